From an optimization exercise on the open Yosys and OpenROAD flow, aimed at small area, a short achievable clock period and few clock cycles per item; shortcuts taken in it are not production practice. Where RTL was checked, it was by simulation tests only, not by an equivalence proof against the original. The runs stand in the order in which they began. Some may have run side by side, so a run need not build on the results above it, and the first need not be the original design. The series may have gaps, and a smaller design here may also do less where the tests do not look. No functional check of the RTL was part of runs 23 to 27, 29, 30, 36, 49, 55 and 59. In runs 51 and 52 the design's own scripts or RTL, not TritonCTS, make the clock network. The flow treats the clock pin as an ideal source. Dropping or thinning the clock tree relies on that and would not hold on a real chip. No activity file was given, so power comes from the tool's default toggle rates.

==> design.v <==
module mdc (clk, rst_n, start, A, B, out, done);
input clk, rst_n, start;
input [7:0] A, B;
output reg [7:0] out;
output reg done;
reg [1:0] state;
reg [7:0] A_aux, B_aux;
localparam IDLE = 2'b00;
localparam SUBTRACT = 2'b01;
localparam FINISHED = 2'b10;
always @(posedge clk or negedge rst_n) begin
    if (!rst_n) begin
        state <= IDLE;
        out <= 0;
        done <= 0;
    end else begin
        done <= 0;
        case (state)
            IDLE: begin
                state <= IDLE;
                if (start) begin
                    state <= SUBTRACT;
                    A_aux <= A;
                    B_aux <= B;
                end
            end
            SUBTRACT: begin
                state <= SUBTRACT;
                if (A_aux > B_aux)
                    A_aux <= A_aux - B_aux;
                else if (B_aux > A_aux)
                    B_aux <= B_aux - A_aux;
                else
                    state <= FINISHED;
            end
            FINISHED: begin
                state <= IDLE;
                done <= 1;
                out <= A_aux;
            end
            default: state <= IDLE;
        endcase
    end
end
endmodule
==> run.sh <==
#!/bin/bash
# synth_recipe.tcl (not shown) runs the flow's synth.tcl, then flattens the netlist and writes it again
# the make line also repeats each setting of config.mk as NAME=value (left out here)
make -C /OpenROAD-flow-scripts/flow DESIGN_CONFIG=/design/flow/config.mk WORK_HOME=/design/flow/orfs CLKGATE_MAP_FILE= SYNTH_SCRIPT=/design/flow/synth_recipe.tcl finish
==> config.mk <==
export PLATFORM = sky130hd
export DESIGN_NAME = mdc
export DESIGN_NICKNAME = mdc
export VERILOG_FILES = /design/flow/design.v
export SDC_FILE = /design/flow/constraint.sdc
export NUM_CORES = 4
export LEC_CHECK = 0
export CAP_MARGIN = 20
export CORE_MARGIN = 2
export CORE_UTILIZATION = 40
export CTS_BUF_LIST = sky130_fd_sc_hd__clkbuf_16
export SLEW_MARGIN = 20
==> constraint.sdc <==
create_clock -name core_clock -period 4.0 [get_ports {clk}]
set_input_delay 0.8000 -clock core_clock [delete_from_list [all_inputs] [get_ports {clk}]]
set_output_delay 0.8000 -clock core_clock [all_outputs]
set_load 0.01 [all_outputs]
==> results of run 1 <==
==> through the flow <==
step                      worst slack, ns  power [µW]  std cells  hold WS, ns  util (%)
after floorplan                      1.50        1380        204        0.454         -
after global placement               1.53        1640        279        0.460      47.4
after detailed placement             1.52        1660        279        0.470      47.4
after CTS                            1.52        1890        283        0.485      49.1
after global routing                 1.42        2060        283        0.510      49.1
final                                1.54        1880        283        0.478      49.1
==> how the worst max path moves through the flow <==
stage	slack [ns]	startpoint	cells after the start	endpoint
5_1_grt	1.42	A_aux[0]	7	B_aux[6]
6_report	1.54	A_aux[0]	7	B_aux[5]
3_5_place_dp	1.52	rst_n	6	B_aux[0]
4_1_cts	1.52	A_aux[0]	7	B_aux[1]
3_3_place_gp	1.53	rst_n	6	B_aux[1]
2_1_floorplan	1.50	A_aux[0]	6	B_aux[0]
==> critical path, delay by kind of cell, from the launching register on <==
| family | cells | cell delay (ns) |
|---|---|---|
| adders and majority gates | 2 | 0.65 |
| DFF | 1 | 0.39 |
| AOI/OAI and AO/OA | 3 | 0.71 |
| buffers and inverters | 1 | 0.23 |
| and+or+nand+nor | 1 | 0.18 |
==> cells in the final DEF (no fill, tap or decap), types with 3 or more instances in the layout <==
cell type and count:
sky130_fd_sc_hd__nand2b_1 4, sky130_fd_sc_hd__ha_1 16, sky130_fd_sc_hd__dfrtp_1 11, sky130_fd_sc_hd__nor3_1 4
sky130_fd_sc_hd__nor2b_1 3, sky130_fd_sc_hd__edfxtp_1 16, sky130_fd_sc_hd__nor3b_1 5, sky130_fd_sc_hd__buf_4 5
sky130_fd_sc_hd__o21ai_0 22, sky130_fd_sc_hd__o31ai_1 4, sky130_fd_sc_hd__xnor2_1 4, sky130_fd_sc_hd__inv_1 19
sky130_fd_sc_hd__o21ai_1 4, sky130_fd_sc_hd__a21oi_1 9, sky130_fd_sc_hd__clkbuf_16 3, sky130_fd_sc_hd__nor2_1 8
sky130_fd_sc_hd__clkdlybuf4s50_1 27, sky130_fd_sc_hd__nand2_1 31
==> layout make-up <==
type,count,share of cell area [%]
inverter,20,3.28
multi-input combinational,146,43.8
clock buffer,3,3.28
timing repair buffer,32,13.4
tap,54,2.95
clock inverter,1,0.219
sequential,27,33.0
==> routing by layer <==
metal  vias to the layer above  global-route usage [%]
li1                        764                       -
met1                       660                    22.5
met2                        28                    26.0
met3                         5                    1.80
met4                         0                    4.73
met5                         -                       0
==> report_power, final <==
group	switching (µW)	internal [µW]	leakage, µW
Combinational	652	479	0.000649
Clock	96.8	135	0.0000409
Sequential	60.5	458	0.000288
Total	810	1070	0.000978
==> registers in the layout, indices dropped and copies added, names as in the netlist <==
name / cells
out: 8
A_aux: 8
state: 2
done: 1
B_aux: 8
==> kinds of logic after synthesis <==
logic type                 after synthesis  share of synthesized area (%)
muxes                                    2                           1.05
xor gates and xnor gates                 6                           2.77
and+or+nand+nor                         62                           16.0
buffers and inverters                   31                           7.32
AOI/OAI and AO/OA                       58                           20.4
DFF                                     27                           39.8
adders and majority gates               18                           12.7
==> impl_metrics.py, run 1 <==
metrics = {
    "status": {
        "outcome": "complete, no violations",
    },
    "logic_synthesis": {
        "synth_edf_count": 16,
        "synthTopCellsByArea": "sky130_fd_sc_hd__edfxtp_1 25%, sky130_fd_sc_hd__dfrtp_1 15%, sky130_fd_sc_hd__ha_1 11%",
        "netlist.top_cell.by_area": "sky130_fd_sc_hd__edfxtp_1",
        "netlist_instances": 204,
        "synth-seq-cells": 27,
        "synth.cell_area_mm2": 0.00190,
        "post_synth_most_frequent_cells": "31 x sky130_fd_sc_hd__nand2_1, 22 x sky130_fd_sc_hd__o21ai_0, 19 x sky130_fd_sc_hd__inv_1, 16 x sky130_fd_sc_hd__edfxtp_1, 16 x sky130_fd_sc_hd__ha_1",
        "synth_most_common_cell": "sky130_fd_sc_hd__nand2_1",
        "yosys.cell_types.count": 43,
        "ys_async_sr_fraction_pct": 40.7,
        "predominant_post_synthesis_flop_cell": "sky130_fd_sc_hd__edfxtp_1",
        "synth_largest_type_area_fraction_pct": 25.3,
        "postSynthNetCount": 241,
        "per_instance_average_area_after_synthesis_um2": 9.30,
        "yosysWarningCount": 1,
        "synth-seq-area-share_pct": 39.8,
    },
    "routing": {
        "initialDrtViolationCount": 73,
        "wirelength_met1_um": 1970,
        "routed_via_density": 5.15,
        "drt.antenna.violating_nets": 0,
        "top_signal_layer_used": "met4",
        "route.met3.wl_um": 128,
        "dr_total_vias": 1457,
        "detailedRoute.firstPassIterationCount": 4,
        "detail_route.drc_violations": 0,
        "met2_wirelength_um": 1800,
        "wire_per_inst_um": 14.0,
        "detail_route.wirelength_um": 3950,
    },
    "die": {
        "starting_utilization_of_the_core_area_pct": 40.7,
        "die_y_um": 72.9,
        "chipWidth_um": 72.9,
        "die-area_mm2": 0.00531,
        "i_o_pin_cnt": 28,
        "placementRows": 25,
        "floorplan.core_area_mm2": 0.00466,
    },
    "min_path": {
        "min_delay_worst_endpoint": "out[1]",
        "min_path_cells": 2,
        "holdCritPathClass": "reg2reg",
        "hp-start": "out[1]",
    },
    "clock_network": {
        "cts_repair_resize_count": 0,
        "cts-buffers-inserted": 3,
        "clock_tree.root_cell": "sky130_fd_sc_hd__clkbuf_16",
        "tritoncts_clock_tree": "yes",
        "cts_setup_buffers": 0,
        "cts_hold_buffers": 0,
        "clock_path_buffers": 2,
        "clock_latency_on_the_worst_skew_pair_ns": 0.26,
        "clock_sinks": 27,
        "path_clk_slew_ns": 0.07,
        "htree_num_levels": 1,
    },
    "flow_run": {
        "maxCapViolCount": 0,
    },
    "finish": {
        "antenna-diode-count": 0,
        "fillers": 449,
        "summed_area_of_non_filler_cells_in_the_final_layout_mm2": 0.00229,
        "multi_input_comb_area_mm2": 0.00100,
        "share_of_post_route_cells_with_drive_strength_above_1_pct": 7.86,
        "layout-area-overhead-vs-synth_pct": 20.6,
        "register_area_um2": 756,
        "number_of_nets_in_the_layout": 267,
    },
    "placed_design": {
        "buffer_ports.inserted": 27,
        "place.gp.congestion": 0.779,
        "postPlaceCellArea_mm2": 0.00221,
        "hpwlAfterDp_um": 3030,
    },
    "setup_path": {
        "max_stage_delay_ns": 0.41,
        "timing.critical_path.from_type": "flip-flop",
        "worst_ep_arrival_time_ns": 2.43,
        "critPathRequiredTime_ns": 3.97,
        "rr_startpoint": "A_aux[0]",
        "crit_path_max_fanout": 8,
        "crit_type": "reg2reg",
        "setup.worst_path.end_class": "flip-flop",
        "slowest_stage": "sky130_fd_sc_hd__fa_1",
        "worstReg2RegEnd": "B_aux[5]",
        "worst-r2r-setup-slack_ns": 1.54,
        "cp_cell_sequence": "ha_1, fa_1, nand2b_1, a21oi_2, a311oi_2, o41ai_2, buf_4",
        "worst-r2r-cell-count": 7,
    },
    "sta": {
        "maxSlewViolCount": 0,
        "slew_headroom_pct": 67.7,
        "worstMarginPinSlew_ns": 0.485,
        "setup_violations": 0,
        "hold_violations": 0,
        "finalWorstPathRequiredPeriod_ns": 2.46,
        "max_freq_mhz": 406,
        "final.period_utilization_pct": 61.5,
        "finalClockSkew_ns": 0.00336,
        "final.setup.tns_ns": 0,
        "unrepaired_setup_endpoints_after_global_routing": "false",
    },
    "global_routing": {
        "vias_in_the_first_global_route": 1375,
        "grt.total_usage_pct": 16.0,
        "gr-total-overflow": 0,
        "grt_first_pass_wirelength_um": 6470,
        "grt_start_max_net_pins": 39,
        "antenna_found_initial": 0,
    },
    "pwr": {
        "ir_worst_vdd_mv": 0.279,
        "power_leakage_uw": 0.000978,
        "power-per-cell-area_mw_per_mm2": 822,
    },
}
Testbench counts, summed over its fixed seeds: cycles 57,280, items 2,400.
==> inputs of run 2 (changes only) <==
==> design.v (replaced) <==
module mdc (clk, rst_n, start, A, B, out, done);
input clk, rst_n, start;
input [7:0] A, B;
output [7:0] out;
output done;
reg       busy;
reg [6:0] ah, bh;    
reg [2:0] k;
function [2:0] ctz8;
    input [7:0] v;
    begin
        casez (v)
            8'b???????1: ctz8 = 3'd0;
            8'b??????10: ctz8 = 3'd1;
            8'b?????100: ctz8 = 3'd2;
            8'b????1000: ctz8 = 3'd3;
            8'b???10000: ctz8 = 3'd4;
            8'b??100000: ctz8 = 3'd5;
            8'b?1000000: ctz8 = 3'd6;
            default:     ctz8 = 3'd7;
        endcase
    end
endfunction
function [6:0] oddh8;
    input [7:0] v;
    begin
        casez (v)
            8'b???????1: oddh8 = v[7:1];
            8'b??????10: oddh8 = {1'b0, v[7:2]};
            8'b?????100: oddh8 = {2'b0, v[7:3]};
            8'b????1000: oddh8 = {3'b0, v[7:4]};
            8'b???10000: oddh8 = {4'b0, v[7:5]};
            8'b??100000: oddh8 = {5'b0, v[7:6]};
            8'b?1000000: oddh8 = {6'b0, v[7]};
            default:     oddh8 = 7'd0;
        endcase
    end
endfunction
wire       gt  = ah > bh;
wire [6:0] dh  = gt ? ah - bh : bh - ah;
wire [6:0] vh  = oddh8({1'b0, dh});
wire       fin = (ah == bh) | (ah == 7'd0) | (bh == 7'd0);
assign done = busy & fin;
wire [7:0] odd = {ah & {7{bh != 7'd0}}, 1'b1};
assign out = odd << k;
always @(posedge clk or negedge rst_n) begin
    if (!rst_n)
        busy <= 1'b0;
    else
        busy <= start | (busy & ~fin);
end
always @(posedge clk) begin
    if (start) begin
        ah <= oddh8(A);
        bh <= oddh8(B);
        k  <= ctz8(A | B);
    end else begin
        ah <= gt ? bh : ah;
        bh <= vh;
    end
end
endmodule
==> impl_metrics.py, run 2 <==
metrics = {
    "sta": {
        "max_freq_mhz": 298,
        "maxSlewViolCount": 0,
        "hold_ws_ns": 0.470,
        "final.period_utilization_pct": 83.8,
        "final.setup.tns_ns": 0,
        "hold_violations": 0,
        "setup_violations": 0,
        "finalWorstPathRequiredPeriod_ns": 3.35,
    },
    "logic_synthesis": {
        "synth_most_common_cell": "sky130_fd_sc_hd__a21oi_1",
        "yosysWarningCount": 1,
        "synthTopCellsByArea": "sky130_fd_sc_hd__edfxtp_1 13%, sky130_fd_sc_hd__a21oi_1 7.9%, sky130_fd_sc_hd__ha_1 7.5%",
        "post_synth_most_frequent_cells": "37 x sky130_fd_sc_hd__a21oi_1, 32 x sky130_fd_sc_hd__nor2_1, 27 x sky130_fd_sc_hd__nand2_1, 22 x sky130_fd_sc_hd__inv_1, 17 x sky130_fd_sc_hd__o21ai_0",
        "synth_edf_count": 10,
        "netlist_instances": 306,
        "synth-seq-area-share_pct": 19.9,
        "synth-seq-cells": 18,
        "ys_async_sr_fraction_pct": 5.56,
        "synth_largest_type_area_fraction_pct": 12.8,
        "per_instance_average_area_after_synthesis_um2": 7.64,
        "netlist.top_cell.by_area": "sky130_fd_sc_hd__edfxtp_1",
    },
    "routing": {
        "dr_total_vias": 2231,
        "detail_route.wirelength_um": 6010,
        "wirelength_met1_um": 2860,
        "route.met3.wl_um": 259,
        "drt.antenna.violating_nets": 0,
        "routed_via_density": 5.75,
        "top_signal_layer_used": "met4",
        "detail_route.drc_violations": 0,
        "wire_per_inst_um": 15.5,
    },
    "finish": {
        "fin_util_pct": 48.1,
        "fillers": 554,
        "number_of_nets_in_the_layout": 352,
        "antenna-diode-count": 0,
        "layoutNonFillerInstCount": 388,
        "final_cell_mix": "37 x sky130_fd_sc_hd__a21oi_1, 32 x sky130_fd_sc_hd__nor2_1, 27 x sky130_fd_sc_hd__nand2_1, 27 x sky130_fd_sc_hd__clkdlybuf4s50_1, 22 x sky130_fd_sc_hd__inv_1",
        "layout.cells.most_common": "sky130_fd_sc_hd__a21oi_1",
    },
    "setup_path": {
        "cpLargestDelayFamily": "buffers and inverters",
        "buffers_inverters_on_critical_path": 2,
        "setup.worst_path.end_class": "primary output",
        "max_stage_delay_ns": 0.58,
        "crit_path_max_fanout": 14,
        "cp_cell_sequence": "inv_1, ha_1, nand4_1, nor2_1, a21oi_1, nor2b_1, clkdlybuf4s50_1",
        "timing.critical_path.from_type": "flip-flop",
    },
    "clock_network": {
        "cts-buffers-inserted": 3,
        "clock_path_buffers": 2,
        "clock_tree.root_cell": "sky130_fd_sc_hd__clkbuf_16",
        "cts_hold_buffers": 0,
        "clock_sinks": 18,
        "cts_setup_buffers": 0,
        "cts_repair_resize_count": 0,
        "htree_num_levels": 1,
        "tritoncts_clock_tree": "yes",
    },
    "placed_design": {
        "placed_cells": 384,
        "hpwlAfterDp_um": 4680,
        "buffer_ports.inserted": 27,
        "place.gp.congestion": 0.916,
    },
    "global_routing": {
        "grt_first_pass_wirelength_um": 10200,
        "gr-total-overflow": 0,
        "use_met3_pct": 4.49,
        "antenna_found_initial": 0,
        "busiest_layer": "met2",
        "global_route.usage.met2_pct": 33.8,
        "gr-usage-met1_pct": 27.2,
        "vias_in_the_first_global_route": 2090,
    },
    "die": {
        "i_o_pin_cnt": 28,
        "die_y_um": 80.5,
        "placementRows": 27,
        "chipWidth_um": 80.5,
        "starting_utilization_of_the_core_area_pct": 42.0,
    },
    "status": {
        "outcome": "complete, no violations",
    },
    "min_path": {
        "holdCritPathClass": "reg2reg",
    },
}
-- run 2: cell types whose count changed in the layout (fill, tap and decap cells not counted), sizes merged, moves of 7 or more --
cell,delta
dfxtp,+7
dfrtp,-10
nor2,+24
o22ai,+10
o21ai,-8
a21oi,+28
-- run 2: through the flow --
step,worst slack (ns),instance area (µm²)
floorplan,1.37,2340
finish,0.649,2680
detailed placement,0.909,2600
global placement,0.881,2600
CTS,0.629,2680
global route,0.421,2680
-- run 2: area by class of cell --
type	count	area, µm²	area share (%)
Sequential cell	18	465	17.4
Clock buffer	3	75.1	2.80
Clock inverter	1	3.75	0.140
Multi-Input combinational cell	245	1690	63.1
Inverter	22	82.6	3.08
Timing Repair Buffer	27	270	10.1
Tap cell	72	90.1	3.36
-- run 2: worst paths after layout --
path | slack (ns) | from | to | cells past startpoint
worst max register to register | 0.89 | ah[0] | bh[2] | 12
worst min-delay path | 0.47 | busy | busy | 1
worst max-delay path | 0.65 | ah[0] | done | 7
worst min register to register | 0.47 | busy | busy | 1
max in group asynchronous | 3.21 | rst_n | busy | 1
min in group asynchronous | 0.69 | rst_n | busy | 1
-- run 2: worst reg2reg max path: cells and delay by family (launching register included) --
kind | cells | cell delay (ns)
adders and majority gates | 2 | 0.57
AOI/OAI and AO/OA | 6 | 1.19
DFF | 1 | 0.49
buffers and inverters | 2 | 0.18
xor gates and xnor gates | 1 | 0.33
muxes | 1 | 0.24
-- run 2: kinds of logic (layout without fill, tap and decap cells) --
family,after synthesis,after routing,synth area share [%]
AO/OA/AOI/OAI,106,106,31.5
XOR/XNOR,3,3,1.44
adder cells (fa/ha/maj),16,16,9.20
buffers and inverters,43,53,7.76
flip-flops,18,18,19.9
multiplexers,11,11,6.42
AND/OR/NAND/NOR,109,109,23.8
Testbench counts for the RTL of run 2, summed over its fixed seeds: cycles 9,100, items 2,400.
Power of run 2 is not shown: the default activity estimate is doubtful for this run.
==> inputs of run 3 (changes only) <==
--- a/design.v
+++ b/design.v
@@ -38,5 +38,21 @@
 endfunction
-wire       gt  = ah > bh;
-wire [6:0] dh  = gt ? ah - bh : bh - ah;
-wire [6:0] vh  = oddh8({1'b0, dh});
+function [6:0] odds8;
+    input [7:0] v;
+    begin
+        casez (v)
+            8'b???????1: odds8 = v[7:1];
+            8'b??????10: odds8 = {{1{v[7]}}, v[7:2]};
+            8'b?????100: odds8 = {{2{v[7]}}, v[7:3]};
+            8'b????1000: odds8 = {{3{v[7]}}, v[7:4]};
+            8'b???10000: odds8 = {{4{v[7]}}, v[7:5]};
+            8'b??100000: odds8 = {{5{v[7]}}, v[7:6]};
+            8'b?1000000: odds8 = {{6{v[7]}}, v[7]};
+            default:     odds8 = {7{v[7]}};
+        endcase
+    end
+endfunction
+wire [7:0] d  = {1'b0, ah} - {1'b0, bh};
+wire       lt = d[7];
+wire [6:0] s  = odds8(d);
+wire [6:0] vh = lt ? ~s : s;
 wire       fin = (ah == bh) | (ah == 7'd0) | (bh == 7'd0);
@@ -57,3 +73,3 @@
     end else begin
-        ah <= gt ? bh : ah;
+        ah <= lt ? ah : bh;
         bh <= vh;
==> impl_metrics.py, run 3 <==
metrics = {
    "status": {
        "outcome": "complete, no violations",
    },
    "routing": {
        "drt.antenna.violating_nets": 0,
        "detail_route.wirelength_um": 5370,
        "wire_per_inst_um": 14.9,
        "initialDrtViolationCount": 196,
        "routed_via_density": 5.71,
        "dr_total_vias": 2049,
        "detail_route.drc_violations": 0,
    },
    "logic_synthesis": {
        "yosys.cell_types.count": 62,
        "synthTopCellsByArea": "sky130_fd_sc_hd__edfxtp_1 15%, sky130_fd_sc_hd__dfxtp_1 6.8%, sky130_fd_sc_hd__nand2_1 6.4%",
        "synth-seq-area-share_pct": 22.5,
        "synth_edf_count": 10,
        "per_instance_average_area_after_synthesis_um2": 7.51,
        "yosysWarningCount": 1,
        "synth-seq-cells": 18,
        "synth_largest_type_area_fraction_pct": 14.5,
        "netlist_instances": 275,
        "post_synth_most_frequent_cells": "35 x sky130_fd_sc_hd__nand2_1, 31 x sky130_fd_sc_hd__nor2_1, 20 x sky130_fd_sc_hd__a21oi_1, 16 x sky130_fd_sc_hd__inv_1, 15 x sky130_fd_sc_hd__clkbuf_1",
        "netlist.top_cell.by_area": "sky130_fd_sc_hd__edfxtp_1",
        "ys_async_sr_fraction_pct": 5.56,
    },
    "setup_path": {
        "max_stage_delay_ns": 0.54,
        "crit_path_max_fanout": 7,
        "cp_cell_sequence": "ha_1, nand3_1, o21ai_0, a21oi_1, nor2b_1, clkdlybuf4s50_1",
        "worst-r2r-cell-count": 11,
        "cpLargestDelayFamily": "buffers and inverters",
        "worst-r2r-setup-slack_ns": 1.12,
        "worstReg2RegEnd": "bh[0]",
        "setup.worst_path.start": "ah[4]",
        "timing.critical_path.from_type": "flip-flop",
        "slowest_stage": "sky130_fd_sc_hd__clkdlybuf4s50_1",
        "buffers_inverters_on_critical_path": 1,
        "worst_ep_arrival_time_ns": 2.34,
        "timing.critical_path.to": "done",
        "setup.worst_path.end_class": "primary output",
        "rr_startpoint": "ah[0]",
        "critical_path_cell_count": 6,
    },
    "placed_design": {
        "hpwlAfterDp_um": 4170,
        "place.gp.congestion": 0.851,
        "buffer_ports.inserted": 27,
    },
    "finish": {
        "antenna-diode-count": 0,
        "layout.cells.most_common": "sky130_fd_sc_hd__nand2_1",
        "final_cell_mix": "35 x sky130_fd_sc_hd__nand2_1, 31 x sky130_fd_sc_hd__nor2_1, 27 x sky130_fd_sc_hd__clkdlybuf4s50_1",
        "number_of_nets_in_the_layout": 317,
    },
    "global_routing": {
        "grt_first_pass_wirelength_um": 8570,
        "vias_in_the_first_global_route": 1742,
        "antenna_found_initial": 0,
        "gr-total-overflow": 0,
    },
    "die": {
        "starting_utilization_of_the_core_area_pct": 40.9,
        "placementRows": 26,
        "die_y_um": 75.8,
        "i_o_pin_cnt": 28,
        "chipWidth_um": 75.8,
    },
    "sta": {
        "setup_violations": 0,
        "hold_violations": 0,
        "slew_headroom_pct": 53.8,
        "final.period_utilization_pct": 78.4,
        "final.setup.tns_ns": 0,
        "finalWorstPathRequiredPeriod_ns": 3.14,
        "max_freq_mhz": 319,
        "maxSlewViolCount": 0,
    },
    "min_path": {
        "hp-start": "busy",
        "min_path_cells": 1,
        "min_delay_worst_endpoint": "busy",
    },
    "clock_network": {
        "clock_path_buffers": 2,
        "tritoncts_clock_tree": "yes",
        "clock_tree.root_cell": "sky130_fd_sc_hd__clkbuf_16",
        "clock_sinks": 18,
        "cts-buffers-inserted": 3,
        "cts_repair_resize_count": 0,
        "htree_num_levels": 1,
        "cts_setup_buffers": 0,
    },
}
run 3: through the flow:
step           instance area (µm²)  std cells  utilization, %  hold slack (ns)  setup slack (ns)
2_1_floorplan                 2060        275               -            0.442              1.51
3_3_place_gp                  2340        355            46.3            0.473              1.06
3_5_place_dp                  2340        355            46.3            0.462              1.04
4_1_cts                       2410        359            47.9            0.474             0.846
5_1_grt                       2410        359            47.9            0.495             0.668
6_report                      2410        359            47.9            0.469             0.863
run 3: metal layers:
layer,GRT usage [%],routed length [µm],vias up,share of wire [%]
met5,0,0,-,0
met4,1.75,16,0,0.30
met3,3.31,191,4,3.6
met2,31.3,2570,44,48
met1,27.4,2590,951,48
li1,-,-,1050,-
run 3: cells by family after synthesis:
family	Yosys count	synth area share, %
AO/OA/AOI/OAI	92	32.1
XOR/XNOR	5	2.12
adder cells (fa/ha/maj)	8	5.21
buffers and inverters	35	7.82
flip-flops	18	22.5
multiplexers	7	4.67
AND/OR/NAND/NOR	110	25.6
run 3: worst register-to-register path, stage by stage (launching register included):
cell and delay (ns):
sky130_fd_sc_hd__edfxtp_1 0.45, sky130_fd_sc_hd__inv_1 0.09, sky130_fd_sc_hd__ha_1 0.18, sky130_fd_sc_hd__inv_1 0.06
sky130_fd_sc_hd__fa_1 0.42, sky130_fd_sc_hd__a21o_1 0.20, sky130_fd_sc_hd__a21oi_2 0.20, sky130_fd_sc_hd__xor2_1 0.45
sky130_fd_sc_hd__o211a_1 0.20, sky130_fd_sc_hd__o32ai_1 0.10, sky130_fd_sc_hd__xor2_1 0.19, sky130_fd_sc_hd__a22o_1 0.24
run 3: final cells by class:
type	instances	area [µm²]
Tap cell	70	87.6
Inverter	16	60.1
Clock buffer	3	75.1
Multi-Input combinational cell	222	1440
Timing Repair Buffer	29	285
Clock inverter	1	3.75
Sequential cell	18	465
Fill cell	519	2630
Testbench counts for the RTL of run 3, summed over its fixed seeds: cycles 9,100, items 2,400.
Power of run 3 is not shown: the default activity estimate is doubtful for this run.
==> inputs of run 4 (changes only) <==
==> flow/run.sh (new file) <==
#!/bin/bash
# Standard layout, with plain buf_1 cells as the port buffers.
set -euo pipefail
export BUFFER_PORTS_ARGS="-buffer_cell sky130_fd_sc_hd__buf_1"
bash standard.sh > standard.log 2>&1
==> standard.sh (new file) <==
#!/bin/bash
# synth_recipe.tcl (not shown) runs the flow's synth.tcl, then flattens the netlist and writes it again
# the make line also repeats each setting of config.mk as NAME=value (left out here)
make -C /OpenROAD-flow-scripts/flow DESIGN_CONFIG=/design/flow/config.mk WORK_HOME=/design/flow/orfs CLKGATE_MAP_FILE= SYNTH_SCRIPT=/design/flow/synth_recipe.tcl "${@:-finish}"
removed: run.sh
==> impl_metrics.py, run 4 <==
metrics = {
    "setup_path": {
        "worst_ep_arrival_time_ns": 3.01,
        "timing.critical_path.from_type": "flip-flop",
        "crit_path_max_fanout": 7,
        "cp_cell_sequence": "inv_1, ha_1, inv_1, fa_1, xnor2_1, nand2_1, a21oi_2, a311oi_1, a221o_1",
        "cpLargestDelayFamily": "compound AO/OA/AOI/OAI gates",
        "slowest_stage": "sky130_fd_sc_hd__xnor2_1",
        "worst-r2r-cell-count": 9,
        "max_stage_delay_ns": 0.53,
        "buffers_inverters_on_critical_path": 2,
        "critical_path_cell_count": 9,
        "setup.worst_path.end_class": "flip-flop",
    },
    "logic_synthesis": {
        "post_synth_most_frequent_cells": "35 x sky130_fd_sc_hd__nand2_1, 31 x sky130_fd_sc_hd__nor2_1, 20 x sky130_fd_sc_hd__a21oi_1, 16 x sky130_fd_sc_hd__inv_1, 15 x sky130_fd_sc_hd__clkbuf_1",
        "per_instance_average_area_after_synthesis_um2": 7.51,
        "netlist_instances": 275,
        "synth-seq-cells": 18,
        "netlist.top_cell.by_area": "sky130_fd_sc_hd__edfxtp_1",
        "ys_async_sr_fraction_pct": 5.56,
        "synth-seq-area-share_pct": 22.5,
        "synth_largest_type_area_fraction_pct": 14.5,
        "synth_edf_count": 10,
        "yosys.cell_types.count": 62,
        "yosysWarningCount": 1,
        "synthTopCellsByArea": "sky130_fd_sc_hd__edfxtp_1 15%, sky130_fd_sc_hd__dfxtp_1 6.8%, sky130_fd_sc_hd__nand2_1 6.4%",
    },
    "finish": {
        "antenna-diode-count": 0,
        "number_of_nets_in_the_layout": 315,
        "layout.cells.most_common": "sky130_fd_sc_hd__nand2_1",
        "fillers": 521,
        "multi_input_comb_area_mm2": 0.00144,
        "final_cell_mix": "35 x sky130_fd_sc_hd__nand2_1, 31 x sky130_fd_sc_hd__nor2_1, 27 x sky130_fd_sc_hd__buf_1",
        "register_area_um2": 465,
        "fin_util_pct": 44.2,
    },
    "routing": {
        "wire_per_inst_um": 14.1,
        "routed_via_density": 5.73,
        "detail_route.drc_violations": 0,
        "drt.antenna.violating_nets": 0,
        "initialDrtViolationCount": 161,
        "detailedRoute.firstPassIterationCount": 5,
        "dr_total_vias": 2045,
        "detail_route.wirelength_um": 5030,
    },
    "clock_network": {
        "htree_num_levels": 1,
        "clock_path_buffers": 2,
        "clock_sinks": 18,
        "cts_setup_buffers": 0,
        "tritoncts_clock_tree": "yes",
        "cts_repair_resize_count": 0,
        "cts-buffers-inserted": 3,
        "clock_tree.root_cell": "sky130_fd_sc_hd__clkbuf_16",
    },
    "sta": {
        "maxSlewViolCount": 0,
        "timing.final.ws_setup_ns": 1.12,
        "final.period_utilization_pct": 71.9,
        "hold_ws_ns": 0.309,
        "finalWorstPathRequiredPeriod_ns": 2.88,
        "max_freq_mhz": 348,
        "finalClockSkew_ns": 0.00191,
        "hold_violations": 0,
        "final.setup.tns_ns": 0,
        "slew_headroom_pct": 37.0,
        "setup_violations": 0,
    },
    "die": {
        "chipWidth_um": 75.8,
        "i_o_pin_cnt": 28,
        "starting_utilization_of_the_core_area_pct": 40.9,
        "die_y_um": 75.8,
        "placementRows": 26,
    },
    "global_routing": {
        "antenna_found_initial": 0,
        "gr-total-overflow": 0,
        "vias_in_the_first_global_route": 1755,
    },
    "status": {
        "outcome": "complete, no violations",
    },
    "placed_design": {
        "placement.setup.worst_slack_ns": 1.16,
        "buffer_ports.inserted": 27,
        "place.gp.congestion": 0.823,
        "hpwlAfterDp_um": 3870,
    },
}
==> run 4: cell types whose count changed in the layout (fill, tap and decap cells not counted) <==
cell	change
sky130_fd_sc_hd__buf_1	+27
sky130_fd_sc_hd__buf_4	-2
sky130_fd_sc_hd__clkdlybuf4s50_1	-27
==> run 4: metal layers <==
metal | global-route usage [%] | share of wire, %
met4 | 1.17 | 0
met2 | 28.2 | 46
met5 | 0 | 0
met1 | 27.5 | 50
met3 | 3.57 | 4.6
==> run 4: metrics by stage <==
step,std cells,cell area (µm²)
after floorplan,275,2060
after global placement,353,2150
after detailed placement,353,2150
after CTS,357,2230
after global routing,357,2230
final,357,2230
==> run 4: worst register-to-register path, delay by kind of cell, from the launching register on <==
family	cells	cell delay (ns)
AO/OA/AOI/OAI	3	0.90
XOR/XNOR	1	0.53
adder cells (fa/ha/maj)	2	0.58
buffers and inverters	2	0.14
flip-flops	1	0.42
AND/OR/NAND/NOR	1	0.19
==> run 4: cells by family (layout without fill, tap and decap cells) <==
group | count (synthesis) | after routing | synth area share (%)
buf+inv | 35 | 47 | 7.82
simple gates | 110 | 110 | 25.6
fa+ha+maj | 8 | 8 | 5.21
mux | 7 | 7 | 4.67
xor+xnor | 5 | 5 | 2.12
compound gates | 92 | 92 | 32.1
flops | 18 | 18 | 22.5
==> run 4: final timing paths <==
| kind | to | from | slack, ns |
|---|---|---|---|
| max | bh[4] | ah[0] | 1.12 |
| min | busy | rst_n | 0.31 |
| max reg2reg | bh[4] | ah[0] | 1.12 |
| min reg2reg | busy | busy | 0.47 |
| max in group asynchronous | busy | rst_n | 3.59 |
| min in group core_clock | busy | busy | 0.47 |
==> run 4: layout make-up <==
type | count | area share, %
inverters | 16 | 2.69
multi-input cells | 222 | 64.4
well taps | 70 | 3.93
clock inverters | 1 | 0.168
repair buffers | 27 | 4.54
clock buffers | 3 | 3.37
flip-flops and latches | 18 | 20.9
Power of run 4 is not shown: the default activity estimate is doubtful for this run.
==> inputs of run 5 (changes only) <==
--- a/config.mk
+++ b/config.mk
@@ -11,2 +11,3 @@
 export CTS_BUF_LIST = sky130_fd_sc_hd__clkbuf_16
+export SETUP_SLACK_MARGIN = 1.5
 export SLEW_MARGIN = 20
==> impl_metrics.py, run 5 <==
metrics = {
    "routing": {
        "detail_route.wirelength_um": 6060,
        "dr_total_vias": 2215,
        "detailedRoute.firstPassIterationCount": 4,
        "drt.antenna.violating_nets": 0,
        "initialDrtViolationCount": 158,
        "routed_via_density": 5.74,
        "wire_per_inst_um": 15.7,
        "detail_route.drc_violations": 0,
    },
    "placed_design": {
        "placement.setup.worst_slack_ns": 1.16,
        "buffer_ports.inserted": 27,
        "place.gp.congestion": 0.823,
        "hpwlAfterDp_um": 3870,
    },
    "clock_network": {
        "clock_latency_on_the_worst_skew_pair_ns": 0.24,
        "path_clk_slew_ns": 0.05,
        "clock_sinks": 18,
        "tritoncts_clock_tree": "yes",
        "clock_tree.root_cell": "sky130_fd_sc_hd__clkbuf_16",
        "cts-buffers-inserted": 3,
        "clock_path_buffers": 2,
        "htree_num_levels": 1,
    },
    "setup_path": {
        "crit_type": "reg2out",
        "setup.worst_path.end_class": "primary output",
        "crit_path_max_fanout": 7,
        "timing.critical_path.from_type": "flip-flop",
        "worst_ep_arrival_time_ns": 1.73,
    },
    "finish": {
        "share_of_post_route_cells_with_drive_strength_above_1_pct": 26.9,
        "biggestRegsByFlops": "ah: 7 flops, bh: 7 flops, k: 3 flops",
        "final_cell_mix": "33 x sky130_fd_sc_hd__nand2_1, 31 x sky130_fd_sc_hd__nor2_1, 25 x sky130_fd_sc_hd__buf_4",
        "number_of_nets_in_the_layout": 344,
        "layout.cells.most_common": "sky130_fd_sc_hd__nand2_1",
        "antenna-diode-count": 0,
        "fillers": 479,
        "layout-area-overhead-vs-synth_pct": 32.5,
    },
    "logic_synthesis": {
        "predominant_post_synthesis_flop_cell": "sky130_fd_sc_hd__edfxtp_1",
        "per_instance_average_area_after_synthesis_um2": 7.51,
        "synth_edf_count": 10,
        "netlist.top_cell.by_area": "sky130_fd_sc_hd__edfxtp_1",
        "ys_async_sr_fraction_pct": 5.56,
        "synth-seq-cells": 18,
        "yosysWarningCount": 1,
        "synth.cell_area_mm2": 0.00206,
        "synth_largest_type_area_fraction_pct": 14.5,
        "netlist_instances": 275,
        "synth-seq-area-share_pct": 22.5,
        "synthTopCellsByArea": "sky130_fd_sc_hd__edfxtp_1 15%, sky130_fd_sc_hd__dfxtp_1 6.8%, sky130_fd_sc_hd__nand2_1 6.4%",
        "synth_most_common_cell": "sky130_fd_sc_hd__nand2_1",
        "post_synth_most_frequent_cells": "35 x sky130_fd_sc_hd__nand2_1, 31 x sky130_fd_sc_hd__nor2_1, 20 x sky130_fd_sc_hd__a21oi_1, 16 x sky130_fd_sc_hd__inv_1, 15 x sky130_fd_sc_hd__clkbuf_1",
        "yosys.cell_types.count": 62,
    },
    "sta": {
        "maxSlewViolCount": 0,
        "timing.final.ws_setup_ns": 1.47,
        "max_freq_mhz": 396,
        "unrepaired_setup_endpoints_after_global_routing": "true",
        "final.setup.tns_ns": 0,
        "hold_violations": 0,
        "finalWorstPathRequiredPeriod_ns": 2.53,
        "slew_headroom_pct": 30.8,
        "finalClockSkew_ns": 0.00133,
        "setup_violations": 0,
        "final.period_utilization_pct": 63.2,
    },
    "global_routing": {
        "antenna_found_initial": 0,
        "vias_in_the_first_global_route": 1858,
        "gr-total-overflow": 0,
    },
    "min_path": {
        "holdCritPathClass": "in2async",
    },
    "flow_run": {
        "maxCapViolCount": 0,
    },
    "status": {
        "outcome": "complete, no violations",
    },
    "die": {
        "placementRows": 26,
        "die_y_um": 75.8,
        "i_o_pin_cnt": 28,
        "starting_utilization_of_the_core_area_pct": 40.9,
        "floorplan.core_area_mm2": 0.00504,
        "chipWidth_um": 75.8,
    },
}
-- run 5: repair_timing --
item                       4_1_cts  5_1_grt
setup buffers                   11       18
hold endpoints to repair         0        0
setup endpoints to repair       14       13
pin swaps                        3       12
gates resized for setup         25       36
-- run 5: stage by stage --
step	hold slack (ns)	util [%]	instances	instance area [µm²]
after CTS	0.306	48.6	368	2450
after floorplan	0.442	-	275	2060
after detailed placement	0.461	42.7	353	2150
after global placement	0.454	42.7	353	2150
final	0.309	54.3	386	2740
after global routing	0.304	54.3	386	2740
-- run 5: cells by family after synthesis --
logic type               synth area share (%)
flip-flops                               22.5
multiplexers                             4.67
adder cells (fa/ha/maj)                  5.21
AO/OA/AOI/OAI                            32.1
AND/OR/NAND/NOR                          25.6
buffers and inverters                    7.82
XOR/XNOR                                 2.12
-- run 5: cell type report --
class / count / area (µm²) / area share, %
Inverter: 16 / 60.1 / 2.19
Clock inverter: 1 / 3.75 / 0.137
Tap cell: 70 / 87.6 / 3.20
Timing Repair Buffer: 56 / 338 / 12.3
Multi-Input combinational cell: 222 / 1700 / 62.2
Clock buffer: 3 / 75.1 / 2.74
Sequential cell: 18 / 470 / 17.2
-- run 5: final timing paths --
path	cells past startpoint	end	start	slack (ns)
max	4	out[7]	k[0]	1.47
min	1	busy	rst_n	0.31
max reg2reg	9	bh[0]	ah[1]	1.49
min reg2reg	1	busy	busy	0.47
max in group asynchronous	1	busy	rst_n	3.59
min in group core_clock	1	busy	busy	0.47
-- run 5: critical path, stage by stage, from the launching register on --
cell	delay, ns
sky130_fd_sc_hd__edfxtp_1	0.52
sky130_fd_sc_hd__buf_4	0.17
sky130_fd_sc_hd__mux4_2	0.48
sky130_fd_sc_hd__a22o_1	0.19
sky130_fd_sc_hd__buf_1	0.12
-- run 5: metal layers --
layer	GRT usage (%)	part of all wire (%)
met5	0	0
met4	2.34	1.2
met3	3.70	4.9
met2	30.9	50
met1	28.4	43
Power of run 5 is not shown: the default activity estimate is doubtful for this run.
==> inputs of run 6 (changes only) <==
--- a/config.mk
+++ b/config.mk
@@ -7,2 +7,3 @@
 export LEC_CHECK = 0
+export ABC_CLOCK_PERIOD_IN_PS = 2000
 export CAP_MARGIN = 20
==> impl_metrics.py, run 6 <==
metrics = {
    "logic_synthesis": {
        "netlist.top_cell.by_area": "sky130_fd_sc_hd__edfxtp_1",
        "synth-seq-area-share_pct": 22.5,
        "predominant_post_synthesis_flop_cell": "sky130_fd_sc_hd__edfxtp_1",
        "per_instance_average_area_after_synthesis_um2": 7.51,
        "yosysWarningCount": 1,
        "yosys.cell_types.count": 62,
        "synthTopCellsByArea": "sky130_fd_sc_hd__edfxtp_1 15%, sky130_fd_sc_hd__dfxtp_1 6.8%, sky130_fd_sc_hd__nand2_1 6.4%",
        "synth_most_common_cell": "sky130_fd_sc_hd__nand2_1",
        "post_synth_most_frequent_cells": "35 x sky130_fd_sc_hd__nand2_1, 31 x sky130_fd_sc_hd__nor2_1, 20 x sky130_fd_sc_hd__a21oi_1, 16 x sky130_fd_sc_hd__inv_1, 15 x sky130_fd_sc_hd__clkbuf_1",
        "synth-seq-cells": 18,
        "synth.cell_area_mm2": 0.00206,
        "synth_largest_type_area_fraction_pct": 14.5,
        "ys_async_sr_fraction_pct": 5.56,
        "synth_edf_count": 10,
    },
    "clock_network": {
        "clock_latency_on_the_worst_skew_pair_ns": 0.24,
        "tritoncts_clock_tree": "yes",
        "clock_tree.root_cell": "sky130_fd_sc_hd__clkbuf_16",
        "htree_num_levels": 1,
        "clock_sinks": 18,
    },
    "routing": {
        "route.met3.wl_um": 295,
        "detailedRoute.firstPassIterationCount": 4,
        "initialDrtViolationCount": 158,
        "detail_route.drc_violations": 0,
        "detail_route.wirelength_um": 6060,
        "drt.antenna.violating_nets": 0,
        "met2_wirelength_um": 3060,
        "dr_total_vias": 2215,
        "routed_via_density": 5.74,
        "wire_per_inst_um": 15.7,
    },
    "global_routing": {
        "global_route.usage.met2_pct": 30.9,
        "busiest_layer": "met2",
        "antenna_found_initial": 0,
        "gr-usage-met1_pct": 28.4,
        "vias_in_the_first_global_route": 1858,
        "use_met3_pct": 3.70,
    },
    "setup_path": {
        "timing.critical_path.to": "out[7]",
        "crit_type": "reg2out",
        "setup.worst_path.end_class": "primary output",
        "worst-r2r-setup-slack_ns": 1.49,
        "rr_startpoint": "ah[1]",
        "worst-r2r-cell-count": 9,
        "worst_ep_arrival_time_ns": 1.73,
        "setup.worst_path.start": "k[0]",
        "worstReg2RegEnd": "bh[0]",
        "crit_path_max_fanout": 7,
    },
    "sta": {
        "hold_violations": 0,
        "finalClockSkew_ns": 0.00133,
        "final.setup.tns_ns": 0,
        "slew_headroom_pct": 30.8,
        "finalWorstPathRequiredPeriod_ns": 2.53,
        "max_freq_mhz": 396,
        "final.period_utilization_pct": 63.2,
        "setup_violations": 0,
    },
    "placed_design": {
        "buffer_ports.inserted": 27,
        "place.gp.congestion": 0.823,
    },
    "finish": {
        "share_of_post_route_cells_with_drive_strength_above_1_pct": 26.9,
        "layout-area-overhead-vs-synth_pct": 32.5,
        "number_of_nets_in_the_layout": 344,
        "layout.cells.most_common": "sky130_fd_sc_hd__nand2_1",
        "biggestRegsByFlops": "ah: 7 flops, bh: 7 flops, k: 3 flops",
        "antenna-diode-count": 0,
        "fillers": 479,
        "final_cell_mix": "33 x sky130_fd_sc_hd__nand2_1, 31 x sky130_fd_sc_hd__nor2_1, 25 x sky130_fd_sc_hd__buf_4",
    },
    "die": {
        "starting_utilization_of_the_core_area_pct": 40.9,
        "die_y_um": 75.8,
        "i_o_pin_cnt": 28,
        "chipWidth_um": 75.8,
        "placementRows": 26,
        "floorplan.core_area_mm2": 0.00504,
    },
    "status": {
        "outcome": "complete, no violations",
    },
    "min_path": {
        "holdCritPathClass": "in2async",
    },
}
run 6: cell counts after synthesis:
No cell type changed its count.
run 6: cells by family after synthesis:
kind of cell	synth area share, %
buffers and inverters	7.82
AO/OA/AOI/OAI	32.1
XOR/XNOR	2.12
multiplexers	4.67
AND/OR/NAND/NOR	25.6
flip-flops	22.5
adder cells (fa/ha/maj)	5.21
run 6: stage by stage:
stage / utilization, % / cell area (µm²) / setup WS (ns) / hold slack [ns] / std cells
6_report: 54.3 / 2740 / 1.47 / 0.309 / 386
5_1_grt: 54.3 / 2740 / 1.38 / 0.304 / 386
4_1_cts: 48.6 / 2450 / 1.50 / 0.306 / 368
3_5_place_dp: 42.7 / 2150 / 1.16 / 0.461 / 353
3_3_place_gp: 42.7 / 2150 / 1.28 / 0.454 / 353
2_1_floorplan: - / 2060 / 1.51 / 0.442 / 275
run 6: how the worst min path moves through the flow:
stage,startpoint,to,cells past startpoint
floorplan,busy,busy,1
global placement,busy,busy,1
detailed placement,busy,busy,1
CTS,rst_n,busy,1
global route,rst_n,busy,1
finish,rst_n,busy,1
run 6: worst max-delay path, stage by stage, from the launching register on:
cell,delay (ns)
sky130_fd_sc_hd__edfxtp_1,0.52
sky130_fd_sc_hd__buf_4,0.17
sky130_fd_sc_hd__mux4_2,0.48
sky130_fd_sc_hd__a22o_1,0.19
sky130_fd_sc_hd__buf_1,0.12
run 6: area by class of cell:
cell class              count  area (µm²)  share of cell area (%)
clock buffers               3        75.1                    2.74
clock inverters             1        3.75                   0.137
inverters                  16        60.1                    2.19
multi-input cells         222        1700                    62.2
flip-flops and latches     18         470                    17.2
well taps                  70        87.6                    3.20
repair buffers             56         338                    12.3
run 6: timing repair:
action                     in CTS  in global routing
setup endpoints to repair      14                 13
buffers inserted               11                 18
resized for setup              25                 36
pin swaps                       3                 12
Power of run 6 is not shown: the default activity estimate is doubtful for this run.
==> inputs of run 7 (changes only) <==
--- a/config.mk
+++ b/config.mk
@@ -7,3 +7,2 @@
 export LEC_CHECK = 0
-export ABC_CLOCK_PERIOD_IN_PS = 2000
 export CAP_MARGIN = 20
@@ -11,4 +10,3 @@
 export CORE_UTILIZATION = 40
-export CTS_BUF_LIST = sky130_fd_sc_hd__clkbuf_16
-export SETUP_SLACK_MARGIN = 1.5
+export CTS_BUF_LIST = sky130_fd_sc_hd__clkbuf_4
 export SLEW_MARGIN = 20
==> impl_metrics.py, run 7 <==
metrics = {
    "logic_synthesis": {
        "synth-seq-cells": 18,
        "synth_most_common_cell": "sky130_fd_sc_hd__nand2_1",
        "synth-seq-area-share_pct": 22.5,
        "per_instance_average_area_after_synthesis_um2": 7.51,
        "synth.cell_area_mm2": 0.00206,
        "netlist.top_cell.by_area": "sky130_fd_sc_hd__edfxtp_1",
        "synth_largest_type_area_fraction_pct": 14.5,
        "ys_async_sr_fraction_pct": 5.56,
        "post_synth_most_frequent_cells": "35 x sky130_fd_sc_hd__nand2_1, 31 x sky130_fd_sc_hd__nor2_1, 20 x sky130_fd_sc_hd__a21oi_1, 16 x sky130_fd_sc_hd__inv_1, 15 x sky130_fd_sc_hd__clkbuf_1",
        "synthTopCellsByArea": "sky130_fd_sc_hd__edfxtp_1 15%, sky130_fd_sc_hd__dfxtp_1 6.8%, sky130_fd_sc_hd__nand2_1 6.4%",
        "yosys.cell_types.count": 62,
        "yosysWarningCount": 1,
        "predominant_post_synthesis_flop_cell": "sky130_fd_sc_hd__edfxtp_1",
    },
    "die": {
        "placementRows": 26,
        "starting_utilization_of_the_core_area_pct": 40.9,
        "floorplan.core_area_mm2": 0.00504,
        "chipWidth_um": 75.8,
        "i_o_pin_cnt": 28,
    },
    "routing": {
        "initialDrtViolationCount": 168,
        "drt.antenna.violating_nets": 0,
        "dr_total_vias": 2031,
        "detail_route.wirelength_um": 5030,
        "detailedRoute.firstPassIterationCount": 4,
        "routed_via_density": 5.69,
        "wire_per_inst_um": 14.1,
        "detail_route.drc_violations": 0,
    },
    "setup_path": {
        "crit_type": "reg2reg",
        "rr_startpoint": "ah[0]",
        "slowest_stage": "sky130_fd_sc_hd__xnor2_1",
        "timing.critical_path.to": "bh[4]",
        "max_stage_delay_ns": 0.54,
        "setup.worst_path.start": "ah[0]",
        "worstReg2RegEnd": "bh[4]",
        "worst-r2r-cell-count": 9,
        "timing.critical_path.mode_cell": "sky130_fd_sc_hd__inv_1",
        "setup.worst_path.end_class": "flip-flop",
        "cp_cell_sequence": "inv_1, ha_1, inv_1, fa_1, xnor2_1, nand2_1, a21oi_2, a311oi_1, a221o_1",
        "worst_ep_arrival_time_ns": 3.08,
        "crit_path_max_fanout": 7,
        "worst-r2r-setup-slack_ns": 1.11,
    },
    "finish": {
        "multi_input_comb_area_mm2": 0.00144,
        "layout.cells.most_common": "sky130_fd_sc_hd__nand2_1",
        "register_area_um2": 465,
        "antenna-diode-count": 0,
        "fillers": 528,
        "number_of_nets_in_the_layout": 315,
        "share_of_post_route_cells_with_drive_strength_above_1_pct": 5.92,
        "biggestRegsByFlops": "ah: 7 flops, bh: 7 flops, k: 3 flops",
        "layout-area-overhead-vs-synth_pct": 5.52,
        "layoutNonFillerInstCount": 357,
        "final_cell_mix": "35 x sky130_fd_sc_hd__nand2_1, 31 x sky130_fd_sc_hd__nor2_1, 27 x sky130_fd_sc_hd__buf_1",
    },
    "sta": {
        "setup_violations": 0,
        "finalWorstPathRequiredPeriod_ns": 2.89,
        "hold_violations": 0,
        "max_freq_mhz": 346,
        "final.period_utilization_pct": 72.2,
        "final.setup.tns_ns": 0,
        "finalClockSkew_ns": 0.00463,
        "slew_headroom_pct": 38.9,
    },
    "placed_design": {
        "buffer_ports.inserted": 27,
        "placed_cells": 353,
        "place.gp.congestion": 0.823,
    },
    "clock_network": {
        "htree_num_levels": 1,
        "cts_setup_buffers": 0,
        "cts_repair_resize_count": 0,
        "clock_tree.root_cell": "sky130_fd_sc_hd__clkbuf_4",
        "tritoncts_clock_tree": "yes",
    },
    "global_routing": {
        "vias_in_the_first_global_route": 1754,
        "antenna_found_initial": 0,
    },
    "min_path": {
        "holdCritPathClass": "in2async",
    },
    "status": {
        "outcome": "complete, no violations",
    },
}
## run 7: cell counts after synthesis
Identical to the previous run, type by type.
## run 7: final cells by class
class / count / share of cell area (%)
Inverter: 16 / 2.76
Multi-Input combinational cell: 222 / 66.0
Timing Repair Buffer: 27 / 4.65
Clock buffer: 3 / 1.03
Tap cell: 70 / 4.02
Sequential cell: 18 / 21.4
Clock inverter: 1 / 0.172
## run 7: logic make-up (layout without fill, tap and decap cells)
| kind of cell | Yosys count | count (layout) | synth area share (%) |
|---|---|---|---|
| muxes | 7 | 7 | 4.67 |
| and+or+nand+nor | 110 | 110 | 25.6 |
| buffers and inverters | 35 | 47 | 7.82 |
| AOI/OAI and AO/OA | 92 | 92 | 32.1 |
| adders and majority gates | 8 | 8 | 5.21 |
| xor gates and xnor gates | 5 | 5 | 2.12 |
| DFF | 18 | 18 | 22.5 |
## run 7: per-stage QoR
stage / util, % / cell area [µm²] / setup slack (ns) / hold slack [ns]
final: 43.2 / 2180 / 1.11 / 0.244
after global routing: 43.2 / 2180 / 0.858 / 0.220
after CTS: 43.2 / 2180 / 1.13 / 0.241
after detailed placement: 42.7 / 2150 / 1.16 / 0.461
after global placement: 42.7 / 2150 / 1.28 / 0.454
after floorplan: - / 2060 / 1.51 / 0.442
## run 7: per-layer routing
layer	routed length (µm)	share of wire (%)	up-vias	global-route usage, %
met5	0	0	-	0
met4	12	0.24	0	1.17
met3	300	6.0	2	3.57
met2	2270	45	63	28.1
met1	2450	49	914	27.8
li1	-	-	1052	-
## run 7: worst max-delay path: cells and delay by family, from the launching register on
family | cells | cell delay (ns)
AOI/OAI and AO/OA | 3 | 0.90
adders and majority gates | 2 | 0.58
DFF | 1 | 0.44
xor gates and xnor gates | 1 | 0.54
buffers and inverters | 2 | 0.14
and+or+nand+nor | 1 | 0.19
Power of run 7 is not shown: the default activity estimate is doubtful for this run.
==> inputs of run 8 (changes only) <==
--- a/config.mk
+++ b/config.mk
@@ -11,2 +11,3 @@
 export CTS_BUF_LIST = sky130_fd_sc_hd__clkbuf_4
+export SETUP_SLACK_MARGIN = 0.6
 export SLEW_MARGIN = 20
==> impl_metrics.py, run 8 <==
metrics = {
    "routing": {
        "met2_wirelength_um": 2270,
        "top_signal_layer_used": "met4",
        "drt.antenna.violating_nets": 0,
        "detail_route.wirelength_um": 5030,
        "dr_total_vias": 2031,
        "initialDrtViolationCount": 168,
        "wire_per_inst_um": 14.1,
    },
    "setup_path": {
        "cpLargestDelayFamily": "compound AO/OA/AOI/OAI gates",
        "slowest_stage": "sky130_fd_sc_hd__xnor2_1",
        "setup.worst_path.start": "ah[0]",
        "max_stage_delay_ns": 0.54,
        "crit_path_max_fanout": 7,
        "critical_path_cell_count": 9,
        "crit_type": "reg2reg",
        "setup.worst_path.end_class": "flip-flop",
        "worst_ep_arrival_time_ns": 3.08,
    },
    "clock_network": {
        "tritoncts_clock_tree": "yes",
        "cts_setup_buffers": 0,
        "cts_repair_resize_count": 0,
        "htree_num_levels": 1,
    },
    "logic_synthesis": {
        "netlist.top_cell.by_area": "sky130_fd_sc_hd__edfxtp_1",
        "synth_top_family_by_area": "compound AO/OA/AOI/OAI gates",
        "yosysWarningCount": 1,
        "predominant_post_synthesis_flop_cell": "sky130_fd_sc_hd__edfxtp_1",
        "synth_mux_area_share_pct": 4.67,
        "synth-seq-area-share_pct": 22.5,
        "per_instance_average_area_after_synthesis_um2": 7.51,
        "post_synth_most_frequent_cells": "35 x sky130_fd_sc_hd__nand2_1, 31 x sky130_fd_sc_hd__nor2_1, 20 x sky130_fd_sc_hd__a21oi_1, 16 x sky130_fd_sc_hd__inv_1, 15 x sky130_fd_sc_hd__clkbuf_1",
        "ys_async_sr_fraction_pct": 5.56,
        "post_synth_fa_ha_maj_area_fraction_pct": 5.21,
        "yosys.cell_types.count": 62,
        "synth_most_common_cell": "sky130_fd_sc_hd__nand2_1",
        "synth_largest_type_area_fraction_pct": 14.5,
    },
    "placed_design": {
        "place.gp.congestion": 0.823,
    },
    "finish": {
        "final_cell_mix": "35 x sky130_fd_sc_hd__nand2_1, 31 x sky130_fd_sc_hd__nor2_1, 27 x sky130_fd_sc_hd__buf_1",
        "layout.cells.most_common": "sky130_fd_sc_hd__nand2_1",
        "share_of_post_route_cells_with_drive_strength_above_1_pct": 5.92,
        "biggestRegsByFlops": "ah: 7 flops, bh: 7 flops, k: 3 flops",
    },
    "die": {
        "placementRows": 26,
        "i_o_pin_cnt": 28,
    },
    "sta": {
        "finalWorstPathRequiredPeriod_ns": 2.89,
        "slew_headroom_pct": 38.9,
        "max_freq_mhz": 346,
        "final.period_utilization_pct": 72.2,
        "finalClockSkew_ns": 0.00463,
        "hold_ws_ns": 0.244,
    },
    "global_routing": {
        "vias_in_the_first_global_route": 1754,
    },
    "min_path": {
        "holdCritPathClass": "in2async",
    },
    "status": {
        "outcome": "complete, no violations",
    },
}
==> run 8: per-layer routing <==
| metal | vias to the layer above | GRT usage, % |
|---|---|---|
| li1 | 1052 | - |
| met1 | 914 | 27.8 |
| met2 | 63 | 28.1 |
| met3 | 2 | 3.57 |
| met4 | 0 | 1.17 |
| met5 | - | 0 |
==> run 8: cell type report <==
class                   instances  area, µm²
clock buffers                   3       22.5
repair buffers                 27        101
multi-input cells             222       1440
flip-flops and latches         18        465
inverters                      16       60.1
well taps                      70       87.6
clock inverters                 1       3.75
fillers                       528       2860
==> run 8: metrics by stage <==
stage | std cells | setup WS (ns) | utilization [%] | area, µm²
2_1_floorplan | 275 | 1.51 | - | 2060
3_3_place_gp | 353 | 1.28 | 42.7 | 2150
3_5_place_dp | 353 | 1.16 | 42.7 | 2150
4_1_cts | 357 | 1.13 | 43.2 | 2180
5_1_grt | 357 | 0.858 | 43.2 | 2180
6_report | 357 | 1.11 | 43.2 | 2180
==> run 8: worst min-delay path by stage <==
| stage | from | endpoint | slack [ns] | cells past startpoint |
|---|---|---|---|---|
| global placement | busy | busy | 0.45 | 1 |
| CTS | rst_n | busy | 0.24 | 1 |
| floorplan | busy | busy | 0.44 | 1 |
| finish | rst_n | busy | 0.24 | 1 |
| global route | rst_n | busy | 0.22 | 1 |
| detailed placement | busy | busy | 0.46 | 1 |
==> run 8: worst register-to-register path: cells and delay by family, from the launching register on <==
kind	cells	cell delay, ns
adder cells (fa/ha/maj)	2	0.58
buffers and inverters	2	0.14
AND/OR/NAND/NOR	1	0.19
XOR/XNOR	1	0.54
AO/OA/AOI/OAI	3	0.91
flip-flops	1	0.44
==> run 8: cells by family after synthesis <==
| logic type | Yosys count |
|---|---|
| adders and majority gates | 8 |
| buffers and inverters | 35 |
| DFF | 18 |
| xor gates and xnor gates | 5 |
| AOI/OAI and AO/OA | 92 |
| and+or+nand+nor | 110 |
| muxes | 7 |
Power of run 8 is not shown: the default activity estimate is doubtful for this run.
==> inputs of run 9 (changes only) <==
==> flow/run.sh (replaced) <==
#!/bin/bash
# The standard layout (standard.sh) with two changes:
#  - the port buffers are plain buf_1 cells;
#  - synthesis maps the logic with the ABC script in flow/abc.script instead of
#    ORFS's speed script. Everything else in synthesis (synth_recipe.tcl) is kept.
# Each tool's output goes to the ORFS logs; make's own output goes to standard.log.
set -euo pipefail
W=$(pwd)
export BUFFER_PORTS_ARGS="-buffer_cell sky130_fd_sc_hd__buf_1"
export MY_ABC_SCRIPT="$W/flow/abc.script"
{ sed -n 1p synth_recipe.tcl; cat flow/abc_override.tcl; sed -n '2,$p' synth_recipe.tcl; } > synth_own.tcl
sed "s#SYNTH_SCRIPT=[^ ]*#SYNTH_SCRIPT=$W/synth_own.tcl#" standard.sh > standard_own.sh
bash standard_own.sh > standard.log 2>&1
==> flow/abc.script (new file) <==
strash
dch
map -a
topo
stime -c
==> flow/abc_override.tcl (new file) <==
# Run ABC with the script in MY_ABC_SCRIPT in place of the one ORFS chose.
proc abc {args} {
  set i [lsearch -exact $args -script]
  if { $i >= 0 } {
    set args [lreplace $args [expr {$i + 1}] [expr {$i + 1}] $::env(MY_ABC_SCRIPT)]
  }
  yosys abc {*}$args
}
--- a/config.mk
+++ b/config.mk
@@ -11,3 +11,2 @@
 export CTS_BUF_LIST = sky130_fd_sc_hd__clkbuf_4
-export SETUP_SLACK_MARGIN = 0.6
 export SLEW_MARGIN = 20
==> impl_metrics.py, run 9 <==
metrics = {
    "status": {
        "outcome": "complete, no violations",
    },
    "placed_design": {
        "placement.setup.worst_slack_ns": 1.19,
        "postPlaceCellArea_mm2": 0.00200,
        "place.gp.congestion": 0.917,
        "placed_cells": 368,
        "buffer_ports.inserted": 27,
    },
    "finish": {
        "share_of_post_route_cells_with_drive_strength_above_1_pct": 1.56,
        "fin_util_pct": 46.2,
        "layout.cells.most_common": "sky130_fd_sc_hd__clkinv_1",
        "fillers": 488,
        "final_cell_mix": "61 x sky130_fd_sc_hd__clkinv_1, 44 x sky130_fd_sc_hd__nor2_1, 40 x sky130_fd_sc_hd__nand2_1",
        "multi_input_comb_area_mm2": 0.00113,
        "antenna-diode-count": 0,
        "summed_area_of_non_filler_cells_in_the_final_layout_mm2": 0.00203,
        "number_of_nets_in_the_layout": 348,
        "biggestRegsByFlops": "ah: 7 flops, bh: 7 flops, k: 3 flops",
        "layout-area-overhead-vs-synth_pct": 11.0,
        "register_area_um2": 465,
        "layoutNonFillerInstCount": 372,
    },
    "setup_path": {
        "crit_type": "reg2out",
        "timing.critical_path.from_type": "flip-flop",
        "setup.worst_path.end_class": "primary output",
        "crit_path_max_fanout": 13,
        "worst_ep_arrival_time_ns": 2.25,
    },
    "global_routing": {
        "gr-total-overflow": 0,
        "global_route.usage.met2_pct": 33.3,
        "use_met3_pct": 0.985,
        "vias_in_the_first_global_route": 1870,
        "grt_start_max_net_pins": 17,
        "gr-usage-met1_pct": 27.5,
        "busiest_layer": "met2",
    },
    "routing": {
        "detail_route.wirelength_um": 4880,
        "top_signal_layer_used": "met4",
        "met2_wirelength_um": 2300,
        "wirelength_met1_um": 2370,
        "drt.antenna.violating_nets": 0,
        "dr_total_vias": 2054,
        "routed_via_density": 5.52,
        "initialDrtViolationCount": 79,
        "wire_per_inst_um": 13.1,
        "detailedRoute.firstPassIterationCount": 4,
    },
    "logic_synthesis": {
        "synth_most_common_cell": "sky130_fd_sc_hd__clkinv_1",
        "yosys.cell_types.count": 30,
        "synth_largest_type_area_fraction_pct": 16.4,
        "netlist.top_cell.by_area": "sky130_fd_sc_hd__edfxtp_1",
        "yosysWarningCount": 1,
        "post_synth_most_frequent_cells": "61 x sky130_fd_sc_hd__clkinv_1, 44 x sky130_fd_sc_hd__nor2_1, 40 x sky130_fd_sc_hd__nand2_1, 21 x sky130_fd_sc_hd__nand3_1, 21 x sky130_fd_sc_hd__o21ai_0",
        "ys_async_sr_fraction_pct": 5.56,
        "predominant_post_synthesis_flop_cell": "sky130_fd_sc_hd__edfxtp_1",
        "synth-seq-area-share_pct": 25.5,
        "per_instance_average_area_after_synthesis_um2": 6.34,
    },
    "sta": {
        "final.period_utilization_pct": 76.2,
        "max_freq_mhz": 328,
        "hold_ws_ns": 0.233,
        "finalWorstPathRequiredPeriod_ns": 3.05,
        "timing.final.ws_setup_ns": 0.951,
        "slew_headroom_pct": 68.9,
        "hold_violations": 0,
        "finalClockSkew_ns": 0.00631,
    },
    "die": {
        "floorplan.core_area_mm2": 0.00438,
        "i_o_pin_cnt": 28,
        "starting_utilization_of_the_core_area_pct": 41.6,
        "placementRows": 24,
    },
    "clock_network": {
        "htree_num_levels": 1,
        "cts-buffers-inserted": 3,
        "clock_path_buffers": 2,
        "cts_repair_resize_count": 0,
        "tritoncts_clock_tree": "yes",
        "cts_setup_buffers": 0,
    },
    "flow_run": {
        "maxCapViolCount": 0,
    },
    "min_path": {
        "holdCritPathClass": "in2async",
    },
}
-- run 9: changes by cell type after synthesis, moves of 8 or more --
cell                       previous run  this run
sky130_fd_sc_hd__o21ai_0             13        21
sky130_fd_sc_hd__clkbuf_1            15         0
sky130_fd_sc_hd__nor2_1              31        44
sky130_fd_sc_hd__clkinv_1             0        61
sky130_fd_sc_hd__inv_1               16         0
sky130_fd_sc_hd__nand3_1              7        21
sky130_fd_sc_hd__o22ai_1              6        19
-- run 9: logic make-up (layout without fill, tap and decap cells) --
logic type | after synthesis | after routing | synth area share (%)
and+or+nand+nor | 117 | 117 | 26.6
xor gates and xnor gates | 3 | 3 | 1.44
buffers and inverters | 61 | 93 | 12.5
AOI/OAI and AO/OA | 81 | 81 | 28.0
adders and majority gates | 8 | 8 | 5.89
DFF | 18 | 18 | 25.5
-- run 9: final cells by class --
cell class	count	share of cell area [%]
inverters	61	11.3
flip-flops and latches	18	23.0
repair buffers	28	5.37
well taps	52	3.21
clock buffers	3	1.11
clock inverters	1	0.185
multi-input cells	209	55.8
-- run 9: critical path, cell delays in order, from the launching register on --
cell and delay, ns:
sky130_fd_sc_hd__dfxtp_1 0.33, sky130_fd_sc_hd__nor4_1 0.32, sky130_fd_sc_hd__nand4_1 0.45, sky130_fd_sc_hd__nand2_1 0.22, sky130_fd_sc_hd__nor2_1 0.05, sky130_fd_sc_hd__a31oi_1 0.19, sky130_fd_sc_hd__nand2_1 0.07, sky130_fd_sc_hd__o21ai_0 0.09
sky130_fd_sc_hd__o21ai_0 0.10, sky130_fd_sc_hd__buf_1 0.13
-- run 9: path summary, 6_finish.rpt --
kind                       startpoint  cells past startpoint     end  slack (ns)
min                             rst_n                      1    busy        0.23
min in group core_clock          busy                      2    busy        0.54
max in group asynchronous       rst_n                      1    busy        3.67
max                             bh[5]                      9  out[7]        0.95
min reg2reg                      busy                      2    busy        0.54
max reg2reg                     ah[0]                     15   bh[1]        1.16
Power of run 9 is not shown: the default activity estimate is doubtful for this run.
==> inputs of run 10 (changes only) <==
==> flow/abc.script (replaced) <==
strash
&get -n
&dch
&nf -R 1000
&put
topo
stime -c
==> impl_metrics.py, run 10 <==
metrics = {
    "logic_synthesis": {
        "synth-xor-area-share_pct": 3.53,
        "synth_most_common_cell": "sky130_fd_sc_hd__nand2_1",
        "yosysWarningCount": 1,
        "post_synth_most_frequent_cells": "30 x sky130_fd_sc_hd__nand2_1, 27 x sky130_fd_sc_hd__nor2_1, 21 x sky130_fd_sc_hd__a21oi_1, 18 x sky130_fd_sc_hd__o21ai_0",
        "synth_simple_gate_area_share_pct": 28.1,
        "predominant_post_synthesis_flop_cell": "sky130_fd_sc_hd__edfxtp_1",
        "netlist_instances": 232,
        "netlist.top_cell.by_area": "sky130_fd_sc_hd__edfxtp_1",
        "synth_largest_type_area_fraction_pct": 17.3,
        "synth.cell_area_mm2": 0.00174,
        "synth_top_family_by_area": "compound AO/OA/AOI/OAI gates",
        "synth_mux_area_share_pct": 1.80,
        "synth-seq-area-share_pct": 26.8,
        "synthesized_area_fraction_occupied_by_ao_oa_aoi_and_oai_cells_pct": 31.1,
        "ys_async_sr_fraction_pct": 5.56,
        "yosys.cell_types.count": 45,
    },
    "flow_run": {
        "maxCapViolCount": 0,
    },
    "routing": {
        "drt.antenna.violating_nets": 0,
        "wire_per_inst_um": 14.6,
        "detail_route.wirelength_um": 4580,
        "initialDrtViolationCount": 124,
        "dr_total_vias": 1875,
        "routed_via_density": 5.97,
    },
    "clock_network": {
        "cts_setup_buffers": 0,
        "clock_path_buffers": 2,
        "htree_num_levels": 1,
        "cts_hold_buffers": 0,
        "cts-buffers-inserted": 3,
        "tritoncts_clock_tree": "yes",
        "cts_repair_resize_count": 0,
    },
    "setup_path": {
        "max_stage_delay_ns": 0.38,
        "crit_type": "reg2out",
        "worst-r2r-cell-count": 8,
        "crit_path_max_fanout": 10,
        "worst-r2r-setup-slack_ns": 1.05,
        "worst_ep_arrival_time_ns": 2.19,
        "cp_cell_sequence": "nor4_1, nand4_1, nand2_1, nor2_1, a31oi_1, nor2_1, a21oi_1, o21ai_0, buf_1",
        "worstReg2RegEnd": "bh[1]",
        "slowest_stage": "sky130_fd_sc_hd__nand4_1",
        "timing.critical_path.mode_cell": "sky130_fd_sc_hd__nor2_1",
    },
    "finish": {
        "fillers": 439,
        "multi_input_comb_area_mm2": 0.00123,
        "biggestRegsByFlops": "ah: 7 flops, bh: 7 flops, k: 3 flops",
        "antenna-diode-count": 0,
        "layout.cells.most_common": "sky130_fd_sc_hd__nand2_1",
        "register_area_um2": 465,
        "share_of_post_route_cells_with_drive_strength_above_1_pct": 1.89,
        "final_cell_mix": "30 x sky130_fd_sc_hd__nand2_1, 27 x sky130_fd_sc_hd__nor2_1, 27 x sky130_fd_sc_hd__buf_1",
        "number_of_nets_in_the_layout": 292,
    },
    "die": {
        "floorplan.core_area_mm2": 0.00409,
        "starting_utilization_of_the_core_area_pct": 42.5,
        "die_y_um": 69.9,
        "placementRows": 23,
        "i_o_pin_cnt": 28,
    },
    "sta": {
        "max_freq_mhz": 335,
        "finalClockSkew_ns": 0.00686,
        "finalWorstPathRequiredPeriod_ns": 2.99,
        "final.period_utilization_pct": 74.6,
    },
    "placed_design": {
        "buffer_ports.inserted": 27,
        "place.gp.congestion": 0.783,
        "hpwlAfterDp_um": 3460,
    },
    "global_routing": {
        "busiest_layer": "met2",
        "grt_start_max_net_pins": 20,
        "global_route.usage.met2_pct": 30.6,
        "use_met3_pct": 2.31,
        "antenna_found_initial": 0,
        "vias_in_the_first_global_route": 1607,
        "gr-usage-met1_pct": 27.9,
        "gr-total-overflow": 0,
    },
    "min_path": {
        "holdCritPathClass": "in2async",
    },
    "status": {
        "outcome": "complete, no violations",
    },
}
run 10: worst max-delay path by stage:
| stage | start | endpoint | cells past startpoint |
|---|---|---|---|
| finish | bh[3] | out[4] | 9 |
| global route | bh[3] | out[4] | 9 |
| CTS | bh[3] | out[4] | 9 |
| detailed placement | ah[2] | bh[1] | 8 |
| global placement | ah[0] | bh[1] | 13 |
| floorplan | ah[2] | bh[1] | 8 |
run 10: cells by family (layout without fill, tap and decap cells):
kind of cell	after synthesis	count (layout)
and+or+nand+nor	103	103
AOI/OAI and AO/OA	82	82
DFF	18	18
buffers and inverters	11	43
adders and majority gates	8	8
xor gates and xnor gates	7	7
muxes	3	3
run 10: layer usage:
layer	vias up	part of all wire [%]
met5	-	0
met4	0	0.74
met3	4	3.7
met2	46	45
met1	859	51
li1	966	-
run 10: cell type report:
class                   instances  area share [%]
well taps                      50            3.24
clock buffers                   3            1.17
inverters                      11            2.14
repair buffers                 28            5.63
clock inverters                 1           0.194
flip-flops and latches         18            24.1
multi-input cells             203            63.6
run 10: stage by stage:
step / worst slack, ns / cell area, µm² / instances / hold WS [ns] / utilization, %
after floorplan: 1.41 / 1740 / 232 / 0.439 / -
after global placement: 1.13 / 1910 / 310 / 0.469 / 46.7
after detailed placement: 1.07 / 1910 / 310 / 0.467 / 46.7
after CTS: 1.02 / 1930 / 314 / 0.235 / 47.3
after global routing: 0.686 / 1930 / 314 / 0.216 / 47.3
final: 1.01 / 1930 / 314 / 0.242 / 47.3
run 10: worst max-delay path: cells and delay by family, from the launching register on:
family | cells | cell delay (ns)
flip-flops | 1 | 0.33
AND/OR/NAND/NOR | 5 | 1.00
buffers and inverters | 1 | 0.14
AO/OA/AOI/OAI | 3 | 0.42
Power of run 10 is not shown: the default activity estimate is doubtful for this run.
==> inputs of run 11 (changes only) <==
==> flow/abc.script (replaced) <==
strash
dch
map -D 1500
topo
stime -c
==> impl_metrics.py, run 11 <==
metrics = {
    "global_routing": {
        "vias_in_the_first_global_route": 1903,
        "gr-total-overflow": 0,
        "antenna_found_initial": 0,
        "grt.total_usage_pct": 20.6,
        "grt_start_max_net_pins": 17,
    },
    "setup_path": {
        "worst-r2r-setup-slack_ns": 1.33,
        "crit_path_max_fanout": 13,
        "setup.worst_path.end_class": "primary output",
        "worstReg2RegEnd": "bh[4]",
        "slowest_stage": "sky130_fd_sc_hd__nand4_1",
        "worst_ep_arrival_time_ns": 2.27,
        "max_stage_delay_ns": 0.47,
        "worst-r2r-cell-count": 14,
        "cp_cell_sequence": "nor4_1, nand4_1, nand2_1, nor2_1, a31oi_1, nand2_1, o21ai_0, o21ai_0, buf_1",
        "crit_type": "reg2out",
    },
    "clock_network": {
        "tritoncts_clock_tree": "yes",
        "htree_num_levels": 1,
        "cts_hold_buffers": 0,
        "cts_setup_buffers": 0,
        "cts-buffers-inserted": 3,
        "clock_path_buffers": 2,
        "cts_repair_resize_count": 0,
    },
    "routing": {
        "detail_route.drc_violations": 0,
        "drt.antenna.violating_nets": 0,
        "routed_via_density": 5.65,
        "initialDrtViolationCount": 116,
        "wire_per_inst_um": 13.1,
        "detailedRoute.firstPassIterationCount": 5,
        "dr_total_vias": 2113,
        "detail_route.wirelength_um": 4900,
    },
    "logic_synthesis": {
        "synth_largest_type_area_fraction_pct": 16.4,
        "synth-seq-area-share_pct": 25.4,
        "ys_async_sr_fraction_pct": 5.56,
        "yosys.cell_types.count": 32,
        "synth_most_common_cell": "sky130_fd_sc_hd__clkinv_1",
        "predominant_post_synthesis_flop_cell": "sky130_fd_sc_hd__edfxtp_1",
        "yosysWarningCount": 1,
        "netlist.top_cell.by_area": "sky130_fd_sc_hd__edfxtp_1",
        "post_synth_most_frequent_cells": "61 x sky130_fd_sc_hd__clkinv_1, 44 x sky130_fd_sc_hd__nand2_1, 40 x sky130_fd_sc_hd__nor2_1, 23 x sky130_fd_sc_hd__o21ai_0, 20 x sky130_fd_sc_hd__nand3_1",
        "synth.cell_area_mm2": 0.00183,
        "per_instance_average_area_after_synthesis_um2": 6.33,
        "netlist_instances": 290,
    },
    "sta": {
        "finalWorstPathRequiredPeriod_ns": 3.07,
        "setup_violations": 0,
        "worstMarginPinSlew_ns": 0.515,
        "hold_violations": 0,
        "timing.final.ws_setup_ns": 0.925,
        "finalClockSkew_ns": 0.0116,
        "max_freq_mhz": 325,
        "final.period_utilization_pct": 76.9,
    },
    "finish": {
        "final_cell_mix": "62 x sky130_fd_sc_hd__clkinv_1, 44 x sky130_fd_sc_hd__nand2_1, 40 x sky130_fd_sc_hd__nor2_1",
        "biggestRegsByFlops": "ah: 7 flops, bh: 7 flops, k: 3 flops",
        "layout-area-overhead-vs-synth_pct": 10.9,
        "antenna-diode-count": 0,
        "layout.cells.most_common": "sky130_fd_sc_hd__clkinv_1",
        "fin_util_pct": 46.4,
        "number_of_nets_in_the_layout": 350,
        "share_of_post_route_cells_with_drive_strength_above_1_pct": 1.86,
    },
    "flow_run": {
        "maxCapViolCount": 0,
    },
    "die": {
        "die_y_um": 71.7,
        "i_o_pin_cnt": 28,
        "starting_utilization_of_the_core_area_pct": 41.8,
        "placementRows": 24,
        "floorplan.core_area_mm2": 0.00438,
        "chipWidth_um": 71.7,
    },
    "status": {
        "outcome": "complete, no violations",
    },
    "placed_design": {
        "hpwlAfterDp_um": 4050,
        "place.gp.congestion": 0.872,
        "placement.setup.worst_slack_ns": 1.28,
        "buffer_ports.inserted": 27,
    },
    "min_path": {
        "holdCritPathClass": "in2async",
    },
}
==> run 11: cell families after synthesis <==
kind of cell / after synthesis / synth area share (%)
compound gates: 82 / 28.1
xor+xnor: 2 / 0.955
fa+ha+maj: 8 / 5.87
buf+inv: 61 / 12.5
flops: 18 / 25.4
simple gates: 119 / 27.2
==> run 11: cell type report <==
cell class	instances	area [µm²]
inverters	61	229
repair buffers	28	109
well taps	52	65.1
clock buffers	3	22.5
fillers	490	2350
clock inverters	1	3.75
multi-input cells	211	1140
flip-flops and latches	18	465
==> run 11: worst max-delay path, delay by kind of cell (launching register included) <==
kind	cells	cell delay, ns
AND/OR/NAND/NOR	5	1.12
AO/OA/AOI/OAI	3	0.40
flip-flops	1	0.34
buffers and inverters	1	0.13
==> run 11: how the worst max path moves through the flow <==
stage	to	slack, ns	cells past startpoint	startpoint
after global routing	out[7]	0.53	9	bh[5]
final	out[7]	0.93	9	bh[5]
after detailed placement	out[7]	1.28	9	bh[5]
after CTS	out[7]	0.96	9	bh[5]
after global placement	out[7]	1.24	9	bh[5]
after floorplan	out[7]	1.63	8	bh[5]
==> run 11: metal layers <==
metal	global-route usage (%)	up-vias	share of wire, %
li1	-	1088	-
met1	27.3	954	46
met3	3.38	4	4.9
met5	0	-	0
met2	35.8	67	48
met4	3.14	0	0.67
==> run 11: per-stage QoR <==
stage	hold WS, ns	cells	cell area [µm²]
floorplan	0.501	290	1830
global placement	0.518	370	2010
detailed placement	0.524	370	2010
CTS	0.235	374	2030
global route	0.208	374	2030
finish	0.236	374	2030
Power of run 11 is not shown: the default activity estimate is doubtful for this run.
==> inputs of run 12 (changes only) <==
==> flow/abc.script (replaced) <==
strash
&get -n
&dch
&nf -R 1000
&put
topo
stime -c
--- a/config.mk
+++ b/config.mk
@@ -10,3 +10,5 @@
 export CORE_UTILIZATION = 40
-export CTS_BUF_LIST = sky130_fd_sc_hd__clkbuf_4
+export CTS_BUF_LIST = sky130_fd_sc_hd__clkbuf_8
+export CTS_CLUSTER_DIAMETER = 200
+export CTS_CLUSTER_SIZE = 30
 export SLEW_MARGIN = 20
==> impl_metrics.py, run 12 <==
metrics = {
    "routing": {
        "drt.antenna.violating_nets": 0,
        "detail_route.wirelength_um": 4580,
        "initialDrtViolationCount": 124,
        "wire_per_inst_um": 14.6,
        "detailedRoute.firstPassIterationCount": 6,
        "dr_total_vias": 1897,
        "routed_via_density": 6.04,
        "detail_route.drc_violations": 0,
    },
    "finish": {
        "layout-area-overhead-vs-synth_pct": 13.0,
        "fin_util_pct": 48.0,
        "summed_area_of_non_filler_cells_in_the_final_layout_mm2": 0.00196,
        "final_cell_mix": "30 x sky130_fd_sc_hd__nand2_1, 27 x sky130_fd_sc_hd__nor2_1, 27 x sky130_fd_sc_hd__buf_1",
        "layout.cells.most_common": "sky130_fd_sc_hd__nand2_1",
        "layoutNonFillerInstCount": 314,
        "share_of_post_route_cells_with_drive_strength_above_1_pct": 1.89,
        "number_of_nets_in_the_layout": 292,
        "biggestRegsByFlops": "ah: 7 flops, bh: 7 flops, k: 3 flops",
    },
    "sta": {
        "worstMarginPinSlew_ns": 0.747,
        "max_freq_mhz": 339,
        "finalWorstPathRequiredPeriod_ns": 2.95,
        "hold_ws_ns": 0.293,
        "final.setup.tns_ns": 0,
        "setup_violations": 0,
        "timing.final.ws_setup_ns": 1.05,
        "finalClockSkew_ns": 0.00434,
        "final.period_utilization_pct": 73.7,
        "hold_violations": 0,
    },
    "setup_path": {
        "cpLargestDelayFamily": "compound AO/OA/AOI/OAI gates",
        "crit_path_max_fanout": 8,
        "worst_ep_arrival_time_ns": 3.09,
        "slowest_stage": "sky130_fd_sc_hd__xnor2_1",
        "max_stage_delay_ns": 0.54,
        "setup.worst_path.end_class": "flip-flop",
        "cp_cell_sequence": "ha_1, nand2_1, o21ai_0, a31oi_1, xnor2_1, o22ai_1, or3_1, a32o_1",
        "crit_type": "reg2reg",
    },
    "status": {
        "outcome": "complete, no violations",
    },
    "placed_design": {
        "postPlaceCellArea_mm2": 0.00191,
        "buffer_ports.inserted": 27,
        "placement.setup.worst_slack_ns": 1.07,
        "hpwlAfterDp_um": 3460,
        "place.gp.congestion": 0.783,
        "placed_cells": 310,
    },
    "die": {
        "die_y_um": 69.9,
        "starting_utilization_of_the_core_area_pct": 42.5,
        "chipWidth_um": 69.9,
        "floorplan.core_area_mm2": 0.00409,
        "i_o_pin_cnt": 28,
        "placementRows": 23,
    },
    "flow_run": {
        "maxCapViolCount": 0,
    },
    "logic_synthesis": {
        "per_instance_average_area_after_synthesis_um2": 7.48,
        "synth.cell_area_mm2": 0.00174,
        "synth_most_common_cell": "sky130_fd_sc_hd__nand2_1",
        "ys_async_sr_fraction_pct": 5.56,
        "post_synth_most_frequent_cells": "30 x sky130_fd_sc_hd__nand2_1, 27 x sky130_fd_sc_hd__nor2_1, 21 x sky130_fd_sc_hd__a21oi_1, 18 x sky130_fd_sc_hd__o21ai_0",
        "netlist_instances": 232,
        "netlist.top_cell.by_area": "sky130_fd_sc_hd__edfxtp_1",
        "synth_largest_type_area_fraction_pct": 17.3,
        "yosys.cell_types.count": 45,
        "yosysWarningCount": 1,
    },
    "global_routing": {
        "grt.total_usage_pct": 19.2,
        "gr-total-overflow": 0,
        "grt_start_max_net_pins": 20,
        "antenna_found_initial": 0,
    },
    "clock_network": {
        "cts_hold_buffers": 0,
        "htree_num_levels": 1,
        "clock_path_buffers": 2,
        "cts-buffers-inserted": 3,
        "cts_setup_buffers": 0,
        "tritoncts_clock_tree": "yes",
        "cts_repair_resize_count": 0,
    },
    "min_path": {
        "holdCritPathClass": "in2async",
    },
}
## run 12: kinds of logic after synthesis
| family | after synthesis | synth area share, % |
|---|---|---|
| buffers and inverters | 11 | 2.38 |
| xor gates and xnor gates | 7 | 3.53 |
| AOI/OAI and AO/OA | 82 | 31.1 |
| muxes | 3 | 1.80 |
| and+or+nand+nor | 103 | 28.1 |
| DFF | 18 | 26.8 |
| adders and majority gates | 8 | 6.20 |
## run 12: metal layers
metal / wire length [µm] / global-route usage (%) / part of all wire [%]
met2: 2040 / 30.5 / 45
met4: 34 / 3.85 / 0.74
met1: 2270 / 27.9 / 50
met5: 0 / 0 / 0
met3: 232 / 2.74 / 5.1
## run 12: worst register-to-register path, cell delays in order (launching register included)
cell and delay [ns]:
sky130_fd_sc_hd__edfxtp_1 0.44, sky130_fd_sc_hd__ha_1 0.40, sky130_fd_sc_hd__nand2_1 0.06, sky130_fd_sc_hd__o21ai_0 0.37
sky130_fd_sc_hd__a31oi_1 0.20, sky130_fd_sc_hd__xnor2_1 0.54, sky130_fd_sc_hd__o22ai_1 0.21, sky130_fd_sc_hd__or3_1 0.37
sky130_fd_sc_hd__a32o_1 0.26
## run 12: area by class of cell
| type | count | area [µm²] |
|---|---|---|
| multi-input combinational | 203 | 1230 |
| inverter | 11 | 41.3 |
| fill | 434 | 2120 |
| sequential | 18 | 465 |
| timing repair buffer | 28 | 109 |
| clock buffer | 4 | 55.1 |
| tap | 50 | 62.6 |
## run 12: worst paths after layout
| path | startpoint | endpoint | slack (ns) | depth (start not counted) |
|---|---|---|---|---|
| worst max-delay path | ah[2] | bh[1] | 1.05 | 8 |
| worst min-delay path | rst_n | busy | 0.29 | 1 |
| min in group core_clock | busy | busy | 0.48 | 2 |
| worst max register to register | ah[2] | bh[1] | 1.05 | 8 |
| worst min register to register | busy | busy | 0.48 | 2 |
| max in group asynchronous | rst_n | busy | 3.61 | 1 |
Power of run 12 is not shown: the default activity estimate is doubtful for this run.
==> inputs of run 13 (changes only) <==
--- a/config.mk
+++ b/config.mk
@@ -10,3 +10,3 @@
 export CORE_UTILIZATION = 40
-export CTS_BUF_LIST = sky130_fd_sc_hd__clkbuf_8
+export CTS_BUF_LIST = sky130_fd_sc_hd__clkbuf_4
 export CTS_CLUSTER_DIAMETER = 200
==> impl_metrics.py, run 13 <==
metrics = {
    "global_routing": {
        "gr-usage-met1_pct": 27.9,
        "antenna_found_initial": 0,
        "use_met3_pct": 2.31,
        "gr-total-overflow": 0,
        "busiest_layer": "met2",
        "grt_start_max_net_pins": 20,
        "global_route.usage.met2_pct": 30.6,
        "grt.total_usage_pct": 19.2,
    },
    "clock_network": {
        "cts_hold_buffers": 0,
        "htree_num_levels": 1,
        "cts-buffers-inserted": 3,
        "tritoncts_clock_tree": "yes",
        "cts_setup_buffers": 0,
        "cts_repair_resize_count": 0,
        "clock_path_buffers": 2,
    },
    "sta": {
        "final.period_utilization_pct": 74.6,
        "max_freq_mhz": 335,
        "finalClockSkew_ns": 0.00686,
        "finalWorstPathRequiredPeriod_ns": 2.99,
        "final.setup.tns_ns": 0,
        "worstMarginPinSlew_ns": 0.750,
        "hold_violations": 0,
        "timing.final.ws_setup_ns": 1.01,
        "hold_ws_ns": 0.242,
    },
    "finish": {
        "number_of_nets_in_the_layout": 292,
        "biggestRegsByFlops": "ah: 7 flops, bh: 7 flops, k: 3 flops",
        "fin_util_pct": 47.3,
        "layout.cells.most_common": "sky130_fd_sc_hd__nand2_1",
        "layout-area-overhead-vs-synth_pct": 11.4,
        "summed_area_of_non_filler_cells_in_the_final_layout_mm2": 0.00193,
        "share_of_post_route_cells_with_drive_strength_above_1_pct": 1.89,
        "layoutNonFillerInstCount": 314,
    },
    "routing": {
        "routed_via_density": 5.97,
        "detail_route.wirelength_um": 4580,
        "dr_total_vias": 1875,
        "wire_per_inst_um": 14.6,
        "drt.antenna.violating_nets": 0,
        "initialDrtViolationCount": 124,
        "detail_route.drc_violations": 0,
        "detailedRoute.firstPassIterationCount": 4,
    },
    "min_path": {
        "holdCritPathClass": "in2async",
    },
    "logic_synthesis": {
        "ys_async_sr_fraction_pct": 5.56,
        "per_instance_average_area_after_synthesis_um2": 7.48,
        "netlist.top_cell.by_area": "sky130_fd_sc_hd__edfxtp_1",
        "synth_largest_type_area_fraction_pct": 17.3,
        "yosys.cell_types.count": 45,
        "synth.cell_area_mm2": 0.00174,
        "yosysWarningCount": 1,
        "post_synth_most_frequent_cells": "30 x sky130_fd_sc_hd__nand2_1, 27 x sky130_fd_sc_hd__nor2_1, 21 x sky130_fd_sc_hd__a21oi_1, 18 x sky130_fd_sc_hd__o21ai_0",
        "synth_most_common_cell": "sky130_fd_sc_hd__nand2_1",
        "netlist_instances": 232,
    },
    "flow_run": {
        "maxCapViolCount": 0,
    },
    "setup_path": {
        "cpLargestDelayFamily": "simple AND/OR/NAND/NOR gates",
        "cp_cell_sequence": "nor4_1, nand4_1, nand2_1, nor2_1, a31oi_1, nor2_1, a21oi_1, o21ai_0, buf_1",
        "worst_ep_arrival_time_ns": 2.19,
        "slowest_stage": "sky130_fd_sc_hd__nand4_1",
        "buffers_inverters_on_critical_path": 1,
        "setup.worst_path.end_class": "primary output",
        "crit_type": "reg2out",
        "max_stage_delay_ns": 0.38,
        "crit_path_max_fanout": 10,
    },
    "status": {
        "outcome": "complete, no violations",
    },
    "die": {
        "starting_utilization_of_the_core_area_pct": 42.5,
        "die_y_um": 69.9,
        "i_o_pin_cnt": 28,
        "chipWidth_um": 69.9,
    },
    "placed_design": {
        "placement.setup.worst_slack_ns": 1.07,
        "buffer_ports.inserted": 27,
        "postPlaceCellArea_mm2": 0.00191,
        "hpwlAfterDp_um": 3460,
        "place.gp.congestion": 0.783,
    },
}
run 13: final timing paths:
check,startpoint,to,slack [ns],cells past startpoint
max,bh[3],out[4],1.01,9
max reg2reg,ah[2],bh[1],1.05,8
min in group core_clock,busy,busy,0.49,2
max in group asynchronous,rst_n,busy,3.66,1
min,rst_n,busy,0.24,1
min reg2reg,busy,busy,0.49,2
run 13: area by class of cell:
type | instances | area [µm²]
Fill cell | 439 | 2150
Multi-Input combinational cell | 203 | 1230
Sequential cell | 18 | 465
Timing Repair Buffer | 28 | 109
Tap cell | 50 | 62.6
Inverter | 11 | 41.3
Clock buffer | 3 | 22.5
Clock inverter | 1 | 3.75
run 13: metal layers:
metal	wire length (µm)	up-vias
met3	168	4
met5	0	-
met1	2320	859
li1	-	966
met4	34	0
met2	2060	46
run 13: logic make-up (layout without fill, tap and decap cells):
logic type | Yosys count | in the layout | share of synthesized area [%]
AOI/OAI and AO/OA | 82 | 82 | 31.1
xor gates and xnor gates | 7 | 7 | 3.53
adders and majority gates | 8 | 8 | 6.20
buffers and inverters | 11 | 43 | 2.38
DFF | 18 | 18 | 26.8
muxes | 3 | 3 | 1.80
and+or+nand+nor | 103 | 103 | 28.1
run 13: worst register-to-register path, cell delays in order, from the launching register on:
cell and delay [ns]:
sky130_fd_sc_hd__edfxtp_1 0.45, sky130_fd_sc_hd__ha_1 0.40, sky130_fd_sc_hd__nand2_1 0.06, sky130_fd_sc_hd__o21ai_0 0.37
sky130_fd_sc_hd__a31oi_1 0.19, sky130_fd_sc_hd__xnor2_1 0.54, sky130_fd_sc_hd__o22ai_1 0.21, sky130_fd_sc_hd__or3_1 0.37
sky130_fd_sc_hd__a32o_1 0.25
Power of run 13 is not shown: the default activity estimate is doubtful for this run.
==> inputs of run 14 (changes only) <==
--- a/config.mk
+++ b/config.mk
@@ -11,4 +11,3 @@
 export CTS_BUF_LIST = sky130_fd_sc_hd__clkbuf_4
-export CTS_CLUSTER_DIAMETER = 200
-export CTS_CLUSTER_SIZE = 30
+export SETUP_SLACK_MARGIN = 1.2
 export SLEW_MARGIN = 20
==> impl_metrics.py, run 14 <==
metrics = {
    "status": {
        "outcome": "complete, no violations",
    },
    "finish": {
        "fillers": 408,
        "fin_util_pct": 53.0,
        "number_of_nets_in_the_layout": 306,
        "multi_input_comb_area_mm2": 0.00135,
        "layout-area-overhead-vs-synth_pct": 24.9,
        "register_area_um2": 468,
        "layoutNonFillerInstCount": 328,
        "biggestRegsByFlops": "ah: 7 flops, bh: 7 flops, k: 3 flops",
        "share_of_post_route_cells_with_drive_strength_above_1_pct": 14.4,
        "layout.cells.most_common": "sky130_fd_sc_hd__nand2_1",
    },
    "sta": {
        "finalClockSkew_ns": 0.00841,
        "final.setup.tns_ns": 0,
        "hold_violations": 0,
        "final.period_utilization_pct": 70.4,
        "finalWorstPathRequiredPeriod_ns": 2.82,
        "unrepaired_setup_endpoints_after_global_routing": "true",
        "max_freq_mhz": 355,
        "worstMarginPinSlew_ns": 0.751,
    },
    "clock_network": {
        "htree_num_levels": 1,
        "cts-buffers-inserted": 3,
        "cts_hold_buffers": 0,
        "tritoncts_clock_tree": "yes",
        "clock_path_buffers": 2,
    },
    "logic_synthesis": {
        "yosys.cell_types.count": 45,
        "per_instance_average_area_after_synthesis_um2": 7.48,
        "synth_largest_type_area_fraction_pct": 17.3,
        "netlist_instances": 232,
        "yosysWarningCount": 1,
        "post_synth_most_frequent_cells": "30 x sky130_fd_sc_hd__nand2_1, 27 x sky130_fd_sc_hd__nor2_1, 21 x sky130_fd_sc_hd__a21oi_1, 18 x sky130_fd_sc_hd__o21ai_0",
        "ys_async_sr_fraction_pct": 5.56,
        "synth_most_common_cell": "sky130_fd_sc_hd__nand2_1",
        "netlist.top_cell.by_area": "sky130_fd_sc_hd__edfxtp_1",
        "synth.cell_area_mm2": 0.00174,
    },
    "flow_run": {
        "maxCapViolCount": 0,
    },
    "setup_path": {
        "slowest_stage": "sky130_fd_sc_hd__dfxtp_2",
        "worst_ep_arrival_time_ns": 2.02,
        "critical_path_cell_count": 8,
        "setup.worst_path.start": "bh[1]",
        "crit_path_max_fanout": 5,
        "cpLargestDelayFamily": "compound AO/OA/AOI/OAI gates",
        "timing.critical_path.to": "out[7]",
        "rr_startpoint": "ah[2]",
        "setup.worst_path.end_class": "primary output",
        "worst-r2r-cell-count": 8,
        "crit_type": "reg2out",
        "worst-r2r-setup-slack_ns": 1.29,
        "worstReg2RegEnd": "bh[1]",
        "buffers_inverters_on_critical_path": 2,
        "max_stage_delay_ns": 0.34,
    },
    "die": {
        "i_o_pin_cnt": 28,
        "starting_utilization_of_the_core_area_pct": 42.5,
        "chipWidth_um": 69.9,
        "floorplan.core_area_mm2": 0.00409,
        "die_y_um": 69.9,
    },
    "routing": {
        "wire_per_inst_um": 15.2,
        "detail_route.wirelength_um": 4990,
        "drt.antenna.violating_nets": 0,
        "detailedRoute.firstPassIterationCount": 4,
        "initialDrtViolationCount": 216,
        "detail_route.drc_violations": 0,
        "dr_total_vias": 1965,
    },
    "global_routing": {
        "grt_start_max_net_pins": 20,
        "gr-total-overflow": 0,
        "grt_first_pass_wirelength_um": 7800,
        "antenna_found_initial": 0,
        "grt.total_usage_pct": 19.4,
    },
    "placed_design": {
        "hpwlAfterDp_um": 3460,
        "place.gp.congestion": 0.783,
        "buffer_ports.inserted": 27,
    },
    "min_path": {
        "holdCritPathClass": "in2async",
    },
}
run 14: layer usage:
layer	up-vias	wire, µm	global-route usage [%]
li1	997	-	-
met1	900	2380	27.9
met2	61	2310	31.4
met3	7	255	2.31
met4	0	49	3.85
met5	-	0	0
run 14: how the worst min path moves through the flow:
stage	startpoint	to	slack [ns]	depth (start not counted)
6_report	rst_n	busy	0.24	1
4_1_cts	rst_n	busy	0.24	1
5_1_grt	rst_n	busy	0.21	1
3_3_place_gp	busy	busy	0.47	2
2_1_floorplan	busy	busy	0.44	2
3_5_place_dp	busy	busy	0.47	2
run 14: cell type report:
type                    instances  area share, %
inverters                      11           1.91
clock buffers                   3           1.04
clock inverters                 1          0.173
multi-input cells             203           62.4
well taps                      50           2.89
flip-flops and latches         18           21.6
repair buffers                 42           10.0
run 14: logic make-up (layout without fill, tap and decap cells):
group / after synthesis / count (layout) / share of synthesized area (%)
adders and majority gates: 8 / 8 / 6.20
DFF: 18 / 18 / 26.8
xor gates and xnor gates: 7 / 7 / 3.53
and+or+nand+nor: 103 / 103 / 28.1
muxes: 3 / 3 / 1.80
AOI/OAI and AO/OA: 82 / 82 / 31.1
buffers and inverters: 11 / 57 / 2.38
run 14: metrics by stage:
stage          setup WS, ns  hold slack (ns)  cell area, µm²
2_1_floorplan          1.41            0.439            1740
3_3_place_gp           1.13            0.469            1910
3_5_place_dp           1.07            0.467            1910
4_1_cts                1.23            0.235            1970
5_1_grt                1.04            0.208            2170
6_report               1.18            0.240            2170
run 14: timing repair:
action,CTS,global route
cloned,0,1
gates resized for setup,4,29
setup buffers,2,11
endpoints found under the setup margin,18,20
pin swaps,1,6
Power of run 14 is not shown: the default activity estimate is doubtful for this run.
==> inputs of run 15 (changes only) <==
--- a/config.mk
+++ b/config.mk
@@ -11,3 +11,3 @@
 export CTS_BUF_LIST = sky130_fd_sc_hd__clkbuf_4
-export SETUP_SLACK_MARGIN = 1.2
+export SETUP_SLACK_MARGIN = 1.4
 export SLEW_MARGIN = 20
==> impl_metrics.py, run 15 <==
metrics = {
    "clock_network": {
        "cts-buffers-inserted": 3,
        "tritoncts_clock_tree": "yes",
        "htree_num_levels": 1,
        "path_clk_slew_ns": 0.10,
        "cts_hold_buffers": 0,
        "clock_latency_on_the_worst_skew_pair_ns": 0.29,
        "clock_path_buffers": 2,
    },
    "logic_synthesis": {
        "per_instance_average_area_after_synthesis_um2": 7.48,
        "yosysWarningCount": 1,
        "synth.cell_area_mm2": 0.00174,
        "netlist.top_cell.by_area": "sky130_fd_sc_hd__edfxtp_1",
        "synth_most_common_cell": "sky130_fd_sc_hd__nand2_1",
        "netlist_instances": 232,
        "synth_largest_type_area_fraction_pct": 17.3,
        "postSynthNetCount": 259,
        "yosys.cell_types.count": 45,
        "post_synth_most_frequent_cells": "30 x sky130_fd_sc_hd__nand2_1, 27 x sky130_fd_sc_hd__nor2_1, 21 x sky130_fd_sc_hd__a21oi_1, 18 x sky130_fd_sc_hd__o21ai_0",
        "ys_async_sr_fraction_pct": 5.56,
    },
    "setup_path": {
        "setup.worst_path.end_class": "primary output",
        "timing.critical_path.to": "out[7]",
        "max_stage_delay_ns": 0.34,
        "worst-r2r-cell-count": 10,
        "crit_type": "reg2out",
        "cp_cell_sequence": "nor4_2, nand4_1, buf_6, a21oi_1, a21oi_1, a221oi_1, a21oi_1, clkbuf_2",
        "setup.worst_path.start": "bh[1]",
        "crit_path_max_fanout": 6,
        "worst_ep_arrival_time_ns": 1.96,
        "timing.critical_path.from_type": "flip-flop",
        "rr_startpoint": "ah[2]",
        "worst-r2r-setup-slack_ns": 1.32,
        "worstReg2RegEnd": "bh[0]",
        "slowest_stage": "sky130_fd_sc_hd__dfxtp_2",
    },
    "die": {
        "die_y_um": 69.9,
        "chipWidth_um": 69.9,
        "starting_utilization_of_the_core_area_pct": 42.5,
        "die-area_mm2": 0.00488,
        "floorplan.core_area_mm2": 0.00409,
        "i_o_pin_cnt": 28,
    },
    "sta": {
        "hold_violations": 0,
        "final.setup.tns_ns": 0,
        "worstMarginPinSlew_ns": 0.762,
        "max_freq_mhz": 362,
        "finalClockSkew_ns": 0.00766,
        "finalWorstPathRequiredPeriod_ns": 2.76,
        "unrepaired_setup_endpoints_after_global_routing": "true",
        "final.period_utilization_pct": 69.0,
    },
    "routing": {
        "detailedRoute.firstPassIterationCount": 5,
        "drt.antenna.violating_nets": 0,
        "wire_per_inst_um": 15.5,
        "detail_route.drc_violations": 0,
        "detail_route.wirelength_um": 5120,
        "initialDrtViolationCount": 163,
        "dr_total_vias": 1994,
    },
    "status": {
        "outcome": "complete, no violations",
    },
    "min_path": {
        "holdCritPathClass": "in2async",
    },
    "finish": {
        "biggestRegsByFlops": "ah: 7 flops, bh: 7 flops, k: 3 flops",
        "number_of_nets_in_the_layout": 309,
        "layout-area-overhead-vs-synth_pct": 34.8,
        "share_of_post_route_cells_with_drive_strength_above_1_pct": 23.5,
        "layout.cells.most_common": "sky130_fd_sc_hd__nand2_1",
        "final_cell_mix": "25 x sky130_fd_sc_hd__nand2_1, 23 x sky130_fd_sc_hd__nor2_1, 21 x sky130_fd_sc_hd__buf_1",
    },
    "global_routing": {
        "grt.total_usage_pct": 19.7,
        "antenna_found_initial": 0,
        "grt_start_max_net_pins": 20,
        "vias_in_the_first_global_route": 1646,
        "grt_first_pass_wirelength_um": 7910,
        "gr-total-overflow": 0,
    },
    "flow_run": {
        "maxCapViolCount": 0,
    },
    "placed_design": {
        "buffer_ports.inserted": 27,
        "place.gp.congestion": 0.783,
        "hpwlAfterDp_um": 3460,
    },
}
-- run 15: cell counts after synthesis --
No cell type changed its count.
-- run 15: worst min path at each step --
stage,from,to
6_report,rst_n,busy
5_1_grt,rst_n,busy
4_1_cts,rst_n,busy
3_5_place_dp,busy,busy
3_3_place_gp,busy,busy
2_1_floorplan,busy,busy
-- run 15: worst max-delay path, delay by kind of cell (launching register included) --
family                 cells  cell delay [ns]
AO/OA/AOI/OAI              4             0.61
AND/OR/NAND/NOR            2             0.40
flip-flops                 1             0.34
buffers and inverters      2             0.30
-- run 15: cell type report --
class,instances,area [µm²]
flip-flops and latches,18,468
repair buffers,45,255
fillers,373,1750
clock buffers,3,22.5
clock inverters,1,3.75
multi-input cells,203,1490
well taps,50,62.6
inverters,11,41.3
-- run 15: kinds of logic after synthesis --
| group | synth area share (%) |
|---|---|
| buffers and inverters | 2.38 |
| and+or+nand+nor | 28.1 |
| adders and majority gates | 6.20 |
| muxes | 1.80 |
| xor gates and xnor gates | 3.53 |
| AOI/OAI and AO/OA | 31.1 |
| DFF | 26.8 |
-- run 15: metal layers --
layer,global-route usage (%),share of wire (%)
met1,28.0,47
met2,31.9,47
met3,2.45,5.5
met4,4.49,1.1
met5,0,0
-- run 15: stage by stage --
stage               instance area, µm²  setup WS (ns)  utilization [%]  cells  hold slack (ns)
floorplan                         1740           1.41                -    232            0.439
global placement                  1910           1.13             46.7    310            0.469
detailed placement                1910           1.07             46.7    310            0.467
CTS                               2050           1.27             50.2    320            0.235
global route                      2340           1.08             57.2    331            0.217
finish                            2340           1.24             57.2    331            0.243
-- run 15: timing repair --
item | CTS | global route
resized for setup | 16 | 53
endpoints found under the setup margin | 21 | 20
buffers inserted | 6 | 11
pin swaps | 3 | 11
Power of run 15 is not shown: the default activity estimate is doubtful for this run.
==> inputs of run 16 (changes only) <==
==> flow/abc.script (replaced) <==
strash
&get -n
&dch -f
&nf -R 1000
&put
strash
&get -n
&dch -f
&nf -R 1000
&put
topo
stime -c
--- a/config.mk
+++ b/config.mk
@@ -11,3 +11,2 @@
 export CTS_BUF_LIST = sky130_fd_sc_hd__clkbuf_4
-export SETUP_SLACK_MARGIN = 1.4
 export SLEW_MARGIN = 20
==> impl_metrics.py, run 16 <==
metrics = {
    "clock_network": {
        "htree_num_levels": 1,
        "clock_path_buffers": 2,
        "cts_hold_buffers": 0,
        "cts_repair_resize_count": 0,
        "cts-buffers-inserted": 3,
        "tritoncts_clock_tree": "yes",
        "path_clk_slew_ns": 0.11,
    },
    "logic_synthesis": {
        "ys_async_sr_fraction_pct": 5.56,
        "synth_top_family_by_area": "compound AO/OA/AOI/OAI gates",
        "synth_mux_area_share_pct": 3.55,
        "postSynthNetCount": 245,
        "netlist.top_cell.by_area": "sky130_fd_sc_hd__edfxtp_1",
        "synth_largest_type_area_fraction_pct": 17.8,
        "per_instance_average_area_after_synthesis_um2": 7.76,
        "synth-xor-area-share_pct": 3.11,
        "post_synth_most_frequent_cells": "21 x sky130_fd_sc_hd__nand2_1, 21 x sky130_fd_sc_hd__nor2_1, 19 x sky130_fd_sc_hd__o21ai_0, 15 x sky130_fd_sc_hd__a21oi_1, 13 x sky130_fd_sc_hd__nand3_1",
        "yosysWarningCount": 1,
        "synthesized_area_fraction_occupied_by_ao_oa_aoi_and_oai_cells_pct": 30.2,
        "netlist_instances": 218,
        "synth_simple_gate_area_share_pct": 27.3,
        "synth.cell_area_mm2": 0.00169,
        "yosys.cell_types.count": 41,
    },
    "die": {
        "die-area_mm2": 0.00477,
        "floorplan.core_area_mm2": 0.00403,
        "starting_utilization_of_the_core_area_pct": 42.0,
        "i_o_pin_cnt": 28,
    },
    "sta": {
        "final.setup.tns_ns": 0,
        "worstMarginPinSlew_ns": 0.768,
        "hold_violations": 0,
        "unrepaired_setup_endpoints_after_global_routing": "false",
        "finalWorstPathRequiredPeriod_ns": 3.02,
        "max_freq_mhz": 331,
        "final.period_utilization_pct": 75.6,
        "timing.final.ws_setup_ns": 0.975,
    },
    "finish": {
        "fin_util_pct": 46.9,
        "biggestRegsByFlops": "ah: 7 flops, bh: 7 flops, k: 3 flops",
        "final_cell_mix": "27 x sky130_fd_sc_hd__buf_1, 21 x sky130_fd_sc_hd__nand2_1, 21 x sky130_fd_sc_hd__nor2_1",
        "register_area_um2": 465,
        "multi_input_comb_area_mm2": 0.00119,
        "number_of_nets_in_the_layout": 278,
    },
    "routing": {
        "dr_total_vias": 1801,
        "initialDrtViolationCount": 145,
        "wire_per_inst_um": 14.6,
        "met2_wirelength_um": 2020,
        "wirelength_met1_um": 2060,
        "detail_route.drc_violations": 0,
        "detail_route.wirelength_um": 4370,
        "drt.antenna.violating_nets": 0,
        "route.met3.wl_um": 263,
    },
    "setup_path": {
        "worst_ep_arrival_time_ns": 3.19,
        "worst-r2r-setup-slack_ns": 0.98,
        "setup.worst_path.end_class": "flip-flop",
        "crit_path_max_fanout": 6,
        "worstReg2RegEnd": "bh[0]",
        "rr_startpoint": "ah[0]",
        "worst-r2r-cell-count": 15,
        "crit_type": "reg2reg",
    },
    "min_path": {
        "holdCritPathClass": "in2async",
    },
    "global_routing": {
        "gr-usage-met1_pct": 26.4,
        "grt_first_pass_wirelength_um": 7200,
        "global_route.usage.met2_pct": 27.8,
        "gr-total-overflow": 0,
        "use_met3_pct": 3.22,
        "antenna_found_initial": 0,
        "vias_in_the_first_global_route": 1503,
        "grt.total_usage_pct": 17.9,
    },
    "placed_design": {
        "buffer_ports.inserted": 27,
        "placement.setup.worst_slack_ns": 0.996,
        "placed_cells": 296,
        "hpwlAfterDp_um": 3350,
    },
    "status": {
        "outcome": "complete, no violations",
    },
}
-- run 16: cell types whose count changed after synthesis, moves of 4 or more --
cell and change:
sky130_fd_sc_hd__nand2_1 -9, sky130_fd_sc_hd__nand4_1 -6, sky130_fd_sc_hd__a21oi_1 -6, sky130_fd_sc_hd__nor2_1 -6
sky130_fd_sc_hd__nand3_1 +5, sky130_fd_sc_hd__a22o_1 -4, sky130_fd_sc_hd__mux2i_1 +4
-- run 16: critical path, cell delays in order (launching register included) --
cell	delay [ns]
sky130_fd_sc_hd__edfxtp_1	0.45
sky130_fd_sc_hd__clkinv_1	0.07
sky130_fd_sc_hd__ha_1	0.16
sky130_fd_sc_hd__clkinv_1	0.08
sky130_fd_sc_hd__fa_1	0.40
sky130_fd_sc_hd__a21o_1	0.17
sky130_fd_sc_hd__a21oi_1	0.21
sky130_fd_sc_hd__nor2_1	0.07
sky130_fd_sc_hd__a211oi_1	0.22
sky130_fd_sc_hd__xor2_1	0.41
sky130_fd_sc_hd__nand2_1	0.10
sky130_fd_sc_hd__nand2_1	0.09
sky130_fd_sc_hd__o221ai_1	0.10
sky130_fd_sc_hd__a21oi_1	0.17
sky130_fd_sc_hd__xnor2_1	0.13
sky130_fd_sc_hd__o21ai_0	0.08
-- run 16: kinds of logic after synthesis --
kind of cell	Yosys count
DFF	18
xor gates and xnor gates	6
adders and majority gates	8
muxes	6
buffers and inverters	9
AOI/OAI and AO/OA	78
and+or+nand+nor	93
-- run 16: worst max-delay path by stage --
| stage | endpoint | depth (start not counted) |
|---|---|---|
| after CTS | bh[0] | 15 |
| after detailed placement | bh[1] | 10 |
| final | bh[0] | 15 |
| after global placement | bh[0] | 15 |
| after global routing | bh[1] | 10 |
| after floorplan | bh[0] | 15 |
-- run 16: area by class of cell --
class	count	area share (%)
clock buffers	3	1.19
repair buffers	28	5.76
flip-flops and latches	18	24.6
well taps	50	3.31
inverters	9	1.79
clock inverters	1	0.199
multi-input cells	191	63.1
Power of run 16 is not shown: the default activity estimate is doubtful for this run.
==> inputs of run 17 (changes only) <==
--- a/flow/abc.script
+++ b/flow/abc.script
@@ -1 +1,6 @@
+strash
+&get -n
+&dch -f
+&nf -R 1000
+&put
 strash
--- a/config.mk
+++ b/config.mk
@@ -9,3 +9,3 @@
 export CORE_MARGIN = 2
-export CORE_UTILIZATION = 40
+export CORE_UTILIZATION = 60
 export CTS_BUF_LIST = sky130_fd_sc_hd__clkbuf_4
==> impl_metrics.py, run 17 <==
metrics = {
    "status": {
        "outcome": "complete, no violations",
    },
    "setup_path": {
        "slowest_stage": "sky130_fd_sc_hd__edfxtp_1",
        "worst-r2r-cell-count": 12,
        "crit_path_max_fanout": 7,
        "timing.critical_path.to": "bh[0]",
        "max_stage_delay_ns": 0.46,
        "rr_startpoint": "ah[0]",
        "cp_cell_sequence": "clkinv_1, ha_1, clkinv_1, fa_1, a21o_1, a21oi_1, o21ai_0, xnor2_1, a211oi_1, a211o_1, xnor2_1, a22o_1",
        "worstReg2RegEnd": "bh[0]",
        "setup.worst_path.end_class": "flip-flop",
        "crit_type": "reg2reg",
        "worst_ep_arrival_time_ns": 3.20,
    },
    "clock_network": {
        "cts_repair_resize_count": 0,
        "tritoncts_clock_tree": "yes",
        "cts_hold_buffers": 0,
        "path_clk_slew_ns": 0.10,
        "cts-buffers-inserted": 3,
        "clock_path_buffers": 2,
        "htree_num_levels": 1,
        "clock_tree.root_cell": "sky130_fd_sc_hd__clkbuf_4",
    },
    "finish": {
        "register_area_um2": 465,
        "biggestRegsByFlops": "ah: 7 flops, bh: 7 flops, k: 3 flops",
        "number_of_nets_in_the_layout": 279,
        "final_cell_mix": "27 x sky130_fd_sc_hd__buf_1, 26 x sky130_fd_sc_hd__nand2_1, 21 x sky130_fd_sc_hd__nor2_1",
        "multi_input_comb_area_mm2": 0.00119,
    },
    "logic_synthesis": {
        "yosysWarningCount": 1,
        "netlist.top_cell.by_area": "sky130_fd_sc_hd__edfxtp_1",
        "ys_async_sr_fraction_pct": 5.56,
        "synth_simple_gate_area_share_pct": 26.7,
        "per_instance_average_area_after_synthesis_um2": 7.78,
        "synth_top_family_by_area": "compound AO/OA/AOI/OAI gates",
        "yosys.cell_types.count": 45,
        "synth-xor-area-share_pct": 3.10,
        "synth_mux_area_share_pct": 4.94,
        "synthTopCellsByArea": "sky130_fd_sc_hd__edfxtp_1 18%, sky130_fd_sc_hd__dfxtp_1 8.3%, sky130_fd_sc_hd__nand2_1 5.8%",
        "postSynthNetCount": 245,
        "synth_largest_type_area_fraction_pct": 17.7,
        "synth.cell_area_mm2": 0.00170,
        "post_synth_most_frequent_cells": "26 x sky130_fd_sc_hd__nand2_1, 21 x sky130_fd_sc_hd__nor2_1, 13 x sky130_fd_sc_hd__a21oi_1, 13 x sky130_fd_sc_hd__nand3_1, 12 x sky130_fd_sc_hd__o21ai_0",
        "synthesized_area_fraction_occupied_by_ao_oa_aoi_and_oai_cells_pct": 29.1,
        "netlist_instances": 218,
    },
    "routing": {
        "detail_route.wirelength_um": 4190,
        "drt.antenna.violating_nets": 0,
        "wire_per_inst_um": 14.9,
        "dr_total_vias": 1844,
        "initialDrtViolationCount": 159,
        "detail_route.drc_violations": 0,
    },
    "min_path": {
        "holdCritPathClass": "in2async",
    },
    "placed_design": {
        "hpwlAfterDp_um": 3270,
        "buffer_ports.inserted": 27,
        "placement.setup.worst_slack_ns": 1.06,
        "placed_cells": 278,
    },
    "global_routing": {
        "gr-total-overflow": 0,
        "grt_first_pass_wirelength_um": 7130,
        "antenna_found_initial": 0,
        "vias_in_the_first_global_route": 1594,
        "grt.total_usage_pct": 26.9,
    },
    "sta": {
        "slew_headroom_pct": 55.4,
        "timing.final.ws_setup_ns": 1.00,
        "finalWorstPathRequiredPeriod_ns": 3.00,
        "hold_violations": 0,
        "final.setup.tns_ns": 0,
        "unrepaired_setup_endpoints_after_global_routing": "false",
        "final.period_utilization_pct": 75.0,
        "max_freq_mhz": 333,
        "worstMarginPinSlew_ns": 0.660,
    },
    "die": {
        "die_y_um": 57.2,
        "starting_utilization_of_the_core_area_pct": 62.6,
        "die-area_mm2": 0.00327,
        "floorplan.core_area_mm2": 0.00271,
        "i_o_pin_cnt": 28,
    },
}
run 17: routing by layer:
metal,routed length (µm),vias to the layer above,GRT usage (%)
met3,223,6,2.72
met5,0,-,0
li1,-,928,-
met4,47,0,8.97
met2,1980,71,43.5
met1,1940,839,38.0
run 17: metrics by stage:
step / util (%) / hold slack (ns)
2_1_floorplan: - / 0.439
6_report: 69.3 / 0.252
4_1_cts: 69.3 / 0.253
3_5_place_dp: 68.3 / 0.473
3_3_place_gp: 68.3 / 0.451
5_1_grt: 69.3 / 0.243
run 17: logic make-up (layout without fill, tap and decap cells):
logic type | Yosys count | in the layout
AND/OR/NAND/NOR | 94 | 94
AO/OA/AOI/OAI | 73 | 73
flip-flops | 18 | 18
buffers and inverters | 11 | 44
adder cells (fa/ha/maj) | 8 | 8
multiplexers | 8 | 8
XOR/XNOR | 6 | 6
run 17: layout make-up:
class	instances	share of cell area (%)
Clock buffer	3	1.20
Clock inverter	1	0.200
Inverter	11	2.20
Multi-Input combinational cell	189	63.4
Sequential cell	18	24.8
Tap cell	31	2.07
Timing Repair Buffer	29	6.20
run 17: how the worst min path moves through the flow:
stage	cells after the start	to	slack, ns
2_1_floorplan	2	busy	0.44
3_3_place_gp	2	busy	0.45
3_5_place_dp	2	busy	0.47
4_1_cts	1	busy	0.25
5_1_grt	1	busy	0.24
6_report	1	busy	0.25
run 17: worst max-delay path, delay by kind of cell, from the launching register on:
kind / cells / cell delay, ns
xor+xnor: 2 / 0.58
compound gates: 6 / 1.13
buf+inv: 2 / 0.16
fa+ha+maj: 2 / 0.57
flops: 1 / 0.46
Power of run 17 is not shown: the default activity estimate is doubtful for this run.
==> inputs of run 18 (changes only) <==
--- a/config.mk
+++ b/config.mk
@@ -9,4 +9,5 @@
 export CORE_MARGIN = 2
-export CORE_UTILIZATION = 60
+export CORE_UTILIZATION = 80
 export CTS_BUF_LIST = sky130_fd_sc_hd__clkbuf_4
+export PLACE_DENSITY = 0.9
 export SLEW_MARGIN = 20
==> impl_metrics.py, run 18 <==
metrics = {
    "logic_synthesis": {
        "per_instance_average_area_after_synthesis_um2": 7.78,
        "predominant_post_synthesis_flop_cell": "sky130_fd_sc_hd__edfxtp_1",
        "post_synth_most_frequent_cells": "26 x sky130_fd_sc_hd__nand2_1, 21 x sky130_fd_sc_hd__nor2_1, 13 x sky130_fd_sc_hd__a21oi_1, 13 x sky130_fd_sc_hd__nand3_1, 12 x sky130_fd_sc_hd__o21ai_0",
        "netlist.top_cell.by_area": "sky130_fd_sc_hd__edfxtp_1",
        "synth_largest_type_area_fraction_pct": 17.7,
        "netlist_instances": 218,
        "synthTopCellsByArea": "sky130_fd_sc_hd__edfxtp_1 18%, sky130_fd_sc_hd__dfxtp_1 8.3%, sky130_fd_sc_hd__nand2_1 5.8%",
        "yosys.cell_types.count": 45,
        "yosysWarningCount": 1,
        "synth_edf_count": 10,
        "synth_most_common_cell": "sky130_fd_sc_hd__nand2_1",
        "ys_async_sr_fraction_pct": 5.56,
        "synth-seq-area-share_pct": 27.4,
        "postSynthNetCount": 245,
        "synth-seq-cells": 18,
        "synth.cell_area_mm2": 0.00170,
    },
    "die": {
        "die_y_um": 50.1,
        "chipWidth_um": 50.1,
        "starting_utilization_of_the_core_area_pct": 85.6,
        "placementRows": 16,
    },
    "status": {
        "outcome": "did not finish",
        "haltStage": "global placement without I/O",
        "first-error": "[ERROR GPL-0301] Utilization 100.518 % exceeds 100%.",
    },
}
run 18: cell families after synthesis:
| family | Yosys count | synth area share [%] |
|---|---|---|
| mux | 8 | 4.94 |
| fa+ha+maj | 8 | 6.34 |
| simple gates | 94 | 26.7 |
| buf+inv | 11 | 2.43 |
| xor+xnor | 6 | 3.10 |
| compound gates | 73 | 29.1 |
| flops | 18 | 27.4 |
==> inputs of run 19 (changes only) <==
--- a/config.mk
+++ b/config.mk
@@ -9,5 +9,4 @@
 export CORE_MARGIN = 2
-export CORE_UTILIZATION = 80
+export CORE_UTILIZATION = 40
 export CTS_BUF_LIST = sky130_fd_sc_hd__clkbuf_4
-export PLACE_DENSITY = 0.9
 export SLEW_MARGIN = 20
==> impl_metrics.py, run 19 <==
metrics = {
    "logic_synthesis": {
        "synth-seq-area-share_pct": 27.4,
        "netlist_instances": 218,
        "yosys.cell_types.count": 45,
        "synth_most_common_cell": "sky130_fd_sc_hd__nand2_1",
        "postSynthNetCount": 245,
        "synthTopCellsByArea": "sky130_fd_sc_hd__edfxtp_1 18%, sky130_fd_sc_hd__dfxtp_1 8.3%, sky130_fd_sc_hd__nand2_1 5.8%",
        "synth-seq-cells": 18,
        "post_synth_most_frequent_cells": "26 x sky130_fd_sc_hd__nand2_1, 21 x sky130_fd_sc_hd__nor2_1, 13 x sky130_fd_sc_hd__a21oi_1, 13 x sky130_fd_sc_hd__nand3_1, 12 x sky130_fd_sc_hd__o21ai_0",
        "yosysWarningCount": 1,
        "per_instance_average_area_after_synthesis_um2": 7.78,
        "synth_largest_type_area_fraction_pct": 17.7,
        "synth.cell_area_mm2": 0.00170,
        "ys_async_sr_fraction_pct": 5.56,
        "predominant_post_synthesis_flop_cell": "sky130_fd_sc_hd__edfxtp_1",
        "netlist.top_cell.by_area": "sky130_fd_sc_hd__edfxtp_1",
        "synth_edf_count": 10,
    },
    "finish": {
        "share_of_post_route_cells_with_drive_strength_above_1_pct": 1.99,
        "biggestRegsByFlops": "ah: 7 flops, bh: 7 flops, k: 3 flops",
        "layout-area-overhead-vs-synth_pct": 12.1,
        "summed_area_of_non_filler_cells_in_the_final_layout_mm2": 0.00190,
        "antenna-diode-count": 0,
        "number_of_nets_in_the_layout": 279,
        "final_cell_mix": "27 x sky130_fd_sc_hd__buf_1, 26 x sky130_fd_sc_hd__nand2_1, 21 x sky130_fd_sc_hd__nor2_1",
    },
    "global_routing": {
        "antenna_found_initial": 0,
        "grt.total_usage_pct": 18.8,
        "grt_start_max_net_pins": 21,
        "vias_in_the_first_global_route": 1556,
        "gr-total-overflow": 0,
        "grt_first_pass_wirelength_um": 7420,
    },
    "setup_path": {
        "timing.critical_path.from_type": "flip-flop",
        "timing.critical_path.mode_cell": "sky130_fd_sc_hd__nand2_1",
        "worst_ep_arrival_time_ns": 2.16,
        "setup.worst_path.end_class": "primary output",
        "critPathRequiredTime_ns": 3.20,
        "cpLargestDelayFamily": "simple AND/OR/NAND/NOR gates",
        "cp_cell_sequence": "nor4_1, nand2_1, nand2_1, nor2_1, a31oi_1, mux2_1, a21oi_1, buf_1",
        "crit_type": "reg2out",
    },
    "status": {
        "outcome": "complete, no violations",
    },
    "clock_network": {
        "path_clk_slew_ns": 0.10,
        "cts_setup_buffers": 0,
        "clock_tree.root_cell": "sky130_fd_sc_hd__clkbuf_4",
        "clock_latency_on_the_worst_skew_pair_ns": 0.30,
        "cts_hold_buffers": 0,
        "clock_path_buffers": 2,
        "cts-buffers-inserted": 3,
        "cts_repair_resize_count": 0,
        "clock_sinks": 18,
        "htree_num_levels": 1,
    },
    "sta": {
        "worstMarginPinSlew_ns": 0.678,
        "unrepaired_setup_endpoints_after_global_routing": "false",
        "maxSlewViolCount": 0,
        "slew_headroom_pct": 54.2,
        "hold_violations": 0,
        "finalClockSkew_ns": 0.000798,
        "final.setup.tns_ns": 0,
        "hold_ws_ns": 0.239,
        "max_freq_mhz": 338,
    },
    "routing": {
        "detail_route.wirelength_um": 4270,
        "routed_via_density": 5.99,
        "drt.antenna.violating_nets": 0,
        "detail_route.drc_violations": 0,
    },
    "die": {
        "floorplan.core_area_mm2": 0.00403,
        "chipWidth_um": 69.1,
        "placementRows": 23,
        "die-area_mm2": 0.00478,
        "starting_utilization_of_the_core_area_pct": 42.1,
        "die_y_um": 69.1,
    },
    "placed_design": {
        "buffer_ports.inserted": 27,
        "postPlaceCellArea_mm2": 0.00188,
        "placed_cells": 297,
        "place.gp.congestion": 0.840,
    },
}
run 19: cell counts after synthesis:
No cell type changed its count.
run 19: cells by family (layout without fill, tap and decap cells):
| kind of cell | count (synthesis) | count (layout) | share of synthesized area (%) |
|---|---|---|---|
| adders and majority gates | 8 | 8 | 6.34 |
| muxes | 8 | 8 | 4.94 |
| buffers and inverters | 11 | 44 | 2.43 |
| AOI/OAI and AO/OA | 73 | 73 | 29.1 |
| xor gates and xnor gates | 6 | 6 | 3.10 |
| DFF | 18 | 18 | 27.4 |
| and+or+nand+nor | 94 | 94 | 26.7 |
run 19: cell type report:
cell class | count | area [µm²] | area share (%)
clock buffer | 3 | 22.5 | 1.18
sequential | 18 | 465 | 24.5
inverter | 11 | 41.3 | 2.17
multi-input combinational | 189 | 1190 | 62.6
clock inverter | 1 | 3.75 | 0.197
timing repair buffer | 29 | 116 | 6.12
tap | 50 | 62.6 | 3.29
run 19: final timing paths:
| kind | from | to | slack, ns | cells after the start |
|---|---|---|---|---|
| min in group core_clock | busy | busy | 0.49 | 2 |
| max in group asynchronous | rst_n | busy | 3.67 | 1 |
| min | rst_n | busy | 0.24 | 1 |
| max reg2reg | ah[0] | bh[0] | 1.06 | 12 |
| min reg2reg | busy | busy | 0.49 | 2 |
| max | bh[3] | out[6] | 1.04 | 8 |
run 19: stage by stage:
| stage | setup slack (ns) | util, % |
|---|---|---|
| 2_1_floorplan | 1.30 | - |
| 3_3_place_gp | 1.17 | 46.6 |
| 3_5_place_dp | 1.12 | 46.6 |
| 4_1_cts | 1.09 | 47.2 |
| 5_1_grt | 0.829 | 47.2 |
| 6_report | 1.04 | 47.2 |
run 19: layer usage:
layer	global-route usage [%]	routed length, µm
met1	27.2	2140
met2	28.6	1890
met3	2.19	162
met4	7.19	72
met5	0	0
Power of run 19 is not shown: the default activity estimate is doubtful for this run.
==> inputs of run 20 (changes only) <==
--- a/flow/run.sh
+++ b/flow/run.sh
@@ -9,2 +9,5 @@
 export BUFFER_PORTS_ARGS="-buffer_cell sky130_fd_sc_hd__buf_1"
+export SETUP_MOVE_SEQUENCE=sizeup,swap
+export SKIP_GATE_CLONING=1
+export SKIP_LAST_GASP=1
 export MY_ABC_SCRIPT="$W/flow/abc.script"
--- a/config.mk
+++ b/config.mk
@@ -11,2 +11,3 @@
 export CTS_BUF_LIST = sky130_fd_sc_hd__clkbuf_4
+export SETUP_SLACK_MARGIN = 1.3
 export SLEW_MARGIN = 20
==> impl_metrics.py, run 20 <==
metrics = {
    "clock_network": {
        "clock_latency_on_the_worst_skew_pair_ns": 0.30,
        "clock_tree.root_cell": "sky130_fd_sc_hd__clkbuf_4",
        "cts_setup_buffers": 0,
        "cts-buffers-inserted": 3,
        "htree_num_levels": 1,
        "clock_path_buffers": 2,
        "clock_sinks": 18,
        "cts_hold_buffers": 0,
    },
    "logic_synthesis": {
        "synth_edf_count": 10,
        "synth_largest_type_area_fraction_pct": 17.7,
        "synth_most_common_cell": "sky130_fd_sc_hd__nand2_1",
        "ys_async_sr_fraction_pct": 5.56,
        "post_synth_most_frequent_cells": "26 x sky130_fd_sc_hd__nand2_1, 21 x sky130_fd_sc_hd__nor2_1, 13 x sky130_fd_sc_hd__a21oi_1, 13 x sky130_fd_sc_hd__nand3_1, 12 x sky130_fd_sc_hd__o21ai_0",
        "predominant_post_synthesis_flop_cell": "sky130_fd_sc_hd__edfxtp_1",
        "yosys.cell_types.count": 45,
        "per_instance_average_area_after_synthesis_um2": 7.78,
        "synth.cell_area_mm2": 0.00170,
        "synth-seq-area-share_pct": 27.4,
        "netlist_instances": 218,
        "netlist.top_cell.by_area": "sky130_fd_sc_hd__edfxtp_1",
        "yosysWarningCount": 1,
    },
    "global_routing": {
        "busiest_layer": "met2",
        "grt.total_usage_pct": 19.6,
        "use_met3_pct": 2.19,
        "global_route.usage.met2_pct": 30.0,
        "antenna_found_initial": 0,
        "vias_in_the_first_global_route": 1584,
        "gr-usage-met1_pct": 28.6,
        "grt_start_max_net_pins": 21,
        "grt_first_pass_wirelength_um": 7700,
    },
    "die": {
        "chipWidth_um": 69.1,
        "starting_utilization_of_the_core_area_pct": 42.1,
        "placementRows": 23,
        "die_y_um": 69.1,
        "floorplan.core_area_mm2": 0.00403,
        "die-area_mm2": 0.00478,
    },
    "setup_path": {
        "timing.critical_path.from_type": "flip-flop",
        "worst_ep_arrival_time_ns": 2.86,
        "setup.worst_path.end_class": "flip-flop",
        "rr_startpoint": "ah[0]",
        "worst-r2r-cell-count": 12,
        "critPathRequiredTime_ns": 4.20,
        "crit_type": "reg2reg",
    },
    "placed_design": {
        "buffer_ports.inserted": 27,
        "place.gp.congestion": 0.840,
        "postPlaceCellArea_mm2": 0.00188,
        "placement.setup.worst_slack_ns": 1.12,
        "placed_cells": 297,
    },
    "finish": {
        "register_area_um2": 470,
        "number_of_nets_in_the_layout": 279,
        "antenna-diode-count": 0,
        "summed_area_of_non_filler_cells_in_the_final_layout_mm2": 0.00218,
        "fin_util_pct": 54.2,
        "layout-area-overhead-vs-synth_pct": 28.8,
        "biggestRegsByFlops": "ah: 7 flops, bh: 7 flops, k: 3 flops",
    },
    "sta": {
        "timing.final.ws_setup_ns": 1.34,
        "maxSlewViolCount": 0,
        "slew_headroom_pct": 53.6,
        "hold_violations": 0,
        "unrepaired_setup_endpoints_after_global_routing": "true",
        "final.setup.tns_ns": 0,
        "finalClockSkew_ns": 0.000627,
        "max_freq_mhz": 376,
        "worstMarginPinSlew_ns": 0.686,
        "hold_ws_ns": 0.240,
    },
    "routing": {
        "routed_via_density": 6.06,
        "top_signal_layer_used": "met4",
        "wire_per_inst_um": 15.4,
        "met2_wirelength_um": 2180,
        "wirelength_met1_um": 2290,
    },
    "status": {
        "outcome": "complete, no violations",
    },
}
[run 20: critical path: stages, from the launching register on]
cell                       delay (ns)
sky130_fd_sc_hd__edfxtp_1        0.47
sky130_fd_sc_hd__inv_2           0.10
sky130_fd_sc_hd__ha_4            0.14
sky130_fd_sc_hd__inv_2           0.04
sky130_fd_sc_hd__fa_2            0.36
sky130_fd_sc_hd__a21o_1          0.20
sky130_fd_sc_hd__a21oi_4         0.24
sky130_fd_sc_hd__o21ai_4         0.11
sky130_fd_sc_hd__xnor2_4         0.25
sky130_fd_sc_hd__a211oi_2        0.10
sky130_fd_sc_hd__a211o_1         0.25
sky130_fd_sc_hd__xnor2_1         0.12
sky130_fd_sc_hd__a22o_1          0.17
[run 20: cells by family (layout without fill, tap and decap cells)]
| kind of cell | count (synthesis) | after routing | synth area share, % |
|---|---|---|---|
| muxes | 8 | 8 | 4.94 |
| adders and majority gates | 8 | 8 | 6.34 |
| xor gates and xnor gates | 6 | 6 | 3.10 |
| buffers and inverters | 11 | 44 | 2.43 |
| DFF | 18 | 18 | 27.4 |
| and+or+nand+nor | 94 | 94 | 26.7 |
| AOI/OAI and AO/OA | 73 | 73 | 29.1 |
[run 20: what timing repair did]
action | in CTS | in global routing
endpoints found under the setup margin | 12 | 13
gates resized for setup | 15 | 45
pin swaps | 5 | 14
[run 20: how the worst max path moves through the flow]
stage	endpoint	depth (start not counted)	slack [ns]	start
3_3_place_gp	bh[0]	12	1.17	ah[0]
6_report	bh[0]	12	1.34	ah[0]
2_1_floorplan	bh[0]	12	1.30	ah[0]
5_1_grt	out[7]	7	1.17	bh[2]
3_5_place_dp	bh[0]	12	1.12	ah[0]
4_1_cts	bh[0]	12	1.25	ah[0]
[run 20: cell type report]
cell class / count / area share, %
tap: 50 / 2.86
inverter: 11 / 1.89
sequential: 18 / 21.5
clock inverter: 1 / 0.172
clock buffer: 3 / 1.03
timing repair buffer: 29 / 5.50
multi-input combinational: 189 / 67.0
Power of run 20 is not shown: the default activity estimate is doubtful for this run.
==> inputs of run 21 (changes only) <==
--- a/config.mk
+++ b/config.mk
@@ -11,3 +11,4 @@
 export CTS_BUF_LIST = sky130_fd_sc_hd__clkbuf_4
-export SETUP_SLACK_MARGIN = 1.3
+export SETUP_SLACK_MARGIN = 1.15
 export SLEW_MARGIN = 20
+export TNS_END_PERCENT = 0
==> impl_metrics.py, run 21 <==
metrics = {
    "clock_network": {
        "htree_num_levels": 1,
        "clock_tree.root_cell": "sky130_fd_sc_hd__clkbuf_4",
        "clock_sinks": 18,
        "cts_hold_buffers": 0,
        "cts-buffers-inserted": 3,
        "clock_latency_on_the_worst_skew_pair_ns": 0.30,
        "cts_setup_buffers": 0,
        "clock_path_buffers": 2,
    },
    "die": {
        "chipWidth_um": 69.1,
        "die_y_um": 69.1,
        "starting_utilization_of_the_core_area_pct": 42.1,
        "die-area_mm2": 0.00478,
        "placementRows": 23,
        "floorplan.core_area_mm2": 0.00403,
    },
    "setup_path": {
        "worst_ep_arrival_time_ns": 2.98,
        "critPathRequiredTime_ns": 4.21,
        "max_stage_delay_ns": 0.46,
        "timing.critical_path.from_type": "flip-flop",
        "crit_type": "reg2reg",
        "timing.critical_path.mode_cell": "sky130_fd_sc_hd__clkinv_1",
        "cp_cell_sequence": "clkinv_1, ha_2, clkinv_1, fa_2, a21o_1, a21oi_4, o21ai_2, xnor2_2, a211oi_1, a211o_1, xnor2_1, a22o_1",
        "slowest_stage": "sky130_fd_sc_hd__edfxtp_1",
        "setup.worst_path.end_class": "flip-flop",
    },
    "placed_design": {
        "place.gp.congestion": 0.840,
        "placement.setup.worst_slack_ns": 1.12,
        "placed_cells": 297,
        "postPlaceCellArea_mm2": 0.00188,
        "buffer_ports.inserted": 27,
    },
    "global_routing": {
        "vias_in_the_first_global_route": 1552,
        "grt_first_pass_wirelength_um": 7420,
        "grt_start_max_net_pins": 21,
        "antenna_found_initial": 0,
        "grt.total_usage_pct": 18.8,
    },
    "finish": {
        "layout-area-overhead-vs-synth_pct": 20.3,
        "share_of_post_route_cells_with_drive_strength_above_1_pct": 9.96,
        "number_of_nets_in_the_layout": 279,
        "fin_util_pct": 50.7,
        "antenna-diode-count": 0,
        "summed_area_of_non_filler_cells_in_the_final_layout_mm2": 0.00204,
        "layout.cells.most_common": "sky130_fd_sc_hd__buf_1",
        "layoutNonFillerInstCount": 301,
        "biggestRegsByFlops": "ah: 7 flops, bh: 7 flops, k: 3 flops",
    },
    "sta": {
        "maxSlewViolCount": 0,
        "slew_headroom_pct": 54.0,
        "worstMarginPinSlew_ns": 0.680,
        "finalWorstPathRequiredPeriod_ns": 2.78,
        "unrepaired_setup_endpoints_after_global_routing": "true",
        "timing.final.ws_setup_ns": 1.22,
        "hold_ws_ns": 0.234,
        "setup_violations": 0,
        "final.setup.tns_ns": 0,
        "hold_violations": 0,
        "finalClockSkew_ns": 0.00551,
        "max_freq_mhz": 360,
    },
    "logic_synthesis": {
        "synth_most_common_cell": "sky130_fd_sc_hd__nand2_1",
        "netlist_instances": 218,
        "ys_async_sr_fraction_pct": 5.56,
        "netlist.top_cell.by_area": "sky130_fd_sc_hd__edfxtp_1",
        "per_instance_average_area_after_synthesis_um2": 7.78,
        "synth_largest_type_area_fraction_pct": 17.7,
        "yosysWarningCount": 1,
        "synth.cell_area_mm2": 0.00170,
        "synth_edf_count": 10,
        "post_synth_most_frequent_cells": "26 x sky130_fd_sc_hd__nand2_1, 21 x sky130_fd_sc_hd__nor2_1, 13 x sky130_fd_sc_hd__a21oi_1, 13 x sky130_fd_sc_hd__nand3_1, 12 x sky130_fd_sc_hd__o21ai_0",
        "predominant_post_synthesis_flop_cell": "sky130_fd_sc_hd__edfxtp_1",
        "synth-seq-area-share_pct": 27.4,
        "yosys.cell_types.count": 45,
    },
    "routing": {
        "detail_route.drc_violations": 0,
        "wire_per_inst_um": 14.8,
        "routed_via_density": 5.98,
    },
    "status": {
        "outcome": "complete, no violations",
    },
}
-- run 21: critical path: cells and delay by family (launching register included) --
family	cells	cell delay, ns
XOR/XNOR	2	0.43
buffers and inverters	2	0.16
flip-flops	1	0.46
AO/OA/AOI/OAI	6	1.09
adder cells (fa/ha/maj)	2	0.55
-- run 21: area by class of cell --
cell class / count / area [µm²] / share of cell area (%)
Sequential cell: 18 / 465 / 22.8
Clock buffer: 3 / 22.5 / 1.10
Multi-Input combinational cell: 189 / 1330 / 65.1
Tap cell: 50 / 62.6 / 3.07
Clock inverter: 1 / 3.75 / 0.184
Timing Repair Buffer: 29 / 116 / 5.70
Inverter: 11 / 41.3 / 2.02
-- run 21: repair_timing --
action,4_1_cts,5_1_grt
gates resized for setup,1,26
pin swaps,0,4
cloned,0,0
hold endpoints to repair,0,0
setup endpoints to repair,6,12
-- run 21: logic make-up after synthesis --
group                      count (synthesis)  share of synthesized area [%]
AOI/OAI and AO/OA                         73                           29.1
xor gates and xnor gates                   6                           3.10
adders and majority gates                  8                           6.34
buffers and inverters                     11                           2.43
DFF                                       18                           27.4
muxes                                      8                           4.94
and+or+nand+nor                           94                           26.7
-- run 21: final timing paths --
path	end	slack, ns	cells after the start	startpoint
min in group core_clock	busy	0.49	2	busy
worst min register to register	busy	0.49	2	busy
worst min-delay path	busy	0.23	1	rst_n
worst max register to register	bh[0]	1.22	12	ah[0]
max in group asynchronous	busy	3.67	1	rst_n
worst max-delay path	bh[0]	1.22	12	ah[0]
-- run 21: per-layer routing --
layer | GRT usage [%] | wire, µm | up-vias
met5 | 0 | 0 | -
met4 | 7.19 | 46 | 0
met3 | 2.19 | 155 | 4
met2 | 28.5 | 2030 | 37
met1 | 27.3 | 2210 | 832
li1 | - | - | 928
Power of run 21 is not shown: the default activity estimate is doubtful for this run.
==> inputs of run 22 (changes only) <==
--- a/config.mk
+++ b/config.mk
@@ -11,3 +11,3 @@
 export CTS_BUF_LIST = sky130_fd_sc_hd__clkbuf_4
-export SETUP_SLACK_MARGIN = 1.15
+export SETUP_SLACK_MARGIN = 1.3
 export SLEW_MARGIN = 20
==> impl_metrics.py, run 22 <==
metrics = {
    "sta": {
        "final.setup.tns_ns": 0,
        "maxSlewViolCount": 0,
        "unrepaired_setup_endpoints_after_global_routing": "true",
        "hold_violations": 0,
        "finalClockSkew_ns": 0.00288,
        "hold_ws_ns": 0.239,
        "finalWorstPathRequiredPeriod_ns": 2.77,
        "timing.final.ws_setup_ns": 1.23,
        "max_freq_mhz": 361,
        "setup_violations": 0,
        "worstMarginPinSlew_ns": 0.681,
        "slew_headroom_pct": 54.0,
    },
    "routing": {
        "detail_route.drc_violations": 0,
        "routed_via_density": 6.05,
        "wire_per_inst_um": 14.7,
        "wirelength_met1_um": 2190,
        "initialDrtViolationCount": 62,
        "route.met3.wl_um": 149,
        "top_signal_layer_used": "met4",
        "met2_wirelength_um": 2020,
    },
    "die": {
        "chipWidth_um": 69.1,
        "die_y_um": 69.1,
        "floorplan.core_area_mm2": 0.00403,
        "starting_utilization_of_the_core_area_pct": 42.1,
        "die-area_mm2": 0.00478,
    },
    "setup_path": {
        "worst-r2r-cell-count": 12,
        "crit_type": "reg2reg",
        "worst_ep_arrival_time_ns": 2.97,
        "max_stage_delay_ns": 0.46,
        "worst-r2r-setup-slack_ns": 1.23,
        "critPathRequiredTime_ns": 4.20,
        "worstReg2RegEnd": "bh[0]",
        "setup.worst_path.end_class": "flip-flop",
        "timing.critical_path.mode_cell": "sky130_fd_sc_hd__clkinv_1",
        "cp_cell_sequence": "clkinv_1, ha_2, clkinv_1, fa_2, a21o_1, a21oi_4, o21ai_2, xnor2_2, a211oi_1, a211o_1, xnor2_1, a22o_1",
        "timing.critical_path.from_type": "flip-flop",
    },
    "finish": {
        "fin_util_pct": 50.7,
        "summed_area_of_non_filler_cells_in_the_final_layout_mm2": 0.00204,
        "share_of_post_route_cells_with_drive_strength_above_1_pct": 9.96,
        "number_of_nets_in_the_layout": 279,
        "antenna-diode-count": 0,
        "layout-area-overhead-vs-synth_pct": 20.3,
        "biggestRegsByFlops": "ah: 7 flops, bh: 7 flops, k: 3 flops",
    },
    "global_routing": {
        "gr-usage-met1_pct": 28.1,
        "antenna_found_initial": 0,
        "grt.total_usage_pct": 19.2,
        "busiest_layer": "met2",
        "grt_first_pass_wirelength_um": 7540,
        "vias_in_the_first_global_route": 1565,
        "grt_start_max_net_pins": 21,
        "global_route.usage.met2_pct": 29.0,
    },
    "logic_synthesis": {
        "synth-seq-area-share_pct": 27.4,
        "netlist_instances": 218,
        "synth_largest_type_area_fraction_pct": 17.7,
        "synth.cell_area_mm2": 0.00170,
        "synth_edf_count": 10,
        "predominant_post_synthesis_flop_cell": "sky130_fd_sc_hd__edfxtp_1",
        "synth_most_common_cell": "sky130_fd_sc_hd__nand2_1",
        "yosys.cell_types.count": 45,
        "post_synth_most_frequent_cells": "26 x sky130_fd_sc_hd__nand2_1, 21 x sky130_fd_sc_hd__nor2_1, 13 x sky130_fd_sc_hd__a21oi_1, 13 x sky130_fd_sc_hd__nand3_1, 12 x sky130_fd_sc_hd__o21ai_0",
        "netlist.top_cell.by_area": "sky130_fd_sc_hd__edfxtp_1",
        "yosysWarningCount": 1,
    },
    "clock_network": {
        "cts-buffers-inserted": 3,
        "clock_sinks": 18,
        "clock_tree.root_cell": "sky130_fd_sc_hd__clkbuf_4",
        "htree_num_levels": 1,
        "clock_latency_on_the_worst_skew_pair_ns": 0.30,
        "clock_path_buffers": 2,
    },
    "placed_design": {
        "buffer_ports.inserted": 27,
        "placement.setup.worst_slack_ns": 1.12,
    },
    "status": {
        "outcome": "complete, no violations",
    },
}
## run 22: changes by cell type in the layout (fill, tap and decap cells not counted)
cell,change
sky130_fd_sc_hd__o21ai_1,-1
sky130_fd_sc_hd__o21ai_0,+1
## run 22: worst max path at each step
| stage | slack (ns) | start | cells past startpoint | endpoint |
|---|---|---|---|---|
| after floorplan | 1.30 | ah[0] | 12 | bh[0] |
| after global placement | 1.17 | ah[0] | 12 | bh[0] |
| after detailed placement | 1.12 | ah[0] | 12 | bh[0] |
| after CTS | 1.25 | bh[3] | 8 | out[6] |
| after global routing | 1.08 | bh[2] | 14 | bh[3] |
| final | 1.23 | ah[0] | 12 | bh[0] |
## run 22: kinds of logic (layout without fill, tap and decap cells)
family	count (synthesis)	in the layout	synth area share [%]
AOI/OAI and AO/OA	73	73	29.1
buffers and inverters	11	44	2.43
muxes	8	8	4.94
and+or+nand+nor	94	94	26.7
xor gates and xnor gates	6	6	3.10
DFF	18	18	27.4
adders and majority gates	8	8	6.34
## run 22: area by class of cell
| type | instances | area, µm² |
|---|---|---|
| Tap cell | 50 | 62.6 |
| Multi-Input combinational cell | 189 | 1330 |
| Clock inverter | 1 | 3.75 |
| Timing Repair Buffer | 29 | 116 |
| Inverter | 11 | 41.3 |
| Clock buffer | 3 | 22.5 |
| Sequential cell | 18 | 465 |
| Fill cell | 417 | 1990 |
## run 22: worst max-delay path: cells and delay by family, from the launching register on
family | cells | cell delay (ns)
adders and majority gates | 2 | 0.55
buffers and inverters | 2 | 0.16
AOI/OAI and AO/OA | 6 | 1.11
xor gates and xnor gates | 2 | 0.40
DFF | 1 | 0.46
## run 22: timing repair
item / in CTS / in global routing
hold buffers: 0 / 0
gates cloned: 0 / 0
pin swaps: 2 / 4
endpoints found under the hold margin: 0 / 0
gates resized for setup: 8 / 18
endpoints found under the setup margin: 12 / 13
setup buffers: 0 / 0
Power of run 22 is not shown: the default activity estimate is doubtful for this run.
==> inputs of run 23 (changes only) <==
--- a/design.v
+++ b/design.v
@@ -38,21 +38,17 @@
 endfunction
-function [6:0] odds8;
-    input [7:0] v;
-    begin
-        casez (v)
-            8'b???????1: odds8 = v[7:1];
-            8'b??????10: odds8 = {{1{v[7]}}, v[7:2]};
-            8'b?????100: odds8 = {{2{v[7]}}, v[7:3]};
-            8'b????1000: odds8 = {{3{v[7]}}, v[7:4]};
-            8'b???10000: odds8 = {{4{v[7]}}, v[7:5]};
-            8'b??100000: odds8 = {{5{v[7]}}, v[7:6]};
-            8'b?1000000: odds8 = {{6{v[7]}}, v[7]};
-            default:     odds8 = {7{v[7]}};
-        endcase
-    end
-endfunction
 wire [7:0] d  = {1'b0, ah} - {1'b0, bh};
 wire       lt = d[7];
-wire [6:0] s  = odds8(d);
-wire [6:0] vh = lt ? ~s : s;
+wire [6:0] m  = d[7:1] ^ {7{lt}};
+reg  [6:0] vh;
+always @* begin
+    casez (ah ^ bh)
+        7'b??????1: vh = m;
+        7'b?????10: vh = {1'b0, m[6:1]};
+        7'b????100: vh = {2'b0, m[6:2]};
+        7'b???1000: vh = {3'b0, m[6:3]};
+        7'b??10000: vh = {4'b0, m[6:4]};
+        7'b?100000: vh = {5'b0, m[6:5]};
+        default:    vh = {6'b0, m[6]};
+    endcase
+end
 wire       fin = (ah == bh) | (ah == 7'd0) | (bh == 7'd0);
--- a/flow/run.sh
+++ b/flow/run.sh
@@ -9,5 +9,2 @@
 export BUFFER_PORTS_ARGS="-buffer_cell sky130_fd_sc_hd__buf_1"
-export SETUP_MOVE_SEQUENCE=sizeup,swap
-export SKIP_GATE_CLONING=1
-export SKIP_LAST_GASP=1
 export MY_ABC_SCRIPT="$W/flow/abc.script"
--- a/config.mk
+++ b/config.mk
@@ -11,4 +11,2 @@
 export CTS_BUF_LIST = sky130_fd_sc_hd__clkbuf_4
-export SETUP_SLACK_MARGIN = 1.3
 export SLEW_MARGIN = 20
-export TNS_END_PERCENT = 0
==> impl_metrics.py, run 23 <==
metrics = {
    "status": {
        "outcome": "complete, no violations",
    },
    "sta": {
        "finalWorstPathRequiredPeriod_ns": 3.18,
        "slew_headroom_pct": 53.1,
        "timing.final.ws_setup_ns": 0.824,
        "setup_violations": 0,
        "finalClockSkew_ns": 0.0148,
        "hold_violations": 0,
        "worstMarginPinSlew_ns": 0.697,
        "maxSlewViolCount": 0,
        "max_freq_mhz": 315,
        "final.setup.tns_ns": 0,
        "unrepaired_setup_endpoints_after_global_routing": "false",
    },
    "placed_design": {
        "buffer_ports.inserted": 27,
        "placement.setup.worst_slack_ns": 1.01,
    },
    "logic_synthesis": {
        "netlist.top_cell.by_area": "sky130_fd_sc_hd__edfxtp_1",
        "yosysWarningCount": 1,
        "predominant_post_synthesis_flop_cell": "sky130_fd_sc_hd__edfxtp_1",
        "netlist_instances": 210,
        "synth_largest_type_area_fraction_pct": 18.1,
        "synth.cell_area_mm2": 0.00166,
        "post_synth_most_frequent_cells": "24 x sky130_fd_sc_hd__nor2_1, 21 x sky130_fd_sc_hd__nand2_1, 16 x sky130_fd_sc_hd__a21oi_1, 12 x sky130_fd_sc_hd__o21ai_0",
        "synth-seq-area-share_pct": 28.1,
        "synth_most_common_cell": "sky130_fd_sc_hd__nor2_1",
        "yosys.cell_types.count": 43,
        "synth_edf_count": 10,
    },
    "global_routing": {
        "grt.total_usage_pct": 20.6,
        "antenna_found_initial": 0,
        "grt_start_max_net_pins": 31,
        "grt_first_pass_wirelength_um": 7360,
        "vias_in_the_first_global_route": 1540,
    },
    "setup_path": {
        "timing.critical_path.mode_cell": "sky130_fd_sc_hd__o21ai_0",
        "timing.critical_path.from_type": "flip-flop",
        "cp_cell_sequence": "nor4_1, nand4_1, nand3_1, o21ai_0, o21ai_0, a221oi_1, buf_1",
        "worst-r2r-cell-count": 11,
        "worst-r2r-setup-slack_ns": 0.95,
        "worst_ep_arrival_time_ns": 2.38,
        "crit_type": "reg2out",
        "cpLargestDelayFamily": "simple AND/OR/NAND/NOR gates",
        "buffers_inverters_on_critical_path": 1,
        "setup.worst_path.end_class": "primary output",
        "rr_startpoint": "ah[1]",
        "worstReg2RegEnd": "bh[0]",
        "critPathRequiredTime_ns": 3.20,
        "max_stage_delay_ns": 0.41,
        "setup.worst_path.start": "bh[3]",
        "crit_path_max_fanout": 11,
    },
    "die": {
        "i_o_pin_cnt": 28,
        "chipWidth_um": 68.4,
        "floorplan.core_area_mm2": 0.00400,
        "die_y_um": 68.4,
        "die-area_mm2": 0.00467,
    },
    "clock_network": {
        "cts-buffers-inserted": 3,
        "clock_latency_on_the_worst_skew_pair_ns": 0.30,
        "htree_num_levels": 1,
        "cts_setup_buffers": 0,
        "clock_tree.root_cell": "sky130_fd_sc_hd__clkbuf_4",
        "cts_hold_buffers": 0,
        "cts_repair_resize_count": 0,
        "clock_path_buffers": 2,
        "path_clk_slew_ns": 0.12,
        "clock_sinks": 18,
    },
    "finish": {
        "antenna-diode-count": 0,
        "fin_util_pct": 46.5,
        "share_of_post_route_cells_with_drive_strength_above_1_pct": 2.06,
        "layout-area-overhead-vs-synth_pct": 12.4,
        "number_of_nets_in_the_layout": 271,
        "biggestRegsByFlops": "ah: 7 flops, bh: 7 flops, k: 3 flops",
    },
    "routing": {
        "detail_route.drc_violations": 0,
        "initialDrtViolationCount": 99,
        "routed_via_density": 6.14,
        "wire_per_inst_um": 15.1,
    },
}
run 23: how the worst max path moves through the flow:
stage	slack, ns	cells past startpoint	end
6_report	0.82	7	out[6]
5_1_grt	0.59	7	out[6]
4_1_cts	0.82	7	out[6]
3_5_place_dp	1.01	11	bh[0]
3_3_place_gp	1.11	13	bh[0]
2_1_floorplan	1.05	10	bh[0]
run 23: area by class of cell:
cell class	count	area, µm²
clock buffers	3	22.5
clock inverters	1	3.75
fillers	416	2140
inverters	10	37.5
multi-input cells	182	1150
flip-flops and latches	18	465
well taps	50	62.6
repair buffers	29	116
run 23: power by group:
group	internal, µW	total [µW]	switching (µW)
Combinational	488	1210	722
Sequential	286	361	75.1
Clock	36.3	97.8	61.5
run 23: routing by layer:
layer / up-vias / share of wire, % / track usage, %
met5: - / 0 / 0
met4: 0 / 2.6 / 7.75
met1: 811 / 46 / 28.4
met2: 79 / 45 / 33.3
li1: 901 / - / -
met3: 8 / 6.9 / 1.97
run 23: cells by family after synthesis:
| kind of cell | synth area share, % |
|---|---|
| AO/OA/AOI/OAI | 30.0 |
| XOR/XNOR | 5.82 |
| adder cells (fa/ha/maj) | 6.50 |
| buffers and inverters | 2.27 |
| flip-flops | 28.1 |
| multiplexers | 1.36 |
| AND/OR/NAND/NOR | 26.0 |
run 23: metrics by stage:
step / cells / hold WS [ns] / area [µm²]
after detailed placement: 289 / 0.480 / 1840
after global placement: 289 / 0.486 / 1840
after CTS: 293 / 0.228 / 1860
after global routing: 293 / 0.232 / 1860
final: 293 / 0.228 / 1860
after floorplan: 210 / 0.461 / 1660
==> inputs of run 24 (changes only) <==
==> flow/abc.script (replaced) <==
strash
&get -n
&dch
&nf -R 1000
&put
topo
stime -c
==> impl_metrics.py, run 24 <==
metrics = {
    "logic_synthesis": {
        "synth-seq-area-share_pct": 27.6,
        "synth_largest_type_area_fraction_pct": 17.8,
        "yosys.cell_types.count": 42,
        "synth_edf_count": 10,
        "yosysWarningCount": 1,
        "synth.cell_area_mm2": 0.00169,
        "synth_most_common_cell": "sky130_fd_sc_hd__nand2_1",
        "netlist_instances": 219,
        "netlist.top_cell.by_area": "sky130_fd_sc_hd__edfxtp_1",
    },
    "routing": {
        "detail_route.wirelength_um": 4220,
        "drt.antenna.violating_nets": 0,
        "detail_route.drc_violations": 0,
        "routed_via_density": 6.05,
        "wire_per_inst_um": 14.0,
        "initialDrtViolationCount": 149,
    },
    "die": {
        "chipWidth_um": 69.0,
        "die-area_mm2": 0.00476,
        "die_y_um": 69.0,
        "floorplan.core_area_mm2": 0.00403,
    },
    "setup_path": {
        "worst-r2r-cell-count": 10,
        "worst-r2r-setup-slack_ns": 0.90,
        "critPathRequiredTime_ns": 4.17,
        "worstReg2RegEnd": "bh[0]",
        "worst_ep_arrival_time_ns": 3.27,
        "crit_type": "reg2reg",
        "crit_path_max_fanout": 9,
        "setup.worst_path.end_class": "flip-flop",
        "setup.worst_path.start": "ah[2]",
    },
    "clock_network": {
        "clock_sinks": 18,
        "path_clk_slew_ns": 0.11,
        "cts_hold_buffers": 0,
        "clock_path_buffers": 2,
        "htree_num_levels": 1,
        "clock_latency_on_the_worst_skew_pair_ns": 0.30,
        "cts_setup_buffers": 0,
        "clock_tree.root_cell": "sky130_fd_sc_hd__clkbuf_4",
        "cts_repair_resize_count": 0,
    },
    "finish": {
        "layoutNonFillerInstCount": 301,
        "number_of_nets_in_the_layout": 279,
        "layout-area-overhead-vs-synth_pct": 11.7,
        "fillers": 414,
        "share_of_post_route_cells_with_drive_strength_above_1_pct": 1.59,
        "fin_util_pct": 46.8,
        "biggestRegsByFlops": "ah: 7 flops, bh: 7 flops, k: 3 flops",
        "antenna-diode-count": 0,
        "summed_area_of_non_filler_cells_in_the_final_layout_mm2": 0.00189,
    },
    "global_routing": {
        "gr-usage-met1_pct": 24.9,
        "grt_start_max_net_pins": 31,
        "grt.total_usage_pct": 18.0,
        "vias_in_the_first_global_route": 1421,
        "antenna_found_initial": 0,
        "busiest_layer": "met2",
        "use_met3_pct": 3.57,
        "grt_first_pass_wirelength_um": 6450,
    },
    "placed_design": {
        "postPlaceCellArea_mm2": 0.00186,
        "buffer_ports.inserted": 27,
        "placement.setup.worst_slack_ns": 0.935,
        "placed_cells": 297,
    },
    "sta": {
        "max_freq_mhz": 322,
        "maxSlewViolCount": 0,
        "setup_violations": 0,
        "finalClockSkew_ns": 0.0156,
        "timing.final.ws_setup_ns": 0.897,
        "unrepaired_setup_endpoints_after_global_routing": "false",
        "hold_violations": 0,
        "slew_headroom_pct": 44.4,
        "finalWorstPathRequiredPeriod_ns": 3.10,
        "final.setup.tns_ns": 0,
        "hold_ws_ns": 0.236,
        "worstMarginPinSlew_ns": 0.830,
    },
    "status": {
        "outcome": "complete, no violations",
    },
}
==> run 24: cell type report <==
class / count / area (µm²) / share of cell area, %
clock inverter: 1 / 3.75 / 0.199
timing repair buffer: 28 / 109 / 5.77
tap: 50 / 62.6 / 3.32
inverter: 12 / 45.0 / 2.39
multi-input combinational: 189 / 1180 / 62.5
sequential: 18 / 465 / 24.7
clock buffer: 3 / 22.5 / 1.19
==> run 24: worst max-delay path: stages, from the launching register on <==
cell                       delay [ns]
sky130_fd_sc_hd__edfxtp_1        0.46
sky130_fd_sc_hd__ha_1            0.44
sky130_fd_sc_hd__a21oi_1         0.15
sky130_fd_sc_hd__o21ai_0         0.14
sky130_fd_sc_hd__and3_1          0.22
sky130_fd_sc_hd__a31oi_1         0.64
sky130_fd_sc_hd__xor2_1          0.37
sky130_fd_sc_hd__nor3_1          0.08
sky130_fd_sc_hd__a211o_1         0.23
sky130_fd_sc_hd__nor3_1          0.14
sky130_fd_sc_hd__o21ai_0         0.09
==> run 24: per-layer routing <==
| metal | part of all wire, % | up-vias |
|---|---|---|
| li1 | - | 917 |
| met1 | 47 | 831 |
| met2 | 47 | 69 |
| met3 | 5.4 | 4 |
| met4 | 0.45 | 0 |
| met5 | 0 | - |
==> run 24: logic make-up (layout without fill, tap and decap cells) <==
kind of cell / after synthesis / after routing / share of synthesized area (%)
adder cells (fa/ha/maj): 8 / 8 / 6.37
AND/OR/NAND/NOR: 96 / 96 / 27.5
AO/OA/AOI/OAI: 69 / 69 / 27.1
XOR/XNOR: 11 / 11 / 5.70
flip-flops: 18 / 18 / 27.6
multiplexers: 5 / 5 / 3.11
buffers and inverters: 12 / 44 / 2.67
Power of run 24 is not shown: the default activity estimate is doubtful for this run.
==> inputs of run 25 (changes only) <==
--- a/design.v
+++ b/design.v
@@ -38,21 +38,24 @@
 endfunction
+function [6:0] odds8;
+    input [7:0] v;
+    begin
+        casez (v)
+            8'b???????1: odds8 = v[7:1];
+            8'b??????10: odds8 = {{1{v[7]}}, v[7:2]};
+            8'b?????100: odds8 = {{2{v[7]}}, v[7:3]};
+            8'b????1000: odds8 = {{3{v[7]}}, v[7:4]};
+            8'b???10000: odds8 = {{4{v[7]}}, v[7:5]};
+            8'b??100000: odds8 = {{5{v[7]}}, v[7:6]};
+            8'b?1000000: odds8 = {{6{v[7]}}, v[7]};
+            default:     odds8 = {7{v[7]}};
+        endcase
+    end
+endfunction
 wire [7:0] d  = {1'b0, ah} - {1'b0, bh};
 wire       lt = d[7];
-wire [6:0] m  = d[7:1] ^ {7{lt}};
-reg  [6:0] vh;
-always @* begin
-    casez (ah ^ bh)
-        7'b??????1: vh = m;
-        7'b?????10: vh = {1'b0, m[6:1]};
-        7'b????100: vh = {2'b0, m[6:2]};
-        7'b???1000: vh = {3'b0, m[6:3]};
-        7'b??10000: vh = {4'b0, m[6:4]};
-        7'b?100000: vh = {5'b0, m[6:5]};
-        default:    vh = {6'b0, m[6]};
-    endcase
-end
-wire       fin = (ah == bh) | (ah == 7'd0) | (bh == 7'd0);
+wire [6:0] s  = odds8(d);
+wire [6:0] vh = lt ? ~s : s;
+wire       fin = (ah == bh) | (ah == 7'd0);
 assign done = busy & fin;
-wire [7:0] odd = {ah & {7{bh != 7'd0}}, 1'b1};
-assign out = odd << k;
+assign out  = {ah, 1'b1} << k;
 always @(posedge clk or negedge rst_n) begin
@@ -65,8 +68,8 @@
     if (start) begin
-        ah <= oddh8(A);
         bh <= oddh8(B);
+        ah <= (oddh8(B) == 7'd0) ? 7'd0 : oddh8(A);
         k  <= ctz8(A | B);
     end else begin
-        ah <= lt ? ah : bh;
-        bh <= vh;
+        bh <= lt ? ah : bh;
+        ah <= vh;
     end
==> impl_metrics.py, run 25 <==
metrics = {
    "global_routing": {
        "grt_first_pass_wirelength_um": 7260,
        "use_met3_pct": 0.872,
        "grt_start_max_net_pins": 25,
        "grt.total_usage_pct": 17.9,
        "vias_in_the_first_global_route": 1543,
        "antenna_found_initial": 0,
        "gr-total-overflow": 0,
        "busiest_layer": "met2",
        "gr-usage-met1_pct": 26.8,
    },
    "clock_network": {
        "cts_setup_buffers": 0,
        "htree_num_levels": 1,
        "clock_sinks": 18,
        "cts_hold_buffers": 0,
        "clock_latency_on_the_worst_skew_pair_ns": 0.30,
        "path_clk_slew_ns": 0.11,
        "clock_tree.root_cell": "sky130_fd_sc_hd__clkbuf_4",
        "clock_path_buffers": 2,
        "cts_repair_resize_count": 0,
        "cts-buffers-inserted": 3,
    },
    "die": {
        "die-area_mm2": 0.00485,
        "floorplan.core_area_mm2": 0.00409,
        "die_y_um": 69.7,
    },
    "sta": {
        "final.setup.tns_ns": 0,
        "maxSlewViolCount": 0,
        "unrepaired_setup_endpoints_after_global_routing": "false",
        "finalWorstPathRequiredPeriod_ns": 2.90,
        "worstMarginPinSlew_ns": 0.749,
        "slew_headroom_pct": 49.6,
        "max_freq_mhz": 345,
        "setup_violations": 0,
        "hold_violations": 0,
        "finalClockSkew_ns": 0.0127,
    },
    "setup_path": {
        "slowest_stage": "sky130_fd_sc_hd__fa_1",
        "crit_path_max_fanout": 4,
        "cp_cell_sequence": "clkinv_1, ha_1, clkinv_1, fa_1, xnor2_1, nand2_1, nor2_1, nand2_1, nor3b_1, nor2_1, nand2_1, nor3_1, nand3_1, o21ai_0, a32o_1",
        "worst-r2r-cell-count": 15,
        "worst-r2r-setup-slack_ns": 1.10,
        "setup.worst_path.end_class": "flip-flop",
        "timing.critical_path.mode_cell": "sky130_fd_sc_hd__nand2_1",
        "worstReg2RegEnd": "ah[5]",
        "max_stage_delay_ns": 0.40,
        "buffers_inverters_on_critical_path": 2,
        "worst_ep_arrival_time_ns": 3.08,
        "critPathRequiredTime_ns": 4.19,
        "crit_type": "reg2reg",
        "cpLargestDelayFamily": "simple AND/OR/NAND/NOR gates",
    },
    "finish": {
        "number_of_nets_in_the_layout": 278,
        "biggestRegsByFlops": "ah: 7 flops, bh: 7 flops, k: 3 flops",
        "share_of_post_route_cells_with_drive_strength_above_1_pct": 2.00,
        "antenna-diode-count": 0,
        "layout-area-overhead-vs-synth_pct": 11.9,
    },
    "routing": {
        "initialDrtViolationCount": 156,
        "routed_via_density": 6.05,
        "detail_route.wirelength_um": 4460,
        "wire_per_inst_um": 14.9,
        "detail_route.drc_violations": 0,
    },
    "placed_design": {
        "buffer_ports.inserted": 27,
    },
    "logic_synthesis": {
        "synth_largest_type_area_fraction_pct": 17.4,
        "synthesized_area_fraction_occupied_by_ao_oa_aoi_and_oai_cells_pct": 26.9,
        "netlist.top_cell.by_area": "sky130_fd_sc_hd__edfxtp_1",
        "yosysWarningCount": 1,
        "post_synth_fa_ha_maj_area_fraction_pct": 6.24,
        "synth_top_family_by_area": "simple AND/OR/NAND/NOR gates",
        "synth.cell_area_mm2": 0.00172,
        "synth-xor-area-share_pct": 3.56,
        "synth_simple_gate_area_share_pct": 29.0,
        "synth_most_common_cell": "sky130_fd_sc_hd__nand2_1",
        "synth_edf_count": 10,
        "netlist_instances": 217,
        "synth-seq-area-share_pct": 27.0,
    },
    "status": {
        "outcome": "complete, no violations",
    },
}
## run 25: changes by cell type after synthesis, sizes merged, moves of 4 or more
cell	delta
a31oi	-4
o21ai	-10
nand4	+4
a32o	+5
a21oi	+5
nand3	-4
## run 25: worst max path at each step
stage	start	to	slack, ns	cells past startpoint
2_1_floorplan	bh[2]	ah[1]	1.47	11
3_3_place_gp	B[0]	ah[2]	1.03	8
3_5_place_dp	B[0]	ah[2]	1.01	8
4_1_cts	ah[0]	ah[5]	1.12	15
5_1_grt	ah[0]	ah[5]	0.84	15
6_report	ah[0]	ah[5]	1.10	15
## run 25: per-layer routing
layer / up-vias / wire length (µm) / share of wire (%)
met5: - / 0 / 0
met2: 78 / 2040 / 46
met4: 0 / 39 / 0.87
met1: 807 / 2130 / 48
li1: 925 / - / -
met3: 4 / 250 / 5.6
## run 25: logic make-up after synthesis
group | Yosys count
xor+xnor | 7
mux | 8
fa+ha+maj | 8
simple gates | 99
compound gates | 66
buf+inv | 11
flops | 18
## run 25: per-stage QoR
step,util [%],std cells,hold slack [ns],area (µm²),setup WS [ns]
5_1_grt,47.2,300,0.217,1930,0.840
3_3_place_gp,46.6,296,0.458,1900,1.03
6_report,47.2,300,0.237,1930,1.10
4_1_cts,47.2,300,0.227,1930,1.12
3_5_place_dp,46.6,296,0.460,1900,1.01
2_1_floorplan,-,217,0.441,1720,1.47
## run 25: area by class of cell
| type | instances | area, µm² |
|---|---|---|
| Fill cell | 420 | 2160 |
| Multi-Input combinational cell | 188 | 1220 |
| Sequential cell | 18 | 465 |
| Timing Repair Buffer | 29 | 116 |
| Tap cell | 50 | 62.6 |
| Inverter | 11 | 41.3 |
| Clock buffer | 3 | 22.5 |
| Clock inverter | 1 | 3.75 |
Power of run 25 is not shown: the default activity estimate is doubtful for this run.
==> inputs of run 26 (changes only) <==
==> flow/abc.script (replaced) <==
strash
&get -n
&dch -f
&nf -R 1000
&put
strash
&get -n
&dch -f
&nf -R 1000
&put
strash
&get -n
&dch -f
&nf -R 1000
&put
topo
stime -c
==> impl_metrics.py, run 26 <==
metrics = {
    "status": {
        "outcome": "complete, no violations",
    },
    "routing": {
        "top_signal_layer_used": "met4",
        "initialDrtViolationCount": 182,
        "routed_via_density": 5.87,
        "met2_wirelength_um": 1920,
        "wire_per_inst_um": 14.1,
        "detailedRoute.firstPassIterationCount": 6,
        "detail_route.drc_violations": 0,
        "detail_route.wirelength_um": 4270,
        "wirelength_met1_um": 2110,
    },
    "sta": {
        "hold_ws_ns": 0.258,
        "maxSlewViolCount": 0,
        "worstMarginPinSlew_ns": 0.653,
        "hold_violations": 0,
        "timing.final.ws_setup_ns": 1.06,
        "final.setup.tns_ns": 0,
        "final.period_utilization_pct": 73.5,
        "slew_headroom_pct": 55.8,
        "max_freq_mhz": 340,
        "finalClockSkew_ns": 0.000981,
        "setup_violations": 0,
        "finalWorstPathRequiredPeriod_ns": 2.94,
    },
    "logic_synthesis": {
        "predominant_post_synthesis_flop_cell": "sky130_fd_sc_hd__edfxtp_1",
        "synth_largest_type_area_fraction_pct": 17.5,
        "synth.cell_area_mm2": 0.00172,
        "netlist.top_cell.by_area": "sky130_fd_sc_hd__edfxtp_1",
        "synth-seq-area-share_pct": 27.1,
        "synth_most_common_cell": "sky130_fd_sc_hd__nor2_1",
        "yosysWarningCount": 1,
        "synth_edf_count": 10,
        "netlist_instances": 219,
    },
    "finish": {
        "share_of_post_route_cells_with_drive_strength_above_1_pct": 2.38,
        "number_of_nets_in_the_layout": 280,
        "antenna-diode-count": 0,
        "biggestRegsByFlops": "ah: 7 flops, bh: 7 flops, k: 3 flops",
        "fillers": 414,
        "layout-area-overhead-vs-synth_pct": 12.0,
    },
    "clock_network": {
        "cts_repair_resize_count": 0,
        "cts_hold_buffers": 0,
        "clock_sinks": 18,
        "cts-buffers-inserted": 3,
        "clock_path_buffers": 2,
        "cts_setup_buffers": 0,
        "tritoncts_clock_tree": "yes",
        "path_clk_slew_ns": 0.09,
    },
    "placed_design": {
        "placement.setup.worst_slack_ns": 0.835,
    },
    "setup_path": {
        "worst-r2r-setup-slack_ns": 1.06,
        "worst_ep_arrival_time_ns": 3.16,
        "max_stage_delay_ns": 0.52,
        "slowest_stage": "sky130_fd_sc_hd__xor2_1",
        "worst-r2r-cell-count": 12,
        "cpLargestDelayFamily": "compound AO/OA/AOI/OAI gates",
        "crit_path_max_fanout": 8,
        "timing.critical_path.mode_cell": "sky130_fd_sc_hd__clkinv_1",
        "crit_type": "reg2reg",
        "critPathRequiredTime_ns": 4.22,
        "setup.worst_path.end_class": "flip-flop",
    },
    "global_routing": {
        "vias_in_the_first_global_route": 1594,
        "gr-usage-met1_pct": 27.7,
        "antenna_found_initial": 0,
        "grt_start_max_net_pins": 21,
        "gr-total-overflow": 0,
        "busiest_layer": "met2",
        "grt_first_pass_wirelength_um": 7480,
        "grt.total_usage_pct": 18.4,
        "use_met3_pct": 0.581,
        "global_route.usage.met2_pct": 28.7,
    },
    "pwr": {
        "power-per-cell-area_mw_per_mm2": 876,
    },
    "die": {
        "floorplan.core_area_mm2": 0.00406,
        "die_y_um": 69.5,
        "die-area_mm2": 0.00483,
    },
}
-- run 26: cell types whose count changed in the layout (fill, tap and decap cells not counted), sizes merged, moves of 3 or more --
cell and change:
o21ai +5, a32oi -3, and3 +3, a21o +3, a32o -4, o22ai +9
nand2 -5, a31oi +3, nand4 -5
-- run 26: worst max path at each step --
stage | start | endpoint | slack (ns) | depth (start not counted)
detailed placement | B[0] | ah[1] | 0.84 | 11
finish | ah[0] | ah[5] | 1.06 | 12
global placement | B[0] | ah[1] | 0.90 | 11
floorplan | B[1] | ah[1] | 1.48 | 10
CTS | ah[0] | ah[5] | 1.08 | 12
global route | B[0] | ah[0] | 0.80 | 10
-- run 26: logic make-up after synthesis --
family,synth area share (%)
AND/OR/NAND/NOR,25.7
AO/OA/AOI/OAI,28.4
flip-flops,27.1
buffers and inverters,2.62
multiplexers,6.78
adder cells (fa/ha/maj),6.27
XOR/XNOR,3.06
-- run 26: final cells by class --
type	count	area, µm²	share of cell area (%)
multi-input cells	189	1210	62.8
flip-flops and latches	18	465	24.2
repair buffers	29	116	6.05
well taps	50	62.6	3.26
inverters	12	45.0	2.34
clock buffers	3	22.5	1.17
clock inverters	1	3.75	0.195
-- run 26: power breakdown --
part	switching, µW	internal, µW	total, µW	leakage (µW)
Sequential	73.3	277	350	0.000171
Clock	51.1	36.2	87.3	0.0000154
Combinational	731	516	1250	0.000497
-- run 26: stage by stage --
step / instance area (µm²) / cells / util [%]
2_1_floorplan: 1720 / 219 / -
3_3_place_gp: 1900 / 298 / 46.7
3_5_place_dp: 1900 / 298 / 46.7
4_1_cts: 1920 / 302 / 47.4
5_1_grt: 1920 / 302 / 47.4
6_report: 1920 / 302 / 47.4
==> inputs of run 27 (changes only) <==
==> flow/abc.script (replaced) <==
strash
dch
map -D 1500
topo
stime -c
==> impl_metrics.py, run 27 <==
metrics = {
    "logic_synthesis": {
        "synth_top_family_by_area": "compound AO/OA/AOI/OAI gates",
        "netlist_instances": 285,
        "synth_simple_gate_area_share_pct": 25.1,
        "post_synth_fa_ha_maj_area_fraction_pct": 5.87,
        "synth-seq-area-share_pct": 25.4,
        "synth.cell_area_mm2": 0.00183,
        "synth_edf_count": 10,
        "synth_most_common_cell": "sky130_fd_sc_hd__clkinv_1",
        "netlist.top_cell.by_area": "sky130_fd_sc_hd__edfxtp_1",
        "predominant_post_synthesis_flop_cell": "sky130_fd_sc_hd__edfxtp_1",
        "synthesized_area_fraction_occupied_by_ao_oa_aoi_and_oai_cells_pct": 29.0,
        "synth-xor-area-share_pct": 1.43,
        "synth_largest_type_area_fraction_pct": 16.4,
    },
    "die": {
        "die_y_um": 71.7,
        "die-area_mm2": 0.00514,
        "floorplan.core_area_mm2": 0.00438,
    },
    "global_routing": {
        "use_met3_pct": 1.83,
        "global_route.usage.met2_pct": 32.1,
        "grt.total_usage_pct": 19.3,
        "gr-usage-met1_pct": 26.9,
        "grt_start_max_net_pins": 17,
        "busiest_layer": "met2",
        "antenna_found_initial": 0,
        "gr-total-overflow": 0,
        "grt_first_pass_wirelength_um": 8150,
    },
    "routing": {
        "met2_wirelength_um": 2180,
        "dr_total_vias": 2019,
        "routed_via_density": 5.47,
        "wire_per_inst_um": 12.8,
        "wirelength_met1_um": 2310,
        "detailedRoute.firstPassIterationCount": 5,
        "detail_route.wirelength_um": 4740,
        "detail_route.drc_violations": 0,
    },
    "clock_network": {
        "cts_setup_buffers": 0,
        "clock_path_buffers": 2,
        "tritoncts_clock_tree": "yes",
        "cts_repair_resize_count": 0,
        "clock_sinks": 18,
        "cts-buffers-inserted": 3,
        "cts_hold_buffers": 0,
        "path_clk_slew_ns": 0.10,
    },
    "setup_path": {
        "worstReg2RegEnd": "ah[3]",
        "worst_ep_arrival_time_ns": 3.40,
        "worst-r2r-setup-slack_ns": 0.76,
        "critPathRequiredTime_ns": 4.16,
        "timing.critical_path.to": "ah[3]",
        "setup.worst_path.end_class": "flip-flop",
        "crit_type": "reg2reg",
        "worst-r2r-cell-count": 15,
        "setup.worst_path.start": "ah[0]",
        "crit_path_max_fanout": 6,
    },
    "finish": {
        "multi_input_comb_area_mm2": 0.00114,
        "share_of_post_route_cells_with_drive_strength_above_1_pct": 2.52,
        "number_of_nets_in_the_layout": 345,
        "fillers": 486,
        "biggestRegsByFlops": "ah: 7 flops, bh: 7 flops, k: 3 flops",
        "register_area_um2": 465,
        "antenna-diode-count": 0,
        "layoutNonFillerInstCount": 369,
    },
    "sta": {
        "maxSlewViolCount": 0,
        "worstMarginPinSlew_ns": 0.739,
        "setup_violations": 0,
        "finalWorstPathRequiredPeriod_ns": 3.24,
        "slew_headroom_pct": 50.3,
        "finalClockSkew_ns": 0.00357,
        "final.period_utilization_pct": 81.0,
        "max_freq_mhz": 309,
        "final.setup.tns_ns": 0,
        "hold_violations": 0,
    },
    "placed_design": {
        "placed_cells": 365,
    },
    "status": {
        "outcome": "complete, no violations",
    },
}
==> run 27: changes by cell type in the layout (fill, tap and decap cells not counted), moves of 5 or more <==
cell	delta
sky130_fd_sc_hd__mux2i_1	-5
sky130_fd_sc_hd__a21o_1	-5
sky130_fd_sc_hd__a222oi_1	-5
sky130_fd_sc_hd__nor2_1	+15
sky130_fd_sc_hd__clkinv_1	+50
sky130_fd_sc_hd__nor2b_1	-6
sky130_fd_sc_hd__nand2_1	+20
sky130_fd_sc_hd__o21ai_0	+15
==> run 27: critical path, cell delays in order, from the launching register on <==
cell                       delay [ns]
sky130_fd_sc_hd__dfxtp_1         0.35
sky130_fd_sc_hd__clkinv_1        0.09
sky130_fd_sc_hd__ha_1            0.17
sky130_fd_sc_hd__clkinv_1        0.08
sky130_fd_sc_hd__fa_1            0.37
sky130_fd_sc_hd__and2_2          0.19
sky130_fd_sc_hd__o21ai_0         0.15
sky130_fd_sc_hd__nand2_1         0.10
sky130_fd_sc_hd__xor2_1          0.34
sky130_fd_sc_hd__clkinv_1        0.15
sky130_fd_sc_hd__nand2_1         0.15
sky130_fd_sc_hd__nand4_1         0.12
sky130_fd_sc_hd__o21ai_0         0.54
sky130_fd_sc_hd__clkinv_1        0.13
sky130_fd_sc_hd__o21ai_0         0.10
sky130_fd_sc_hd__o32ai_1         0.10
==> run 27: final cells by class <==
class                      instances  share of cell area (%)
multi-input combinational        205                    55.8
inverter                          62                    11.4
timing repair buffer              28                    5.35
tap                               52                    3.20
clock inverter                     1                   0.185
clock buffer                       3                    1.11
sequential                        18                    22.9
==> run 27: per-stage QoR <==
step	setup slack [ns]	util, %	hold WS [ns]	instance area (µm²)
2_1_floorplan	1.23	-	0.502	1830
3_3_place_gp	0.739	45.8	0.524	2010
3_5_place_dp	0.797	45.8	0.525	2010
4_1_cts	0.740	46.4	0.246	2030
5_1_grt	0.526	46.4	0.230	2030
6_report	0.759	46.4	0.252	2030
Power of run 27 is not shown: the default activity estimate is doubtful for this run.
==> inputs of run 28 (changes only) <==
--- a/design.v
+++ b/design.v
@@ -38,21 +38,17 @@
 endfunction
-function [6:0] odds8;
-    input [7:0] v;
-    begin
-        casez (v)
-            8'b???????1: odds8 = v[7:1];
-            8'b??????10: odds8 = {{1{v[7]}}, v[7:2]};
-            8'b?????100: odds8 = {{2{v[7]}}, v[7:3]};
-            8'b????1000: odds8 = {{3{v[7]}}, v[7:4]};
-            8'b???10000: odds8 = {{4{v[7]}}, v[7:5]};
-            8'b??100000: odds8 = {{5{v[7]}}, v[7:6]};
-            8'b?1000000: odds8 = {{6{v[7]}}, v[7]};
-            default:     odds8 = {7{v[7]}};
-        endcase
-    end
-endfunction
 wire [7:0] d  = {1'b0, ah} - {1'b0, bh};
 wire       lt = d[7];
-wire [6:0] s  = odds8(d);
-wire [6:0] vh = lt ? ~s : s;
+wire [6:0] m  = d[7:1] ^ {7{lt}};
+reg  [6:0] vh;
+always @* begin
+    casez (ah ^ bh)
+        7'b??????1: vh = m;
+        7'b?????10: vh = {1'b0, m[6:1]};
+        7'b????100: vh = {2'b0, m[6:2]};
+        7'b???1000: vh = {3'b0, m[6:3]};
+        7'b??10000: vh = {4'b0, m[6:4]};
+        7'b?100000: vh = {5'b0, m[6:5]};
+        default:    vh = {6'b0, m[6]};
+    endcase
+end
 wire       fin = (ah == bh) | (ah == 7'd0);
==> flow/abc.script (replaced) <==
strash
&get -n
&dch
&nf -R 1000
&put
topo
stime -c
==> impl_metrics.py, run 28 <==
metrics = {
    "global_routing": {
        "antenna_found_initial": 0,
        "gr-usage-met1_pct": 27.4,
        "grt_first_pass_wirelength_um": 6650,
        "busiest_layer": "met2",
        "gr-total-overflow": 0,
        "grt.total_usage_pct": 18.8,
    },
    "routing": {
        "detail_route.drc_violations": 0,
        "detail_route.wirelength_um": 4180,
        "detailedRoute.firstPassIterationCount": 4,
        "wire_per_inst_um": 13.9,
        "met2_wirelength_um": 1990,
        "dr_total_vias": 1753,
    },
    "die": {
        "die-area_mm2": 0.00470,
        "floorplan.core_area_mm2": 0.00400,
        "die_y_um": 68.5,
        "well_tap_count": 50,
    },
    "logic_synthesis": {
        "synth_edf_count": 10,
        "predominant_post_synthesis_flop_cell": "sky130_fd_sc_hd__edfxtp_1",
        "synth_largest_type_area_fraction_pct": 18.0,
        "synth-seq-area-share_pct": 27.9,
        "synth.cell_area_mm2": 0.00167,
        "netlist.top_cell.by_area": "sky130_fd_sc_hd__edfxtp_1",
        "netlist_instances": 218,
        "synth_most_common_cell": "sky130_fd_sc_hd__nor2_1",
    },
    "sta": {
        "final.period_utilization_pct": 75.1,
        "worstMarginPinSlew_ns": 0.779,
        "hold_violations": 0,
        "finalClockSkew_ns": 0.0137,
        "timing.final.ws_setup_ns": 0.997,
        "max_freq_mhz": 333,
        "slew_headroom_pct": 47.8,
        "maxSlewViolCount": 0,
        "setup_violations": 0,
        "final.setup.tns_ns": 0,
        "finalWorstPathRequiredPeriod_ns": 3.00,
    },
    "finish": {
        "biggestRegsByFlops": "ah: 7 flops, bh: 7 flops, k: 3 flops",
        "multi_input_comb_area_mm2": 0.00116,
        "final.clkbuf_count": 3,
        "number_of_nets_in_the_layout": 279,
        "share_of_post_route_cells_with_drive_strength_above_1_pct": 1.99,
        "layout.cells.largest_class": "multi-input gates",
        "fillers": 423,
        "seq_share_pct": 24.9,
        "final.signal_buffer_count": 29,
        "register_area_um2": 465,
        "multi_input_gates": 190,
        "nonclk_buf_share_pct": 6.22,
        "antenna-diode-count": 0,
    },
    "setup_path": {
        "setup.worst_path.start": "ah[0]",
        "timing.critical_path.to": "done",
        "critPathRequiredTime_ns": 3.20,
        "worst-r2r-setup-slack_ns": 1.06,
        "cpLargestDelayFamily": "simple AND/OR/NAND/NOR gates",
        "crit_type": "reg2out",
        "crit_path_max_fanout": 10,
        "worst-r2r-cell-count": 11,
        "critical_path_cell_count": 9,
        "max_stage_delay_ns": 0.48,
        "buffers_inverters_on_critical_path": 3,
        "cp_cell_sequence": "clkinv_1, ha_1, nand3_1, clkinv_1, nand3_1, nor2_1, a21oi_1, nor2b_1, buf_1",
        "setup.worst_path.end_class": "primary output",
    },
    "clock_network": {
        "clock_path_buffers": 2,
        "cts_repair_resize_count": 0,
        "path_clk_slew_ns": 0.12,
        "cts-buffers-inserted": 3,
        "tritoncts_clock_tree": "yes",
        "cts_hold_buffers": 0,
        "cts_setup_buffers": 0,
    },
    "placed_design": {
        "placement.setup.worst_slack_ns": 1.09,
        "placed_cells": 297,
    },
    "status": {
        "outcome": "complete, no violations",
    },
}
## run 28: cell count changes in the layout (fill, tap and decap cells not counted), moves of 4 or more
| cell | change |
|---|---|
| sky130_fd_sc_hd__a21oi_1 | +9 |
| sky130_fd_sc_hd__a222oi_1 | +6 |
| sky130_fd_sc_hd__clkinv_1 | -52 |
| sky130_fd_sc_hd__nand2_1 | -17 |
| sky130_fd_sc_hd__nand3_1 | -4 |
| sky130_fd_sc_hd__nor2b_1 | +8 |
| sky130_fd_sc_hd__o21ai_0 | -21 |
| sky130_fd_sc_hd__o22ai_1 | -4 |
| sky130_fd_sc_hd__xnor2_1 | +6 |
## run 28: logic make-up (layout without fill, tap and decap cells)
logic type	Yosys count	count (layout)	synth area share, %
AO/OA/AOI/OAI	71	71	28.4
multiplexers	3	3	1.88
adder cells (fa/ha/maj)	8	8	6.46
buffers and inverters	10	43	2.25
flip-flops	18	18	27.9
AND/OR/NAND/NOR	97	97	27.3
XOR/XNOR	11	11	5.78
## run 28: where the power goes
| group | switching [µW] | internal [µW] | total, µW |
|---|---|---|---|
| logic | 656 | 447 | 1100 |
| clock network | 59.5 | 36.3 | 95.8 |
| registers | 69.2 | 275 | 344 |
| total | 785 | 758 | 1540 |
## run 28: how the worst min path moves through the flow
stage	startpoint	endpoint	slack [ns]	cells past startpoint
4_1_cts	rst_n	busy	0.24	1
3_3_place_gp	busy	busy	0.45	1
6_report	rst_n	busy	0.25	1
2_1_floorplan	busy	busy	0.44	1
5_1_grt	rst_n	busy	0.23	1
3_5_place_dp	busy	busy	0.46	1
## run 28: stage by stage
stage | area (µm²) | power [µW]
3_5_place_dp | 1840 | 1440
6_report | 1870 | 1540
4_1_cts | 1870 | 1540
5_1_grt | 1870 | 1680
3_3_place_gp | 1840 | 1450
2_1_floorplan | 1670 | 1190
Testbench counts for the RTL of run 28, summed over its fixed seeds: cycles 9,100, items 2,400.
==> inputs of run 29 (changes only) <==
--- a/design.v
+++ b/design.v
@@ -6,3 +6,4 @@
 reg       busy;
-reg [6:0] ah, bh;    
+reg [6:0] mh;    
+reg [7:0] dh;    
 reg [2:0] k;
@@ -38,20 +39,41 @@
 endfunction
-wire [7:0] d  = {1'b0, ah} - {1'b0, bh};
-wire       lt = d[7];
-wire [6:0] m  = d[7:1] ^ {7{lt}};
-reg  [6:0] vh;
-always @* begin
-    casez (ah ^ bh)
-        7'b??????1: vh = m;
-        7'b?????10: vh = {1'b0, m[6:1]};
-        7'b????100: vh = {2'b0, m[6:2]};
-        7'b???1000: vh = {3'b0, m[6:3]};
-        7'b??10000: vh = {4'b0, m[6:4]};
-        7'b?100000: vh = {5'b0, m[6:5]};
-        default:    vh = {6'b0, m[6]};
-    endcase
-end
-wire       fin = (ah == bh) | (ah == 7'd0);
+function [6:0] odds8;
+    input [7:0] v;
+    begin
+        casez (v)
+            8'b???????1: odds8 = v[7:1];
+            8'b??????10: odds8 = {{1{v[7]}}, v[7:2]};
+            8'b?????100: odds8 = {{2{v[7]}}, v[7:3]};
+            8'b????1000: odds8 = {{3{v[7]}}, v[7:4]};
+            8'b???10000: odds8 = {{4{v[7]}}, v[7:5]};
+            8'b??100000: odds8 = {{5{v[7]}}, v[7:6]};
+            8'b?1000000: odds8 = {{6{v[7]}}, v[7]};
+            default:     odds8 = {7{v[7]}};
+        endcase
+    end
+endfunction
+function pow2s;
+    input [7:0] v;
+    integer i;
+    reg one, ones;
+    begin
+        one = |v[6:0];
+        for (i = 1; i < 7; i = i + 1)
+            one = one & ~(v[i] & |(v[6:0] & ((8'd1 << i) - 8'd1)));
+        ones = 1'b1;
+        for (i = 0; i < 7; i = i + 1)
+            ones = ones & (~v[i] | v[i+1]);
+        pow2s = v[7] ? ones : one;
+    end
+endfunction
+wire [6:0] s  = odds8(dh);
+wire [6:0] vh = dh[7] ? ~s : s;
+wire [6:0] xh = start ? oddh8(A) : mh;
+wire [6:0] yh = start ? oddh8(B) : vh;
+wire [7:0] dn = {1'b0, xh} - {1'b0, yh};
+wire [6:0] mn = dn[7] ? xh : yh;
+wire p2  = pow2s(dh);
+wire fin = (dh == 8'd0) | (mh == 7'd0) | p2;
 assign done = busy & fin;
-assign out  = {ah, 1'b1} << k;
+assign out  = p2 ? 8'd1 << k : {mh, 1'b1} << k;
 always @(posedge clk or negedge rst_n) begin
@@ -63,10 +85,6 @@
 always @(posedge clk) begin
-    if (start) begin
-        bh <= oddh8(B);
-        ah <= (oddh8(B) == 7'd0) ? 7'd0 : oddh8(A);
-        k  <= ctz8(A | B);
-    end else begin
-        bh <= lt ? ah : bh;
-        ah <= vh;
-    end
+    mh <= mn;
+    dh <= dn;
+    if (start)
+        k <= ctz8(A | B);
 end
==> impl_metrics.py, run 29 <==
metrics = {
    "status": {
        "outcome": "complete, no violations",
    },
    "pwr": {
        "power_leakage_uw": 0.000773,
        "power.largest_group": "combinational cells",
        "sequentialPowerShare_pct": 32.4,
        "clock_net_power_uw": 102,
        "pwr-share-clk_pct": 7.2,
        "design_power_total_uw": 1410,
        "p_seq_uw": 456,
        "total_switching_power_uw": 698,
    },
    "setup_path": {
        "crit_path_max_fanout": 13,
        "max_stage_delay_ns": 0.59,
        "cp_cell_sequence": "nor2_1, buf_4, nand2_1, nor3_1, a21oi_1, nand4_1, o21ai_0, buf_4, clkinv_1, nand3_1, o21ai_0, o21ai_0, o22ai_1, buf_1",
        "cpLargestDelayFamily": "compound AO/OA/AOI/OAI gates",
        "crit_type": "reg2out",
        "buffers_inverters_on_critical_path": 4,
        "critPathRequiredTime_ns": 3.20,
    },
    "placed_design": {
        "placement.setup.worst_slack_ns": 0.185,
        "postPlaceCellArea_mm2": 0.00203,
        "placed_cells": 332,
    },
    "routing": {
        "dr_total_vias": 2013,
        "met2_wirelength_um": 2240,
        "detailedRoute.firstPassIterationCount": 4,
        "detail_route.drc_violations": 0,
        "detail_route.wirelength_um": 4820,
    },
    "logic_synthesis": {
        "synthesized_area_fraction_occupied_by_ao_oa_aoi_and_oai_cells_pct": 33.8,
        "synth-seq-area-share_pct": 23.2,
        "post_synth_most_frequent_cells": "29 x sky130_fd_sc_hd__nand2_1, 27 x sky130_fd_sc_hd__nor2_1, 23 x sky130_fd_sc_hd__o21ai_0, 19 x sky130_fd_sc_hd__a21oi_1, 15 x sky130_fd_sc_hd__dfxtp_1",
        "post_synth_fa_ha_maj_area_fraction_pct": 6.02,
        "synth_most_common_cell": "sky130_fd_sc_hd__nand2_1",
        "synth_largest_type_area_fraction_pct": 16.8,
        "synth_edf_count": 3,
        "synth_simple_gate_area_share_pct": 26.5,
        "per_instance_average_area_after_synthesis_um2": 7.36,
        "synth_mux_area_share_pct": 4.13,
        "netlist.top_cell.by_area": "sky130_fd_sc_hd__dfxtp_1",
        "netlist_instances": 243,
        "synth-xor-area-share_pct": 4.41,
        "synth.cell_area_mm2": 0.00179,
        "synth_top_family_by_area": "compound AO/OA/AOI/OAI gates",
        "predominant_post_synthesis_flop_cell": "sky130_fd_sc_hd__dfxtp_1",
    },
    "global_routing": {
        "busiest_layer": "met2",
        "grt_first_pass_wirelength_um": 8340,
        "gr-usage-met1_pct": 28.9,
        "grt.total_usage_pct": 20.1,
        "gr-total-overflow": 0,
        "antenna_found_initial": 0,
    },
    "sta": {
        "setup_violations": 0,
        "final.period_utilization_pct": 89.8,
        "finalWorstPathRequiredPeriod_ns": 3.59,
        "hold_violations": 0,
        "unrepaired_setup_endpoints_after_global_routing": "false",
        "timing.final.ws_setup_ns": 0.407,
        "final.setup.tns_ns": 0,
        "worstMarginPinSlew_ns": 0.631,
        "slew_headroom_pct": 57.6,
        "finalClockSkew_ns": 0.0123,
        "maxSlewViolCount": 0,
    },
    "die": {
        "die_y_um": 70.9,
        "die-area_mm2": 0.00502,
    },
    "clock_network": {
        "cts_setup_buffers": 0,
        "cts_hold_buffers": 0,
        "clock_path_buffers": 2,
        "cts_repair_resize_count": 0,
        "tritoncts_clock_tree": "yes",
        "path_clk_slew_ns": 0.12,
        "cts-buffers-inserted": 3,
    },
    "finish": {
        "antenna-diode-count": 0,
        "summed_area_of_non_filler_cells_in_the_final_layout_mm2": 0.00206,
        "number_of_nets_in_the_layout": 312,
        "registers.top_by_ff_count": "dh",
        "biggestRegsByFlops": "dh: 8 flops, mh: 7 flops, k: 3 flops",
    },
}
run 29: changes by cell type in the layout (fill, tap and decap cells not counted), sizes merged, moves of 4 or more:
cell and change:
dfxtp +8, nand2 +5, a21o +5, edfxtp -7, a22oi +7, nand3 +8
a21oi -5, buf +8, o22ai -6, o21ai +15, xnor2 -4, nor2 -7
run 29: worst register-to-register path, cell delays in order (launching register included):
cell                       delay [ns]
sky130_fd_sc_hd__dfxtp_1         0.59
sky130_fd_sc_hd__nor2_1          0.10
sky130_fd_sc_hd__and2_0          0.21
sky130_fd_sc_hd__a222oi_1        0.32
sky130_fd_sc_hd__nand3_1         0.14
sky130_fd_sc_hd__xor2_1          0.16
sky130_fd_sc_hd__a22oi_1         0.31
sky130_fd_sc_hd__ha_1            0.30
sky130_fd_sc_hd__nand2_1         0.06
sky130_fd_sc_hd__o21ai_0         0.11
sky130_fd_sc_hd__a21o_1          0.20
sky130_fd_sc_hd__a21o_1          0.19
sky130_fd_sc_hd__a21o_1          0.17
sky130_fd_sc_hd__a21oi_1         0.21
sky130_fd_sc_hd__buf_4           0.22
sky130_fd_sc_hd__nor2_1          0.05
sky130_fd_sc_hd__a21oi_1         0.11
run 29: path summary, 6_finish.rpt:
path | cells past startpoint | endpoint | slack [ns] | from
setup / recovery | 14 | out[6] | 0.41 | dh[0]
hold / removal | 1 | busy | 0.22 | rst_n
setup reg to reg | 16 | mh[0] | 0.46 | dh[0]
hold reg to reg | 1 | busy | 0.48 | busy
max in group asynchronous | 1 | busy | 3.68 | rst_n
min in group core_clock | 1 | busy | 0.48 | busy
run 29: area by class of cell:
class / count / area, µm²
clock buffers: 3 / 22.5
clock inverters: 1 / 5.00
fillers: 459 / 2270
inverters: 9 / 33.8
multi-input cells: 215 / 1340
flip-flops and latches: 19 / 415
well taps: 52 / 65.1
repair buffers: 37 / 176
==> inputs of run 30 (changes only) <==
==> flow/abc.script (replaced) <==
strash
&get -n
&dch -f
&nf -R 1000
&put
strash
&get -n
&dch -f
&nf -R 1000
&put
strash
&get -n
&dch -f
&nf -R 1000
&put
topo
stime -c
==> impl_metrics.py, run 30 <==
metrics = {
    "clock_network": {
        "clock_path_buffers": 2,
        "path_clk_slew_ns": 0.12,
        "cts_repair_resize_count": 0,
        "cts-buffers-inserted": 3,
        "cts_setup_buffers": 0,
        "tritoncts_clock_tree": "yes",
        "cts_hold_buffers": 0,
    },
    "sta": {
        "timing.final.ws_setup_ns": 0.280,
        "final.setup.tns_ns": 0,
        "final.period_utilization_pct": 93.0,
        "setup_violations": 0,
        "slew_headroom_pct": 66.9,
        "maxSlewViolCount": 0,
        "finalClockSkew_ns": 0.00978,
        "hold_violations": 0,
        "worstMarginPinSlew_ns": 0.495,
        "unrepaired_setup_endpoints_after_global_routing": "false",
        "finalWorstPathRequiredPeriod_ns": 3.72,
    },
    "global_routing": {
        "grt.total_usage_pct": 20.3,
        "grt_first_pass_wirelength_um": 8270,
        "vias_in_the_first_global_route": 1758,
        "gr-total-overflow": 0,
        "antenna_found_initial": 0,
    },
    "pwr": {
        "power_leakage_uw": 0.000775,
    },
    "setup_path": {
        "cp_cell_sequence": "nor4_1, nand2_1, o211ai_1, a21oi_1, a21oi_1, and2_0, a22oi_1, mux2_1, a21oi_1, buf_1",
        "worstReg2RegEnd": "mh[0]",
        "crit_type": "reg2out",
        "setup.worst_path.start": "dh[0]",
        "worst-r2r-cell-count": 16,
        "worst_ep_arrival_time_ns": 2.92,
        "worst-r2r-setup-slack_ns": 0.50,
        "critPathRequiredTime_ns": 3.20,
        "max_stage_delay_ns": 0.44,
        "rr_startpoint": "dh[0]",
        "timing.critical_path.to": "out[6]",
        "crit_path_max_fanout": 11,
    },
    "finish": {
        "registers.top_by_ff_count": "dh",
        "layout.cells.most_common": "sky130_fd_sc_hd__nand2_1",
        "biggestRegsByFlops": "dh: 8 flops, mh: 7 flops, k: 3 flops",
        "summed_area_of_non_filler_cells_in_the_final_layout_mm2": 0.00205,
        "antenna-diode-count": 0,
        "final_cell_mix": "28 x sky130_fd_sc_hd__nand2_1, 27 x sky130_fd_sc_hd__nor2_1, 27 x sky130_fd_sc_hd__buf_1",
        "number_of_flip_flops_in_the_largest_register": 8,
        "number_of_nets_in_the_layout": 307,
        "fin_util_pct": 47.7,
    },
    "die": {
        "placementRows": 24,
        "die-area_mm2": 0.00493,
        "floorplan.core_area_mm2": 0.00429,
        "die_y_um": 70.2,
    },
    "status": {
        "outcome": "complete, no violations",
    },
    "logic_synthesis": {
        "per_instance_average_area_after_synthesis_um2": 7.47,
        "synth_largest_type_area_fraction_pct": 17.1,
        "synth-seq-area-share_pct": 23.7,
        "synth_edf_count": 3,
        "synth_most_common_cell": "sky130_fd_sc_hd__nand2_1",
        "postSynthNetCount": 262,
        "netlist_instances": 235,
        "yosys.cell_types.count": 45,
        "post_synth_most_frequent_cells": "28 x sky130_fd_sc_hd__nand2_1, 27 x sky130_fd_sc_hd__nor2_1, 26 x sky130_fd_sc_hd__a21oi_1, 15 x sky130_fd_sc_hd__dfxtp_1, 14 x sky130_fd_sc_hd__a22oi_1",
        "netlist.top_cell.by_area": "sky130_fd_sc_hd__dfxtp_1",
        "synth.cell_area_mm2": 0.00176,
        "predominant_post_synthesis_flop_cell": "sky130_fd_sc_hd__dfxtp_1",
    },
    "routing": {
        "detailedRoute.firstPassIterationCount": 4,
        "initialDrtViolationCount": 129,
        "routed_via_density": 5.92,
        "dr_total_vias": 1958,
        "detail_route.wirelength_um": 4870,
        "detail_route.drc_violations": 0,
        "wire_per_inst_um": 14.7,
    },
    "placed_design": {
        "placement.setup.worst_slack_ns": 0.225,
        "postPlaceCellArea_mm2": 0.00202,
    },
}
-- run 30: changes by cell type in the layout (fill, tap and decap cells not counted), sizes merged, moves of 3 or more --
cell    previous run  this run
o21ai             23        13
a21oi             19        26
nand3             13         7
a22oi              9        14
clkinv            10         6
a21o               6         9
a31oi              1         4
buf               37        40
mux2i              4         1
o22ai              5         2
-- run 30: area by class of cell --
class | count | area, µm²
sequential | 19 | 415
inverter | 5 | 18.8
fill | 456 | 2240
multi-input combinational | 211 | 1320
clock inverter | 1 | 5.00
timing repair buffer | 40 | 199
tap | 52 | 65.1
clock buffer | 3 | 22.5
-- run 30: cell families (layout without fill, tap and decap cells) --
kind of cell | Yosys count | in the layout | share of synthesized area [%]
muxes | 3 | 3 | 1.85
and+or+nand+nor | 94 | 94 | 25.3
xor gates and xnor gates | 9 | 9 | 4.49
adders and majority gates | 8 | 8 | 6.13
AOI/OAI and AO/OA | 97 | 97 | 37.5
buffers and inverters | 5 | 49 | 1.07
DFF | 19 | 19 | 23.7
-- run 30: routing by layer --
layer | up-vias | track usage [%] | part of all wire, %
li1 | 1010 | - | -
met1 | 881 | 29.7 | 47
met2 | 63 | 31.4 | 47
met3 | 4 | 2.31 | 5.5
met4 | 0 | 5.77 | 1.0
met5 | - | 0 | 0
-- run 30: critical path: cells and delay by family (launching register included) --
kind,cells,cell delay (ns)
and+or+nand+nor,3,0.90
DFF,1,0.44
AOI/OAI and AO/OA,5,0.81
buffers and inverters,1,0.16
muxes,1,0.32
-- run 30: where the power goes --
part / internal [µW] / switching (µW)
combinational: 393 / 470
sequential: 291 / 153
clock: 37.3 / 62.8
-- run 30: stage by stage --
step | instances | total power (µW) | hold slack [ns]
2_1_floorplan | 235 | 1050 | 0.441
3_3_place_gp | 327 | 1300 | 0.453
3_5_place_dp | 327 | 1300 | 0.458
4_1_cts | 331 | 1400 | 0.236
5_1_grt | 331 | 1550 | 0.228
6_report | 331 | 1410 | 0.230
==> inputs of run 31 (changes only) <==
==> design.v (replaced) <==
module mdc (clk, rst_n, start, A, B, out, done);
input clk, rst_n, start;
input [7:0] A, B;
output [7:0] out;
output done;
reg       busy;
reg [6:0] ah, bh;    
reg [2:0] k;
function [2:0] ctz8;
    input [7:0] v;
    begin
        casez (v)
            8'b???????1: ctz8 = 3'd0;
            8'b??????10: ctz8 = 3'd1;
            8'b?????100: ctz8 = 3'd2;
            8'b????1000: ctz8 = 3'd3;
            8'b???10000: ctz8 = 3'd4;
            8'b??100000: ctz8 = 3'd5;
            8'b?1000000: ctz8 = 3'd6;
            default:     ctz8 = 3'd7;
        endcase
    end
endfunction
function [6:0] oddh8;
    input [7:0] v;
    begin
        casez (v)
            8'b???????1: oddh8 = v[7:1];
            8'b??????10: oddh8 = {1'b0, v[7:2]};
            8'b?????100: oddh8 = {2'b0, v[7:3]};
            8'b????1000: oddh8 = {3'b0, v[7:4]};
            8'b???10000: oddh8 = {4'b0, v[7:5]};
            8'b??100000: oddh8 = {5'b0, v[7:6]};
            8'b?1000000: oddh8 = {6'b0, v[7]};
            default:     oddh8 = 7'd0;
        endcase
    end
endfunction
wire [7:0] d  = {1'b0, ah} - {1'b0, bh};
wire       lt = d[7];
wire [6:0] m  = d[7:1] ^ {7{lt}};
reg  [6:0] vh;
always @* begin
    casez (ah ^ bh)
        7'b??????1: vh = m;
        7'b?????10: vh = {1'b0, m[6:1]};
        7'b????100: vh = {2'b0, m[6:2]};
        7'b???1000: vh = {3'b0, m[6:3]};
        7'b??10000: vh = {4'b0, m[6:4]};
        7'b?100000: vh = {5'b0, m[6:5]};
        default:    vh = {6'b0, m[6]};
    endcase
end
wire       fin = (ah == bh) | (ah == 7'd0);
assign done = busy & fin;
assign out  = {ah, 1'b1} << k;
always @(posedge clk or negedge rst_n) begin
    if (!rst_n)
        busy <= 1'b0;
    else
        busy <= start | (busy & ~fin);
end
always @(posedge clk) begin
    if (start) begin
        bh <= oddh8(B);
        ah <= (oddh8(B) == 7'd0) ? 7'd0 : oddh8(A);
        k  <= ctz8(A | B);
    end else begin
        bh <= lt ? ah : bh;
        ah <= vh;
    end
end
endmodule
==> impl_metrics.py, run 31 <==
metrics = {
    "finish": {
        "register_area_um2": 465,
        "antenna-diode-count": 0,
        "number_of_nets_in_the_layout": 284,
        "fillers": 426,
        "final_cell_mix": "30 x sky130_fd_sc_hd__nand2_1, 27 x sky130_fd_sc_hd__buf_1, 20 x sky130_fd_sc_hd__nor2_1",
        "multi_input_comb_area_mm2": 0.00116,
        "layoutNonFillerInstCount": 306,
        "layout.cells.most_common": "sky130_fd_sc_hd__nand2_1",
    },
    "logic_synthesis": {
        "synth_most_common_cell": "sky130_fd_sc_hd__nand2_1",
        "synth_simple_gate_area_share_pct": 28.5,
        "synth_largest_type_area_fraction_pct": 18.0,
        "netlist_instances": 223,
        "synth-xor-area-share_pct": 5.76,
        "post_synth_fa_ha_maj_area_fraction_pct": 6.44,
        "synth.cell_area_mm2": 0.00167,
        "per_instance_average_area_after_synthesis_um2": 7.50,
        "post_synth_most_frequent_cells": "30 x sky130_fd_sc_hd__nand2_1, 20 x sky130_fd_sc_hd__nor2_1, 18 x sky130_fd_sc_hd__o21ai_0, 16 x sky130_fd_sc_hd__a21oi_1, 16 x sky130_fd_sc_hd__nor3_1",
        "netlist.top_cell.by_area": "sky130_fd_sc_hd__edfxtp_1",
        "synth_top_family_by_area": "simple AND/OR/NAND/NOR gates",
        "synth_edf_count": 10,
        "postSynthNetCount": 250,
        "synthTopCellsByArea": "sky130_fd_sc_hd__edfxtp_1 18%, sky130_fd_sc_hd__dfxtp_1 8.4%, sky130_fd_sc_hd__nand2_1 6.7%",
        "yosys.cell_types.count": 38,
        "synth_mux_area_share_pct": 1.20,
        "synth-seq-area-share_pct": 27.8,
    },
    "setup_path": {
        "worst-r2r-setup-slack_ns": 1.15,
        "cpLargestDelayFamily": "simple AND/OR/NAND/NOR gates",
        "max_stage_delay_ns": 0.47,
        "worst-r2r-cell-count": 12,
        "crit_type": "reg2out",
        "critPathRequiredTime_ns": 3.20,
        "rr_startpoint": "ah[0]",
        "buffers_inverters_on_critical_path": 2,
    },
    "sta": {
        "setup_violations": 0,
        "hold_violations": 0,
        "worstMarginPinSlew_ns": 0.768,
        "final.period_utilization_pct": 76.2,
        "finalClockSkew_ns": 0.00754,
        "unrepaired_setup_endpoints_after_global_routing": "false",
        "slew_headroom_pct": 48.8,
        "hold_ws_ns": 0.252,
        "final.setup.tns_ns": 0,
        "maxSlewViolCount": 0,
        "finalWorstPathRequiredPeriod_ns": 3.05,
    },
    "clock_network": {
        "clock_path_buffers": 2,
        "path_clk_slew_ns": 0.09,
        "cts_hold_buffers": 0,
        "cts-buffers-inserted": 3,
        "cts_setup_buffers": 0,
    },
    "pwr": {
        "power_leakage_uw": 0.000665,
        "design_power_total_uw": 1630,
    },
    "status": {
        "outcome": "complete, no violations",
    },
    "die": {
        "die-area_mm2": 0.00471,
        "placementRows": 23,
        "die_y_um": 68.6,
        "floorplan.core_area_mm2": 0.00400,
    },
    "global_routing": {
        "vias_in_the_first_global_route": 1548,
        "use_met3_pct": 0.974,
        "busiest_layer": "met2",
        "grt_first_pass_wirelength_um": 7190,
        "gr-total-overflow": 0,
        "gr-usage-met1_pct": 27.2,
        "antenna_found_initial": 0,
        "global_route.usage.met2_pct": 34.0,
    },
    "routing": {
        "initialDrtViolationCount": 153,
        "dr_total_vias": 1785,
        "detail_route.drc_violations": 0,
        "detail_route.wirelength_um": 4330,
        "routed_via_density": 5.83,
        "wire_per_inst_um": 14.1,
    },
    "placed_design": {
        "placed_cells": 302,
    },
}
==> run 31: cell types whose count changed after synthesis, sizes merged, moves of 4 or more <==
cell | before | now
clkinv | 5 | 12
a21o | 9 | 3
a21oi | 26 | 16
a22oi | 14 | 2
dfxtp | 15 | 7
nor3 | 7 | 16
xor2 | 7 | 2
nand3 | 7 | 13
and3 | 0 | 4
o21ai | 13 | 18
xnor2 | 2 | 9
nor2 | 27 | 20
edfxtp | 3 | 10
==> run 31: stage by stage <==
step                setup slack, ns  cell area [µm²]  utilization [%]
global route                  0.739             1880             47.0
floorplan                      1.20             1670                -
finish                        0.950             1880             47.0
CTS                           0.964             1880             47.0
detailed placement             1.17             1850             46.3
global placement               1.13             1850             46.3
==> run 31: worst max path at each step <==
stage               start     to  slack [ns]  cells after the start
floorplan           bh[2]  ah[0]        1.20                     10
global placement    ah[0]  ah[0]        1.13                     12
detailed placement   B[0]  ah[2]        1.17                     10
CTS                 ah[0]   done        0.96                      8
global route        ah[0]   done        0.74                      8
finish              ah[0]   done        0.95                      8
==> run 31: power by group <==
group / switching (µW) / leakage [µW] / internal (µW)
registers: 69.6 / 0.000170 / 278
clock network: 55.6 / 0.0000184 / 45.6
logic: 714 / 0.000476 / 464
total: 840 / 0.000665 / 787
==> run 31: worst reg2reg max path: cells and delay by family (launching register included) <==
kind            cells  cell delay (ns)
compound gates      5             0.80
fa+ha+maj           2             0.58
xor+xnor            2             0.58
flops               1             0.39
simple gates        1             0.23
buf+inv             2             0.15
==> run 31: layout make-up <==
| type | instances | share of cell area [%] |
|---|---|---|
| clock buffers | 4 | 1.60 |
| inverters | 12 | 2.40 |
| multi-input cells | 193 | 61.7 |
| flip-flops and latches | 18 | 24.8 |
| well taps | 50 | 3.33 |
| repair buffers | 29 | 6.19 |
==> run 31: layer usage <==
layer / share of wire [%] / vias up
li1: - / 919
met1: 47 / 798
met2: 47 / 64
met3: 4.5 / 4
met4: 1.1 / 0
met5: 0 / -
Testbench counts for the RTL of run 31, summed over its fixed seeds: cycles 9,100, items 2,400.
==> inputs of run 32 (changes only) <==
--- a/flow/abc.script
+++ b/flow/abc.script
@@ -15,2 +15,3 @@
 &put
+mfs3 -a
 topo
==> impl_metrics.py, run 32 <==
metrics = {
    "clock_network": {
        "clock_path_buffers": 2,
        "clock_latency_on_the_worst_skew_pair_ns": 0.29,
        "cts_hold_buffers": 0,
        "path_clk_slew_ns": 0.10,
        "clock_tree.root_cell": "sky130_fd_sc_hd__clkbuf_4",
        "cts-buffers-inserted": 3,
        "cts_setup_buffers": 0,
    },
    "pwr": {
        "design_power_total_uw": 1570,
        "power-per-cell-area_mw_per_mm2": 846,
        "power_leakage_uw": 0.000665,
    },
    "finish": {
        "final_cell_mix": "30 x sky130_fd_sc_hd__nand2_1, 27 x sky130_fd_sc_hd__buf_1, 19 x sky130_fd_sc_hd__nor2_1",
        "summed_area_of_non_filler_cells_in_the_final_layout_mm2": 0.00186,
        "antenna-diode-count": 0,
        "share_of_post_route_cells_with_drive_strength_above_1_pct": 1.59,
        "layout.cells.most_common": "sky130_fd_sc_hd__nand2_1",
        "layoutNonFillerInstCount": 302,
        "number_of_nets_in_the_layout": 280,
        "layout-area-overhead-vs-synth_pct": 11.9,
        "fillers": 403,
        "fin_util_pct": 46.4,
    },
    "sta": {
        "hold_violations": 0,
        "setup_violations": 0,
        "worstMarginPinSlew_ns": 0.953,
        "unrepaired_setup_endpoints_after_global_routing": "false",
        "final.period_utilization_pct": 74.8,
        "slew_headroom_pct": 36.5,
        "hold_ws_ns": 0.250,
        "max_freq_mhz": 334,
        "finalWorstPathRequiredPeriod_ns": 2.99,
        "timing.final.ws_setup_ns": 1.01,
        "final.setup.tns_ns": 0,
        "maxSlewViolCount": 0,
        "finalClockSkew_ns": 0.00177,
    },
    "logic_synthesis": {
        "synth-seq-area-share_pct": 28.1,
        "postSynthNetCount": 247,
        "synth_most_common_cell": "sky130_fd_sc_hd__nand2_1",
        "synth_edf_count": 10,
        "netlist.top_cell.by_area": "sky130_fd_sc_hd__edfxtp_1",
        "synthTopCellsByArea": "sky130_fd_sc_hd__edfxtp_1 18%, sky130_fd_sc_hd__dfxtp_1 8.4%, sky130_fd_sc_hd__nand2_1 6.8%",
        "yosys.cell_types.count": 38,
        "post_synth_most_frequent_cells": "30 x sky130_fd_sc_hd__nand2_1, 19 x sky130_fd_sc_hd__nor2_1, 17 x sky130_fd_sc_hd__a21oi_1, 17 x sky130_fd_sc_hd__o21ai_0, 16 x sky130_fd_sc_hd__nor3_1",
        "synth_largest_type_area_fraction_pct": 18.1,
        "per_instance_average_area_after_synthesis_um2": 7.54,
        "netlist_instances": 220,
        "synth.cell_area_mm2": 0.00166,
    },
    "status": {
        "outcome": "complete, no violations",
    },
    "global_routing": {
        "antenna_found_initial": 0,
        "vias_in_the_first_global_route": 1431,
        "gr-total-overflow": 0,
        "grt.total_usage_pct": 19.1,
        "grt_first_pass_wirelength_um": 6790,
    },
    "die": {
        "chipWidth_um": 68.4,
        "die_y_um": 68.4,
        "floorplan.core_area_mm2": 0.00400,
        "die-area_mm2": 0.00468,
        "placementRows": 23,
    },
    "routing": {
        "detail_route.wirelength_um": 4100,
        "routed_via_density": 5.73,
        "detail_route.drc_violations": 0,
        "wire_per_inst_um": 13.6,
        "dr_total_vias": 1730,
        "initialDrtViolationCount": 141,
    },
    "setup_path": {
        "setup.worst_path.start": "ah[2]",
        "critPathRequiredTime_ns": 4.15,
        "timing.critical_path.from_type": "flip-flop",
        "crit_type": "reg2reg",
        "rr_startpoint": "ah[2]",
    },
    "placed_design": {
        "postPlaceCellArea_mm2": 0.00183,
        "placement.setup.worst_slack_ns": 1.02,
        "placed_cells": 298,
    },
    "flow_run": {
        "maxCapViolCount": 0,
    },
}
==> run 32: final cells by class <==
cell class              count  area (µm²)  area share (%)
repair buffers             28         109            5.86
flip-flops and latches     18         465            25.1
clock buffers               3        22.5            1.21
multi-input cells         190        1150            61.9
well taps                  50        62.6            3.37
inverters                  12        45.0            2.43
clock inverters             1        3.75           0.202
==> run 32: final timing paths <==
path / end / cells past startpoint / slack, ns
max: ah[0] / 11 / 1.01
min: busy / 1 / 0.25
max reg2reg: ah[0] / 11 / 1.01
min reg2reg: busy / 1 / 0.48
max in group asynchronous: busy / 1 / 3.65
min in group core_clock: busy / 1 / 0.48
==> run 32: cell families (layout without fill, tap and decap cells) <==
family          count (synthesis)  after routing  share of synthesized area [%]
simple gates                   99             99                           27.8
compound gates                 70             70                           28.0
flops                          18             18                           28.1
buf+inv                        12             44                           2.71
xor+xnor                       11             11                           5.81
fa+ha+maj                       8              8                           6.49
mux                             2              2                           1.21
==> run 32: layer usage <==
metal,up-vias,routed length (µm),GRT usage (%)
met4,0,56,5.25
met3,6,165,2.30
met2,53,1820,29.3
met1,754,2060,28.1
li1,917,-,-
met5,-,0,0
==> run 32: critical path, cell delays in order, from the launching register on <==
cell and delay, ns:
sky130_fd_sc_hd__dfxtp_1 0.44, sky130_fd_sc_hd__ha_1 0.38, sky130_fd_sc_hd__a21oi_1 0.16, sky130_fd_sc_hd__o21ai_0 0.15, sky130_fd_sc_hd__a21o_1 0.21, sky130_fd_sc_hd__a21oi_1 0.20
sky130_fd_sc_hd__o21ai_0 0.11, sky130_fd_sc_hd__buf_4 0.18, sky130_fd_sc_hd__xnor2_1 0.44, sky130_fd_sc_hd__o32ai_1 0.17, sky130_fd_sc_hd__nor4_1 0.30, sky130_fd_sc_hd__o21ai_0 0.11
==> run 32: where the power goes <==
group	switching, µW	internal [µW]
registers	72.0	277
logic	676	455
clock network	54.4	36.3
==> inputs of run 33 (changes only) <==
--- a/flow/run.sh
+++ b/flow/run.sh
@@ -9,2 +9,5 @@
 export BUFFER_PORTS_ARGS="-buffer_cell sky130_fd_sc_hd__buf_1"
+export SETUP_MOVE_SEQUENCE=sizeup,swap
+export SKIP_GATE_CLONING=1
+export SKIP_LAST_GASP=1
 export MY_ABC_SCRIPT="$W/flow/abc.script"
--- a/config.mk
+++ b/config.mk
@@ -11,2 +11,4 @@
 export CTS_BUF_LIST = sky130_fd_sc_hd__clkbuf_4
+export SETUP_SLACK_MARGIN = 1.2
 export SLEW_MARGIN = 20
+export TNS_END_PERCENT = 0
==> impl_metrics.py, run 33 <==
metrics = {
    "status": {
        "outcome": "complete, no violations",
    },
    "routing": {
        "dr_total_vias": 1768,
        "wire_per_inst_um": 14.7,
        "detail_route.drc_violations": 0,
        "initialDrtViolationCount": 99,
        "detailedRoute.firstPassIterationCount": 6,
        "wirelength_met1_um": 2060,
        "routed_via_density": 5.87,
        "met2_wirelength_um": 2100,
        "top_signal_layer_used": "met4",
        "route.met3.wl_um": 239,
        "detail_route.wirelength_um": 4430,
    },
    "logic_synthesis": {
        "netlist_instances": 220,
        "synth_edf_count": 10,
        "per_instance_average_area_after_synthesis_um2": 7.54,
        "synthTopCellsByArea": "sky130_fd_sc_hd__edfxtp_1 18%, sky130_fd_sc_hd__dfxtp_1 8.4%, sky130_fd_sc_hd__nand2_1 6.8%",
        "synth_largest_type_area_fraction_pct": 18.1,
        "postSynthNetCount": 247,
        "netlist.top_cell.by_area": "sky130_fd_sc_hd__edfxtp_1",
        "yosys.cell_types.count": 38,
        "synth_most_common_cell": "sky130_fd_sc_hd__nand2_1",
        "synth-seq-area-share_pct": 28.1,
        "post_synth_most_frequent_cells": "30 x sky130_fd_sc_hd__nand2_1, 19 x sky130_fd_sc_hd__nor2_1, 17 x sky130_fd_sc_hd__a21oi_1, 17 x sky130_fd_sc_hd__o21ai_0, 16 x sky130_fd_sc_hd__nor3_1",
        "synth.cell_area_mm2": 0.00166,
    },
    "clock_network": {
        "clock_path_buffers": 2,
        "clock_tree.root_cell": "sky130_fd_sc_hd__clkbuf_4",
        "htree_num_levels": 1,
        "cts-buffers-inserted": 3,
        "clock_sinks": 18,
    },
    "sta": {
        "slew_headroom_pct": 36.7,
        "maxSlewViolCount": 0,
        "finalClockSkew_ns": 0.0101,
        "worstMarginPinSlew_ns": 0.949,
        "final.setup.tns_ns": 0,
        "max_freq_mhz": 375,
        "unrepaired_setup_endpoints_after_global_routing": "true",
        "finalWorstPathRequiredPeriod_ns": 2.67,
        "setup_violations": 0,
        "hold_violations": 0,
        "final.period_utilization_pct": 66.7,
    },
    "die": {
        "die_y_um": 68.4,
        "chipWidth_um": 68.4,
        "die-area_mm2": 0.00468,
        "placementRows": 23,
        "floorplan.core_area_mm2": 0.00400,
    },
    "global_routing": {
        "vias_in_the_first_global_route": 1534,
        "busiest_layer": "met2",
        "gr-usage-met1_pct": 28.2,
        "global_route.usage.met2_pct": 31.9,
        "gr-total-overflow": 0,
        "grt_first_pass_wirelength_um": 7080,
        "grt.total_usage_pct": 20.0,
        "antenna_found_initial": 0,
        "use_met3_pct": 2.30,
    },
    "finish": {
        "layout-area-overhead-vs-synth_pct": 19.2,
        "antenna-diode-count": 0,
        "multi_input_comb_area_mm2": 0.00127,
        "number_of_nets_in_the_layout": 279,
        "layout.cells.most_common": "sky130_fd_sc_hd__nand2_1",
        "share_of_post_route_cells_with_drive_strength_above_1_pct": 8.37,
        "final_cell_mix": "30 x sky130_fd_sc_hd__nand2_1, 26 x sky130_fd_sc_hd__buf_1, 19 x sky130_fd_sc_hd__nor2_1",
        "register_area_um2": 469,
        "fillers": 414,
    },
    "setup_path": {
        "cp_cell_sequence": "inv_2, ha_4, nand4_1, nand2b_4, nor2_1, a21oi_1, nor2b_1, clkbuf_2",
        "slowest_stage": "sky130_fd_sc_hd__dfxtp_4",
        "max_stage_delay_ns": 0.41,
        "critPathRequiredTime_ns": 3.20,
        "crit_type": "reg2out",
    },
    "placed_design": {
        "place.gp.congestion": 0.852,
        "hpwlAfterDp_um": 3300,
    },
    "flow_run": {
        "maxCapViolCount": 0,
    },
}
==> run 33: critical path: cells and delay by family (launching register included) <==
kind	cells	cell delay, ns
compound gates	1	0.07
fa+ha+maj	1	0.32
buf+inv	2	0.19
flops	1	0.41
simple gates	4	0.58
==> run 33: path summary, 6_finish.rpt <==
| path | from | end | slack [ns] | cells after the start |
|---|---|---|---|---|
| worst max-delay path | ah[0] | done | 1.33 | 8 |
| worst min-delay path | rst_n | busy | 0.23 | 1 |
| worst max register to register | ah[0] | ah[0] | 1.34 | 12 |
| worst min register to register | busy | busy | 0.48 | 1 |
| max in group asynchronous | rst_n | busy | 3.68 | 1 |
| min in group core_clock | busy | busy | 0.48 | 1 |
==> run 33: timing repair <==
| action | 4_1_cts | 5_1_grt |
|---|---|---|
| hold endpoints to repair | 0 | 0 |
| endpoints found under the setup margin | 6 | 7 |
| pin swaps | 0 | 6 |
| resized for setup | 6 | 18 |
| cloned | 0 | 0 |
| setup buffers | 0 | 0 |
==> run 33: cells by family (layout without fill, tap and decap cells) <==
family	Yosys count	after routing	synth area share, %
flops	18	18	28.1
mux	2	2	1.21
simple gates	99	99	27.8
xor+xnor	11	11	5.81
buf+inv	12	43	2.71
fa+ha+maj	8	8	6.49
compound gates	70	70	28.0
==> run 33: final cells by class <==
class	instances	area share (%)
multi-input combinational	190	64.3
sequential	18	23.7
timing repair buffer	27	5.19
tap	50	3.16
inverter	12	2.28
clock buffer	3	1.14
clock inverter	1	0.190
==> run 33: metrics by stage <==
stage / utilization, % / instance area (µm²) / cells / setup WS (ns)
after global placement: 45.6 / 1820 / 297 / 1.05
after global routing: 49.4 / 1980 / 301 / 1.11
final: 49.4 / 1980 / 301 / 1.33
after CTS: 47.0 / 1880 / 301 / 1.16
after floorplan: - / 1660 / 220 / 1.37
after detailed placement: 45.6 / 1820 / 297 / 1.01
Power of run 33 is not shown: the default activity estimate is doubtful for this run.
==> inputs of run 34 (changes only) <==
--- a/config.mk
+++ b/config.mk
@@ -11,3 +11,3 @@
 export CTS_BUF_LIST = sky130_fd_sc_hd__clkbuf_4
-export SETUP_SLACK_MARGIN = 1.2
+export SETUP_SLACK_MARGIN = 1.6
 export SLEW_MARGIN = 20
==> impl_metrics.py, run 34 <==
metrics = {
    "status": {
        "outcome": "complete, no violations",
    },
    "setup_path": {
        "worst-r2r-cell-count": 11,
        "worstReg2RegEnd": "ah[0]",
        "cpLargestDelayFamily": "compound AO/OA/AOI/OAI gates",
        "crit_type": "reg2reg",
        "buffers_inverters_on_critical_path": 1,
        "critical_path_cell_count": 11,
        "max_stage_delay_ns": 0.38,
        "worst-r2r-setup-slack_ns": 1.37,
    },
    "finish": {
        "number_of_nets_in_the_layout": 279,
        "antenna-diode-count": 0,
        "share_of_post_route_cells_with_drive_strength_above_1_pct": 12.4,
        "summed_area_of_non_filler_cells_in_the_final_layout_mm2": 0.00204,
        "layout-area-overhead-vs-synth_pct": 22.7,
        "fillers": 399,
        "final_cell_mix": "30 x sky130_fd_sc_hd__nand2_1, 25 x sky130_fd_sc_hd__buf_1, 18 x sky130_fd_sc_hd__nor2_1",
        "layout.cells.most_common": "sky130_fd_sc_hd__nand2_1",
        "fin_util_pct": 50.9,
    },
    "global_routing": {
        "gr-total-overflow": 0,
        "grt.total_usage_pct": 21.1,
        "global_route.usage.met2_pct": 35.8,
        "grt_first_pass_wirelength_um": 7650,
        "antenna_found_initial": 0,
        "busiest_layer": "met2",
        "use_met3_pct": 1.15,
        "gr-usage-met1_pct": 28.8,
    },
    "clock_network": {
        "clock_sinks": 18,
        "cts_setup_buffers": 0,
        "htree_num_levels": 1,
        "clock_tree.root_cell": "sky130_fd_sc_hd__clkbuf_4",
        "clock_path_buffers": 2,
        "cts-buffers-inserted": 3,
    },
    "die": {
        "die_y_um": 68.4,
        "floorplan.core_area_mm2": 0.00400,
        "chipWidth_um": 68.4,
        "placementRows": 23,
        "die-area_mm2": 0.00468,
    },
    "logic_synthesis": {
        "netlist_instances": 220,
        "yosys.cell_types.count": 38,
        "post_synth_most_frequent_cells": "30 x sky130_fd_sc_hd__nand2_1, 19 x sky130_fd_sc_hd__nor2_1, 17 x sky130_fd_sc_hd__a21oi_1, 17 x sky130_fd_sc_hd__o21ai_0, 16 x sky130_fd_sc_hd__nor3_1",
        "postSynthNetCount": 247,
        "synth.cell_area_mm2": 0.00166,
        "synth_edf_count": 10,
        "netlist.top_cell.by_area": "sky130_fd_sc_hd__edfxtp_1",
        "synthTopCellsByArea": "sky130_fd_sc_hd__edfxtp_1 18%, sky130_fd_sc_hd__dfxtp_1 8.4%, sky130_fd_sc_hd__nand2_1 6.8%",
        "synth_largest_type_area_fraction_pct": 18.1,
        "synth_most_common_cell": "sky130_fd_sc_hd__nand2_1",
    },
    "sta": {
        "worstMarginPinSlew_ns": 1.03,
        "hold_violations": 0,
        "final.setup.tns_ns": 0,
        "timing.final.ws_setup_ns": 1.37,
        "final.period_utilization_pct": 65.8,
        "finalClockSkew_ns": 0.0123,
        "max_freq_mhz": 380,
        "setup_violations": 0,
        "unrepaired_setup_endpoints_after_global_routing": "true",
        "slew_headroom_pct": 31.4,
    },
    "routing": {
        "met2_wirelength_um": 2250,
        "initialDrtViolationCount": 126,
        "top_signal_layer_used": "met4",
        "detail_route.drc_violations": 0,
        "route.met3.wl_um": 186,
        "dr_total_vias": 1801,
        "detail_route.wirelength_um": 4490,
        "wire_per_inst_um": 14.9,
        "wirelength_met1_um": 2010,
    },
    "placed_design": {
        "place.gp.congestion": 0.940,
        "hpwlAfterDp_um": 3270,
        "postPlaceCellArea_mm2": 0.00185,
        "placement.setup.worst_slack_ns": 1.04,
    },
    "flow_run": {
        "maxCapViolCount": 0,
    },
}
-- run 34: cell types whose count changed in the layout (fill, tap and decap cells not counted), sizes merged --
cell / previous run / this run
inv: 3 / 1
buf: 26 / 27
clkinv: 10 / 11
-- run 34: worst register-to-register path, cell delays in order (launching register included) --
cell	delay, ns
sky130_fd_sc_hd__edfxtp_1	0.38
sky130_fd_sc_hd__inv_2	0.08
sky130_fd_sc_hd__ha_4	0.23
sky130_fd_sc_hd__a21oi_1	0.25
sky130_fd_sc_hd__o21ai_2	0.12
sky130_fd_sc_hd__a21o_1	0.20
sky130_fd_sc_hd__a21oi_2	0.21
sky130_fd_sc_hd__o21ai_4	0.19
sky130_fd_sc_hd__xnor2_1	0.30
sky130_fd_sc_hd__o32ai_1	0.14
sky130_fd_sc_hd__nor4_1	0.26
sky130_fd_sc_hd__o21ai_0	0.10
-- run 34: final cells by class --
| class | count | area [µm²] | share of cell area, % |
|---|---|---|---|
| inverter | 12 | 48.8 | 2.40 |
| sequential | 18 | 470 | 23.1 |
| clock buffer | 4 | 30.0 | 1.48 |
| tap | 50 | 62.6 | 3.07 |
| multi-input combinational | 190 | 1320 | 64.8 |
| timing repair buffer | 27 | 104 | 5.10 |
-- run 34: timing repair --
| action | 4_1_cts | 5_1_grt |
|---|---|---|
| hold buffers | 0 | 0 |
| setup endpoints to repair | 20 | 22 |
| pin swaps | 8 | 9 |
| gates resized for setup | 23 | 11 |
-- run 34: cells by family (layout without fill, tap and decap cells) --
kind of cell,Yosys count,after routing,share of synthesized area (%)
muxes,2,2,1.21
and+or+nand+nor,99,99,27.8
xor gates and xnor gates,11,11,5.81
AOI/OAI and AO/OA,70,70,28.0
DFF,18,18,28.1
buffers and inverters,12,43,2.71
adders and majority gates,8,8,6.49
-- run 34: per-stage QoR --
step	instances	hold slack (ns)
final	301	0.268
after detailed placement	297	0.462
after floorplan	220	0.441
after CTS	301	0.257
after global routing	301	0.264
after global placement	297	0.453
Power of run 34 is not shown: the default activity estimate is doubtful for this run.
==> inputs of run 35 (changes only) <==
--- a/config.mk
+++ b/config.mk
@@ -11,3 +11,3 @@
 export CTS_BUF_LIST = sky130_fd_sc_hd__clkbuf_4
-export SETUP_SLACK_MARGIN = 1.6
+export SETUP_SLACK_MARGIN = 1.9
 export SLEW_MARGIN = 20
==> impl_metrics.py, run 35 <==
metrics = {
    "sta": {
        "worstMarginPinSlew_ns": 0.618,
        "setup_violations": 0,
        "unrepaired_setup_endpoints_after_global_routing": "true",
        "final.setup.tns_ns": 0,
        "max_freq_mhz": 379,
        "slew_headroom_pct": 58.8,
        "final.period_utilization_pct": 65.9,
        "hold_ws_ns": 0.221,
        "hold_violations": 0,
        "finalClockSkew_ns": 0.00353,
    },
    "logic_synthesis": {
        "synth_largest_type_area_fraction_pct": 18.1,
        "synth_edf_count": 10,
        "synth.cell_area_mm2": 0.00166,
        "synthTopCellsByArea": "sky130_fd_sc_hd__edfxtp_1 18%, sky130_fd_sc_hd__dfxtp_1 8.4%, sky130_fd_sc_hd__nand2_1 6.8%",
        "netlist.top_cell.by_area": "sky130_fd_sc_hd__edfxtp_1",
        "netlist_instances": 220,
        "post_synth_most_frequent_cells": "30 x sky130_fd_sc_hd__nand2_1, 19 x sky130_fd_sc_hd__nor2_1, 17 x sky130_fd_sc_hd__a21oi_1, 17 x sky130_fd_sc_hd__o21ai_0, 16 x sky130_fd_sc_hd__nor3_1",
        "synth_most_common_cell": "sky130_fd_sc_hd__nand2_1",
        "predominant_post_synthesis_flop_cell": "sky130_fd_sc_hd__edfxtp_1",
        "postSynthNetCount": 247,
        "yosys.cell_types.count": 38,
    },
    "global_routing": {
        "use_met3_pct": 1.81,
        "gr-total-overflow": 0,
        "antenna_found_initial": 0,
        "gr-usage-met1_pct": 28.6,
        "grt.total_usage_pct": 20.6,
        "global_route.usage.met2_pct": 33.7,
        "grt_first_pass_wirelength_um": 7420,
        "busiest_layer": "met2",
    },
    "die": {
        "placementRows": 23,
        "die-area_mm2": 0.00468,
        "floorplan.core_area_mm2": 0.00400,
        "starting_utilization_of_the_core_area_pct": 41.5,
        "die_y_um": 68.4,
    },
    "clock_network": {
        "cts_hold_buffers": 0,
        "tritoncts_clock_tree": "yes",
        "cts-buffers-inserted": 3,
        "htree_num_levels": 1,
        "cts_setup_buffers": 0,
        "clock_tree.root_cell": "sky130_fd_sc_hd__clkbuf_4",
        "clock_sinks": 18,
        "clock_path_buffers": 2,
    },
    "finish": {
        "biggestRegsByFlops": "ah: 7 flops, bh: 7 flops, k: 3 flops",
        "antenna-diode-count": 0,
        "layout-area-overhead-vs-synth_pct": 20.1,
        "share_of_post_route_cells_with_drive_strength_above_1_pct": 9.52,
        "register_area_um2": 469,
        "layout.cells.most_common": "sky130_fd_sc_hd__nand2_1",
        "multi_input_comb_area_mm2": 0.00127,
        "number_of_nets_in_the_layout": 280,
        "final_cell_mix": "30 x sky130_fd_sc_hd__nand2_1, 26 x sky130_fd_sc_hd__buf_1, 18 x sky130_fd_sc_hd__nor2_1",
    },
    "placed_design": {
        "buffer_ports.inserted": 27,
        "hpwlAfterDp_um": 3370,
    },
    "setup_path": {
        "buffers_inverters_on_critical_path": 2,
        "worst-r2r-setup-slack_ns": 1.45,
        "crit_type": "reg2out",
        "cpLargestDelayFamily": "simple AND/OR/NAND/NOR gates",
        "setup.worst_path.end_class": "primary output",
        "worstReg2RegEnd": "ah[2]",
        "max_stage_delay_ns": 0.42,
        "worst-r2r-cell-count": 12,
    },
    "routing": {
        "initialDrtViolationCount": 125,
        "dr_total_vias": 1762,
        "routed_via_density": 5.83,
        "detail_route.wirelength_um": 4400,
        "detail_route.drc_violations": 0,
        "wire_per_inst_um": 14.6,
    },
    "pwr": {
        "p_seq_uw": 368,
        "relative_contribution_of_combinational_cells_to_total_power_pct": 73.1,
    },
    "status": {
        "outcome": "complete, no violations",
    },
    "flow_run": {
        "maxCapViolCount": 0,
    },
}
[run 35: cell counts after synthesis]
Identical to the previous run, type by type.
[run 35: worst reg2reg max path: stages (launching register included)]
cell	delay (ns)
sky130_fd_sc_hd__dfxtp_4	0.39
sky130_fd_sc_hd__clkinv_4	0.06
sky130_fd_sc_hd__ha_4	0.12
sky130_fd_sc_hd__clkinv_1	0.07
sky130_fd_sc_hd__fa_2	0.36
sky130_fd_sc_hd__a21o_1	0.18
sky130_fd_sc_hd__a21oi_2	0.17
sky130_fd_sc_hd__o21ai_1	0.11
sky130_fd_sc_hd__xnor2_1	0.28
sky130_fd_sc_hd__xnor2_2	0.22
sky130_fd_sc_hd__nor3_1	0.09
sky130_fd_sc_hd__nor3_1	0.21
sky130_fd_sc_hd__o21ai_0	0.13
[run 35: area by class of cell]
cell class | instances | share of cell area, %
Multi-Input combinational cell | 190 | 63.7
Sequential cell | 18 | 23.6
Timing Repair Buffer | 28 | 5.53
Tap cell | 50 | 3.14
Inverter | 12 | 2.58
Clock buffer | 4 | 1.51
[run 35: through the flow]
stage	instance area, µm²	std cells	util (%)	worst slack, ns
floorplan	1760	220	-	1.80
global placement	1930	298	48.2	1.18
detailed placement	1930	298	48.2	1.19
CTS	1990	302	49.8	1.36
global route	1990	302	49.8	1.23
finish	1990	302	49.8	1.36
[run 35: timing repair]
item,in CTS,in global routing
endpoints found under the hold margin,0,0
setup endpoints to repair,25,27
gates resized for setup,8,0
pin swaps,2,1
[run 35: logic make-up after synthesis]
family	after synthesis	share of synthesized area [%]
flip-flops	18	28.1
multiplexers	2	1.21
AO/OA/AOI/OAI	70	28.0
buffers and inverters	12	2.71
AND/OR/NAND/NOR	99	27.8
XOR/XNOR	11	5.81
adder cells (fa/ha/maj)	8	6.49
[run 35: layer usage]
metal / up-vias / routed length [µm]
met5: - / 0
met1: 803 / 2110
met3: 7 / 153
met2: 44 / 2060
met4: 0 / 81
li1: 908 / -
==> inputs of run 36 (changes only) <==
--- a/design.v
+++ b/design.v
@@ -38,17 +38,21 @@
 endfunction
+function [6:0] odds8;
+    input [7:0] v;
+    begin
+        casez (v)
+            8'b???????1: odds8 = v[7:1];
+            8'b??????10: odds8 = {{1{v[7]}}, v[7:2]};
+            8'b?????100: odds8 = {{2{v[7]}}, v[7:3]};
+            8'b????1000: odds8 = {{3{v[7]}}, v[7:4]};
+            8'b???10000: odds8 = {{4{v[7]}}, v[7:5]};
+            8'b??100000: odds8 = {{5{v[7]}}, v[7:6]};
+            8'b?1000000: odds8 = {{6{v[7]}}, v[7]};
+            default:     odds8 = {7{v[7]}};
+        endcase
+    end
+endfunction
 wire [7:0] d  = {1'b0, ah} - {1'b0, bh};
 wire       lt = d[7];
-wire [6:0] m  = d[7:1] ^ {7{lt}};
-reg  [6:0] vh;
-always @* begin
-    casez (ah ^ bh)
-        7'b??????1: vh = m;
-        7'b?????10: vh = {1'b0, m[6:1]};
-        7'b????100: vh = {2'b0, m[6:2]};
-        7'b???1000: vh = {3'b0, m[6:3]};
-        7'b??10000: vh = {4'b0, m[6:4]};
-        7'b?100000: vh = {5'b0, m[6:5]};
-        default:    vh = {6'b0, m[6]};
-    endcase
-end
+wire [6:0] s  = odds8(d);
+wire [6:0] vh = lt ? ~s : s;
 wire       fin = (ah == bh) | (ah == 7'd0);
--- a/config.mk
+++ b/config.mk
@@ -11,3 +11,3 @@
 export CTS_BUF_LIST = sky130_fd_sc_hd__clkbuf_4
-export SETUP_SLACK_MARGIN = 1.9
+export SETUP_SLACK_MARGIN = 1.4
 export SLEW_MARGIN = 20
==> impl_metrics.py, run 36 <==
metrics = {
    "status": {
        "outcome": "complete, no violations",
    },
    "finish": {
        "layout-area-overhead-vs-synth_pct": 26.1,
        "number_of_nets_in_the_layout": 276,
        "final_cell_mix": "24 x sky130_fd_sc_hd__buf_1, 21 x sky130_fd_sc_hd__nor2_1, 20 x sky130_fd_sc_hd__nand2_1",
        "fin_util_pct": 52.9,
        "biggestRegsByFlops": "ah: 7 flops, bh: 7 flops, k: 3 flops",
        "antenna-diode-count": 0,
        "layout.cells.most_common": "sky130_fd_sc_hd__buf_1",
        "share_of_post_route_cells_with_drive_strength_above_1_pct": 18.1,
    },
    "global_routing": {
        "grt_start_max_net_pins": 21,
        "use_met3_pct": 0.872,
        "global_route.usage.met2_pct": 29.2,
        "gr-total-overflow": 0,
        "gr-usage-met1_pct": 27.5,
        "antenna_found_initial": 0,
        "grt.total_usage_pct": 18.5,
        "busiest_layer": "met2",
    },
    "setup_path": {
        "max_stage_delay_ns": 0.38,
        "buffers_inverters_on_critical_path": 2,
        "crit_type": "reg2reg",
        "setup.worst_path.end_class": "flip-flop",
        "slowest_stage": "sky130_fd_sc_hd__fa_2",
        "worst-r2r-setup-slack_ns": 1.45,
        "critPathRequiredTime_ns": 4.22,
    },
    "logic_synthesis": {
        "synth_top_family_by_area": "compound AO/OA/AOI/OAI gates",
        "predominant_post_synthesis_flop_cell": "sky130_fd_sc_hd__edfxtp_1",
        "synth_simple_gate_area_share_pct": 25.6,
        "netlist_instances": 217,
        "postSynthNetCount": 244,
        "synth_mux_area_share_pct": 6.84,
        "synthTopCellsByArea": "sky130_fd_sc_hd__edfxtp_1 18%, sky130_fd_sc_hd__dfxtp_1 8.2%, sky130_fd_sc_hd__a21oi_1 5.9%",
        "post_synth_fa_ha_maj_area_fraction_pct": 6.32,
        "synth_largest_type_area_fraction_pct": 17.6,
        "synth_edf_count": 10,
        "per_instance_average_area_after_synthesis_um2": 7.84,
        "synth.cell_area_mm2": 0.00170,
        "synth-xor-area-share_pct": 3.09,
        "synthesized_area_fraction_occupied_by_ao_oa_aoi_and_oai_cells_pct": 28.2,
        "post_synth_most_frequent_cells": "22 x sky130_fd_sc_hd__nor2_1, 21 x sky130_fd_sc_hd__nand2_1, 20 x sky130_fd_sc_hd__a21oi_1, 13 x sky130_fd_sc_hd__o21ai_0",
        "netlist.top_cell.by_area": "sky130_fd_sc_hd__edfxtp_1",
        "synth_most_common_cell": "sky130_fd_sc_hd__nor2_1",
    },
    "sta": {
        "slew_headroom_pct": 40.3,
        "worstMarginPinSlew_ns": 0.896,
        "hold_ws_ns": 0.250,
        "finalWorstPathRequiredPeriod_ns": 2.55,
        "unrepaired_setup_endpoints_after_global_routing": "true",
        "final.setup.tns_ns": 0,
        "finalClockSkew_ns": 0.00690,
        "setup_violations": 0,
        "final.period_utilization_pct": 63.8,
        "hold_violations": 0,
    },
    "routing": {
        "routed_via_density": 6.13,
        "detail_route.drc_violations": 0,
        "wire_per_inst_um": 15.6,
        "detail_route.wirelength_um": 4660,
        "dr_total_vias": 1827,
    },
    "die": {
        "placementRows": 23,
        "floorplan.core_area_mm2": 0.00406,
        "chipWidth_um": 69.2,
        "die-area_mm2": 0.00479,
        "die_y_um": 69.2,
        "starting_utilization_of_the_core_area_pct": 41.9,
    },
    "clock_network": {
        "cts_hold_buffers": 0,
        "cts-buffers-inserted": 3,
        "clock_tree.root_cell": "sky130_fd_sc_hd__clkbuf_4",
        "tritoncts_clock_tree": "yes",
        "clock_sinks": 18,
        "htree_num_levels": 1,
    },
    "placed_design": {
        "hpwlAfterDp_um": 3230,
        "placed_cells": 294,
        "buffer_ports.inserted": 27,
    },
}
[run 36: cell types whose count changed after synthesis, sizes merged, moves of 4 or more]
cell	change
mux2i	+4
nand2	-9
nand3	-5
nor3	-5
nor3b	+4
o21ai	-4
o22ai	+8
xnor2	-4
[run 36: cells by family after synthesis]
| family | Yosys count |
|---|---|
| compound gates | 74 |
| buf+inv | 12 |
| xor+xnor | 6 |
| flops | 18 |
| fa+ha+maj | 8 |
| mux | 10 |
| simple gates | 89 |
[run 36: what timing repair did]
action | in CTS | in global routing
setup buffers | 0 | 0
hold endpoints to repair | 0 | 0
endpoints found under the setup margin | 15 | 18
pin swaps | 5 | 22
gates resized for setup | 20 | 37
[run 36: final cells by class]
type	count	area, µm²
Fill cell	368	1910
Multi-Input combinational cell	187	1430
Sequential cell	18	472
Timing Repair Buffer	27	105
Tap cell	50	62.6
Inverter	12	47.5
Clock buffer	4	30.0
[run 36: metal layers]
metal / up-vias / part of all wire (%)
li1: 904 / -
met1: 851 / 49
met2: 68 / 46
met3: 4 / 4.7
met4: 0 / 0.97
met5: - / 0
[run 36: worst paths after layout]
path	to	cells past startpoint
worst min register to register	busy	1
worst max register to register	ah[4]	12
worst min-delay path	busy	1
worst max-delay path	ah[4]	12
max in group asynchronous	busy	1
min in group core_clock	busy	1
[run 36: metrics by stage]
step / instance area, µm² / setup slack (ns)
2_1_floorplan: 1710 / 1.48
3_3_place_gp: 1870 / 0.858
3_5_place_dp: 1870 / 0.797
4_1_cts: 1990 / 1.40
5_1_grt: 2150 / 1.34
6_report: 2150 / 1.45
[run 36: worst register-to-register path, delay by kind of cell (launching register included)]
family | cells | cell delay (ns)
AOI/OAI and AO/OA | 4 | 0.75
xor gates and xnor gates | 1 | 0.31
adders and majority gates | 2 | 0.51
buffers and inverters | 2 | 0.11
DFF | 1 | 0.37
muxes | 1 | 0.07
and+or+nand+nor | 2 | 0.36
Power of run 36 is not shown: the default activity estimate is doubtful for this run.
==> inputs of run 37 (changes only) <==
--- a/design.v
+++ b/design.v
@@ -38,21 +38,17 @@
 endfunction
-function [6:0] odds8;
-    input [7:0] v;
-    begin
-        casez (v)
-            8'b???????1: odds8 = v[7:1];
-            8'b??????10: odds8 = {{1{v[7]}}, v[7:2]};
-            8'b?????100: odds8 = {{2{v[7]}}, v[7:3]};
-            8'b????1000: odds8 = {{3{v[7]}}, v[7:4]};
-            8'b???10000: odds8 = {{4{v[7]}}, v[7:5]};
-            8'b??100000: odds8 = {{5{v[7]}}, v[7:6]};
-            8'b?1000000: odds8 = {{6{v[7]}}, v[7]};
-            default:     odds8 = {7{v[7]}};
-        endcase
-    end
-endfunction
 wire [7:0] d  = {1'b0, ah} - {1'b0, bh};
 wire       lt = d[7];
-wire [6:0] s  = odds8(d);
-wire [6:0] vh = lt ? ~s : s;
+wire [6:0] m  = d[7:1] ^ {7{lt}};
+reg  [6:0] vh;
+always @* begin
+    casez (ah ^ bh)
+        7'b??????1: vh = m;
+        7'b?????10: vh = {1'b0, m[6:1]};
+        7'b????100: vh = {2'b0, m[6:2]};
+        7'b???1000: vh = {3'b0, m[6:3]};
+        7'b??10000: vh = {4'b0, m[6:4]};
+        7'b?100000: vh = {5'b0, m[6:5]};
+        default:    vh = {6'b0, m[6]};
+    endcase
+end
 wire       fin = (ah == bh) | (ah == 7'd0);
==> flow/abc.script (replaced) <==
strash
&get -n
&dch
&nf -R 1000
&put
topo
stime -c
==> impl_metrics.py, run 37 <==
metrics = {
    "status": {
        "outcome": "complete, no violations",
    },
    "clock_network": {
        "htree_num_levels": 1,
        "clock_tree.root_cell": "sky130_fd_sc_hd__clkbuf_4",
        "tritoncts_clock_tree": "yes",
        "cts-buffers-inserted": 3,
        "clock_path_buffers": 2,
        "clock_sinks": 18,
        "cts_hold_buffers": 0,
    },
    "logic_synthesis": {
        "netlist_instances": 218,
        "synth_most_common_cell": "sky130_fd_sc_hd__nor2_1",
        "synth_largest_type_area_fraction_pct": 18.0,
        "post_synth_most_frequent_cells": "34 x sky130_fd_sc_hd__nor2_1, 24 x sky130_fd_sc_hd__a21oi_1, 24 x sky130_fd_sc_hd__nand2_1, 11 x sky130_fd_sc_hd__o22ai_1",
        "predominant_post_synthesis_flop_cell": "sky130_fd_sc_hd__edfxtp_1",
        "netlist.top_cell.by_area": "sky130_fd_sc_hd__edfxtp_1",
        "yosysWarningCount": 1,
        "synth_edf_count": 10,
        "per_instance_average_area_after_synthesis_um2": 7.64,
        "postSynthNetCount": 245,
        "synthTopCellsByArea": "sky130_fd_sc_hd__edfxtp_1 18%, sky130_fd_sc_hd__dfxtp_1 8.4%, sky130_fd_sc_hd__nor2_1 7.7%",
        "synth.cell_area_mm2": 0.00167,
    },
    "setup_path": {
        "buffers_inverters_on_critical_path": 2,
        "crit_type": "reg2out",
        "slowest_stage": "sky130_fd_sc_hd__edfxtp_1",
        "setup.worst_path.end_class": "primary output",
        "max_stage_delay_ns": 0.42,
        "worst_ep_arrival_time_ns": 1.74,
        "critPathRequiredTime_ns": 3.20,
        "cpLargestDelayFamily": "flip-flops",
    },
    "global_routing": {
        "vias_in_the_first_global_route": 1441,
        "grt_start_max_net_pins": 19,
        "gr-total-overflow": 0,
        "busiest_layer": "met2",
        "gr-usage-met1_pct": 28.1,
        "global_route.usage.met2_pct": 32.0,
        "antenna_found_initial": 0,
        "use_met3_pct": 0.974,
        "grt.total_usage_pct": 19.6,
    },
    "die": {
        "die_y_um": 68.5,
        "i_o_pin_cnt": 28,
        "die-area_mm2": 0.00470,
        "placementRows": 23,
        "chipWidth_um": 68.5,
        "floorplan.core_area_mm2": 0.00400,
        "starting_utilization_of_the_core_area_pct": 41.6,
    },
    "routing": {
        "routed_via_density": 5.86,
        "detail_route.drc_violations": 0,
        "wire_per_inst_um": 14.3,
        "detail_route.wirelength_um": 4290,
        "dr_total_vias": 1759,
        "initialDrtViolationCount": 166,
    },
    "sta": {
        "finalWorstPathRequiredPeriod_ns": 2.54,
        "worstMarginPinSlew_ns": 0.742,
        "finalClockSkew_ns": 0.00153,
        "hold_violations": 0,
        "final.setup.tns_ns": 0,
        "slew_headroom_pct": 50.5,
        "setup_violations": 0,
        "maxSlewViolCount": 0,
        "unrepaired_setup_endpoints_after_global_routing": "true",
        "final.period_utilization_pct": 63.5,
    },
    "flow_run": {
        "maxCapViolCount": 0,
    },
    "placed_design": {
        "hpwlAfterDp_um": 3210,
        "buffer_ports.inserted": 27,
    },
    "finish": {
        "antenna-diode-count": 0,
        "layout-area-overhead-vs-synth_pct": 21.9,
        "layout.cells.most_common": "sky130_fd_sc_hd__nor2_1",
        "biggestRegsByFlops": "ah: 7 flops, bh: 7 flops, k: 3 flops",
        "final_cell_mix": "34 x sky130_fd_sc_hd__nor2_1, 26 x sky130_fd_sc_hd__buf_1, 24 x sky130_fd_sc_hd__nand2_1",
        "share_of_post_route_cells_with_drive_strength_above_1_pct": 12.4,
        "number_of_nets_in_the_layout": 278,
    },
    "min_path": {
        "holdCritPathClass": "in2async",
    },
}
[run 37: per-stage QoR]
stage	utilization (%)	instances	setup slack, ns	instance area, µm²	hold WS [ns]
final	50.7	300	1.46	2030	0.252
after global routing	50.7	300	1.35	2030	0.230
after CTS	47.7	300	1.34	1910	0.243
after detailed placement	46.1	296	1.04	1840	0.458
after global placement	46.1	296	1.12	1840	0.455
after floorplan	-	218	1.52	1670	0.441
[run 37: kinds of logic (layout without fill, tap and decap cells)]
logic type	count (synthesis)	in the layout	share of synthesized area, %
buf+inv	10	42	2.25
compound gates	71	71	28.4
fa+ha+maj	8	8	6.46
simple gates	97	97	27.3
mux	3	3	1.88
flops	18	18	27.9
xor+xnor	11	11	5.78
[run 37: final timing paths]
| kind | start | to | cells past startpoint | slack (ns) |
|---|---|---|---|---|
| setup / recovery | bh[0] | done | 8 | 1.46 |
| hold / removal | rst_n | busy | 1 | 0.25 |
| setup reg to reg | ah[0] | ah[0] | 14 | 1.51 |
| hold reg to reg | busy | busy | 1 | 0.48 |
| max in group asynchronous | rst_n | busy | 1 | 3.65 |
| min in group core_clock | busy | busy | 1 | 0.48 |
[run 37: cell type report]
class                   instances  area (µm²)
clock buffers                   3        22.5
clock inverters                 1        3.75
fillers                       388        1970
inverters                      10        40.0
multi-input cells             190        1320
flip-flops and latches         18         475
well taps                      50        62.6
repair buffers                 28         110
[run 37: layer usage]
metal	routed length, µm	vias up
met3	133	0
met5	0	-
li1	-	896
met1	2080	814
met4	0	0
met2	2080	49
[run 37: what timing repair did]
item                       CTS  global route
pin swaps                    1             5
setup endpoints to repair    6            19
resized for setup            8            31
setup buffers                0             0
Testbench counts for the RTL of run 37, summed over its fixed seeds: cycles 9,100, items 2,400.
Power of run 37 is not shown: the default activity estimate is doubtful for this run.
==> inputs of run 38 (changes only) <==
==> flow/abc.script (replaced) <==
strash
&get -n
&dch -f
&nf -R 1000
&put
strash
&get -n
&dch -f
&nf -R 1000
&put
strash
&get -n
&dch -f
&nf -R 1000
&put
mfs3 -a
topo
stime -c
==> impl_metrics.py, run 38 <==
metrics = {
    "logic_synthesis": {
        "yosysWarningCount": 1,
        "per_instance_average_area_after_synthesis_um2": 7.54,
        "synth_largest_type_area_fraction_pct": 18.1,
        "synthTopCellsByArea": "sky130_fd_sc_hd__edfxtp_1 18%, sky130_fd_sc_hd__dfxtp_1 8.4%, sky130_fd_sc_hd__nand2_1 6.8%",
        "post_synth_most_frequent_cells": "30 x sky130_fd_sc_hd__nand2_1, 19 x sky130_fd_sc_hd__nor2_1, 17 x sky130_fd_sc_hd__a21oi_1, 17 x sky130_fd_sc_hd__o21ai_0, 16 x sky130_fd_sc_hd__nor3_1",
        "postSynthNetCount": 247,
        "netlist.top_cell.by_area": "sky130_fd_sc_hd__edfxtp_1",
        "synth.cell_area_mm2": 0.00166,
        "predominant_post_synthesis_flop_cell": "sky130_fd_sc_hd__edfxtp_1",
        "synth_edf_count": 10,
        "synth_most_common_cell": "sky130_fd_sc_hd__nand2_1",
    },
    "die": {
        "die-area_mm2": 0.00468,
        "chipWidth_um": 68.4,
        "floorplan.core_area_mm2": 0.00400,
        "die_y_um": 68.4,
        "placementRows": 23,
        "i_o_pin_cnt": 28,
        "starting_utilization_of_the_core_area_pct": 41.5,
    },
    "finish": {
        "layout.cells.most_common": "sky130_fd_sc_hd__nand2_1",
        "antenna-diode-count": 0,
        "final_cell_mix": "30 x sky130_fd_sc_hd__nand2_1, 25 x sky130_fd_sc_hd__buf_1, 18 x sky130_fd_sc_hd__nor2_1",
        "layout-area-overhead-vs-synth_pct": 20.1,
        "fin_util_pct": 49.8,
        "multi_input_comb_area_mm2": 0.00127,
        "layoutNonFillerInstCount": 302,
        "share_of_post_route_cells_with_drive_strength_above_1_pct": 11.1,
        "number_of_nets_in_the_layout": 280,
        "biggestRegsByFlops": "ah: 7 flops, bh: 7 flops, k: 3 flops",
        "fillers": 403,
        "register_area_um2": 473,
    },
    "routing": {
        "dr_total_vias": 1785,
        "initialDrtViolationCount": 86,
        "detail_route.wirelength_um": 4550,
        "routed_via_density": 5.91,
        "wire_per_inst_um": 15.1,
        "detail_route.drc_violations": 0,
        "detailedRoute.firstPassIterationCount": 4,
    },
    "global_routing": {
        "gr-usage-met1_pct": 28.5,
        "use_met3_pct": 2.14,
        "grt.total_usage_pct": 21.1,
        "vias_in_the_first_global_route": 1600,
        "gr-total-overflow": 0,
        "grt_start_max_net_pins": 27,
        "global_route.usage.met2_pct": 35.2,
    },
    "sta": {
        "hold_violations": 0,
        "setup_violations": 0,
        "finalClockSkew_ns": 0.00484,
        "maxSlewViolCount": 0,
        "worstMarginPinSlew_ns": 0.559,
        "hold_ws_ns": 0.250,
        "finalWorstPathRequiredPeriod_ns": 2.59,
        "unrepaired_setup_endpoints_after_global_routing": "true",
        "final.setup.tns_ns": 0,
        "final.period_utilization_pct": 64.8,
        "slew_headroom_pct": 62.4,
    },
    "placed_design": {
        "hpwlAfterDp_um": 3430,
        "buffer_ports.inserted": 27,
        "placed_cells": 298,
    },
    "flow_run": {
        "maxCapViolCount": 0,
    },
    "min_path": {
        "holdCritPathClass": "in2async",
    },
    "clock_network": {
        "clock_tree.root_cell": "sky130_fd_sc_hd__clkbuf_4",
        "htree_num_levels": 1,
        "cts_setup_buffers": 0,
        "cts-buffers-inserted": 3,
        "tritoncts_clock_tree": "yes",
        "clock_sinks": 18,
    },
    "status": {
        "outcome": "complete, no violations",
    },
    "setup_path": {
        "critPathRequiredTime_ns": 3.20,
        "slowest_stage": "sky130_fd_sc_hd__edfxtp_1",
        "setup.worst_path.end_class": "primary output",
        "crit_type": "reg2out",
    },
}
-- run 38: metal layers --
metal	routed length, µm	up-vias
li1	-	905
met1	2070	819
met2	2180	54
met3	250	7
met4	56	0
met5	0	-
-- run 38: area by class of cell --
cell class | count | share of cell area (%)
sequential | 18 | 23.7
inverter | 12 | 2.32
timing repair buffer | 28 | 5.59
clock inverter | 1 | 0.188
clock buffer | 3 | 1.13
tap | 50 | 3.14
multi-input combinational | 190 | 63.9
-- run 38: final timing paths --
check                      start  endpoint  slack [ns]  depth (start not counted)
min in group core_clock     busy      busy        0.48                          1
max                        bh[0]      done        1.41                          7
min reg2reg                 busy      busy        0.48                          1
max reg2reg                bh[2]     ah[0]        1.48                         11
max in group asynchronous  rst_n      busy        3.65                          1
min                        rst_n      busy        0.25                          1
-- run 38: stage by stage --
stage               area (µm²)  worst slack, ns
floorplan                 1660             1.54
global placement          1830             1.17
detailed placement        1830             1.17
CTS                       1950             1.37
global route              1990             1.29
finish                    1990             1.41
-- run 38: cells by family after synthesis --
logic type | Yosys count | share of synthesized area [%]
xor gates and xnor gates | 11 | 5.81
DFF | 18 | 28.1
adders and majority gates | 8 | 6.49
and+or+nand+nor | 99 | 27.8
AOI/OAI and AO/OA | 70 | 28.0
muxes | 2 | 1.21
buffers and inverters | 12 | 2.71
-- run 38: what timing repair did --
| action | CTS | global route |
|---|---|---|
| resized for setup | 17 | 15 |
| endpoints found under the setup margin | 6 | 14 |
| pin swaps | 2 | 7 |
-- run 38: worst max-delay path, delay by kind of cell (launching register included) --
kind            cells  cell delay (ns)
compound gates      1             0.05
fa+ha+maj           1             0.36
buf+inv             1             0.14
flops               1             0.43
simple gates        4             0.52
Power of run 38 is not shown: the default activity estimate is doubtful for this run.
==> inputs of run 39 (changes only) <==
--- a/flow/abc.script
+++ b/flow/abc.script
@@ -15,3 +15,2 @@
 &put
-mfs3 -a
 topo
==> impl_metrics.py, run 39 <==
metrics = {
    "setup_path": {
        "setup.worst_path.end_class": "primary output",
        "crit_type": "reg2out",
        "buffers_inverters_on_critical_path": 1,
        "cpLargestDelayFamily": "simple AND/OR/NAND/NOR gates",
        "slowest_stage": "sky130_fd_sc_hd__edfxtp_1",
        "critPathRequiredTime_ns": 3.20,
    },
    "placed_design": {
        "hpwlAfterDp_um": 3260,
        "buffer_ports.inserted": 27,
        "placement.setup.worst_slack_ns": 0.874,
        "postPlaceCellArea_mm2": 0.00184,
    },
    "sta": {
        "timing.final.ws_setup_ns": 1.23,
        "hold_violations": 0,
        "unrepaired_setup_endpoints_after_global_routing": "true",
        "hold_ws_ns": 0.261,
        "finalClockSkew_ns": 0.0198,
        "slew_headroom_pct": 58.8,
        "setup_violations": 0,
        "final.period_utilization_pct": 69.1,
        "maxSlewViolCount": 0,
        "final.setup.tns_ns": 0,
    },
    "global_routing": {
        "global_route.usage.met2_pct": 33.7,
        "use_met3_pct": 0.974,
        "grt.total_usage_pct": 19.9,
        "gr-usage-met1_pct": 28.0,
        "grt_start_max_net_pins": 27,
        "gr-total-overflow": 0,
    },
    "logic_synthesis": {
        "post_synth_most_frequent_cells": "30 x sky130_fd_sc_hd__nand2_1, 20 x sky130_fd_sc_hd__nor2_1, 18 x sky130_fd_sc_hd__o21ai_0, 16 x sky130_fd_sc_hd__a21oi_1, 16 x sky130_fd_sc_hd__nor3_1",
        "synthTopCellsByArea": "sky130_fd_sc_hd__edfxtp_1 18%, sky130_fd_sc_hd__dfxtp_1 8.4%, sky130_fd_sc_hd__nand2_1 6.7%",
        "per_instance_average_area_after_synthesis_um2": 7.50,
        "netlist.top_cell.by_area": "sky130_fd_sc_hd__edfxtp_1",
        "synth_largest_type_area_fraction_pct": 18.0,
        "synth_most_common_cell": "sky130_fd_sc_hd__nand2_1",
        "synth_edf_count": 10,
        "predominant_post_synthesis_flop_cell": "sky130_fd_sc_hd__edfxtp_1",
        "yosysWarningCount": 1,
        "postSynthNetCount": 250,
    },
    "finish": {
        "layout-area-overhead-vs-synth_pct": 18.9,
        "final_cell_mix": "30 x sky130_fd_sc_hd__nand2_1, 26 x sky130_fd_sc_hd__buf_1, 19 x sky130_fd_sc_hd__nor2_1",
        "register_area_um2": 469,
        "summed_area_of_non_filler_cells_in_the_final_layout_mm2": 0.00199,
        "layout.cells.most_common": "sky130_fd_sc_hd__nand2_1",
        "fillers": 403,
        "number_of_nets_in_the_layout": 283,
        "share_of_post_route_cells_with_drive_strength_above_1_pct": 8.63,
        "fin_util_pct": 49.7,
        "biggestRegsByFlops": "ah: 7 flops, bh: 7 flops, k: 3 flops",
        "antenna-diode-count": 0,
    },
    "clock_network": {
        "clock_sinks": 18,
        "htree_num_levels": 1,
        "tritoncts_clock_tree": "yes",
        "clock_tree.root_cell": "sky130_fd_sc_hd__clkbuf_4",
        "cts_setup_buffers": 0,
    },
    "die": {
        "starting_utilization_of_the_core_area_pct": 41.8,
        "floorplan.core_area_mm2": 0.00400,
        "chipWidth_um": 68.6,
        "placementRows": 23,
        "die_y_um": 68.6,
        "die-area_mm2": 0.00471,
    },
    "routing": {
        "wirelength_met1_um": 2100,
        "wire_per_inst_um": 14.3,
        "dr_total_vias": 1760,
        "detailedRoute.firstPassIterationCount": 4,
        "routed_via_density": 5.77,
        "route.met3.wl_um": 170,
        "detail_route.wirelength_um": 4360,
        "initialDrtViolationCount": 184,
        "top_signal_layer_used": "met4",
        "detail_route.drc_violations": 0,
    },
    "min_path": {
        "holdCritPathClass": "in2async",
    },
    "flow_run": {
        "maxCapViolCount": 0,
    },
    "status": {
        "outcome": "complete, no violations",
    },
}
run 39: layout make-up:
class                      count  area share (%)
timing repair buffer          28            5.54
inverter                      12            2.39
multi-input combinational    193            63.8
sequential                    18            23.6
clock buffer                   4            1.51
tap                           50            3.15
run 39: worst reg2reg max path: stages (launching register included):
cell and delay (ns):
sky130_fd_sc_hd__edfxtp_1 0.42, sky130_fd_sc_hd__ha_4 0.15, sky130_fd_sc_hd__clkinv_1 0.07, sky130_fd_sc_hd__fa_2 0.36, sky130_fd_sc_hd__a21o_1 0.18, sky130_fd_sc_hd__a21oi_2 0.17, sky130_fd_sc_hd__o21ai_1 0.11, sky130_fd_sc_hd__xnor2_1 0.16
sky130_fd_sc_hd__xnor2_2 0.32, sky130_fd_sc_hd__o32ai_1 0.14, sky130_fd_sc_hd__nor4_1 0.33, sky130_fd_sc_hd__o21ai_0 0.11
run 39: final timing paths:
path	startpoint	endpoint	slack, ns	depth (start not counted)
min	rst_n	busy	0.26	1
max	bh[0]	done	1.23	7
min reg2reg	busy	busy	0.47	1
max reg2reg	bh[0]	ah[0]	1.33	11
min in group core_clock	busy	busy	0.47	1
max in group asynchronous	rst_n	busy	3.64	1
run 39: power by group through the flow:
stage / Clock [µW] / Combinational, µW / Sequential (µW)
floorplan: 0 / 893 / 327
global placement: 0 / 1150 / 355
detailed placement: 0 / 1140 / 355
CTS: 102 / 1280 / 367
global route: 111 / 1490 / 377
finish: 102 / 1330 / 371
run 39: cell families (layout without fill, tap and decap cells):
kind of cell	Yosys count	after routing	synth area share, %
compound gates	70	70	27.5
xor+xnor	11	11	5.76
fa+ha+maj	8	8	6.44
buf+inv	12	44	2.69
flops	18	18	27.8
mux	2	2	1.20
simple gates	102	102	28.5
run 39: repair_timing:
action | 4_1_cts | 5_1_grt
hold buffers | 0 | 0
resized for setup | 21 | 5
setup endpoints to repair | 14 | 11
pin swaps | 7 | 7
==> inputs of run 40 (changes only) <==
--- a/flow/run.sh
+++ b/flow/run.sh
@@ -12,2 +12,3 @@
 export SKIP_LAST_GASP=1
+export CTS_ARGS="-root_buf sky130_fd_sc_hd__clkbuf_16 -buf_list sky130_fd_sc_hd__clkbuf_16 -sink_clustering_enable -sink_clustering_size 50 -sink_clustering_max_diameter 500"
 export MY_ABC_SCRIPT="$W/flow/abc.script"
--- a/flow/abc.script
+++ b/flow/abc.script
@@ -15,2 +15,3 @@
 &put
+mfs3 -a
 topo
==> impl_metrics.py, run 40 <==
metrics = {
    "clock_network": {
        "clock_path_buffers": 2,
        "cts_hold_buffers": 0,
        "cts_repair_resize_count": 14,
        "htree_num_levels": 1,
        "clock_sinks": 18,
        "clock_tree.root_cell": "sky130_fd_sc_hd__clkbuf_16",
        "tritoncts_clock_tree": "yes",
        "cts_setup_buffers": 0,
    },
    "sta": {
        "maxSlewViolCount": 0,
        "final.period_utilization_pct": 63.6,
        "finalClockSkew_ns": 0.000851,
        "final.setup.tns_ns": 0,
        "unrepaired_setup_endpoints_after_global_routing": "true",
        "hold_violations": 0,
        "timing.final.ws_setup_ns": 1.46,
        "hold_ws_ns": 0.304,
        "setup_violations": 0,
        "slew_headroom_pct": 61.5,
        "max_freq_mhz": 393,
    },
    "logic_synthesis": {
        "synthTopCellsByArea": "sky130_fd_sc_hd__edfxtp_1 18%, sky130_fd_sc_hd__dfxtp_1 8.4%, sky130_fd_sc_hd__nand2_1 6.8%",
        "synth_largest_type_area_fraction_pct": 18.1,
        "per_instance_average_area_after_synthesis_um2": 7.54,
        "postSynthNetCount": 247,
        "yosysWarningCount": 1,
        "synth_most_common_cell": "sky130_fd_sc_hd__nand2_1",
        "predominant_post_synthesis_flop_cell": "sky130_fd_sc_hd__edfxtp_1",
        "post_synth_most_frequent_cells": "30 x sky130_fd_sc_hd__nand2_1, 19 x sky130_fd_sc_hd__nor2_1, 17 x sky130_fd_sc_hd__a21oi_1, 17 x sky130_fd_sc_hd__o21ai_0, 16 x sky130_fd_sc_hd__nor3_1",
        "netlist.top_cell.by_area": "sky130_fd_sc_hd__edfxtp_1",
        "synth_edf_count": 10,
    },
    "placed_design": {
        "buffer_ports.inserted": 27,
        "placement.setup.worst_slack_ns": 1.17,
        "placed_cells": 298,
        "postPlaceCellArea_mm2": 0.00183,
        "hpwlAfterDp_um": 3430,
    },
    "global_routing": {
        "use_met3_pct": 2.14,
        "gr-total-overflow": 0,
        "global_route.usage.met2_pct": 35.1,
        "grt_start_max_net_pins": 27,
        "gr-usage-met1_pct": 28.6,
        "grt.total_usage_pct": 21.1,
    },
    "finish": {
        "fillers": 392,
        "biggestRegsByFlops": "ah: 7 flops, bh: 7 flops, k: 3 flops",
        "register_area_um2": 470,
        "number_of_nets_in_the_layout": 280,
        "layout.cells.most_common": "sky130_fd_sc_hd__nand2_1",
        "antenna-diode-count": 0,
        "share_of_post_route_cells_with_drive_strength_above_1_pct": 13.9,
        "layout-area-overhead-vs-synth_pct": 26.5,
        "fin_util_pct": 52.5,
        "final_cell_mix": "29 x sky130_fd_sc_hd__nand2_1, 25 x sky130_fd_sc_hd__buf_1, 18 x sky130_fd_sc_hd__nor2_1",
        "summed_area_of_non_filler_cells_in_the_final_layout_mm2": 0.00210,
    },
    "die": {
        "starting_utilization_of_the_core_area_pct": 41.5,
        "chipWidth_um": 68.4,
        "placementRows": 23,
        "die-area_mm2": 0.00468,
        "die_y_um": 68.4,
        "floorplan.core_area_mm2": 0.00400,
    },
    "routing": {
        "initialDrtViolationCount": 73,
        "route.met3.wl_um": 216,
        "detail_route.wirelength_um": 4540,
        "dr_total_vias": 1804,
        "detail_route.drc_violations": 0,
        "top_signal_layer_used": "met4",
        "routed_via_density": 5.97,
    },
    "status": {
        "outcome": "complete, no violations",
    },
    "flow_run": {
        "maxCapViolCount": 0,
    },
    "min_path": {
        "holdCritPathClass": "in2async",
    },
    "setup_path": {
        "crit_type": "reg2out",
        "setup.worst_path.end_class": "primary output",
        "critPathRequiredTime_ns": 3.20,
        "slowest_stage": "sky130_fd_sc_hd__edfxtp_1",
    },
}
==> run 40: changes by cell type in the layout (fill, tap and decap cells not counted), moves of 2 or more <==
| cell | delta |
|---|---|
| sky130_fd_sc_hd__xnor2_1 | -6 |
| sky130_fd_sc_hd__dfxtp_1 | -3 |
| sky130_fd_sc_hd__clkinv_2 | -2 |
| sky130_fd_sc_hd__clkbuf_4 | -4 |
| sky130_fd_sc_hd__clkbuf_16 | +3 |
| sky130_fd_sc_hd__inv_2 | +3 |
| sky130_fd_sc_hd__dfxtp_2 | +4 |
| sky130_fd_sc_hd__o21ai_0 | -2 |
| sky130_fd_sc_hd__xnor2_2 | +4 |
==> run 40: area by class of cell <==
type / instances / share of cell area [%]
multi-input combinational: 190 / 63.3
sequential: 18 / 22.4
timing repair buffer: 28 / 5.30
clock buffer: 3 / 3.58
tap: 50 / 2.98
inverter: 12 / 2.26
clock inverter: 1 / 0.179
==> run 40: worst max-delay path, delay by kind of cell (launching register included) <==
| kind | cells | cell delay, ns |
|---|---|---|
| and+or+nand+nor | 4 | 0.53 |
| DFF | 1 | 0.42 |
| adders and majority gates | 1 | 0.35 |
| buffers and inverters | 1 | 0.14 |
| AOI/OAI and AO/OA | 1 | 0.05 |
==> run 40: worst paths after layout <==
| path | depth (start not counted) | start | slack [ns] | end |
|---|---|---|---|---|
| max in group asynchronous | 1 | rst_n | 3.60 | busy |
| min in group core_clock | 1 | busy | 0.47 | busy |
| max | 7 | bh[0] | 1.46 | done |
| min | 1 | rst_n | 0.30 | busy |
| max reg2reg | 11 | bh[1] | 1.48 | ah[0] |
| min reg2reg | 1 | busy | 0.47 | busy |
==> run 40: kinds of logic after synthesis <==
family / count (synthesis) / synth area share (%)
muxes: 2 / 1.21
adders and majority gates: 8 / 6.49
and+or+nand+nor: 99 / 27.8
buffers and inverters: 12 / 2.71
AOI/OAI and AO/OA: 70 / 28.0
xor gates and xnor gates: 11 / 5.81
DFF: 18 / 28.1
Power of run 40 is not shown: the default activity estimate is doubtful for this run.
==> inputs of run 41 (changes only) <==
--- a/flow/run.sh
+++ b/flow/run.sh
@@ -12,3 +12,2 @@
 export SKIP_LAST_GASP=1
-export CTS_ARGS="-root_buf sky130_fd_sc_hd__clkbuf_16 -buf_list sky130_fd_sc_hd__clkbuf_16 -sink_clustering_enable -sink_clustering_size 50 -sink_clustering_max_diameter 500"
 export MY_ABC_SCRIPT="$W/flow/abc.script"
--- a/flow/abc.script
+++ b/flow/abc.script
@@ -15,3 +15,12 @@
 &put
-mfs3 -a
+strash
+&get -n
+&dch -f
+&nf -R 1000
+&put
+strash
+&get -n
+&dch -f
+&nf -R 1000
+&put
 topo
==> impl_metrics.py, run 41 <==
metrics = {
    "clock_network": {
        "clock_tree.root_cell": "sky130_fd_sc_hd__clkbuf_4",
        "cts_setup_buffers": 0,
        "tritoncts_clock_tree": "yes",
        "clock_sinks": 18,
        "clock_path_buffers": 2,
        "htree_num_levels": 1,
        "cts_hold_buffers": 0,
    },
    "setup_path": {
        "crit_type": "reg2out",
        "setup.worst_path.end_class": "primary output",
        "buffers_inverters_on_critical_path": 2,
        "slowest_stage": "sky130_fd_sc_hd__edfxtp_1",
        "cpLargestDelayFamily": "simple AND/OR/NAND/NOR gates",
    },
    "finish": {
        "biggestRegsByFlops": "ah: 7 flops, bh: 7 flops, k: 3 flops",
        "layout-area-overhead-vs-synth_pct": 19.2,
        "final_cell_mix": "31 x sky130_fd_sc_hd__nand2_1, 26 x sky130_fd_sc_hd__buf_1, 21 x sky130_fd_sc_hd__nor2_1",
        "number_of_nets_in_the_layout": 288,
        "layout.cells.most_common": "sky130_fd_sc_hd__nand2_1",
        "antenna-diode-count": 0,
        "summed_area_of_non_filler_cells_in_the_final_layout_mm2": 0.00199,
        "fillers": 411,
        "share_of_post_route_cells_with_drive_strength_above_1_pct": 9.23,
    },
    "global_routing": {
        "use_met3_pct": 1.79,
        "grt_start_max_net_pins": 20,
        "grt.total_usage_pct": 20.8,
        "global_route.usage.met2_pct": 32.1,
        "gr-total-overflow": 0,
    },
    "logic_synthesis": {
        "yosys.cell_types.count": 37,
        "predominant_post_synthesis_flop_cell": "sky130_fd_sc_hd__edfxtp_1",
        "netlist.top_cell.by_area": "sky130_fd_sc_hd__edfxtp_1",
        "synth_top_family_by_area": "compound AO/OA/AOI/OAI gates",
        "postSynthNetCount": 255,
        "synth_mux_area_share_pct": 0.673,
        "synth-xor-area-share_pct": 5.76,
        "synth_edf_count": 10,
        "post_synth_fa_ha_maj_area_fraction_pct": 6.43,
        "synth_most_common_cell": "sky130_fd_sc_hd__nand2_1",
        "synthesized_area_fraction_occupied_by_ao_oa_aoi_and_oai_cells_pct": 29.2,
        "yosysWarningCount": 1,
        "post_synth_most_frequent_cells": "32 x sky130_fd_sc_hd__nand2_1, 23 x sky130_fd_sc_hd__nor2_1, 22 x sky130_fd_sc_hd__o21ai_0, 19 x sky130_fd_sc_hd__a21oi_1, 17 x sky130_fd_sc_hd__clkinv_1",
        "per_instance_average_area_after_synthesis_um2": 7.34,
    },
    "routing": {
        "wirelength_met1_um": 2150,
        "dr_total_vias": 1856,
        "top_signal_layer_used": "met4",
        "routed_via_density": 5.99,
        "route.met3.wl_um": 236,
        "initialDrtViolationCount": 229,
        "detail_route.drc_violations": 0,
        "detail_route.wirelength_um": 4580,
    },
    "die": {
        "die_y_um": 68.7,
        "chipWidth_um": 68.7,
        "starting_utilization_of_the_core_area_pct": 41.8,
        "placementRows": 23,
        "die-area_mm2": 0.00472,
    },
    "sta": {
        "unrepaired_setup_endpoints_after_global_routing": "true",
        "slew_headroom_pct": 63.2,
        "setup_violations": 0,
        "hold_violations": 0,
        "final.period_utilization_pct": 65.9,
        "maxSlewViolCount": 0,
        "finalClockSkew_ns": 0.00438,
        "timing.final.ws_setup_ns": 1.37,
        "hold_ws_ns": 0.232,
        "max_freq_mhz": 380,
    },
    "min_path": {
        "holdCritPathClass": "in2async",
    },
    "placed_design": {
        "placed_cells": 306,
        "postPlaceCellArea_mm2": 0.00184,
        "buffer_ports.inserted": 27,
        "hpwlAfterDp_um": 3400,
        "placement.setup.worst_slack_ns": 0.906,
    },
    "flow_run": {
        "maxCapViolCount": 0,
    },
    "status": {
        "outcome": "complete, no violations",
    },
}
-- run 41: cell count changes in the layout (fill, tap and decap cells not counted), moves of 4 or more --
cell / delta
sky130_fd_sc_hd__clkinv_1: +5
sky130_fd_sc_hd__xnor2_1: +6
sky130_fd_sc_hd__dfxtp_2: -4
sky130_fd_sc_hd__o21ai_0: +4
sky130_fd_sc_hd__xnor2_2: -4
sky130_fd_sc_hd__nand3_1: -4
sky130_fd_sc_hd__nor3_1: -5
-- run 41: final timing paths --
| path | from | to | slack, ns | cells after the start |
|---|---|---|---|---|
| max in group asynchronous | rst_n | busy | 3.67 | 1 |
| worst min register to register | busy | busy | 0.48 | 1 |
| worst max register to register | ah[0] | ah[0] | 1.44 | 12 |
| worst max-delay path | bh[0] | done | 1.37 | 8 |
| worst min-delay path | rst_n | busy | 0.23 | 1 |
| min in group core_clock | busy | busy | 0.48 | 1 |
-- run 41: what timing repair did --
item / CTS / global route
endpoints found under the setup margin: 14 / 11
pin swaps: 5 / 7
gates resized for setup: 26 / 7
-- run 41: final cells by class --
type | instances | area (µm²) | area share (%)
clock inverter | 1 | 3.75 | 0.188
multi-input combinational | 193 | 1250 | 62.7
sequential | 18 | 469 | 23.5
inverter | 17 | 76.3 | 3.83
tap | 50 | 62.6 | 3.14
timing repair buffer | 28 | 110 | 5.52
clock buffer | 3 | 22.5 | 1.13
-- run 41: cell families (layout without fill, tap and decap cells) --
| kind of cell | count (synthesis) | count (layout) |
|---|---|---|
| AO/OA/AOI/OAI | 77 | 77 |
| XOR/XNOR | 11 | 11 |
| adder cells (fa/ha/maj) | 8 | 8 |
| buffers and inverters | 17 | 49 |
| flip-flops | 18 | 18 |
| multiplexers | 1 | 1 |
| AND/OR/NAND/NOR | 96 | 96 |
Power of run 41 is not shown: the default activity estimate is doubtful for this run.
==> inputs of run 42 (changes only) <==
==> flow/abc.script (replaced) <==
strash
&get -n
&dch -f
&nf -R 1000
&put
strash
&get -n
&dch -f
&nf -R 1000
&put
strash
&get -n
&dch -f
&nf -R 1000
&put
mfs3 -a
topo
stime -c
--- a/config.mk
+++ b/config.mk
@@ -11,3 +11,3 @@
 export CTS_BUF_LIST = sky130_fd_sc_hd__clkbuf_4
-export SETUP_SLACK_MARGIN = 1.4
+export SETUP_SLACK_MARGIN = 1.5
 export SLEW_MARGIN = 20
==> impl_metrics.py, run 42 <==
metrics = {
    "status": {
        "outcome": "complete, no violations",
    },
    "clock_network": {
        "clock_tree.root_cell": "sky130_fd_sc_hd__clkbuf_4",
        "htree_num_levels": 1,
        "cts_setup_buffers": 0,
        "cts_hold_buffers": 0,
        "cts_repair_resize_count": 17,
        "cts-buffers-inserted": 3,
        "clock_sinks": 18,
        "tritoncts_clock_tree": "yes",
        "clock_path_buffers": 2,
    },
    "sta": {
        "final.period_utilization_pct": 64.8,
        "setup_violations": 0,
        "slew_headroom_pct": 62.4,
        "finalClockSkew_ns": 0.00484,
        "unrepaired_setup_endpoints_after_global_routing": "true",
        "hold_violations": 0,
        "max_freq_mhz": 386,
        "maxSlewViolCount": 0,
    },
    "logic_synthesis": {
        "yosysWarningCount": 1,
        "post_synth_fa_ha_maj_area_fraction_pct": 6.49,
        "synth_edf_count": 10,
        "synth_top_family_by_area": "compound AO/OA/AOI/OAI gates",
        "predominant_post_synthesis_flop_cell": "sky130_fd_sc_hd__edfxtp_1",
        "yosys.cell_types.count": 38,
        "synth_mux_area_share_pct": 1.21,
        "synth_most_common_cell": "sky130_fd_sc_hd__nand2_1",
        "per_instance_average_area_after_synthesis_um2": 7.54,
        "postSynthNetCount": 247,
        "synth_simple_gate_area_share_pct": 27.8,
        "netlist.top_cell.by_area": "sky130_fd_sc_hd__edfxtp_1",
        "netlist_instances": 220,
        "synth-xor-area-share_pct": 5.81,
        "post_synth_most_frequent_cells": "30 x sky130_fd_sc_hd__nand2_1, 19 x sky130_fd_sc_hd__nor2_1, 17 x sky130_fd_sc_hd__a21oi_1, 17 x sky130_fd_sc_hd__o21ai_0, 16 x sky130_fd_sc_hd__nor3_1",
        "synthesized_area_fraction_occupied_by_ao_oa_aoi_and_oai_cells_pct": 28.0,
    },
    "placed_design": {
        "hpwlAfterDp_um": 3430,
        "buffer_ports.inserted": 27,
        "placed_cells": 298,
    },
    "finish": {
        "final_cell_mix": "30 x sky130_fd_sc_hd__nand2_1, 25 x sky130_fd_sc_hd__buf_1, 18 x sky130_fd_sc_hd__nor2_1",
        "share_of_post_route_cells_with_drive_strength_above_1_pct": 11.1,
        "fillers": 403,
        "antenna-diode-count": 0,
        "biggestRegsByFlops": "ah: 7 flops, bh: 7 flops, k: 3 flops",
        "layoutNonFillerInstCount": 302,
        "layout-area-overhead-vs-synth_pct": 20.1,
        "number_of_nets_in_the_layout": 280,
        "layout.cells.most_common": "sky130_fd_sc_hd__nand2_1",
    },
    "global_routing": {
        "grt_start_max_net_pins": 27,
        "gr-total-overflow": 0,
        "vias_in_the_first_global_route": 1600,
        "grt.total_usage_pct": 21.1,
    },
    "routing": {
        "dr_total_vias": 1785,
        "detail_route.wirelength_um": 4550,
        "detail_route.drc_violations": 0,
        "drt.antenna.violating_nets": 0,
        "initialDrtViolationCount": 86,
        "routed_via_density": 5.91,
        "detailedRoute.firstPassIterationCount": 4,
    },
    "die": {
        "chipWidth_um": 68.4,
        "die-area_mm2": 0.00468,
        "die_y_um": 68.4,
        "starting_utilization_of_the_core_area_pct": 41.5,
        "placementRows": 23,
    },
    "setup_path": {
        "slowest_stage": "sky130_fd_sc_hd__edfxtp_1",
        "setup.worst_path.end_class": "primary output",
        "cpLargestDelayFamily": "simple AND/OR/NAND/NOR gates",
        "crit_type": "reg2out",
        "timing.critical_path.from_type": "flip-flop",
        "buffers_inverters_on_critical_path": 1,
        "critPathRequiredTime_ns": 3.20,
    },
    "min_path": {
        "holdCritPathClass": "in2async",
    },
    "flow_run": {
        "maxCapViolCount": 0,
    },
}
[run 42: cell types whose count changed after synthesis, moves of 2 or more]
cell / previous run / this run
sky130_fd_sc_hd__nand3_1: 10 / 13
sky130_fd_sc_hd__nand2_1: 32 / 30
sky130_fd_sc_hd__o21ai_0: 22 / 17
sky130_fd_sc_hd__nor3_1: 11 / 16
sky130_fd_sc_hd__a22oi_1: 5 / 2
sky130_fd_sc_hd__a21oi_1: 19 / 17
sky130_fd_sc_hd__nor2_1: 23 / 19
sky130_fd_sc_hd__clkinv_1: 17 / 12
sky130_fd_sc_hd__mux2i_1: 0 / 2
sky130_fd_sc_hd__a222oi_1: 3 / 5
[run 42: per-stage QoR]
step / cell area [µm²] / worst slack (ns) / hold slack [ns]
2_1_floorplan: 1660 / 1.54 / 0.441
3_3_place_gp: 1830 / 1.17 / 0.452
3_5_place_dp: 1830 / 1.17 / 0.458
4_1_cts: 1950 / 1.37 / 0.244
5_1_grt: 1990 / 1.29 / 0.240
6_report: 1990 / 1.41 / 0.250
[run 42: worst paths after layout]
kind                       startpoint    end  slack (ns)  depth (start not counted)
min reg2reg                      busy   busy        0.48                          1
min in group core_clock          busy   busy        0.48                          1
max in group asynchronous       rst_n   busy        3.65                          1
max reg2reg                     bh[2]  ah[0]        1.48                         11
min                             rst_n   busy        0.25                          1
max                             bh[0]   done        1.41                          7
[run 42: cell type report]
cell class / count / area (µm²) / share of cell area [%]
multi-input combinational: 190 / 1270 / 63.9
sequential: 18 / 473 / 23.7
clock buffer: 3 / 22.5 / 1.13
inverter: 12 / 46.3 / 2.32
timing repair buffer: 28 / 111 / 5.59
tap: 50 / 62.6 / 3.14
clock inverter: 1 / 3.75 / 0.188
[run 42: layer usage]
| layer | track usage, % | wire length [µm] |
|---|---|---|
| met1 | 28.5 | 2070 |
| met5 | 0 | 0 |
| met3 | 2.14 | 250 |
| met2 | 35.2 | 2180 |
| met4 | 6.25 | 56 |
Power of run 42 is not shown: the default activity estimate is doubtful for this run.
==> inputs of run 43 (changes only) <==
--- a/config.mk
+++ b/config.mk
@@ -9,5 +9,5 @@
 export CORE_MARGIN = 2
-export CORE_UTILIZATION = 40
+export CORE_UTILIZATION = 65
 export CTS_BUF_LIST = sky130_fd_sc_hd__clkbuf_4
-export SETUP_SLACK_MARGIN = 1.5
+export SETUP_SLACK_MARGIN = 1.4
 export SLEW_MARGIN = 20
==> impl_metrics.py, run 43 <==
metrics = {
    "logic_synthesis": {
        "yosys.cell_types.count": 38,
        "netlist_instances": 220,
        "post_synth_most_frequent_cells": "30 x sky130_fd_sc_hd__nand2_1, 19 x sky130_fd_sc_hd__nor2_1, 17 x sky130_fd_sc_hd__a21oi_1, 17 x sky130_fd_sc_hd__o21ai_0, 16 x sky130_fd_sc_hd__nor3_1",
        "yosysWarningCount": 1,
        "per_instance_average_area_after_synthesis_um2": 7.54,
        "synth_most_common_cell": "sky130_fd_sc_hd__nand2_1",
        "synth_edf_count": 10,
        "synth_largest_type_area_fraction_pct": 18.1,
        "postSynthNetCount": 247,
        "predominant_post_synthesis_flop_cell": "sky130_fd_sc_hd__edfxtp_1",
        "netlist.top_cell.by_area": "sky130_fd_sc_hd__edfxtp_1",
    },
    "finish": {
        "final_cell_mix": "30 x sky130_fd_sc_hd__nand2_1, 25 x sky130_fd_sc_hd__buf_1, 18 x sky130_fd_sc_hd__nor2_1",
        "antenna-diode-count": 0,
        "layoutNonFillerInstCount": 281,
        "layout-area-overhead-vs-synth_pct": 18.7,
        "number_of_nets_in_the_layout": 279,
        "biggestRegsByFlops": "ah: 7 flops, bh: 7 flops, k: 3 flops",
        "layout.cells.most_common": "sky130_fd_sc_hd__nand2_1",
        "fillers": 175,
        "summed_area_of_non_filler_cells_in_the_final_layout_mm2": 0.00197,
        "share_of_post_route_cells_with_drive_strength_above_1_pct": 10.4,
    },
    "routing": {
        "detail_route.drc_violations": 0,
        "routed_via_density": 6.76,
        "detailedRoute.firstPassIterationCount": 9,
        "detail_route.wirelength_um": 4670,
        "route.met3.wl_um": 252,
        "top_signal_layer_used": "met4",
        "initialDrtViolationCount": 117,
        "met2_wirelength_um": 2370,
        "dr_total_vias": 1899,
        "drt.antenna.violating_nets": 0,
        "wirelength_met1_um": 1930,
    },
    "min_path": {
        "holdCritPathClass": "in2async",
    },
    "global_routing": {
        "grt_start_max_net_pins": 27,
        "vias_in_the_first_global_route": 1618,
        "gr-total-overflow": 0,
        "busiest_layer": "met2",
        "grt.total_usage_pct": 32.5,
        "gr-usage-met1_pct": 39.2,
        "global_route.usage.met2_pct": 58.0,
        "use_met3_pct": 1.64,
    },
    "placed_design": {
        "buffer_ports.inserted": 27,
        "hpwlAfterDp_um": 3340,
        "placed_cells": 277,
        "placement.setup.worst_slack_ns": 1.17,
    },
    "sta": {
        "finalClockSkew_ns": 0.00420,
        "max_freq_mhz": 376,
        "maxSlewViolCount": 0,
        "setup_violations": 0,
        "timing.final.ws_setup_ns": 1.34,
        "hold_ws_ns": 0.246,
        "unrepaired_setup_endpoints_after_global_routing": "true",
        "slew_headroom_pct": 38.2,
    },
    "die": {
        "die_y_um": 54.5,
        "die-area_mm2": 0.00297,
        "chipWidth_um": 54.5,
    },
    "setup_path": {
        "critPathRequiredTime_ns": 3.20,
        "timing.critical_path.from_type": "flip-flop",
        "crit_type": "reg2out",
        "crit_path_max_fanout": 10,
        "setup.worst_path.end_class": "primary output",
    },
    "flow_run": {
        "maxCapViolCount": 0,
    },
    "clock_network": {
        "cts_hold_buffers": 0,
        "cts_setup_buffers": 0,
        "clock_sinks": 18,
        "clock_path_buffers": 2,
        "tritoncts_clock_tree": "yes",
        "clock_tree.root_cell": "sky130_fd_sc_hd__clkbuf_4",
        "cts-buffers-inserted": 3,
        "htree_num_levels": 1,
    },
    "status": {
        "outcome": "complete, no violations",
    },
}
## run 43: final timing paths
| path | startpoint | end | slack [ns] | depth (start not counted) |
|---|---|---|---|---|
| setup / recovery | bh[0] | done | 1.34 | 7 |
| hold / removal | rst_n | busy | 0.25 | 1 |
| setup reg to reg | ah[0] | ah[2] | 1.40 | 12 |
| hold reg to reg | busy | busy | 0.49 | 1 |
| max in group asynchronous | rst_n | busy | 3.66 | 1 |
| min in group core_clock | busy | busy | 0.49 | 1 |
## run 43: kinds of logic (layout without fill, tap and decap cells)
| kind of cell | count (synthesis) | count (layout) | synth area share (%) |
|---|---|---|---|
| mux | 2 | 2 | 1.21 |
| xor+xnor | 11 | 11 | 5.81 |
| fa+ha+maj | 8 | 8 | 6.49 |
| simple gates | 99 | 99 | 27.8 |
| compound gates | 70 | 70 | 28.0 |
| buf+inv | 12 | 43 | 2.71 |
| flops | 18 | 18 | 28.1 |
## run 43: what timing repair did
action / in CTS / in global routing
pin swaps: 2 / 7
endpoints found under the setup margin: 6 / 11
gates resized for setup: 17 / 13
## run 43: critical path: stages (launching register included)
cell	delay, ns
sky130_fd_sc_hd__edfxtp_1	0.43
sky130_fd_sc_hd__ha_4	0.35
sky130_fd_sc_hd__nand4_1	0.18
sky130_fd_sc_hd__nand2b_4	0.21
sky130_fd_sc_hd__nor2_4	0.09
sky130_fd_sc_hd__a21oi_2	0.05
sky130_fd_sc_hd__nor2b_1	0.12
sky130_fd_sc_hd__buf_2	0.13
## run 43: area by class of cell
class | count | area [µm²] | share of cell area, %
inverters | 12 | 47.5 | 2.41
flip-flops and latches | 18 | 470 | 23.9
clock inverters | 1 | 3.75 | 0.191
repair buffers | 27 | 104 | 5.27
multi-input cells | 190 | 1280 | 65.2
clock buffers | 3 | 22.5 | 1.14
well taps | 30 | 37.5 | 1.91
Power of run 43 is not shown: the default activity estimate is doubtful for this run.
==> inputs of run 44 (changes only) <==
--- a/config.mk
+++ b/config.mk
@@ -9,4 +9,5 @@
 export CORE_MARGIN = 2
-export CORE_UTILIZATION = 65
+export CORE_UTILIZATION = 40
 export CTS_BUF_LIST = sky130_fd_sc_hd__clkbuf_4
+export PLACE_DENSITY = 0.8
 export SETUP_SLACK_MARGIN = 1.4
==> impl_metrics.py, run 44 <==
metrics = {
    "die": {
        "chipWidth_um": 68.4,
        "die-area_mm2": 0.00468,
        "die_y_um": 68.4,
    },
    "setup_path": {
        "max_stage_delay_ns": 0.44,
        "critPathRequiredTime_ns": 3.20,
        "setup.worst_path.end_class": "primary output",
        "cp_cell_sequence": "ha_4, nand4_1, nand2b_4, nor2_4, a21oi_2, nor2b_1, buf_2",
        "setup.worst_path.start": "bh[0]",
        "worst-r2r-setup-slack_ns": 1.37,
        "cpLargestDelayFamily": "simple AND/OR/NAND/NOR gates",
        "timing.critical_path.from_type": "flip-flop",
        "slowest_stage": "sky130_fd_sc_hd__edfxtp_1",
        "crit_path_max_fanout": 10,
        "worstReg2RegEnd": "ah[0]",
        "rr_startpoint": "ah[2]",
        "crit_type": "reg2out",
        "critical_path_cell_count": 7,
        "worst-r2r-cell-count": 10,
        "buffers_inverters_on_critical_path": 1,
    },
    "finish": {
        "final_cell_mix": "30 x sky130_fd_sc_hd__nand2_1, 25 x sky130_fd_sc_hd__buf_1, 18 x sky130_fd_sc_hd__nor2_1",
        "fillers": 400,
        "biggestRegsByFlops": "ah: 7 flops, bh: 7 flops, k: 3 flops",
        "antenna-diode-count": 0,
        "layout-area-overhead-vs-synth_pct": 21.9,
        "layout.cells.most_common": "sky130_fd_sc_hd__nand2_1",
        "number_of_nets_in_the_layout": 279,
    },
    "flow_run": {
        "maxCapViolCount": 0,
    },
    "clock_network": {
        "clock_sinks": 18,
        "htree_num_levels": 1,
        "clock_path_buffers": 2,
        "tritoncts_clock_tree": "yes",
        "cts_hold_buffers": 0,
        "cts_repair_resize_count": 23,
        "clock_tree.root_cell": "sky130_fd_sc_hd__clkbuf_4",
    },
    "min_path": {
        "holdCritPathClass": "in2async",
    },
    "global_routing": {
        "gr-total-overflow": 0,
        "grt_start_max_net_pins": 27,
        "use_met3_pct": 3.13,
        "grt.total_usage_pct": 21.1,
        "global_route.usage.met2_pct": 32.0,
        "busiest_layer": "met2",
        "gr-usage-met1_pct": 29.0,
    },
    "routing": {
        "detailedRoute.firstPassIterationCount": 5,
        "routed_via_density": 6.10,
        "detail_route.wirelength_um": 4650,
        "dr_total_vias": 1836,
        "route.met3.wl_um": 260,
        "top_signal_layer_used": "met4",
        "detail_route.drc_violations": 0,
        "met2_wirelength_um": 2180,
        "drt.antenna.violating_nets": 0,
        "wirelength_met1_um": 2060,
        "initialDrtViolationCount": 142,
    },
    "logic_synthesis": {
        "predominant_post_synthesis_flop_cell": "sky130_fd_sc_hd__edfxtp_1",
        "synth_edf_count": 10,
        "per_instance_average_area_after_synthesis_um2": 7.54,
        "netlist.top_cell.by_area": "sky130_fd_sc_hd__edfxtp_1",
        "synth_most_common_cell": "sky130_fd_sc_hd__nand2_1",
        "post_synth_most_frequent_cells": "30 x sky130_fd_sc_hd__nand2_1, 19 x sky130_fd_sc_hd__nor2_1, 17 x sky130_fd_sc_hd__a21oi_1, 17 x sky130_fd_sc_hd__o21ai_0, 16 x sky130_fd_sc_hd__nor3_1",
        "netlist_instances": 220,
        "postSynthNetCount": 247,
        "yosysWarningCount": 1,
    },
    "sta": {
        "max_freq_mhz": 375,
        "unrepaired_setup_endpoints_after_global_routing": "true",
        "maxSlewViolCount": 0,
        "slew_headroom_pct": 33.4,
        "setup_violations": 0,
        "finalClockSkew_ns": 0.00743,
    },
    "status": {
        "outcome": "complete, no violations",
    },
    "placed_design": {
        "hpwlAfterDp_um": 3150,
        "buffer_ports.inserted": 27,
    },
}
-- run 44: cell counts after synthesis --
No cell type changed its count.
-- run 44: logic make-up (layout without fill, tap and decap cells) --
family                     Yosys count  count (layout)  share of synthesized area, %
buffers and inverters               12              43                          2.71
xor gates and xnor gates            11              11                          5.81
muxes                                2               2                          1.21
adders and majority gates            8               8                          6.49
and+or+nand+nor                     99              99                          27.8
AOI/OAI and AO/OA                   70              70                          28.0
DFF                                 18              18                          28.1
-- run 44: layout make-up --
| cell class | instances | area (µm²) | share of cell area (%) |
|---|---|---|---|
| tap | 50 | 62.6 | 3.09 |
| inverter | 12 | 50.0 | 2.47 |
| sequential | 18 | 472 | 23.3 |
| clock inverter | 1 | 3.75 | 0.186 |
| multi-input combinational | 190 | 1310 | 64.7 |
| timing repair buffer | 27 | 104 | 5.13 |
| clock buffer | 3 | 22.5 | 1.11 |
-- run 44: worst register-to-register path: stages, from the launching register on --
cell                      delay (ns)
sky130_fd_sc_hd__dfxtp_1        0.47
sky130_fd_sc_hd__ha_4           0.28
sky130_fd_sc_hd__a21oi_1        0.19
sky130_fd_sc_hd__o21ai_2        0.10
sky130_fd_sc_hd__a21o_1         0.19
sky130_fd_sc_hd__a21oi_2        0.26
sky130_fd_sc_hd__o21ai_4        0.19
sky130_fd_sc_hd__xnor2_2        0.21
sky130_fd_sc_hd__o32ai_1        0.42
sky130_fd_sc_hd__nor4_2         0.10
sky130_fd_sc_hd__o21ai_0        0.14
-- run 44: through the flow --
step	setup slack [ns]	hold slack [ns]	cells	utilization [%]	instance area [µm²]
3_3_place_gp	1.21	0.453	297	45.7	1830
4_1_cts	1.38	0.242	301	49.0	1960
5_1_grt	1.20	0.216	301	50.6	2020
3_5_place_dp	1.17	0.466	297	45.7	1830
6_report	1.33	0.249	301	50.6	2020
2_1_floorplan	1.54	0.441	220	-	1660
Power of run 44 is not shown: the default activity estimate is doubtful for this run.
==> inputs of run 45 (changes only) <==
--- a/flow/run.sh
+++ b/flow/run.sh
@@ -9,4 +9,2 @@
 export BUFFER_PORTS_ARGS="-buffer_cell sky130_fd_sc_hd__buf_1"
-export SETUP_MOVE_SEQUENCE=sizeup,swap
-export SKIP_GATE_CLONING=1
 export SKIP_LAST_GASP=1
--- a/config.mk
+++ b/config.mk
@@ -11,3 +11,2 @@
 export CTS_BUF_LIST = sky130_fd_sc_hd__clkbuf_4
-export PLACE_DENSITY = 0.8
 export SETUP_SLACK_MARGIN = 1.4
==> impl_metrics.py, run 45 <==
metrics = {
    "finish": {
        "fillers": 394,
        "number_of_nets_in_the_layout": 291,
        "final_cell_mix": "30 x sky130_fd_sc_hd__nand2_1, 25 x sky130_fd_sc_hd__buf_1, 18 x sky130_fd_sc_hd__nor2_1",
        "layout.cells.most_common": "sky130_fd_sc_hd__nand2_1",
        "layout-area-overhead-vs-synth_pct": 26.9,
        "layoutNonFillerInstCount": 313,
        "antenna-diode-count": 0,
        "fin_util_pct": 52.6,
        "register_area_um2": 473,
        "multi_input_comb_area_mm2": 0.00130,
        "biggestRegsByFlops": "ah: 7 flops, bh: 7 flops, k: 3 flops",
    },
    "logic_synthesis": {
        "per_instance_average_area_after_synthesis_um2": 7.54,
        "synth_edf_count": 10,
        "netlist_instances": 220,
        "post_synth_most_frequent_cells": "30 x sky130_fd_sc_hd__nand2_1, 19 x sky130_fd_sc_hd__nor2_1, 17 x sky130_fd_sc_hd__a21oi_1, 17 x sky130_fd_sc_hd__o21ai_0, 16 x sky130_fd_sc_hd__nor3_1",
        "yosys.cell_types.count": 38,
        "synth_top_family_by_area": "compound AO/OA/AOI/OAI gates",
        "synth_simple_gate_area_share_pct": 27.8,
        "synth_most_common_cell": "sky130_fd_sc_hd__nand2_1",
        "synth-xor-area-share_pct": 5.81,
        "postSynthNetCount": 247,
        "synthesized_area_fraction_occupied_by_ao_oa_aoi_and_oai_cells_pct": 28.0,
        "synth-seq-cells": 18,
        "yosysWarningCount": 1,
        "netlist.top_cell.by_area": "sky130_fd_sc_hd__edfxtp_1",
        "post_synth_fa_ha_maj_area_fraction_pct": 6.49,
        "predominant_post_synthesis_flop_cell": "sky130_fd_sc_hd__edfxtp_1",
        "synth_mux_area_share_pct": 1.21,
    },
    "die": {
        "placementRows": 23,
        "chipWidth_um": 68.4,
        "floorplan.core_area_mm2": 0.00400,
        "die_y_um": 68.4,
        "die-area_mm2": 0.00468,
    },
    "sta": {
        "setup_violations": 0,
        "slew_headroom_pct": 62.2,
        "final.setup.tns_ns": 0,
        "maxSlewViolCount": 0,
        "finalClockSkew_ns": 0.00342,
        "worstMarginPinSlew_ns": 0.562,
        "unrepaired_setup_endpoints_after_global_routing": "true",
        "hold_ws_ns": 0.251,
        "max_freq_mhz": 391,
    },
    "routing": {
        "wire_per_inst_um": 15.3,
        "detail_route.drc_violations": 0,
        "routed_via_density": 5.86,
        "dr_total_vias": 1835,
        "initialDrtViolationCount": 95,
        "detailedRoute.firstPassIterationCount": 5,
        "detail_route.wirelength_um": 4780,
        "drt.antenna.violating_nets": 0,
    },
    "min_path": {
        "holdCritPathClass": "in2async",
    },
    "global_routing": {
        "grt_start_max_net_pins": 27,
        "gr-total-overflow": 0,
        "antenna_found_initial": 0,
        "grt.total_usage_pct": 21.2,
    },
    "setup_path": {
        "critPathRequiredTime_ns": 3.20,
        "crit_path_max_fanout": 3,
        "crit_type": "reg2out",
        "timing.critical_path.from_type": "flip-flop",
        "setup.worst_path.end_class": "primary output",
    },
    "placed_design": {
        "placed_cells": 298,
        "buffer_ports.inserted": 27,
        "hpwlAfterDp_um": 3430,
    },
    "clock_network": {
        "clock_sinks": 18,
        "cts_hold_buffers": 0,
        "tritoncts_clock_tree": "yes",
        "clock_tree.root_cell": "sky130_fd_sc_hd__clkbuf_4",
        "htree_num_levels": 1,
        "clock_path_buffers": 2,
    },
    "flow_run": {
        "maxCapViolCount": 0,
    },
    "status": {
        "outcome": "complete, no violations",
    },
}
==> run 45: metal layers <==
layer | GRT usage (%) | up-vias | wire length, µm
met5 | 0 | - | 0
met4 | 6.00 | 0 | 34
met3 | 1.97 | 5 | 201
met2 | 35.6 | 56 | 2310
met1 | 28.7 | 845 | 2240
li1 | - | 929 | -
==> run 45: repair_timing <==
action / 4_1_cts / 5_1_grt
resized for setup: 15 / 21
endpoints found under the setup margin: 6 / 14
pin swaps: 1 / 8
setup buffers: 1 / 10
==> run 45: worst max-delay path, cell delays in order, from the launching register on <==
cell                       delay [ns]
sky130_fd_sc_hd__edfxtp_1        0.36
sky130_fd_sc_hd__clkinv_2        0.09
sky130_fd_sc_hd__ha_4            0.28
sky130_fd_sc_hd__nand4_1         0.15
sky130_fd_sc_hd__nand2b_4        0.19
sky130_fd_sc_hd__nor2_2          0.10
sky130_fd_sc_hd__a21oi_2         0.05
sky130_fd_sc_hd__nor2b_1         0.11
sky130_fd_sc_hd__buf_2           0.14
==> run 45: path summary, 6_finish.rpt <==
check / start / slack (ns) / depth (start not counted) / end
worst max-delay path: bh[1] / 1.45 / 8 / done
worst min-delay path: rst_n / 0.25 / 1 / busy
worst max register to register: bh[2] / 1.52 / 12 / ah[1]
worst min register to register: busy / 0.48 / 1 / busy
max in group asynchronous: rst_n / 3.65 / 1 / busy
min in group core_clock: busy / 0.48 / 1 / busy
==> run 45: stage by stage <==
step | setup slack, ns | area, µm²
after floorplan | 1.54 | 1660
after global placement | 1.17 | 1830
after detailed placement | 1.17 | 1830
after CTS | 1.38 | 1950
after global routing | 1.32 | 2110
final | 1.45 | 2110
==> run 45: cell type report <==
cell class                      instances  share of cell area (%)
Inverter                               12                    2.20
Tap cell                               50                    2.97
Timing Repair Buffer                   39                    9.21
Clock buffer                            3                    1.07
Clock inverter                          1                   0.178
Multi-Input combinational cell        190                    61.9
Sequential cell                        18                    22.5
Power of run 45 is not shown: the default activity estimate is doubtful for this run.
==> inputs of run 46 (changes only) <==
--- a/flow/run.sh
+++ b/flow/run.sh
@@ -9,2 +9,4 @@
 export BUFFER_PORTS_ARGS="-buffer_cell sky130_fd_sc_hd__buf_1"
+export SETUP_MOVE_SEQUENCE=sizeup,swap,buffer
+export SKIP_GATE_CLONING=1
 export SKIP_LAST_GASP=1
==> impl_metrics.py, run 46 <==
metrics = {
    "status": {
        "outcome": "complete, no violations",
    },
    "setup_path": {
        "critPathRequiredTime_ns": 3.20,
        "rr_startpoint": "bh[2]",
        "timing.critical_path.from_type": "flip-flop",
        "crit_path_max_fanout": 3,
        "setup.worst_path.start": "bh[1]",
        "worstReg2RegEnd": "ah[1]",
        "worst-r2r-setup-slack_ns": 1.52,
        "timing.critical_path.to": "done",
        "setup.worst_path.end_class": "primary output",
        "worst-r2r-cell-count": 12,
        "crit_type": "reg2out",
    },
    "global_routing": {
        "global_route.usage.met2_pct": 35.6,
        "grt_start_max_net_pins": 27,
        "busiest_layer": "met2",
        "gr-usage-met1_pct": 28.7,
        "use_met3_pct": 1.97,
        "gr-total-overflow": 0,
        "grt.total_usage_pct": 21.2,
        "antenna_found_initial": 0,
    },
    "logic_synthesis": {
        "netlist_instances": 220,
        "synth_most_common_cell": "sky130_fd_sc_hd__nand2_1",
        "predominant_post_synthesis_flop_cell": "sky130_fd_sc_hd__edfxtp_1",
        "yosysWarningCount": 1,
        "yosys.cell_types.count": 38,
        "per_instance_average_area_after_synthesis_um2": 7.54,
        "postSynthNetCount": 247,
        "synth_edf_count": 10,
        "netlist.top_cell.by_area": "sky130_fd_sc_hd__edfxtp_1",
        "synth-seq-cells": 18,
    },
    "finish": {
        "fillers": 394,
        "number_of_nets_in_the_layout": 291,
        "layout-area-overhead-vs-synth_pct": 26.9,
        "antenna-diode-count": 0,
        "final_cell_mix": "30 x sky130_fd_sc_hd__nand2_1, 25 x sky130_fd_sc_hd__buf_1, 18 x sky130_fd_sc_hd__nor2_1",
        "share_of_post_route_cells_with_drive_strength_above_1_pct": 16.7,
        "layout.cells.most_common": "sky130_fd_sc_hd__nand2_1",
        "fin_util_pct": 52.6,
        "biggestRegsByFlops": "ah: 7 flops, bh: 7 flops, k: 3 flops",
    },
    "sta": {
        "finalClockSkew_ns": 0.00342,
        "final.setup.tns_ns": 0,
        "unrepaired_setup_endpoints_after_global_routing": "true",
        "max_freq_mhz": 391,
        "timing.final.ws_setup_ns": 1.45,
        "worstMarginPinSlew_ns": 0.562,
        "slew_headroom_pct": 62.2,
        "maxSlewViolCount": 0,
        "setup_violations": 0,
        "hold_ws_ns": 0.251,
    },
    "clock_network": {
        "clock_path_buffers": 2,
        "htree_num_levels": 1,
        "clock_sinks": 18,
        "clock_tree.root_cell": "sky130_fd_sc_hd__clkbuf_4",
        "tritoncts_clock_tree": "yes",
    },
    "placed_design": {
        "hpwlAfterDp_um": 3430,
        "placement.setup.worst_slack_ns": 1.17,
        "buffer_ports.inserted": 27,
    },
    "routing": {
        "drt.antenna.violating_nets": 0,
        "detailedRoute.firstPassIterationCount": 5,
        "routed_via_density": 5.86,
        "dr_total_vias": 1835,
        "initialDrtViolationCount": 95,
        "detail_route.wirelength_um": 4780,
        "wire_per_inst_um": 15.3,
        "detail_route.drc_violations": 0,
    },
    "die": {
        "die-area_mm2": 0.00468,
        "floorplan.core_area_mm2": 0.00400,
        "chipWidth_um": 68.4,
        "die_y_um": 68.4,
        "placementRows": 23,
    },
    "min_path": {
        "holdCritPathClass": "in2async",
    },
}
==> run 46: cell counts after synthesis <==
Identical to the previous run, type by type.
==> run 46: stage by stage <==
step	instance area [µm²]	instances
after global routing	2110	313
final	2110	313
after detailed placement	1830	298
after global placement	1830	298
after CTS	1950	303
after floorplan	1660	220
==> run 46: kinds of logic after synthesis <==
group / synth area share, %
mux: 1.21
fa+ha+maj: 6.49
compound gates: 28.0
buf+inv: 2.71
flops: 28.1
simple gates: 27.8
xor+xnor: 5.81
==> run 46: worst min-delay path by stage <==
stage,from,end,cells after the start
3_5_place_dp,busy,busy,1
4_1_cts,rst_n,busy,1
5_1_grt,rst_n,busy,1
6_report,rst_n,busy,1
3_3_place_gp,busy,busy,1
2_1_floorplan,busy,busy,1
==> run 46: worst max-delay path: stages (launching register included) <==
cell and delay, ns:
sky130_fd_sc_hd__edfxtp_1 0.36, sky130_fd_sc_hd__clkinv_2 0.09, sky130_fd_sc_hd__ha_4 0.28, sky130_fd_sc_hd__nand4_1 0.15, sky130_fd_sc_hd__nand2b_4 0.19, sky130_fd_sc_hd__nor2_2 0.10, sky130_fd_sc_hd__a21oi_2 0.05, sky130_fd_sc_hd__nor2b_1 0.11
sky130_fd_sc_hd__buf_2 0.14
==> run 46: layout make-up <==
class	count	area (µm²)	share of cell area [%]
Tap cell	50	62.6	2.97
Multi-Input combinational cell	190	1300	61.9
Inverter	12	46.3	2.20
Clock buffer	3	22.5	1.07
Sequential cell	18	473	22.5
Clock inverter	1	3.75	0.178
Timing Repair Buffer	39	194	9.21
==> run 46: metal layers <==
layer	share of wire (%)	up-vias
met5	0	-
met1	47	845
met4	0.71	0
met2	48	56
met3	4.2	5
li1	-	929
==> run 46: what timing repair did <==
| item | 4_1_cts | 5_1_grt |
|---|---|---|
| endpoints found under the setup margin | 6 | 14 |
| setup buffers | 1 | 10 |
| gates resized for setup | 15 | 21 |
| pin swaps | 1 | 8 |
Power of run 46 is not shown: the default activity estimate is doubtful for this run.
==> inputs of run 47 (changes only) <==
--- a/flow/run.sh
+++ b/flow/run.sh
@@ -9,3 +9,3 @@
 export BUFFER_PORTS_ARGS="-buffer_cell sky130_fd_sc_hd__buf_1"
-export SETUP_MOVE_SEQUENCE=sizeup,swap,buffer
+export SETUP_MOVE_SEQUENCE=sizeup,swap
 export SKIP_GATE_CLONING=1
--- a/config.mk
+++ b/config.mk
@@ -11,2 +11,3 @@
 export CTS_BUF_LIST = sky130_fd_sc_hd__clkbuf_4
+export GPL_TIMING_DRIVEN = 1
 export SETUP_SLACK_MARGIN = 1.4
==> impl_metrics.py, run 47 <==
metrics = {
    "finish": {
        "layout-area-overhead-vs-synth_pct": 20.1,
        "fillers": 403,
        "biggestRegsByFlops": "ah: 7 flops, bh: 7 flops, k: 3 flops",
        "final_cell_mix": "30 x sky130_fd_sc_hd__nand2_1, 25 x sky130_fd_sc_hd__buf_1, 18 x sky130_fd_sc_hd__nor2_1",
        "layout.cells.most_common": "sky130_fd_sc_hd__nand2_1",
        "share_of_post_route_cells_with_drive_strength_above_1_pct": 11.1,
        "multi_input_comb_area_mm2": 0.00127,
        "number_of_nets_in_the_layout": 280,
        "antenna-diode-count": 0,
    },
    "logic_synthesis": {
        "per_instance_average_area_after_synthesis_um2": 7.54,
        "synth_most_common_cell": "sky130_fd_sc_hd__nand2_1",
        "netlist_instances": 220,
        "postSynthNetCount": 247,
        "yosysWarningCount": 1,
        "ys_async_sr_fraction_pct": 5.56,
        "predominant_post_synthesis_flop_cell": "sky130_fd_sc_hd__edfxtp_1",
        "yosys.cell_types.count": 38,
        "netlist.top_cell.by_area": "sky130_fd_sc_hd__edfxtp_1",
        "synth-seq-cells": 18,
        "synth_edf_count": 10,
    },
    "global_routing": {
        "gr-total-overflow": 0,
        "busiest_layer": "met2",
        "global_route.usage.met2_pct": 35.2,
        "grt_start_max_net_pins": 27,
        "antenna_found_initial": 0,
        "gr-usage-met1_pct": 28.5,
        "use_met3_pct": 2.14,
        "grt.total_usage_pct": 21.1,
    },
    "setup_path": {
        "crit_type": "reg2out",
        "worst-r2r-setup-slack_ns": 1.48,
        "setup.worst_path.end_class": "primary output",
        "cp_cell_sequence": "ha_4, nand4_1, nand2b_4, nor2_4, a21oi_2, nor2b_1, buf_2",
        "slowest_stage": "sky130_fd_sc_hd__edfxtp_1",
        "timing.critical_path.from_type": "flip-flop",
        "cpLargestDelayFamily": "simple AND/OR/NAND/NOR gates",
        "buffers_inverters_on_critical_path": 1,
        "critPathRequiredTime_ns": 3.20,
        "crit_path_max_fanout": 10,
    },
    "clock_network": {
        "clock_sinks": 18,
        "htree_num_levels": 1,
        "clock_path_buffers": 2,
        "tritoncts_clock_tree": "yes",
        "cts_setup_buffers": 0,
        "clock_tree.root_cell": "sky130_fd_sc_hd__clkbuf_4",
    },
    "sta": {
        "finalWorstPathRequiredPeriod_ns": 2.59,
        "timing.final.ws_setup_ns": 1.41,
        "final.setup.tns_ns": 0,
        "max_freq_mhz": 386,
        "slew_headroom_pct": 62.4,
        "maxSlewViolCount": 0,
        "worstMarginPinSlew_ns": 0.559,
        "setup_violations": 0,
        "finalClockSkew_ns": 0.00484,
        "unrepaired_setup_endpoints_after_global_routing": "true",
    },
    "routing": {
        "detail_route.drc_violations": 0,
        "wire_per_inst_um": 15.1,
        "detailedRoute.firstPassIterationCount": 4,
        "routed_via_density": 5.91,
        "drt.antenna.violating_nets": 0,
        "initialDrtViolationCount": 86,
        "detail_route.wirelength_um": 4550,
    },
    "die": {
        "chipWidth_um": 68.4,
        "floorplan.core_area_mm2": 0.00400,
        "die-area_mm2": 0.00468,
        "placementRows": 23,
        "die_y_um": 68.4,
    },
    "status": {
        "outcome": "complete, no violations",
    },
    "placed_design": {
        "placement.setup.worst_slack_ns": 1.17,
        "hpwlAfterDp_um": 3430,
        "buffer_ports.inserted": 27,
    },
    "min_path": {
        "holdCritPathClass": "in2async",
    },
}
## run 47: cell count changes in the layout (fill, tap and decap cells not counted), sizes merged
cell,before,now
buf,38,27
## run 47: cell families (layout without fill, tap and decap cells)
kind of cell | Yosys count | in the layout | share of synthesized area [%]
fa+ha+maj | 8 | 8 | 6.49
xor+xnor | 11 | 11 | 5.81
mux | 2 | 2 | 1.21
compound gates | 70 | 70 | 28.0
flops | 18 | 18 | 28.1
buf+inv | 12 | 44 | 2.71
simple gates | 99 | 99 | 27.8
## run 47: final timing paths
check	from	endpoint	depth (start not counted)
worst max register to register	bh[2]	ah[0]	11
worst max-delay path	bh[0]	done	7
max in group asynchronous	rst_n	busy	1
worst min-delay path	rst_n	busy	1
min in group core_clock	busy	busy	1
worst min register to register	busy	busy	1
## run 47: worst register-to-register path: cells and delay by family, from the launching register on
kind,cells,cell delay (ns)
buffers and inverters,1,0.08
AO/OA/AOI/OAI,6,0.98
AND/OR/NAND/NOR,2,0.38
XOR/XNOR,1,0.36
adder cells (fa/ha/maj),1,0.23
flip-flops,1,0.38
## run 47: what timing repair did
item | in CTS | in global routing
resized for setup | 17 | 15
setup endpoints to repair | 6 | 14
gates cloned | 0 | 0
pin swaps | 2 | 7
## run 47: per-layer routing
metal  share of wire [%]  wire, µm
met2                  48      2180
met5                   0         0
met3                 5.5       250
met1                  45      2070
met4                 1.2        56
## run 47: through the flow
step	utilization, %	instances	area [µm²]	hold WS (ns)
after global routing	49.8	302	1990	0.240
after floorplan	-	220	1660	0.441
final	49.8	302	1990	0.250
after global placement	45.9	298	1830	0.452
after CTS	48.7	302	1950	0.244
after detailed placement	45.9	298	1830	0.458
## run 47: area by class of cell
cell class,count,share of cell area [%]
flip-flops and latches,18,23.7
repair buffers,28,5.59
well taps,50,3.14
multi-input cells,190,63.9
inverters,12,2.32
clock inverters,1,0.188
clock buffers,3,1.13
Power of run 47 is not shown: the default activity estimate is doubtful for this run.
==> inputs of run 48 (changes only) <==
--- a/config.mk
+++ b/config.mk
@@ -9,5 +9,4 @@
 export CORE_MARGIN = 2
-export CORE_UTILIZATION = 40
+export CORE_UTILIZATION = 30
 export CTS_BUF_LIST = sky130_fd_sc_hd__clkbuf_4
-export GPL_TIMING_DRIVEN = 1
 export SETUP_SLACK_MARGIN = 1.4
==> impl_metrics.py, run 48 <==
metrics = {
    "logic_synthesis": {
        "postSynthNetCount": 247,
        "netlist_instances": 220,
        "yosys.cell_types.count": 38,
        "synth_most_common_cell": "sky130_fd_sc_hd__nand2_1",
        "post_synth_fa_ha_maj_area_fraction_pct": 6.49,
        "ys_async_sr_fraction_pct": 5.56,
        "synth_mux_area_share_pct": 1.21,
        "synth-xor-area-share_pct": 5.81,
        "synth_edf_count": 10,
        "yosysWarningCount": 1,
        "per_instance_average_area_after_synthesis_um2": 7.54,
        "synth-seq-cells": 18,
        "synth_simple_gate_area_share_pct": 27.8,
        "predominant_post_synthesis_flop_cell": "sky130_fd_sc_hd__edfxtp_1",
        "synth_top_family_by_area": "compound AO/OA/AOI/OAI gates",
        "synthesized_area_fraction_occupied_by_ao_oa_aoi_and_oai_cells_pct": 28.0,
        "netlist.top_cell.by_area": "sky130_fd_sc_hd__edfxtp_1",
    },
    "setup_path": {
        "timing.critical_path.from_type": "flip-flop",
        "timing.critical_path.to": "done",
        "setup.worst_path.end_class": "primary output",
        "rr_startpoint": "ah[2]",
        "setup.worst_path.start": "bh[0]",
        "worst-r2r-setup-slack_ns": 1.44,
        "crit_path_max_fanout": 10,
        "worstReg2RegEnd": "ah[2]",
        "critPathRequiredTime_ns": 3.20,
    },
    "global_routing": {
        "antenna_found_initial": 0,
        "grt_start_max_net_pins": 27,
        "gr-total-overflow": 0,
        "grt.total_usage_pct": 15.1,
    },
    "pwr": {
        "power-per-cell-area_mw_per_mm2": 905,
        "pwr-share-clk_pct": 5.0,
    },
    "clock_network": {
        "clock_sinks": 18,
        "tritoncts_clock_tree": "yes",
        "clock_path_buffers": 2,
        "htree_num_levels": 1,
        "cts_repair_resize_count": 25,
        "cts_setup_buffers": 0,
    },
    "placed_design": {
        "postPlaceCellArea_mm2": 0.00185,
        "placement.setup.worst_slack_ns": 1.15,
        "hpwlAfterDp_um": 3350,
        "buffer_ports.inserted": 27,
    },
    "sta": {
        "timing.final.ws_setup_ns": 1.37,
        "max_freq_mhz": 380,
        "finalWorstPathRequiredPeriod_ns": 2.63,
        "finalClockSkew_ns": 0.00971,
        "maxSlewViolCount": 0,
        "worstMarginPinSlew_ns": 0.981,
        "unrepaired_setup_endpoints_after_global_routing": "true",
        "final.setup.tns_ns": 0,
        "setup_violations": 0,
        "slew_headroom_pct": 34.6,
        "hold_ws_ns": 0.242,
    },
    "finish": {
        "layout-area-overhead-vs-synth_pct": 21.5,
        "layout.cells.most_common": "sky130_fd_sc_hd__nand2_1",
        "share_of_post_route_cells_with_drive_strength_above_1_pct": 11.2,
        "biggestRegsByFlops": "ah: 7 flops, bh: 7 flops, k: 3 flops",
        "antenna-diode-count": 0,
        "layoutNonFillerInstCount": 323,
        "number_of_nets_in_the_layout": 279,
        "summed_area_of_non_filler_cells_in_the_final_layout_mm2": 0.00202,
    },
    "die": {
        "die_y_um": 78.4,
        "die-area_mm2": 0.00614,
        "chipWidth_um": 78.4,
    },
    "routing": {
        "drt.antenna.violating_nets": 0,
        "detailedRoute.firstPassIterationCount": 6,
        "detail_route.wirelength_um": 4530,
        "initialDrtViolationCount": 144,
        "routed_via_density": 5.58,
    },
    "min_path": {
        "holdCritPathClass": "in2async",
    },
    "status": {
        "outcome": "complete, no violations",
    },
}
-- run 48: routing by layer --
metal	track usage (%)	wire length, µm	vias to the layer above
met5	0	0	-
met4	3.68	42	0
met3	1.38	205	4
met2	24.3	2100	53
met1	21.7	2190	836
li1	-	-	908
-- run 48: worst max-delay path, stage by stage, from the launching register on --
cell	delay, ns
sky130_fd_sc_hd__edfxtp_1	0.43
sky130_fd_sc_hd__ha_4	0.35
sky130_fd_sc_hd__nand4_1	0.16
sky130_fd_sc_hd__nand2b_4	0.19
sky130_fd_sc_hd__nor2_4	0.10
sky130_fd_sc_hd__a21oi_2	0.06
sky130_fd_sc_hd__nor2b_1	0.12
sky130_fd_sc_hd__buf_2	0.14
-- run 48: power by group through the flow --
stage	Clock, µW	Combinational, µW	Sequential (µW)
floorplan	0	883	326
global placement	0	1120	352
detailed placement	0	1110	355
CTS	96.6	1320	369
global route	100	1480	381
finish	91.4	1360	369
-- run 48: worst min path at each step --
stage / from / endpoint / cells past startpoint
2_1_floorplan: busy / busy / 1
4_1_cts: rst_n / busy / 1
5_1_grt: rst_n / busy / 1
6_report: rst_n / busy / 1
3_5_place_dp: busy / busy / 1
3_3_place_gp: busy / busy / 1
-- run 48: layout make-up --
| cell class | instances | area, µm² |
|---|---|---|
| Fill cell | 564 | 3420 |
| Multi-Input combinational cell | 190 | 1270 |
| Sequential cell | 18 | 472 |
| Timing Repair Buffer | 27 | 104 |
| Tap cell | 72 | 90.1 |
| Inverter | 12 | 48.8 |
| Clock buffer | 3 | 22.5 |
| Clock inverter | 1 | 3.75 |
-- run 48: stage by stage --
| step | util (%) | total power, µW |
|---|---|---|
| detailed placement | 34.1 | 1460 |
| floorplan | - | 1210 |
| CTS | 36.8 | 1790 |
| global route | 37.1 | 1960 |
| finish | 37.1 | 1830 |
| global placement | 34.1 | 1470 |
==> inputs of run 49 (changes only) <==
--- a/design.v
+++ b/design.v
@@ -38,17 +38,21 @@
 endfunction
+function [6:0] odds8;
+    input [7:0] v;
+    begin
+        casez (v)
+            8'b???????1: odds8 = v[7:1];
+            8'b??????10: odds8 = {{1{v[7]}}, v[7:2]};
+            8'b?????100: odds8 = {{2{v[7]}}, v[7:3]};
+            8'b????1000: odds8 = {{3{v[7]}}, v[7:4]};
+            8'b???10000: odds8 = {{4{v[7]}}, v[7:5]};
+            8'b??100000: odds8 = {{5{v[7]}}, v[7:6]};
+            8'b?1000000: odds8 = {{6{v[7]}}, v[7]};
+            default:     odds8 = {7{v[7]}};
+        endcase
+    end
+endfunction
 wire [7:0] d  = {1'b0, ah} - {1'b0, bh};
 wire       lt = d[7];
-wire [6:0] m  = d[7:1] ^ {7{lt}};
-reg  [6:0] vh;
-always @* begin
-    casez (ah ^ bh)
-        7'b??????1: vh = m;
-        7'b?????10: vh = {1'b0, m[6:1]};
-        7'b????100: vh = {2'b0, m[6:2]};
-        7'b???1000: vh = {3'b0, m[6:3]};
-        7'b??10000: vh = {4'b0, m[6:4]};
-        7'b?100000: vh = {5'b0, m[6:5]};
-        default:    vh = {6'b0, m[6]};
-    endcase
-end
+wire [6:0] s  = odds8(d);
+wire [6:0] vh = lt ? ~s : s;
 wire       fin = (ah == bh) | (ah == 7'd0);
==> flow/abc.script (replaced) <==
strash
&get -n
&dch
&nf -R 1000
&put
topo
stime -c
--- a/config.mk
+++ b/config.mk
@@ -9,3 +9,3 @@
 export CORE_MARGIN = 2
-export CORE_UTILIZATION = 30
+export CORE_UTILIZATION = 40
 export CTS_BUF_LIST = sky130_fd_sc_hd__clkbuf_4
==> impl_metrics.py, run 49 <==
metrics = {
    "die": {
        "starting_utilization_of_the_core_area_pct": 42.2,
        "well_tap_count": 50,
        "die_y_um": 69.7,
        "chipWidth_um": 69.7,
    },
    "finish": {
        "antenna-diode-count": 0,
        "layout.non_clock_inverters": 11,
        "nonclk_buf_share_pct": 5.49,
        "layout-area-overhead-vs-synth_pct": 24.2,
        "final-clk-cell-share_pct": 1.23,
        "layoutNonFillerInstCount": 300,
        "number_of_nets_in_the_layout": 278,
        "final.signal_buffer_count": 29,
        "multi_input_gates": 188,
        "multi_input_comb_area_mm2": 0.00142,
        "nFlopsAndLatches": 18,
        "share_of_post_route_cells_with_drive_strength_above_1_pct": 14.8,
        "share_of_cell_area_taken_by_multi_input_logic_gates_pct": 66.3,
        "seq_share_pct": 22.0,
        "layout.cells.largest_class": "multi-input gates",
        "final.clkbuf_count": 3,
        "register_area_um2": 470,
        "layout.cells.most_common": "sky130_fd_sc_hd__buf_1",
        "biggestRegsByFlops": "ah: 7 flops, bh: 7 flops, k: 3 flops",
        "fillers": 393,
    },
    "routing": {
        "met2_wirelength_um": 2210,
        "detailedRoute.firstPassIterationCount": 4,
        "top_signal_layer_used": "met4",
        "detail_route.wirelength_um": 4770,
        "initialDrtViolationCount": 137,
        "route.met3.wl_um": 222,
        "wirelength_met1_um": 2310,
    },
    "logic_synthesis": {
        "synth_mux_area_share_pct": 4.93,
        "postSynthNetCount": 244,
        "predominant_post_synthesis_flop_cell": "sky130_fd_sc_hd__edfxtp_1",
        "synth_most_common_cell": "sky130_fd_sc_hd__nand2_1",
        "yosysWarningCount": 1,
        "synth-xor-area-share_pct": 3.56,
        "synth_simple_gate_area_share_pct": 29.0,
        "netlist_instances": 217,
        "synthesized_area_fraction_occupied_by_ao_oa_aoi_and_oai_cells_pct": 26.9,
        "synth-seq-cells": 18,
        "post_synth_fa_ha_maj_area_fraction_pct": 6.24,
        "per_instance_average_area_after_synthesis_um2": 7.95,
        "synth_edf_count": 10,
        "yosys.cell_types.count": 44,
    },
    "setup_path": {
        "timing.critical_path.mode_cell": "sky130_fd_sc_hd__nand2_2",
        "timing.critical_path.from_type": "flip-flop",
        "slowest_stage": "sky130_fd_sc_hd__dfxtp_4",
        "setup.worst_path.end_class": "flip-flop",
        "crit_path_max_fanout": 4,
        "critPathRequiredTime_ns": 4.19,
    },
    "clock_network": {
        "clock_sinks": 18,
        "clock_path_buffers": 2,
        "htree_num_levels": 1,
        "cts_setup_buffers": 0,
        "tritoncts_clock_tree": "yes",
    },
    "sta": {
        "maxSlewViolCount": 0,
        "finalWorstPathRequiredPeriod_ns": 2.61,
        "worstMarginPinSlew_ns": 0.749,
        "finalClockSkew_ns": 0.0155,
        "setup_violations": 0,
        "slew_headroom_pct": 49.6,
        "unrepaired_setup_endpoints_after_global_routing": "true",
        "max_freq_mhz": 384,
    },
    "global_routing": {
        "grt_start_max_net_pins": 25,
        "grt.total_usage_pct": 18.5,
        "gr-total-overflow": 0,
    },
    "status": {
        "outcome": "complete, no violations",
    },
    "placed_design": {
        "buffer_ports.inserted": 27,
        "hpwlAfterDp_um": 3320,
    },
    "min_path": {
        "holdCritPathClass": "in2async",
    },
}
run 49: stage by stage:
step | worst slack (ns) | instance area [µm²] | hold slack, ns | util [%]
floorplan | 1.47 | 1720 | 0.441 | -
global placement | 1.03 | 1900 | 0.458 | 46.6
detailed placement | 1.01 | 1900 | 0.460 | 46.6
CTS | 1.32 | 1990 | 0.227 | 48.6
global route | 1.23 | 2140 | 0.217 | 52.4
finish | 1.39 | 2140 | 0.232 | 52.4
run 49: kinds of logic after synthesis:
logic type | Yosys count
AO/OA/AOI/OAI | 66
XOR/XNOR | 7
adder cells (fa/ha/maj) | 8
buffers and inverters | 11
flip-flops | 18
multiplexers | 8
AND/OR/NAND/NOR | 99
run 49: worst paths after layout:
| check | start | endpoint | slack (ns) | depth (start not counted) |
|---|---|---|---|---|
| max in group asynchronous | rst_n | busy | 3.67 | 1 |
| min in group core_clock | busy | busy | 0.48 | 1 |
| worst min register to register | busy | busy | 0.48 | 1 |
| worst max register to register | ah[0] | ah[5] | 1.39 | 15 |
| worst min-delay path | rst_n | busy | 0.23 | 1 |
| worst max-delay path | ah[0] | ah[5] | 1.39 | 15 |
run 49: critical path: cells and delay by family, from the launching register on:
kind | cells | cell delay [ns]
adder cells (fa/ha/maj) | 2 | 0.54
buffers and inverters | 2 | 0.11
AO/OA/AOI/OAI | 2 | 0.28
flip-flops | 1 | 0.38
AND/OR/NAND/NOR | 8 | 0.93
XOR/XNOR | 1 | 0.25
run 49: what timing repair did:
item / in CTS / in global routing
gates resized for setup: 11 / 37
pin swaps: 3 / 16
setup endpoints to repair: 9 / 19
cloned: 0 / 0
run 49: layer usage:
layer | global-route usage [%] | vias up
li1 | - | 925
met1 | 27.4 | 825
met2 | 29.4 | 71
met3 | 0.872 | 4
met4 | 4.91 | 0
met5 | 0 | -
Power of run 49 is not shown: the default activity estimate is doubtful for this run.
==> inputs of run 50 (changes only) <==
--- a/design.v
+++ b/design.v
@@ -38,21 +38,17 @@
 endfunction
-function [6:0] odds8;
-    input [7:0] v;
-    begin
-        casez (v)
-            8'b???????1: odds8 = v[7:1];
-            8'b??????10: odds8 = {{1{v[7]}}, v[7:2]};
-            8'b?????100: odds8 = {{2{v[7]}}, v[7:3]};
-            8'b????1000: odds8 = {{3{v[7]}}, v[7:4]};
-            8'b???10000: odds8 = {{4{v[7]}}, v[7:5]};
-            8'b??100000: odds8 = {{5{v[7]}}, v[7:6]};
-            8'b?1000000: odds8 = {{6{v[7]}}, v[7]};
-            default:     odds8 = {7{v[7]}};
-        endcase
-    end
-endfunction
 wire [7:0] d  = {1'b0, ah} - {1'b0, bh};
 wire       lt = d[7];
-wire [6:0] s  = odds8(d);
-wire [6:0] vh = lt ? ~s : s;
+wire [6:0] m  = d[7:1] ^ {7{lt}};
+reg  [6:0] vh;
+always @* begin
+    casez (ah ^ bh)
+        7'b??????1: vh = m;
+        7'b?????10: vh = {1'b0, m[6:1]};
+        7'b????100: vh = {2'b0, m[6:2]};
+        7'b???1000: vh = {3'b0, m[6:3]};
+        7'b??10000: vh = {4'b0, m[6:4]};
+        7'b?100000: vh = {5'b0, m[6:5]};
+        default:    vh = {6'b0, m[6]};
+    endcase
+end
 wire       fin = (ah == bh) | (ah == 7'd0);
==> flow/abc.script (replaced) <==
strash
&get -n
&dch -f
&nf -R 1000
&put
strash
&get -n
&dch -f
&nf -R 1000
&put
topo
stime -c
==> impl_metrics.py, run 50 <==
metrics = {
    "status": {
        "outcome": "complete, no violations",
    },
    "routing": {
        "detailedRoute.firstPassIterationCount": 5,
        "initialDrtViolationCount": 128,
        "routed_via_density": 5.95,
        "detail_route.wirelength_um": 4400,
    },
    "setup_path": {
        "slowest_stage": "sky130_fd_sc_hd__a211oi_4",
        "worst-r2r-cell-count": 12,
        "worstReg2RegEnd": "ah[0]",
        "max_stage_delay_ns": 0.59,
        "crit_path_max_fanout": 10,
        "rr_startpoint": "bh[2]",
        "critPathRequiredTime_ns": 4.16,
        "setup.worst_path.end_class": "flip-flop",
        "buffers_inverters_on_critical_path": 2,
        "worst_ep_arrival_time_ns": 2.79,
        "worst-r2r-setup-slack_ns": 1.38,
        "cpLargestDelayFamily": "compound AO/OA/AOI/OAI gates",
        "timing.critical_path.from_type": "flip-flop",
    },
    "min_path": {
        "holdCritPathClass": "in2async",
    },
    "finish": {
        "fillers": 399,
        "number_of_nets_in_the_layout": 273,
        "antenna-diode-count": 0,
        "summed_area_of_non_filler_cells_in_the_final_layout_mm2": 0.00200,
        "fin_util_pct": 50.1,
        "share_of_post_route_cells_with_drive_strength_above_1_pct": 13.5,
        "biggestRegsByFlops": "ah: 7 flops, bh: 7 flops, k: 3 flops",
        "layout-area-overhead-vs-synth_pct": 20.7,
        "layoutNonFillerInstCount": 295,
    },
    "global_routing": {
        "vias_in_the_first_global_route": 1498,
        "grt_start_max_net_pins": 26,
        "gr-total-overflow": 0,
        "grt.total_usage_pct": 19.7,
        "antenna_found_initial": 0,
    },
    "logic_synthesis": {
        "post_synth_most_frequent_cells": "25 x sky130_fd_sc_hd__nand2_1, 21 x sky130_fd_sc_hd__nor2_1, 15 x sky130_fd_sc_hd__a21oi_1, 14 x sky130_fd_sc_hd__nor3_1, 11 x sky130_fd_sc_hd__o21ai_0",
        "per_instance_average_area_after_synthesis_um2": 7.79,
        "synth_most_common_cell": "sky130_fd_sc_hd__nand2_1",
        "postSynthNetCount": 240,
        "predominant_post_synthesis_flop_cell": "sky130_fd_sc_hd__edfxtp_1",
        "yosysWarningCount": 1,
        "synth-seq-cells": 18,
        "netlist.top_cell.by_area": "sky130_fd_sc_hd__edfxtp_1",
        "synth_largest_type_area_fraction_pct": 18.1,
        "synth_edf_count": 10,
        "netlist_instances": 213,
        "yosys.cell_types.count": 40,
    },
    "placed_design": {
        "postPlaceCellArea_mm2": 0.00184,
        "hpwlAfterDp_um": 3210,
        "buffer_ports.inserted": 27,
        "placed_cells": 291,
        "placement.setup.worst_slack_ns": 1.06,
    },
    "clock_network": {
        "clock_path_buffers": 2,
        "tritoncts_clock_tree": "yes",
        "clock_tree.root_cell": "sky130_fd_sc_hd__clkbuf_4",
        "htree_num_levels": 1,
        "clock_sinks": 18,
    },
    "sta": {
        "hold_ws_ns": 0.244,
        "max_freq_mhz": 381,
        "finalClockSkew_ns": 0.0115,
        "worstMarginPinSlew_ns": 0.735,
        "hold_violations": 0,
        "setup_violations": 0,
        "slew_headroom_pct": 50.3,
        "timing.final.ws_setup_ns": 1.38,
        "unrepaired_setup_endpoints_after_global_routing": "true",
        "finalWorstPathRequiredPeriod_ns": 2.62,
        "maxSlewViolCount": 0,
    },
    "die": {
        "chipWidth_um": 68.4,
        "die_y_um": 68.4,
        "die-area_mm2": 0.00468,
        "starting_utilization_of_the_core_area_pct": 41.5,
    },
    "flow_run": {
        "maxCapViolCount": 0,
    },
}
-- run 50: timing repair --
action | CTS | global route
setup buffers | 0 | 0
pin swaps | 6 | 7
endpoints found under the setup margin | 15 | 21
gates cloned | 0 | 0
resized for setup | 24 | 9
-- run 50: metal layers --
metal	GRT usage, %	part of all wire (%)	vias up	wire length (µm)
li1	-	-	890	-
met1	28.8	47	807	2070
met2	31.4	47	55	2070
met3	1.15	5.2	4	230
met5	0	0	-	0
met4	5.25	0.66	0	29
-- run 50: area by class of cell --
class,instances,area [µm²],share of cell area [%]
clock buffers,3,22.5,1.12
well taps,50,62.6,3.12
multi-input cells,185,1290,64.6
flip-flops and latches,18,469,23.4
clock inverters,1,3.75,0.187
inverters,10,40.0,2.00
repair buffers,28,111,5.56
-- run 50: logic make-up (layout without fill, tap and decap cells) --
kind of cell / after synthesis / in the layout / synth area share (%)
flops: 18 / 18 / 28.1
fa+ha+maj: 8 / 8 / 6.49
mux: 5 / 5 / 3.17
buf+inv: 10 / 42 / 2.26
simple gates: 95 / 95 / 27.4
xor+xnor: 11 / 11 / 5.81
compound gates: 66 / 66 / 26.8
-- run 50: worst max-delay path by stage --
stage          startpoint     end  cells past startpoint
2_1_floorplan       bh[2]   ah[0]                     11
3_3_place_gp        ah[2]   ah[0]                     10
3_5_place_dp        ah[2]   ah[0]                     10
4_1_cts              k[0]  out[4]                      5
5_1_grt             bh[2]   ah[0]                     12
6_report            bh[2]   ah[0]                     12
Testbench counts for the RTL of run 50, summed over its fixed seeds: cycles 9,100, items 2,400.
Power of run 50 is not shown: the default activity estimate is doubtful for this run.
==> inputs of run 51 (changes only) <==
--- a/flow/run.sh
+++ b/flow/run.sh
@@ -12,2 +12,4 @@
 export SKIP_LAST_GASP=1
+export ONE_CLKBUF=sky130_fd_sc_hd__clkbuf_8
+export PRE_CTS_TCL="$W/flow/pre_cts.tcl"
 export MY_ABC_SCRIPT="$W/flow/abc.script"
--- a/flow/abc.script
+++ b/flow/abc.script
@@ -10,2 +10,8 @@
 &put
+strash
+&get -n
+&dch -f
+&nf -R 1000
+&put
+mfs3 -a
 topo
==> flow/pre_cts.tcl (new file) <==
# A one-buffer clock tree. The design has a few dozen flip-flops, so one
# clock buffer, placed at their centre, drives all of their clock pins; the
# clock port drives only that buffer. Replaces clock_tree_synthesis, which
# builds a two-level H-tree here.
proc clock_tree_synthesis { args } {
  set block [ord::get_db_block]
  set port_net [[$block findBTerm clk] getNet]
  set master [[ord::get_db] findMaster $::env(ONE_CLKBUF)]
  set buf [odb::dbInst_create $block $master clkbuf_root]
  set net [odb::dbNet_create $block clknet_root]
  $port_net setSigType CLOCK
  $net setSigType CLOCK
  set n 0
  set sx 0
  set sy 0
  foreach it [$port_net getITerms] {
    set inst [$it getInst]
    set bb [$inst getBBox]
    set sx [expr {$sx + ([$bb xMin] + [$bb xMax]) / 2}]
    set sy [expr {$sy + ([$bb yMin] + [$bb yMax]) / 2}]
    incr n
    $it disconnect
    $it connect $net
  }
  [$buf findITerm A] connect $port_net
  [$buf findITerm X] connect $net
  $buf setLocation [expr {$sx / $n}] [expr {$sy / $n}]
  $buf setPlacementStatus PLACED
  puts "one-buffer clock tree: $::env(ONE_CLKBUF) drives $n clock pins"
  set_propagated_clock [all_clocks]
}
--- a/config.mk
+++ b/config.mk
@@ -11,3 +11,3 @@
 export CTS_BUF_LIST = sky130_fd_sc_hd__clkbuf_4
-export SETUP_SLACK_MARGIN = 1.4
+export SETUP_SLACK_MARGIN = 1.5
 export SLEW_MARGIN = 20
==> impl_metrics.py, run 51 <==
metrics = {
    "sta": {
        "final.period_utilization_pct": 62.7,
        "hold_ws_ns": 0.374,
        "maxSlewViolCount": 0,
        "max_freq_mhz": 399,
        "slew_headroom_pct": 62.8,
        "worstMarginPinSlew_ns": 0.553,
        "finalClockSkew_ns": 0.00209,
        "setup_violations": 0,
        "finalWorstPathRequiredPeriod_ns": 2.51,
        "unrepaired_setup_endpoints_after_global_routing": "true",
        "hold_violations": 0,
        "final.setup.tns_ns": 0,
    },
    "logic_synthesis": {
        "netlist_instances": 220,
        "synth-seq-area-share_pct": 28.1,
        "synth-seq-cells": 18,
        "post_synth_most_frequent_cells": "30 x sky130_fd_sc_hd__nand2_1, 19 x sky130_fd_sc_hd__nor2_1, 17 x sky130_fd_sc_hd__a21oi_1, 17 x sky130_fd_sc_hd__o21ai_0, 16 x sky130_fd_sc_hd__nor3_1",
        "postSynthNetCount": 247,
        "synth_edf_count": 10,
        "synth.cell_area_mm2": 0.00166,
        "netlist.top_cell.by_area": "sky130_fd_sc_hd__edfxtp_1",
        "synth_largest_type_area_fraction_pct": 18.1,
        "synth_most_common_cell": "sky130_fd_sc_hd__nand2_1",
        "synthTopCellsByArea": "sky130_fd_sc_hd__edfxtp_1 18%, sky130_fd_sc_hd__dfxtp_1 8.4%, sky130_fd_sc_hd__nand2_1 6.8%",
        "ys_async_sr_fraction_pct": 5.56,
        "per_instance_average_area_after_synthesis_um2": 7.54,
        "predominant_post_synthesis_flop_cell": "sky130_fd_sc_hd__edfxtp_1",
        "yosys.cell_types.count": 38,
        "yosysWarningCount": 1,
    },
    "setup_path": {
        "timing.critical_path.from_type": "flip-flop",
        "worst_ep_arrival_time_ns": 1.71,
        "critPathRequiredTime_ns": 3.20,
        "cp_cell_sequence": "ha_4, nand4_1, nand2b_4, nor2_4, a21oi_2, nor2b_1, buf_2",
        "slowest_stage": "sky130_fd_sc_hd__edfxtp_1",
        "max_stage_delay_ns": 0.44,
        "buffers_inverters_on_critical_path": 1,
        "setup.worst_path.end_class": "primary output",
        "crit_type": "reg2out",
        "crit_path_max_fanout": 10,
        "cpLargestDelayFamily": "simple AND/OR/NAND/NOR gates",
    },
    "finish": {
        "fillers": 386,
        "biggestRegsByFlops": "ah: 7 flops, bh: 7 flops, k: 3 flops",
        "antenna-diode-count": 0,
        "share_of_post_route_cells_with_drive_strength_above_1_pct": 15.3,
        "layout-area-overhead-vs-synth_pct": 24.9,
        "layout.cells.most_common": "sky130_fd_sc_hd__nand2_1",
        "fin_util_pct": 51.8,
        "number_of_nets_in_the_layout": 278,
        "final_cell_mix": "29 x sky130_fd_sc_hd__nand2_1, 24 x sky130_fd_sc_hd__buf_1, 18 x sky130_fd_sc_hd__nor2_1",
    },
    "clock_network": {
        "cts_setup_buffers": 0,
        "clock_latency_on_the_worst_skew_pair_ns": 0.16,
        "path_clk_slew_ns": 0.11,
        "cts_hold_buffers": 0,
    },
    "global_routing": {
        "grt_start_max_net_pins": 27,
        "grt.total_usage_pct": 20.5,
        "vias_in_the_first_global_route": 1603,
        "antenna_found_initial": 0,
        "gr-total-overflow": 0,
        "grt_first_pass_wirelength_um": 7530,
    },
    "routing": {
        "wire_per_inst_um": 15.8,
        "routed_via_density": 6.03,
        "drt.antenna.violating_nets": 0,
        "dr_total_vias": 1802,
        "initialDrtViolationCount": 94,
        "detail_route.wirelength_um": 4720,
        "detailedRoute.firstPassIterationCount": 6,
        "detail_route.drc_violations": 0,
    },
    "die": {
        "floorplan.core_area_mm2": 0.00400,
        "placementRows": 23,
        "chipWidth_um": 68.4,
        "i_o_pin_cnt": 28,
        "die_y_um": 68.4,
        "starting_utilization_of_the_core_area_pct": 41.5,
        "die-area_mm2": 0.00468,
    },
    "placed_design": {
        "buffer_ports.inserted": 27,
        "place.gp.congestion": 0.866,
        "hpwlAfterDp_um": 3430,
    },
    "min_path": {
        "holdCritPathClass": "in2async",
    },
    "flow_run": {
        "maxCapViolCount": 0,
    },
    "status": {
        "outcome": "complete, no violations",
    },
}
==> run 51: through the flow <==
stage	setup WS, ns	cells	area [µm²]
5_1_grt	1.38	299	2070
2_1_floorplan	1.54	220	1660
6_report	1.49	299	2070
3_3_place_gp	1.17	298	1830
4_1_cts	1.46	299	1980
3_5_place_dp	1.17	298	1830
==> run 51: final timing paths <==
kind | cells past startpoint | to | slack [ns] | start
worst max-delay path | 7 | done | 1.49 | bh[0]
worst min register to register | 1 | busy | 0.48 | busy
worst min-delay path | 1 | busy | 0.37 | rst_n
worst max register to register | 11 | ah[0] | 1.53 | bh[1]
min in group core_clock | 1 | busy | 0.48 | busy
max in group asynchronous | 1 | busy | 3.53 | rst_n
==> run 51: cell type report <==
| class | count | area (µm²) | area share [%] |
|---|---|---|---|
| tap | 50 | 62.6 | 3.02 |
| sequential | 18 | 472 | 22.8 |
| inverter | 12 | 47.5 | 2.29 |
| multi-input combinational | 190 | 1360 | 65.7 |
| timing repair buffer | 28 | 115 | 5.56 |
| buffer | 1 | 13.8 | 0.664 |
==> run 51: per-layer routing <==
metal / vias up / share of wire, % / global-route usage (%)
met2: 57 / 48 / 35.8
li1: 903 / - / -
met5: - / 0 / 0
met1: 838 / 47 / 28.2
met4: 0 / 1.1 / 2.75
met3: 4 / 4.3 / 1.32
==> run 51: repair_timing <==
action,4_1_cts,5_1_grt
pin swaps,5,15
endpoints found under the hold margin,0,0
gates resized for setup,24,25
setup endpoints to repair,8,20
==> run 51: kinds of logic after synthesis <==
kind of cell,after synthesis,synth area share (%)
and+or+nand+nor,99,27.8
xor gates and xnor gates,11,5.81
AOI/OAI and AO/OA,70,28.0
adders and majority gates,8,6.49
DFF,18,28.1
muxes,2,1.21
buffers and inverters,12,2.71
Power of run 51 is not shown: the default activity estimate is doubtful for this run.
==> inputs of run 52 (changes only) <==
--- a/config.mk
+++ b/config.mk
@@ -11,3 +11,3 @@
 export CTS_BUF_LIST = sky130_fd_sc_hd__clkbuf_4
-export SETUP_SLACK_MARGIN = 1.5
+export SETUP_SLACK_MARGIN = 1.25
 export SLEW_MARGIN = 20
==> impl_metrics.py, run 52 <==
metrics = {
    "sta": {
        "setup_violations": 0,
        "final.period_utilization_pct": 66.0,
        "hold_violations": 0,
        "unrepaired_setup_endpoints_after_global_routing": "true",
        "maxSlewViolCount": 0,
        "finalWorstPathRequiredPeriod_ns": 2.64,
        "worstMarginPinSlew_ns": 0.941,
        "hold_ws_ns": 0.367,
        "slew_headroom_pct": 37.3,
        "final.setup.tns_ns": 0,
        "finalClockSkew_ns": 0.00109,
    },
    "setup_path": {
        "worst-r2r-setup-slack_ns": 1.36,
        "worst-r2r-cell-count": 12,
        "crit_type": "reg2out",
        "setup.worst_path.end_class": "primary output",
        "crit_path_max_fanout": 10,
        "setup.worst_path.start": "ah[0]",
        "rr_startpoint": "ah[0]",
        "worst_ep_arrival_time_ns": 1.84,
        "timing.critical_path.to": "done",
        "timing.critical_path.from_type": "flip-flop",
    },
    "finish": {
        "fillers": 412,
        "biggestRegsByFlops": "ah: 7 flops, bh: 7 flops, k: 3 flops",
        "final_cell_mix": "30 x sky130_fd_sc_hd__nand2_1, 26 x sky130_fd_sc_hd__buf_1, 19 x sky130_fd_sc_hd__nor2_1",
        "layout-area-overhead-vs-synth_pct": 19.3,
        "antenna-diode-count": 0,
        "layoutNonFillerInstCount": 298,
        "number_of_nets_in_the_layout": 277,
        "fin_util_pct": 49.5,
    },
    "logic_synthesis": {
        "post_synth_most_frequent_cells": "30 x sky130_fd_sc_hd__nand2_1, 19 x sky130_fd_sc_hd__nor2_1, 17 x sky130_fd_sc_hd__a21oi_1, 17 x sky130_fd_sc_hd__o21ai_0, 16 x sky130_fd_sc_hd__nor3_1",
        "netlist.top_cell.by_area": "sky130_fd_sc_hd__edfxtp_1",
        "synth_most_common_cell": "sky130_fd_sc_hd__nand2_1",
        "synth_edf_count": 10,
        "synth_largest_type_area_fraction_pct": 18.1,
        "yosysWarningCount": 1,
        "postSynthNetCount": 247,
        "per_instance_average_area_after_synthesis_um2": 7.54,
        "synth.cell_area_mm2": 0.00166,
        "netlist_instances": 220,
        "yosys.cell_types.count": 38,
        "synth-seq-cells": 18,
        "synth-seq-area-share_pct": 28.1,
    },
    "routing": {
        "wire_per_inst_um": 15.1,
        "wirelength_met1_um": 2080,
        "detail_route.drc_violations": 0,
        "detailedRoute.firstPassIterationCount": 4,
        "dr_total_vias": 1762,
        "routed_via_density": 5.91,
        "initialDrtViolationCount": 74,
        "met2_wirelength_um": 2140,
        "route.met3.wl_um": 251,
        "top_signal_layer_used": "met4",
    },
    "placed_design": {
        "buffer_ports.inserted": 27,
        "hpwlAfterDp_um": 3300,
    },
    "die": {
        "starting_utilization_of_the_core_area_pct": 41.5,
        "floorplan.core_area_mm2": 0.00400,
        "i_o_pin_cnt": 28,
        "placementRows": 23,
        "chipWidth_um": 68.4,
    },
    "global_routing": {
        "vias_in_the_first_global_route": 1510,
        "use_met3_pct": 0.987,
        "antenna_found_initial": 0,
        "grt.total_usage_pct": 19.3,
        "global_route.usage.met2_pct": 32.1,
        "grt_first_pass_wirelength_um": 7050,
        "gr-total-overflow": 0,
    },
    "clock_network": {
        "clock_latency_on_the_worst_skew_pair_ns": 0.17,
        "path_clk_slew_ns": 0.11,
    },
    "status": {
        "outcome": "complete, no violations",
    },
    "min_path": {
        "holdCritPathClass": "in2async",
    },
    "flow_run": {
        "maxCapViolCount": 0,
    },
}
run 52: worst min-delay path by stage:
stage	startpoint	end	cells past startpoint
2_1_floorplan	busy	busy	1
3_3_place_gp	busy	busy	1
3_5_place_dp	busy	busy	1
4_1_cts	rst_n	busy	1
5_1_grt	rst_n	busy	1
6_report	rst_n	busy	1
run 52: cell families after synthesis:
kind of cell / synth area share, %
buffers and inverters: 2.71
flip-flops: 28.1
adder cells (fa/ha/maj): 6.49
XOR/XNOR: 5.81
multiplexers: 1.21
AO/OA/AOI/OAI: 28.0
AND/OR/NAND/NOR: 27.8
run 52: cell type report:
class	instances	area, µm²	share of cell area (%)
multi-input cells	190	1280	64.9
flip-flops and latches	18	470	23.8
repair buffers	27	103	5.18
well taps	50	62.6	3.16
inverters	12	45.0	2.28
plain buffers	1	13.8	0.695
run 52: what timing repair did:
action	CTS	global route
hold buffers	0	0
buffers inserted	0	0
gates resized for setup	7	20
setup endpoints to repair	6	8
pin swaps	1	6
endpoints found under the hold margin	0	0
run 52: stage by stage:
step | setup WS [ns] | cell area (µm²)
3_5_place_dp | 1.01 | 1820
2_1_floorplan | 1.37 | 1660
4_1_cts | 1.25 | 1870
3_3_place_gp | 1.05 | 1820
5_1_grt | 1.19 | 1980
6_report | 1.36 | 1980
run 52: worst max-delay path: stages, from the launching register on:
cell and delay [ns]:
sky130_fd_sc_hd__dfxtp_4 0.40, sky130_fd_sc_hd__clkinv_1 0.11, sky130_fd_sc_hd__ha_4 0.34, sky130_fd_sc_hd__nand4_1 0.17, sky130_fd_sc_hd__nand2b_1 0.20, sky130_fd_sc_hd__nor2_1 0.10
sky130_fd_sc_hd__a21oi_1 0.06, sky130_fd_sc_hd__nor2b_1 0.12, sky130_fd_sc_hd__buf_1 0.16
Power of run 52 is not shown: the default activity estimate is doubtful for this run.
==> inputs of run 53 (changes only) <==
--- a/design.v
+++ b/design.v
@@ -53,3 +53,3 @@
 end
-wire       fin = (ah == bh) | (ah == 7'd0);
+wire       fin = ~|((ah & ~bh) | (~ah & bh)) | ~|ah;
 assign done = busy & fin;
--- a/flow/run.sh
+++ b/flow/run.sh
@@ -12,4 +12,2 @@
 export SKIP_LAST_GASP=1
-export ONE_CLKBUF=sky130_fd_sc_hd__clkbuf_8
-export PRE_CTS_TCL="$W/flow/pre_cts.tcl"
 export MY_ABC_SCRIPT="$W/flow/abc.script"
--- a/config.mk
+++ b/config.mk
@@ -11,3 +11,3 @@
 export CTS_BUF_LIST = sky130_fd_sc_hd__clkbuf_4
-export SETUP_SLACK_MARGIN = 1.25
+export SETUP_SLACK_MARGIN = 1.4
 export SLEW_MARGIN = 20
removed: flow/pre_cts.tcl
==> impl_metrics.py, run 53 <==
metrics = {
    "logic_synthesis": {
        "yosys.cell_types.count": 43,
        "synth_edf_count": 10,
        "netlist.top_cell.by_area": "sky130_fd_sc_hd__edfxtp_1",
        "synth_largest_type_area_fraction_pct": 18.2,
        "synth-seq-area-share_pct": 28.2,
        "synth-seq-cells": 18,
        "post_synth_most_frequent_cells": "24 x sky130_fd_sc_hd__nand2_1, 23 x sky130_fd_sc_hd__nor2_1, 13 x sky130_fd_sc_hd__a21oi_1, 13 x sky130_fd_sc_hd__clkinv_1, 13 x sky130_fd_sc_hd__o21ai_0",
        "synth.cell_area_mm2": 0.00165,
        "postSynthNetCount": 235,
        "yosysWarningCount": 1,
        "synth_most_common_cell": "sky130_fd_sc_hd__nand2_1",
        "per_instance_average_area_after_synthesis_um2": 7.94,
    },
    "setup_path": {
        "crit_path_max_fanout": 7,
        "worst-r2r-cell-count": 8,
        "max_stage_delay_ns": 0.44,
        "buffers_inverters_on_critical_path": 1,
        "cpLargestDelayFamily": "simple AND/OR/NAND/NOR gates",
        "worst-r2r-setup-slack_ns": 1.46,
        "slowest_stage": "sky130_fd_sc_hd__edfxtp_1",
        "timing.critical_path.from_type": "flip-flop",
        "worst_ep_arrival_time_ns": 1.76,
        "critical_path_cell_count": 6,
        "cp_cell_sequence": "ha_4, nand4_1, nand2b_4, o21ai_2, and2_0, clkbuf_2",
    },
    "finish": {
        "layout-area-overhead-vs-synth_pct": 19.2,
        "fillers": 388,
        "summed_area_of_non_filler_cells_in_the_final_layout_mm2": 0.00197,
        "antenna-diode-count": 0,
        "biggestRegsByFlops": "ah: 7 flops, bh: 7 flops, k: 3 flops",
        "multi_input_comb_area_mm2": 0.00124,
        "number_of_nets_in_the_layout": 269,
        "final_cell_mix": "25 x sky130_fd_sc_hd__buf_1, 24 x sky130_fd_sc_hd__nand2_1, 23 x sky130_fd_sc_hd__nor2_1",
    },
    "routing": {
        "detail_route.drc_violations": 0,
        "detail_route.wirelength_um": 4270,
        "detailedRoute.firstPassIterationCount": 5,
        "wire_per_inst_um": 14.7,
        "routed_via_density": 5.81,
        "dr_total_vias": 1690,
        "initialDrtViolationCount": 137,
    },
    "global_routing": {
        "grt_first_pass_wirelength_um": 7140,
        "antenna_found_initial": 0,
        "grt.total_usage_pct": 19.9,
        "gr-total-overflow": 0,
        "vias_in_the_first_global_route": 1468,
    },
    "sta": {
        "worstMarginPinSlew_ns": 0.676,
        "final.setup.tns_ns": 0,
        "hold_ws_ns": 0.255,
        "finalClockSkew_ns": 0.00505,
        "finalWorstPathRequiredPeriod_ns": 2.56,
        "slew_headroom_pct": 54.5,
        "final.period_utilization_pct": 64.0,
        "hold_violations": 0,
        "maxSlewViolCount": 0,
        "setup_violations": 0,
    },
    "die": {
        "floorplan.core_area_mm2": 0.00400,
        "i_o_pin_cnt": 28,
        "placementRows": 23,
        "chipWidth_um": 68.3,
        "starting_utilization_of_the_core_area_pct": 41.3,
    },
    "clock_network": {
        "path_clk_slew_ns": 0.10,
        "clock_latency_on_the_worst_skew_pair_ns": 0.28,
        "cts_setup_buffers": 0,
    },
    "status": {
        "outcome": "complete, no violations",
    },
    "placed_design": {
        "buffer_ports.inserted": 27,
        "hpwlAfterDp_um": 3210,
        "place.gp.congestion": 0.871,
        "postPlaceCellArea_mm2": 0.00183,
    },
    "flow_run": {
        "maxCapViolCount": 0,
    },
    "min_path": {
        "holdCritPathClass": "in2async",
    },
    "pwr": {
        "design_power_total_uw": 1720,
        "power_leakage_uw": 0.000674,
        "ir_worst_vdd_mv": 0.272,
    },
}
## run 53: cell type report
type	count	share of cell area, %
repair buffers	29	6.04
multi-input cells	177	63.0
flip-flops and latches	18	23.8
well taps	50	3.18
clock inverters	1	0.191
clock buffers	3	1.14
inverters	13	2.67
## run 53: how the worst max path moves through the flow
stage,from,to,slack (ns)
floorplan,B[1],ah[1],1.34
finish,bh[0],done,1.44
global route,ah[0],ah[3],1.30
CTS,ah[0],done,1.33
global placement,B[0],ah[1],1.02
detailed placement,B[0],ah[1],0.94
## run 53: report_power, final
group          switching [µW]  leakage, µW  internal, µW
logic                     721     0.000488           550
clock network            51.1    0.0000154          36.2
registers                80.6     0.000171           278
total                     852     0.000674           864
## run 53: through the flow
step | util, % | instances | setup slack [ns]
after floorplan | - | 208 | 1.34
after global placement | 45.9 | 287 | 1.02
after detailed placement | 45.9 | 287 | 0.939
after CTS | 48.2 | 291 | 1.33
after global routing | 49.2 | 291 | 1.30
final | 49.2 | 291 | 1.44
## run 53: cell families after synthesis
logic type,after synthesis,synth area share (%)
buffers and inverters,13,2.95
flip-flops,18,28.2
adder cells (fa/ha/maj),8,6.51
multiplexers,4,3.33
AND/OR/NAND/NOR,83,23.9
XOR/XNOR,11,5.83
AO/OA/AOI/OAI,71,29.3
## run 53: what timing repair did
| action | 4_1_cts | 5_1_grt |
|---|---|---|
| pin swaps | 1 | 5 |
| hold buffers | 0 | 0 |
| endpoints found under the setup margin | 5 | 8 |
| gates resized for setup | 14 | 13 |
| gates cloned | 0 | 0 |
## run 53: metal layers
metal	GRT usage (%)	share of wire (%)
met5	0	0
met1	27.5	47
met2	33.4	49
met3	1.15	3.0
met4	5.75	0.91
Testbench counts for the RTL of run 53, summed over its fixed seeds: cycles 9,100, items 2,400.
==> inputs of run 54 (changes only) <==
==> flow/abc.script (replaced) <==
strash
&get -n
&dch
&nf -R 1000
&put
topo
stime -c
==> impl_metrics.py, run 54 <==
metrics = {
    "status": {
        "outcome": "complete, no violations",
    },
    "pwr": {
        "sequentialPowerShare_pct": 20.9,
        "total_switching_power_uw": 855,
        "pwr-share-clk_pct": 5.5,
        "comb_power_uw": 1260,
        "netSwitchingFraction_pct": 49.8,
        "power_report.internal_total_uw": 861,
        "clock_net_power_uw": 93.6,
        "design_power_total_uw": 1720,
        "ir_worst_vdd_mv": 0.279,
        "power.largest_group": "combinational cells",
        "power_leakage_uw": 0.000702,
        "p_seq_uw": 358,
        "relative_contribution_of_combinational_cells_to_total_power_pct": 73.7,
    },
    "sta": {
        "maxSlewViolCount": 0,
        "setup_violations": 0,
        "hold_violations": 0,
        "hold_ws_ns": 0.236,
        "worstMarginPinSlew_ns": 0.518,
        "final.setup.tns_ns": 0,
        "finalWorstPathRequiredPeriod_ns": 2.55,
        "final.period_utilization_pct": 63.9,
        "finalClockSkew_ns": 0.0139,
    },
    "finish": {
        "final_cell_mix": "28 x sky130_fd_sc_hd__nor2_1, 25 x sky130_fd_sc_hd__buf_1, 21 x sky130_fd_sc_hd__nand2_1",
        "layout-area-overhead-vs-synth_pct": 19.1,
        "antenna-diode-count": 0,
        "number_of_nets_in_the_layout": 280,
        "fillers": 428,
        "fin_util_pct": 49.5,
    },
    "routing": {
        "routed_via_density": 5.88,
        "wire_per_inst_um": 15.1,
        "initialDrtViolationCount": 153,
        "dr_total_vias": 1775,
        "detail_route.wirelength_um": 4570,
        "detailedRoute.firstPassIterationCount": 6,
        "detail_route.drc_violations": 0,
    },
    "flow_run": {
        "maxCapViolCount": 0,
    },
    "logic_synthesis": {
        "netlist.top_cell.by_area": "sky130_fd_sc_hd__edfxtp_1",
        "synth-seq-cells": 18,
        "synth_most_common_cell": "sky130_fd_sc_hd__nor2_1",
        "synth_edf_count": 10,
        "synth-seq-area-share_pct": 27.8,
        "post_synth_most_frequent_cells": "29 x sky130_fd_sc_hd__nor2_1, 22 x sky130_fd_sc_hd__nand2_1, 20 x sky130_fd_sc_hd__a21oi_1",
        "synth.cell_area_mm2": 0.00168,
        "postSynthNetCount": 246,
        "yosys.cell_types.count": 45,
    },
    "setup_path": {
        "worst_ep_arrival_time_ns": 1.75,
        "max_stage_delay_ns": 0.43,
        "buffers_inverters_on_critical_path": 2,
        "timing.critical_path.from_type": "flip-flop",
        "worst-r2r-setup-slack_ns": 1.49,
        "worst-r2r-cell-count": 14,
        "rr_startpoint": "ah[0]",
        "slowest_stage": "sky130_fd_sc_hd__edfxtp_1",
        "cp_cell_sequence": "ha_4, nand4_1, inv_2, nand2_2, nor2_4, o21a_1, buf_2",
        "crit_path_max_fanout": 10,
    },
    "clock_network": {
        "path_clk_slew_ns": 0.11,
        "cts_setup_buffers": 0,
    },
    "min_path": {
        "holdCritPathClass": "in2async",
    },
    "global_routing": {
        "grt_first_pass_wirelength_um": 6960,
        "vias_in_the_first_global_route": 1487,
        "grt.total_usage_pct": 19.3,
        "gr-total-overflow": 0,
        "antenna_found_initial": 0,
    },
    "die": {
        "floorplan.core_area_mm2": 0.00403,
        "placementRows": 23,
        "i_o_pin_cnt": 28,
        "chipWidth_um": 68.7,
    },
    "placed_design": {
        "place.gp.congestion": 0.838,
        "buffer_ports.inserted": 27,
        "hpwlAfterDp_um": 3380,
    },
}
-- run 54: changes by cell type after synthesis, sizes merged, moves of 3 or more --
cell,previous run,this run
a211oi,3,0
o22ai,6,12
nor2,23,29
o31ai,0,3
nand3,3,7
a21oi,13,20
a31oi,7,3
-- run 54: layer usage --
metal	wire length (µm)	vias to the layer above	track usage (%)
met5	0	-	0
met4	26	0	2.21
met3	246	2	1.95
met2	2180	60	32.2
met1	2120	807	27.6
li1	-	906	-
-- run 54: layout make-up --
class | instances | area (µm²) | share of cell area, %
multi-input cells | 189 | 1270 | 63.8
flip-flops and latches | 18 | 468 | 23.4
repair buffers | 29 | 119 | 5.96
well taps | 50 | 62.6 | 3.13
inverters | 12 | 47.5 | 2.38
clock buffers | 3 | 22.5 | 1.13
clock inverters | 1 | 3.75 | 0.188
-- run 54: metrics by stage --
stage	cell area [µm²]	std cells	setup slack, ns
6_report	2000	302	1.45
5_1_grt	2000	302	1.31
4_1_cts	1960	302	1.41
3_5_place_dp	1860	298	1.04
3_3_place_gp	1860	298	1.03
2_1_floorplan	1680	219	1.46
-- run 54: logic make-up after synthesis --
| family | after synthesis | synth area share [%] |
|---|---|---|
| simple gates | 93 | 26.6 |
| compound gates | 74 | 28.9 |
| flops | 18 | 27.8 |
| buf+inv | 12 | 2.69 |
| xor+xnor | 11 | 5.75 |
| fa+ha+maj | 8 | 6.42 |
| mux | 3 | 1.87 |
-- run 54: how the worst max path moves through the flow --
stage	startpoint	to	slack, ns	depth (start not counted)
after floorplan	B[1]	ah[5]	1.46	8
after global placement	B[0]	ah[0]	1.03	11
after detailed placement	B[0]	ah[0]	1.04	11
after CTS	ah[0]	done	1.41	8
after global routing	ah[0]	ah[0]	1.31	14
final	bh[0]	done	1.45	7
-- run 54: repair_timing --
| item | CTS | global route |
|---|---|---|
| endpoints found under the setup margin | 3 | 8 |
| gates resized for setup | 13 | 15 |
| cloned | 0 | 0 |
| pin swaps | 2 | 6 |
==> inputs of run 55 (changes only) <==
--- a/design.v
+++ b/design.v
@@ -43,3 +43,3 @@
 always @* begin
-    casez (ah ^ bh)
+    casez ((ah & ~bh) | (~ah & bh))
         7'b??????1: vh = m;
==> flow/abc.script (replaced) <==
strash
&get -n
&dch -f
&nf -R 1000
&put
strash
&get -n
&dch -f
&nf -R 1000
&put
strash
&get -n
&dch -f
&nf -R 1000
&put
mfs3 -a
topo
stime -c
==> impl_metrics.py, run 55 <==
metrics = {
    "global_routing": {
        "grt.total_usage_pct": 20.0,
        "gr-total-overflow": 0,
        "vias_in_the_first_global_route": 1490,
        "grt_first_pass_wirelength_um": 7150,
        "antenna_found_initial": 0,
    },
    "min_path": {
        "holdCritPathClass": "in2async",
    },
    "sta": {
        "timing.final.ws_setup_ns": 1.42,
        "setup_violations": 0,
        "worstMarginPinSlew_ns": 0.682,
        "finalWorstPathRequiredPeriod_ns": 2.58,
        "hold_violations": 0,
        "maxSlewViolCount": 0,
        "final.setup.tns_ns": 0,
        "max_freq_mhz": 388,
        "finalClockSkew_ns": 0.00987,
        "final.period_utilization_pct": 64.4,
    },
    "logic_synthesis": {
        "netlist.top_cell.by_area": "sky130_fd_sc_hd__edfxtp_1",
        "postSynthNetCount": 241,
        "synth.cell_area_mm2": 0.00168,
        "synth-seq-area-share_pct": 27.7,
        "synth_edf_count": 10,
        "predominant_post_synthesis_flop_cell": "sky130_fd_sc_hd__edfxtp_1",
        "netlist_instances": 214,
        "synth-seq-cells": 18,
        "synth_most_common_cell": "sky130_fd_sc_hd__nand2_1",
        "yosys.cell_types.count": 43,
        "post_synth_most_frequent_cells": "28 x sky130_fd_sc_hd__nand2_1, 17 x sky130_fd_sc_hd__o21ai_0, 16 x sky130_fd_sc_hd__a21oi_1, 16 x sky130_fd_sc_hd__nor2_1",
    },
    "routing": {
        "drt.antenna.violating_nets": 0,
        "wire_per_inst_um": 15.2,
        "initialDrtViolationCount": 193,
        "routed_via_density": 5.83,
        "dr_total_vias": 1726,
        "detail_route.drc_violations": 0,
        "detailedRoute.firstPassIterationCount": 4,
        "detail_route.wirelength_um": 4510,
    },
    "clock_network": {
        "cts_repair_resize_count": 18,
        "clock_path_buffers": 2,
        "cts_hold_buffers": 0,
        "htree_num_levels": 1,
        "cts_setup_buffers": 0,
        "path_clk_slew_ns": 0.11,
    },
    "setup_path": {
        "timing.critical_path.from_type": "flip-flop",
        "slowest_stage": "sky130_fd_sc_hd__edfxtp_1",
        "worst-r2r-setup-slack_ns": 1.48,
        "buffers_inverters_on_critical_path": 1,
        "crit_path_max_fanout": 8,
        "max_stage_delay_ns": 0.43,
        "worst-r2r-cell-count": 10,
        "cp_cell_sequence": "ha_4, nand2_4, nor2_4, nand2_2, o21ai_2, and2_1, buf_2",
        "worst_ep_arrival_time_ns": 1.78,
        "rr_startpoint": "bh[1]",
        "cpLargestDelayFamily": "flip-flops",
    },
    "die": {
        "starting_utilization_of_the_core_area_pct": 41.6,
        "floorplan.core_area_mm2": 0.00403,
        "placementRows": 23,
        "i_o_pin_cnt": 28,
        "chipWidth_um": 68.8,
        "die_y_um": 68.8,
    },
    "flow_run": {
        "maxCapViolCount": 0,
    },
    "finish": {
        "layout.cells.most_common": "sky130_fd_sc_hd__buf_1",
        "layout-area-overhead-vs-synth_pct": 23.5,
        "number_of_nets_in_the_layout": 274,
        "fillers": 423,
        "antenna-diode-count": 0,
        "final_cell_mix": "25 x sky130_fd_sc_hd__buf_1, 24 x sky130_fd_sc_hd__nand2_1, 16 x sky130_fd_sc_hd__a21oi_1",
        "share_of_post_route_cells_with_drive_strength_above_1_pct": 15.4,
    },
    "status": {
        "outcome": "complete, no violations",
    },
    "placed_design": {
        "place.gp.congestion": 0.869,
        "hpwlAfterDp_um": 3290,
        "placement.setup.worst_slack_ns": 1.04,
        "buffer_ports.inserted": 27,
    },
}
run 55: cell count changes in the layout (fill, tap and decap cells not counted), moves of 3 or more:
| cell | change |
|---|---|
| sky130_fd_sc_hd__nor2_1 | -13 |
| sky130_fd_sc_hd__o31ai_1 | -3 |
| sky130_fd_sc_hd__a21oi_1 | -3 |
| sky130_fd_sc_hd__nand3_1 | -3 |
| sky130_fd_sc_hd__nand2_1 | +3 |
| sky130_fd_sc_hd__o22ai_1 | -7 |
| sky130_fd_sc_hd__o21ai_0 | +3 |
run 55: worst max path at each step:
stage          depth (start not counted)  startpoint    end
2_1_floorplan                         10       bh[2]  ah[3]
3_3_place_gp                           7        B[0]  ah[3]
3_5_place_dp                           7        B[0]  ah[3]
4_1_cts                                8       ah[0]   done
5_1_grt                                7       bh[0]   done
6_report                               7       bh[0]   done
run 55: routing by layer:
metal	wire length [µm]	global-route usage (%)	share of wire [%]	vias to the layer above
met5	0	0	0	-
li1	-	-	-	883
met3	183	1.30	4.1	2
met1	2150	28.8	48	799
met2	2150	32.9	48	42
met4	28	4.41	0.62	0
run 55: area by class of cell:
type | count | area (µm²) | area share (%)
multi-input combinational | 183 | 1350 | 64.9
sequential | 18 | 470 | 22.7
timing repair buffer | 28 | 111 | 5.37
tap | 50 | 62.6 | 3.02
inverter | 13 | 52.6 | 2.54
clock buffer | 4 | 30.0 | 1.45
run 55: per-stage QoR:
step	hold slack, ns	area (µm²)	util [%]	cells
after global placement	0.509	1850	46.0	292
after detailed placement	0.514	1850	46.0	292
after global routing	0.252	2070	51.4	296
after CTS	0.240	1960	48.8	296
after floorplan	0.494	1680	-	214
final	0.242	2070	51.4	296
run 55: cells by family after synthesis:
group                      count (synthesis)  synth area share, %
and+or+nand+nor                           87                 25.2
AOI/OAI and AO/OA                         72                 28.9
DFF                                       18                 27.7
buffers and inverters                     13                 2.91
xor gates and xnor gates                  12                 6.26
adders and majority gates                  8                 6.41
muxes                                      4                 2.54
Power of run 55 is not shown: the default activity estimate is doubtful for this run.
==> inputs of run 56 (changes only) <==
--- a/design.v
+++ b/design.v
@@ -43,3 +43,3 @@
 always @* begin
-    casez ((ah & ~bh) | (~ah & bh))
+    casez (ah ^ bh)
         7'b??????1: vh = m;
--- a/config.mk
+++ b/config.mk
@@ -11,3 +11,3 @@
 export CTS_BUF_LIST = sky130_fd_sc_hd__clkbuf_4
-export SETUP_SLACK_MARGIN = 1.4
+export SETUP_SLACK_MARGIN = 1.35
 export SLEW_MARGIN = 20
==> impl_metrics.py, run 56 <==
metrics = {
    "routing": {
        "detailedRoute.firstPassIterationCount": 5,
        "wire_per_inst_um": 14.7,
        "initialDrtViolationCount": 138,
        "detail_route.wirelength_um": 4280,
        "detail_route.drc_violations": 0,
        "dr_total_vias": 1730,
        "routed_via_density": 5.95,
    },
    "setup_path": {
        "timing.critical_path.from_type": "flip-flop",
        "cp_cell_sequence": "mux4_2, nand2_1, o21ai_0, buf_1",
        "max_stage_delay_ns": 0.63,
        "buffers_inverters_on_critical_path": 1,
        "crit_path_max_fanout": 12,
        "cpLargestDelayFamily": "flip-flops",
        "worst_ep_arrival_time_ns": 1.77,
    },
    "placed_design": {
        "postPlaceCellArea_mm2": 0.00183,
        "hpwlAfterDp_um": 3210,
        "place.gp.congestion": 0.871,
        "placed_cells": 287,
        "buffer_ports.inserted": 27,
        "placement.setup.worst_slack_ns": 0.939,
    },
    "logic_synthesis": {
        "postSynthNetCount": 235,
        "synth_most_common_cell": "sky130_fd_sc_hd__nand2_1",
        "synth-seq-cells": 18,
        "predominant_post_synthesis_flop_cell": "sky130_fd_sc_hd__edfxtp_1",
        "synth_edf_count": 10,
        "post_synth_most_frequent_cells": "24 x sky130_fd_sc_hd__nand2_1, 23 x sky130_fd_sc_hd__nor2_1, 13 x sky130_fd_sc_hd__a21oi_1, 13 x sky130_fd_sc_hd__clkinv_1, 13 x sky130_fd_sc_hd__o21ai_0",
        "netlist.top_cell.by_area": "sky130_fd_sc_hd__edfxtp_1",
        "synth-seq-area-share_pct": 28.2,
        "yosys.cell_types.count": 43,
        "synth.cell_area_mm2": 0.00165,
        "netlist_instances": 208,
        "synthTopCellsByArea": "sky130_fd_sc_hd__edfxtp_1 18%, sky130_fd_sc_hd__dfxtp_1 8.5%, sky130_fd_sc_hd__nand2_1 5.5%",
    },
    "clock_network": {
        "clock_path_buffers": 2,
        "cts_hold_buffers": 0,
        "htree_num_levels": 1,
        "cts_setup_buffers": 0,
        "path_clk_slew_ns": 0.10,
        "cts_repair_resize_count": 12,
    },
    "sta": {
        "final.period_utilization_pct": 64.2,
        "finalClockSkew_ns": 0.00389,
        "setup_violations": 0,
        "hold_ws_ns": 0.251,
        "timing.final.ws_setup_ns": 1.43,
        "worstMarginPinSlew_ns": 0.672,
        "max_freq_mhz": 389,
        "hold_violations": 0,
        "finalWorstPathRequiredPeriod_ns": 2.57,
        "final.setup.tns_ns": 0,
        "maxSlewViolCount": 0,
    },
    "finish": {
        "summed_area_of_non_filler_cells_in_the_final_layout_mm2": 0.00197,
        "layout-area-overhead-vs-synth_pct": 19.0,
        "share_of_post_route_cells_with_drive_strength_above_1_pct": 11.2,
        "final_cell_mix": "25 x sky130_fd_sc_hd__buf_1, 24 x sky130_fd_sc_hd__nand2_1, 23 x sky130_fd_sc_hd__nor2_1",
        "number_of_nets_in_the_layout": 269,
        "antenna-diode-count": 0,
        "layout.cells.most_common": "sky130_fd_sc_hd__buf_1",
        "layoutNonFillerInstCount": 291,
    },
    "global_routing": {
        "grt_first_pass_wirelength_um": 7100,
        "vias_in_the_first_global_route": 1463,
        "antenna_found_initial": 0,
        "gr-total-overflow": 0,
        "grt.total_usage_pct": 19.8,
    },
    "pwr": {
        "power_leakage_uw": 0.000670,
    },
    "status": {
        "outcome": "complete, no violations",
    },
    "die": {
        "die_y_um": 68.3,
        "i_o_pin_cnt": 28,
        "starting_utilization_of_the_core_area_pct": 41.3,
        "floorplan.core_area_mm2": 0.00400,
        "chipWidth_um": 68.3,
        "placementRows": 23,
    },
    "min_path": {
        "holdCritPathClass": "in2async",
    },
}
-- run 56: cell count changes after synthesis, moves of 4 or more --
cell / previous run / this run
sky130_fd_sc_hd__a31oi_1: 1 / 7
sky130_fd_sc_hd__nor3_1: 13 / 9
sky130_fd_sc_hd__nand2_1: 28 / 24
sky130_fd_sc_hd__o21ai_0: 17 / 13
sky130_fd_sc_hd__nor2_1: 16 / 23
-- run 56: final cells by class --
class | instances | area (µm²)
timing repair buffer | 29 | 119
fill | 392 | 2030
inverter | 13 | 51.3
clock buffer | 3 | 22.5
multi-input combinational | 177 | 1240
sequential | 18 | 469
tap | 50 | 62.6
clock inverter | 1 | 3.75
-- run 56: power groups by stage --
stage	clock, µW	sequential, µW	combinational [µW]
global placement	0	344	1110
detailed placement	0	345	1080
floorplan	0	320	857
finish	88.9	357	1250
CTS	91.2	353	1150
global route	98.5	369	1380
-- run 56: metal layers --
metal / share of wire (%) / GRT usage, % / vias up
met5: 0 / 0 / -
met4: 1.9 / 6.00 / 0
met3: 3.6 / 1.15 / 6
met2: 47 / 33.0 / 50
met1: 47 / 27.5 / 798
li1: - / - / 876
-- run 56: worst paths after layout --
kind                            startpoint      to  slack [ns]  depth (start not counted)
worst max-delay path                  k[0]  out[6]        1.43                          4
worst min-delay path                 rst_n    busy        0.25                          1
worst max register to register       ah[4]   ah[0]        1.48                          9
worst min register to register        busy    busy        0.52                          2
max in group asynchronous            rst_n    busy        3.65                          1
min in group core_clock               busy    busy        0.52                          2
-- run 56: kinds of logic (layout without fill, tap and decap cells) --
logic type	count (synthesis)	in the layout	share of synthesized area, %
AND/OR/NAND/NOR	83	83	23.9
AO/OA/AOI/OAI	71	71	29.3
flip-flops	18	18	28.2
buffers and inverters	13	46	2.95
XOR/XNOR	11	11	5.83
adder cells (fa/ha/maj)	8	8	6.51
multiplexers	4	4	3.33
Testbench counts for the RTL of run 56, summed over its fixed seeds: cycles 9,100, items 2,400.
==> inputs of run 57 (changes only) <==
--- a/config.mk
+++ b/config.mk
@@ -11,3 +11,3 @@
 export CTS_BUF_LIST = sky130_fd_sc_hd__clkbuf_4
-export SETUP_SLACK_MARGIN = 1.35
+export SETUP_SLACK_MARGIN = 1.45
 export SLEW_MARGIN = 20
==> impl_metrics.py, run 57 <==
metrics = {
    "sta": {
        "maxSlewViolCount": 0,
        "finalClockSkew_ns": 0.00477,
        "hold_violations": 0,
        "worstMarginPinSlew_ns": 0.669,
        "setup_violations": 0,
        "final.setup.tns_ns": 0,
        "max_freq_mhz": 382,
        "finalWorstPathRequiredPeriod_ns": 2.62,
        "final.period_utilization_pct": 65.5,
    },
    "finish": {
        "nonclk_buf_share_pct": 5.98,
        "seq_share_pct": 23.7,
        "layout-area-overhead-vs-synth_pct": 20.4,
        "nFlopsAndLatches": 18,
        "register_area_um2": 472,
        "final.signal_buffer_count": 29,
        "multi_input_comb_area_mm2": 0.00125,
        "number_of_nets_in_the_layout": 269,
        "share_of_cell_area_taken_by_multi_input_logic_gates_pct": 62.9,
        "final.clkbuf_count": 3,
        "multi_input_gates": 177,
        "share_of_post_route_cells_with_drive_strength_above_1_pct": 12.0,
        "layout.non_clock_inverters": 13,
        "final-clk-cell-share_pct": 1.32,
        "fillers": 384,
        "layout.cells.most_common": "sky130_fd_sc_hd__buf_1",
    },
    "pwr": {
        "clock_net_power_uw": 87.3,
        "p_seq_uw": 362,
        "comb_power_uw": 1320,
    },
    "routing": {
        "detailedRoute.firstPassIterationCount": 5,
        "routed_via_density": 5.86,
        "detail_route.wirelength_um": 4330,
        "detail_route.drc_violations": 0,
    },
    "logic_synthesis": {
        "synth_edf_count": 10,
        "netlist_instances": 208,
        "synth_most_common_cell": "sky130_fd_sc_hd__nand2_1",
        "synth-seq-cells": 18,
        "post_synth_most_frequent_cells": "24 x sky130_fd_sc_hd__nand2_1, 23 x sky130_fd_sc_hd__nor2_1, 13 x sky130_fd_sc_hd__a21oi_1, 13 x sky130_fd_sc_hd__clkinv_1, 13 x sky130_fd_sc_hd__o21ai_0",
        "synth-seq-area-share_pct": 28.2,
        "synth_top_family_by_area": "compound AO/OA/AOI/OAI gates",
        "synth_mux_area_share_pct": 3.33,
        "synth-xor-area-share_pct": 5.83,
        "yosys.cell_types.count": 43,
        "synth_simple_gate_area_share_pct": 23.9,
        "postSynthNetCount": 235,
        "post_synth_fa_ha_maj_area_fraction_pct": 6.52,
        "synthesized_area_fraction_occupied_by_ao_oa_aoi_and_oai_cells_pct": 29.3,
        "synthTopCellsByArea": "sky130_fd_sc_hd__edfxtp_1 18%, sky130_fd_sc_hd__dfxtp_1 8.5%, sky130_fd_sc_hd__nand2_1 5.5%",
    },
    "placed_design": {
        "buffer_ports.inserted": 27,
        "place.gp.congestion": 0.871,
        "hpwlAfterDp_um": 3210,
    },
    "status": {
        "outcome": "complete, no violations",
    },
    "global_routing": {
        "vias_in_the_first_global_route": 1491,
        "grt_first_pass_wirelength_um": 7230,
        "gr-total-overflow": 0,
        "grt.total_usage_pct": 20.2,
    },
    "setup_path": {
        "setup.worst_path.start": "bh[0]",
        "worst_ep_arrival_time_ns": 1.82,
        "crit_path_max_fanout": 7,
        "rr_startpoint": "ah[4]",
        "worst-r2r-cell-count": 8,
        "worst-r2r-setup-slack_ns": 1.45,
    },
    "clock_network": {
        "clock_path_buffers": 2,
        "path_clk_slew_ns": 0.10,
        "htree_num_levels": 1,
    },
    "die": {
        "starting_utilization_of_the_core_area_pct": 41.3,
        "placementRows": 23,
        "chipWidth_um": 68.3,
        "i_o_pin_cnt": 28,
        "well_tap_count": 50,
        "floorplan.core_area_mm2": 0.00400,
    },
    "min_path": {
        "holdCritPathClass": "in2async",
    },
}
-- run 57: cells by family (layout without fill, tap and decap cells) --
| family | count (synthesis) | in the layout |
|---|---|---|
| xor gates and xnor gates | 11 | 11 |
| DFF | 18 | 18 |
| and+or+nand+nor | 83 | 83 |
| AOI/OAI and AO/OA | 71 | 71 |
| muxes | 4 | 4 |
| buffers and inverters | 13 | 46 |
| adders and majority gates | 8 | 8 |
-- run 57: worst max-delay path: stages, from the launching register on --
cell and delay, ns:
sky130_fd_sc_hd__edfxtp_1 0.43, sky130_fd_sc_hd__ha_4 0.33, sky130_fd_sc_hd__nand4_1 0.18, sky130_fd_sc_hd__nand2b_4 0.20
sky130_fd_sc_hd__o21ai_2 0.14, sky130_fd_sc_hd__and2_0 0.13, sky130_fd_sc_hd__buf_2 0.12
-- run 57: per-layer routing --
layer / wire length [µm] / vias to the layer above / GRT usage, % / part of all wire (%)
met2: 2140 / 49 / 33.7 / 49
met5: 0 / - / 0 / 0
met4: 44 / 0 / 6.25 / 1.0
met1: 2000 / 777 / 27.7 / 46
li1: - / 875 / - / -
met3: 151 / 4 / 1.15 / 3.5
-- run 57: metrics by stage --
stage	power [µW]	hold WS (ns)	worst slack, ns	utilization (%)	std cells
after floorplan	1180	0.494	1.34	-	208
after global placement	1450	0.506	1.02	45.9	287
after detailed placement	1420	0.513	0.939	45.9	287
after CTS	1660	0.247	1.43	49.0	291
after global routing	1910	0.251	1.29	49.7	291
final	1770	0.255	1.38	49.7	291
-- run 57: repair_timing --
item                       CTS  global route
gates resized for setup     24             6
buffers inserted             0             0
setup endpoints to repair    8            12
pin swaps                    5             5
hold buffers                 0             0
hold endpoints to repair     0             0
-- run 57: worst min path at each step --
stage,from,end,slack (ns),depth (start not counted)
finish,rst_n,busy,0.26,1
global route,rst_n,busy,0.25,1
CTS,rst_n,busy,0.25,1
detailed placement,busy,busy,0.51,2
global placement,busy,busy,0.51,2
floorplan,busy,busy,0.49,2
==> inputs of run 58 (changes only) <==
--- a/flow/run.sh
+++ b/flow/run.sh
@@ -1,7 +1,7 @@
 #!/bin/bash
-# The standard layout (standard.sh) with two changes:
+# The standard layout (standard.sh), with these changes:
+#  - synthesis maps the logic with the area-oriented ABC script in
+#    flow/abc.script instead of ORFS's speed script (flow/abc_override.tcl
+#    swaps the script; everything else in synth_recipe.tcl is kept);
 #  - the port buffers are plain buf_1 cells;
-#  - synthesis maps the logic with the ABC script in flow/abc.script instead of
-#    ORFS's speed script. Everything else in synthesis (synth_recipe.tcl) is kept.
-# Each tool's output goes to the ORFS logs; make's own output goes to standard.log.
 set -euo pipefail
--- a/config.mk
+++ b/config.mk
@@ -11,3 +11,3 @@
 export CTS_BUF_LIST = sky130_fd_sc_hd__clkbuf_4
-export SETUP_SLACK_MARGIN = 1.45
+export SETUP_SLACK_MARGIN = 1.4
 export SLEW_MARGIN = 20
==> impl_metrics.py, run 58 <==
metrics = {
    "logic_synthesis": {
        "synth_most_common_cell": "sky130_fd_sc_hd__nand2_1",
        "synthesized_area_fraction_occupied_by_ao_oa_aoi_and_oai_cells_pct": 29.3,
        "synth-seq-cells": 18,
        "synth_mux_area_share_pct": 3.33,
        "postSynthNetCount": 235,
        "netlist_instances": 208,
        "per_instance_average_area_after_synthesis_um2": 7.94,
        "synth-seq-area-share_pct": 28.2,
        "post_synth_most_frequent_cells": "24 x sky130_fd_sc_hd__nand2_1, 23 x sky130_fd_sc_hd__nor2_1, 13 x sky130_fd_sc_hd__a21oi_1, 13 x sky130_fd_sc_hd__clkinv_1, 13 x sky130_fd_sc_hd__o21ai_0",
        "synth_simple_gate_area_share_pct": 23.9,
        "post_synth_fa_ha_maj_area_fraction_pct": 6.52,
        "synth-xor-area-share_pct": 5.83,
        "synth_edf_count": 10,
        "yosys.cell_types.count": 43,
        "synth_top_family_by_area": "compound AO/OA/AOI/OAI gates",
        "synthTopCellsByArea": "sky130_fd_sc_hd__edfxtp_1 18%, sky130_fd_sc_hd__dfxtp_1 8.5%, sky130_fd_sc_hd__nand2_1 5.5%",
    },
    "clock_network": {
        "clock_path_buffers": 2,
        "clock_tree.root_cell": "sky130_fd_sc_hd__clkbuf_4",
        "htree_num_levels": 1,
        "cts_hold_buffers": 0,
        "cts-buffers-inserted": 3,
        "path_clk_slew_ns": 0.10,
    },
    "routing": {
        "detail_route.wirelength_um": 4270,
        "detailedRoute.firstPassIterationCount": 5,
        "routed_via_density": 5.81,
        "detail_route.drc_violations": 0,
    },
    "setup_path": {
        "crit_path_max_fanout": 7,
        "slowest_stage": "sky130_fd_sc_hd__edfxtp_1",
        "worst-r2r-cell-count": 8,
        "worst-r2r-setup-slack_ns": 1.46,
        "critical_path_cell_count": 6,
        "buffers_inverters_on_critical_path": 1,
        "max_stage_delay_ns": 0.44,
        "cpLargestDelayFamily": "simple AND/OR/NAND/NOR gates",
        "setup.worst_path.start": "bh[0]",
        "worst_ep_arrival_time_ns": 1.76,
        "rr_startpoint": "ah[4]",
        "cp_cell_sequence": "ha_4, nand4_1, nand2b_4, o21ai_2, and2_0, clkbuf_2",
    },
    "global_routing": {
        "gr-total-overflow": 0,
        "grt.total_usage_pct": 19.9,
        "vias_in_the_first_global_route": 1468,
        "grt_first_pass_wirelength_um": 7140,
    },
    "finish": {
        "layout-area-overhead-vs-synth_pct": 19.2,
        "number_of_nets_in_the_layout": 269,
        "layoutNonFillerInstCount": 291,
        "layout.cells.most_common": "sky130_fd_sc_hd__buf_1",
        "share_of_post_route_cells_with_drive_strength_above_1_pct": 11.2,
        "fin_util_pct": 49.2,
    },
    "die": {
        "i_o_pin_cnt": 28,
        "starting_utilization_of_the_core_area_pct": 41.3,
        "chipWidth_um": 68.3,
        "placementRows": 23,
        "floorplan.core_area_mm2": 0.00400,
        "die_y_um": 68.3,
    },
    "status": {
        "outcome": "complete, no violations",
    },
    "sta": {
        "finalWorstPathRequiredPeriod_ns": 2.56,
        "setup_violations": 0,
        "final.period_utilization_pct": 64.0,
        "worstMarginPinSlew_ns": 0.676,
        "maxSlewViolCount": 0,
        "finalClockSkew_ns": 0.00505,
        "max_freq_mhz": 391,
        "final.setup.tns_ns": 0,
        "hold_violations": 0,
        "slew_headroom_pct": 54.5,
    },
    "placed_design": {
        "buffer_ports.inserted": 27,
        "placed_cells": 287,
        "hpwlAfterDp_um": 3210,
        "place.gp.congestion": 0.871,
    },
    "min_path": {
        "holdCritPathClass": "in2async",
    },
    "pwr": {
        "pwr-share-clk_pct": 5.1,
    },
}
run 58: per-layer routing:
layer  vias to the layer above  share of wire (%)  track usage, %
met5                         -                  0               0
met1                       764                 47            27.5
met3                         4                3.0            1.15
met4                         0               0.91            5.75
li1                        881                  -               -
met2                        41                 49            33.4
run 58: what timing repair did:
item | 4_1_cts | 5_1_grt
endpoints found under the hold margin | 0 | 0
endpoints found under the setup margin | 5 | 8
gates resized for setup | 14 | 13
pin swaps | 1 | 5
setup buffers | 0 | 0
run 58: power by group through the flow:
stage / clock (µW) / combinational (µW) / sequential (µW)
final: 87.3 / 1270 / 359
after global routing: 98.5 / 1390 / 369
after CTS: 91.2 / 1170 / 354
after detailed placement: 0 / 1080 / 345
after global placement: 0 / 1110 / 344
after floorplan: 0 / 857 / 320
run 58: layout make-up:
| class | count | area (µm²) |
|---|---|---|
| clock buffer | 3 | 22.5 |
| multi-input combinational | 177 | 1240 |
| tap | 50 | 62.6 |
| sequential | 18 | 469 |
| fill | 388 | 2030 |
| clock inverter | 1 | 3.75 |
| timing repair buffer | 29 | 119 |
| inverter | 13 | 52.6 |
run 58: per-stage QoR:
step	total power, µW	setup WS (ns)	area [µm²]	hold slack [ns]
finish	1720	1.44	1970	0.255
global route	1850	1.30	1970	0.251
CTS	1620	1.33	1930	0.247
detailed placement	1420	0.939	1830	0.513
global placement	1450	1.02	1830	0.506
floorplan	1180	1.34	1660	0.494
run 58: worst min path at each step:
stage                from    to  slack [ns]
global placement     busy  busy        0.51
global route        rst_n  busy        0.25
finish              rst_n  busy        0.26
detailed placement   busy  busy        0.51
floorplan            busy  busy        0.49
CTS                 rst_n  busy        0.25
run 58: logic make-up (layout without fill, tap and decap cells):
group	count (synthesis)	in the layout
AOI/OAI and AO/OA	71	71
and+or+nand+nor	83	83
muxes	4	4
xor gates and xnor gates	11	11
buffers and inverters	13	46
adders and majority gates	8	8
DFF	18	18
==> inputs of run 59 (changes only) <==
--- a/design.v
+++ b/design.v
@@ -40,15 +40,15 @@
 wire       lt = d[7];
-wire [6:0] m  = d[7:1] ^ {7{lt}};
-reg  [6:0] vh;
+reg  [6:0] sh, mk;    
 always @* begin
     casez (ah ^ bh)
-        7'b??????1: vh = m;
-        7'b?????10: vh = {1'b0, m[6:1]};
-        7'b????100: vh = {2'b0, m[6:2]};
-        7'b???1000: vh = {3'b0, m[6:3]};
-        7'b??10000: vh = {4'b0, m[6:4]};
-        7'b?100000: vh = {5'b0, m[6:5]};
-        default:    vh = {6'b0, m[6]};
+        7'b??????1: begin sh = d[7:1];               mk = 7'h7f; end
+        7'b?????10: begin sh = {1'b0, d[7:2]};       mk = 7'h3f; end
+        7'b????100: begin sh = {2'b0, d[7:3]};       mk = 7'h1f; end
+        7'b???1000: begin sh = {3'b0, d[7:4]};       mk = 7'h0f; end
+        7'b??10000: begin sh = {4'b0, d[7:5]};       mk = 7'h07; end
+        7'b?100000: begin sh = {5'b0, d[7:6]};       mk = 7'h03; end
+        default:    begin sh = {6'b0, d[7]};         mk = 7'h01; end
     endcase
 end
+wire [6:0] vh = sh ^ (mk & {7{lt}});
 wire       fin = ~|((ah & ~bh) | (~ah & bh)) | ~|ah;
--- a/flow/run.sh
+++ b/flow/run.sh
@@ -1,7 +1,7 @@
 #!/bin/bash
-# The standard layout (standard.sh), with these changes:
-#  - synthesis maps the logic with the area-oriented ABC script in
-#    flow/abc.script instead of ORFS's speed script (flow/abc_override.tcl
-#    swaps the script; everything else in synth_recipe.tcl is kept);
+# The standard layout (standard.sh) with two changes:
 #  - the port buffers are plain buf_1 cells;
+#  - synthesis maps the logic with the ABC script in flow/abc.script instead of
+#    ORFS's speed script. Everything else in synthesis (synth_recipe.tcl) is kept.
+# Each tool's output goes to the ORFS logs; make's own output goes to standard.log.
 set -euo pipefail
==> impl_metrics.py, run 59 <==
metrics = {
    "logic_synthesis": {
        "per_instance_average_area_after_synthesis_um2": 7.53,
        "synthTopCellsByArea": "sky130_fd_sc_hd__edfxtp_1 18%, sky130_fd_sc_hd__dfxtp_1 8.2%, sky130_fd_sc_hd__a21oi_1 7.3%",
        "synth-seq-cells": 18,
        "synth_most_common_cell": "sky130_fd_sc_hd__a21oi_1",
        "netlist_instances": 227,
        "postSynthNetCount": 254,
        "synth-xor-area-share_pct": 4.10,
        "post_synth_most_frequent_cells": "25 x sky130_fd_sc_hd__a21oi_1, 24 x sky130_fd_sc_hd__nand2_1, 23 x sky130_fd_sc_hd__nor2_1, 14 x sky130_fd_sc_hd__o21ai_0, 13 x sky130_fd_sc_hd__clkinv_1",
        "synth_mux_area_share_pct": 1.83,
        "synth_edf_count": 10,
        "synth_top_family_by_area": "compound AO/OA/AOI/OAI gates",
        "synth-seq-area-share_pct": 27.2,
        "post_synth_fa_ha_maj_area_fraction_pct": 6.29,
        "synthesized_area_fraction_occupied_by_ao_oa_aoi_and_oai_cells_pct": 29.4,
        "synth_simple_gate_area_share_pct": 28.3,
    },
    "finish": {
        "register_area_um2": 470,
        "fin_util_pct": 50.1,
        "fillers": 408,
        "number_of_nets_in_the_layout": 287,
        "share_of_post_route_cells_with_drive_strength_above_1_pct": 11.2,
        "layout-area-overhead-vs-synth_pct": 18.9,
        "layout.cells.most_common": "sky130_fd_sc_hd__buf_1",
        "multi_input_comb_area_mm2": 0.00131,
    },
    "sta": {
        "max_freq_mhz": 382,
        "finalWorstPathRequiredPeriod_ns": 2.62,
        "worstMarginPinSlew_ns": 0.491,
        "finalClockSkew_ns": 0.000671,
        "maxSlewViolCount": 0,
        "timing.final.ws_setup_ns": 1.38,
        "final.period_utilization_pct": 65.5,
        "final.setup.tns_ns": 0,
        "hold_violations": 0,
        "slew_headroom_pct": 66.8,
    },
    "routing": {
        "route.met3.wl_um": 270,
        "met2_wirelength_um": 2120,
        "initialDrtViolationCount": 124,
        "detailedRoute.firstPassIterationCount": 4,
        "routed_via_density": 5.96,
        "detail_route.drc_violations": 0,
        "top_signal_layer_used": "met4",
        "detail_route.wirelength_um": 4490,
    },
    "min_path": {
        "holdCritPathClass": "in2async",
    },
    "status": {
        "outcome": "complete, no violations",
    },
    "global_routing": {
        "vias_in_the_first_global_route": 1562,
        "gr-total-overflow": 0,
        "grt_first_pass_wirelength_um": 7430,
    },
    "setup_path": {
        "crit_path_max_fanout": 10,
        "rr_startpoint": "ah[0]",
        "worst_ep_arrival_time_ns": 1.82,
        "worst-r2r-cell-count": 12,
        "worst-r2r-setup-slack_ns": 1.42,
    },
    "clock_network": {
        "cts_hold_buffers": 0,
        "htree_num_levels": 1,
        "path_clk_slew_ns": 0.11,
        "clock_tree.root_cell": "sky130_fd_sc_hd__clkbuf_4",
        "cts-buffers-inserted": 3,
    },
    "die": {
        "starting_utilization_of_the_core_area_pct": 42.2,
        "chipWidth_um": 69.4,
        "die_y_um": 69.4,
        "i_o_pin_cnt": 28,
        "floorplan.core_area_mm2": 0.00406,
        "placementRows": 23,
    },
    "pwr": {
        "power.largest_group": "combinational cells",
        "design_power_total_uw": 1740,
        "comb_power_uw": 1280,
        "p_seq_uw": 362,
        "pwr-share-clk_pct": 5.6,
        "clock_net_power_uw": 96.8,
    },
    "placed_design": {
        "placement.setup.worst_slack_ns": 0.947,
        "place.gp.congestion": 0.884,
        "hpwlAfterDp_um": 3430,
    },
}
-- run 59: changes by cell type after synthesis, sizes merged, moves of 3 or more --
cell,before,now
a21o,2,7
nand3,3,10
o31ai,0,3
a21oi,13,25
and3,0,3
a31oi,7,3
xnor2,8,5
-- run 59: area by class of cell --
type,instances,area share [%]
clock buffer,3,1.11
multi-input combinational,196,64.5
inverter,13,2.52
tap,50,3.08
clock inverter,1,0.185
sequential,18,23.1
timing repair buffer,28,5.48
-- run 59: how the worst max path moves through the flow --
stage                     startpoint  endpoint  cells after the start
after floorplan                bh[2]     bh[0]                      9
after global placement          B[0]     ah[0]                      9
after detailed placement        B[0]     ah[0]                      9
after CTS                      bh[0]      done                      6
after global routing           bh[0]      done                      6
final                          bh[0]      done                      6
-- run 59: worst max-delay path, stage by stage, from the launching register on --
cell and delay, ns:
sky130_fd_sc_hd__edfxtp_1 0.44, sky130_fd_sc_hd__ha_4 0.35, sky130_fd_sc_hd__nand4_1 0.21, sky130_fd_sc_hd__nor2_2 0.20
sky130_fd_sc_hd__a21oi_2 0.09, sky130_fd_sc_hd__nor2b_1 0.11, sky130_fd_sc_hd__buf_2 0.13
-- run 59: per-layer routing --
layer,vias up,GRT usage (%)
met3,8,2.03
met4,0,3.27
li1,941,-
met2,78,29.9
met1,814,26.8
met5,-,0
-- run 59: timing repair --
| action | in CTS | in global routing |
|---|---|---|
| setup endpoints to repair | 13 | 15 |
| pin swaps | 8 | 7 |
| gates resized for setup | 21 | 13 |
| setup buffers | 0 | 0 |
-- run 59: metrics by stage --
stage               area (µm²)  hold slack, ns  cells
finish                    2030           0.240    309
global route              2030           0.233    309
CTS                       2000           0.240    309
detailed placement        1890           0.462    305
global placement          1890           0.459    305
floorplan                 1710           0.441    227
==> inputs of run 60 (changes only) <==
--- a/design.v
+++ b/design.v
@@ -40,15 +40,15 @@
 wire       lt = d[7];
-reg  [6:0] sh, mk;    
+wire [6:0] m  = d[7:1] ^ {7{lt}};
+reg  [6:0] vh;
 always @* begin
     casez (ah ^ bh)
-        7'b??????1: begin sh = d[7:1];               mk = 7'h7f; end
-        7'b?????10: begin sh = {1'b0, d[7:2]};       mk = 7'h3f; end
-        7'b????100: begin sh = {2'b0, d[7:3]};       mk = 7'h1f; end
-        7'b???1000: begin sh = {3'b0, d[7:4]};       mk = 7'h0f; end
-        7'b??10000: begin sh = {4'b0, d[7:5]};       mk = 7'h07; end
-        7'b?100000: begin sh = {5'b0, d[7:6]};       mk = 7'h03; end
-        default:    begin sh = {6'b0, d[7]};         mk = 7'h01; end
+        7'b??????1: vh = m;
+        7'b?????10: vh = {1'b0, m[6:1]};
+        7'b????100: vh = {2'b0, m[6:2]};
+        7'b???1000: vh = {3'b0, m[6:3]};
+        7'b??10000: vh = {4'b0, m[6:4]};
+        7'b?100000: vh = {5'b0, m[6:5]};
+        default:    vh = {6'b0, m[6]};
     endcase
 end
-wire [6:0] vh = sh ^ (mk & {7{lt}});
 wire       fin = ~|((ah & ~bh) | (~ah & bh)) | ~|ah;
--- a/flow/abc.script
+++ b/flow/abc.script
@@ -15,3 +15,2 @@
 &put
-mfs3 -a
 topo
==> impl_metrics.py, run 60 <==
metrics = {
    "global_routing": {
        "busiest_layer": "met2",
        "gr-usage-met1_pct": 30.2,
        "grt_first_pass_wirelength_um": 7130,
        "gr-total-overflow": 0,
        "use_met3_pct": 1.48,
        "vias_in_the_first_global_route": 1493,
    },
    "placed_design": {
        "postPlaceCellArea_mm2": 0.00184,
        "hpwlAfterDp_um": 3250,
    },
    "sta": {
        "worstMarginPinSlew_ns": 0.763,
        "finalClockSkew_ns": 0.00304,
        "unrepaired_setup_endpoints_after_global_routing": "true",
        "slew_headroom_pct": 48.7,
        "maxSlewViolCount": 0,
        "final.setup.tns_ns": 0,
        "hold_ws_ns": 0.246,
        "final.period_utilization_pct": 64.6,
        "max_freq_mhz": 387,
    },
    "pwr": {
        "clock_net_power_uw": 93.2,
        "p_seq_uw": 358,
        "pwr-share-clk_pct": 5.5,
        "comb_power_uw": 1230,
    },
    "finish": {
        "register_area_um2": 470,
        "layout.cells.most_common": "sky130_fd_sc_hd__buf_1",
        "multi_input_comb_area_mm2": 0.00122,
        "summed_area_of_non_filler_cells_in_the_final_layout_mm2": 0.00196,
        "multi_input_gates": 178,
        "layout-area-overhead-vs-synth_pct": 17.8,
        "number_of_nets_in_the_layout": 271,
        "final-clk-cell-share_pct": 1.34,
        "fillers": 392,
        "seq_share_pct": 24.0,
        "final.clkbuf_count": 3,
        "share_of_post_route_cells_with_drive_strength_above_1_pct": 9.88,
        "nonclk_buf_share_pct": 6.07,
        "final.signal_buffer_count": 29,
        "share_of_cell_area_taken_by_multi_input_logic_gates_pct": 62.6,
    },
    "logic_synthesis": {
        "synth.cell_area_mm2": 0.00166,
        "synthTopCellsByArea": "sky130_fd_sc_hd__edfxtp_1 18%, sky130_fd_sc_hd__dfxtp_1 8.4%, sky130_fd_sc_hd__nand2_1 5.4%",
        "post_synth_most_frequent_cells": "24 x sky130_fd_sc_hd__nand2_1, 24 x sky130_fd_sc_hd__nor2_1, 14 x sky130_fd_sc_hd__clkinv_1, 13 x sky130_fd_sc_hd__a21oi_1, 13 x sky130_fd_sc_hd__o21ai_0",
        "synth-seq-cells": 18,
        "synth-seq-area-share_pct": 28.0,
        "ys_async_sr_fraction_pct": 5.56,
        "synth_edf_count": 10,
        "netlist_instances": 210,
    },
    "clock_network": {
        "cts_hold_buffers": 0,
        "clock_latency_on_the_worst_skew_pair_ns": 0.29,
        "clock_tree.root_cell": "sky130_fd_sc_hd__clkbuf_4",
        "path_clk_slew_ns": 0.11,
        "cts_setup_buffers": 0,
        "cts-buffers-inserted": 3,
    },
    "die": {
        "floorplan.core_area_mm2": 0.00400,
        "i_o_pin_cnt": 28,
        "die_y_um": 68.5,
        "well_tap_count": 50,
        "chipWidth_um": 68.5,
        "placementRows": 23,
        "starting_utilization_of_the_core_area_pct": 41.5,
    },
    "routing": {
        "met2_wirelength_um": 2030,
        "initialDrtViolationCount": 118,
        "routed_via_density": 5.99,
        "route.met3.wl_um": 243,
        "detail_route.drc_violations": 0,
        "detail_route.wirelength_um": 4380,
        "wire_per_inst_um": 15.0,
        "top_signal_layer_used": "met4",
    },
    "min_path": {
        "holdCritPathClass": "in2async",
    },
    "status": {
        "outcome": "complete, no violations",
    },
    "setup_path": {
        "worst-r2r-setup-slack_ns": 1.42,
        "setup.worst_path.start": "ah[3]",
        "worst-r2r-cell-count": 9,
        "rr_startpoint": "ah[4]",
    },
}
run 60: cell types whose count changed after synthesis, moves of 3 or more:
| cell | change |
|---|---|
| sky130_fd_sc_hd__a31oi_1 | +4 |
| sky130_fd_sc_hd__xnor2_1 | +3 |
| sky130_fd_sc_hd__o31ai_1 | -3 |
| sky130_fd_sc_hd__and3_1 | -3 |
| sky130_fd_sc_hd__a21oi_1 | -12 |
| sky130_fd_sc_hd__a21o_1 | -5 |
| sky130_fd_sc_hd__nand3_1 | -7 |
run 60: logic make-up after synthesis:
family	Yosys count	synth area share [%]
flip-flops	18	28.0
adder cells (fa/ha/maj)	8	6.48
AND/OR/NAND/NOR	84	24.1
multiplexers	4	3.31
AO/OA/AOI/OAI	71	29.1
XOR/XNOR	11	5.80
buffers and inverters	14	3.16
run 60: critical path: stages, from the launching register on:
cell and delay [ns]:
sky130_fd_sc_hd__dfxtp_1 0.41, sky130_fd_sc_hd__ha_4 0.35, sky130_fd_sc_hd__nand4_1 0.17, sky130_fd_sc_hd__inv_2 0.09, sky130_fd_sc_hd__nand2_2 0.07, sky130_fd_sc_hd__o21ai_2 0.16, sky130_fd_sc_hd__and2_1 0.13, sky130_fd_sc_hd__buf_2 0.12
run 60: repair_timing:
action | in CTS | in global routing
pin swaps | 2 | 6
cloned | 0 | 0
resized for setup | 13 | 14
setup endpoints to repair | 6 | 10
run 60: metrics by stage:
| step | power [µW] | setup WS [ns] | util, % | std cells |
|---|---|---|---|---|
| floorplan | 1180 | 1.34 | - | 210 |
| global placement | 1450 | 0.993 | 46.1 | 289 |
| detailed placement | 1440 | 1.02 | 46.1 | 289 |
| CTS | 1630 | 1.32 | 48.2 | 293 |
| global route | 1830 | 1.30 | 49.0 | 293 |
| finish | 1680 | 1.41 | 49.0 | 293 |
Testbench counts for the RTL of run 60, summed over its fixed seeds: cycles 9,100, items 2,400.
==> inputs of run 61 (changes only) <==
--- a/flow/abc.script
+++ b/flow/abc.script
@@ -1 +1,11 @@
+strash
+&get -n
+&dch -f
+&nf -R 1000
+&put
+strash
+&get -n
+&dch -f
+&nf -R 1000
+&put
 strash
==> impl_metrics.py, run 61 <==
metrics = {
    "status": {
        "outcome": "complete, no violations",
    },
    "finish": {
        "fin_util_pct": 51.2,
        "multi_input_gates": 180,
        "share_of_post_route_cells_with_drive_strength_above_1_pct": 14.7,
        "multi_input_comb_area_mm2": 0.00132,
        "final.signal_buffer_count": 28,
        "register_area_um2": 468,
        "final_cell_mix": "25 x sky130_fd_sc_hd__buf_1, 24 x sky130_fd_sc_hd__nor2_1, 20 x sky130_fd_sc_hd__a21oi_1",
        "layout-area-overhead-vs-synth_pct": 22.3,
        "number_of_nets_in_the_layout": 273,
        "final.clkbuf_count": 4,
        "final-clk-cell-share_pct": 1.47,
        "fillers": 393,
        "biggestRegsByFlops": "ah: 7 flops, bh: 7 flops, k: 3 flops",
        "seq_share_pct": 22.9,
        "share_of_cell_area_taken_by_multi_input_logic_gates_pct": 64.4,
        "nonclk_buf_share_pct": 5.44,
        "layout.cells.most_common": "sky130_fd_sc_hd__buf_1",
    },
    "sta": {
        "max_freq_mhz": 385,
        "finalClockSkew_ns": 0.0160,
        "slew_headroom_pct": 51.7,
        "unrepaired_setup_endpoints_after_global_routing": "true",
        "maxSlewViolCount": 0,
        "finalWorstPathRequiredPeriod_ns": 2.59,
        "hold_violations": 0,
        "setup_violations": 0,
        "final.setup.tns_ns": 0,
        "final.period_utilization_pct": 64.9,
        "worstMarginPinSlew_ns": 0.715,
    },
    "global_routing": {
        "vias_in_the_first_global_route": 1493,
        "gr-total-overflow": 0,
        "grt_first_pass_wirelength_um": 6990,
        "antenna_found_initial": 0,
    },
    "clock_network": {
        "htree_num_levels": 1,
        "clock_tree.root_cell": "sky130_fd_sc_hd__clkbuf_4",
        "cts_hold_buffers": 0,
        "path_clk_slew_ns": 0.11,
        "cts-buffers-inserted": 3,
        "clock_latency_on_the_worst_skew_pair_ns": 0.29,
        "cts_setup_buffers": 0,
    },
    "logic_synthesis": {
        "synth_largest_type_area_fraction_pct": 17.9,
        "synth_edf_count": 10,
        "synth.cell_area_mm2": 0.00167,
        "post_synth_most_frequent_cells": "26 x sky130_fd_sc_hd__nor2_1, 22 x sky130_fd_sc_hd__nand2_1, 21 x sky130_fd_sc_hd__a21oi_1, 15 x sky130_fd_sc_hd__clkinv_1, 10 x sky130_fd_sc_hd__edfxtp_1",
        "ys_async_sr_fraction_pct": 5.56,
        "synth-seq-area-share_pct": 27.8,
        "synth-seq-cells": 18,
        "synthTopCellsByArea": "sky130_fd_sc_hd__edfxtp_1 18%, sky130_fd_sc_hd__dfxtp_1 8.4%, sky130_fd_sc_hd__a21oi_1 6.3%",
        "postSynthNetCount": 240,
        "netlist_instances": 213,
    },
    "die": {
        "well_tap_count": 50,
        "starting_utilization_of_the_core_area_pct": 41.9,
        "chipWidth_um": 68.7,
        "floorplan.core_area_mm2": 0.00400,
        "i_o_pin_cnt": 28,
        "placementRows": 23,
        "die_y_um": 68.7,
    },
    "setup_path": {
        "cpLargestDelayFamily": "compound AO/OA/AOI/OAI gates",
        "max_stage_delay_ns": 0.41,
        "timing.critical_path.from_type": "flip-flop",
        "slowest_stage": "sky130_fd_sc_hd__edfxtp_1",
        "buffers_inverters_on_critical_path": 1,
        "cp_cell_sequence": "ha_4, inv_2, fa_2, nand3_2, nand2_2, a21o_1, a21oi_2, xor2_2, xnor2_4, nor2_2, o2bb2ai_2, a211oi_2, o22ai_1",
    },
    "placed_design": {
        "hpwlAfterDp_um": 3360,
    },
    "routing": {
        "routed_via_density": 5.94,
        "initialDrtViolationCount": 126,
        "detail_route.drc_violations": 0,
        "wire_per_inst_um": 15.3,
        "dr_total_vias": 1753,
        "detail_route.wirelength_um": 4510,
    },
    "min_path": {
        "holdCritPathClass": "in2async",
    },
}
[run 61: cell count changes after synthesis, sizes merged, moves of 3 or more]
cell	before	now
a31oi	7	4
o21ai	13	9
o22ai	6	9
a21oi	13	21
a222oi	7	3
nand3	3	7
and3	0	4
nand4	3	0
[run 61: timing repair]
action / in CTS / in global routing
pin swaps: 2 / 16
endpoints found under the setup margin: 5 / 11
gates resized for setup: 12 / 27
[run 61: stage by stage]
| step | hold WS (ns) | cells | setup slack, ns | cell area, µm² |
|---|---|---|---|---|
| floorplan | 0.439 | 213 | 1.54 | 1670 |
| global placement | 0.454 | 291 | 1.07 | 1850 |
| detailed placement | 0.479 | 291 | 1.09 | 1850 |
| CTS | 0.256 | 295 | 1.37 | 1920 |
| global route | 0.245 | 295 | 1.28 | 2050 |
| finish | 0.251 | 295 | 1.41 | 2050 |
[run 61: worst paths after layout]
check                           slack, ns  cells after the start  endpoint   from
worst max-delay path                 1.41                     13     ah[1]  bh[0]
worst min-delay path                 0.25                      1      busy  rst_n
worst max register to register       1.41                     13     ah[1]  bh[0]
worst min register to register       0.49                      2      busy   busy
max in group asynchronous            3.65                      1      busy  rst_n
min in group core_clock              0.49                      2      busy   busy
[run 61: metal layers]
layer | wire length [µm] | global-route usage (%) | up-vias | share of wire (%)
met2 | 2150 | 32.9 | 66 | 48
met5 | 0 | 0 | - | 0
met4 | 27 | 4.66 | 0 | 0.60
li1 | - | - | 885 | -
met3 | 226 | 2.27 | 2 | 5.0
met1 | 2100 | 26.5 | 800 | 47
[run 61: kinds of logic (layout without fill, tap and decap cells)]
group	Yosys count	after routing	share of synthesized area, %
adders and majority gates	8	8	6.43
muxes	5	5	3.89
and+or+nand+nor	86	86	24.4
xor gates and xnor gates	10	10	6.05
AOI/OAI and AO/OA	71	71	28.0
DFF	18	18	27.8
buffers and inverters	15	47	3.36
Power of run 61 is not shown: the default activity estimate is doubtful for this run.
==> inputs of run 62 (changes only) <==
--- a/flow/run.sh
+++ b/flow/run.sh
@@ -9,3 +9,3 @@
 export BUFFER_PORTS_ARGS="-buffer_cell sky130_fd_sc_hd__buf_1"
-export SETUP_MOVE_SEQUENCE=sizeup,swap
+export SETUP_MOVE_SEQUENCE=sizeup
 export SKIP_GATE_CLONING=1
==> flow/abc.script (replaced) <==
strash
&get -n
&dch -f
&nf -R 1000
&put
strash
&get -n
&dch -f
&nf -R 1000
&put
strash
&get -n
&dch -f
&nf -R 1000
&put
mfs3 -a
topo
stime -c
==> impl_metrics.py, run 62 <==
metrics = {
    "logic_synthesis": {
        "synthTopCellsByArea": "sky130_fd_sc_hd__edfxtp_1 18%, sky130_fd_sc_hd__dfxtp_1 8.5%, sky130_fd_sc_hd__nand2_1 5.5%",
        "ys_async_sr_fraction_pct": 5.56,
        "synth-seq-area-share_pct": 28.2,
        "synth_edf_count": 10,
        "synth.cell_area_mm2": 0.00165,
        "postSynthNetCount": 235,
        "synth-seq-cells": 18,
        "post_synth_most_frequent_cells": "24 x sky130_fd_sc_hd__nand2_1, 23 x sky130_fd_sc_hd__nor2_1, 13 x sky130_fd_sc_hd__a21oi_1, 13 x sky130_fd_sc_hd__clkinv_1, 13 x sky130_fd_sc_hd__o21ai_0",
    },
    "setup_path": {
        "buffers_inverters_on_critical_path": 1,
        "cpLargestDelayFamily": "simple AND/OR/NAND/NOR gates",
        "worstReg2RegEnd": "ah[0]",
        "max_stage_delay_ns": 0.43,
        "worst-r2r-cell-count": 10,
        "cp_cell_sequence": "ha_4, nand4_1, nand2b_4, o21ai_2, and2_0, buf_2",
        "timing.critical_path.from_type": "flip-flop",
        "slowest_stage": "sky130_fd_sc_hd__edfxtp_1",
        "worst_ep_arrival_time_ns": 1.76,
        "worst-r2r-setup-slack_ns": 1.46,
        "critical_path_cell_count": 6,
        "rr_startpoint": "bh[1]",
    },
    "sta": {
        "hold_ws_ns": 0.256,
        "finalWorstPathRequiredPeriod_ns": 2.56,
        "worstMarginPinSlew_ns": 0.676,
        "maxSlewViolCount": 0,
        "finalClockSkew_ns": 0.00360,
        "max_freq_mhz": 391,
        "timing.final.ws_setup_ns": 1.44,
        "setup_violations": 0,
        "hold_violations": 0,
        "unrepaired_setup_endpoints_after_global_routing": "true",
        "final.period_utilization_pct": 64.0,
        "slew_headroom_pct": 54.5,
    },
    "routing": {
        "routed_via_density": 5.94,
        "detail_route.wirelength_um": 4270,
        "detail_route.drc_violations": 0,
        "wire_per_inst_um": 14.7,
        "dr_total_vias": 1728,
        "initialDrtViolationCount": 155,
    },
    "flow_run": {
        "maxCapViolCount": 0,
    },
    "die": {
        "die_y_um": 68.3,
        "floorplan.core_area_mm2": 0.00400,
        "i_o_pin_cnt": 28,
        "starting_utilization_of_the_core_area_pct": 41.3,
    },
    "finish": {
        "fin_util_pct": 49.4,
        "layout.cells.most_common": "sky130_fd_sc_hd__buf_1",
        "register_area_um2": 469,
        "share_of_post_route_cells_with_drive_strength_above_1_pct": 11.6,
        "number_of_nets_in_the_layout": 269,
        "fillers": 389,
        "biggestRegsByFlops": "ah: 7 flops, bh: 7 flops, k: 3 flops",
        "layoutNonFillerInstCount": 291,
        "layout-area-overhead-vs-synth_pct": 19.6,
    },
    "clock_network": {
        "cts_hold_buffers": 0,
        "cts_setup_buffers": 0,
        "clock_latency_on_the_worst_skew_pair_ns": 0.28,
        "tritoncts_clock_tree": "yes",
        "htree_num_levels": 1,
        "clock_tree.root_cell": "sky130_fd_sc_hd__clkbuf_4",
        "cts-buffers-inserted": 3,
        "path_clk_slew_ns": 0.10,
    },
    "global_routing": {
        "gr-total-overflow": 0,
        "grt_first_pass_wirelength_um": 7140,
        "vias_in_the_first_global_route": 1468,
        "antenna_found_initial": 0,
    },
    "status": {
        "outcome": "complete, no violations",
    },
    "placed_design": {
        "postPlaceCellArea_mm2": 0.00183,
        "hpwlAfterDp_um": 3210,
        "placed_cells": 287,
        "placement.setup.worst_slack_ns": 0.939,
    },
    "pwr": {
        "ir_worst_vdd_mv": 0.268,
    },
    "min_path": {
        "holdCritPathClass": "in2async",
    },
}
run 62: metal layers:
layer,vias up,track usage [%],routed length [µm]
met2,59,33.4,2100
met5,-,0,0
li1,880,-,-
met1,785,27.5,1960
met3,4,1.15,172
met4,0,5.75,40
run 62: cells by family (layout without fill, tap and decap cells):
kind of cell / Yosys count / after routing / synth area share (%)
multiplexers: 4 / 4 / 3.33
buffers and inverters: 13 / 46 / 2.95
flip-flops: 18 / 18 / 28.2
AND/OR/NAND/NOR: 83 / 83 / 23.9
XOR/XNOR: 11 / 11 / 5.83
AO/OA/AOI/OAI: 71 / 71 / 29.3
adder cells (fa/ha/maj): 8 / 8 / 6.51
run 62: timing repair:
item / 4_1_cts / 5_1_grt
setup endpoints to repair: 5 / 7
resized for setup: 15 / 13
pin swaps: 0 / 0
gates cloned: 0 / 0
run 62: final cells by class:
class / instances / area share (%)
Tap cell: 50 / 3.17
Clock inverter: 1 / 0.190
Clock buffer: 3 / 1.14
Inverter: 13 / 2.66
Timing Repair Buffer: 29 / 6.02
Multi-Input combinational cell: 177 / 63.1
Sequential cell: 18 / 23.7
run 62: power by group through the flow:
| stage | Combinational (µW) | Clock, µW | Sequential, µW |
|---|---|---|---|
| global placement | 1110 | 0 | 344 |
| global route | 1410 | 98.5 | 370 |
| detailed placement | 1080 | 0 | 345 |
| CTS | 1170 | 91.2 | 354 |
| floorplan | 857 | 0 | 320 |
| finish | 1290 | 87.7 | 357 |
run 62: worst max-delay path by stage:
stage	from	slack, ns	end
after detailed placement	B[0]	0.94	ah[1]
after global routing	bh[0]	1.33	done
after CTS	ah[0]	1.36	done
after floorplan	B[1]	1.34	ah[1]
final	bh[0]	1.44	done
after global placement	B[0]	1.02	ah[1]
==> inputs of run 63 (changes only) <==
--- a/flow/run.sh
+++ b/flow/run.sh
@@ -9,3 +9,3 @@
 export BUFFER_PORTS_ARGS="-buffer_cell sky130_fd_sc_hd__buf_1"
-export SETUP_MOVE_SEQUENCE=sizeup
+export SETUP_MOVE_SEQUENCE=sizeup,swap
 export SKIP_GATE_CLONING=1
--- a/config.mk
+++ b/config.mk
@@ -8,2 +8,4 @@
 export CAP_MARGIN = 20
+export CELL_PAD_IN_SITES_DETAIL_PLACEMENT = 0
+export CELL_PAD_IN_SITES_GLOBAL_PLACEMENT = 0
 export CORE_MARGIN = 2
==> impl_metrics.py, run 63 <==
metrics = {
    "status": {
        "outcome": "complete, no violations",
    },
    "placed_design": {
        "placed_cells": 287,
        "placement.setup.worst_slack_ns": 0.939,
        "hpwlAfterDp_um": 3210,
    },
    "routing": {
        "routed_via_density": 5.81,
        "wire_per_inst_um": 14.7,
        "detail_route.wirelength_um": 4270,
        "initialDrtViolationCount": 137,
        "detail_route.drc_violations": 0,
        "dr_total_vias": 1690,
    },
    "sta": {
        "max_freq_mhz": 391,
        "finalWorstPathRequiredPeriod_ns": 2.56,
        "maxSlewViolCount": 0,
        "timing.final.ws_setup_ns": 1.44,
        "slew_headroom_pct": 54.5,
        "hold_ws_ns": 0.255,
        "final.setup.tns_ns": 0,
        "hold_violations": 0,
        "setup_violations": 0,
        "unrepaired_setup_endpoints_after_global_routing": "true",
        "worstMarginPinSlew_ns": 0.676,
        "finalClockSkew_ns": 0.00505,
        "final.period_utilization_pct": 64.0,
    },
    "logic_synthesis": {
        "synth-seq-cells": 18,
        "ys_async_sr_fraction_pct": 5.56,
        "synthTopCellsByArea": "sky130_fd_sc_hd__edfxtp_1 18%, sky130_fd_sc_hd__dfxtp_1 8.5%, sky130_fd_sc_hd__nand2_1 5.5%",
        "post_synth_most_frequent_cells": "24 x sky130_fd_sc_hd__nand2_1, 23 x sky130_fd_sc_hd__nor2_1, 13 x sky130_fd_sc_hd__a21oi_1, 13 x sky130_fd_sc_hd__clkinv_1, 13 x sky130_fd_sc_hd__o21ai_0",
        "postSynthNetCount": 235,
        "netlist_instances": 208,
        "synth-seq-area-share_pct": 28.2,
        "synth.cell_area_mm2": 0.00165,
    },
    "setup_path": {
        "worst-r2r-setup-slack_ns": 1.46,
        "timing.critical_path.from_type": "flip-flop",
        "timing.critical_path.to": "done",
        "max_stage_delay_ns": 0.44,
        "rr_startpoint": "ah[4]",
        "buffers_inverters_on_critical_path": 1,
        "worstReg2RegEnd": "ah[3]",
        "worst_ep_arrival_time_ns": 1.76,
        "slowest_stage": "sky130_fd_sc_hd__edfxtp_1",
        "crit_type": "reg2out",
        "worst-r2r-cell-count": 8,
        "critical_path_cell_count": 6,
        "cp_cell_sequence": "ha_4, nand4_1, nand2b_4, o21ai_2, and2_0, clkbuf_2",
        "setup.worst_path.start": "bh[0]",
        "cpLargestDelayFamily": "simple AND/OR/NAND/NOR gates",
    },
    "clock_network": {
        "cts-buffers-inserted": 3,
        "htree_num_levels": 1,
        "clock_tree.root_cell": "sky130_fd_sc_hd__clkbuf_4",
        "tritoncts_clock_tree": "yes",
        "cts_hold_buffers": 0,
        "clock_latency_on_the_worst_skew_pair_ns": 0.28,
    },
    "global_routing": {
        "gr-usage-met1_pct": 27.5,
        "global_route.usage.met2_pct": 33.4,
        "vias_in_the_first_global_route": 1468,
        "busiest_layer": "met2",
        "antenna_found_initial": 0,
        "grt_first_pass_wirelength_um": 7140,
        "gr-total-overflow": 0,
        "use_met3_pct": 1.15,
    },
    "die": {
        "starting_utilization_of_the_core_area_pct": 41.3,
        "floorplan.core_area_mm2": 0.00400,
        "i_o_pin_cnt": 28,
    },
    "finish": {
        "layout.cells.most_common": "sky130_fd_sc_hd__buf_1",
        "layoutNonFillerInstCount": 291,
        "biggestRegsByFlops": "ah: 7 flops, bh: 7 flops, k: 3 flops",
        "share_of_post_route_cells_with_drive_strength_above_1_pct": 11.2,
        "layout-area-overhead-vs-synth_pct": 19.2,
        "number_of_nets_in_the_layout": 269,
    },
    "min_path": {
        "holdCritPathClass": "in2async",
    },
    "pwr": {
        "power-per-cell-area_mw_per_mm2": 872,
    },
}
[run 63: changes by cell type in the layout (fill, tap and decap cells not counted)]
cell | before | now
sky130_fd_sc_hd__a221oi_1 | 0 | 1
sky130_fd_sc_hd__a221oi_2 | 1 | 0
sky130_fd_sc_hd__clkbuf_2 | 0 | 1
sky130_fd_sc_hd__buf_2 | 2 | 1
[run 63: power by group]
part	internal [µW]	switching (µW)
Sequential	278	80.6
Combinational	550	721
Clock	36.2	51.1
[run 63: repair_timing]
action,4_1_cts,5_1_grt
endpoints found under the hold margin,0,0
gates resized for setup,14,13
endpoints found under the setup margin,5,8
pin swaps,1,5
setup buffers,0,0
[run 63: worst min path at each step]
stage                      end  slack (ns)  cells after the start
after floorplan           busy        0.49                      2
after global placement    busy        0.51                      2
after detailed placement  busy        0.51                      2
after CTS                 busy        0.25                      1
after global routing      busy        0.25                      1
final                     busy        0.26                      1
[run 63: logic make-up after synthesis]
family                   Yosys count  synth area share [%]
AND/OR/NAND/NOR                   83                  23.9
AO/OA/AOI/OAI                     71                  29.3
flip-flops                        18                  28.2
buffers and inverters             13                  2.95
XOR/XNOR                          11                  5.83
adder cells (fa/ha/maj)            8                  6.51
multiplexers                       4                  3.33
[run 63: stage by stage]
stage	cell area, µm²	utilization (%)	power [µW]
2_1_floorplan	1660	-	1180
3_3_place_gp	1830	45.9	1450
3_5_place_dp	1830	45.9	1420
4_1_cts	1930	48.2	1620
5_1_grt	1970	49.2	1850
6_report	1970	49.2	1720
[run 63: area by class of cell]
class                   count  area [µm²]
fillers                   388        2030
multi-input cells         177        1240
flip-flops and latches     18         469
repair buffers             29         119
well taps                  50        62.6
inverters                  13        52.6
clock buffers               3        22.5
clock inverters             1        3.75
[run 63: routing by layer]
metal,vias to the layer above,wire length [µm]
li1,881,-
met1,764,2000
met2,41,2110
met3,4,126
met4,0,39
met5,-,0
==> inputs of run 64 (changes only) <==
--- a/config.mk
+++ b/config.mk
@@ -9,3 +9,3 @@
 export CELL_PAD_IN_SITES_DETAIL_PLACEMENT = 0
-export CELL_PAD_IN_SITES_GLOBAL_PLACEMENT = 0
+export CELL_PAD_IN_SITES_GLOBAL_PLACEMENT = 1
 export CORE_MARGIN = 2
@@ -13,2 +13,3 @@
 export CTS_BUF_LIST = sky130_fd_sc_hd__clkbuf_4
+export PLACE_DENSITY = 0.7
 export SETUP_SLACK_MARGIN = 1.4
==> impl_metrics.py, run 64 <==
metrics = {
    "logic_synthesis": {
        "synth-seq-cells": 18,
        "post_synth_most_frequent_cells": "24 x sky130_fd_sc_hd__nand2_1, 23 x sky130_fd_sc_hd__nor2_1, 13 x sky130_fd_sc_hd__a21oi_1, 13 x sky130_fd_sc_hd__clkinv_1, 13 x sky130_fd_sc_hd__o21ai_0",
        "synth.cell_area_mm2": 0.00165,
        "netlist.top_cell.by_area": "sky130_fd_sc_hd__edfxtp_1",
        "synth-seq-area-share_pct": 28.2,
        "ys_async_sr_fraction_pct": 5.56,
        "postSynthNetCount": 235,
        "synth_edf_count": 10,
        "netlist_instances": 208,
    },
    "sta": {
        "max_freq_mhz": 385,
        "finalWorstPathRequiredPeriod_ns": 2.60,
        "worstMarginPinSlew_ns": 0.762,
        "final.setup.tns_ns": 0,
        "setup_violations": 0,
        "finalClockSkew_ns": 0.00225,
        "unrepaired_setup_endpoints_after_global_routing": "true",
        "slew_headroom_pct": 48.8,
        "timing.final.ws_setup_ns": 1.40,
        "hold_violations": 0,
        "final.period_utilization_pct": 64.9,
        "maxSlewViolCount": 0,
    },
    "global_routing": {
        "grt.total_usage_pct": 21.8,
        "vias_in_the_first_global_route": 1512,
        "antenna_found_initial": 0,
        "grt_first_pass_wirelength_um": 7470,
        "gr-total-overflow": 0,
    },
    "setup_path": {
        "max_stage_delay_ns": 0.41,
        "slowest_stage": "sky130_fd_sc_hd__ha_1",
        "buffers_inverters_on_critical_path": 1,
        "cp_cell_sequence": "clkinv_1, ha_1, a21o_1, a31oi_2, o21ai_4, xnor2_1, o32ai_1, a221o_1, a211oi_2, o22ai_1",
        "timing.critical_path.from_type": "flip-flop",
        "worst_ep_arrival_time_ns": 2.80,
        "cpLargestDelayFamily": "compound AO/OA/AOI/OAI gates",
        "crit_type": "reg2reg",
    },
    "die": {
        "floorplan.core_area_mm2": 0.00400,
        "starting_utilization_of_the_core_area_pct": 41.3,
        "i_o_pin_cnt": 28,
    },
    "status": {
        "outcome": "complete, no violations",
    },
    "finish": {
        "share_of_post_route_cells_with_drive_strength_above_1_pct": 12.9,
        "layout-area-overhead-vs-synth_pct": 20.5,
        "final_cell_mix": "24 x sky130_fd_sc_hd__nand2_1, 24 x sky130_fd_sc_hd__buf_1, 23 x sky130_fd_sc_hd__nor2_1",
        "fin_util_pct": 49.7,
        "number_of_nets_in_the_layout": 269,
        "biggestRegsByFlops": "ah: 7 flops, bh: 7 flops, k: 3 flops",
    },
    "min_path": {
        "holdCritPathClass": "in2async",
    },
    "pwr": {
        "power.largest_group": "combinational cells",
        "total_switching_power_uw": 879,
        "clock_net_power_uw": 108,
        "netSwitchingFraction_pct": 49.5,
        "power_leakage_uw": 0.000684,
        "pwr-share-clk_pct": 6.0,
        "relative_contribution_of_combinational_cells_to_total_power_pct": 73.4,
        "power-per-cell-area_mw_per_mm2": 893,
        "p_seq_uw": 365,
        "sequentialPowerShare_pct": 20.6,
        "comb_power_uw": 1300,
        "design_power_total_uw": 1780,
        "power_report.internal_total_uw": 898,
    },
    "clock_network": {
        "clock_tree.root_cell": "sky130_fd_sc_hd__clkbuf_4",
        "tritoncts_clock_tree": "yes",
        "clock_latency_on_the_worst_skew_pair_ns": 0.30,
        "cts-buffers-inserted": 3,
        "htree_num_levels": 1,
    },
    "placed_design": {
        "placement.setup.worst_slack_ns": 0.962,
        "hpwlAfterDp_um": 3630,
    },
    "routing": {
        "dr_total_vias": 1747,
        "detail_route.wirelength_um": 4770,
        "detail_route.drc_violations": 0,
        "initialDrtViolationCount": 120,
        "wire_per_inst_um": 16.4,
        "routed_via_density": 6.00,
    },
}
==> run 64: logic make-up (layout without fill, tap and decap cells) <==
kind of cell	after synthesis	in the layout	synth area share, %
AND/OR/NAND/NOR	83	83	23.9
flip-flops	18	18	28.2
AO/OA/AOI/OAI	71	71	29.3
XOR/XNOR	11	11	5.83
buffers and inverters	13	46	2.95
adder cells (fa/ha/maj)	8	8	6.51
multiplexers	4	4	3.33
==> run 64: what timing repair did <==
| item | CTS | global route |
|---|---|---|
| hold buffers | 0 | 0 |
| pin swaps | 1 | 6 |
| endpoints found under the setup margin | 5 | 9 |
| cloned | 0 | 0 |
| gates resized for setup | 16 | 20 |
| buffers inserted | 0 | 0 |
==> run 64: area by class of cell <==
cell class	count	area (µm²)
Fill cell	408	2010
Inverter	13	51.3
Multi-Input combinational cell	177	1250
Sequential cell	18	474
Clock buffer	4	30.0
Timing Repair Buffer	29	120
Tap cell	50	62.6
==> run 64: metrics by stage <==
step / instance area [µm²] / hold WS (ns) / std cells
final: 1990 / 0.241 / 291
after detailed placement: 1830 / 0.550 / 287
after CTS: 1940 / 0.241 / 291
after global routing: 1990 / 0.233 / 291
after global placement: 1830 / 0.506 / 287
after floorplan: 1660 / 0.494 / 208
==> run 64: path summary, 6_finish.rpt <==
| kind | start | endpoint | slack, ns | depth (start not counted) |
|---|---|---|---|---|
| max | bh[4] | ah[0] | 1.40 | 10 |
| min | rst_n | busy | 0.24 | 1 |
| max reg2reg | bh[4] | ah[0] | 1.40 | 10 |
| min reg2reg | busy | busy | 0.55 | 2 |
| max in group asynchronous | rst_n | busy | 3.65 | 1 |
| min in group core_clock | busy | busy | 0.55 | 2 |
==> run 64: layer usage <==
metal / part of all wire [%] / global-route usage (%)
met1: 45 / 28.3
met3: 4.4 / 3.95
met5: 0 / 0
met4: 0.88 / 5.50
met2: 50 / 37.1

[separate check: timing with driven ports]
No port has a modelled driver above. Below, the same layouts with a new extraction and two added sets of constraints.
Step 1, drivers: a clkbuf_16 drives clk and a buf_2 each remaining input, both assumed.
Step 2 also shifts input and output timing later by t, the mid clock arrival at the registers, as if the neighbouring blocks saw the same clock.
Three values: ideal, step 1, step 2; two values: the first two.
| run | t, ns | setup slack, ns | cell pins on the clock port's net |
|---|---|---|---|
| run 1 | 0.291 | 1.539 / 1.539 / 1.516 | 1 |
| run 2 | 0.280 | 0.649 / 0.616 / 0.895 | 1 |
| run 3 | 0.278 | 0.863 / 0.833 / 1.023 | 1 |
| run 4 | 0.270 | 1.123 / 1.123 / 1.123 | 1 |
| run 5 | 0.272 | 1.473 / 1.446 / 1.417 | 1 |
| run 6 | 0.272 | 1.473 / 1.446 / 1.417 | 1 |
| run 7 | 0.314 | 1.112 / 1.111 / 1.111 | 1 |
| run 8 | 0.314 | 1.112 / 1.111 / 1.111 | 1 |
| run 9 | 0.321 | 0.951 / 0.928 / 1.157 | 1 |
| run 10 | 0.312 | 1.015 / 0.993 / 1.052 | 1 |
| run 11 | 0.316 | 0.925 / 0.900 / 1.216 | 1 |
| run 12 | 0.275 | 1.053 / 1.053 / 1.053 | 1 |
| run 13 | 0.312 | 1.015 / 0.993 / 1.052 | 1 |
| run 14 | 0.315 | 1.183 / 1.160 / 1.285 | 1 |
| run 15 | 0.310 | 1.239 / 1.217 / 1.318 | 1 |
| run 16 | 0.314 | 0.975 / 0.975 / 0.975 | 1 |
| run 17 | 0.316 | 1.000 / 1.000 / 1.000 | 1 |
| run 19 | 0.320 | 1.045 / 1.020 / 1.059 | 1 |
| run 20 | 0.321 | 1.340 / 1.319 / 1.340 | 1 |
| run 21 | 0.322 | 1.224 / 1.224 / 1.224 | 1 |
| run 22 | 0.320 | 1.229 / 1.229 / 1.229 | 1 |
| run 23 | 0.320 | 0.824 / 0.801 / 0.946 | 1 |
| run 24 | 0.314 | 0.897 / 0.897 / 0.897 | 1 |
| run 25 | 0.310 | 1.104 / 1.104 / 0.994 | 1 |
| run 26 | 0.301 | 1.061 / 1.061 / 0.789 | 1 |
| run 27 | 0.309 | 0.759 / 0.759 / 0.714 | 1 |
| run 28 | 0.316 | 0.997 / 0.974 / 1.060 | 1 |
| run 29 | 0.326 | 0.407 / 0.383 / 0.102 | 1 |
| run 30 | 0.323 | 0.280 / 0.254 / 0.231 | 1 |
| run 31 | 0.314 | 0.950 / 0.927 / 1.146 | 1 |
| run 32 | 0.311 | 1.006 / 1.006 / 1.006 | 1 |
| run 33 | 0.316 | 1.330 / 1.309 / 1.159 | 1 |
| run 34 | 0.298 | 1.368 / 1.368 / 1.273 | 1 |
| run 35 | 0.329 | 1.362 / 1.345 / 1.183 | 1 |
| run 36 | 0.309 | 1.449 / 1.449 / 1.222 | 1 |
| run 37 | 0.306 | 1.460 / 1.440 / 1.381 | 1 |
| run 38 | 0.311 | 1.407 / 1.386 / 1.264 | 1 |
| run 39 | 0.312 | 1.235 / 1.213 / 1.179 | 1 |
| run 40 | 0.274 | 1.457 / 1.429 / 1.340 | 1 |
| run 41 | 0.329 | 1.365 / 1.340 / 1.245 | 1 |
| run 42 | 0.311 | 1.407 / 1.386 / 1.264 | 1 |
| run 43 | 0.311 | 1.338 / 1.318 / 1.248 | 1 |
| run 44 | 0.317 | 1.335 / 1.313 / 1.289 | 1 |
| run 45 | 0.310 | 1.445 / 1.424 / 1.353 | 1 |
| run 46 | 0.310 | 1.445 / 1.424 / 1.353 | 1 |
| run 47 | 0.311 | 1.407 / 1.386 / 1.264 | 1 |
| run 48 | 0.314 | 1.366 / 1.344 / 1.233 | 1 |
| run 49 | 0.312 | 1.393 / 1.374 / 1.238 | 1 |
| run 50 | 0.305 | 1.375 / 1.371 / 1.144 | 1 |
| run 51 | 0.187 | 1.491 / 1.465 / 1.441 | 1 |
| run 52 | 0.189 | 1.358 / 1.334 / 1.358 | 1 |
| run 53 | 0.303 | 1.441 / 1.417 / 1.260 | 1 |
| run 54 | 0.311 | 1.445 / 1.424 / 1.250 | 1 |
| run 55 | 0.310 | 1.424 / 1.400 / 1.277 | 1 |
| run 56 | 0.308 | 1.431 / 1.407 / 1.246 | 1 |
| run 57 | 0.300 | 1.381 / 1.360 / 1.257 | 1 |
| run 58 | 0.303 | 1.441 / 1.417 / 1.260 | 1 |
| run 59 | 0.316 | 1.379 / 1.358 / 1.200 | 1 |
| run 60 | 0.309 | 1.415 / 1.393 / 1.238 | 1 |
| run 61 | 0.302 | 1.406 / 1.400 / 1.202 | 1 |
| run 62 | 0.304 | 1.441 / 1.416 / 1.246 | 1 |
| run 63 | 0.303 | 1.441 / 1.417 / 1.260 | 1 |
| run 64 | 0.329 | 1.402 / 1.381 / 1.210 | 1 |
After both steps every run listed still meets setup and hold. For run 29, which loses most, drivers alone change the setup slack by -0.024 ns; drivers and shift together by -0.305 ns.
